Background: an optimization exercise with open tools, aiming at small area. Do not read the settings as production practice. RTL that was checked went through simulation tests only; none was proved equivalent to the original. The runs stand in the order in which they began. Some may have run side by side, so a run need not build on the results above it, and the first need not be the original design. Not every run is shown, and edits may drop behaviour that the tests do not exercise. Function not checked in runs 1 to 10, 13 and 15: the RTL went through the layout flow alone. Power figures rest on the tool's default switching activity, not on a simulated workload.

==> design/flow/design.v <==
module	outCPLD	(
	input	pclk_50M,
	input	[1:8]	outP,
	input	[1:28]	out,
	output	logic	[1:8]	eoutP,
	output	logic	[1:28]	eout);
logic	[0:26]	cnt1;	
logic	[0:26]	cnt2;
logic	[0:26]	cnt3;
logic	[0:26]	cnt4;
logic	[0:26]	cnt5;
logic	[0:26]	cnt6;
logic	[0:26]	cnt7;
logic	[0:26]	cnt8;
localparam	logic	[0:26] delay		=	5000000;
logic	[6:0]	g1;
logic	[6:0]	g2;
logic	[6:0]	g3;
logic	[6:0]	g4;
logic	[6:0]	g5;
logic	[6:0]	g6;
logic	[6:0]	g7;
logic	[6:0]	g8;
always_comb	begin
	g1	=	{outP[8]	&	out[22],	outP[7]	&	out[16],	outP[6]	&	out[11],	outP[5]	&	out[7],		outP[4]	&	out[4],		outP[3]	&	out[2],		outP[2]	&	out[1]};
	g2	=	{outP[8]	&	out[23],	outP[7]	&	out[17],	outP[6]	&	out[12],	outP[5]	&	out[8],		outP[4]	&	out[5],		outP[3]	&	out[3],		outP[1]	&	out[1]};
	g3	=	{outP[8]	&	out[24],	outP[7]	&	out[18],	outP[6]	&	out[13],	outP[5]	&	out[9],		outP[4]	&	out[6],		outP[2]	&	out[3],		outP[1]	&	out[2]};
	g4	=	{outP[8]	&	out[25],	outP[7]	&	out[19],	outP[6]	&	out[14],	outP[5]	&	out[10],	outP[3]	&	out[6],		outP[2]	&	out[5],		outP[1]	&	out[4]};
	g5	=	{outP[8]	&	out[26],	outP[7]	&	out[20],	outP[6]	&	out[15],	outP[4]	&	out[10],	outP[3]	&	out[9],		outP[2]	&	out[8],		outP[1]	&	out[7]};
	g6	=	{outP[8]	&	out[27],	outP[7]	&	out[21],	outP[5]	&	out[15],	outP[4]	&	out[14],	outP[3]	&	out[13],	outP[2]	&	out[12],	outP[1]	&	out[11]};
	g7	=	{outP[8]	&	out[28],	outP[6]	&	out[21],	outP[5]	&	out[20],	outP[4]	&	out[19],	outP[3]	&	out[18],	outP[2]	&	out[17],	outP[1]	&	out[16]};
	g8	=	{outP[7]	&	out[28],	outP[6]	&	out[27],	outP[5]	&	out[26],	outP[4]	&	out[25],	outP[3]	&	out[24],	outP[2]	&	out[23],	outP[1]	&	out[22]};
end
always_ff	@(posedge	pclk_50M)	begin
	begin
	if	(outP[1]	==	1'b0) eoutP[1]	<=	(outP[1]	&	1'b1);
	if	(outP[2]	==	1'b0) eoutP[2]	<=	(outP[2]	&	1'b1);
	if	(outP[3]	==	1'b0)	eoutP[3]	<=	(outP[3]	&	1'b1);
	if	(outP[4]	==	1'b0)	eoutP[4]	<=	(outP[4]	&	1'b1);
	if	(outP[5]	==	1'b0)	eoutP[5]	<=	(outP[5]	&	1'b1);
	if	(outP[6]	==	1'b0)	eoutP[6]	<=	(outP[6]	&	1'b1);
	if	(outP[7]	==	1'b0)	eoutP[7]	<=	(outP[7]	&	1'b1);
	if	(outP[8]	==	1'b0)	eoutP[8]	<=	(outP[8]	&	1'b1);
	if	(out[1]	==	1'b0)	eout[1]	<=	(out[1]	&	1'b1);
	if	(out[2]	==	1'b0)	eout[2]	<=	(out[2]	&	1'b1);
	if	(out[3]	==	1'b0)	eout[3]	<=	(out[3]	&	1'b1);
	if	(out[4]	==	1'b0)	eout[4]	<=	(out[4]	&	1'b1);
	if	(out[5]	==	1'b0)	eout[5]	<=	(out[5]	&	1'b1);
	if	(out[6]	==	1'b0)	eout[6]	<=	(out[6]	&	1'b1);
	if	(out[7]	==	1'b0)	eout[7]	<=	(out[7]	&	1'b1);
	if	(out[8]	==	1'b0)	eout[8]	<=	(out[8]	&	1'b1);
	if	(out[9]	==	1'b0)	eout[9]	<=	(out[9]	&	1'b1);
	if	(out[10]	==	1'b0)	eout[10]	<=	(out[10]	&	1'b1);
	if	(out[11]	==	1'b0)	eout[11]	<=	(out[11]	&	1'b1);
	if	(out[12]	==	1'b0)	eout[12]	<=	(out[12]	&	1'b1);
	if	(out[13]	==	1'b0)	eout[13]	<=	(out[13]	&	1'b1);
	if	(out[14]	==	1'b0)	eout[14]	<=	(out[14]	&	1'b1);
	if	(out[15]	==	1'b0)	eout[15]	<=	(out[15]	&	1'b1);
	if	(out[16]	==	1'b0)	eout[16]	<=	(out[16]	&	1'b1);
	if	(out[17]	==	1'b0)	eout[17]	<=	(out[17]	&	1'b1);
	if	(out[18]	==	1'b0)	eout[18]	<=	(out[18]	&	1'b1);
	if	(out[19]	==	1'b0)	eout[19]	<=	(out[19]	&	1'b1);
	if	(out[20]	==	1'b0)	eout[20]	<=	(out[20]	&	1'b1);
	if	(out[21]	==	1'b0)	eout[21]	<=	(out[21]	&	1'b1);
	if	(out[22]	==	1'b0)	eout[22]	<=	(out[22]	&	1'b1);
	if	(out[23]	==	1'b0)	eout[23]	<=	(out[23]	&	1'b1);
	if	(out[24]	==	1'b0)	eout[24]	<=	(out[24]	&	1'b1);
	if	(out[25]	==	1'b0)	eout[25]	<=	(out[25]	&	1'b1);
	if	(out[26]	==	1'b0)	eout[26]	<=	(out[26]	&	1'b1);
	if	(out[27]	==	1'b0)	eout[27]	<=	(out[27]	&	1'b1);
	if	(out[28]	==	1'b0)	eout[28]	<=	(out[28]	&	1'b1);
	if	(~(outP[1]	^	outP[2]))	eout[1]	<=	out[1]	&	1'b0;	
	if	(~(outP[1]	^	outP[3]))	eout[2]	<=	out[2]	&	1'b0;	
	if	(~(outP[2]	^	outP[3]))	eout[3]	<=	out[3]	&	1'b0;	
	if	(~(outP[1]	^	outP[4]))	eout[4]	<=	out[4]	&	1'b0;	
	if	(~(outP[2]	^	outP[4]))	eout[5]	<=	out[5]	&	1'b0;
	if	(~(outP[3]	^	outP[4]))	eout[6]	<=	out[6]	&	1'b0;	
	if	(~(outP[1]	^	outP[5]))	eout[7]	<=	out[7]	&	1'b0;	
	if	(~(outP[2]	^	outP[5]))	eout[8]	<=	out[8]	&	1'b0;	
	if	(~(outP[3]	^	outP[5]))	eout[9]	<=	out[9]	&	1'b0;	
	if	(~(outP[4]	^	outP[5]))	eout[10]	<=	out[10]	&	1'b0;	
	if	(~(outP[1]	^	outP[6]))	eout[11]	<=	out[11]	&	1'b0;	
	if	(~(outP[2]	^	outP[6]))	eout[12]	<=	out[12]	&	1'b0;	
	if	(~(outP[3]	^	outP[6]))	eout[13]	<=	out[13]	&	1'b0;	
	if	(~(outP[4]	^	outP[6]))	eout[14]	<=	out[14]	&	1'b0;	
	if	(~(outP[5]	^	outP[6]))	eout[15]	<=	out[15]	&	1'b0;	
	if	(~(outP[1]	^	outP[7]))	eout[16]	<=	out[16]	&	1'b0;	
	if	(~(outP[2]	^	outP[7]))	eout[17]	<=	out[17]	&	1'b0;	
	if	(~(outP[3]	^	outP[7]))	eout[18]	<=	out[18]	&	1'b0;	
	if	(~(outP[4]	^	outP[7]))	eout[19]	<=	out[19]	&	1'b0;	
	if	(~(outP[5]	^	outP[7]))	eout[20]	<=	out[20]	&	1'b0;	
	if	(~(outP[6]	^	outP[7]))	eout[21]	<=	out[21]	&	1'b0;	
	if	(~(outP[1]	^	outP[8]))	eout[22]	<=	out[22]	&	1'b0;	
	if	(~(outP[2]	^	outP[8]))	eout[23]	<=	out[23]	&	1'b0;	
	if	(~(outP[3]	^	outP[8]))	eout[24]	<=	out[24]	&	1'b0;	
	if	(~(outP[4]	^	outP[8]))	eout[25]	<=	out[25]	&	1'b0;	
	if	(~(outP[5]	^	outP[8]))	eout[26]	<=	out[26]	&	1'b0;	
	if	(~(outP[6]	^	outP[8]))	eout[27]	<=	out[27]	&	1'b0;	
	if	(~(outP[7]	^	outP[8]))	eout[28]	<=	out[28]	&	1'b0;	
	if	(outP[1]	==	1'b0)	
	if	((g1	&	7'b0000001)	==	7'b0000001)	begin
	eout[1]	<=	out[1]	&	1'b1;
	if	(outP[3]	==	1'b1)	eout[2]		<=	out[2]	&	1'b0;
	if	(outP[4]	==	1'b1)	eout[4]		<=	out[4]	&	1'b0;
	if	(outP[5]	==	1'b1)	eout[7]		<=	out[7]	&	1'b0;
	if	(outP[6]	==	1'b1)	eout[11]	<=	out[11]	&	1'b0;
	if	(outP[7]	==	1'b1)	eout[16]	<=	out[16]	&	1'b0;
	if	(outP[8]	==	1'b1)	eout[22]	<=	out[22]	&	1'b0;
	end	else
	if	((g1	&	7'b0000011)	==	7'b0000010)	begin
	if	(outP[2]	==	1'b1)	eout[1]		<=	out[1]	&	1'b0;	
	eout[2]	<=	out[2]	&	1'b1;
	if	(outP[4]	==	1'b1)	eout[4]		<=	out[4]	&	1'b0;
	if	(outP[5]	==	1'b1)	eout[7]		<=	out[7]	&	1'b0;
	if	(outP[6]	==	1'b1)	eout[11]	<=	out[11]	&	1'b0;
	if	(outP[7]	==	1'b1)	eout[16]	<=	out[16]	&	1'b0;
	if	(outP[8]	==	1'b1)	eout[22]	<=	out[22]	&	1'b0;
	end	else
	if	((g1	&	7'b0000111)	==	7'b0000100)	begin
	if	(outP[2]	==	1'b1)	eout[1]		<=	out[1]	&	1'b0;	
	if	(outP[3]	==	1'b1)	eout[2]		<=	out[2]	&	1'b0;	
	eout[4]	<=	out[4]	&	1'b1;
	if	(outP[5]	==	1'b1)	eout[7]		<=	out[7]	&	1'b0;
	if	(outP[6]	==	1'b1)	eout[11]	<=	out[11]	&	1'b0;
	if	(outP[7]	==	1'b1)	eout[16]	<=	out[16]	&	1'b0;
	if	(outP[8]	==	1'b1)	eout[22]	<=	out[22]	&	1'b0;
	end	else
	if	((g1	&	7'b0001111)	==	7'b0001000)	begin
	if	(outP[2]	==	1'b1)	eout[1]		<=	out[1]	&	1'b0;	
	if	(outP[3]	==	1'b1)	eout[2]		<=	out[2]	&	1'b0;	
	if	(outP[4]	==	1'b1)	eout[4]		<=	out[4]	&	1'b0;
	eout[7]	<=	out[7]	&	1'b1;
	if	(outP[6]	==	1'b1)	eout[11]	<=	out[11]	&	1'b0;
	if	(outP[7]	==	1'b1)	eout[16]	<=	out[16]	&	1'b0;
	if	(outP[8]	==	1'b1)	eout[22]	<=	out[22]	&	1'b0;
	end	else
	if	((g1	&	7'b0011111)	==	7'b0010000)	begin
	if	(outP[2]	==	1'b1)	eout[1]		<=	out[1]	&	1'b0;	
	if	(outP[3]	==	1'b1)	eout[2]		<=	out[2]	&	1'b0;	
	if	(outP[4]	==	1'b1)	eout[4]		<=	out[4]	&	1'b0;
	if	(outP[5]	==	1'b1)	eout[7]		<=	out[7]	&	1'b0;
	eout[11]	<=	out[11]	&	1'b1;
	if	(outP[7]	==	1'b1)	eout[16]	<=	out[16]	&	1'b0;
	if	(outP[8]	==	1'b1)	eout[22]	<=	out[22]	&	1'b0;
	end	else
	if	((g1	&	7'b0111111)	==	7'b0100000)	begin
	if	(outP[2]	==	1'b1)	eout[1]		<=	out[1]	&	1'b0;	
	if	(outP[3]	==	1'b1)	eout[2]		<=	out[2]	&	1'b0;	
	if	(outP[4]	==	1'b1)	eout[4]		<=	out[4]	&	1'b0;
	if	(outP[5]	==	1'b1)	eout[7]		<=	out[7]	&	1'b0;
	if	(outP[6]	==	1'b1)	eout[11]	<=	out[11]	&	1'b0;
	eout[16]	<=	out[16]	&	1'b1;
	if	(outP[8]	==	1'b1)	eout[22]	<=	out[22]	&	1'b0;
	end	else
	if	((g1	&	7'b1111111)	==	7'b1000000)	begin
	if	(outP[2]	==	1'b1)	eout[1]		<=	out[1]	&	1'b0;	
	if	(outP[3]	==	1'b1)	eout[2]		<=	out[2]	&	1'b0;	
	if	(outP[4]	==	1'b1)	eout[4]		<=	out[4]	&	1'b0;
	if	(outP[5]	==	1'b1)	eout[7]		<=	out[7]	&	1'b0;
	if	(outP[6]	==	1'b1)	eout[11]	<=	out[11]	&	1'b0;
	if	(outP[7]	==	1'b1)	eout[16]	<=	out[16]	&	1'b0;
	eout[22]	<=	out[22]	&	1'b1;
	end
	if	(outP[2]	==	1'b0)	
	if	((g2	&	7'b0000001)	==	7'b0000001)	begin
	eout[1]	<=	out[1]	&	1'b1;
	if	(outP[3]	==	1'b1)	eout[3]		<=	out[3]	&	1'b0;
	if	(outP[4]	==	1'b1)	eout[5]		<=	out[5]	&	1'b0;
	if	(outP[5]	==	1'b1)	eout[8]		<=	out[8]	&	1'b0;
	if	(outP[6]	==	1'b1)	eout[12]	<=	out[12]	&	1'b0;
	if	(outP[7]	==	1'b1)	eout[17]	<=	out[17]	&	1'b0;
	if	(outP[8]	==	1'b1)	eout[23]	<=	out[23]	&	1'b0;
	end	else
	if	((g2	&	7'b0000011)	==	7'b0000010)	begin
	if	(outP[1]	==	1'b1)	eout[1]		<=	out[1]	&	1'b0;
	eout[3]	<=	out[3]	&	1'b1;
	if	(outP[4]	==	1'b1)	eout[5]		<=	out[5]	&	1'b0;
	if	(outP[5]	==	1'b1)	eout[8]		<=	out[8]	&	1'b0;
	if	(outP[6]	==	1'b1)	eout[12]	<=	out[12]	&	1'b0;
	if	(outP[7]	==	1'b1)	eout[17]	<=	out[17]	&	1'b0;
	if	(outP[8]	==	1'b1)	eout[23]	<=	out[23]	&	1'b0;
	end	else
	if	((g2	&	7'b0000111)	==	7'b0000100)	begin
	if	(outP[1]	==	1'b1)	eout[1]		<=	out[1]	&	1'b0;
	if	(outP[3]	==	1'b1)	eout[3]		<=	out[3]	&	1'b0;
	eout[5]	<=	out[5]	&	1'b1;
	if	(outP[5]	==	1'b1)	eout[8]		<=	out[8]	&	1'b0;
	if	(outP[6]	==	1'b1)	eout[12]	<=	out[12]	&	1'b0;
	if	(outP[7]	==	1'b1)	eout[17]	<=	out[17]	&	1'b0;
	if	(outP[8]	==	1'b1)	eout[23]	<=	out[23]	&	1'b0;
	end	else
	if	((g2	&	7'b0001111)	==	7'b0001000)	begin
	if	(outP[1]	==	1'b1)	eout[1]		<=	out[1]	&	1'b0;
	if	(outP[3]	==	1'b1)	eout[3]		<=	out[3]	&	1'b0;
	if	(outP[4]	==	1'b1)	eout[5]		<=	out[5]	&	1'b0;
	eout[8]	<=	out[8]	&	1'b1;
	if	(outP[6]	==	1'b1)	eout[12]	<=	out[12]	&	1'b0;
	if	(outP[7]	==	1'b1)	eout[17]	<=	out[17]	&	1'b0;
	if	(outP[8]	==	1'b1)	eout[23]	<=	out[23]	&	1'b0;
	end	else
	if	((g2	&	7'b0011111)	==	7'b0010000)	begin
	if	(outP[1]	==	1'b1)	eout[1]		<=	out[1]	&	1'b0;
	if	(outP[3]	==	1'b1)	eout[3]		<=	out[3]	&	1'b0;
	if	(outP[4]	==	1'b1)	eout[5]		<=	out[5]	&	1'b0;
	if	(outP[5]	==	1'b1)	eout[8]		<=	out[8]	&	1'b0;
	eout[12]	<=	out[12]	&	1'b1;
	if	(outP[7]	==	1'b1)	eout[17]	<=	out[17]	&	1'b0;
	if	(outP[8]	==	1'b1)	eout[23]	<=	out[23]	&	1'b0;
	end	else
	if	((g2	&	7'b0111111)	==	7'b0100000)	begin
	if	(outP[1]	==	1'b1)	eout[1]		<=	out[1]	&	1'b0;
	if	(outP[3]	==	1'b1)	eout[3]		<=	out[3]	&	1'b0;
	if	(outP[4]	==	1'b1)	eout[5]		<=	out[5]	&	1'b0;
	if	(outP[5]	==	1'b1)	eout[8]		<=	out[8]	&	1'b0;
	if	(outP[6]	==	1'b1)	eout[12]	<=	out[12]	&	1'b0;
	eout[17]	<=	out[17]	&	1'b1;
	if	(outP[8]	==	1'b1)	eout[23]	<=	out[23]	&	1'b0;
	end	else
	if	((g2	&	7'b1111111)	==	7'b1000000)	begin
	if	(outP[1]	==	1'b1)	eout[1]		<=	out[1]	&	1'b0;
	if	(outP[3]	==	1'b1)	eout[3]		<=	out[3]	&	1'b0;
	if	(outP[4]	==	1'b1)	eout[5]		<=	out[5]	&	1'b0;
	if	(outP[5]	==	1'b1)	eout[8]		<=	out[8]	&	1'b0;
	if	(outP[6]	==	1'b1)	eout[12]	<=	out[12]	&	1'b0;
	if	(outP[7]	==	1'b1)	eout[17]	<=	out[17]	&	1'b0;
	eout[23]	<=	out[23]	&	1'b1;
	end
	if	(outP[3]	==	1'b0)	
	if	((g3	&	7'b0000001)	==	7'b0000001)	begin
	eout[2]	<=	out[2]	&	1'b1;
	if	(outP[2]	==	1'b1)	eout[3]		<=	out[3]	&	1'b0;
	if	(outP[4]	==	1'b1)	eout[6]		<=	out[6]	&	1'b0;
	if	(outP[5]	==	1'b1)	eout[9]		<=	out[9]	&	1'b0;
	if	(outP[6]	==	1'b1)	eout[13]	<=	out[13]	&	1'b0;
	if	(outP[7]	==	1'b1)	eout[18]	<=	out[18]	&	1'b0;
	if	(outP[8]	==	1'b1)	eout[24]	<=	out[24]	&	1'b0;
	end	else
	if	((g3	&	7'b0000011)	==	7'b0000010)	begin
	if	(outP[1]	==	1'b1)	eout[2]		<=	out[2]	&	1'b0;
	eout[3]	<=	out[3]	&	1'b1;
	if	(outP[4]	==	1'b1)	eout[6]		<=	out[6]	&	1'b0;
	if	(outP[5]	==	1'b1)	eout[9]		<=	out[9]	&	1'b0;
	if	(outP[6]	==	1'b1)	eout[13]	<=	out[13]	&	1'b0;
	if	(outP[7]	==	1'b1)	eout[18]	<=	out[18]	&	1'b0;
	if	(outP[8]	==	1'b1)	eout[24]	<=	out[24]	&	1'b0;
	end	else
	if	((g3	&	7'b0000111)	==	7'b0000100)	begin
	if	(outP[1]	==	1'b1)	eout[2]		<=	out[2]	&	1'b0;
	if	(outP[2]	==	1'b1)	eout[3]		<=	out[3]	&	1'b0;
	eout[6]	<=	out[6]	&	1'b1;
	if	(outP[5]	==	1'b1)	eout[9]		<=	out[9]	&	1'b0;
	if	(outP[6]	==	1'b1)	eout[13]	<=	out[13]	&	1'b0;
	if	(outP[7]	==	1'b1)	eout[18]	<=	out[18]	&	1'b0;
	if	(outP[8]	==	1'b1)	eout[24]	<=	out[24]	&	1'b0;
	end	else
	if	((g3	&	7'b0001111)	==	7'b0001000)	begin
	if	(outP[1]	==	1'b1)	eout[2]		<=	out[2]	&	1'b0;
	if	(outP[2]	==	1'b1)	eout[3]		<=	out[3]	&	1'b0;
	if	(outP[4]	==	1'b1)	eout[6]		<=	out[6]	&	1'b0;
	eout[9]	<=	out[9]	&	1'b1;
	if	(outP[6]	==	1'b1)	eout[13]	<=	out[13]	&	1'b0;
	if	(outP[7]	==	1'b1)	eout[18]	<=	out[18]	&	1'b0;
	if	(outP[8]	==	1'b1)	eout[24]	<=	out[24]	&	1'b0;
	end	else
	if	((g3	&	7'b0011111)	==	7'b0010000)	begin
	if	(outP[1]	==	1'b1)	eout[2]		<=	out[2]	&	1'b0;
	if	(outP[2]	==	1'b1)	eout[3]		<=	out[3]	&	1'b0;
	if	(outP[4]	==	1'b1)	eout[6]		<=	out[6]	&	1'b0;
	if	(outP[5]	==	1'b1)	eout[9]		<=	out[9]	&	1'b0;
	eout[13]	<=	out[13]	&	1'b1;
	if	(outP[7]	==	1'b1)	eout[18]	<=	out[18]	&	1'b0;
	if	(outP[8]	==	1'b1)	eout[24]	<=	out[24]	&	1'b0;
	end	else
	if	((g3	&	7'b0111111)	==	7'b0100000)	begin
	if	(outP[1]	==	1'b1)	eout[2]		<=	out[2]	&	1'b0;
	if	(outP[2]	==	1'b1)	eout[3]		<=	out[3]	&	1'b0;
	if	(outP[4]	==	1'b1)	eout[6]		<=	out[6]	&	1'b0;
	if	(outP[5]	==	1'b1)	eout[9]		<=	out[9]	&	1'b0;
	if	(outP[6]	==	1'b1)	eout[13]	<=	out[13]	&	1'b0;
	eout[18]	<=	out[18]	&	1'b1;
	if	(outP[8]	==	1'b1)	eout[24]	<=	out[24]	&	1'b0;
	end	else
	if	((g3	&	7'b1111111)	==	7'b1000000)	begin
	if	(outP[1]	==	1'b1)	eout[2]		<=	out[2]	&	1'b0;
	if	(outP[2]	==	1'b1)	eout[3]		<=	out[3]	&	1'b0;
	if	(outP[4]	==	1'b1)	eout[6]		<=	out[6]	&	1'b0;
	if	(outP[5]	==	1'b1)	eout[9]		<=	out[9]	&	1'b0;
	if	(outP[6]	==	1'b1)	eout[13]	<=	out[13]	&	1'b0;
	if	(outP[7]	==	1'b1)	eout[18]	<=	out[18]	&	1'b0;
	eout[24]	<=	out[24]	&	1'b1;
	end
	if	(outP[4]	==	1'b0)	
	if	((g4	&	7'b0000001)	==	7'b0000001)	begin
	eout[4]	<=	out[4]	&	1'b1;
	if	(outP[2]	==	1'b1)	eout[5]		<=	out[5]	&	1'b0;
	if	(outP[3]	==	1'b1)	eout[6]		<=	out[6]	&	1'b0;
	if	(outP[5]	==	1'b1)	eout[10]	<=	out[10]	&	1'b0;
	if	(outP[6]	==	1'b1)	eout[14]	<=	out[14]	&	1'b0;
	if	(outP[7]	==	1'b1)	eout[19]	<=	out[19]	&	1'b0;
	if	(outP[8]	==	1'b1)	eout[25]	<=	out[25]	&	1'b0;
	end	else
	if	((g4	&	7'b0000011)	==	7'b0000010)	begin
	if	(outP[1]	==	1'b1)	eout[4]		<=	out[4]	&	1'b0;
	eout[5]	<=	out[5]	&	1'b1;
	if	(outP[3]	==	1'b1)	eout[6]		<=	out[6]	&	1'b0;
	if	(outP[5]	==	1'b1)	eout[10]	<=	out[10]	&	1'b0;
	if	(outP[6]	==	1'b1)	eout[14]	<=	out[14]	&	1'b0;
	if	(outP[7]	==	1'b1)	eout[19]	<=	out[19]	&	1'b0;
	if	(outP[8]	==	1'b1)	eout[25]	<=	out[25]	&	1'b0;
	end	else
	if	((g4	&	7'b0000111)	==	7'b0000100)	begin
	if	(outP[1]	==	1'b1)	eout[4]		<=	out[4]	&	1'b0;
	if	(outP[2]	==	1'b1)	eout[5]		<=	out[5]	&	1'b0;
	eout[6]	<=	out[6]	&	1'b1;
	if	(outP[5]	==	1'b1)	eout[10]	<=	out[10]	&	1'b0;
	if	(outP[6]	==	1'b1)	eout[14]	<=	out[14]	&	1'b0;
	if	(outP[7]	==	1'b1)	eout[19]	<=	out[19]	&	1'b0;
	if	(outP[8]	==	1'b1)	eout[25]	<=	out[25]	&	1'b0;
	end	else
	if	((g4	&	7'b0001111)	==	7'b0001000)	begin
	if	(outP[1]	==	1'b1)	eout[4]		<=	out[4]	&	1'b0;
	if	(outP[2]	==	1'b1)	eout[5]		<=	out[5]	&	1'b0;
	if	(outP[3]	==	1'b1)	eout[6]		<=	out[6]	&	1'b0;
	eout[10]	<=	out[10]	&	1'b1;
	if	(outP[6]	==	1'b1)	eout[14]	<=	out[14]	&	1'b0;
	if	(outP[7]	==	1'b1)	eout[19]	<=	out[19]	&	1'b0;
	if	(outP[8]	==	1'b1)	eout[25]	<=	out[25]	&	1'b0;
	end	else
	if	((g4	&	7'b0011111)	==	7'b0010000)	begin
	if	(outP[1]	==	1'b1)	eout[4]		<=	out[4]	&	1'b0;
	if	(outP[2]	==	1'b1)	eout[5]		<=	out[5]	&	1'b0;
	if	(outP[3]	==	1'b1)	eout[6]		<=	out[6]	&	1'b0;
	if	(outP[5]	==	1'b1)	eout[10]	<=	out[10]	&	1'b0;
	eout[14]	<=	out[14]	&	1'b1;
	if	(outP[7]	==	1'b1)	eout[19]	<=	out[19]	&	1'b0;
	if	(outP[8]	==	1'b1)	eout[25]	<=	out[25]	&	1'b0;
	end	else
	if	((g4	&	7'b0111111)	==	7'b0100000)	begin
	if	(outP[1]	==	1'b1)	eout[4]		<=	out[4]	&	1'b0;
	if	(outP[2]	==	1'b1)	eout[5]		<=	out[5]	&	1'b0;
	if	(outP[3]	==	1'b1)	eout[6]		<=	out[6]	&	1'b0;
	if	(outP[5]	==	1'b1)	eout[10]	<=	out[10]	&	1'b0;
	if	(outP[6]	==	1'b1)	eout[14]	<=	out[14]	&	1'b0;
	eout[19]	<=	out[19]	&	1'b1;
	if	(outP[8]	==	1'b1)	eout[25]	<=	out[25]	&	1'b0;
	end	else
	if	((g4	&	7'b1111111)	==	7'b1000000)	begin
	if	(outP[1]	==	1'b1)	eout[4]		<=	out[4]	&	1'b0;
	if	(outP[2]	==	1'b1)	eout[5]		<=	out[5]	&	1'b0;
	if	(outP[3]	==	1'b1)	eout[6]		<=	out[6]	&	1'b0;
	if	(outP[5]	==	1'b1)	eout[10]	<=	out[10]	&	1'b0;
	if	(outP[6]	==	1'b1)	eout[14]	<=	out[14]	&	1'b0;
	if	(outP[7]	==	1'b1)	eout[19]	<=	out[19]	&	1'b0;
	eout[25]	<=	out[25]	&	1'b1;
	end
	if	(outP[5]	==	1'b0)	
	if	((g5	&	7'b0000001)	==	7'b0000001)	begin
	eout[7]	<=	out[7]	&	1'b1;
	if	(outP[2]	==	1'b1)	eout[8]		<=	out[8]	&	1'b0;
	if	(outP[3]	==	1'b1)	eout[9]		<=	out[9]	&	1'b0;
	if	(outP[4]	==	1'b1)	eout[10]	<=	out[10]	&	1'b0;
	if	(outP[6]	==	1'b1)	eout[15]	<=	out[15]	&	1'b0;
	if	(outP[7]	==	1'b1)	eout[20]	<=	out[20]	&	1'b0;
	if	(outP[8]	==	1'b1)	eout[26]	<=	out[26]	&	1'b0;
	end	else
	if	((g5	&	7'b0000011)	==	7'b0000010)	begin
	if	(outP[1]	==	1'b1)	eout[7]		<=	out[7]	&	1'b0;
	eout[8]	<=	out[8]	&	1'b1;
	if	(outP[3]	==	1'b1)	eout[9]		<=	out[9]	&	1'b0;
	if	(outP[4]	==	1'b1)	eout[10]	<=	out[10]	&	1'b0;
	if	(outP[6]	==	1'b1)	eout[15]	<=	out[15]	&	1'b0;
	if	(outP[7]	==	1'b1)	eout[20]	<=	out[20]	&	1'b0;
	if	(outP[8]	==	1'b1)	eout[26]	<=	out[26]	&	1'b0;
	end	else
	if	((g5	&	7'b0000111)	==	7'b0000100)	begin
	if	(outP[1]	==	1'b1)	eout[7]		<=	out[7]	&	1'b0;
	if	(outP[2]	==	1'b1)	eout[8]		<=	out[8]	&	1'b0;
	eout[9]	<=	out[9]	&	1'b1;
	if	(outP[4]	==	1'b1)	eout[10]	<=	out[10]	&	1'b0;
	if	(outP[6]	==	1'b1)	eout[15]	<=	out[15]	&	1'b0;
	if	(outP[7]	==	1'b1)	eout[20]	<=	out[20]	&	1'b0;
	if	(outP[8]	==	1'b1)	eout[26]	<=	out[26]	&	1'b0;
	end	else
	if	((g5	&	7'b0001111)	==	7'b0001000)	begin
	if	(outP[1]	==	1'b1)	eout[7]		<=	out[7]	&	1'b0;
	if	(outP[2]	==	1'b1)	eout[8]		<=	out[8]	&	1'b0;
	if	(outP[3]	==	1'b1)	eout[9]		<=	out[9]	&	1'b0;
	eout[10]	<=	out[10]	&	1'b1;
	if	(outP[6]	==	1'b1)	eout[15]	<=	out[15]	&	1'b0;
	if	(outP[7]	==	1'b1)	eout[20]	<=	out[20]	&	1'b0;
	if	(outP[8]	==	1'b1)	eout[26]	<=	out[26]	&	1'b0;
	end	else
	if	((g5	&	7'b0011111)	==	7'b0010000)	begin
	if	(outP[1]	==	1'b1)	eout[7]		<=	out[7]	&	1'b0;
	if	(outP[2]	==	1'b1)	eout[8]		<=	out[8]	&	1'b0;
	if	(outP[3]	==	1'b1)	eout[9]		<=	out[9]	&	1'b0;
	if	(outP[4]	==	1'b1)	eout[10]	<=	out[10]	&	1'b0;
	eout[15]	<=	out[15]	&	1'b1;
	if	(outP[7]	==	1'b1)	eout[20]	<=	out[20]	&	1'b0;
	if	(outP[8]	==	1'b1)	eout[26]	<=	out[26]	&	1'b0;
	end	else
	if	((g5	&	7'b0111111)	==	7'b0100000)	begin
	if	(outP[1]	==	1'b1)	eout[7]		<=	out[7]	&	1'b0;
	if	(outP[2]	==	1'b1)	eout[8]		<=	out[8]	&	1'b0;
	if	(outP[3]	==	1'b1)	eout[9]		<=	out[9]	&	1'b0;
	if	(outP[4]	==	1'b1)	eout[10]	<=	out[10]	&	1'b0;
	if	(outP[6]	==	1'b1)	eout[15]	<=	out[15]	&	1'b0;
	eout[20]	<=	out[20]	&	1'b1;
	if	(outP[8]	==	1'b1)	eout[26]	<=	out[26]	&	1'b0;
	end	else
	if	((g5	&	7'b1111111)	==	7'b1000000)	begin
	if	(outP[1]	==	1'b1)	eout[7]		<=	out[7]	&	1'b0;
	if	(outP[2]	==	1'b1)	eout[8]		<=	out[8]	&	1'b0;
	if	(outP[3]	==	1'b1)	eout[9]		<=	out[9]	&	1'b0;
	if	(outP[4]	==	1'b1)	eout[10]	<=	out[10]	&	1'b0;
	if	(outP[6]	==	1'b1)	eout[15]	<=	out[15]	&	1'b0;
	if	(outP[7]	==	1'b1)	eout[20]	<=	out[20]	&	1'b0;
	eout[26]	<=	out[26]	&	1'b1;
	end
	if	(outP[6]	==	1'b0)	
	if	((g6	&	7'b0000001)	==	7'b0000001)	begin
	eout[11]	<=	out[11]	&	1'b1;
	if	(outP[2]	==	1'b1)	eout[12]	<=	out[12]	&	1'b0;
	if	(outP[3]	==	1'b1)	eout[13]	<=	out[13]	&	1'b0;
	if	(outP[4]	==	1'b1)	eout[14]	<=	out[14]	&	1'b0;
	if	(outP[5]	==	1'b1)	eout[15]	<=	out[15]	&	1'b0;
	if	(outP[7]	==	1'b1)	eout[21]	<=	out[21]	&	1'b0;
	if	(outP[8]	==	1'b1)	eout[27]	<=	out[27]	&	1'b0;
	end	else
	if	((g6	&	7'b0000011)	==	7'b0000010)	begin
	if	(outP[1]	==	1'b1)	eout[11]	<=	out[11]	&	1'b0;
	eout[12]	<=	out[12]	&	1'b1;
	if	(outP[3]	==	1'b1)	eout[13]	<=	out[13]	&	1'b0;
	if	(outP[4]	==	1'b1)	eout[14]	<=	out[14]	&	1'b0;
	if	(outP[5]	==	1'b1)	eout[15]	<=	out[15]	&	1'b0;
	if	(outP[7]	==	1'b1)	eout[21]	<=	out[21]	&	1'b0;
	if	(outP[8]	==	1'b1)	eout[27]	<=	out[27]	&	1'b0;
	end	else
	if	((g6	&	7'b0000111)	==	7'b0000100)	begin
	if	(outP[1]	==	1'b1)	eout[11]	<=	out[11]	&	1'b0;
	if	(outP[2]	==	1'b1)	eout[12]	<=	out[12]	&	1'b0;
	eout[13]	<=	out[13]	&	1'b1;
	if	(outP[4]	==	1'b1)	eout[14]	<=	out[14]	&	1'b0;
	if	(outP[5]	==	1'b1)	eout[15]	<=	out[15]	&	1'b0;
	if	(outP[7]	==	1'b1)	eout[21]	<=	out[21]	&	1'b0;
	if	(outP[8]	==	1'b1)	eout[27]	<=	out[27]	&	1'b0;
	end	else
	if	((g6	&	7'b0001111)	==	7'b0001000)	begin
	if	(outP[1]	==	1'b1)	eout[11]	<=	out[11]	&	1'b0;
	if	(outP[2]	==	1'b1)	eout[12]	<=	out[12]	&	1'b0;
	if	(outP[3]	==	1'b1)	eout[13]	<=	out[13]	&	1'b0;
	eout[14]	<=	out[14]	&	1'b1;
	if	(outP[5]	==	1'b1)	eout[15]	<=	out[15]	&	1'b0;
	if	(outP[7]	==	1'b1)	eout[21]	<=	out[21]	&	1'b0;
	if	(outP[8]	==	1'b1)	eout[27]	<=	out[27]	&	1'b0;
	end	else
	if	((g6	&	7'b0011111)	==	7'b0010000)	begin
	if	(outP[1]	==	1'b1)	eout[11]	<=	out[11]	&	1'b0;
	if	(outP[2]	==	1'b1)	eout[12]	<=	out[12]	&	1'b0;
	if	(outP[3]	==	1'b1)	eout[13]	<=	out[13]	&	1'b0;
	if	(outP[4]	==	1'b1)	eout[14]	<=	out[14]	&	1'b0;
	eout[15]	<=	out[15]	&	1'b1;
	if	(outP[7]	==	1'b1)	eout[21]	<=	out[21]	&	1'b0;
	if	(outP[8]	==	1'b1)	eout[27]	<=	out[27]	&	1'b0;
	end	else
	if	((g6	&	7'b0111111)	==	7'b0100000)	begin
	if	(outP[1]	==	1'b1)	eout[11]	<=	out[11]	&	1'b0;
	if	(outP[2]	==	1'b1)	eout[12]	<=	out[12]	&	1'b0;
	if	(outP[3]	==	1'b1)	eout[13]	<=	out[13]	&	1'b0;
	if	(outP[4]	==	1'b1)	eout[14]	<=	out[14]	&	1'b0;
	if	(outP[5]	==	1'b1)	eout[15]	<=	out[15]	&	1'b0;
	eout[21]	<=	out[21]	&	1'b1;
	if	(outP[8]	==	1'b1)	eout[27]	<=	out[27]	&	1'b0;
	end	else
	if	((g6	&	7'b1111111)	==	7'b1000000)	begin
	if	(outP[1]	==	1'b1)	eout[11]	<=	out[11]	&	1'b0;
	if	(outP[2]	==	1'b1)	eout[12]	<=	out[12]	&	1'b0;
	if	(outP[3]	==	1'b1)	eout[13]	<=	out[13]	&	1'b0;
	if	(outP[4]	==	1'b1)	eout[14]	<=	out[14]	&	1'b0;
	if	(outP[5]	==	1'b1)	eout[15]	<=	out[15]	&	1'b0;
	if	(outP[7]	==	1'b1)	eout[21]	<=	out[21]	&	1'b0;
	eout[27]	<=	out[27]	&	1'b1;
	end
	if	(outP[7]	==	1'b0)	
	if	((g7	&	7'b0000001)	==	7'b0000001)	begin
	eout[16]	<=	out[16]	&	1'b1;
	if	(outP[2]	==	1'b1)	eout[17]	<=	out[17]	&	1'b0;
	if	(outP[3]	==	1'b1)	eout[18]	<=	out[18]	&	1'b0;
	if	(outP[4]	==	1'b1)	eout[19]	<=	out[19]	&	1'b0;
	if	(outP[5]	==	1'b1)	eout[20]	<=	out[20]	&	1'b0;
	if	(outP[6]	==	1'b1)	eout[21]	<=	out[21]	&	1'b0;
	if	(outP[8]	==	1'b1)	eout[28]	<=	out[28]	&	1'b0;
	end	else
	if	((g7	&	7'b0000011)	==	7'b0000010)	begin
	if	(outP[1]	==	1'b1)	eout[16]	<=	out[16]	&	1'b0;
	eout[17]	<=	out[17]	&	1'b1;
	if	(outP[3]	==	1'b1)	eout[18]	<=	out[18]	&	1'b0;
	if	(outP[4]	==	1'b1)	eout[19]	<=	out[19]	&	1'b0;
	if	(outP[5]	==	1'b1)	eout[20]	<=	out[20]	&	1'b0;
	if	(outP[6]	==	1'b1)	eout[21]	<=	out[21]	&	1'b0;
	if	(outP[8]	==	1'b1)	eout[28]	<=	out[28]	&	1'b0;
	end	else
	if	((g7	&	7'b0000111)	==	7'b0000100)	begin
	if	(outP[1]	==	1'b1)	eout[16]	<=	out[16]	&	1'b0;
	if	(outP[2]	==	1'b1)	eout[17]	<=	out[17]	&	1'b0;
	eout[18]	<=	out[18]	&	1'b1;
	if	(outP[4]	==	1'b1)	eout[19]	<=	out[19]	&	1'b0;
	if	(outP[5]	==	1'b1)	eout[20]	<=	out[20]	&	1'b0;
	if	(outP[6]	==	1'b1)	eout[21]	<=	out[21]	&	1'b0;
	if	(outP[8]	==	1'b1)	eout[28]	<=	out[28]	&	1'b0;
	end	else
	if	((g7	&	7'b0001111)	==	7'b0001000)	begin
	if	(outP[1]	==	1'b1)	eout[16]	<=	out[16]	&	1'b0;
	if	(outP[2]	==	1'b1)	eout[17]	<=	out[17]	&	1'b0;
	if	(outP[3]	==	1'b1)	eout[18]	<=	out[18]	&	1'b0;
	eout[19]	<=	out[19]	&	1'b1;
	if	(outP[5]	==	1'b1)	eout[20]	<=	out[20]	&	1'b0;
	if	(outP[6]	==	1'b1)	eout[21]	<=	out[21]	&	1'b0;
	if	(outP[8]	==	1'b1)	eout[28]	<=	out[28]	&	1'b0;
	end	else
	if	((g7	&	7'b0011111)	==	7'b0010000)	begin
	if	(outP[1]	==	1'b1)	eout[16]	<=	out[16]	&	1'b0;
	if	(outP[2]	==	1'b1)	eout[17]	<=	out[17]	&	1'b0;
	if	(outP[3]	==	1'b1)	eout[18]	<=	out[18]	&	1'b0;
	if	(outP[4]	==	1'b1)	eout[19]	<=	out[19]	&	1'b0;
	eout[20]	<=	out[20]	&	1'b1;
	if	(outP[6]	==	1'b1)	eout[21]	<=	out[21]	&	1'b0;
	if	(outP[8]	==	1'b1)	eout[28]	<=	out[28]	&	1'b0;
	end	else
	if	((g7	&	7'b0111111)	==	7'b0100000)	begin
	if	(outP[1]	==	1'b1)	eout[16]	<=	out[16]	&	1'b0;
	if	(outP[2]	==	1'b1)	eout[17]	<=	out[17]	&	1'b0;
	if	(outP[3]	==	1'b1)	eout[18]	<=	out[18]	&	1'b0;
	if	(outP[4]	==	1'b1)	eout[19]	<=	out[19]	&	1'b0;
	if	(outP[5]	==	1'b1)	eout[20]	<=	out[20]	&	1'b0;
	eout[21]	<=	out[21]	&	1'b1;
	if	(outP[8]	==	1'b1)	eout[28]	<=	out[28]	&	1'b0;
	end	else
	if	((g7	&	7'b1111111)	==	7'b1000000)	begin
	if	(outP[1]	==	1'b1)	eout[16]	<=	out[16]	&	1'b0;
	if	(outP[2]	==	1'b1)	eout[17]	<=	out[17]	&	1'b0;
	if	(outP[3]	==	1'b1)	eout[18]	<=	out[18]	&	1'b0;
	if	(outP[4]	==	1'b1)	eout[19]	<=	out[19]	&	1'b0;
	if	(outP[5]	==	1'b1)	eout[20]	<=	out[20]	&	1'b0;
	if	(outP[6]	==	1'b1)	eout[21]	<=	out[21]	&	1'b0;
	eout[28]	<=	out[28]	&	1'b1;
	end
	if	(outP[8]	==	1'b0)	
	if	((g8	&	7'b0000001)	==	7'b0000001)	begin
	eout[22]	<=	out[22]	&	1'b1;
	if	(outP[2]	==	1'b1)	eout[23]	<=	out[23]	&	1'b0;
	if	(outP[3]	==	1'b1)	eout[24]	<=	out[24]	&	1'b0;
	if	(outP[4]	==	1'b1)	eout[25]	<=	out[25]	&	1'b0;
	if	(outP[5]	==	1'b1)	eout[26]	<=	out[26]	&	1'b0;
	if	(outP[6]	==	1'b1)	eout[27]	<=	out[27]	&	1'b0;
	if	(outP[7]	==	1'b1)	eout[28]	<=	out[28]	&	1'b0;
	end	else
	if	((g8	&	7'b0000011)	==	7'b0000010)	begin
	if	(outP[1]	==	1'b1)	eout[22]	<=	out[22]	&	1'b0;
	eout[23]	<=	out[23]	&	1'b1;
	if	(outP[3]	==	1'b1)	eout[24]	<=	out[24]	&	1'b0;
	if	(outP[4]	==	1'b1)	eout[25]	<=	out[25]	&	1'b0;
	if	(outP[5]	==	1'b1)	eout[26]	<=	out[26]	&	1'b0;
	if	(outP[6]	==	1'b1)	eout[27]	<=	out[27]	&	1'b0;
	if	(outP[7]	==	1'b1)	eout[28]	<=	out[28]	&	1'b0;
	end	else
	if	((g8	&	7'b0000111)	==	7'b0000100)	begin
	if	(outP[1]	==	1'b1)	eout[22]	<=	out[22]	&	1'b0;
	if	(outP[2]	==	1'b1)	eout[23]	<=	out[23]	&	1'b0;
	eout[24]	<=	out[24]	&	1'b1;
	if	(outP[4]	==	1'b1)	eout[25]	<=	out[25]	&	1'b0;
	if	(outP[5]	==	1'b1)	eout[26]	<=	out[26]	&	1'b0;
	if	(outP[6]	==	1'b1)	eout[27]	<=	out[27]	&	1'b0;
	if	(outP[7]	==	1'b1)	eout[28]	<=	out[28]	&	1'b0;
	end	else
	if	((g8	&	7'b0001111)	==	7'b0001000)	begin
	if	(outP[1]	==	1'b1)	eout[22]	<=	out[22]	&	1'b0;
	if	(outP[2]	==	1'b1)	eout[23]	<=	out[23]	&	1'b0;
	if	(outP[3]	==	1'b1)	eout[24]	<=	out[24]	&	1'b0;
	eout[25]	<=	out[25]	&	1'b1;
	if	(outP[5]	==	1'b1)	eout[26]	<=	out[26]	&	1'b0;
	if	(outP[6]	==	1'b1)	eout[27]	<=	out[27]	&	1'b0;
	if	(outP[7]	==	1'b1)	eout[28]	<=	out[28]	&	1'b0;
	end	else
	if	((g8	&	7'b0011111)	==	7'b0010000)	begin
	if	(outP[1]	==	1'b1)	eout[22]	<=	out[22]	&	1'b0;
	if	(outP[2]	==	1'b1)	eout[23]	<=	out[23]	&	1'b0;
	if	(outP[3]	==	1'b1)	eout[24]	<=	out[24]	&	1'b0;
	if	(outP[4]	==	1'b1)	eout[25]	<=	out[25]	&	1'b0;
	eout[26]	<=	out[26]	&	1'b1;
	if	(outP[6]	==	1'b1)	eout[27]	<=	out[27]	&	1'b0;
	if	(outP[7]	==	1'b1)	eout[28]	<=	out[28]	&	1'b0;
	end	else
	if	((g8	&	7'b0111111)	==	7'b0100000)	begin
	if	(outP[1]	==	1'b1)	eout[22]	<=	out[22]	&	1'b0;
	if	(outP[2]	==	1'b1)	eout[23]	<=	out[23]	&	1'b0;
	if	(outP[3]	==	1'b1)	eout[24]	<=	out[24]	&	1'b0;
	if	(outP[4]	==	1'b1)	eout[25]	<=	out[25]	&	1'b0;
	if	(outP[5]	==	1'b1)	eout[26]	<=	out[26]	&	1'b0;
	eout[27]	<=	out[27]	&	1'b1;
	if	(outP[7]	==	1'b1)	eout[28]	<=	out[28]	&	1'b0;
	end	else
	if	((g8	&	7'b1111111)	==	7'b1000000)	begin
	if	(outP[1]	==	1'b1)	eout[22]	<=	out[22]	&	1'b0;
	if	(outP[2]	==	1'b1)	eout[23]	<=	out[23]	&	1'b0;
	if	(outP[3]	==	1'b1)	eout[24]	<=	out[24]	&	1'b0;
	if	(outP[4]	==	1'b1)	eout[25]	<=	out[25]	&	1'b0;
	if	(outP[5]	==	1'b1)	eout[26]	<=	out[26]	&	1'b0;
	if	(outP[6]	==	1'b1)	eout[27]	<=	out[27]	&	1'b0;
	eout[28]	<=	out[28]	&	1'b1;
	end
	end
	begin
	if(cnt1<delay) cnt1	<=	cnt1	+	1'b1;
	else if(outP[1]	==	1'b1)	eoutP[1]	<=	(outP[1]	&	1'b1);
	if(cnt2<delay) cnt2	<=	cnt2	+	1'b1;
	else if(outP[2]	==	1'b1)	eoutP[2]	<=	(outP[2]	&	1'b1);
	if(cnt3<delay) cnt3	<=	cnt3	+	1'b1;
	else if(outP[3]	==	1'b1)	eoutP[3]	<=	(outP[3]	&	1'b1);
	if(cnt4<delay) cnt4	<=	cnt4	+	1'b1;
	else if(outP[4]	==	1'b1)	eoutP[4]	<=	(outP[4]	&	1'b1);
	if(cnt5<delay) cnt5	<=	cnt5	+	1'b1;
	else if(outP[5]	==	1'b1)	eoutP[5]	<=	(outP[5]	&	1'b1);
	if(cnt6<delay) cnt6	<=	cnt6	+	1'b1;
	else if(outP[6]	==	1'b1)	eoutP[6]	<=	(outP[6]	&	1'b1);
	if(cnt7<delay) cnt7	<=	cnt7	+	1'b1;
	else if(outP[7]	==	1'b1)	eoutP[7]	<=	(outP[7]	&	1'b1);
	if(cnt8<delay) cnt8	<=	cnt8	+	1'b1;
	else if(outP[8]	==	1'b1)	eoutP[8]	<=	(outP[8]	&	1'b1);
	end
	begin
	if(outP[1]	==	1'b0)  cnt1	<= 0;
	if(outP[2]	==	1'b0)  cnt2	<= 0;
	if(outP[3]	==	1'b0)  cnt3	<= 0;
	if(outP[4]	==	1'b0)  cnt4	<= 0;
	if(outP[5]	==	1'b0)  cnt5	<= 0;
	if(outP[6]	==	1'b0)  cnt6	<= 0;
	if(outP[7]	==	1'b0)  cnt7	<= 0;
	if(outP[8]	==	1'b0)  cnt8	<= 0;
	end
end
endmodule
==> design/flow/run.sh <==
#!/bin/bash
# synth_recipe.tcl (not shown) runs the flow's synth.tcl, then flattens the netlist and writes it again
# the make line also repeats each setting of config.mk as NAME=value (left out here)
make -C /OpenROAD-flow-scripts/flow DESIGN_CONFIG=/design/flow/config.mk WORK_HOME=/design/flow/orfs CLKGATE_MAP_FILE= SYNTH_SCRIPT=/design/flow/synth_recipe.tcl finish
==> design/flow/config.mk <==
export PLATFORM = sky130hd
export DESIGN_NAME = outCPLD
export DESIGN_NICKNAME = outCPLD
export VERILOG_FILES = /design/flow/design.v
export SDC_FILE = /design/flow/constraint.sdc
export NUM_CORES = 4
export LEC_CHECK = 0
export CAP_MARGIN = 20
export CORE_MARGIN = 2
export CORE_UTILIZATION = 40
export SLEW_MARGIN = 20
==> design/flow/constraint.sdc <==
create_clock -name core_clock -period 5.0 [get_ports {pclk_50M}]
set_input_delay 1.0000 -clock core_clock [delete_from_list [all_inputs] [get_ports {pclk_50M}]]
set_output_delay 1.0000 -clock core_clock [all_outputs]
set_load 0.01 [all_outputs]
==> results.txt, run 1 <==
- Setup repair after global routing left no endpoint under its margin.
- The synthesized design contains 0 enable-type register cells.
- Power spread over the standard cell area amounts to 325 nW/um2.
- Combinational logic burns 4.9% of the power.
- The number of hold buffers added after CTS was 0.
- The worst register-to-register path has a depth of 5.
- The total overflow left after global routing is 0.
- The total negative setup slack is 0 ns.
- The leakage power summed over all cells is 4.58 nW.
- The floorplan step defined a core boundary enclosing 29500 um2.
- The worst clock skew is 0.00746 ns.
- Data on the critical path is required at its endpoint by 5.47 ns.
- In this run the number of H-tree levels came out at 1.
- The number of setup buffers added after CTS is 0.
- The beginning of the worst hold path is cnt2[1]$_SDFFE_PN0P_.
- The pin count of the biggest net entering global routing is 44.
- The startpoint identified for the worst register-to-register timing path is cnt7[11]$_SDFFE_PN0P_.
- The final routed DRC violation total is 0.
- Along the worst hold path, the cell count comes to 1.
- The placed wire-length estimate after detailed placement is 20000 um.
- The critical path class is primary input to flip-flop.
- The flow ran to the end and the layout has no timing, DRC or antenna violations.
- The die is 177 um wide.
- For this configuration, the core starts out at a cell density of 40.5%.
- After synthesis, flip-flops and latches occupy 42.3% of the total area.
- For the pin with the worst max-slew slack, the measured transition is 0.978 ns.
- The final design utilization is 47.2%.
- The share of total power dissipated in the clock network is 49.5%.
- Max-cap violations in this run came to 0.
- The area enclosed by the die boundary is 31200 um2.
- The first global-routing pass estimated 48800 um of wire.
- Gates resized during post-CTS repair numbered 0.
- Data on the critical path arrives at its endpoint at 3.15 ns.
- The netlist area before placement is 11900 um2.
- The worst setup slack for register-to-register paths is 2.48 ns.
- The synthesized netlist contains 66 unique library cells.
- After detailed placement, the design holds a cell count of 1809.
- Synthesis produced a netlist whose cell count is 1416.
- Subtracting the final worst setup slack from the clock period gives 2.68 ns.
- Of the total power, registers draw 45.6%.
- The routability-driven placement congestion ratio is 0.857.
- The synthesis-to-finish area growth is 16.6%.
- In this run, synthesis produced a sequential element count of 252.
- The path with the worst hold slack has its endpoint at cnt2[1]$_SDFFE_PN0P_.
- Among all flip-flop cells after synthesis, the most frequent one is dfxtp_1.
- The I/O pin count is 73.
- The portion of the clock cycle consumed by the worst path in the final layout is 53.7%.
- Timing would allow up to 0.373 GHz.
- A synthesized cell averages 8.42 um2.
- The type of element capturing the critical path is a flip-flop.
- The number of violations reported at the end of detailed-routing iteration 0 is 658.
- After synthesis, the share of flip-flops with an asynchronous set or reset is 0%.
- Port buffering added 72 buffers.
- After layout, the design draws a total of 0.00452 W.
- Global routing consumed, over all layers together, 18.7% of the routing resources.
- Wires add up to 29600 um.
- The switching power total is 0.000988 W.
- For this run, the number of Yosys warnings is 1.
- The library cell used as clock root buffer is clkbuf_16.
- The type of the worst min-delay path is flip-flop to flip-flop.
- The largest driver fanout on the critical path is 22.
- In this run, CTS created clock tree buffers numbering 28.
- TritonCTS built the clock tree.
- Leaving out filler cells and counting taps, the final layout contains 1861.
- The launching element type of the critical path is a primary input.
- The final setup violation count is 0.
- The detailed-route wire length per cell is 15.9 um.
- The count of final max-slew check failures came to 0.
- The number of nets in the synthesized netlist is 1461.
- The via count of the first global-routing pass was 9708.
- IR analysis of the VDD net gives a maximum drop of 254 uV.
- The worst slew margin relative to its limit is 34.5%.
- The number of rows in the core area is 63.
- No sink is reached through more buffers than the 3 on the longest clock path.
- The source-to-sink clock delay at the later pin of the worst-skew pair is 0.53 ns.
- The hold violation count in the final report was 0.
- The endpoint identified for the worst register-to-register timing path is cnt7[11]$_SDFFE_PN0P_.
- The routed layout has 10700 vias.
- In the final layout, the share of cells above drive strength 1 is 4.97%.
- The remaining antenna violation count after routing is 0.
- Using the TritonRoute via totals, the vias-per-cell ratio works out to 5.75.
- The fraction of power spent switching nets is 21.9%.
- The chip height is 177 um.
- The initial antenna violation count is 1.
- The number of search-and-repair iterations in the first detailed-routing pass is 6.
- The final net count is 1495.
- The clock transition time at the flip-flop clock pins of the worst setup and hold paths is 0.06 ns.
- The design internal power is 0.00353 W.
- The clock net in this run drives a total of 252 sinks.
-- sequential cells by signal (all words and copies together), names as in the netlist, 27 cells and up --
signal  count
cnt2       27
cnt1       27
cnt7       27
eout       28
cnt5       27
cnt4       27
cnt8       27
cnt6       27
cnt3       27
-- final cells by class --
type / count / area [um2]
fill: 2887 / 15600
clock buffer: 36 / 782
multi-input combinational: 1057 / 6460
sequential: 252 / 5040
inverter: 28 / 105
tap: 390 / 488
antenna: 1 / 2.50
timing repair buffer: 83 / 798
clock inverter: 14 / 223
-- power groups by stage --
stage	sequential (W)	clock (W)	combinational, W
2_1_floorplan	0.00210	0	0.000119
3_3_place_gp	0.00211	0	0.000218
3_5_place_dp	0.00211	0	0.000221
4_1_cts	0.00206	0.00229	0.000222
5_1_grt	0.00206	0.00239	0.000246
6_report	0.00206	0.00224	0.000222
-- routing by layer --
metal / vias up / global-route usage, % / wire (um)
met2: 197 / 30.2 / 13500
met3: 44 / 2.88 / 1240
li1: 5402 / - / -
met4: 0 / 5.06 / 733
met5: - / 0 / 0
met1: 5060 / 26.0 / 14100
-- cells in the final DEF (no fill, tap or decap), types with 8 or more instances in the layout --
cell type,count
and3_1,13
nand2_1,150
dfxtp_1,252
nor4bb_1,10
or4_1,54
inv_1,27
ha_1,8
mux2i_1,33
nor2b_1,13
o21ai_0,75
a21oi_1,125
or3_1,64
buf_4,10
o41ai_1,9
xnor2_1,11
nand4_1,56
o211ai_1,15
clkdlybuf4s50_1,71
and2_1,44
nor4_1,42
nor2_1,55
clkbuf_16,29
nand3_1,75
nand2b_1,27
o21a_1,16
o31ai_1,51
o31a_1,8
nor3_1,16
-- how the worst max path moves through the flow --
stage | end | from | cells past startpoint
CTS | eout[20]$_DFF_P_ | outP[1] | 7
floorplan | cnt3[23]$_SDFFE_PN0P_ | outP[3] | 5
detailed placement | eout[20]$_DFF_P_ | outP[1] | 7
global route | eout[26]$_DFF_P_ | outP[1] | 7
finish | eout[20]$_DFF_P_ | outP[1] | 7
global placement | cnt4[23]$_SDFFE_PN0P_ | outP[4] | 4
-- logic make-up (layout without fill, tap and decap cells) --
logic type | Yosys count | count (layout) | synth area share, %
buffers and inverters | 107 | 161 | 3.62
muxes | 34 | 34 | 2.86
AOI/OAI and AO/OA | 343 | 343 | 18.3
xor gates and xnor gates | 18 | 18 | 1.32
and+or+nand+nor | 654 | 654 | 30.8
other | 0 | 1 | 0
DFF | 252 | 252 | 42.3
adders and majority gates | 8 | 8 | 0.839
-- per-stage QoR --
| step | hold WS [ns] | setup WS, ns | area, um2 |
|---|---|---|---|
| 3_5_place_dp | 0.446 | 1.75 | 12900 |
| 3_3_place_gp | 0.442 | 1.79 | 12900 |
| 2_1_floorplan | 0.430 | 2.62 | 11900 |
| 5_1_grt | 0.476 | 2.15 | 13900 |
| 4_1_cts | 0.463 | 2.32 | 13900 |
| 6_report | 0.460 | 2.32 | 13900 |
-- synthesized netlist by cell type, types with 33 or more instances --
| cell | instances | area share (%) |
|---|---|---|
| dfxtp_1 | 252 | 42 |
| nand2_1 | 150 | 4.7 |
| a21oi_1 | 125 | 5.2 |
| nand3_1 | 75 | 3.1 |
| o21ai_0 | 75 | 3.1 |
| or3_1 | 65 | 3.4 |
| clkbuf_1 | 62 | 2.0 |
| nand4_1 | 56 | 2.9 |
| nor2_1 | 55 | 1.7 |
| or4_1 | 54 | 3.4 |
| o31ai_1 | 51 | 3.2 |
| and2_1 | 44 | 2.3 |
| nor4_1 | 42 | 2.2 |
| mux2i_1 | 33 | 2.8 |
-- critical path, cell delays in order --
cell and delay, ns:
clkdlybuf4s50_1 0.66, buf_4 0.34, a221oi_1 0.38, nand2_1 0.16, a221oi_1 0.36, a21oi_1 0.12, nor2b_1 0.12
==> run 2, diff against run 1 <==
==> design/flow/design.v (replaced) <==
module outCPLD (
    input              pclk_50M,
    input        [1:8] outP,
    input       [1:28] out,
    output logic [1:8] eoutP,
    output logic [1:28] eout
);
  localparam logic [22:0] DONE  = 23'h14dd03;
  localparam logic [22:0] DMASK = 23'h3ffff9;
  logic [22:0] cnt1;
  logic [22:0] cnt2;
  logic [22:0] cnt3;
  logic [22:0] cnt4;
  logic [22:0] cnt5;
  logic [22:0] cnt6;
  logic [22:0] cnt7;
  logic [22:0] cnt8;
  always_ff @(posedge pclk_50M) begin
    cnt1 <= outP[1] ? {~cnt1[21:0], ~(cnt1[20] ^ cnt1[22])} : '1;
    cnt2 <= outP[2] ? {~cnt2[21:0], ~(cnt2[20] ^ cnt2[22])} : '1;
    cnt3 <= outP[3] ? {~cnt3[21:0], ~(cnt3[20] ^ cnt3[22])} : '1;
    cnt4 <= outP[4] ? {~cnt4[21:0], ~(cnt4[20] ^ cnt4[22])} : '1;
    cnt5 <= outP[5] ? {~cnt5[21:0], ~(cnt5[20] ^ cnt5[22])} : '1;
    cnt6 <= outP[6] ? {~cnt6[21:0], ~(cnt6[20] ^ cnt6[22])} : '1;
    cnt7 <= outP[7] ? {~cnt7[21:0], ~(cnt7[20] ^ cnt7[22])} : '1;
    cnt8 <= outP[8] ? {~cnt8[21:0], ~(cnt8[20] ^ cnt8[22])} : '1;
    eoutP[1] <= outP[1] & (eoutP[1] | ((cnt1 & DMASK) == (DONE & DMASK)));
    eoutP[2] <= outP[2] & (eoutP[2] | ((cnt2 & DMASK) == (DONE & DMASK)));
    eoutP[3] <= outP[3] & (eoutP[3] | ((cnt3 & DMASK) == (DONE & DMASK)));
    eoutP[4] <= outP[4] & (eoutP[4] | ((cnt4 & DMASK) == (DONE & DMASK)));
    eoutP[5] <= outP[5] & (eoutP[5] | ((cnt5 & DMASK) == (DONE & DMASK)));
    eoutP[6] <= outP[6] & (eoutP[6] | ((cnt6 & DMASK) == (DONE & DMASK)));
    eoutP[7] <= outP[7] & (eoutP[7] | ((cnt7 & DMASK) == (DONE & DMASK)));
    eoutP[8] <= outP[8] & (eoutP[8] | ((cnt8 & DMASK) == (DONE & DMASK)));
  end
  always_ff @(posedge pclk_50M) begin
    eout[1] <= out[1] & ((~outP[1] & outP[2]) | (outP[1] & ~outP[2]));
    eout[2] <= out[2] & ((~outP[1] & outP[3] & ~((outP[2] & out[1]))) | (outP[1] & ~outP[3]));
    eout[3] <= out[3] & ((~outP[2] & outP[3] & ~((outP[1] & out[1]))) | (outP[2] & ~outP[3] & ~((outP[1] & out[2]))));
    eout[4] <= out[4] & ((~outP[1] & outP[4] & ~((outP[2] & out[1]) | (outP[3] & out[2]))) | (outP[1] & ~outP[4]));
    eout[5] <= out[5] & ((~outP[2] & outP[4] & ~((outP[1] & out[1]) | (outP[3] & out[3]))) | (outP[2] & ~outP[4] & ~((outP[1] & out[4]))));
    eout[6] <= out[6] & ((~outP[3] & outP[4] & ~((outP[1] & out[2]) | (outP[2] & out[3]))) | (outP[3] & ~outP[4] & ~((outP[1] & out[4]) | (outP[2] & out[5]))));
    eout[7] <= out[7] & ((~outP[1] & outP[5] & ~((outP[2] & out[1]) | (outP[3] & out[2]) | (outP[4] & out[4]))) | (outP[1] & ~outP[5]));
    eout[8] <= out[8] & ((~outP[2] & outP[5] & ~((outP[1] & out[1]) | (outP[3] & out[3]) | (outP[4] & out[5]))) | (outP[2] & ~outP[5] & ~((outP[1] & out[7]))));
    eout[9] <= out[9] & ((~outP[3] & outP[5] & ~((outP[1] & out[2]) | (outP[2] & out[3]) | (outP[4] & out[6]))) | (outP[3] & ~outP[5] & ~((outP[1] & out[7]) | (outP[2] & out[8]))));
    eout[10] <= out[10] & ((~outP[4] & outP[5] & ~((outP[1] & out[4]) | (outP[2] & out[5]) | (outP[3] & out[6]))) | (outP[4] & ~outP[5] & ~((outP[1] & out[7]) | (outP[2] & out[8]) | (outP[3] & out[9]))));
    eout[11] <= out[11] & ((~outP[1] & outP[6] & ~((outP[2] & out[1]) | (outP[3] & out[2]) | (outP[4] & out[4]) | (outP[5] & out[7]))) | (outP[1] & ~outP[6]));
    eout[12] <= out[12] & ((~outP[2] & outP[6] & ~((outP[1] & out[1]) | (outP[3] & out[3]) | (outP[4] & out[5]) | (outP[5] & out[8]))) | (outP[2] & ~outP[6] & ~((outP[1] & out[11]))));
    eout[13] <= out[13] & ((~outP[3] & outP[6] & ~((outP[1] & out[2]) | (outP[2] & out[3]) | (outP[4] & out[6]) | (outP[5] & out[9]))) | (outP[3] & ~outP[6] & ~((outP[1] & out[11]) | (outP[2] & out[12]))));
    eout[14] <= out[14] & ((~outP[4] & outP[6] & ~((outP[1] & out[4]) | (outP[2] & out[5]) | (outP[3] & out[6]) | (outP[5] & out[10]))) | (outP[4] & ~outP[6] & ~((outP[1] & out[11]) | (outP[2] & out[12]) | (outP[3] & out[13]))));
    eout[15] <= out[15] & ((~outP[5] & outP[6] & ~((outP[1] & out[7]) | (outP[2] & out[8]) | (outP[3] & out[9]) | (outP[4] & out[10]))) | (outP[5] & ~outP[6] & ~((outP[1] & out[11]) | (outP[2] & out[12]) | (outP[3] & out[13]) | (outP[4] & out[14]))));
    eout[16] <= out[16] & ((~outP[1] & outP[7] & ~((outP[2] & out[1]) | (outP[3] & out[2]) | (outP[4] & out[4]) | (outP[5] & out[7]) | (outP[6] & out[11]))) | (outP[1] & ~outP[7]));
    eout[17] <= out[17] & ((~outP[2] & outP[7] & ~((outP[1] & out[1]) | (outP[3] & out[3]) | (outP[4] & out[5]) | (outP[5] & out[8]) | (outP[6] & out[12]))) | (outP[2] & ~outP[7] & ~((outP[1] & out[16]))));
    eout[18] <= out[18] & ((~outP[3] & outP[7] & ~((outP[1] & out[2]) | (outP[2] & out[3]) | (outP[4] & out[6]) | (outP[5] & out[9]) | (outP[6] & out[13]))) | (outP[3] & ~outP[7] & ~((outP[1] & out[16]) | (outP[2] & out[17]))));
    eout[19] <= out[19] & ((~outP[4] & outP[7] & ~((outP[1] & out[4]) | (outP[2] & out[5]) | (outP[3] & out[6]) | (outP[5] & out[10]) | (outP[6] & out[14]))) | (outP[4] & ~outP[7] & ~((outP[1] & out[16]) | (outP[2] & out[17]) | (outP[3] & out[18]))));
    eout[20] <= out[20] & ((~outP[5] & outP[7] & ~((outP[1] & out[7]) | (outP[2] & out[8]) | (outP[3] & out[9]) | (outP[4] & out[10]) | (outP[6] & out[15]))) | (outP[5] & ~outP[7] & ~((outP[1] & out[16]) | (outP[2] & out[17]) | (outP[3] & out[18]) | (outP[4] & out[19]))));
    eout[21] <= out[21] & ((~outP[6] & outP[7] & ~((outP[1] & out[11]) | (outP[2] & out[12]) | (outP[3] & out[13]) | (outP[4] & out[14]) | (outP[5] & out[15]))) | (outP[6] & ~outP[7] & ~((outP[1] & out[16]) | (outP[2] & out[17]) | (outP[3] & out[18]) | (outP[4] & out[19]) | (outP[5] & out[20]))));
    eout[22] <= out[22] & ((~outP[1] & outP[8] & ~((outP[2] & out[1]) | (outP[3] & out[2]) | (outP[4] & out[4]) | (outP[5] & out[7]) | (outP[6] & out[11]) | (outP[7] & out[16]))) | (outP[1] & ~outP[8]));
    eout[23] <= out[23] & ((~outP[2] & outP[8] & ~((outP[1] & out[1]) | (outP[3] & out[3]) | (outP[4] & out[5]) | (outP[5] & out[8]) | (outP[6] & out[12]) | (outP[7] & out[17]))) | (outP[2] & ~outP[8] & ~((outP[1] & out[22]))));
    eout[24] <= out[24] & ((~outP[3] & outP[8] & ~((outP[1] & out[2]) | (outP[2] & out[3]) | (outP[4] & out[6]) | (outP[5] & out[9]) | (outP[6] & out[13]) | (outP[7] & out[18]))) | (outP[3] & ~outP[8] & ~((outP[1] & out[22]) | (outP[2] & out[23]))));
    eout[25] <= out[25] & ((~outP[4] & outP[8] & ~((outP[1] & out[4]) | (outP[2] & out[5]) | (outP[3] & out[6]) | (outP[5] & out[10]) | (outP[6] & out[14]) | (outP[7] & out[19]))) | (outP[4] & ~outP[8] & ~((outP[1] & out[22]) | (outP[2] & out[23]) | (outP[3] & out[24]))));
    eout[26] <= out[26] & ((~outP[5] & outP[8] & ~((outP[1] & out[7]) | (outP[2] & out[8]) | (outP[3] & out[9]) | (outP[4] & out[10]) | (outP[6] & out[15]) | (outP[7] & out[20]))) | (outP[5] & ~outP[8] & ~((outP[1] & out[22]) | (outP[2] & out[23]) | (outP[3] & out[24]) | (outP[4] & out[25]))));
    eout[27] <= out[27] & ((~outP[6] & outP[8] & ~((outP[1] & out[11]) | (outP[2] & out[12]) | (outP[3] & out[13]) | (outP[4] & out[14]) | (outP[5] & out[15]) | (outP[7] & out[21]))) | (outP[6] & ~outP[8] & ~((outP[1] & out[22]) | (outP[2] & out[23]) | (outP[3] & out[24]) | (outP[4] & out[25]) | (outP[5] & out[26]))));
    eout[28] <= out[28] & ((~outP[7] & outP[8] & ~((outP[1] & out[16]) | (outP[2] & out[17]) | (outP[3] & out[18]) | (outP[4] & out[19]) | (outP[5] & out[20]) | (outP[6] & out[21]))) | (outP[7] & ~outP[8] & ~((outP[1] & out[22]) | (outP[2] & out[23]) | (outP[3] & out[24]) | (outP[4] & out[25]) | (outP[5] & out[26]) | (outP[6] & out[27]))));
  end
endmodule
--- a/design/flow/config.mk
+++ b/design/flow/config.mk
@@ -7,5 +7,6 @@
 export LEC_CHECK = 0
+export ABC_AREA = 1
 export CAP_MARGIN = 20
 export CORE_MARGIN = 2
-export CORE_UTILIZATION = 40
+export CORE_UTILIZATION = 70
 export SLEW_MARGIN = 20
==> results.txt, run 2 <==
- The placed wire-length estimate after detailed placement is 10300 um (-49%).
- The leakage power summed over all cells is 3.92 nW (-14%).
- Among all flip-flop cells after synthesis, the most frequent one is dfxtp_1.
- The post-cts sizing count was 0 (unchanged).
- The run finished with no timing, DRC or antenna violations.
- The area enclosed by the die boundary is 10900 um2 (-65%).
- The area growth from synthesis to layout is 20.6%.
- The final net count was 909 (-39%).
- The biggest area contributor in the post-synthesis netlist is dfxtp_1.
- The arrival time at the worst endpoint is 3.04 ns (-0.11 ns).
- The CTS H-tree depth is 1 (unchanged).
- The synthesized instance count is 800 (-44%).
- Leaving out fill and tap cells, the most frequent cell in the layout is nand2_1.
- The mean instance size in the synthesized netlist is 8.78 um2 (+4.3%).
- The critical path class is primary input to flip-flop.
- The time the worst path needs with I/O delays and setup is 2.61 ns (-0.0744 ns).
- The portion of the clock cycle consumed by the worst path in the final layout was 52.2% (-1.5 points).
- The netlist area before placement came to 7030 um2 (-41%).
- The share of flip-flops with an asynchronous set or reset is 0% (unchanged).
- The worst setup path is captured at a flip-flop.
- The portion of netlist area occupied by mux cells is 0% (-2.9 points).
- The tree is rooted in a clkbuf_8.
- The power per cell area came to 448 nW/um2 (+38%).
- The path class of the tightest hold or removal check is flip-flop to flip-flop.
- The post-CTS setup buffer count is 0 (unchanged).
- The number of nets in the synthesized netlist was 837 (-43%).
- The number of violations reported at the end of detailed-routing iteration 0 came to 304 (-54%).
- The number of rows in the core area was 36 (-43%).
- The remaining antenna violation count after routing is 0 (unchanged).
- The adder-cell share of the synthesized area is 0% (-0.84 points).
- The starting utilization of the core area came to 71.9% (+31 points).
- The post-route worst setup slack came to 2.39 ns (+0.0744 ns).
- The number of search-and-repair iterations in the first detailed-routing pass is 7 (+1).
- The via count of the first global-routing pass was 5521 (-43%).
- The average vias per placed instance is 5.35 (-6.9%).
- The CTS sink count is 220 (-13%).
- The aggregate global routing overflow was 0 (unchanged).
- The register bit count reported by yosys is 220 (-13%).
- The combined global-route utilization of all metal layers is 30.4% (+12 points).
- The pin count of the biggest net entering global routing is 41 (-6.8%).
- The area share of the largest cell type after synthesis is 62.7% (+20 points).
- The source-to-sink clock delay at the later pin of the worst-skew pair came to 0.55 ns (+0.02 ns).
- The register with the most flip-flops in the final layout is eout.
- The minimum hold slack is 0.365 ns (-0.0948 ns).
- The count of hold-fix buffers inserted at cts is 0 (unchanged).
- The most numerous cell in the Yosys netlist is nand2_1.
- By area, the combinational part of the netlist is dominated by simple AND/OR/NAND/NOR gates.
- The number of flops mapped to enable cells by yosys is 0 (unchanged).
- The share of layout cells above drive strength 1 is 8.47% (+3.5 points).
- The final routed DRC violation total was 0 (unchanged).
- STA classifies the critical path startpoint as a primary input.
- The number of buffers inserted by port buffering is 72 (unchanged).
- The compound-cell area share of the yosys netlist is 4.52% (-14 points).
- The final setup violation count is 0 (unchanged).
- The routability-driven placement congestion ratio came to 0.852 (-0.50%).
- The fraction of synthesized cell area in xor and xnor cells is 0% (-1.3 points).
- The detailed-route wire length per cell is 16.1 um (+1.4%).
- The die span in x is 104 um (-41%).
- The antenna diode instance count is 0 (-1).
- The CTS buffer count is 20 (-29%).
- The number of flip-flops under the largest register name came to 28 (unchanged).
- Counting instances in the post-synthesis netlist gives the leading cell types as nand2_1 (283), dfxtp_1 (220), nor2_1 (74), inv_1 (47), nand3_1 (33).
- The post-place setup slack is 1.90 ns (+0.151 ns).
- The yosys synthesis warning count is 1 (unchanged).
- The largest driver fanout on the critical path came to 22 (unchanged).
- The upper clock frequency limit came to 0.383 GHz (+2.9%).
- The worst slew margin relative to its limit is 32.4% (-2.1 points).
- The area share of and/or/nand/nor cells after synthesis is 26.9% (-3.8 points).
- The core area is 9770 um2 (-67%).
- The initial antenna violation count came to 0 (-1).
- The number of buffers on the longest clock path is 3 (unchanged).
- The worst clock skew was 0.0161 ns (+0.00861 ns).
- The number of vias after detailed routing is 5456 (-49%).
- The hold violation count in the final report was 0 (unchanged).
- The data required time of the critical path is 5.43 ns (-0.04 ns).
- The I/O pin count is 73 (unchanged).
- The sum of routed wire length over all layers is 16400 um (-44%).
- Setup repair after global routing left no endpoint under its margin.
- The clock transition time at the flip-flop clock pins of the worst setup and hold paths came to 0.07 ns (about the same).
- The first-pass GRT wire length is 26600 um (-46%).
- The worst-case vdd ir drop is 468 uV (+84%).
- The number of violations of the max-capacitance limit came to 0 (unchanged).
- The top cell types in the final layout, fill and taps aside, are nand2_1 (283), dfxtp_1 (220), nor2_1 (74), clkdlybuf4s50_1 (72), inv_1 (47).
- TritonCTS built the clock tree.
- The post-synthesis sequential area ratio is 62.7% (+20 points).
- The total negative setup slack was 0 ns (unchanged).
- The count of final max-slew check failures was 0 (unchanged).
- The number of distinct library cells after synthesis is 30 (-55%).
- The chip height was 104 um (-41%).
- Sorting the synthesized cells by area gives the leading types as dfxtp_1 (63%), nand2_1 (15%), nor2_1 (4.0%).
- The worst-margin pin slew was 1.01 ns (+0.0333 ns).
[run 2: path summary, 6_finish.rpt]
| path | cells past startpoint | startpoint | to | slack [ns] |
|---|---|---|---|---|
| worst max-delay path | 8 | outP[1] | eout[23]$_DFF_P_ | 2.39 |
| worst min-delay path | 1 | cnt3[2]$_SDFF_PN1_ | cnt3[3]$_SDFF_PN1_ | 0.36 |
| worst max register to register | 6 | cnt1[0]$_SDFF_PN1_ | eoutP[1]$_DFF_P_ | 3.93 |
| worst min register to register | 1 | cnt3[2]$_SDFF_PN1_ | cnt3[3]$_SDFF_PN1_ | 0.36 |
[run 2: cell type report]
cell class                 instances  area, um2
timing repair buffer              80        781
inverter                          57        216
sequential                       220       4400
clock buffer                      25        547
multi-input combinational        493       2210
clock inverter                    11        149
tap                              133        166
fill                             526       1300
[run 2: per-layer routing]
metal,vias up,part of all wire [%],global-route usage [%],wire length [um]
met1,2554,40,36.7,6560
li1,2647,-,-,-
met3,59,6.0,5.14,978
met2,196,50,54.3,8290
met5,-,0,0,0
met4,0,3.7,11.5,605
[run 2: metrics by stage]
step           utilization [%]  power, W  cells  area (um2)
3_5_place_dp              79.6   0.00223    983        7780
6_report                  86.7   0.00379   1019        8470
4_1_cts                   86.7   0.00380   1019        8470
2_1_floorplan                -   0.00212    800        7030
3_3_place_gp              79.6   0.00221    983        7780
5_1_grt                   86.7   0.00391   1019        8470
[run 2: logic make-up (layout without fill, tap and decap cells)]
logic type / after synthesis / count (layout)
flip-flops: 220 / 220
AND/OR/NAND/NOR: 438 / 438
buffers and inverters: 87 / 173
AO/OA/AOI/OAI: 55 / 55
[run 2: power breakdown]
| group | switching (W) | internal (W) |
|---|---|---|
| Clock | 0.000658 | 0.000929 |
| Sequential | 0.0000695 | 0.00187 |
| Combinational | 0.000153 | 0.000110 |
| Total | 0.000880 | 0.00291 |
[run 2: worst max-delay path, stage by stage]
cell and delay (ns):
clkdlybuf4s50_1 1.14, buf_4 0.33, nand2_1 0.10, nand2_1 0.13, inv_2 0.05, and3_1 0.16
nand3_1 0.07, nand2_1 0.06
==> run 3, diff against run 2 <==
--- a/design/flow/config.mk
+++ b/design/flow/config.mk
@@ -7,6 +7,5 @@
 export LEC_CHECK = 0
-export ABC_AREA = 1
 export CAP_MARGIN = 20
 export CORE_MARGIN = 2
-export CORE_UTILIZATION = 70
+export CORE_UTILIZATION = 40
 export SLEW_MARGIN = 20
==> results.txt, run 3 <==
- The initial antenna violation count is 0 (unchanged).
- The portion of the clock cycle consumed by the worst path in the final layout is 48.4% (-3.8 points).
- The CTS sink count is 220 (unchanged).
- The synthesized design spends more area on one cell type than any other, namely dfxtp_1.
- The CTS H-tree depth is 1 (unchanged).
- The number of distinct library cells after synthesis came to 37 (+23%).
- The worst slew margin relative to its limit came to 55.7% (+23 points).
- The yosys synthesis warning count came to 1 (unchanged).
- The chip height is 132 um (+26%).
- The number of flip-flops under the largest register name was 28 (unchanged).
- The number of flops mapped to enable cells by yosys is 0 (unchanged).
- The depth of the worst register-to-register path is 3 (-3).
- The synthesized instance count was 646 (-19%).
- The number of violations of the max-capacitance limit is 0 (unchanged).
- The share of layout cells above drive strength 1 was 5.75% (-2.7 points).
- The arrival time at the worst endpoint is 2.84 ns (-0.20 ns).
- The worst setup path is of the primary input to flip-flop kind.
- The worst clock skew is 0.0140 ns (-0.00205 ns).
- The clock transition time at the flip-flop clock pins of the worst setup and hold paths came to 0.06 ns (about the same).
- The post-cts sizing count is 0 (unchanged).
- The placed wire-length estimate after detailed placement is 9360 um (-9.0%).
- The delay contributed by the slowest stage of the critical path is 0.77 ns (-0.37 ns).
- The netlist area before placement was 6500 um2 (-7.4%).
- The detailed-route wire length per cell came to 14.1 um (-13%).
- The leakage power summed over all cells is 3.38 nW (-14%).
- The number of gates on the worst path with buffers counted is 4 (-4).
- The share of flip-flops with an asynchronous set or reset came to 0% (unchanged).
- The largest driver fanout on the critical path is 17 (-23%).
- The number of violations reported at the end of detailed-routing iteration 0 is 315 (+3.6%).
- The tree is rooted in a clkbuf_16.
- Following the worst setup path forward leads to its endpoint at eout[18]$_DFF_P_.
- The number of rows in the core area is 46 (+28%).
- The final routed DRC violation total came to 0 (unchanged).
- The core area was 15900 um2 (+63%).
- The power per cell area is 461 nW/um2 (+3.0%).
- In the layout the commonest cells are nand2_1 (239), dfxtp_1 (220), clkdlybuf4s50_1 (72).
- The endpoint of the worst-slack reg-to-reg timing path is eoutP[3]$_DFF_P_.
- The primary flip-flop cell chosen by synthesis mapping is dfxtp_1.
- The power after layout is 0.00374 W (-1.4%).
- The mean instance size in the synthesized netlist is 10.1 um2 (+15%).
- The number of vias after detailed routing is 4591 (-16%).
- The pin count of the biggest net entering global routing is 41 (unchanged).
- The number of nets in the synthesized netlist is 683 (-18%).
- The aggregate global routing overflow was 0 (unchanged).
- The data required time of the critical path came to 5.42 ns (about the same).
- The area enclosed by the die boundary came to 17300 um2 (+59%).
- The area occupied by multi-input gates is 1920 um2 (-13%).
- The average vias per placed instance is 4.85 (-9.5%).
- The antenna diode instance count is 0 (unchanged).
- The time the worst path needs with I/O delays and setup is 2.42 ns (-0.188 ns).
- The upper clock frequency limit was 0.413 GHz (+7.8%).
- The final setup violation count was 0 (unchanged).
- The final design utilization is 51.0% (-36 points).
- The sum of routed wire length over all layers is 13300 um (-19%).
- The count of final max-slew check failures is 0 (unchanged).
- The hold violation count in the final report is 0 (unchanged).
- The remaining antenna violation count after routing is 0 (unchanged).
- The area share of the largest cell type after synthesis is 67.7% (+5.0 points).
- The combined global-route utilization of all metal layers was 15.6% (-15 points).
- The I/O pin count is 73 (unchanged).
- The commonest non-fill, non-tap cell in the layout is nand2_1.
- The number of cells in the finished layout apart from fillers came to 947 (-7.1%).
- The cell count after placement is 909 (-7.5%).
- After synthesis, the cell types taking the most area are dfxtp_1 (68%), nand2_1 (14%), nand4_1 (2.2%).
- The number of buffers inserted by port buffering is 72 (unchanged).
- The count of hold-fix buffers inserted at cts is 0 (unchanged).
- The worst setup slack for register-to-register paths was 3.70 ns (-0.23 ns).
- Walking the worst path, the cells encountered are clkdlybuf4s50_1, a222oi_1, nand3_1, o21ai_0.
- TritonCTS built the clock tree.
- The first-pass GRT wire length is 22300 um (-16%).
- The critical path launch point is outP[1].
- The final net count came to 754 (-17%).
- The starting utilization of the core area is 40.9% (-31 points).
- The CTS buffer count is 22 (+10%).
- The cell family with the largest share of critical-path delay is compound AO/OA/AOI/OAI gates.
- The total negative setup slack is 0 ns (unchanged).
- The synthesis-to-finish area growth is 24.7%.
- The number of search-and-repair iterations in the first detailed-routing pass is 5 (-2).
- Among all cell types in the netlist, the one instantiated most often is nand2_1.
- In this run the critical register-to-register path is launched from cnt3[16]$_SDFF_PN1_.
- Setup repair after global routing left no endpoint under its margin.
- The number of fill cells was 1439 (+170%).
- The worst-case vdd ir drop is 238 uV (-49%).
- The sequential cell area is 4400 um2 (unchanged).
- The post-synthesis sequential area ratio is 67.7% (+5.0 points).
- The source-to-sink clock delay at the later pin of the worst-skew pair was 0.49 ns (-0.06 ns).
- The routability-driven placement congestion ratio is 0.800 (-6.1%).
- Counting flops per register, the top entry is eout.
- The type of the worst min-delay path is flip-flop to flip-flop.
- STA classifies the critical path startpoint as a primary input.
- The number of buffers and inverters on the critical path is 1 (-2).
- The worst-margin pin slew was 0.665 ns (-0.347 ns).
- By count the netlist is led by nand2_1 (239), dfxtp_1 (220), nand3_1 (23), nand4_1 (23).
- The largest individual stage delay along the critical path comes from the cell a222oi_1.
- The register bit count reported by yosys was 220 (unchanged).
- The die span in x is 132 um (+26%).
- The flow ran to the end and the layout has no timing, DRC or antenna violations.
- The number of buffers on the longest clock path is 3 (unchanged).
- The via count of the first global-routing pass is 4467 (-19%).
- The type of element capturing the critical path is a flip-flop.
- The post-CTS setup buffer count is 0 (unchanged).
## run 3: kinds of logic (layout without fill, tap and decap cells)
| family | count (synthesis) | in the layout | synth area share (%) |
|---|---|---|---|
| xor+xnor | 10 | 10 | 1.35 |
| simple gates | 327 | 327 | 22.2 |
| compound gates | 47 | 47 | 5.54 |
| mux | 2 | 2 | 0.327 |
| flops | 220 | 220 | 67.7 |
| buf+inv | 40 | 125 | 2.83 |
## run 3: per-layer routing
layer	GRT usage [%]	routed length [um]	vias up
li1	-	-	2318
met1	21.4	6390	2110
met2	24.8	5810	140
met3	3.47	854	23
met4	4.47	282	0
met5	0	0	-
## run 3: cell type report
type                            instances  share of cell area, %
Multi-Input combinational cell        386                   23.6
Tap cell                              216                   3.33
Inverter                                7                  0.324
Sequential cell                       220                   54.3
Timing Repair Buffer                   80                   9.63
Clock buffer                           35                   8.27
Clock inverter                          3                  0.494
## run 3: report_power, final
group | switching (W) | internal (W) | leakage, nW
Clock | 0.000624 | 0.000966 | 0.350
Sequential | 0.0000599 | 0.00188 | 1.84
Combinational | 0.000116 | 0.0000977 | 1.19
## run 3: how the worst min path moves through the flow
stage / startpoint / slack (ns) / end / depth (start not counted)
floorplan: cnt1[1]$_SDFF_PN1_ / 0.34 / cnt1[2]$_SDFF_PN1_ / 1
global placement: cnt7[1]$_SDFF_PN1_ / 0.35 / cnt7[2]$_SDFF_PN1_ / 1
detailed placement: cnt7[1]$_SDFF_PN1_ / 0.35 / cnt7[2]$_SDFF_PN1_ / 1
CTS: cnt6[2]$_SDFF_PN1_ / 0.36 / cnt6[3]$_SDFF_PN1_ / 1
global route: cnt5[2]$_SDFF_PN1_ / 0.37 / cnt5[3]$_SDFF_PN1_ / 1
finish: cnt6[2]$_SDFF_PN1_ / 0.36 / cnt6[3]$_SDFF_PN1_ / 1
## run 3: through the flow
step | setup WS, ns | instance area (um2) | hold slack, ns
6_report | 2.58 | 8110 | 0.357
5_1_grt | 2.42 | 8110 | 0.369
4_1_cts | 2.57 | 8110 | 0.359
3_5_place_dp | 2.11 | 7400 | 0.348
2_1_floorplan | 3.08 | 6500 | 0.343
3_3_place_gp | 2.20 | 7400 | 0.346
==> run 4, diff against run 3 <==
--- a/design/flow/config.mk
+++ b/design/flow/config.mk
@@ -9,3 +9,6 @@
 export CORE_MARGIN = 2
-export CORE_UTILIZATION = 40
+export CORE_UTILIZATION = 60
+export CTS_BUF_LIST = sky130_fd_sc_hd__clkbuf_2 sky130_fd_sc_hd__clkbuf_4 sky130_fd_sc_hd__clkbuf_8
+export CTS_CLUSTER_DIAMETER = 60
+export CTS_CLUSTER_SIZE = 20
 export SLEW_MARGIN = 20
==> results.txt, run 4 <==
- The mean instance size in the synthesized netlist is 10.1 um2 (unchanged).
- The number of nets in the synthesized netlist was 683 (unchanged).
- The synthesized instance count is 646 (unchanged).
- The upper clock frequency limit is 0.385 GHz (-6.9%).
- The netlist area before placement is 6500 um2 (unchanged).
- Compared with the post-synthesis result, the final layout area differs by 16.1%.
- The first-pass GRT wire length came to 20900 um (-6.4%).
- The data required time of the critical path is 5.41 ns (about the same).
- The total negative setup slack is 0 ns (unchanged).
- The clock transition time at the flip-flop clock pins of the worst setup and hold paths was 0.11 ns (+0.05 ns).
- The number of buffers on the longest clock path is 3 (unchanged).
- The most numerous cell in the Yosys netlist is nand2_1.
- The worst clock skew is 0.0256 ns (+0.0116 ns).
- The hold violation count in the final report is 0 (unchanged).
- The CTS H-tree depth is 1 (unchanged).
- In the post-synthesis netlist, the biggest area contributors are dfxtp_1 (68%), nand2_1 (14%), nand4_1 (2.2%).
- STA classifies the critical path startpoint as a primary input.
- The type of the worst min-delay path is flip-flop to flip-flop.
- The count of hold-fix buffers inserted at cts was 0 (unchanged).
- The final routed DRC violation total was 0 (unchanged).
- The number of violations of the max-capacitance limit came to 0 (unchanged).
- The number of violations reported at the end of detailed-routing iteration 0 is 288 (-8.6%).
- The initial antenna violation count is 0 (unchanged).
- The share of flip-flops with an asynchronous set or reset is 0% (unchanged).
- The number of rows in the core area is 38 (-17%).
- The number of flip-flops under the largest register name is 28 (unchanged).
- The via count of the first global-routing pass is 4384 (-1.9%).
- The remaining antenna violation count after routing is 0 (unchanged).
- The share of layout cells above drive strength 1 is 4.35% (-1.4 points).
- The sum of routed wire length over all layers is 12800 um (-4.0%).
- The post-route worst setup slack was 2.40 ns (-0.179 ns).
- The routability-driven placement congestion ratio was 0.880 (+10%).
- The core area is 10700 um2 (-33%).
- The placed wire-length estimate after detailed placement is 9200 um (-1.7%).
- The portion of the clock cycle consumed by the worst path in the final layout is 52.0% (+3.6 points).
- The detailed-route wire length per cell is 15.0 um (+6.7%).
- The number of buffers inserted by port buffering is 72 (unchanged).
- The number of flops mapped to enable cells by yosys is 0 (unchanged).
- The chip height is 108 um (-18%).
- The area enclosed by the die boundary is 11700 um2 (-32%).
- The leakage power summed over all cells is 3.15 nW (-6.6%).
- Leaving out fill and tap cells, the most frequent cells in the layout are nand2_1 (239), dfxtp_1 (220), clkdlybuf4s50_1 (71), nand4_1 (23), nand3_1 (23).
- The commonest non-fill, non-tap cell in the layout is nand2_1.
- The area share of the largest cell type after synthesis is 67.7% (unchanged).
- The post-CTS setup buffer count is 0 (unchanged).
- The aggregate global routing overflow is 0 (unchanged).
- The largest driver fanout on the critical path is 26 (+9).
- The clock tree from TritonCTS is built.
- The library cell used as clock root buffer is clkbuf_8.
- The post-place setup slack is 1.88 ns (-0.222 ns).
- The number of vias after detailed routing is 4572 (-0.41%).
- The arrival time at the worst endpoint was 3.01 ns (+0.17 ns).
- The worst-case vdd ir drop is 313 uV (+31%).
- The average vias per placed instance is 5.37 (+11%).
- The CTS sink count came to 220 (unchanged).
- The delay contributed by the slowest stage of the critical path is 0.90 ns (+0.13 ns).
- The register bit count reported by yosys is 220 (unchanged).
- The pin count of the biggest net entering global routing is 41 (unchanged).
- The final setup violation count is 0 (unchanged).
- The die span in x is 108 um (-18%).
- The combined global-route utilization of all metal layers came to 22.3% (+6.7 points).
- The register with the most flip-flops is eout.
- The CTS buffer count was 15 (-32%).
- The starting utilization of the core area is 60.8% (+20 points).
- The worst slew margin relative to its limit is 36.1% (-20 points).
- The time the worst path needs with I/O delays and setup is 2.60 ns (+0.179 ns).
- STA classifies the critical path endpoint as a flip-flop.
- The worst-margin pin slew is 0.955 ns (+0.291 ns).
- The post-synthesis sequential area ratio is 67.7% (unchanged).
- The source-to-sink clock delay at the later pin of the worst-skew pair came to 0.48 ns (about the same).
- The slowest stage of the critical path is the clkdlybuf4s50_1 cell.
- The yosys synthesis warning count is 1 (unchanged).
- The I/O pin count is 73 (unchanged).
- The number of distinct library cells after synthesis was 37 (unchanged).
- The critical path goes through clkdlybuf4s50_1, a221oi_1, nand4_1, o22ai_1.
- The power per cell area is 394 nW/um2 (-15%).
- The count of final max-slew check failures is 0 (unchanged).
- The worst setup path is of the primary input to flip-flop kind.
- The number of search-and-repair iterations in the first detailed-routing pass is 5 (unchanged).
- The commonest cells after synthesis are nand2_1 (239), dfxtp_1 (220), nand3_1 (23), nand4_1 (23).
- The final net count is 746 (-1.1%).
- The antenna diode instance count is 0 (unchanged).
- Among all flip-flop cells after synthesis, the most frequent one is dfxtp_1.
- The cell taking the most area after synthesis is dfxtp_1.
- Setup repair after global routing left no endpoint under its margin.
- The flow ran to the end and the layout has no timing, DRC or antenna violations.
- The post-cts sizing count is 0 (unchanged).
run 4: where the power goes:
| part | switching, W | internal (W) |
|---|---|---|
| logic | 0.000117 | 0.0000971 |
| registers | 0.0000596 | 0.00187 |
| clock network | 0.000512 | 0.000316 |
run 4: layout make-up:
| cell class | count | area (um2) |
|---|---|---|
| Sequential cell | 220 | 4400 |
| Fill cell | 884 | 3150 |
| Multi-Input combinational cell | 386 | 1920 |
| Timing Repair Buffer | 79 | 768 |
| Clock buffer | 18 | 235 |
| Tap cell | 140 | 175 |
| Inverter | 7 | 26.3 |
| Clock inverter | 2 | 23.8 |
run 4: metal layers:
metal	vias to the layer above	track usage (%)	wire length [um]
met3	23	3.86	773
met2	122	37.4	6140
met4	0	5.59	214
met1	2141	30.1	5680
li1	2286	-	-
met5	-	0	0
run 4: stage by stage:
stage | area, um2 | util, % | total power [W] | instances | hold WS [ns]
floorplan | 6500 | - | 0.00208 | 646 | 0.343
global placement | 7290 | 68.2 | 0.00218 | 832 | 0.344
detailed placement | 7290 | 68.2 | 0.00219 | 832 | 0.351
CTS | 7550 | 70.6 | 0.00300 | 852 | 0.358
global route | 7550 | 70.6 | 0.00311 | 852 | 0.374
finish | 7550 | 70.6 | 0.00297 | 852 | 0.356
run 4: kinds of logic (layout without fill, tap and decap cells):
group           after synthesis  after routing  synth area share [%]
compound gates               47             47                  5.54
xor+xnor                     10             10                  1.35
buf+inv                      40            106                  2.83
flops                       220            220                  67.7
mux                           2              2                 0.327
simple gates                327            327                  22.2
run 4: path summary, 6_finish.rpt:
| path | to | cells after the start | slack [ns] | startpoint |
|---|---|---|---|---|
| hold / removal | cnt6[3]$_SDFF_PN1_ | 1 | 0.36 | cnt6[2]$_SDFF_PN1_ |
| setup / recovery | eout[21]$_DFF_P_ | 4 | 2.40 | outP[2] |
| hold reg to reg | cnt6[3]$_SDFF_PN1_ | 1 | 0.36 | cnt6[2]$_SDFF_PN1_ |
| setup reg to reg | eoutP[6]$_DFF_P_ | 2 | 3.66 | cnt6[20]$_SDFF_PN1_ |
run 4: worst max-delay path: cells and delay by family:
family | cells | cell delay, ns
AOI/OAI and AO/OA | 2 | 0.89
buffers and inverters | 1 | 0.90
and+or+nand+nor | 1 | 0.22
==> run 5, diff against run 4 <==
--- a/design/flow/config.mk
+++ b/design/flow/config.mk
@@ -10,5 +10,5 @@
 export CORE_UTILIZATION = 60
-export CTS_BUF_LIST = sky130_fd_sc_hd__clkbuf_2 sky130_fd_sc_hd__clkbuf_4 sky130_fd_sc_hd__clkbuf_8
-export CTS_CLUSTER_DIAMETER = 60
-export CTS_CLUSTER_SIZE = 20
+export CTS_BUF_LIST = sky130_fd_sc_hd__clkbuf_4
+export CTS_CLUSTER_DIAMETER = 40
+export CTS_CLUSTER_SIZE = 12
 export SLEW_MARGIN = 20
==> results.txt, run 5 <==
- The compound-cell area share of the yosys netlist was 5.54% (unchanged).
- The commonest non-fill, non-tap cell in the layout is nand2_1.
- The delay contributed by the slowest stage of the critical path is 0.55 ns (-0.35 ns).
- The count of final max-slew check failures is 0 (unchanged).
- The post-cts sizing count is 0 (unchanged).
- The starting utilization of the core area is 60.8% (unchanged).
- The number of violations reported at the end of detailed-routing iteration 0 is 301 (+4.5%).
- The amount of wire on met3 after detailed routing is 778 um (+0.65%).
- The arrival time at the worst endpoint came to 1.52 ns (-1.49 ns).
- The register with the most flip-flops is eout.
- The leakage power summed over all cells was 3.20 nW (+1.4%).
- The detailed route wirelength on metal2 came to 6110 um (-0.52%).
- Ranked by instance count, the synthesized netlist is headed by nand2_1 (239), dfxtp_1 (220), nand3_1 (23), nand4_1 (23).
- The cell family contributing the most delay on the critical path is buffers and inverters.
- The cell count after placement is 832 (unchanged).
- The largest driver fanout on the critical path was 1 (-96%).
- The core area came to 10700 um2 (unchanged).
- The clock transition time at the flip-flop clock pins of the worst setup and hold paths is 0.12 ns (about the same).
- The time the worst path needs with I/O delays and setup is 2.52 ns (-0.0772 ns).
- In the layout the commonest cells are nand2_1 (239), dfxtp_1 (220), clkdlybuf4s50_1 (71), clkbuf_4 (29).
- The chip height is 108 um (unchanged).
- The hold violation count in the final report is 0 (unchanged).
- Setup repair after global routing left no endpoint under its margin.
- The number of flip-flops under the largest register name is 28 (unchanged).
- For this run, the leading register cell type out of synthesis is dfxtp_1.
- The netlist area before placement is 6500 um2 (unchanged).
- The first-pass GRT wire length is 21000 um (+0.59%).
- The register bit count reported by yosys was 220 (unchanged).
- The number of flops mapped to enable cells by yosys is 0 (unchanged).
- The adder-cell share of the synthesized area came to 0% (unchanged).
- The yosys synthesis warning count is 1 (unchanged).
- The portion of netlist area occupied by mux cells is 0.327% (unchanged).
- The sum of routed wire length over all layers is 12900 um (+0.91%).
- The number of rows in the core area is 38 (unchanged).
- The final net count came to 756 (+1.3%).
- The via count of the first global-routing pass is 4451 (+1.5%).
- The average vias per placed instance was 5.31 (-1.1%).
- The fraction of synthesized cell area in xor and xnor cells came to 1.35% (unchanged).
- The final routed DRC violation total is 0 (unchanged).
- The number of search-and-repair iterations in the first detailed-routing pass is 5 (unchanged).
- The number of distinct library cells after synthesis is 37 (unchanged).
- The upper clock frequency limit was 0.396 GHz (+3.1%).
- The synthesized instance count is 646 (unchanged).
- The data required time of the critical path is 4.00 ns (-1.41 ns).
- The cell taking the most area after synthesis is dfxtp_1.
- The area share of and/or/nand/nor cells after synthesis is 22.2% (unchanged).
- The mean instance size in the synthesized netlist is 10.1 um2 (unchanged).
- The worst clock skew is 0.0154 ns (-0.0103 ns).
- The most numerous cell in the Yosys netlist is nand2_1.
- The number of buffers on the longest clock path is 3 (unchanged).
- The antenna diode instance count is 0 (unchanged).
- The portion of the clock cycle consumed by the worst path in the final layout is 50.4% (-1.5 points).
- Sorting the synthesized cells by area gives the leading types as dfxtp_1 (68%), nand2_1 (14%), nand4_1 (2.2%).
- TritonCTS built the clock tree.
- The remaining antenna violation count after routing is 0 (unchanged).
- The detailed-route wire length per cell is 14.8 um (-1.5%).
- The area enclosed by the die boundary is 11700 um2 (unchanged).
- The source-to-sink clock delay at the later pin of the worst-skew pair is 0.59 ns (+0.11 ns).
- The post-CTS setup buffer count was 0 (unchanged).
- The area share of the largest cell type after synthesis is 67.7% (unchanged).
- The CTS buffer count came to 25 (+10).
- The post-synthesis sequential area ratio came to 67.7% (unchanged).
- The initial antenna violation count is 0 (unchanged).
- The cell type of the slowest stage on the worst timing path is clkdlybuf4s50_1.
- The number of vias after detailed routing is 4633 (+1.3%).
- The number of buffers and inverters on the critical path is 1 (unchanged).
- From synthesis to final layout, the design area changed by 16.8%.
- The critical path is of the flip-flop to output port type.
- The share of flip-flops with an asynchronous set or reset came to 0% (unchanged).
- The number of nets in the synthesized netlist is 683 (unchanged).
- The number of cells in the finished layout apart from fillers was 873 (+2.5%).
- The pin count of the biggest net entering global routing is 41 (unchanged).
- The aggregate global routing overflow is 0 (unchanged).
- The min-delay analysis places its worst path in the category flip-flop to flip-flop.
- The count of hold-fix buffers inserted at cts is 0 (unchanged).
- The worst-margin pin slew is 0.958 ns (+0.00332 ns).
- The worst-case vdd ir drop is 390 uV (+25%).
- The post-route met1 wirelength is 5770 um (+1.6%).
- The number of violations of the max-capacitance limit is 0 (unchanged).
- The flow ran to the end and the layout has no timing, DRC or antenna violations.
- The tree is rooted in a clkbuf_4.
- The power per cell area is 400 nW/um2 (+1.5%).
- The total negative setup slack is 0 ns (unchanged).
- The placed wire-length estimate after detailed placement is 9200 um (unchanged).
- The largest family of logic cells by synthesized area is simple AND/OR/NAND/NOR gates.
- The number of buffers inserted by port buffering is 72 (unchanged).
- The worst slew margin relative to its limit is 35.9% (-0.22 points).
- Traced cell by cell, the critical path runs through clkdlybuf4s50_1.
- The routability-driven placement congestion ratio is 0.880 (unchanged).
- STA classifies the critical path startpoint as a flip-flop.
- The CTS H-tree depth is 1 (unchanged).
- Signal routing reaches up to met4.
- The CTS sink count came to 220 (unchanged).
- The I/O pin count was 73 (unchanged).
- The die span in x came to 108 um (unchanged).
- The type of element capturing the critical path is an output port.
- The combined global-route utilization of all metal layers is 22.4% (+0.15 points).
- The final setup violation count is 0 (unchanged).
- The share of layout cells above drive strength 1 is 6.41% (+2.1 points).
run 5: metrics by stage:
step                      power, W  instance area, um2  worst slack, ns  util (%)  hold WS, ns
final                      0.00304                7600             2.48      71.0        0.374
after global routing       0.00318                7600             2.40      71.0        0.388
after CTS                  0.00306                7600             2.42      71.1        0.379
after detailed placement   0.00219                7290             1.88      68.2        0.351
after global placement     0.00218                7290             2.01      68.2        0.344
after floorplan            0.00208                6500             3.08         -        0.343
run 5: path summary, 6_finish.rpt:
check	startpoint	to	slack [ns]	cells past startpoint
hold / removal	cnt1[19]$_SDFF_PN1_	cnt1[20]$_SDFF_PN1_	0.37	1
setup / recovery	eout[17]$_DFF_P_	eout[17]	2.48	1
hold reg to reg	cnt1[19]$_SDFF_PN1_	cnt1[20]$_SDFF_PN1_	0.37	1
setup reg to reg	cnt6[20]$_SDFF_PN1_	eoutP[6]$_DFF_P_	3.63	2
run 5: logic make-up after synthesis:
family / after synthesis
and+or+nand+nor: 327
xor gates and xnor gates: 10
AOI/OAI and AO/OA: 47
buffers and inverters: 40
DFF: 220
muxes: 2
run 5: layout make-up:
cell class | instances | area (um2)
inverter | 7 | 26.3
sequential | 220 | 4400
multi-input combinational | 386 | 1920
timing repair buffer | 79 | 768
fill | 860 | 3100
clock buffer | 29 | 218
clock inverter | 12 | 88.8
tap | 140 | 175
run 5: power breakdown:
| group | internal (W) | switching [W] | total, W |
|---|---|---|---|
| clock | 0.000337 | 0.000555 | 0.000893 |
| combinational | 0.0000971 | 0.000117 | 0.000214 |
| sequential | 0.00187 | 0.0000595 | 0.00193 |
run 5: routing by layer:
| metal | vias up | track usage, % |
|---|---|---|
| met5 | - | 0 |
| met1 | 2164 | 29.7 |
| met4 | 0 | 7.14 |
| met3 | 19 | 4.28 |
| li1 | 2322 | - |
| met2 | 128 | 37.4 |
==> run 6, diff against run 5 <==
==> design/flow/flow/run.sh (new file) <==
#!/bin/bash
# Own layout flow: the standard ORFS flow, with the port buffers that
# global placement inserts made sky130_fd_sc_hd__buf_1 (the smallest buffer)
# instead of the cell buffer_ports picks by default.
set -euo pipefail
export BUFFER_PORTS_ARGS="-buffer_cell sky130_fd_sc_hd__buf_1"
bash standard.sh finish > standard_finish.log 2>&1
==> design/flow/standard.sh (new file) <==
#!/bin/bash
# synth_recipe.tcl (not shown) runs the flow's synth.tcl, then flattens the netlist and writes it again
# the make line also repeats each setting of config.mk as NAME=value (left out here)
make -C /OpenROAD-flow-scripts/flow DESIGN_CONFIG=/design/flow/config.mk WORK_HOME=/design/flow/orfs CLKGATE_MAP_FILE= SYNTH_SCRIPT=/design/flow/synth_recipe.tcl "${@:-finish}"
--- a/design/flow/config.mk
+++ b/design/flow/config.mk
@@ -10,5 +10,5 @@
 export CORE_UTILIZATION = 60
-export CTS_BUF_LIST = sky130_fd_sc_hd__clkbuf_4
-export CTS_CLUSTER_DIAMETER = 40
-export CTS_CLUSTER_SIZE = 12
+export CTS_BUF_LIST = sky130_fd_sc_hd__clkbuf_2 sky130_fd_sc_hd__clkbuf_4 sky130_fd_sc_hd__clkbuf_8
+export CTS_CLUSTER_DIAMETER = 60
+export CTS_CLUSTER_SIZE = 20
 export SLEW_MARGIN = 20
removed: design/flow/run.sh
==> results.txt, run 6 <==
- The primary flip-flop cell chosen by synthesis mapping is dfxtp_1.
- By instance count, the leading cell after synthesis is nand2_1.
- The routability-driven placement congestion ratio is 0.822 (-6.6%).
- The power per cell area is 416 nW/um2 (+3.9%).
- The number of flip-flops under the largest register name was 28 (unchanged).
- The area after detailed placement is 6840 um2 (-6.2%).
- The highest metal layer used by the detailed router is met4.
- The I/O pin count was 73 (unchanged).
- The number of violations of the max-capacitance limit was 0 (unchanged).
- The CTS buffer count is 15 (-40%).
- The area enclosed by the die boundary is 11700 um2 (unchanged).
- The top cell types in the final layout, fill and taps aside, are nand2_1 (239), dfxtp_1 (220), buf_1 (70), nand4_1 (23), nand3_1 (23).
- The antenna diode instance count came to 0 (unchanged).
- The portion of the clock cycle consumed by the worst path in the final layout came to 43.8% (-6.6 points).
- The count of hold-fix buffers inserted at cts was 0 (unchanged).
- The total negative setup slack came to 0 ns (unchanged).
- The first-pass GRT wire length is 20500 um (-2.4%).
- The compound-cell area share of the yosys netlist is 5.54% (unchanged).
- The final setup violation count is 0 (unchanged).
- The worst slew margin relative to its limit is 40.1% (+4.2 points).
- The largest family of logic cells by synthesized area is simple AND/OR/NAND/NOR gates.
- The register bit count reported by yosys is 220 (unchanged).
- The netlist area before placement came to 6500 um2 (unchanged).
- The adder-cell share of the synthesized area is 0% (unchanged).
- By count the netlist is led by nand2_1 (239), dfxtp_1 (220), nand3_1 (23), nand4_1 (23).
- The cell family with the largest share of critical-path delay is compound AO/OA/AOI/OAI gates.
- The number of violations reported at the end of detailed-routing iteration 0 is 303 (+0.66%).
- The source-to-sink clock delay at the later pin of the worst-skew pair is 0.48 ns (-0.11 ns).
- The number of buffers on the longest clock path is 3 (unchanged).
- The CTS sink count is 220 (unchanged).
- The number of vias after detailed routing is 4498 (-2.9%).
- The area share of the largest cell type after synthesis was 67.7% (unchanged).
- The post-route met1 wirelength was 5630 um (-2.4%).
- The switching power total is 0.000677 W (-7.5%).
- The number of flops mapped to enable cells by yosys is 0 (unchanged).
- The relative contribution of sequential cells to total power is 65.5% (+1.9 points).
- The combined global-route utilization of all metal layers is 21.8% (-0.62 points).
- The largest driver fanout on the critical path came to 46 (+45).
- STA classifies the critical path startpoint as a primary input.
- The final routed DRC violation total is 0 (unchanged).
- The clock transition time at the flip-flop clock pins of the worst setup and hold paths came to 0.11 ns (about the same).
- The initial antenna violation count is 0 (unchanged).
- The placed wire-length estimate after detailed placement came to 8790 um (-4.4%).
- The number of buffers and inverters on the critical path is 1 (unchanged).
- The leakage power summed over all cells came to 2.98 nW (-6.9%).
- The sum of routed wire length over all layers is 12500 um (-3.6%).
- The chip height is 108 um (unchanged).
- The post-cts sizing count came to 0 (unchanged).
- The cell count after placement was 831 (-0.12%).
- The arrival time at the worst endpoint came to 2.60 ns (+1.08 ns).
- The hold violation count in the final report is 0 (unchanged).
- Setup repair after global routing left no endpoint under its margin.
- The share of layout cells above drive strength 1 is 4.23% (-2.2 points).
- The fraction of synthesized cell area in xor and xnor cells is 1.35% (unchanged).
- The count of final max-slew check failures is 0 (unchanged).
- The final net count is 745 (-1.5%).
- The average vias per placed instance was 5.29 (-0.29%).
- The worst-case vdd ir drop was 304 uV (-22%).
- The detailed-route wire length per cell is 14.7 um (-1.0%).
- The remaining antenna violation count after routing is 0 (unchanged).
- The share of flip-flops with an asynchronous set or reset is 0% (unchanged).
- Ranked by flip-flop count, first place goes to eout.
- The share of power burned in combinational logic is 6.1% (-0.9 points).
- The area of all placed cells without fillers is 7100 um2 (-6.6%).
- The data required time of the critical path is 5.41 ns (+1.41 ns).
- The number of nets in the synthesized netlist is 683 (unchanged).
- The clock tree from TritonCTS is built.
- The critical path class is primary input to flip-flop.
- The largest individual stage delay along the critical path comes from the cell a222oi_1.
- By area the synthesized netlist is led by dfxtp_1 (68%), nand2_1 (14%), nand4_1 (2.2%).
- The post-synthesis sequential area ratio was 67.7% (unchanged).
- The fraction of power spent switching nets is 22.9% (-1.1 points).
- The number of search-and-repair iterations in the first detailed-routing pass is 4 (-1).
- The final design utilization is 66.4% (-4.7 points).
- The pin count of the biggest net entering global routing came to 47 (+15%).
- The upper clock frequency limit came to 0.456 GHz (+15%).
- The yosys synthesis warning count is 1 (unchanged).
- The number of cells in the finished layout apart from fillers is 850 (-2.6%).
- The commonest non-fill, non-tap cell in the layout is nand2_1.
- The time the worst path needs with I/O delays and setup was 2.19 ns (-0.330 ns).
- The synthesis-to-finish area growth is 9.14%.
- The design internal power is 0.00227 W (-1.5%).
- The sequential cell area is 4400 um2 (unchanged).
- The tree is rooted in a clkbuf_8.
- The synthesized design spends more area on one cell type than any other, namely dfxtp_1.
- The signal on the critical path passes through clkbuf_2, a222oi_1, nand4_1, a21boi_1.
- The die span in x is 108 um (unchanged).
- The min-delay analysis places its worst path in the category flip-flop to flip-flop.
- The post-CTS setup buffer count was 0 (unchanged).
- The flow ran to the end and the layout has no timing, DRC or antenna violations.
- STA classifies the critical path endpoint as a flip-flop.
- The mean instance size in the synthesized netlist is 10.1 um2 (unchanged).
- The portion of netlist area occupied by mux cells is 0.327% (unchanged).
- The number of rows in the core area is 38 (unchanged).
- The area share of and/or/nand/nor cells after synthesis is 22.2% (unchanged).
- The detailed route wirelength on metal2 is 5790 um (-5.2%).
- The area occupied by multi-input gates came to 1920 um2 (unchanged).
- The starting utilization of the core area is 60.8% (unchanged).
- The amount of wire on met3 after detailed routing came to 858 um (+10%).
- The number of fill cells was 911 (+5.9%).
- The aggregate global routing overflow is 0 (unchanged).
- The number of buffers inserted by port buffering came to 72 (unchanged).
- The fraction of power consumed by the clock network is 28.4% (-1.0 points).
- The CTS H-tree depth is 1 (unchanged).
- The power after layout is 0.00295 W (-2.9%).
- The via count of the first global-routing pass is 4379 (-1.6%).
- The synthesized instance count came to 646 (unchanged).
- The core area is 10700 um2 (unchanged).
- The number of distinct library cells after synthesis was 37 (unchanged).
- The worst clock skew came to 0.0161 ns (+0.000701 ns).
- The worst-margin pin slew is 0.898 ns (-0.0606 ns).
- The delay contributed by the slowest stage of the critical path was 0.78 ns (+0.23 ns).
[run 6: cell counts after synthesis]
Identical to the previous run, type by type.
[run 6: logic make-up (layout without fill, tap and decap cells)]
kind of cell | count (synthesis) | after routing
xor+xnor | 10 | 10
compound gates | 47 | 47
flops | 220 | 220
mux | 2 | 2
simple gates | 327 | 327
buf+inv | 40 | 104
[run 6: stage by stage]
stage | hold slack [ns] | setup WS, ns
CTS | 0.374 | 2.84
floorplan | 0.343 | 3.08
detailed placement | 0.349 | 2.34
global placement | 0.345 | 2.40
finish | 0.370 | 2.81
global route | 0.382 | 2.51
[run 6: final cells by class]
| class | instances | area share [%] |
|---|---|---|
| clock inverter | 4 | 0.740 |
| tap | 140 | 2.47 |
| timing repair buffer | 78 | 4.48 |
| inverter | 7 | 0.370 |
| sequential | 220 | 62.0 |
| clock buffer | 15 | 2.91 |
| multi-input combinational | 386 | 27.0 |
[run 6: metal layers]
metal,track usage [%],vias to the layer above
met5,0,-
met4,5.49,0
met3,5.00,12
met2,35.8,95
met1,29.4,2105
li1,-,2286
[run 6: power by group through the flow]
stage               registers, W  logic (W)  clock network [W]
floorplan                0.00196   0.000120                  0
global placement         0.00197   0.000174                  0
finish                   0.00193   0.000180           0.000838
CTS                      0.00193   0.000182           0.000871
detailed placement       0.00197   0.000181                  0
global route             0.00195   0.000207           0.000929
[run 6: worst paths after layout]
| path | from | end | slack, ns | depth (start not counted) |
|---|---|---|---|---|
| max | outP[1] | eout[13]$_DFF_P_ | 2.81 | 4 |
| min | cnt2[2]$_SDFF_PN1_ | cnt2[3]$_SDFF_PN1_ | 0.37 | 1 |
| max reg2reg | cnt4[16]$_SDFF_PN1_ | eoutP[4]$_DFF_P_ | 3.64 | 3 |
| min reg2reg | cnt2[2]$_SDFF_PN1_ | cnt2[3]$_SDFF_PN1_ | 0.37 | 1 |
==> run 7, diff against run 6 <==
==> design/flow/run.sh (new file) <==
#!/bin/bash
# synth_recipe.tcl (not shown) runs the flow's synth.tcl, then flattens the netlist and writes it again
# the make line also repeats each setting of config.mk as NAME=value (left out here)
make -C /OpenROAD-flow-scripts/flow DESIGN_CONFIG=/design/flow/config.mk WORK_HOME=/design/flow/orfs CLKGATE_MAP_FILE= SYNTH_SCRIPT=/design/flow/synth_recipe.tcl finish
==> design/flow/config.mk (replaced) <==
export PLATFORM = sky130hd
export DESIGN_NAME = outCPLD
export DESIGN_NICKNAME = outCPLD
export VERILOG_FILES = /design/flow/design.v
export SDC_FILE = /design/flow/constraint.sdc
export NUM_CORES = 4
export LEC_CHECK = 0
export CAP_MARGIN = 20
export CORE_MARGIN = 2
export CORE_UTILIZATION = 75
export CTS_BUF_LIST = sky130_fd_sc_hd__clkbuf_4 sky130_fd_sc_hd__clkbuf_8
export CTS_CLUSTER_DIAMETER = 40
export CTS_CLUSTER_SIZE = 16
export PLACE_DENSITY = 0.8
export SLEW_MARGIN = 20
removed: design/flow/flow/run.sh
removed: design/flow/standard.sh
==> results.txt, run 7 <==
- Leaving out fill and tap cells, the most frequent cell in the layout is nand2_1.
- The post-CTS setup buffer count came to 0 (unchanged).
- The register with the most flip-flops in the final layout is eout.
- The worst-case vdd ir drop is 343 uV (+13%).
- The initial antenna violation count came to 0 (unchanged).
- The clock tree from TritonCTS is built.
- The average vias per placed instance came to 6.02 (+14%).
- The combined global-route utilization of all metal layers came to 33.6% (+12 points).
- The hold violation count in the final report was 0 (unchanged).
- The mean instance size in the synthesized netlist is 10.1 um2 (unchanged).
- The fraction of power spent switching nets is 23.7% (+0.78 points).
- The final routed DRC violation total came to 0 (unchanged).
- The netlist area before placement is 6500 um2 (unchanged).
- The chip height is 97.1 um (-10%).
- The number of fill cells is 309 (-66%).
- The number of buffers inserted by port buffering is 72 (unchanged).
- The number of violations reported at the end of detailed-routing iteration 0 is 487 (+61%).
- The relative contribution of sequential cells to total power is 60.0% (-5.5 points).
- The pin count of the biggest net entering global routing is 47 (unchanged).
- The core area is 8300 um2 (-22%).
- By area the synthesized netlist is led by dfxtp_1 (68%), nand2_1 (14%), nand4_1 (2.2%).
- The number of flip-flops under the largest register name is 28 (unchanged).
- The cell taking the most area after synthesis is dfxtp_1.
- The flow ran to the end and the layout has no timing, DRC or antenna violations.
- The final net count is 748 (+0.40%).
- The detailed-route wire length per cell is 19.5 um (+33%).
- The startpoint identified for the worst hold timing path is cnt4[2]$_SDFF_PN1_.
- The clock transition time at the flip-flop clock pins of the worst setup and hold paths was 0.10 ns (about the same).
- The data required time of the critical path is 5.38 ns (-0.03 ns).
- The area enclosed by the die boundary is 9430 um2 (-19%).
- The worst setup path is captured at a flip-flop.
- The count of final max-slew check failures is 0 (unchanged).
- The number of nets in the synthesized netlist is 683 (unchanged).
- The routability-driven placement congestion ratio came to 0.935 (+14%).
- The share of power burned in combinational logic is 7.0% (+0.9 points).
- The antenna diode instance count is 0 (unchanged).
- The arrival time at the worst endpoint came to 3.15 ns (+0.55 ns).
- The type of the worst min-delay path is flip-flop to flip-flop.
- The starting utilization of the core area is 78.4% (+18 points).
- The remaining antenna violation count after routing is 0 (unchanged).
- The leakage power summed over all cells is 3.21 nW (+7.8%).
- The synthesized instance count was 646 (unchanged).
- The upper clock frequency limit is 0.361 GHz (-21%).
- The design internal power came to 0.00247 W (+8.8%).
- The synthesis-to-finish area growth is 17.1%.
- The portion of the clock cycle consumed by the worst path in the final layout came to 55.5% (+12 points).
- The worst-case hold path end point is cnt4[3]$_SDFF_PN1_.
- In the post-synthesis netlist, the cell with the most instances is nand2_1.
- The count of cells along the worst hold path is 1 (unchanged).
- The number of distinct library cells after synthesis came to 37 (unchanged).
- Setup repair after global routing left no endpoint under its margin.
- The depth of the worst register-to-register path is 3 (unchanged).
- The register bit count reported by yosys is 220 (unchanged).
- The number of vias after detailed routing is 4967 (+10%).
- The worst-margin pin slew came to 0.806 ns (-0.0913 ns).
- The critical path class is primary input to flip-flop.
- The area of all placed cells without fillers is 7620 um2 (+7.3%).
- The placed wire-length estimate after detailed placement came to 9700 um (+10%).
- The CTS H-tree depth is 1 (unchanged).
- The number of buffers on the longest clock path is 3 (unchanged).
- In this run the critical register-to-register path is captured at eoutP[4]$_DFF_P_.
- The number of violations of the max-capacitance limit was 0 (unchanged).
- The time the worst path needs with I/O delays and setup is 2.77 ns (+0.581 ns).
- The worst clock skew was 0.0191 ns (+0.00303 ns).
- The switching power total is 0.000769 W (+14%).
- The post-synthesis sequential area ratio is 67.7% (unchanged).
- The first-pass GRT wire length is 25500 um (+24%).
- The critical path starts at outP[2].
- The source-to-sink clock delay at the later pin of the worst-skew pair is 0.51 ns (+0.03 ns).
- The yosys synthesis warning count is 1 (unchanged).
- The critical register-to-register path startpoint is cnt4[16]$_SDFF_PN1_.
- The aggregate global routing overflow came to 0 (unchanged).
- The post-route worst setup slack is 2.23 ns (-0.581 ns).
- The area after detailed placement is 7240 um2 (+5.8%).
- The count of hold-fix buffers inserted at cts was 0 (unchanged).
- The library cell used as clock root buffer is clkbuf_8.
- The final setup violation count is 0 (unchanged).
- The primary flip-flop cell chosen by synthesis mapping is dfxtp_1.
- The share of layout cells above drive strength 1 is 5.69% (+1.5 points).
- The share of flip-flops with an asynchronous set or reset is 0% (unchanged).
- The worst slew margin relative to its limit is 46.1% (+5.9 points).
- The commonest cells after synthesis are nand2_1 (239), dfxtp_1 (220), nand3_1 (23), nand4_1 (23).
- The total negative setup slack is 0 ns (unchanged).
- The fraction of power consumed by the clock network is 33.0% (+4.6 points).
- The I/O pin count is 73 (unchanged).
- The library cells used most frequently in the layout, excluding fill and tap cells, are nand2_1 (239), dfxtp_1 (220), clkdlybuf4s50_1 (69), nand4_1 (23), nand3_1 (23).
- The number of search-and-repair iterations in the first detailed-routing pass was 6 (+2).
- The die span in x is 97.1 um (-10%).
- The largest driver fanout on the critical path was 19 (-59%).
- The number of rows in the core area was 33 (-13%).
- The post-place setup slack was 1.86 ns (-0.482 ns).
- The via count of the first global-routing pass is 4999 (+14%).
- The CTS buffer count was 19 (+4).
- The launching element type of the critical path is a primary input.
- The CTS sink count came to 220 (unchanged).
- The worst setup slack for register-to-register paths came to 3.54 ns (-0.10 ns).
- The power per cell area came to 426 nW/um2 (+2.4%).
- The area share of the largest cell type after synthesis is 67.7% (unchanged).
- The number of flops mapped to enable cells by yosys is 0 (unchanged).
- The post-cts sizing count was 0 (unchanged).
- The sum of routed wire length over all layers came to 16100 um (+29%).
[run 7: cell count changes in the layout (fill, tap and decap cells not counted), sizes merged]
cell and delta:
clkbuf +5, bufinv +1, buf -68, clkinvlp +3
clkdlybuf4s50 +69
[run 7: logic make-up after synthesis]
logic type	count (synthesis)	share of synthesized area, %
and+or+nand+nor	327	22.2
DFF	220	67.7
AOI/OAI and AO/OA	47	5.54
buffers and inverters	40	2.83
xor gates and xnor gates	10	1.35
muxes	2	0.327
[run 7: through the flow]
stage	util (%)	hold WS, ns	total power [W]	cells
after global routing	91.8	0.384	0.00334	825
after CTS	92.0	0.369	0.00324	825
after global placement	87.2	0.344	0.00217	795
final	91.8	0.368	0.00324	825
after floorplan	-	0.343	0.00208	646
after detailed placement	87.2	0.352	0.00219	795
[run 7: layout make-up]
cell class	count	area, um2	share of cell area [%]
Inverter	7	26.3	0.345
Sequential cell	220	4400	57.8
Multi-Input combinational cell	386	1920	25.1
Tap cell	105	131	1.72
Clock inverter	8	101	1.33
Timing Repair Buffer	77	743	9.76
Clock buffer	22	297	3.89
[run 7: power by group through the flow]
stage | Sequential (W) | Combinational, W | Clock, W
after floorplan | 0.00196 | 0.000120 | 0
after detailed placement | 0.00198 | 0.000216 | 0
after global routing | 0.00195 | 0.000247 | 0.00114
after global placement | 0.00197 | 0.000202 | 0
final | 0.00194 | 0.000228 | 0.00107
after CTS | 0.00194 | 0.000227 | 0.00107
[run 7: worst max-delay path by stage]
stage / endpoint / slack [ns] / cells after the start
floorplan: eout[19]$_DFF_P_ / 3.08 / 4
finish: eout[19]$_DFF_P_ / 2.23 / 4
CTS: eout[18]$_DFF_P_ / 2.15 / 4
global route: eout[19]$_DFF_P_ / 2.19 / 4
global placement: eout[9]$_DFF_P_ / 1.89 / 4
detailed placement: eout[9]$_DFF_P_ / 1.86 / 4
[run 7: routing by layer]
| metal | GRT usage, % | vias up | share of wire, % |
|---|---|---|---|
| met5 | 0 | - | 0 |
| met3 | 7.34 | 62 | 8.6 |
| met4 | 13.9 | 0 | 4.0 |
| met2 | 57.5 | 290 | 49 |
| li1 | - | 2290 | - |
| met1 | 41.4 | 2325 | 39 |
[run 7: critical path, stage by stage]
cell and delay [ns]:
clkdlybuf4s50_1 0.83, a222oi_1 0.62, nand2_1 0.24, o32ai_1 0.45
==> run 8, diff against run 7 <==
==> design/flow/flow/run.sh (new file) <==
#!/bin/bash
# Own layout flow: the standard ORFS flow, with the port buffers that
# global placement inserts made sky130_fd_sc_hd__buf_1 (the smallest buffer)
# instead of the cell buffer_ports picks by default.
set -euo pipefail
export BUFFER_PORTS_ARGS="-buffer_cell sky130_fd_sc_hd__buf_1"
bash standard.sh finish > standard_finish.log 2>&1
==> design/flow/standard.sh (new file) <==
#!/bin/bash
# synth_recipe.tcl (not shown) runs the flow's synth.tcl, then flattens the netlist and writes it again
# the make line also repeats each setting of config.mk as NAME=value (left out here)
make -C /OpenROAD-flow-scripts/flow DESIGN_CONFIG=/design/flow/config.mk WORK_HOME=/design/flow/orfs CLKGATE_MAP_FILE= SYNTH_SCRIPT=/design/flow/synth_recipe.tcl "${@:-finish}"
--- a/design/flow/config.mk
+++ b/design/flow/config.mk
@@ -9,7 +9,6 @@
 export CORE_MARGIN = 2
-export CORE_UTILIZATION = 75
-export CTS_BUF_LIST = sky130_fd_sc_hd__clkbuf_4 sky130_fd_sc_hd__clkbuf_8
+export CORE_UTILIZATION = 60
+export CTS_BUF_LIST = sky130_fd_sc_hd__clkbuf_8
 export CTS_CLUSTER_DIAMETER = 40
-export CTS_CLUSTER_SIZE = 16
-export PLACE_DENSITY = 0.8
+export CTS_CLUSTER_SIZE = 22
 export SLEW_MARGIN = 20
removed: design/flow/run.sh
==> results.txt, run 8 <==
- The run finished with no timing, DRC or antenna violations.
- Relative to the synthesized area, the layout overhead comes to 14.1%.
- The synthesized instance count was 646 (unchanged).
- The detailed-route wire length per cell is 14.6 um (-25%).
- The cell taking the most area after synthesis is dfxtp_1.
- The arrival time at the worst endpoint is 2.64 ns (-0.51 ns).
- The area share of the largest cell type after synthesis is 67.7% (unchanged).
- The data required time of the critical path is 5.46 ns (+0.08 ns).
- The number of distinct library cells after synthesis is 37 (unchanged).
- The worst setup path is launched from a primary input.
- The chip height is 108 um (+11%).
- The endpoint of the worst-slack reg-to-reg timing path is eoutP[4]$_DFF_P_.
- The remaining antenna violation count after routing is 0 (unchanged).
- The portion of the clock cycle consumed by the worst path in the final layout is 43.6% (-12 points).
- The average vias per placed instance is 5.31 (-12%).
- The upper clock frequency limit is 0.459 GHz (+27%).
- The clock transition time at the flip-flop clock pins of the worst setup and hold paths is 0.10 ns (about the same).
- The area share of and/or/nand/nor cells after synthesis is 22.2% (unchanged).
- The netlist area before placement is 6500 um2 (unchanged).
- The total negative setup slack is 0 ns (unchanged).
- The hold violation count in the final report is 0 (unchanged).
- The final net count is 754 (+0.80%).
- The number of violations of the max-capacitance limit is 0 (unchanged).
- The post-synthesis sequential area ratio is 67.7% (unchanged).
- The register bit count reported by yosys is 220 (unchanged).
- Setup repair after global routing left no endpoint under its margin.
- In the post-synthesis netlist, the biggest area contributors are dfxtp_1 (68%), nand2_1 (14%), nand4_1 (2.2%).
- The die span in x is 108 um (+11%).
- The most numerous cell in the Yosys netlist is nand2_1.
- The compound-cell area share of the yosys netlist was 5.54% (unchanged).
- The number of buffers inserted by port buffering came to 72 (unchanged).
- The final routed DRC violation total is 0 (unchanged).
- The CTS sink count is 220 (unchanged).
- The number of cells in the finished layout apart from fillers is 875 (+6.1%).
- By count the netlist is led by nand2_1 (239), dfxtp_1 (220), nand3_1 (23), nand4_1 (23).
- The routability-driven placement congestion ratio is 0.822 (-12%).
- The number of vias after detailed routing came to 4644 (-6.5%).
- The combined global-route utilization of all metal layers came to 22.5% (-11 points).
- The CTS buffer count is 24 (+5).
- The share of flip-flops with an asynchronous set or reset is 0% (unchanged).
- The clock tree from TritonCTS is built.
- The power per cell area was 462 nW/um2 (+8.7%).
- The core area is 10700 um2 (+29%).
- The initial antenna violation count is 0 (unchanged).
- The path with the worst hold slack has its endpoint at cnt2[3]$_SDFF_PN1_.
- The portion of netlist area occupied by mux cells is 0.327% (unchanged).
- The leakage power summed over all cells is 3.13 nW (-2.5%).
- More flip-flops sit in one register than any other, and that register is eout.
- The count of cells along the worst hold path was 1 (unchanged).
- The depth of the worst register-to-register path is 3 (unchanged).
- The area enclosed by the die boundary came to 11700 um2 (+24%).
- The number of flip-flops under the largest register name is 28 (unchanged).
- The worst setup path is captured at a flip-flop.
- The first-pass GRT wire length is 21100 um (-17%).
- The CTS H-tree depth is 1 (unchanged).
- The number of nets in the synthesized netlist was 683 (unchanged).
- The number of violations reported at the end of detailed-routing iteration 0 is 322 (-34%).
- The worst-case vdd ir drop was 340 uV (-0.94%).
- The number of flops mapped to enable cells by yosys was 0 (unchanged).
- The post-cts sizing count is 0 (unchanged).
- The fraction of synthesized cell area in xor and xnor cells is 1.35% (unchanged).
- The share of layout cells above drive strength 1 is 7.48% (+1.8 points).
- The pin count of the biggest net entering global routing came to 47 (unchanged).
- The count of final max-slew check failures is 0 (unchanged).
- The worst setup slack for register-to-register paths is 3.64 ns (+0.10 ns).
- The worst slew margin relative to its limit is 39.7% (-6.3 points).
- The I/O pin count is 73 (unchanged).
- In this run the worst setup path begins at outP[1].
- By area, the combinational part of the netlist is dominated by simple AND/OR/NAND/NOR gates.
- The yosys synthesis warning count is 1 (unchanged).
- The sum of routed wire length over all layers is 12800 um (-20%).
- The path class of the tightest hold or removal check is flip-flop to flip-flop.
- The number of search-and-repair iterations in the first detailed-routing pass is 7 (+1).
- The post-CTS setup buffer count was 0 (unchanged).
- The top cell types in the final layout, fill and taps aside, are nand2_1 (239), dfxtp_1 (220), buf_1 (70), clkbuf_8 (27).
- The aggregate global routing overflow is 0 (unchanged).
- The primary flip-flop cell chosen by synthesis mapping is dfxtp_1.
- The adder-cell share of the synthesized area is 0% (unchanged).
- The worst clock skew is 0.0192 ns (+0.000110 ns).
- The final setup violation count is 0 (unchanged).
- The number of fill cells was 865 (+180%).
- The count of hold-fix buffers inserted at cts is 0 (unchanged).
- Leaving out fill and tap cells, the most frequent cell in the layout is nand2_1.
- The worst-margin pin slew is 0.904 ns (+0.0976 ns).
- The critical register-to-register path startpoint is cnt4[16]$_SDFF_PN1_.
- In this run the clock root is driven by a clkbuf_8.
- The antenna diode instance count is 0 (unchanged).
- The number of buffers on the longest clock path was 3 (unchanged).
- The largest driver fanout on the critical path is 46 (+27).
- The source-to-sink clock delay at the later pin of the worst-skew pair is 0.54 ns (+0.03 ns).
- The number of rows in the core area came to 38 (+15%).
- The cell count after placement is 831 (+4.5%).
- The time the worst path needs with I/O delays and setup came to 2.18 ns (-0.593 ns).
- The critical path class is primary input to flip-flop.
- The startpoint identified for the worst hold timing path is cnt2[2]$_SDFF_PN1_.
- The starting utilization of the core area is 60.8% (-18 points).
- The mean instance size in the synthesized netlist came to 10.1 um2 (unchanged).
- The placed wire-length estimate after detailed placement is 8790 um (-9.4%).
- The via count of the first global-routing pass is 4506 (-9.9%).
==> run 8: cell counts after synthesis <==
No cell type changed its count.
==> run 8: stage by stage <==
stage / instance area (um2) / power, W / worst slack [ns] / utilization [%] / hold WS (ns)
after floorplan: 6500 / 0.00208 / 3.08 / - / 0.343
after global placement: 6840 / 0.00214 / 2.40 / 63.9 / 0.345
after detailed placement: 6840 / 0.00215 / 2.34 / 63.9 / 0.349
after CTS: 7420 / 0.00346 / 2.84 / 69.4 / 0.370
after global routing: 7420 / 0.00357 / 2.56 / 69.4 / 0.382
final: 7420 / 0.00343 / 2.82 / 69.4 / 0.362
==> run 8: worst max-delay path by stage <==
| stage | to | slack, ns |
|---|---|---|
| 3_5_place_dp | eout[13]$_DFF_P_ | 2.34 |
| 4_1_cts | eout[13]$_DFF_P_ | 2.84 |
| 3_3_place_gp | eout[18]$_DFF_P_ | 2.40 |
| 5_1_grt | eout[13]$_DFF_P_ | 2.56 |
| 6_report | eout[13]$_DFF_P_ | 2.82 |
| 2_1_floorplan | eout[19]$_DFF_P_ | 3.08 |
==> run 8: final cells by class <==
cell class / instances / area (um2) / area share (%)
inverter: 7 / 26.3 / 0.354
tap: 140 / 175 / 2.36
sequential: 220 / 4400 / 59.3
timing repair buffer: 78 / 318 / 4.28
multi-input combinational: 386 / 1920 / 25.8
clock buffer: 27 / 372 / 5.01
clock inverter: 17 / 211 / 2.85
==> run 8: routing by layer <==
metal | up-vias | share of wire (%) | global-route usage (%)
met2 | 139 | 46 | 36.3
met4 | 0 | 2.2 | 6.59
li1 | 2328 | - | -
met5 | - | 0 | 0
met1 | 2156 | 45 | 29.9
met3 | 21 | 7.8 | 5.91
==> run 8: kinds of logic after synthesis <==
logic type,after synthesis
AOI/OAI and AO/OA,47
DFF,220
and+or+nand+nor,327
muxes,2
buffers and inverters,40
xor gates and xnor gates,10
==> run 8: power by group <==
part | internal [W] | switching, W | leakage (nW)
Sequential | 0.00187 | 0.0000580 | 1.84
Combinational | 0.0000642 | 0.000117 | 1.00
Clock | 0.000577 | 0.000744 | 0.287
Total | 0.00251 | 0.000919 | 3.13
==> run 8: critical path, cell delays in order <==
cell	delay (ns)
clkbuf_2	0.49
a222oi_1	0.78
nand4_1	0.18
a21boi_1	0.16
==> run 9, diff against run 8 <==
--- a/design/flow/config.mk
+++ b/design/flow/config.mk
@@ -10,5 +10,5 @@
 export CORE_UTILIZATION = 60
-export CTS_BUF_LIST = sky130_fd_sc_hd__clkbuf_8
-export CTS_CLUSTER_DIAMETER = 40
-export CTS_CLUSTER_SIZE = 22
+export CTS_BUF_LIST = sky130_fd_sc_hd__clkbuf_16
+export CTS_CLUSTER_DIAMETER = 60
+export CTS_CLUSTER_SIZE = 40
 export SLEW_MARGIN = 20
==> results.txt, run 9 <==
- The upper clock frequency limit was 0.449 GHz (-2.1%).
- The number of distinct library cells after synthesis is 37 (unchanged).
- The sum of routed wire length over all layers came to 12600 um (-1.8%).
- The portion of the clock cycle consumed by the worst path in the final layout is 44.5% (+0.93 points).
- The I/O pin count is 73 (unchanged).
- The chip height is 108 um (unchanged).
- The number of vias after detailed routing is 4559 (-1.8%).
- The yosys synthesis warning count came to 1 (unchanged).
- The worst setup path is launched from a primary input.
- The mean instance size in the synthesized netlist is 10.1 um2 (unchanged).
- The number of rows in the core area was 38 (unchanged).
- The power per cell area is 451 nW/um2 (-2.5%).
- In the synthesized netlist the dominant register cell turns out to be dfxtp_1.
- Compared with the post-synthesis result, the final layout area differs by 12.5%.
- The leakage power summed over all cells came to 3.07 nW (-2.0%).
- The share of layout cells above drive strength 1 came to 4.76% (-2.7 points).
- The area share of and/or/nand/nor cells after synthesis is 22.2% (unchanged).
- The clock tree from TritonCTS is built.
- The via count of the first global-routing pass is 4370 (-3.0%).
- The number of flip-flops under the largest register name is 28 (unchanged).
- The first-pass GRT wire length was 20700 um (-1.9%).
- The type of element capturing the critical path is a flip-flop.
- The data required time of the critical path is 5.39 ns (-0.07 ns).
- The post-synthesis sequential area ratio is 67.7% (unchanged).
- The number of buffers inserted by port buffering is 72 (unchanged).
- The arrival time at the worst endpoint was 2.61 ns (-0.03 ns).
- The remaining antenna violation count after routing is 0 (unchanged).
- The CTS buffer count came to 14 (-42%).
- The most numerous cell in the Yosys netlist is nand2_1.
- The path class of the tightest hold or removal check is flip-flop to flip-flop.
- The core area is 10700 um2 (unchanged).
- The fraction of synthesized cell area in xor and xnor cells is 1.35% (unchanged).
- The worst slew margin relative to its limit was 40.0% (+0.27 points).
- The initial antenna violation count came to 0 (unchanged).
- The number of search-and-repair iterations in the first detailed-routing pass is 6 (-1).
- The final net count is 744 (-1.3%).
- The share of flip-flops with an asynchronous set or reset came to 0% (unchanged).
- The area enclosed by the die boundary is 11700 um2 (unchanged).
- The final setup violation count is 0 (unchanged).
- The worst-margin pin slew is 0.900 ns (-0.00409 ns).
- The compound-cell area share of the yosys netlist is 5.54% (unchanged).
- The critical path class is primary input to flip-flop.
- The aggregate global routing overflow is 0 (unchanged).
- The number of flops mapped to enable cells by yosys is 0 (unchanged).
- The number of nets in the synthesized netlist is 683 (unchanged).
- The average vias per placed instance is 5.33 (+0.47%).
- The post-place setup slack was 2.34 ns (unchanged).
- The number of violations reported at the end of detailed-routing iteration 0 is 331 (+2.8%).
- The placed wire-length estimate after detailed placement is 8790 um (unchanged).
- The detailed-route wire length per cell is 14.7 um (+0.52%).
- The synthesized instance count is 646 (unchanged).
- The die span in x is 108 um (unchanged).
- The starting utilization of the core area is 60.8% (unchanged).
- The number of fill cells is 887 (+2.5%).
- More flip-flops sit in one register than any other, and that register is eout.
- The post-cts sizing count is 0 (unchanged).
- The worst clock skew is 0.0156 ns (-0.00360 ns).
- The time the worst path needs with I/O delays and setup was 2.23 ns (+0.0464 ns).
- Clock tree synthesis selected as its root buffer the cell clkbuf_16.
- Of all cell types, the one taking the most synthesized area is dfxtp_1.
- The number of violations of the max-capacitance limit is 0 (unchanged).
- The pin count of the biggest net entering global routing is 47 (unchanged).
- By area, the combinational part of the netlist is dominated by simple AND/OR/NAND/NOR gates.
- Setup repair after global routing left no endpoint under its margin.
- The post-CTS setup buffer count was 0 (unchanged).
- The portion of netlist area occupied by mux cells is 0.327% (unchanged).
- The source-to-sink clock delay at the later pin of the worst-skew pair is 0.46 ns (-0.08 ns).
- Yosys attributes the largest share of cell area to dfxtp_1 (68%), nand2_1 (14%), nand4_1 (2.2%).
- The worst setup slack for register-to-register paths came to 3.63 ns (about the same).
- The CTS sink count was 220 (unchanged).
- The adder-cell share of the synthesized area is 0% (unchanged).
- The count of hold-fix buffers inserted at cts is 0 (unchanged).
- The total negative setup slack is 0 ns (unchanged).
- The commonest non-fill, non-tap cell in the layout is nand2_1.
- The worst-case vdd ir drop is 365 uV (+7.3%).
- The antenna diode instance count came to 0 (unchanged).
- The flow ran to the end and the layout has no timing, DRC or antenna violations.
- The final routed DRC violation total is 0 (unchanged).
- The clock transition time at the flip-flop clock pins of the worst setup and hold paths is 0.08 ns (-0.02 ns).
- The CTS H-tree depth is 1 (unchanged).
- The netlist area before placement was 6500 um2 (unchanged).
- The hold violation count in the final report is 0 (unchanged).
- The register bit count reported by yosys is 220 (unchanged).
- The combined global-route utilization of all metal layers was 22.1% (-0.40 points).
- The largest driver fanout on the critical path came to 46 (unchanged).
- The number of buffers on the longest clock path came to 3 (unchanged).
- The library cells used most frequently in the layout, excluding fill and tap cells, are nand2_1 (239), dfxtp_1 (220), buf_1 (70), nand4_1 (23), nand3_1 (23).
- The count of final max-slew check failures is 0 (unchanged).
- Ranked by instance count, the synthesized netlist is headed by nand2_1 (239), dfxtp_1 (220), nand3_1 (23), nand4_1 (23).
- The area share of the largest cell type after synthesis came to 67.7% (unchanged).
- The post-route worst setup slack is 2.77 ns (-0.0464 ns).
- The routability-driven placement congestion ratio is 0.822 (unchanged).
==> run 9: changes by cell type in the layout (fill, tap and decap cells not counted), sizes merged <==
cell    before  now
clkbuf      29   17
clkinv       8    4
inv         14   10
==> run 9: worst max-delay path, stage by stage <==
cell,delay (ns)
clkbuf_2,0.50
a222oi_1,0.79
nand4_1,0.16
a21boi_1,0.15
==> run 9: power by group <==
part | total, W | internal (W) | switching, W
Clock | 0.00119 | 0.000581 | 0.000608
Combinational | 0.000181 | 0.0000642 | 0.000117
Sequential | 0.00193 | 0.00187 | 0.0000587
==> run 9: routing by layer <==
metal	part of all wire [%]	GRT usage (%)	wire [um]
met5	0	0	0
met4	1.4	5.31	176
met3	6.6	4.88	831
met2	46	36.0	5820
met1	46	30.1	5750
==> run 9: path summary, 6_finish.rpt <==
kind,startpoint,endpoint,cells past startpoint
worst max-delay path,outP[1],eout[13]$_DFF_P_,4
worst min-delay path,cnt5[2]$_SDFF_PN1_,cnt5[3]$_SDFF_PN1_,1
worst max register to register,cnt4[16]$_SDFF_PN1_,eoutP[4]$_DFF_P_,3
worst min register to register,cnt5[2]$_SDFF_PN1_,cnt5[3]$_SDFF_PN1_,1
==> run 9: cells by family after synthesis <==
logic type / Yosys count
AOI/OAI and AO/OA: 47
xor gates and xnor gates: 10
buffers and inverters: 40
DFF: 220
muxes: 2
and+or+nand+nor: 327
==> run 9: area by class of cell <==
type                    count  area, um2  share of cell area [%]
inverters                   7       26.3                   0.359
well taps                 140        175                    2.39
repair buffers             78        318                    4.34
flip-flops and latches    220       4400                    60.2
multi-input cells         386       1920                    26.2
clock buffers              15        375                    5.13
clock inverters             9        104                    1.42
==> run 9: stage by stage <==
| step | std cells | instance area [um2] | total power [W] | util (%) | hold slack [ns] |
|---|---|---|---|---|---|
| after detailed placement | 831 | 6840 | 0.00215 | 63.9 | 0.349 |
| after CTS | 855 | 7320 | 0.00333 | 68.4 | 0.367 |
| after global placement | 831 | 6840 | 0.00214 | 63.9 | 0.345 |
| final | 855 | 7320 | 0.00330 | 68.4 | 0.369 |
| after global routing | 855 | 7320 | 0.00344 | 68.4 | 0.378 |
| after floorplan | 646 | 6500 | 0.00208 | - | 0.343 |
==> run 10, diff against run 9 <==
==> design/flow/flow/run.sh (replaced) <==
#!/bin/bash
# Own layout flow: the standard ORFS flow with
#  - port buffers inserted by global placement made sky130_fd_sc_hd__buf_1,
#  - clock tree synthesis without dummy loads.
set -euo pipefail
export BUFFER_PORTS_ARGS="-buffer_cell sky130_fd_sc_hd__buf_1"
export CTS_ARGS="-sink_clustering_enable -repair_clock_nets -sink_clustering_size 20 -sink_clustering_max_diameter 60 -buf_list {sky130_fd_sc_hd__clkbuf_2 sky130_fd_sc_hd__clkbuf_4 sky130_fd_sc_hd__clkbuf_8} -dont_use_dummy_load"
bash standard.sh finish > standard_finish.log 2>&1
--- a/design/flow/config.mk
+++ b/design/flow/config.mk
@@ -10,5 +10,5 @@
 export CORE_UTILIZATION = 60
-export CTS_BUF_LIST = sky130_fd_sc_hd__clkbuf_16
+export CTS_BUF_LIST = sky130_fd_sc_hd__clkbuf_2 sky130_fd_sc_hd__clkbuf_4 sky130_fd_sc_hd__clkbuf_8
 export CTS_CLUSTER_DIAMETER = 60
-export CTS_CLUSTER_SIZE = 40
+export CTS_CLUSTER_SIZE = 20
 export SLEW_MARGIN = 20
==> results.txt, run 10 <==
- In the post-synthesis netlist, the cell with the most instances is nand2_1.
- The synthesis-to-finish area growth is 8.33%.
- The type of the worst min-delay path is flip-flop to flip-flop.
- The share of power burned in combinational logic is 6.3% (+0.8 points).
- The mean instance size in the synthesized netlist was 10.1 um2 (unchanged).
- The CTS buffer count is 15 (+1).
- The design internal power is 0.00221 W (-12%).
- The core area is 10700 um2 (unchanged).
- The routability-driven placement congestion ratio is 0.822 (unchanged).
- The remaining antenna violation count after routing is 0 (unchanged).
- The primary flip-flop cell chosen by synthesis mapping is dfxtp_1.
- The post-synthesis sequential area ratio came to 67.7% (unchanged).
- The number of vias after detailed routing was 4533 (-0.57%).
- The fraction of power spent switching nets was 22.8% (-0.93 points).
- The share of layout cells above drive strength 1 is 3.68% (-1.1 points).
- The power per cell area came to 406 nW/um2 (-9.9%).
- The count of cells along the worst hold path was 1 (unchanged).
- The relative contribution of sequential cells to total power is 67.5% (+9.0 points).
- The netlist area before placement came to 6500 um2 (unchanged).
- The worst setup slack for register-to-register paths came to 3.64 ns (about the same).
- The first-pass GRT wire length is 20500 um (-1.1%).
- The final setup violation count came to 0 (unchanged).
- The largest driver fanout on the critical path is 46 (unchanged).
- CTS placed an instance of clkbuf_8 at the clock tree root.
- The final net count is 745 (+0.13%).
- The number of buffers inserted by port buffering came to 72 (unchanged).
- The source-to-sink clock delay at the later pin of the worst-skew pair came to 0.48 ns (+0.02 ns).
- The die span in x is 108 um (unchanged).
- The number of nets in the synthesized netlist was 683 (unchanged).
- The combined global-route utilization of all metal layers is 21.8% (-0.25 points).
- The depth of the worst register-to-register path was 3 (unchanged).
- The post-CTS setup buffer count was 0 (unchanged).
- The number of search-and-repair iterations in the first detailed-routing pass is 5 (-1).
- The share of flip-flops with an asynchronous set or reset is 0% (unchanged).
- Setup repair after global routing left no endpoint under its margin.
- The register with the most flip-flops is eout.
- The worst-case vdd ir drop is 304 uV (-17%).
- The placed wire-length estimate after detailed placement is 8790 um (unchanged).
- The final design utilization is 65.9% (-2.5 points).
- The post-cts sizing count is 0 (unchanged).
- The final routed DRC violation total is 0 (unchanged).
- The cell taking the most area after synthesis is dfxtp_1.
- The library cell used most frequently in the layout, excluding fill and tap cells, is nand2_1.
- The worst slew margin relative to its limit is 39.8% (-0.20 points).
- The worst-margin pin slew came to 0.903 ns (+0.00302 ns).
- The register bit count reported by yosys is 220 (unchanged).
- The leakage power summed over all cells is 2.95 nW (-3.8%).
- By count the netlist is led by nand2_1 (239), dfxtp_1 (220), nand3_1 (23), nand4_1 (23).
- The number of violations reported at the end of detailed-routing iteration 0 is 306 (-7.6%).
- The number of buffers on the longest clock path is 3 (unchanged).
- The sum of routed wire length over all layers is 12500 um (-0.74%).
- The portion of the clock cycle consumed by the worst path in the final layout is 44.9% (+0.35 points).
- The number of distinct library cells after synthesis is 37 (unchanged).
- The starting utilization of the core area is 60.8% (unchanged).
- The number of violations of the max-capacitance limit is 0 (unchanged).
- The type of element capturing the critical path is a flip-flop.
- The number of rows in the core area is 38 (unchanged).
- In the post-synthesis netlist, the biggest area contributors are dfxtp_1 (68%), nand2_1 (14%), nand4_1 (2.2%).
- The number of flip-flops under the largest register name is 28 (unchanged).
- The time the worst path needs with I/O delays and setup is 2.24 ns (+0.0175 ns).
- The synthesized instance count is 646 (unchanged).
- The CTS sink count is 220 (unchanged).
- The worst setup path is launched from a primary input.
- The average vias per placed instance came to 5.36 (+0.49%).
- The run finished with no timing, DRC or antenna violations.
- The initial antenna violation count was 0 (unchanged).
- The data required time of the critical path is 5.39 ns (about the same).
- The antenna diode instance count is 0 (unchanged).
- The area share of the largest cell type after synthesis is 67.7% (unchanged).
- The detailed-route wire length per cell was 14.8 um (+0.32%).
- The clock transition time at the flip-flop clock pins of the worst setup and hold paths is 0.10 ns (+0.02 ns).
- The fraction of power consumed by the clock network is 26.2% (-9.8 points).
- The clock tree from TritonCTS is built.
- The total negative setup slack was 0 ns (unchanged).
- The count of final max-slew check failures is 0 (unchanged).
- The aggregate global routing overflow is 0 (unchanged).
- The via count of the first global-routing pass is 4376 (+0.14%).
- The hold violation count in the final report came to 0 (unchanged).
- The count of hold-fix buffers inserted at cts is 0 (unchanged).
- The yosys synthesis warning count is 1 (unchanged).
- The top cell types in the final layout, fill and taps aside, are nand2_1 (239), dfxtp_1 (220), buf_1 (70), nand4_1 (23), nand3_1 (23).
- The switching power total was 0.000652 W (-17%).
- The chip height is 108 um (unchanged).
- The worst clock skew is 0.0245 ns (+0.00890 ns).
- The CTS H-tree depth is 1 (unchanged).
- The worst setup path is of the primary input to flip-flop kind.
- The arrival time at the worst endpoint is 2.63 ns (+0.02 ns).
- The I/O pin count is 73 (unchanged).
- The area enclosed by the die boundary is 11700 um2 (unchanged).
- The pin count of the biggest net entering global routing is 47 (unchanged).
- The upper clock frequency limit came to 0.446 GHz (-0.78%).
- The number of flops mapped to enable cells by yosys is 0 (unchanged).
run 10: changes by cell type in the layout (fill, tap and decap cells not counted), sizes merged:
cell	before	now
clkinvlp	2	0
clkinv	4	0
inv	10	7
run 10: metal layers:
metal  vias to the layer above  wire [um]  GRT usage, %
met5                         -          0             0
met4                         0        212          5.77
met3                        16        883          4.76
met2                       121       5790          35.7
met1                      2113       5600          29.5
li1                       2283          -             -
run 10: logic make-up (layout without fill, tap and decap cells):
logic type                Yosys count  after routing  synth area share, %
AOI/OAI and AO/OA                  47             47                 5.54
xor gates and xnor gates           10             10                 1.35
buffers and inverters              40            100                 2.83
DFF                               220            220                 67.7
muxes                               2              2                0.327
and+or+nand+nor                   327            327                 22.2
run 10: path summary, 6_finish.rpt:
| check | startpoint | endpoint |
|---|---|---|
| setup / recovery | outP[1] | eout[13]$_DFF_P_ |
| hold / removal | cnt2[2]$_SDFF_PN1_ | cnt2[3]$_SDFF_PN1_ |
| setup reg to reg | cnt4[16]$_SDFF_PN1_ | eoutP[4]$_DFF_P_ |
| hold reg to reg | cnt2[2]$_SDFF_PN1_ | cnt2[3]$_SDFF_PN1_ |
run 10: power by group through the flow:
stage | Sequential [W] | Clock, W | Combinational, W
after floorplan | 0.00196 | 0 | 0.000120
after global placement | 0.00197 | 0 | 0.000174
after detailed placement | 0.00197 | 0 | 0.000181
after CTS | 0.00193 | 0.000783 | 0.000182
after global routing | 0.00195 | 0.000841 | 0.000207
final | 0.00193 | 0.000750 | 0.000181
run 10: cell type report:
cell class,instances,area [um2]
inverters,7,26.3
fillers,917,3650
clock buffers,15,206
repair buffers,78,318
well taps,140,175
multi-input cells,386,1920
flip-flops and latches,220,4400
run 10: worst max-delay path, stage by stage:
cell	delay, ns
clkbuf_2	0.50
a222oi_1	0.81
nand4_1	0.16
a21boi_1	0.15
run 10: stage by stage:
stage / area [um2] / power [W] / hold WS (ns) / setup WS, ns / instances
finish: 7050 / 0.00286 / 0.356 / 2.76 / 846
global route: 7050 / 0.00299 / 0.380 / 2.49 / 846
CTS: 7050 / 0.00290 / 0.364 / 2.83 / 846
detailed placement: 6840 / 0.00215 / 0.349 / 2.34 / 831
floorplan: 6500 / 0.00208 / 0.343 / 3.08 / 646
global placement: 6840 / 0.00214 / 0.345 / 2.40 / 831
==> run 11, diff against run 10 <==
==> design/flow/design.v (replaced) <==
module outCPLD (
    input              pclk_50M,
    input        [1:8] outP,
    input       [1:28] out,
    output logic [1:8] eoutP,
    output logic [1:28] eout
);
  localparam logic [22:0] DONE  = 23'h14dd03;
  localparam logic [22:0] DMASK = 23'h3ffff9;
  logic [22:0] cnt1;
  logic [22:0] cnt2;
  logic [22:0] cnt3;
  logic [22:0] cnt4;
  logic [22:0] cnt5;
  logic [22:0] cnt6;
  logic [22:0] cnt7;
  logic [22:0] cnt8;
  always_ff @(posedge pclk_50M) begin
    cnt1 <= outP[1] ? {~cnt1[21:0], ~(cnt1[20] ^ cnt1[22])} : '1;
    cnt2 <= outP[2] ? {~cnt2[21:0], ~(cnt2[20] ^ cnt2[22])} : '1;
    cnt3 <= outP[3] ? {~cnt3[21:0], ~(cnt3[20] ^ cnt3[22])} : '1;
    cnt4 <= outP[4] ? {~cnt4[21:0], ~(cnt4[20] ^ cnt4[22])} : '1;
    cnt5 <= outP[5] ? {~cnt5[21:0], ~(cnt5[20] ^ cnt5[22])} : '1;
    cnt6 <= outP[6] ? {~cnt6[21:0], ~(cnt6[20] ^ cnt6[22])} : '1;
    cnt7 <= outP[7] ? {~cnt7[21:0], ~(cnt7[20] ^ cnt7[22])} : '1;
    cnt8 <= outP[8] ? {~cnt8[21:0], ~(cnt8[20] ^ cnt8[22])} : '1;
    eoutP[1] <= outP[1] & (eoutP[1] | ((cnt1 & DMASK) == (DONE & DMASK)));
    eoutP[2] <= outP[2] & (eoutP[2] | ((cnt2 & DMASK) == (DONE & DMASK)));
    eoutP[3] <= outP[3] & (eoutP[3] | ((cnt3 & DMASK) == (DONE & DMASK)));
    eoutP[4] <= outP[4] & (eoutP[4] | ((cnt4 & DMASK) == (DONE & DMASK)));
    eoutP[5] <= outP[5] & (eoutP[5] | ((cnt5 & DMASK) == (DONE & DMASK)));
    eoutP[6] <= outP[6] & (eoutP[6] | ((cnt6 & DMASK) == (DONE & DMASK)));
    eoutP[7] <= outP[7] & (eoutP[7] | ((cnt7 & DMASK) == (DONE & DMASK)));
    eoutP[8] <= outP[8] & (eoutP[8] | ((cnt8 & DMASK) == (DONE & DMASK)));
  end
  wire m_1_2 = ~outP[1];
  wire m_1_3 = m_1_2 & ~(outP[2] & out[1]);
  wire m_1_4 = m_1_3 & ~(outP[3] & out[2]);
  wire m_1_5 = m_1_4 & ~(outP[4] & out[4]);
  wire m_1_6 = m_1_5 & ~(outP[5] & out[7]);
  wire m_1_7 = m_1_6 & ~(outP[6] & out[11]);
  wire m_1_8 = m_1_7 & ~(outP[7] & out[16]);
  wire m_2_1 = ~outP[2];
  wire m_2_3 = m_2_1 & ~(outP[1] & out[1]);
  wire m_2_4 = m_2_3 & ~(outP[3] & out[3]);
  wire m_2_5 = m_2_4 & ~(outP[4] & out[5]);
  wire m_2_6 = m_2_5 & ~(outP[5] & out[8]);
  wire m_2_7 = m_2_6 & ~(outP[6] & out[12]);
  wire m_2_8 = m_2_7 & ~(outP[7] & out[17]);
  wire m_3_1 = ~outP[3];
  wire m_3_2 = m_3_1 & ~(outP[1] & out[2]);
  wire m_3_4 = m_3_2 & ~(outP[2] & out[3]);
  wire m_3_5 = m_3_4 & ~(outP[4] & out[6]);
  wire m_3_6 = m_3_5 & ~(outP[5] & out[9]);
  wire m_3_7 = m_3_6 & ~(outP[6] & out[13]);
  wire m_3_8 = m_3_7 & ~(outP[7] & out[18]);
  wire m_4_1 = ~outP[4];
  wire m_4_2 = m_4_1 & ~(outP[1] & out[4]);
  wire m_4_3 = m_4_2 & ~(outP[2] & out[5]);
  wire m_4_5 = m_4_3 & ~(outP[3] & out[6]);
  wire m_4_6 = m_4_5 & ~(outP[5] & out[10]);
  wire m_4_7 = m_4_6 & ~(outP[6] & out[14]);
  wire m_4_8 = m_4_7 & ~(outP[7] & out[19]);
  wire m_5_1 = ~outP[5];
  wire m_5_2 = m_5_1 & ~(outP[1] & out[7]);
  wire m_5_3 = m_5_2 & ~(outP[2] & out[8]);
  wire m_5_4 = m_5_3 & ~(outP[3] & out[9]);
  wire m_5_6 = m_5_4 & ~(outP[4] & out[10]);
  wire m_5_7 = m_5_6 & ~(outP[6] & out[15]);
  wire m_5_8 = m_5_7 & ~(outP[7] & out[20]);
  wire m_6_1 = ~outP[6];
  wire m_6_2 = m_6_1 & ~(outP[1] & out[11]);
  wire m_6_3 = m_6_2 & ~(outP[2] & out[12]);
  wire m_6_4 = m_6_3 & ~(outP[3] & out[13]);
  wire m_6_5 = m_6_4 & ~(outP[4] & out[14]);
  wire m_6_7 = m_6_5 & ~(outP[5] & out[15]);
  wire m_6_8 = m_6_7 & ~(outP[7] & out[21]);
  wire m_7_1 = ~outP[7];
  wire m_7_2 = m_7_1 & ~(outP[1] & out[16]);
  wire m_7_3 = m_7_2 & ~(outP[2] & out[17]);
  wire m_7_4 = m_7_3 & ~(outP[3] & out[18]);
  wire m_7_5 = m_7_4 & ~(outP[4] & out[19]);
  wire m_7_6 = m_7_5 & ~(outP[5] & out[20]);
  wire m_7_8 = m_7_6 & ~(outP[6] & out[21]);
  wire m_8_1 = ~outP[8];
  wire m_8_2 = m_8_1 & ~(outP[1] & out[22]);
  wire m_8_3 = m_8_2 & ~(outP[2] & out[23]);
  wire m_8_4 = m_8_3 & ~(outP[3] & out[24]);
  wire m_8_5 = m_8_4 & ~(outP[4] & out[25]);
  wire m_8_6 = m_8_5 & ~(outP[5] & out[26]);
  wire m_8_7 = m_8_6 & ~(outP[6] & out[27]);
  always_ff @(posedge pclk_50M) begin
    eout[1] <= (outP[2] & out[1] & m_1_2) | (outP[1] & out[1] & m_2_1);
    eout[2] <= (outP[3] & out[2] & m_1_3) | (outP[1] & out[2] & m_3_1);
    eout[3] <= (outP[3] & out[3] & m_2_3) | (outP[2] & out[3] & m_3_2);
    eout[4] <= (outP[4] & out[4] & m_1_4) | (outP[1] & out[4] & m_4_1);
    eout[5] <= (outP[4] & out[5] & m_2_4) | (outP[2] & out[5] & m_4_2);
    eout[6] <= (outP[4] & out[6] & m_3_4) | (outP[3] & out[6] & m_4_3);
    eout[7] <= (outP[5] & out[7] & m_1_5) | (outP[1] & out[7] & m_5_1);
    eout[8] <= (outP[5] & out[8] & m_2_5) | (outP[2] & out[8] & m_5_2);
    eout[9] <= (outP[5] & out[9] & m_3_5) | (outP[3] & out[9] & m_5_3);
    eout[10] <= (outP[5] & out[10] & m_4_5) | (outP[4] & out[10] & m_5_4);
    eout[11] <= (outP[6] & out[11] & m_1_6) | (outP[1] & out[11] & m_6_1);
    eout[12] <= (outP[6] & out[12] & m_2_6) | (outP[2] & out[12] & m_6_2);
    eout[13] <= (outP[6] & out[13] & m_3_6) | (outP[3] & out[13] & m_6_3);
    eout[14] <= (outP[6] & out[14] & m_4_6) | (outP[4] & out[14] & m_6_4);
    eout[15] <= (outP[6] & out[15] & m_5_6) | (outP[5] & out[15] & m_6_5);
    eout[16] <= (outP[7] & out[16] & m_1_7) | (outP[1] & out[16] & m_7_1);
    eout[17] <= (outP[7] & out[17] & m_2_7) | (outP[2] & out[17] & m_7_2);
    eout[18] <= (outP[7] & out[18] & m_3_7) | (outP[3] & out[18] & m_7_3);
    eout[19] <= (outP[7] & out[19] & m_4_7) | (outP[4] & out[19] & m_7_4);
    eout[20] <= (outP[7] & out[20] & m_5_7) | (outP[5] & out[20] & m_7_5);
    eout[21] <= (outP[7] & out[21] & m_6_7) | (outP[6] & out[21] & m_7_6);
    eout[22] <= (outP[8] & out[22] & m_1_8) | (outP[1] & out[22] & m_8_1);
    eout[23] <= (outP[8] & out[23] & m_2_8) | (outP[2] & out[23] & m_8_2);
    eout[24] <= (outP[8] & out[24] & m_3_8) | (outP[3] & out[24] & m_8_3);
    eout[25] <= (outP[8] & out[25] & m_4_8) | (outP[4] & out[25] & m_8_4);
    eout[26] <= (outP[8] & out[26] & m_5_8) | (outP[5] & out[26] & m_8_5);
    eout[27] <= (outP[8] & out[27] & m_6_8) | (outP[6] & out[27] & m_8_6);
    eout[28] <= (outP[8] & out[28] & m_7_8) | (outP[7] & out[28] & m_8_7);
  end
endmodule
==> results.txt, run 11 <==
- The routability-driven placement congestion ratio was 0.817 (-0.54%).
- The area share of the largest cell type after synthesis is 67.2% (-0.52 points).
- The aggregate global routing overflow is 0 (unchanged).
- The worst setup path is of the primary input to flip-flop kind.
- The portion of the clock cycle consumed by the worst path in the final layout is 41.9% (-3.0 points).
- The number of nets in the synthesized netlist is 678 (-0.73%).
- The synthesized instance count came to 641 (-0.77%).
- The die span in x came to 109 um (+0.37%).
- The upper clock frequency limit is 0.478 GHz (+7.2%).
- The depth of the worst register-to-register path was 3 (unchanged).
- The initial antenna violation count was 0 (unchanged).
- The data required time of the critical path is 5.41 ns (+0.02 ns).
- The clock tree from TritonCTS is built.
- The register bit count reported by yosys is 220 (unchanged).
- The number of rows in the core area was 38 (unchanged).
- The number of fill cells is 912 (-0.55%).
- The worst clock skew is 0.0480 ns (+0.0235 ns).
- The most numerous cell in the Yosys netlist is nand2_1.
- The synthesis-to-finish area growth is 8.17%.
- The number of violations of the max-capacitance limit came to 0 (unchanged).
- The clock transition time at the flip-flop clock pins of the worst setup and hold paths was 0.11 ns (about the same).
- The average vias per placed instance is 5.33 (-0.49%).
- The remaining antenna violation count after routing is 0 (unchanged).
- The power per cell area was 406 nW/um2 (about the same).
- The number of gates on the worst path with buffers counted is 4 (unchanged).
- In this run the critical register-to-register path is launched from cnt4[16]$_SDFF_PN1_.
- Walking the worst path, the cells encountered are clkbuf_2, a221oi_2, nand4_1, o22ai_1.
- The run finished with no timing, DRC or antenna violations.
- The tree is rooted in a clkbuf_8.
- The arrival time at the worst endpoint is 2.50 ns (-0.13 ns).
- The netlist area before placement is 6550 um2 (+0.77%).
- The share of layout cells above drive strength 1 is 4.71% (+1.0 points).
- The number of violations reported at the end of detailed-routing iteration 0 is 337 (+10%).
- The placed wire-length estimate after detailed placement is 8810 um (+0.19%).
- The number of distinct library cells after synthesis came to 42 (+14%).
- The worst setup slack for register-to-register paths is 3.64 ns (about the same).
- The primary flip-flop cell chosen by synthesis mapping is dfxtp_1.
- The commonest cells after synthesis are nand2_1 (237), dfxtp_1 (220), nand3_1 (20), nand4_1 (20), buf_2 (17).
- The chip height came to 109 um (+0.37%).
- The combined global-route utilization of all metal layers came to 21.1% (-0.69 points).
- Leaving out fill and tap cells, the most frequent cell in the layout is nand2_1.
- The hold violation count in the final report came to 0 (unchanged).
- In the layout the commonest cells are nand2_1 (237), dfxtp_1 (220), buf_1 (70), nand4_1 (20), nand3_1 (20).
- The power after layout was 0.00288 W (+0.53%).
- The time the worst path needs with I/O delays and setup is 2.09 ns (-0.150 ns).
- The type of the worst min-delay path is flip-flop to flip-flop.
- The source-to-sink clock delay at the later pin of the worst-skew pair is 0.48 ns (about the same).
- The cell type of the slowest stage on the worst timing path is a221oi_2.
- The post-CTS setup buffer count is 0 (unchanged).
- The antenna diode instance count was 0 (unchanged).
- The worst setup path is captured at a flip-flop.
- The final setup violation count is 0 (unchanged).
- The register with the most flip-flops is eout.
- The final net count is 740 (-0.67%).
- The sum of routed wire length over all layers is 12300 um (-1.4%).
- The largest driver fanout on the critical path is 45 (-2.2%).
- The first-pass GRT wire length is 19800 um (-3.2%).
- The minimum hold slack is 0.328 ns (-0.0283 ns).
- The area enclosed by the die boundary is 11800 um2 (+0.74%).
- The number of flops mapped to enable cells by yosys came to 0 (unchanged).
- The endpoint of the worst-slack reg-to-reg timing path is eoutP[4]$_DFF_P_.
- The cell family with the largest share of critical-path delay is compound AO/OA/AOI/OAI gates.
- The yosys synthesis warning count is 1 (unchanged).
- The last element of the critical path is eout[20]$_DFF_P_.
- The via count of the first global-routing pass is 4183 (-4.4%).
- The final routed DRC violation total came to 0 (unchanged).
- The worst slew margin relative to its limit is 35.7% (-4.2 points).
- The launching element type of the critical path is a primary input.
- Setup repair after global routing left no endpoint under its margin.
- The post-cts sizing count was 0 (unchanged).
- The share of flip-flops with an asynchronous set or reset is 0% (unchanged).
- The number of buffers inserted by port buffering is 72 (unchanged).
- The sequential cell area is 4400 um2 (unchanged).
- The count of hold-fix buffers inserted at cts is 0 (unchanged).
- The total negative setup slack is 0 ns (unchanged).
- The count of final max-slew check failures is 0 (unchanged).
- The core area came to 10700 um2 (+0.44%).
- The starting utilization of the core area is 61.0% (+0.20 points).
- The number of buffers and inverters on the critical path came to 1 (unchanged).
- The delay contributed by the slowest stage of the critical path came to 0.57 ns (-0.24 ns).
- The CTS H-tree depth is 1 (unchanged).
- The leakage power summed over all cells was 2.96 nW (+0.36%).
- The area occupied by multi-input gates is 1960 um2 (+2.3%).
- The pin count of the biggest net entering global routing is 46 (-2.1%).
- The critical path launch point is outP[1].
- The worst-margin pin slew is 0.965 ns (+0.0623 ns).
- The I/O pin count is 73 (unchanged).
- The number of search-and-repair iterations in the first detailed-routing pass is 4 (-1).
- The CTS sink count is 220 (unchanged).
- The synthesized design spends more area on one cell type than any other, namely dfxtp_1.
- The detailed-route wire length per cell is 14.6 um (-0.77%).
- The worst-case vdd ir drop came to 303 uV (-0.26%).
- The post-synthesis sequential area ratio is 67.2% (-0.52 points).
- The number of vias after detailed routing is 4484 (-1.1%).
- The mean instance size in the synthesized netlist was 10.2 um2 (+1.6%).
- Ranked by total cell area, the synthesized netlist is headed by dfxtp_1 (67%), nand2_1 (14%), nand4_1 (1.9%).
- The number of buffers on the longest clock path is 3 (unchanged).
- The number of flip-flops under the largest register name is 28 (unchanged).
- The CTS buffer count is 15 (unchanged).
[run 11: changes by cell type after synthesis, moves of 3 or more]
| cell | previous run | this run |
|---|---|---|
| nand4_1 | 23 | 20 |
| o21ai_0 | 9 | 5 |
| o22ai_1 | 5 | 9 |
| a21boi_0 | 4 | 1 |
| a221oi_1 | 4 | 1 |
| a221oi_2 | 2 | 5 |
| nand3_1 | 23 | 20 |
| o21ai_1 | 0 | 3 |
| buf_4 | 0 | 3 |
[run 11: through the flow]
step / setup slack [ns] / util, % / cell area, um2 / std cells
finish: 2.91 / 66.0 / 7090 / 841
global route: 2.72 / 66.0 / 7090 / 841
CTS: 2.94 / 66.0 / 7090 / 841
detailed placement: 2.41 / 64.1 / 6880 / 826
global placement: 2.47 / 64.1 / 6880 / 826
floorplan: 3.12 / - / 6550 / 641
[run 11: layer usage]
layer	wire length (um)	GRT usage (%)
met1	5690	29.6
met4	123	5.31
met5	0	0
met3	903	4.46
met2	5600	33.5
[run 11: cells by family after synthesis]
kind of cell / count (synthesis) / share of synthesized area (%)
AOI/OAI and AO/OA: 47 / 6.41
buffers and inverters: 40 / 2.90
DFF: 220 / 67.2
and+or+nand+nor: 322 / 21.8
muxes: 2 / 0.325
xor gates and xnor gates: 10 / 1.34
[run 11: power by group]
group          switching, W  internal [W]  total, W
sequential        0.0000592       0.00187   0.00193
clock              0.000488      0.000273  0.000761
combinational      0.000117     0.0000664  0.000183
total              0.000665       0.00221   0.00288
[run 11: worst register-to-register path, cell delays in order (launching register included)]
cell and delay [ns]:
dfxtp_1 0.34, or4_1 0.55, nor4_1 0.22, a32o_1 0.20
[run 11: worst min path at each step]
stage | from | to | slack (ns) | cells past startpoint
6_report | cnt6[17]$_SDFF_PN1_ | cnt6[18]$_SDFF_PN1_ | 0.33 | 1
5_1_grt | cnt6[17]$_SDFF_PN1_ | cnt6[18]$_SDFF_PN1_ | 0.34 | 1
4_1_cts | cnt6[17]$_SDFF_PN1_ | cnt6[18]$_SDFF_PN1_ | 0.33 | 1
3_5_place_dp | cnt2[2]$_SDFF_PN1_ | cnt2[3]$_SDFF_PN1_ | 0.35 | 1
3_3_place_gp | cnt1[1]$_SDFF_PN1_ | cnt1[2]$_SDFF_PN1_ | 0.35 | 1
2_1_floorplan | cnt1[1]$_SDFF_PN1_ | cnt1[2]$_SDFF_PN1_ | 0.34 | 1
[run 11: area by class of cell]
class	count	share of cell area, %
Timing Repair Buffer	78	4.48
Multi-Input combinational cell	381	27.6
Clock buffer	15	2.91
Tap cell	140	2.47
Inverter	7	0.371
Sequential cell	220	62.1
==> run 12, diff against run 11 <==
==> design/flow/flow/run.sh (replaced) <==
#!/bin/bash
# Own layout flow: the standard ORFS flow (standard.sh) with three changes.
#  1. After the standard synthesis, the combinational gates between the
#     flip-flops are re-mapped by ABC with an area-oriented script
#     (flow/resyn.ys.in); the flip-flops keep their cells, instance names and
#     nets. Logs: resyn.log, orfs/results/.../resyn_stat.txt.
#  2. Port buffers inserted at global placement are sky130_fd_sc_hd__buf_1.
#  3. Clock tree synthesis uses no dummy loads.
set -euo pipefail
here=$(pwd)
res=$here/orfs/results/$FLOW_PLATFORM/outCPLD/base
lib=$FLOW_HOME/platforms/$FLOW_PLATFORM/lib/sky130_fd_sc_hd__tt_025C_1v80.lib

export BUFFER_PORTS_ARGS="-buffer_cell sky130_fd_sc_hd__buf_1"
export CTS_ARGS="-sink_clustering_enable -repair_clock_nets -sink_clustering_size 20 -sink_clustering_max_diameter 60 -buf_list {sky130_fd_sc_hd__clkbuf_2 sky130_fd_sc_hd__clkbuf_4 sky130_fd_sc_hd__clkbuf_8} -dont_use_dummy_load"

bash standard.sh synth > standard_synth.log 2>&1

# the dont-use list the standard synthesis gave ABC
dontuse=$(grep -o -- '-dont_use [^ ]*' $here/orfs/logs/$FLOW_PLATFORM/outCPLD/base/1_2_yosys.log | sort -u | tr '\n' ' ')
cp $res/1_2_yosys.v $res/1_2_yosys_standard.v
sed -e "s|@LIB@|$lib|g" -e "s|@IN@|$res/1_2_yosys_standard.v|g" -e "s|@OUT@|$res/1_2_yosys.v|g" \
    -e "s|@OUTDIR@|$res|g" -e "s|@TOP@|$FLOW_TOP|g" -e "s|@DONTUSE@|$dontuse|g" \
    -e "s|@ABC@|+\&get,-n;\&st;\&dch;\&nf;\&put|g" \
    flow/resyn.ys.in > resyn.ys
yosys -s resyn.ys > resyn.log 2>&1
rm -f $res/1_synth.odb $res/1_synth.sdc

bash standard.sh finish > standard_finish.log 2>&1
==> design/flow/flow/resyn.tcl (new file) <==
# Re-map the combinational logic of the standard synthesis netlist for area.
# Flip-flops are kept as they are (same cells, instance names and nets); only
# the gates between them are re-mapped by ABC with an area-oriented script.
yosys -import
set lib $::env(LIB_FILE)
read_liberty -ignore_miss_func $lib
read_verilog $::env(IN_NETLIST)
hierarchy -top $::env(FLOW_TOP)
foreach ff {dfxtp_1 dfxtp_2 dfxtp_4} {
  catch { setattr -mod -set keep_hierarchy 1 sky130_fd_sc_hd__$ff }
}
flatten
delete {t:$scopeinfo}
opt_clean
set du {}
foreach c $::env(DONT_USE) { lappend du -dont_use $c }
abc -liberty $lib {*}$du -script $::env(ABC_SCRIPT)
splitnets
opt_clean -purge
hilomap -singleton -hicell sky130_fd_sc_hd__conb_1 HI -locell sky130_fd_sc_hd__conb_1 LO
insbuf -buf sky130_fd_sc_hd__buf_1 A X
tee -o $::env(OUT_DIR)/resyn_stat.txt stat -top $::env(FLOW_TOP) -liberty $lib
yosys select -module $::env(FLOW_TOP)
yosys write_verilog -noattr -noexpr -nohex -nodec -selected $::env(OUT_NETLIST)
design -reset
read_liberty -lib -ignore_miss_func $lib
read_verilog $::env(OUT_NETLIST)
hierarchy -top $::env(FLOW_TOP)
tee -o $::env(OUT_DIR)/resyn_check.txt check -assert -mapped
==> design/flow/flow/resyn.ys.in (new file) <==
# Re-map the combinational logic of the standard synthesis netlist for area.
# The flip-flops are kept as they are (same cells, instance names and nets);
# only the gates between them are re-mapped by ABC with another script.
read_liberty -ignore_miss_func @LIB@
read_verilog @IN@
hierarchy -top @TOP@
setattr -mod -set keep_hierarchy 1 sky130_fd_sc_hd__dfxtp_1
flatten
delete t:$scopeinfo
rename -hide w:*.*
opt_clean
abc -liberty @LIB@ @DONTUSE@ -script "@ABC@"
splitnets
opt_clean -purge
hilomap -singleton -hicell sky130_fd_sc_hd__conb_1 HI -locell sky130_fd_sc_hd__conb_1 LO
insbuf -buf sky130_fd_sc_hd__buf_1 A X
tee -o @OUTDIR@/resyn_stat.txt stat -liberty @LIB@
select @TOP@
write_verilog -noattr -noexpr -nohex -nodec -selected @OUT@
design -reset
read_liberty -lib -ignore_miss_func @LIB@
read_verilog @OUT@
hierarchy -top @TOP@
tee -o @OUTDIR@/resyn_check.txt check -assert -mapped
==> results.txt, run 12 <==
- The most critical setup path has its startpoint at outP[1].
- The chip height was 106 um (-2.1%).
- The arrival time at the worst endpoint came to 2.60 ns (+0.10 ns).
- The number of buffers inserted by port buffering is 72 (unchanged).
- The detailed-route wire length per cell is 14.0 um (-4.5%).
- The average vias per placed instance is 5.27 (-1.2%).
- The cell family with the largest share of critical-path delay is compound AO/OA/AOI/OAI gates.
- TritonCTS built the clock tree.
- The aggregate global routing overflow is 0 (unchanged).
- The initial antenna violation count was 0 (unchanged).
- The netlist area before placement is 6270 um2 (-4.3%).
- The worst-margin pin slew came to 0.801 ns (-0.164 ns).
- The area enclosed by the die boundary is 11300 um2 (-4.1%).
- The last element of the critical path is eout[27]$_DFF_P_.
- The signal on the critical path passes through clkbuf_2, a221oi_1, nand4_1, o22ai_1.
- The remaining antenna violation count after routing is 0 (unchanged).
- The count of cells along the worst hold path is 1 (unchanged).
- The mean instance size in the synthesized netlist is 10.3 um2 (+1.1%).
- The worst setup slack for register-to-register paths came to 3.81 ns (+0.17 ns).
- The post-cts sizing count was 0 (unchanged).
- The number of violations of the max-capacitance limit was 0 (unchanged).
- The depth of the worst register-to-register path is 3 (unchanged).
- The placed wire-length estimate after detailed placement came to 8110 um (-7.9%).
- The library cell used most frequently in the layout, excluding fill and tap cells, is nand2_1.
- The number of search-and-repair iterations in the first detailed-routing pass is 6 (+2).
- The post-CTS setup buffer count is 0 (unchanged).
- The type of element capturing the critical path is a flip-flop.
- The clock transition time at the flip-flop clock pins of the worst setup and hold paths is 0.11 ns (about the same).
- Relative to the synthesized area, the layout overhead comes to 10.9%.
- The number of gates on the worst path with buffers counted is 4 (unchanged).
- The CTS H-tree depth is 1 (unchanged).
- The largest driver fanout on the critical path is 45 (unchanged).
- The slowest stage of the critical path is the a221oi_1 cell.
- The post-place setup slack is 2.34 ns (-0.0752 ns).
- The core area is 10200 um2 (-4.8%).
- The total negative setup slack is 0 ns (unchanged).
- The worst register-to-register path begins at cnt5[16]$_SDFF_PN1_.
- The pin count of the biggest net entering global routing was 46 (unchanged).
- Setup repair after global routing left no endpoint under its margin.
- eout holds more flip-flops than any other register.
- The power per cell area is 408 nW/um2 (+0.41%).
- The sequential cell area is 4400 um2 (unchanged).
- The number of nets in the synthesized netlist came to 644 (-5.0%).
- The number of buffers and inverters on the critical path is 1 (unchanged).
- The leakage power summed over all cells is 2.90 nW (-2.2%).
- The time the worst path needs with I/O delays and setup is 2.19 ns (+0.0984 ns).
- The launching element type of the critical path is a primary input.
- The delay contributed by the slowest stage of the critical path came to 0.70 ns (+0.13 ns).
- The endpoint of the worst-slack reg-to-reg timing path is eoutP[5]$_DFF_P_.
- The first-pass GRT wire length is 19500 um (-1.5%).
- The synthesized instance count is 607 (-5.3%).
- The final routed DRC violation total is 0 (unchanged).
- The count of final max-slew check failures is 0 (unchanged).
- The post-route worst setup slack is 2.81 ns (-0.0984 ns).
- The source-to-sink clock delay at the later pin of the worst-skew pair is 0.47 ns (about the same).
- The I/O pin count is 73 (unchanged).
- The sum of routed wire length over all layers was 11700 um (-5.0%).
- The routability-driven placement congestion ratio is 0.811 (-0.73%).
- The yosys synthesis warning count is 1 (unchanged).
- The number of rows in the core area is 37 (-2.6%).
- The count of hold-fix buffers inserted at cts was 0 (unchanged).
- The worst-case vdd ir drop came to 270 uV (-11%).
- The upper clock frequency limit came to 0.456 GHz (-4.5%).
- The via count of the first global-routing pass was 4183 (unchanged).
- The number of vias after detailed routing was 4404 (-1.8%).
- The combined global-route utilization of all metal layers is 21.2% (+0.064 points).
- The area occupied by multi-input gates is 1870 um2 (-4.7%).
- The antenna diode instance count is 0 (unchanged).
- The worst slew margin relative to its limit is 46.6% (+11 points).
- The critical path in this run is classified as primary input to flip-flop.
- The portion of the clock cycle consumed by the worst path in the final layout is 43.8% (+2.0 points).
- The hold violation count in the final report came to 0 (unchanged).
- The type of the worst min-delay path is flip-flop to flip-flop.
- The share of layout cells above drive strength 1 was 3.14% (-1.6 points).
- The data required time of the critical path is 5.40 ns (about the same).
- The number of buffers on the longest clock path is 3 (unchanged).
- The CTS sink count came to 220 (unchanged).
- The CTS buffer count is 14 (-1).
- The number of fill cells is 835 (-8.4%).
- The top cell types in the final layout, fill and taps aside, are nand2_1 (235), dfxtp_1 (220), buf_1 (71), nand3_1 (29), nand4_1 (23).
- The worst clock skew was 0.00494 ns (-0.0431 ns).
- The final setup violation count was 0 (unchanged).
- The number of violations reported at the end of detailed-routing iteration 0 was 265 (-21%).
- The flow ran to the end and the layout has no timing, DRC or antenna violations.
- The number of flip-flops under the largest register name is 28 (unchanged).
- The starting utilization of the core area is 61.3% (+0.34 points).
- The library cell used as clock root buffer is clkbuf_8.
- The die span in x was 106 um (-2.1%).
- The final net count came to 739 (-0.14%).
[run 12: layout make-up]
type / instances / area share [%]
sequential: 220 / 63.3
multi-input combinational: 386 / 26.8
timing repair buffer: 79 / 4.65
clock buffer: 14 / 2.77
tap: 136 / 2.44
inverter: 1 / 0.0539
[run 12: per-layer routing]
metal | routed length (um) | GRT usage, % | share of wire [%]
met5 | 0 | 0 | 0
met4 | 265 | 6.39 | 2.3
met3 | 779 | 4.84 | 6.7
met2 | 5180 | 32.6 | 44
met1 | 5480 | 30.0 | 47
[run 12: how the worst min path moves through the flow]
stage	startpoint	endpoint
finish	cnt8[1]$_SDFF_PN1_	cnt8[2]$_SDFF_PN1_
global route	cnt8[1]$_SDFF_PN1_	cnt8[2]$_SDFF_PN1_
floorplan	cnt1[1]$_SDFF_PN1_	cnt1[2]$_SDFF_PN1_
detailed placement	cnt2[2]$_SDFF_PN1_	cnt2[3]$_SDFF_PN1_
CTS	cnt6[2]$_SDFF_PN1_	cnt6[3]$_SDFF_PN1_
global placement	cnt6[1]$_SDFF_PN1_	cnt6[2]$_SDFF_PN1_
[run 12: through the flow]
stage / std cells / instance area [um2] / util [%] / hold slack (ns) / power, W
4_1_cts: 836 / 6960 / 68.0 / 0.384 / 0.00286
6_report: 836 / 6960 / 68.0 / 0.381 / 0.00284
3_5_place_dp: 822 / 6770 / 66.2 / 0.359 / 0.00214
3_3_place_gp: 822 / 6770 / 66.2 / 0.353 / 0.00214
2_1_floorplan: 607 / 6270 / - / 0.350 / 0.00205
5_1_grt: 836 / 6960 / 68.0 / 0.399 / 0.00296
[run 12: where the power goes]
part           total [W]  switching (W)  internal, W
sequential       0.00193      0.0000592      0.00187
combinational   0.000172       0.000108    0.0000646
clock           0.000732       0.000476     0.000256
total            0.00284       0.000643      0.00219
==> run 13, diff against run 12 <==
==> design/flow/design.v: back to that of run 2 <==
==> design/flow/flow/run.sh (replaced) <==
#!/bin/bash
# Own layout flow: the standard ORFS flow with
#  - port buffers inserted by global placement made sky130_fd_sc_hd__buf_1,
#  - clock tree synthesis without dummy loads.
set -euo pipefail
export BUFFER_PORTS_ARGS="-buffer_cell sky130_fd_sc_hd__buf_1"
export CTS_ARGS="-sink_clustering_enable -repair_clock_nets -sink_clustering_size 36 -sink_clustering_max_diameter 80 -buf_list {sky130_fd_sc_hd__clkbuf_16} -root_buf sky130_fd_sc_hd__clkbuf_8 -tree_buf sky130_fd_sc_hd__clkbuf_8 -dont_use_dummy_load"
bash standard.sh finish > standard_finish.log 2>&1
removed: design/flow/flow/resyn.tcl
removed: design/flow/flow/resyn.ys.in
==> results.txt, run 13 <==
- The chip height came to 108 um (+1.7%).
- The first-pass GRT wire length came to 20400 um (+4.8%).
- The share of layout cells above drive strength 1 is 3.00% (-0.15 points).
- The depth of the worst register-to-register path is 3 (unchanged).
- The power after layout was 0.00289 W (+2.0%).
- By count the netlist is led by nand2_1 (239), dfxtp_1 (220), nand3_1 (23), nand4_1 (23).
- The count of final max-slew check failures came to 0 (unchanged).
- The I/O pin count was 73 (unchanged).
- The mean instance size in the synthesized netlist is 10.1 um2 (-2.6%).
- The library cell used as clock root buffer is clkbuf_8.
- By area the synthesized netlist is led by dfxtp_1 (68%), nand2_1 (14%), nand4_1 (2.2%).
- The register with the most flip-flops is eout.
- The area enclosed by the die boundary is 11700 um2 (+3.5%).
- The placed wire-length estimate after detailed placement is 8790 um (+8.4%).
- The number of flip-flops under the largest register name came to 28 (unchanged).
- Setup repair after global routing left no endpoint under its margin.
- The CTS buffer count was 10 (-4).
- The netlist area before placement is 6500 um2 (+3.6%).
- The flow ran to the end and the layout has no timing, DRC or antenna violations.
- The worst slew margin relative to its limit is 39.7% (-6.9 points).
- The power per cell area is 410 nW/um2 (+0.67%).
- The initial antenna violation count is 0 (unchanged).
- The worst-margin pin slew was 0.904 ns (+0.103 ns).
- The remaining antenna violation count after routing is 0 (unchanged).
- The largest driver fanout on the critical path is 46 (+2.2%).
- The final routed DRC violation total was 0 (unchanged).
- The area share of the largest cell type after synthesis is 67.7%.
- The CTS sink count was 220 (unchanged).
- The die span in x is 108 um (+1.7%).
- The count of hold-fix buffers inserted at cts is 0 (unchanged).
- From synthesis to final layout, the design area changed by 8.48%.
- The time the worst path needs with I/O delays and setup is 2.19 ns (+0.00187 ns).
- Of all cell types, the one taking the most synthesized area is dfxtp_1.
- The number of rows in the core area came to 38 (+2.7%).
- The CTS H-tree depth is 1 (unchanged).
- The number of buffers inserted by port buffering is 72 (unchanged).
- The combined global-route utilization of all metal layers is 21.7% (+0.56 points).
- The area of all placed cells without fillers is 7060 um2 (+1.3%).
- The post-cts sizing count is 0 (unchanged).
- STA classifies the critical path endpoint as a flip-flop.
- The worst-case vdd ir drop is 386 uV (+43%).
- The routability-driven placement congestion ratio came to 0.822 (+1.3%).
- The arrival time at the worst endpoint is 2.61 ns (about the same).
- Leaving out fill and tap cells, the most frequent cell in the layout is nand2_1.
- The number of fill cells is 917 (+9.8%).
- The pin count of the biggest net entering global routing is 47 (+2.2%).
- The share of flip-flops with an asynchronous set or reset is 0%.
- The synthesized instance count came to 646 (+6.4%).
- The total negative setup slack is 0 ns (unchanged).
- The detailed-route wire length per cell is 14.7 um (+4.9%).
- The portion of the clock cycle consumed by the worst path in the final layout is 43.9% (about the same).
- The number of distinct library cells after synthesis is 37.
- In this run, synthesis inferred 0 flip-flops with an integrated enable.
- The count of cells along the worst hold path is 1 (unchanged).
- The aggregate global routing overflow is 0 (unchanged).
- The register bit count reported by yosys is 220.
- The leakage power summed over all cells is 2.95 nW (+1.9%).
- The number of nets in the synthesized netlist is 683 (+6.1%).
- The source-to-sink clock delay at the later pin of the worst-skew pair is 0.49 ns (+0.02 ns).
- The via count of the first global-routing pass is 4350 (+4.0%).
- The final setup violation count is 0 (unchanged).
- The clock transition time at the flip-flop clock pins of the worst setup and hold paths is 0.12 ns (about the same).
- In this run the worst hold path is classified as flip-flop to flip-flop.
- The top cell types in the final layout, fill and taps aside, are nand2_1 (239), dfxtp_1 (220), buf_1 (70), nand4_1 (23), nand3_1 (23).
- The share of the Yosys chip area taken by registers is 67.7%.
- nand2_1 is the most common cell in the netlist.
- The sum of routed wire length over all layers was 12300 um (+5.6%).
- The final net count is 740 (+0.14%).
- The critical path class is primary input to flip-flop.
- The number of search-and-repair iterations in the first detailed-routing pass came to 5 (-1).
- The final design utilization is 66.0% (-2.1 points).
- The average vias per placed instance was 5.36 (+1.7%).
- The upper clock frequency limit is 0.456 GHz (about the same).
- The data required time of the critical path came to 5.41 ns (about the same).
- The area after detailed placement is 6840 um2 (+1.0%).
- The number of buffers on the longest clock path is 3 (unchanged).
- The hold violation count in the final report came to 0 (unchanged).
- The core area is 10700 um2 (+4.6%).
- The worst clock skew is 0.0487 ns (+0.0438 ns).
- The number of violations of the max-capacitance limit is 0 (unchanged).
- TritonCTS built the clock tree.
- The primary flip-flop cell chosen by synthesis mapping is dfxtp_1.
- The antenna diode instance count was 0 (unchanged).
- The number of vias after detailed routing is 4504 (+2.3%).
- The yosys synthesis warning count was 1 (unchanged).
- STA classifies the critical path startpoint as a primary input.
- The starting utilization of the core area came to 60.8% (-0.54 points).
- The post-CTS setup buffer count was 0 (unchanged).
- The number of violations reported at the end of detailed-routing iteration 0 is 322 (+22%).
run 13: cell count changes in the layout (fill, tap and decap cells not counted), moves of 6 or more:
cell	before	now
o22ai_1	12	5
clkbuf_8	14	3
nor4bb_1	7	0
inv_1	0	7
clkbuf_16	0	7
or4_1	0	6
a32o_1	0	6
nand3_1	29	23
run 13: area by class of cell:
type | count | area, um2 | area share [%]
timing repair buffer | 78 | 318 | 4.50
multi-input combinational | 386 | 1920 | 27.2
inverter | 7 | 26.3 | 0.372
tap | 140 | 175 | 2.48
sequential | 220 | 4400 | 62.4
clock buffer | 10 | 216 | 3.07
run 13: critical path, cell delays in order:
cell	delay (ns)
clkbuf_2	0.50
a222oi_1	0.79
nand4_1	0.16
a21boi_1	0.15
run 13: final timing paths:
| kind | startpoint | end | slack (ns) |
|---|---|---|---|
| worst max-delay path | outP[1] | eout[13]$_DFF_P_ | 2.81 |
| worst min-delay path | cnt6[5]$_SDFF_PN1_ | cnt6[6]$_SDFF_PN1_ | 0.32 |
| worst max register to register | cnt4[16]$_SDFF_PN1_ | eoutP[4]$_DFF_P_ | 3.65 |
| worst min register to register | cnt6[5]$_SDFF_PN1_ | cnt6[6]$_SDFF_PN1_ | 0.32 |
run 13: cells by family after synthesis:
family          after synthesis  synth area share [%]
mux                           2                 0.327
flops                       220                  67.7
compound gates               47                  5.54
xor+xnor                     10                  1.35
simple gates                327                  22.2
buf+inv                      40                  2.83
run 13: stage by stage:
stage | setup WS (ns) | hold WS [ns] | instances
after floorplan | 3.08 | 0.343 | 646
after global placement | 2.40 | 0.345 | 831
after detailed placement | 2.34 | 0.349 | 831
after CTS | 2.84 | 0.329 | 841
after global routing | 2.55 | 0.346 | 841
final | 2.81 | 0.323 | 841
run 13: routing by layer:
metal  vias up  GRT usage (%)  share of wire (%)
met5         -              0                  0
met4         0           5.04                2.0
met3        18           4.46                6.7
met2       108           35.7                 46
met1      2102           29.8                 45
li1       2276              -                  -
run 13: where the power goes:
group / internal, W / switching (W)
clock network: 0.000310 / 0.000472
registers: 0.00187 / 0.0000585
logic: 0.0000642 / 0.000116
==> run 14, diff against run 13 <==
==> design/flow/design.v: back to that of run 11 <==
==> design/flow/flow/run.sh (replaced) <==
#!/bin/bash
# Own layout flow: the standard ORFS flow (standard.sh) with three changes.
#  1. After the standard synthesis, the combinational gates between the
#     flip-flops are re-mapped by ABC with an area-oriented script
#     (flow/resyn.ys.in); the flip-flops keep their cells, instance names and
#     nets. Logs: resyn.log, orfs/results/.../resyn_stat.txt.
#  2. Port buffers inserted at global placement are sky130_fd_sc_hd__buf_1.
#  3. Clock tree synthesis uses no dummy loads.
set -euo pipefail
here=$(pwd)
res=$here/orfs/results/$FLOW_PLATFORM/outCPLD/base
lib=$FLOW_HOME/platforms/$FLOW_PLATFORM/lib/sky130_fd_sc_hd__tt_025C_1v80.lib

export BUFFER_PORTS_ARGS="-buffer_cell sky130_fd_sc_hd__buf_1"
export CTS_ARGS="-sink_clustering_enable -repair_clock_nets -sink_clustering_size 20 -sink_clustering_max_diameter 60 -buf_list {sky130_fd_sc_hd__clkbuf_2 sky130_fd_sc_hd__clkbuf_4 sky130_fd_sc_hd__clkbuf_8} -dont_use_dummy_load"

bash standard.sh synth > standard_synth.log 2>&1

# the dont-use list the standard synthesis gave ABC
dontuse=$(grep -o -- '-dont_use [^ ]*' $here/orfs/logs/$FLOW_PLATFORM/outCPLD/base/1_2_yosys.log | sort -u | tr '\n' ' ')
cp $res/1_2_yosys.v $res/1_2_yosys_standard.v
sed -e "s|@LIB@|$lib|g" -e "s|@IN@|$res/1_2_yosys_standard.v|g" -e "s|@OUT@|$res/1_2_yosys.v|g" \
    -e "s|@OUTDIR@|$res|g" -e "s|@TOP@|$FLOW_TOP|g" -e "s|@DONTUSE@|$dontuse|g" \
    -e "s|@ABC@|+\&get,-n;\&st;\&dch,-f;\&nf,-R,1000;\&put|g" \
    flow/resyn.ys.in > resyn.ys
yosys -s resyn.ys > resyn.log 2>&1
rm -f $res/1_synth.odb $res/1_synth.sdc

bash standard.sh finish > standard_finish.log 2>&1
==> design/flow/flow/resyn.ys.in (new file) <==
# Re-map the combinational logic of the standard synthesis netlist for area.
# The flip-flops are kept as they are (same cells, instance names and nets);
# only the gates between them are re-mapped by ABC with another script.
read_liberty -ignore_miss_func @LIB@
read_verilog @IN@
hierarchy -top @TOP@
setattr -mod -set keep_hierarchy 1 sky130_fd_sc_hd__dfxtp_1
flatten
delete t:$scopeinfo
rename -hide w:*.*
opt_clean
abc -liberty @LIB@ @DONTUSE@ -script "@ABC@"
splitnets
opt_clean -purge
hilomap -singleton -hicell sky130_fd_sc_hd__conb_1 HI -locell sky130_fd_sc_hd__conb_1 LO
insbuf -buf sky130_fd_sc_hd__buf_1 A X
tee -o @OUTDIR@/resyn_stat.txt stat -liberty @LIB@
select @TOP@
write_verilog -noattr -noexpr -nohex -nodec -selected @OUT@
design -reset
read_liberty -lib -ignore_miss_func @LIB@
read_verilog @OUT@
hierarchy -top @TOP@
tee -o @OUTDIR@/resyn_check.txt check -assert -mapped
==> results.txt, run 14 <==
- The run finished with no timing, DRC or antenna violations.
- The share of layout cells above drive strength 1 came to 3.23% (+0.24 points).
- The final setup violation count is 0 (unchanged).
- The final routed DRC violation total is 0 (unchanged).
- The CTS H-tree depth came to 1 (unchanged).
- The average vias per placed instance was 5.20 (-2.9%).
- The number of nets in the synthesized netlist is 653 (-4.4%).
- The number of flip-flops under the largest register name came to 28 (unchanged).
- The worst slew margin relative to its limit was 70.0% (+30 points).
- The post-CTS setup buffer count is 0 (unchanged).
- The largest driver fanout on the critical path was 1 (-98%).
- The sequential cell area is 4400 um2 (unchanged).
- The number of violations reported at the end of detailed-routing iteration 0 is 339 (+5.3%).
- The core area is 10200 um2 (-4.4%).
- The starting utilization of the core area is 61.1% (+0.30 points).
- The critical path goes through buf_1.
- In the layout the commonest cells are nand2_1 (245), dfxtp_1 (220), buf_1 (72), nand3_1 (28), nand4_1 (21).
- The worst setup path is of the flip-flop to output port kind.
- The total negative setup slack is 0 ns (unchanged).
- The number of search-and-repair iterations in the first detailed-routing pass is 5 (unchanged).
- Setup repair after global routing left no endpoint under its margin.
- The source-to-sink clock delay at the later pin of the worst-skew pair is 0.47 ns (-0.02 ns).
- Leaving out fill and tap cells, the most frequent cell in the layout is nand2_1.
- Ranked by flip-flop count, first place goes to eout.
- The post-cts sizing count is 0 (unchanged).
- The pin count of the biggest net entering global routing is 44 (-6.4%).
- The CTS buffer count is 15 (+5).
- The mean instance size in the synthesized netlist is 10.1 um2 (+0.79%).
- The netlist area before placement is 6250 um2 (-3.9%).
- The delay contributed by the slowest stage of the critical path is 0.36 ns (-0.43 ns).
- On the critical path, the stage with the largest delay is an instance of dfxtp_1.
- The number of violations of the max-capacitance limit is 0 (unchanged).
- The worst-margin pin slew is 0.449 ns (-0.455 ns).
- The worst setup path is captured at an output port.
- The combined global-route utilization of all metal layers came to 21.3% (-0.39 points).
- The number of vias after detailed routing is 4404 (-2.2%).
- The number of buffers inserted by port buffering is 72 (unchanged).
- The routability-driven placement congestion ratio was 0.809 (-1.5%).
- The area of all placed cells without fillers came to 6960 um2 (-1.4%).
- The aggregate global routing overflow is 0 (unchanged).
- The count of hold-fix buffers inserted at cts is 0 (unchanged).
- The clock transition time at the flip-flop clock pins of the worst setup and hold paths is 0.11 ns (about the same).
- The data required time of the critical path was 4.00 ns (-1.41 ns).
- The detailed-route wire length per cell is 13.6 um (-7.1%).
- The worst clock skew is 0.0657 ns (+0.0170 ns).
- The power after layout is 0.00285 W (-1.4%).
- The leakage power summed over all cells is 2.93 nW (-0.67%).
- The arrival time at the worst endpoint is 1.01 ns (-1.60 ns).
- The first-pass GRT wire length was 19500 um (-4.6%).
- The remaining antenna violation count after routing is 0 (unchanged).
- The upper clock frequency limit is 0.496 GHz (+8.9%).
- The worst setup path is launched from a flip-flop.
- The power per cell area is 410 nW/um2 (about the same).
- The sum of routed wire length over all layers is 11600 um (-6.4%).
- The number of fill cells is 819 (-11%).
- The area enclosed by the die boundary was 11300 um2 (-3.7%).
- The final design utilization came to 68.0% (+2.1 points).
- The CTS sink count is 220 (unchanged).
- The I/O pin count was 73 (unchanged).
- The yosys synthesis warning count is 1 (unchanged).
- The hold violation count in the final report is 0 (unchanged).
- The number of buffers and inverters on the critical path is 1 (unchanged).
- The final net count came to 750 (+1.4%).
- The chip height came to 106 um (-1.9%).
- The portion of the clock cycle consumed by the worst path in the final layout was 40.3% (-3.6 points).
- TritonCTS built the clock tree.
- The library cell used as clock root buffer is clkbuf_8.
- The placed wire-length estimate after detailed placement came to 8130 um (-7.6%).
- The minimum hold slack was 0.307 ns (-0.0160 ns).
- The antenna diode instance count is 0 (unchanged).
- The number of buffers on the longest clock path is 3 (unchanged).
- The initial antenna violation count is 0 (unchanged).
- In this run the worst hold path is classified as flip-flop to flip-flop.
- The count of final max-slew check failures came to 0 (unchanged).
- The synthesized instance count is 616 (-4.6%).
- The area occupied by multi-input gates is 1850 um2 (-3.6%).
- The area after detailed placement was 6750 um2 (-1.3%).
- The number of rows in the core area came to 37 (-2.6%).
- The time the worst path needs with I/O delays and setup is 2.01 ns (-0.180 ns).
- The synthesis-to-finish area growth is 11.3%.
- The worst-case vdd ir drop was 342 uV (-11%).
- The cell family with the largest share of critical-path delay is flip-flops.
- The die span in x is 106 um (-1.9%).
- The via count of the first global-routing pass is 4154 (-4.5%).
-- run 14: changes by cell type in the layout (fill, tap and decap cells not counted), moves of 5 or more --
cell,previous run,this run
inv_1,7,0
clkbuf_8,3,15
clkbuf_16,7,0
a32o_1,6,0
nand3_1,23,28
o22ai_1,5,12
nand2_1,239,245
a21oi_1,4,13
nand4b_1,8,3
nor2b_1,1,6
-- run 14: final cells by class --
cell class / instances / area share [%]
clock buffers: 15 / 2.97
multi-input cells: 396 / 26.5
flip-flops and latches: 220 / 63.3
well taps: 136 / 2.45
repair buffers: 80 / 4.75
-- run 14: path summary, 6_finish.rpt --
check,from,end,slack [ns],depth (start not counted)
max reg2reg,cnt1[5]$_SDFF_PN1_,eoutP[1]$_DFF_P_,3.67,3
max,eout[12]$_DFF_P_,eout[12],2.99,1
min,cnt3[9]$_SDFF_PN1_,cnt3[10]$_SDFF_PN1_,0.31,1
min reg2reg,cnt3[9]$_SDFF_PN1_,cnt3[10]$_SDFF_PN1_,0.31,1
-- run 14: stage by stage --
step / setup WS [ns] / std cells
3_3_place_gp: 2.67 / 832
6_report: 2.99 / 847
5_1_grt: 2.91 / 847
3_5_place_dp: 2.63 / 832
4_1_cts: 2.96 / 847
2_1_floorplan: 3.08 / 616
-- run 14: layer usage --
| layer | vias up | wire, um | global-route usage [%] |
|---|---|---|---|
| li1 | 2254 | - | - |
| met5 | - | 0 | 0 |
| met4 | 0 | 191 | 5.36 |
| met3 | 17 | 667 | 4.90 |
| met2 | 97 | 5270 | 34.0 |
| met1 | 2036 | 5430 | 29.7 |
-- run 14: power breakdown --
part | switching, W | internal [W] | leakage [nW]
logic | 0.000107 | 0.0000625 | 0.981
clock network | 0.000477 | 0.000272 | 0.108
registers | 0.0000604 | 0.00187 | 1.84
total | 0.000645 | 0.00221 | 2.93
==> run 15, diff against run 14 <==
==> design/flow/design.v: back to that of run 2 <==
==> design/flow/flow/run.sh (replaced) <==
#!/bin/bash
# Own layout flow: the standard ORFS flow with
#  - port buffers inserted by global placement made sky130_fd_sc_hd__buf_1,
#  - clock tree synthesis without dummy loads.
set -euo pipefail
export BUFFER_PORTS_ARGS="-buffer_cell sky130_fd_sc_hd__buf_1"
export CTS_ARGS="-sink_clustering_enable -repair_clock_nets -sink_clustering_size 20 -sink_clustering_max_diameter 60 -buf_list {sky130_fd_sc_hd__clkbuf_2 sky130_fd_sc_hd__clkbuf_4 sky130_fd_sc_hd__clkbuf_8} -dont_use_dummy_load"
bash standard.sh finish > standard_finish.log 2>&1
==> design/flow/config.mk (replaced) <==
export PLATFORM = sky130hd
export DESIGN_NAME = outCPLD
export DESIGN_NICKNAME = outCPLD
export VERILOG_FILES = /design/flow/design.v
export SDC_FILE = /design/flow/constraint.sdc
export NUM_CORES = 4
export LEC_CHECK = 0
export CAP_MARGIN = 0
export CORE_MARGIN = 2
export CORE_UTILIZATION = 60
export SLEW_MARGIN = 0
removed: design/flow/flow/resyn.ys.in
==> results.txt, run 15 <==
- The synthesized netlist contains 37 unique library cells.
- The area enclosed by the die boundary is 11700 um2 (+3.9%).
- Sorting the synthesized cells by how often they occur yields nand2_1 (239), dfxtp_1 (220), nand3_1 (23), nand4_1 (23).
- The run finished with no timing, DRC or antenna violations.
- The number of buffers inserted by port buffering was 72 (unchanged).
- The switching power total is 0.000652 W (+1.2%).
- The number of violations reported at the end of detailed-routing iteration 0 was 306 (-9.7%).
- The via count of the first global-routing pass was 4376 (+5.3%).
- The largest driver fanout on the critical path is 46 (+45).
- The design internal power came to 0.00221 W (about the same).
- The number of violations of the max-capacitance limit was 0 (unchanged).
- The cell count after placement is 831 (-0.12%).
- The post-CTS setup buffer count is 0 (unchanged).
- STA classifies the critical path startpoint as a primary input.
- On the critical path, the stage with the largest delay is an instance of a222oi_1.
- The worst clock skew is 0.0245 ns (-0.0412 ns).
- The fraction of power consumed by the clock network was 26.2% (about the same).
- The time the worst path needs with I/O delays and setup is 2.24 ns (+0.229 ns).
- The relative contribution of sequential cells to total power is 67.5% (-0.3 points).
- The worst slew margin relative to its limit came to 39.8% (-30 points).
- The synthesized instance count is 646 (+4.9%).
- The final setup violation count is 0 (unchanged).
- The upper clock frequency limit is 0.446 GHz (-10%).
- The arrival time at the worst endpoint came to 2.63 ns (+1.62 ns).
- The final net count is 745 (-0.67%).
- The synthesis-to-finish area growth is 8.33%.
- The aggregate global routing overflow came to 0 (unchanged).
- The worst setup path is of the primary input to flip-flop kind.
- The total negative setup slack is 0 ns (unchanged).
- The data required time of the critical path is 5.39 ns (+1.39 ns).
- The share of layout cells above drive strength 1 came to 3.68% (+0.45 points).
- The count of final max-slew check failures was 0 (unchanged).
- The number of cells in the finished layout apart from fillers is 846 (-0.12%).
- The netlist area before placement came to 6500 um2 (+4.0%).
- The I/O pin count is 73 (unchanged).
- Grouping stages by cell kind, the critical path spends the most delay in compound AO/OA/AOI/OAI gates.
- The minimum hold slack is 0.356 ns (+0.0487 ns).
- The top cell types in the final layout, fill and taps aside, are nand2_1 (239), dfxtp_1 (220), buf_1 (70), nand4_1 (23), nand3_1 (23).
- The final design utilization was 65.9% (-2.1 points).
- The number of flip-flops under the largest register name is 28 (unchanged).
- The critical path goes through clkbuf_2, a222oi_1, nand4_1, a21boi_1.
- The mean instance size in the synthesized netlist is 10.1 um2 (-0.79%).
- The fraction of power spent switching nets is 22.8% (+0.20 points).
- For this run, the leading register cell type out of synthesis is dfxtp_1.
- The count of hold-fix buffers inserted at cts is 0 (unchanged).
- The core area is 10700 um2 (+4.6%).
- The combined global-route utilization of all metal layers is 21.8% (+0.46 points).
- The cell taking the most area after synthesis is dfxtp_1.
- Setup repair after global routing left no endpoint under its margin.
- Of the post-synthesis cell area, the dominant cell type holds 67.7%.
- The share of power burned in combinational logic is 6.3% (+0.4 points).
- Clock tree synthesis selected as its root buffer the cell clkbuf_8.
- The remaining antenna violation count after routing came to 0 (unchanged).
- The number of buffers on the longest clock path is 3 (unchanged).
- The chip height is 108 um (+1.9%).
- The final routed DRC violation total was 0 (unchanged).
- The CTS buffer count was 15 (unchanged).
- The routability-driven placement congestion ratio is 0.822 (+1.5%).
- The number of search-and-repair iterations in the first detailed-routing pass is 5 (unchanged).
- The CTS sink count was 220 (unchanged).
- The post-cts sizing count came to 0 (unchanged).
- The most common cell in the synthesized netlist is nand2_1.
- The type of the worst min-delay path is flip-flop to flip-flop.
- The post-place setup slack is 2.34 ns (-0.291 ns).
- The first-pass GRT wire length was 20500 um (+4.9%).
- The share of flip-flops with an asynchronous set or reset is 0%.
- The die span in x was 108 um (+1.9%).
- The number of nets in the synthesized netlist is 683 (+4.6%).
- The initial antenna violation count was 0 (unchanged).
- The post-synthesis sequential area ratio is 67.7%.
- The clock transition time at the flip-flop clock pins of the worst setup and hold paths was 0.10 ns (about the same).
- The number of rows in the core area is 38 (+2.7%).
- The number of flops mapped to enable cells by yosys is 0.
- After synthesis the netlist holds a flip-flop and latch count of 220.
- The delay contributed by the slowest stage of the critical path is 0.81 ns (+0.45 ns).
- The portion of the clock cycle consumed by the worst path in the final layout came to 44.9% (+4.6 points).
- eout holds more flip-flops than any other register.
- The commonest non-fill, non-tap cell in the layout is nand2_1.
- The number of buffers and inverters on the critical path is 1 (unchanged).
- The post-route worst setup slack is 2.76 ns (-0.229 ns).
- The placed wire-length estimate after detailed placement was 8790 um (+8.2%).
- The pin count of the biggest net entering global routing is 47 (+6.8%).
- STA classifies the critical path endpoint as a flip-flop.
- The worst-margin pin slew is 0.903 ns (+0.453 ns).
- The number of vias after detailed routing is 4533 (+2.9%).
- The hold violation count in the final report is 0 (unchanged).
- The yosys synthesis warning count is 1 (unchanged).
- TritonCTS built the clock tree.
- The average vias per placed instance came to 5.36 (+3.1%).
- The starting utilization of the core area is 60.8% (-0.30 points).
- The sum of routed wire length over all layers is 12500 um (+8.1%).
- After synthesis, the cell types taking the most area are dfxtp_1 (68%), nand2_1 (14%), nand4_1 (2.2%).
- The leakage power summed over all cells was 2.95 nW (+0.68%).
- The antenna diode instance count is 0 (unchanged).
- The CTS H-tree depth is 1 (unchanged).
- The power per cell area is 406 nW/um2 (-0.94%).
- The source-to-sink clock delay at the later pin of the worst-skew pair came to 0.48 ns (about the same).
- The detailed-route wire length per cell came to 14.8 um (+8.2%).
- The worst-case vdd ir drop is 304 uV (-11%).
## run 15: final timing paths
check                      start                  to  slack [ns]  cells after the start
max                      outP[1]    eout[13]$_DFF_P_        2.76                      4
min reg2reg   cnt2[2]$_SDFF_PN1_  cnt2[3]$_SDFF_PN1_        0.36                      1
max reg2reg  cnt4[16]$_SDFF_PN1_    eoutP[4]$_DFF_P_        3.64                      3
min           cnt2[2]$_SDFF_PN1_  cnt2[3]$_SDFF_PN1_        0.36                      1
## run 15: metal layers
metal / wire, um / part of all wire [%] / track usage (%) / vias up
met2: 5790 / 46 / 35.7 / 121
met5: 0 / 0 / 0 / -
li1: - / - / - / 2283
met1: 5600 / 45 / 29.5 / 2113
met3: 883 / 7.1 / 4.76 / 16
met4: 212 / 1.7 / 5.77 / 0
## run 15: area by class of cell
cell class	instances	area, um2
timing repair buffer	78	318
multi-input combinational	386	1920
fill	917	3650
clock buffer	15	206
sequential	220	4400
tap	140	175
inverter	7	26.3
## run 15: through the flow
step | instance area [um2] | total power (W)
final | 7050 | 0.00286
after global routing | 7050 | 0.00299
after CTS | 7050 | 0.00290
after detailed placement | 6840 | 0.00215
after global placement | 6840 | 0.00214
after floorplan | 6500 | 0.00208
## run 15: cell families after synthesis
| kind of cell | synth area share, % |
|---|---|
| buffers and inverters | 2.83 |
| AOI/OAI and AO/OA | 5.54 |
| xor gates and xnor gates | 1.35 |
| DFF | 67.7 |
| muxes | 0.327 |
| and+or+nand+nor | 22.2 |
## run 15: power groups by stage
stage | clock network, W | logic [W] | registers [W]
after global routing | 0.000841 | 0.000207 | 0.00195
after detailed placement | 0 | 0.000181 | 0.00197
after floorplan | 0 | 0.000120 | 0.00196
after CTS | 0.000783 | 0.000182 | 0.00193
final | 0.000750 | 0.000181 | 0.00193
after global placement | 0 | 0.000174 | 0.00197
==> run 16, diff against run 15 <==
==> design/flow/design.v: back to that of run 11 <==
==> design/flow/flow/run.sh (replaced) <==
#!/bin/bash
# Own layout flow: the standard ORFS flow (standard.sh) with three changes.
#  1. After the standard synthesis, the combinational gates between the
#     flip-flops are re-mapped by ABC with an area-oriented script
#     (flow/resyn.ys.in); the flip-flops keep their cells, instance names and
#     nets. Logs: resyn.log, orfs/results/.../resyn_stat.txt.
#  2. Port buffers inserted at global placement are sky130_fd_sc_hd__buf_1.
#  3. Clock tree synthesis uses no dummy loads.
set -euo pipefail
here=$(pwd)
res=$here/orfs/results/$FLOW_PLATFORM/outCPLD/base
lib=$FLOW_HOME/platforms/$FLOW_PLATFORM/lib/sky130_fd_sc_hd__tt_025C_1v80.lib

export BUFFER_PORTS_ARGS="-buffer_cell sky130_fd_sc_hd__buf_1"
export CTS_ARGS="-sink_clustering_enable -repair_clock_nets -sink_clustering_size 20 -sink_clustering_max_diameter 60 -buf_list {sky130_fd_sc_hd__clkbuf_2 sky130_fd_sc_hd__clkbuf_4 sky130_fd_sc_hd__clkbuf_8} -dont_use_dummy_load"

bash standard.sh synth > standard_synth.log 2>&1

# the dont-use list the standard synthesis gave ABC
dontuse=$(grep -o -- '-dont_use [^ ]*' $here/orfs/logs/$FLOW_PLATFORM/outCPLD/base/1_2_yosys.log | sort -u | tr '\n' ' ')
cp $res/1_2_yosys.v $res/1_2_yosys_standard.v
sed -e "s|@LIB@|$lib|g" -e "s|@IN@|$res/1_2_yosys_standard.v|g" -e "s|@OUT@|$res/1_2_yosys.v|g" \
    -e "s|@OUTDIR@|$res|g" -e "s|@TOP@|$FLOW_TOP|g" -e "s|@DONTUSE@|$dontuse|g" \
    -e "s|@ABC@|+\&get,-n;\&st;\&dch,-f;\&nf,-R,1000;\&put|g" \
    flow/resyn.ys.in > resyn.ys
yosys -s resyn.ys > resyn.log 2>&1
rm -f $res/1_synth.odb $res/1_synth.sdc

bash standard.sh finish > standard_finish.log 2>&1
==> design/flow/flow/resyn.ys.in (new file) <==
# Re-map the combinational logic of the standard synthesis netlist for area.
# The flip-flops are kept as they are (same cells, instance names and nets);
# only the gates between them are re-mapped by ABC with another script.
read_liberty -ignore_miss_func @LIB@
read_verilog @IN@
hierarchy -top @TOP@
setattr -mod -set keep_hierarchy 1 sky130_fd_sc_hd__dfxtp_1
flatten
delete t:$scopeinfo
rename -hide w:*.*
opt_clean
abc -liberty @LIB@ @DONTUSE@ -script "@ABC@"
splitnets
opt_clean -purge
hilomap -singleton -hicell sky130_fd_sc_hd__conb_1 HI -locell sky130_fd_sc_hd__conb_1 LO
insbuf -buf sky130_fd_sc_hd__buf_1 A X
tee -o @OUTDIR@/resyn_stat.txt stat -liberty @LIB@
select @TOP@
write_verilog -noattr -noexpr -nohex -nodec -selected @OUT@
design -reset
read_liberty -lib -ignore_miss_func @LIB@
read_verilog @OUT@
hierarchy -top @TOP@
tee -o @OUTDIR@/resyn_check.txt check -assert -mapped
--- a/design/flow/config.mk
+++ b/design/flow/config.mk
@@ -7,5 +7,6 @@
 export LEC_CHECK = 0
-export CAP_MARGIN = 0
+export CAP_MARGIN = 20
 export CORE_MARGIN = 2
 export CORE_UTILIZATION = 60
-export SLEW_MARGIN = 0
+export GPL_TIMING_DRIVEN = 0
+export SLEW_MARGIN = 20
==> results.txt, run 16 <==
- The flow ran to the end and the layout has no timing, DRC or antenna violations.
- The share of layout cells above drive strength 1 is 3.13% (-0.55 points).
- The initial antenna violation count is 0 (unchanged).
- The number of vias after detailed routing came to 4379 (-3.4%).
- The remaining antenna violation count after routing came to 0 (unchanged).
- The CTS H-tree depth is 1 (unchanged).
- The power per cell area is 411 nW/um2 (+1.0%).
- The post-CTS setup buffer count is 0 (unchanged).
- The critical path class is primary input to flip-flop.
- The mean instance size in the synthesized netlist is 10.1 um2 (+0.79%).
- Leaving out fill and tap cells, the most frequent cells in the layout are nand2_1 (245), dfxtp_1 (220), buf_1 (64), nand3_1 (28), nand4_1 (21).
- The chip height came to 106 um (-1.9%).
- In this run the critical register-to-register path is captured at eoutP[1]$_DFF_P_.
- The source-to-sink clock delay at the later pin of the worst-skew pair was 0.47 ns (about the same).
- The via count of the first global-routing pass is 4060 (-7.2%).
- The number of violations reported at the end of detailed-routing iteration 0 is 205 (-33%).
- The post-cts sizing count was 0 (unchanged).
- The die span in x is 106 um (-1.9%).
- The number of search-and-repair iterations in the first detailed-routing pass is 4 (-1).
- The worst-case hold path end point is cnt2[2]$_SDFF_PN1_.
- The number of rows in the core area was 37 (-2.6%).
- The worst setup slack for register-to-register paths is 3.54 ns (-0.10 ns).
- The number of fill cells is 893 (-2.6%).
- The number of buffers on the longest clock path came to 3 (unchanged).
- Setup repair after global routing left no endpoint under its margin.
- The I/O pin count is 73 (unchanged).
- The count of cells along the worst hold path is 1 (unchanged).
- The number of flip-flops under the largest register name is 28 (unchanged).
- The upper clock frequency limit is 0.466 GHz (+4.7%).
- The library cell used most frequently in the layout, excluding fill and tap cells, is nand2_1.
- The worst-case vdd ir drop came to 284 uV (-6.4%).
- The aggregate global routing overflow came to 0 (unchanged).
- The placed wire-length estimate after detailed placement is 7940 um (-9.7%).
- STA classifies the critical path endpoint as a flip-flop.
- The startpoint identified for the worst hold timing path is cnt2[1]$_SDFF_PN1_.
- The synthesis-to-finish area growth is 10.3%.
- The count of hold-fix buffers inserted at cts came to 0 (unchanged).
- The sum of routed wire length over all layers is 11500 um (-8.1%).
- The starting utilization of the core area is 61.1% (+0.30 points).
- The leakage power summed over all cells came to 2.91 nW (-1.5%).
- TritonCTS built the clock tree.
- The detailed-route wire length per cell is 13.7 um (-7.2%).
- The area enclosed by the die boundary is 11300 um2 (-3.7%).
- The hold violation count in the final report is 0 (unchanged).
- The worst clock skew is 0.0189 ns (-0.00556 ns).
- The synthesized instance count is 616 (-4.6%).
- The time the worst path needs with I/O delays and setup is 2.14 ns (-0.100 ns).
- The clock transition time at the flip-flop clock pins of the worst setup and hold paths is 0.11 ns (about the same).
- The routability-driven placement congestion ratio is 0.756 (-8.0%).
- The largest driver fanout on the critical path is 43 (-6.5%).
- The type of the worst min-delay path is flip-flop to flip-flop.
- The number of buffers inserted by port buffering came to 72 (unchanged).
- The average vias per placed instance is 5.23 (-2.5%).
- The pin count of the biggest net entering global routing is 44 (-6.4%).
- The yosys synthesis warning count is 1 (unchanged).
- The arrival time at the worst endpoint is 2.55 ns (-0.08 ns).
- The total negative setup slack came to 0 ns (unchanged).
- In this run the clock root is driven by a clkbuf_8.
- The worst-margin pin slew is 0.704 ns (-0.199 ns).
- The core area is 10200 um2 (-4.4%).
- The power after layout is 0.00283 W (-1.1%).
- The worst setup path is launched from a primary input.
- The final net count is 741 (-0.54%).
- The netlist area before placement is 6250 um2 (-3.9%).
- The CTS sink count is 220 (unchanged).
- The register with the most flip-flops is eout.
- The portion of the clock cycle consumed by the worst path in the final layout came to 42.9% (-2.0 points).
- The first-pass GRT wire length is 18800 um (-8.0%).
- In this run the critical register-to-register path is launched from cnt1[5]$_SDFF_PN1_.
- The combined global-route utilization of all metal layers was 20.5% (-1.3 points).
- The CTS buffer count is 14 (-1).
- The depth of the worst register-to-register path is 3 (unchanged).
- The antenna diode instance count is 0 (unchanged).
- The final routed DRC violation total came to 0 (unchanged).
- The data required time of the critical path was 5.41 ns (+0.02 ns).
- The worst slew margin relative to its limit is 53.1% (+13 points).
- The count of final max-slew check failures is 0 (unchanged).
- The final setup violation count came to 0 (unchanged).
- The number of nets in the synthesized netlist came to 653 (-4.4%).
- The number of violations of the max-capacitance limit is 0 (unchanged).
==> run 16: critical path, cell delays in order <==
cell and delay [ns]:
buf_2 0.33, a221o_1 0.45, a21oi_1 0.33, nand3_1 0.23, o22ai_1 0.21
==> run 16: how the worst max path moves through the flow <==
stage               startpoint  cells after the start  slack [ns]               end
CTS                    outP[2]                      5        2.86  eout[27]$_DFF_P_
global route           outP[1]                      6        2.78  eout[21]$_DFF_P_
detailed placement     outP[2]                      5        2.33  eout[27]$_DFF_P_
global placement       outP[2]                      6        1.75  eout[21]$_DFF_P_
floorplan              out[17]                      5        3.08  eout[21]$_DFF_P_
finish                 outP[2]                      5        2.86  eout[27]$_DFF_P_
==> run 16: report_power, final <==
group / switching, W / internal [W] / total [W]
Combinational: 0.000108 / 0.0000602 / 0.000168
Clock: 0.000474 / 0.000256 / 0.000729
Sequential: 0.0000593 / 0.00187 / 0.00193
==> run 16: metrics by stage <==
stage	cells	instance area (um2)	utilization, %	hold slack [ns]	worst slack (ns)
6_report	838	6890	67.4	0.370	2.86
4_1_cts	838	6890	67.4	0.367	2.86
3_3_place_gp	824	6690	65.4	0.354	1.75
5_1_grt	838	6890	67.4	0.381	2.78
3_5_place_dp	824	6700	65.5	0.356	2.33
2_1_floorplan	616	6250	-	0.350	3.08
==> run 16: cell type report <==
cell class	instances	area (um2)	share of cell area, %
Clock buffer	14	193	2.79
Multi-Input combinational cell	396	1850	26.8
Sequential cell	220	4400	63.9
Tap cell	136	170	2.47
Timing Repair Buffer	72	280	4.07
==> run 16: layer usage <==
metal	vias up	global-route usage, %	part of all wire, %
met3	16	3.86	5.1
met5	-	0	0
met1	2041	28.7	48
li1	2241	-	-
met4	0	4.32	1.2
met2	81	33.6	46
==> run 17, diff against run 16 <==
--- a/design/flow/config.mk
+++ b/design/flow/config.mk
@@ -9,3 +9,4 @@
 export CORE_MARGIN = 2
-export CORE_UTILIZATION = 60
+export CORE_UTILIZATION = 70
+export GPL_ROUTABILITY_DRIVEN = 0
 export GPL_TIMING_DRIVEN = 0
==> results.txt, run 17 <==
- The number of nets in the synthesized netlist is 653 (unchanged).
- The die span in x is 98.5 um (-7.1%).
- Leaving out fill and tap cells, the most frequent cells in the layout are nand2_1 (245), dfxtp_1 (220), buf_1 (64), nand3_1 (28), nand4_1 (21).
- The worst-case hold path end point is cnt3[3]$_SDFF_PN1_.
- The area enclosed by the die boundary is 9700 um2 (-14%).
- The worst setup path is captured at a flip-flop.
- The endpoint identified for the worst register-to-register timing path is eoutP[1]$_DFF_P_.
- The starting utilization of the core area was 72.0% (+11 points).
- The chip height is 98.5 um (-7.1%).
- The combined global-route utilization of all metal layers came to 24.2% (+3.6 points).
- The area growth from synthesis to layout is 9.73%.
- The tightest min-delay check is of the flip-flop to flip-flop type.
- The antenna diode instance count was 0 (unchanged).
- The mean instance size in the synthesized netlist is 10.1 um2 (unchanged).
- The number of buffers on the longest clock path came to 3 (unchanged).
- The clock transition time at the flip-flop clock pins of the worst setup and hold paths is 0.11 ns (about the same).
- The root buffer cell chosen for the clock tree is clkbuf_8.
- The remaining antenna violation count after routing was 0 (unchanged).
- The aggregate global routing overflow is 0 (unchanged).
- The worst-case vdd ir drop is 294 uV (+3.5%).
- The depth of the worst register-to-register path is 3 (unchanged).
- The number of vias after detailed routing is 4453 (+1.7%).
- The I/O pin count is 73 (unchanged).
- The detailed-route wire length per cell is 14.4 um (+5.3%).
- The total negative setup slack is 0 ns (unchanged).
- The worst clock skew is 0.0258 ns (+0.00682 ns).
- The final net count was 741 (unchanged).
- The final routed DRC violation total is 0 (unchanged).
- The number of flip-flops under the largest register name is 28 (unchanged).
- The arrival time at the worst endpoint is 2.52 ns (-0.03 ns).
- The via count of the first global-routing pass is 4206 (+3.6%).
- The final design utilization is 79.0% (+12 points).
- The upper clock frequency limit was 0.468 GHz (+0.42%).
- The number of violations of the max-capacitance limit is 0 (unchanged).
- The portion of the clock cycle consumed by the worst path in the final layout is 42.7% (-0.18 points).
- The post-cts sizing count came to 0 (unchanged).
- The post-route worst setup slack is 2.87 ns (+0.00893 ns).
- The signal on the critical path passes through buf_2, a221o_1, a21oi_1, nand3_1, o22ai_1.
- The register with the most flip-flops is eout.
- The number of violations reported at the end of detailed-routing iteration 0 is 266 (+30%).
- The pin count of the biggest net entering global routing came to 44 (unchanged).
- The worst register-to-register path begins at cnt1[5]$_SDFF_PN1_.
- The share of layout cells above drive strength 1 was 3.13% (unchanged).
- The CTS sink count is 220 (unchanged).
- The count of cells along the worst hold path was 1 (unchanged).
- The largest driver fanout on the critical path is 43 (unchanged).
- The core area was 8680 um2 (-15%).
- The worst setup slack for register-to-register paths came to 3.65 ns (+0.11 ns).
- The run finished with no timing, DRC or antenna violations.
- The minimum hold slack is 0.377 ns (+0.00712 ns).
- Setup repair after global routing left no endpoint under its margin.
- The number of fill cells is 585 (-34%).
- The synthesized instance count was 616 (unchanged).
- The first-pass GRT wire length was 19300 um (+2.7%).
- The leakage power summed over all cells is 2.91 nW (unchanged).
- The count of final max-slew check failures is 0 (unchanged).
- The source-to-sink clock delay at the later pin of the worst-skew pair came to 0.48 ns (about the same).
- The power after layout is 0.00283 W (about the same).
- The count of hold-fix buffers inserted at cts is 0 (unchanged).
- The number of search-and-repair iterations in the first detailed-routing pass came to 5 (+1).
- The beginning of the worst hold path is cnt3[2]$_SDFF_PN1_.
- The worst-margin pin slew was 0.680 ns (-0.0238 ns).
- The number of rows in the core area is 34 (-8.1%).
- The average vias per placed instance is 5.50 (+5.2%).
- The data required time of the critical path is 5.39 ns (-0.02 ns).
- The hold violation count in the final report is 0 (unchanged).
- The clock tree from TritonCTS is built.
- The CTS buffer count is 14 (unchanged).
- The netlist area before placement is 6250 um2 (unchanged).
- The final setup violation count is 0 (unchanged).
- The sum of routed wire length over all layers is 11700 um (+1.8%).
- The cell type of the slowest stage on the worst timing path is a221o_1.
- The launching element type of the critical path is a primary input.
- Leaving out fill and tap cells, the most frequent cell in the layout is nand2_1.
- The initial antenna violation count is 0 (unchanged).
- The number of buffers inserted by port buffering is 72 (unchanged).
- The yosys synthesis warning count is 1 (unchanged).
- The most critical setup path has its startpoint at outP[2].
- The CTS H-tree depth was 1 (unchanged).
- The worst slew margin relative to its limit is 54.7% (+1.6 points).
- The power per cell area is 413 nW/um2 (+0.60%).
- The delay contributed by the slowest stage of the critical path is 0.44 ns (about the same).
- The post-CTS setup buffer count is 0 (unchanged).
- The critical path class is primary input to flip-flop.
- The placed wire-length estimate after detailed placement is 8080 um (+1.8%).
- The time the worst path needs with I/O delays and setup is 2.13 ns (-0.00893 ns).
- The post-place setup slack is 2.43 ns (+0.0978 ns).
run 17: cell counts in the layout (fill, tap and decap cells not counted):
Identical to the previous run, type by type.
run 17: critical path, delay by kind of cell:
kind                   cells  cell delay (ns)
buffers and inverters      1             0.32
AO/OA/AOI/OAI              3             0.98
AND/OR/NAND/NOR            1             0.21
run 17: cell type report:
class | count | area (um2) | share of cell area (%)
multi-input combinational | 396 | 1850 | 26.9
clock buffer | 14 | 193 | 2.81
sequential | 220 | 4400 | 64.2
timing repair buffer | 72 | 280 | 4.09
tap | 108 | 135 | 1.97
run 17: metal layers:
layer  track usage [%]  vias up  wire length [um]
met5                 0        -                 0
met2              41.1      113              5530
met1              32.7     2079              5260
met3              4.33       19               676
li1                  -     2242                 -
met4              5.37        0               211
run 17: power breakdown:
part	internal, W	leakage [nW]	switching [W]
Clock	0.000256	0.101	0.000473
Combinational	0.0000601	0.965	0.000108
Sequential	0.00187	1.84	0.0000626
Total	0.00219	2.91	0.000643
run 17: worst max path at each step:
stage | endpoint
floorplan | eout[21]$_DFF_P_
detailed placement | eout[27]$_DFF_P_
CTS | eout[27]$_DFF_P_
finish | eout[27]$_DFF_P_
global placement | eout[21]$_DFF_P_
global route | eout[27]$_DFF_P_
run 17: stage by stage:
stage,std cells,instance area [um2]
global route,810,6860
detailed placement,796,6670
global placement,796,6660
finish,810,6860
CTS,810,6860
floorplan,616,6250
==> run 18, diff against run 17 <==
==> design/flow/flow/run.sh (replaced) <==
#!/bin/bash
# Own layout flow: the standard ORFS flow (standard.sh) with these changes.
#  1. Synthesis: the standard synthesis runs first (standard_synth.log). Then
#     the RTL is synthesized again for area (flow/ownsynth.ys.in, ownsynth.log),
#     and flow/rename_ff.py gives its flip-flops the standard synthesis's
#     instance names (matched by register, i.e. Q net), checking that the
#     flip-flop sets match. If any of that fails, the standard netlist's
#     combinational gates are re-mapped instead (flow/resyn.ys.in, resyn.log).
#     The result replaces 1_2_yosys.v; the standard one is kept beside it.
#  2. Port buffers inserted at global placement are sky130_fd_sc_hd__buf_1.
#  3. Clock tree synthesis uses no dummy loads.
set -euo pipefail
here=$(pwd)
res=$here/orfs/results/$FLOW_PLATFORM/outCPLD/base
lib=$FLOW_HOME/platforms/$FLOW_PLATFORM/lib/sky130_fd_sc_hd__tt_025C_1v80.lib
abc='+\&get,-n;\&st;\&dch,-f;\&nf,-R,1000;\&put'

export BUFFER_PORTS_ARGS="-buffer_cell sky130_fd_sc_hd__buf_1"
export CTS_ARGS="-sink_clustering_enable -repair_clock_nets -sink_clustering_size 20 -sink_clustering_max_diameter 60 -buf_list {sky130_fd_sc_hd__clkbuf_2 sky130_fd_sc_hd__clkbuf_4 sky130_fd_sc_hd__clkbuf_8} -dont_use_dummy_load"

bash standard.sh synth > standard_synth.log 2>&1

# the dont-use list the standard synthesis gave ABC
dontuse=$(grep -o -- '-dont_use [^ ]*' $here/orfs/logs/$FLOW_PLATFORM/outCPLD/base/1_2_yosys.log | sort -u | tr '\n' ' ')
cp $res/1_2_yosys.v $res/1_2_yosys_standard.v

subst() {
  sed -e "s|@LIB@|$lib|g" -e "s|@DESIGN@|$FLOW_DESIGN|g" -e "s|@TOP@|$FLOW_TOP|g" \
      -e "s|@DONTUSE@|$dontuse|g" -e "s|@ABC@|$abc|g" -e "s|@OUTDIR@|$res|g" \
      -e "s|@IN@|$res/1_2_yosys_standard.v|g" -e "s|@OUT@|$2|g" "$1"
}

ok=0
subst flow/ownsynth.ys.in $res/1_2_yosys_own.v > ownsynth.ys
if yosys -s ownsynth.ys > ownsynth.log 2>&1 &&
   python3 flow/rename_ff.py $res/1_2_yosys_standard.v $res/1_2_yosys_own.v $res/1_2_yosys_own_renamed.v > rename_ff.log 2>&1; then
  cp $res/1_2_yosys_own_renamed.v $res/1_2_yosys.v
  ok=1
fi
if [[ $ok != 1 ]]; then
  subst flow/resyn.ys.in $res/1_2_yosys.v > resyn.ys
  yosys -s resyn.ys > resyn.log 2>&1
fi
rm -f $res/1_synth.odb $res/1_synth.sdc

bash standard.sh finish > standard_finish.log 2>&1
==> design/flow/flow/ownsynth.ys.in (new file) <==
read_verilog -sv @DESIGN@
hierarchy -check -top @TOP@
synth -flatten -top @TOP@ -nofsm -noshare
rename -hide w:*$func$*
dfflibmap -liberty @LIB@ @DONTUSE@
opt
setundef -zero
abc -liberty @LIB@ @DONTUSE@ -script "@ABC@"
splitnets
opt_clean -purge
hilomap -singleton -hicell sky130_fd_sc_hd__conb_1 HI -locell sky130_fd_sc_hd__conb_1 LO
insbuf -buf sky130_fd_sc_hd__buf_1 A X
tee -o @OUTDIR@/ownsynth_stat.txt stat -liberty @LIB@
write_verilog -noattr -noexpr -nohex -nodec @OUT@
design -reset
read_liberty -lib -ignore_miss_func @LIB@
read_verilog @OUT@
hierarchy -top @TOP@
tee -o @OUTDIR@/ownsynth_check.txt check -assert -mapped
==> design/flow/flow/rename_ff.py (new file) <==
#!/usr/bin/env python3
"""rename_ff.py STANDARD.v OWN.v OUT.v

Gives each flip-flop in OWN.v the instance name that the flip-flop driving the
same Q net has in STANDARD.v. Fails (exit 1) unless both netlists have the
same number of flip-flops, on the same Q nets, with the same cell types."""
import re
import sys

FF = re.compile(r"(sky130_fd_sc_hd__(?:dfxtp|dfxbp|dfrtp|dfstp|edfxtp|sdfxtp)_\d+)\s+(\\\S+\s|[A-Za-z_]\w*)\s*\((.*?)\);", re.S)
Q = re.compile(r"\.Q\(\s*(\\\S+\s|[^\s()]+)\s*\)")


def flops(text):
    out = {}
    for m in FF.finditer(text):
        q = Q.search(m.group(3))
        if not q:
            sys.exit(f"no Q pin on {m.group(2)}")
        net = q.group(1).strip().lstrip("\\")
        if net in out:
            sys.exit(f"two flip-flops drive {net}")
        out[net] = (m.group(1), m.group(2).strip(), m)
    return out


std_text = open(sys.argv[1]).read()
own_text = open(sys.argv[2]).read()
std = flops(std_text)
own = flops(own_text)
if set(std) != set(own):
    sys.exit(f"flip-flop Q nets differ: {sorted(set(std) ^ set(own))[:10]}")
for net, (cell, _, _) in own.items():
    if std[net][0] != cell:
        sys.exit(f"cell type differs on {net}: {cell} vs {std[net][0]}")
names = [v[1] for v in std.values()]
if len(set(names)) != len(names):
    sys.exit("duplicate flip-flop names in the standard netlist")

pieces = []
pos = 0
for m in sorted((v[2] for v in own.values()), key=lambda m: m.start()):
    net = Q.search(m.group(3)).group(1).strip().lstrip("\\")
    name = std[net][1]
    if name.startswith("\\"):
        name += " "
    pieces.append(own_text[pos:m.start(2)])
    pieces.append(name)
    pos = m.end(2)
pieces.append(own_text[pos:])
new = "".join(pieces)
# every instance name must be unique
inst = re.findall(r"^\s*sky130_fd_sc_hd__\w+\s+(\\\S+|[A-Za-z_]\w*)\s*\(", new, re.M)
if len(set(inst)) != len(inst):
    sys.exit("instance names are not unique after renaming")
open(sys.argv[3], "w").write(new)
print(f"renamed {len(own)} flip-flops")
--- a/design/flow/config.mk
+++ b/design/flow/config.mk
@@ -9,4 +9,3 @@
 export CORE_MARGIN = 2
-export CORE_UTILIZATION = 70
-export GPL_ROUTABILITY_DRIVEN = 0
+export CORE_UTILIZATION = 60
 export GPL_TIMING_DRIVEN = 0
==> results.txt, run 18 <==
- The post-route worst setup slack is 2.65 ns (-0.211 ns).
- The pin count of the biggest net entering global routing is 40 (-9.1%).
- The upper clock frequency limit is 0.426 GHz (-9.0%).
- The final net count is 735 (-0.81%).
- The via count of the first global-routing pass is 4142 (-1.5%).
- The core area was 10200 um2 (+17%).
- The first-pass GRT wire length was 18700 um (-3.1%).
- Counting flops per register, the top entry is eout.
- The worst-margin pin slew is 0.642 ns (-0.0375 ns).
- The CTS sink count is 220 (unchanged).
- The worst slew margin relative to its limit is 57.2% (+2.5 points).
- The data required time of the critical path is 5.39 ns (about the same).
- The arrival time at the worst endpoint is 2.73 ns (+0.21 ns).
- The final setup violation count came to 0 (unchanged).
- The number of fill cells is 862 (+47%).
- The sequential cell area is 4400 um2 (unchanged).
- The number of search-and-repair iterations in the first detailed-routing pass came to 4 (-1).
- The routability-driven placement congestion ratio is 0.766.
- The switching power total came to 0.000642 W (-0.12%).
- The I/O pin count is 73 (unchanged).
- The flow ran to the end and the layout has no timing, DRC or antenna violations.
- The commonest non-fill, non-tap cell in the layout is nand2_1.
- Setup repair after global routing left no endpoint under its margin.
- The count of final max-slew check failures came to 0 (unchanged).
- The number of violations reported at the end of detailed-routing iteration 0 is 209 (-21%).
- The power per cell area was 415 nW/um2 (+0.60%).
- The number of nets in the synthesized netlist is 646 (-1.1%).
- The number of flip-flops under the largest register name is 28 (unchanged).
- The area of all placed cells without fillers is 6850 um2 (about the same).
- The library cell used as clock root buffer is clkbuf_8.
- The area after detailed placement came to 6650 um2 (-0.28%).
- The mean instance size in the synthesized netlist is 10.2 um2 (+0.28%).
- The netlist area before placement is 6200 um2 (-0.86%).
- The synthesized instance count is 609 (-1.1%).
- The last element of the critical path is eout[22]$_DFF_P_.
- The leakage power summed over all cells is 2.89 nW (-0.67%).
- The worst clock skew was 0.0562 ns (+0.0304 ns).
- The critical register-to-register path startpoint is cnt6[19]$_SDFF_PN1_.
- The CTS H-tree depth is 1 (unchanged).
- The post-CTS setup buffer count is 0 (unchanged).
- The critical path class is primary input to flip-flop.
- Relative to the synthesized area, the layout overhead comes to 10.6%.
- The post-place setup slack is 2.21 ns (-0.212 ns).
- The share of layout cells above drive strength 1 is 3.30% (+0.17 points).
- The number of violations of the max-capacitance limit is 0 (unchanged).
- The worst-case vdd ir drop is 310 uV (+5.3%).
- The clock transition time at the flip-flop clock pins of the worst setup and hold paths is 0.10 ns (about the same).
- The clock tree from TritonCTS is built.
- The remaining antenna violation count after routing is 0 (unchanged).
- The yosys synthesis warning count is 1 (unchanged).
- The initial antenna violation count is 0 (unchanged).
- The fraction of power spent switching nets is 22.6% (-0.15 points).
- The number of buffers on the longest clock path is 3 (unchanged).
- Leaving out fill and tap cells, the most frequent cells in the layout are nand2_1 (242), dfxtp_1 (220), buf_1 (64), nand3_1 (34), a21oi_1 (21).
- The fraction of power consumed by the clock network was 26.4% (+0.7 points).
- The CTS buffer count is 15 (+1).
- The launching element type of the critical path is a primary input.
- The relative contribution of sequential cells to total power was 67.9% (-0.5 points).
- The placed wire-length estimate after detailed placement is 7740 um (-4.2%).
- The design internal power was 0.00221 W (+0.72%).
- The share of power burned in combinational logic is 5.7% (-0.2 points).
- The number of buffers inserted by port buffering is 72 (unchanged).
- The number of vias after detailed routing is 4362 (-2.0%).
- The area enclosed by the die boundary is 11200 um2 (+15%).
- The portion of the clock cycle consumed by the worst path in the final layout was 46.9% (+4.2 points).
- The aggregate global routing overflow came to 0 (unchanged).
- The type of the worst min-delay path is flip-flop to flip-flop.
- The critical path launch point is outP[2].
- The source-to-sink clock delay at the later pin of the worst-skew pair came to 0.48 ns (about the same).
- The worst setup slack for register-to-register paths was 3.69 ns (+0.04 ns).
- The number of rows in the core area is 37 (+8.8%).
- The endpoint identified for the worst register-to-register timing path is eoutP[6]$_DFF_P_.
- The chip height is 106 um (+7.2%).
- The total negative setup slack was 0 ns (unchanged).
- The largest driver fanout on the critical path is 38 (-12%).
- The starting utilization of the core area is 60.8% (-11 points).
- The combined global-route utilization of all metal layers is 20.5% (-3.7 points).
- The die span in x came to 106 um (+7.2%).
- The post-cts sizing count is 0 (unchanged).
- The time the worst path needs with I/O delays and setup is 2.35 ns (+0.211 ns).
- The detailed-route wire length per cell is 13.3 um (-7.5%).
- The type of element capturing the critical path is a flip-flop.
- The final routed DRC violation total is 0 (unchanged).
- The average vias per placed instance came to 5.24 (-4.6%).
- The count of hold-fix buffers inserted at cts came to 0 (unchanged).
- The antenna diode instance count came to 0 (unchanged).
- The depth of the worst register-to-register path was 4 (+1).
- The area occupied by multi-input gates came to 1790 um2 (-2.9%).
- The sum of routed wire length over all layers is 11100 um (-5.0%).
- The hold violation count in the final report is 0 (unchanged).
run 18: worst min path at each step:
stage,depth (start not counted),slack [ns],end,start
floorplan,1,0.34,cnt1[2]$_SDFF_PN1_,cnt1[1]$_SDFF_PN1_
global placement,1,0.34,cnt3[3]$_SDFF_PN1_,cnt3[2]$_SDFF_PN1_
detailed placement,1,0.35,cnt2[3]$_SDFF_PN1_,cnt2[2]$_SDFF_PN1_
CTS,1,0.32,cnt3[18]$_SDFF_PN1_,cnt3[17]$_SDFF_PN1_
global route,1,0.34,cnt3[18]$_SDFF_PN1_,cnt3[17]$_SDFF_PN1_
finish,1,0.32,cnt3[18]$_SDFF_PN1_,cnt3[17]$_SDFF_PN1_
run 18: power groups by stage:
stage          sequential [W]  combinational, W  clock, W
2_1_floorplan         0.00196         0.0000821         0
3_3_place_gp          0.00197          0.000160         0
3_5_place_dp          0.00197          0.000165         0
4_1_cts               0.00193          0.000166  0.000777
5_1_grt               0.00195          0.000190  0.000840
6_report              0.00193          0.000163  0.000751
run 18: final cells by class:
type | instances | area share (%)
clock buffers | 15 | 3.01
multi-input cells | 389 | 26.2
flip-flops and latches | 220 | 64.3
well taps | 136 | 2.48
repair buffers | 72 | 4.09
run 18: through the flow:
stage / power [W] / std cells / hold slack, ns / util (%)
after global placement: 0.00213 / 817 / 0.344 / 65.2
after CTS: 0.00288 / 832 / 0.318 / 67.3
final: 0.00285 / 832 / 0.322 / 67.3
after floorplan: 0.00205 / 609 / 0.343 / -
after global routing: 0.00298 / 832 / 0.338 / 67.3
after detailed placement: 0.00214 / 817 / 0.348 / 65.3
run 18: routing by layer:
layer / global-route usage, % / part of all wire, % / up-vias
li1: - / - / 2216
met5: 0 / 0 / -
met3: 4.21 / 5.9 / 18
met4: 5.73 / 1.5 / 0
met1: 27.8 / 46 / 2040
met2: 33.7 / 46 / 88
run 18: critical path, stage by stage:
cell and delay [ns]:
buf_2 0.31, a21oi_1 0.32, a21boi_0 0.36, nand2_1 0.09, a21oi_1 0.35, nand4_1 0.14
a21oi_1 0.17
==> run 19, diff against run 18 <==
==> design/flow/design.v (replaced) <==
module outCPLD (
    input              pclk_50M,
    input        [1:8] outP,
    input       [1:28] out,
    output logic [1:8] eoutP,
    output logic [1:28] eout
);
  localparam logic [22:0] DONE  = 23'h14dd03;
  localparam logic [22:0] DMASK = 23'h3ffff9;
  logic [22:0] cnt1;
  logic [22:0] cnt2;
  logic [22:0] cnt3;
  logic [22:0] cnt4;
  logic [22:0] cnt5;
  logic [22:0] cnt6;
  logic [22:0] cnt7;
  logic [22:0] cnt8;
  always_ff @(posedge pclk_50M) begin
    cnt1 <= outP[1] ? {~cnt1[21:0], ~(cnt1[20] ^ cnt1[22])} : '1;
    cnt2 <= outP[2] ? {~cnt2[21:0], ~(cnt2[20] ^ cnt2[22])} : '1;
    cnt3 <= outP[3] ? {~cnt3[21:0], ~(cnt3[20] ^ cnt3[22])} : '1;
    cnt4 <= outP[4] ? {~cnt4[21:0], ~(cnt4[20] ^ cnt4[22])} : '1;
    cnt5 <= outP[5] ? {~cnt5[21:0], ~(cnt5[20] ^ cnt5[22])} : '1;
    cnt6 <= outP[6] ? {~cnt6[21:0], ~(cnt6[20] ^ cnt6[22])} : '1;
    cnt7 <= outP[7] ? {~cnt7[21:0], ~(cnt7[20] ^ cnt7[22])} : '1;
    cnt8 <= outP[8] ? {~cnt8[21:0], ~(cnt8[20] ^ cnt8[22])} : '1;
    eoutP[1] <= outP[1] & (eoutP[1] | ((cnt1 & DMASK) == (DONE & DMASK)));
    eoutP[2] <= outP[2] & (eoutP[2] | ((cnt2 & DMASK) == (DONE & DMASK)));
    eoutP[3] <= outP[3] & (eoutP[3] | ((cnt3 & DMASK) == (DONE & DMASK)));
    eoutP[4] <= outP[4] & (eoutP[4] | ((cnt4 & DMASK) == (DONE & DMASK)));
    eoutP[5] <= outP[5] & (eoutP[5] | ((cnt5 & DMASK) == (DONE & DMASK)));
    eoutP[6] <= outP[6] & (eoutP[6] | ((cnt6 & DMASK) == (DONE & DMASK)));
    eoutP[7] <= outP[7] & (eoutP[7] | ((cnt7 & DMASK) == (DONE & DMASK)));
    eoutP[8] <= outP[8] & (eoutP[8] | ((cnt8 & DMASK) == (DONE & DMASK)));
  end
  wire m_1_2 = ~outP[1];
  wire w_1_2 = m_1_2 & outP[2] & out[1];
  wire m_1_3 = m_1_2 & ~w_1_2;
  wire w_1_3 = m_1_3 & outP[3] & out[2];
  wire m_1_4 = m_1_3 & ~w_1_3;
  wire w_1_4 = m_1_4 & outP[4] & out[4];
  wire m_1_5 = m_1_4 & ~w_1_4;
  wire w_1_5 = m_1_5 & outP[5] & out[7];
  wire m_1_6 = m_1_5 & ~w_1_5;
  wire w_1_6 = m_1_6 & outP[6] & out[11];
  wire m_1_7 = m_1_6 & ~w_1_6;
  wire w_1_7 = m_1_7 & outP[7] & out[16];
  wire m_1_8 = m_1_7 & ~w_1_7;
  wire w_1_8 = m_1_8 & outP[8] & out[22];
  wire m_2_1 = ~outP[2];
  wire w_2_1 = m_2_1 & outP[1] & out[1];
  wire m_2_3 = m_2_1 & ~w_2_1;
  wire w_2_3 = m_2_3 & outP[3] & out[3];
  wire m_2_4 = m_2_3 & ~w_2_3;
  wire w_2_4 = m_2_4 & outP[4] & out[5];
  wire m_2_5 = m_2_4 & ~w_2_4;
  wire w_2_5 = m_2_5 & outP[5] & out[8];
  wire m_2_6 = m_2_5 & ~w_2_5;
  wire w_2_6 = m_2_6 & outP[6] & out[12];
  wire m_2_7 = m_2_6 & ~w_2_6;
  wire w_2_7 = m_2_7 & outP[7] & out[17];
  wire m_2_8 = m_2_7 & ~w_2_7;
  wire w_2_8 = m_2_8 & outP[8] & out[23];
  wire m_3_1 = ~outP[3];
  wire w_3_1 = m_3_1 & outP[1] & out[2];
  wire m_3_2 = m_3_1 & ~w_3_1;
  wire w_3_2 = m_3_2 & outP[2] & out[3];
  wire m_3_4 = m_3_2 & ~w_3_2;
  wire w_3_4 = m_3_4 & outP[4] & out[6];
  wire m_3_5 = m_3_4 & ~w_3_4;
  wire w_3_5 = m_3_5 & outP[5] & out[9];
  wire m_3_6 = m_3_5 & ~w_3_5;
  wire w_3_6 = m_3_6 & outP[6] & out[13];
  wire m_3_7 = m_3_6 & ~w_3_6;
  wire w_3_7 = m_3_7 & outP[7] & out[18];
  wire m_3_8 = m_3_7 & ~w_3_7;
  wire w_3_8 = m_3_8 & outP[8] & out[24];
  wire m_4_1 = ~outP[4];
  wire w_4_1 = m_4_1 & outP[1] & out[4];
  wire m_4_2 = m_4_1 & ~w_4_1;
  wire w_4_2 = m_4_2 & outP[2] & out[5];
  wire m_4_3 = m_4_2 & ~w_4_2;
  wire w_4_3 = m_4_3 & outP[3] & out[6];
  wire m_4_5 = m_4_3 & ~w_4_3;
  wire w_4_5 = m_4_5 & outP[5] & out[10];
  wire m_4_6 = m_4_5 & ~w_4_5;
  wire w_4_6 = m_4_6 & outP[6] & out[14];
  wire m_4_7 = m_4_6 & ~w_4_6;
  wire w_4_7 = m_4_7 & outP[7] & out[19];
  wire m_4_8 = m_4_7 & ~w_4_7;
  wire w_4_8 = m_4_8 & outP[8] & out[25];
  wire m_5_1 = ~outP[5];
  wire w_5_1 = m_5_1 & outP[1] & out[7];
  wire m_5_2 = m_5_1 & ~w_5_1;
  wire w_5_2 = m_5_2 & outP[2] & out[8];
  wire m_5_3 = m_5_2 & ~w_5_2;
  wire w_5_3 = m_5_3 & outP[3] & out[9];
  wire m_5_4 = m_5_3 & ~w_5_3;
  wire w_5_4 = m_5_4 & outP[4] & out[10];
  wire m_5_6 = m_5_4 & ~w_5_4;
  wire w_5_6 = m_5_6 & outP[6] & out[15];
  wire m_5_7 = m_5_6 & ~w_5_6;
  wire w_5_7 = m_5_7 & outP[7] & out[20];
  wire m_5_8 = m_5_7 & ~w_5_7;
  wire w_5_8 = m_5_8 & outP[8] & out[26];
  wire m_6_1 = ~outP[6];
  wire w_6_1 = m_6_1 & outP[1] & out[11];
  wire m_6_2 = m_6_1 & ~w_6_1;
  wire w_6_2 = m_6_2 & outP[2] & out[12];
  wire m_6_3 = m_6_2 & ~w_6_2;
  wire w_6_3 = m_6_3 & outP[3] & out[13];
  wire m_6_4 = m_6_3 & ~w_6_3;
  wire w_6_4 = m_6_4 & outP[4] & out[14];
  wire m_6_5 = m_6_4 & ~w_6_4;
  wire w_6_5 = m_6_5 & outP[5] & out[15];
  wire m_6_7 = m_6_5 & ~w_6_5;
  wire w_6_7 = m_6_7 & outP[7] & out[21];
  wire m_6_8 = m_6_7 & ~w_6_7;
  wire w_6_8 = m_6_8 & outP[8] & out[27];
  wire m_7_1 = ~outP[7];
  wire w_7_1 = m_7_1 & outP[1] & out[16];
  wire m_7_2 = m_7_1 & ~w_7_1;
  wire w_7_2 = m_7_2 & outP[2] & out[17];
  wire m_7_3 = m_7_2 & ~w_7_2;
  wire w_7_3 = m_7_3 & outP[3] & out[18];
  wire m_7_4 = m_7_3 & ~w_7_3;
  wire w_7_4 = m_7_4 & outP[4] & out[19];
  wire m_7_5 = m_7_4 & ~w_7_4;
  wire w_7_5 = m_7_5 & outP[5] & out[20];
  wire m_7_6 = m_7_5 & ~w_7_5;
  wire w_7_6 = m_7_6 & outP[6] & out[21];
  wire m_7_8 = m_7_6 & ~w_7_6;
  wire w_7_8 = m_7_8 & outP[8] & out[28];
  wire m_8_1 = ~outP[8];
  wire w_8_1 = m_8_1 & outP[1] & out[22];
  wire m_8_2 = m_8_1 & ~w_8_1;
  wire w_8_2 = m_8_2 & outP[2] & out[23];
  wire m_8_3 = m_8_2 & ~w_8_2;
  wire w_8_3 = m_8_3 & outP[3] & out[24];
  wire m_8_4 = m_8_3 & ~w_8_3;
  wire w_8_4 = m_8_4 & outP[4] & out[25];
  wire m_8_5 = m_8_4 & ~w_8_4;
  wire w_8_5 = m_8_5 & outP[5] & out[26];
  wire m_8_6 = m_8_5 & ~w_8_5;
  wire w_8_6 = m_8_6 & outP[6] & out[27];
  wire m_8_7 = m_8_6 & ~w_8_6;
  wire w_8_7 = m_8_7 & outP[7] & out[28];
  always_ff @(posedge pclk_50M) begin
    eout[1] <= w_1_2 | w_2_1;
    eout[2] <= w_1_3 | w_3_1;
    eout[3] <= w_2_3 | w_3_2;
    eout[4] <= w_1_4 | w_4_1;
    eout[5] <= w_2_4 | w_4_2;
    eout[6] <= w_3_4 | w_4_3;
    eout[7] <= w_1_5 | w_5_1;
    eout[8] <= w_2_5 | w_5_2;
    eout[9] <= w_3_5 | w_5_3;
    eout[10] <= w_4_5 | w_5_4;
    eout[11] <= w_1_6 | w_6_1;
    eout[12] <= w_2_6 | w_6_2;
    eout[13] <= w_3_6 | w_6_3;
    eout[14] <= w_4_6 | w_6_4;
    eout[15] <= w_5_6 | w_6_5;
    eout[16] <= w_1_7 | w_7_1;
    eout[17] <= w_2_7 | w_7_2;
    eout[18] <= w_3_7 | w_7_3;
    eout[19] <= w_4_7 | w_7_4;
    eout[20] <= w_5_7 | w_7_5;
    eout[21] <= w_6_7 | w_7_6;
    eout[22] <= w_1_8 | w_8_1;
    eout[23] <= w_2_8 | w_8_2;
    eout[24] <= w_3_8 | w_8_3;
    eout[25] <= w_4_8 | w_8_4;
    eout[26] <= w_5_8 | w_8_5;
    eout[27] <= w_6_8 | w_8_6;
    eout[28] <= w_7_8 | w_8_7;
  end
endmodule
--- a/design/flow/flow/run.sh
+++ b/design/flow/flow/run.sh
@@ -15,3 +15,3 @@
 lib=$FLOW_HOME/platforms/$FLOW_PLATFORM/lib/sky130_fd_sc_hd__tt_025C_1v80.lib
-abc='+\&get,-n;\&st;\&dch,-f;\&nf,-R,1000;\&put'
+abc='+\&get,-n;\&st;\&dch,-f;\&nf,-R,1000;\&put;\&get,-n;\&st;\&dch,-f;\&nf,-R,1000;\&put'
 
==> results.txt, run 19 <==
- The count of hold-fix buffers inserted at cts is 0 (unchanged).
- The synthesized instance count came to 596 (-2.1%).
- The worst-margin pin slew is 0.673 ns (+0.0303 ns).
- The average vias per placed instance came to 5.18 (-1.3%).
- The total negative setup slack was 0 ns (unchanged).
- STA classifies the critical path startpoint as a primary input.
- The run finished with no timing, DRC or antenna violations.
- The area growth from synthesis to layout is 10.4%.
- The number of fill cells came to 805 (-6.6%).
- The number of buffers on the longest clock path was 3 (unchanged).
- Ranked by flip-flop count, first place goes to eout.
- In this run the worst hold path is classified as flip-flop to flip-flop.
- The CTS H-tree depth was 1 (unchanged).
- The final routed DRC violation total is 0 (unchanged).
- The largest driver fanout on the critical path is 33 (-13%).
- Clock tree synthesis selected as its root buffer the cell clkbuf_8.
- The final net count came to 721 (-1.9%).
- The antenna diode instance count is 0 (unchanged).
- The routability-driven placement congestion ratio was 0.739 (-3.5%).
- The worst slew margin relative to its limit was 54.8% (-2.4 points).
- The time the worst path needs with I/O delays and setup is 2.70 ns (+0.353 ns).
- The initial antenna violation count came to 0 (unchanged).
- The type of element capturing the critical path is a flip-flop.
- The number of flip-flops under the largest register name is 28 (unchanged).
- The data required time of the critical path is 5.40 ns (about the same).
- The area occupied by multi-input gates came to 1730 um2 (-3.8%).
- The placed wire-length estimate after detailed placement is 7810 um (+0.87%).
- The detailed-route wire length per cell is 13.5 um (+1.6%).
- The CTS sink count is 220 (unchanged).
- The beginning of the worst hold path is cnt8[2]$_SDFF_PN1_.
- The remaining antenna violation count after routing was 0 (unchanged).
- The worst-case vdd ir drop was 303 uV (-2.1%).
- The critical path class is primary input to flip-flop.
- The number of cells in the finished layout apart from fillers is 815 (-2.0%).
- The post-cts sizing count is 0 (unchanged).
- The pin count of the biggest net entering global routing is 39 (-2.5%).
- The post-CTS setup buffer count is 0 (unchanged).
- The critical path launch point is outP[7].
- The number of rows in the core area is 36 (-2.7%).
- The area enclosed by the die boundary is 11000 um2 (-1.0%).
- The via count of the first global-routing pass is 4047 (-2.3%).
- The CTS buffer count is 14 (-1).
- The number of search-and-repair iterations in the first detailed-routing pass is 5 (+1).
- In this run the critical register-to-register path is launched from cnt6[9]$_SDFF_PN1_.
- The upper clock frequency limit came to 0.371 GHz (-13%).
- The core area is 9860 um2 (-3.1%).
- The number of violations reported at the end of detailed-routing iteration 0 is 185 (-11%).
- The first-pass GRT wire length came to 18800 um (+0.56%).
- The number of buffers inserted by port buffering is 72 (unchanged).
- The arrival time at the worst endpoint is 3.10 ns (+0.37 ns).
- The clock tree from TritonCTS is built.
- The count of final max-slew check failures is 0 (unchanged).
- The cell count after placement was 801 (-2.0%).
- The library cell used most frequently in the layout, excluding fill and tap cells, is nand2_1.
- The combined global-route utilization of all metal layers was 20.8% (+0.23 points).
- The top cell types in the final layout, fill and taps aside, are nand2_1 (225), dfxtp_1 (220), buf_1 (64), nand4_1 (30), nand3_1 (28).
- The number of vias after detailed routing is 4219 (-3.3%).
- The starting utilization of the core area is 62.1% (+1.3 points).
- The clock transition time at the flip-flop clock pins of the worst setup and hold paths came to 0.11 ns (about the same).
- The portion of the clock cycle consumed by the worst path in the final layout was 54.0% (+7.1 points).
- The source-to-sink clock delay at the later pin of the worst-skew pair was 0.48 ns (about the same).
- The chip height was 105 um (-0.53%).
- The mean instance size in the synthesized netlist is 10.3 um2 (+1.1%).
- The number of nets in the synthesized netlist is 633 (-2.0%).
- The yosys synthesis warning count is 1 (unchanged).
- The I/O pin count was 73 (unchanged).
- The final setup violation count is 0 (unchanged).
- The netlist area before placement is 6130 um2 (-1.1%).
- The share of layout cells above drive strength 1 came to 3.23% (-0.079 points).
- The sum of routed wire length over all layers came to 11000 um (-0.49%).
- Setup repair after global routing left no endpoint under its margin.
- The leakage power summed over all cells was 2.88 nW (-0.23%).
- The power per cell area is 418 nW/um2 (+0.63%).
- The aggregate global routing overflow is 0 (unchanged).
- The hold violation count in the final report is 0 (unchanged).
- The sequential cell area is 4400 um2 (unchanged).
- The die span in x is 105 um (-0.53%).
- The number of violations of the max-capacitance limit is 0 (unchanged).
- The worst clock skew came to 0.0308 ns (-0.0254 ns).
run 19: cell count changes in the layout (fill, tap and decap cells not counted), sizes merged, moves of 2 or more:
cell    change
nand2      -17
o22ai       -8
a21oi       +6
nand4      +10
nor4b       -7
nand2b      -2
and2        +6
nor3        +7
nand3       -6
run 19: worst paths after layout:
path                                      endpoint  slack (ns)  cells after the start
worst min-delay path            cnt8[3]$_SDFF_PN1_        0.37                      1
worst max register to register    eoutP[6]$_DFF_P_        3.75                      4
worst min register to register  cnt8[3]$_SDFF_PN1_        0.37                      1
worst max-delay path              eout[28]$_DFF_P_        2.30                     12
run 19: cell type report:
type / count / area share [%]
Tap cell: 133 / 2.46
Multi-Input combinational cell: 376 / 25.5
Clock buffer: 14 / 2.85
Timing Repair Buffer: 72 / 4.14
Sequential cell: 220 / 65.1
run 19: per-layer routing:
layer  routed length (um)  GRT usage [%]  part of all wire (%)  up-vias
li1                     -              -                     -     2162
met1                 5210           28.9                    47     1972
met2                 5170           33.9                    47       71
met3                  491           3.81                   4.4       14
met4                  175           4.76                   1.6        0
met5                    0              0                     0        -
run 19: worst max-delay path: stages:
cell,delay (ns)
buf_2,0.28
a21oi_1,0.32
nand3_1,0.14
and2_0,0.23
nand3_1,0.11
nand2_1,0.09
a21oi_1,0.20
nand3_1,0.13
and2_0,0.25
nand3_1,0.12
nand4_1,0.12
nand2_1,0.11
run 19: where the power goes:
part / total (W) / switching [W] / internal, W
combinational: 0.000161 / 0.000105 / 0.0000561
clock: 0.000732 / 0.000477 / 0.000255
sequential: 0.00194 / 0.0000602 / 0.00188
run 19: stage by stage:
| stage | util (%) | area [um2] | worst slack [ns] | hold slack [ns] | power (W) |
|---|---|---|---|---|---|
| detailed placement | 66.7 | 6580 | 1.84 | 0.349 | 0.00214 |
| finish | 68.6 | 6770 | 2.30 | 0.373 | 0.00283 |
| global route | 68.6 | 6770 | 2.06 | 0.379 | 0.00295 |
| CTS | 68.6 | 6770 | 2.32 | 0.378 | 0.00286 |
| floorplan | - | 6130 | 2.70 | 0.343 | 0.00205 |
| global placement | 66.6 | 6570 | 1.14 | 0.344 | 0.00213 |
==> run 20, diff against run 19 <==
--- a/design/flow/flow/run.sh
+++ b/design/flow/flow/run.sh
@@ -18,3 +18,3 @@
 export BUFFER_PORTS_ARGS="-buffer_cell sky130_fd_sc_hd__buf_1"
-export CTS_ARGS="-sink_clustering_enable -repair_clock_nets -sink_clustering_size 20 -sink_clustering_max_diameter 60 -buf_list {sky130_fd_sc_hd__clkbuf_2 sky130_fd_sc_hd__clkbuf_4 sky130_fd_sc_hd__clkbuf_8} -dont_use_dummy_load"
+export CTS_ARGS="-sink_clustering_enable -repair_clock_nets -sink_clustering_size 22 -sink_clustering_max_diameter 50 -buf_list {sky130_fd_sc_hd__clkbuf_2 sky130_fd_sc_hd__clkbuf_4 sky130_fd_sc_hd__clkbuf_8} -dont_use_dummy_load"
 
==> results.txt, run 20 <==
- The run finished with no timing, DRC or antenna violations.
- The combined global-route utilization of all metal layers is 20.8% (+0.048 points).
- The area enclosed by the die boundary was 11000 um2 (unchanged).
- The count of cells along the worst hold path is 1 (unchanged).
- The final setup violation count is 0 (unchanged).
- The number of cells in the finished layout apart from fillers was 816 (+0.12%).
- The upper clock frequency limit is 0.368 GHz (-0.60%).
- The launching element type of the critical path is a primary input.
- Leaving out fill and tap cells, the most frequent cells in the layout are nand2_1 (225), dfxtp_1 (220), buf_1 (64), nand4_1 (30), nand3_1 (28).
- The placed wire-length estimate after detailed placement is 7810 um (unchanged).
- The number of buffers inserted by port buffering came to 72 (unchanged).
- The cell count after placement was 801 (unchanged).
- The CTS buffer count came to 15 (+1).
- STA classifies the critical path endpoint as a flip-flop.
- The number of fill cells came to 797 (-0.99%).
- The clock tree from TritonCTS is built.
- The core area is 9860 um2 (unchanged).
- The data required time of the critical path is 5.41 ns (about the same).
- The I/O pin count is 73 (unchanged).
- The post-CTS setup buffer count was 0 (unchanged).
- The detailed-route wire length per cell is 13.6 um (+0.68%).
- Tracing the worst setup path back leads to its startpoint at outP[7].
- The minimum hold slack is 0.357 ns (-0.0161 ns).
- The die span in x is 105 um (unchanged).
- The fraction of power spent switching nets is 22.6% (-0.11 points).
- The source-to-sink clock delay at the later pin of the worst-skew pair is 0.48 ns (about the same).
- The number of search-and-repair iterations in the first detailed-routing pass was 5 (unchanged).
- The design internal power is 0.00220 W (+0.78%).
- The share of power burned in combinational logic is 5.7% (about the same).
- The switching power total is 0.000643 W (+0.17%).
- The portion of the clock cycle consumed by the worst path in the final layout is 54.3% (+0.32 points).
- The depth of the worst register-to-register path was 4 (unchanged).
- The chip height is 105 um (unchanged).
- The routability-driven placement congestion ratio was 0.739 (unchanged).
- The number of violations of the max-capacitance limit is 0 (unchanged).
- The total negative setup slack is 0 ns (unchanged).
- The worst-margin pin slew is 0.692 ns (+0.0199 ns).
- The arrival time at the worst endpoint is 3.13 ns (+0.03 ns).
- The count of final max-slew check failures is 0 (unchanged).
- Counting flops per register, the top entry is eout.
- The number of violations reported at the end of detailed-routing iteration 0 came to 151 (-18%).
- The critical register-to-register path startpoint is cnt6[9]$_SDFF_PN1_.
- The post-cts sizing count is 0 (unchanged).
- Setup repair after global routing left no endpoint under its margin.
- The worst setup slack for register-to-register paths is 3.75 ns (about the same).
- The commonest non-fill, non-tap cell in the layout is nand2_1.
- The area occupied by multi-input gates came to 1730 um2 (unchanged).
- The beginning of the worst hold path is cnt7[1]$_SDFF_PN1_.
- The pin count of the biggest net entering global routing is 39 (unchanged).
- The relative contribution of sequential cells to total power is 68.0% (-0.4 points).
- The initial antenna violation count is 0 (unchanged).
- The number of vias after detailed routing is 4235 (+0.38%).
- The path with the worst hold slack has its endpoint at cnt7[2]$_SDFF_PN1_.
- The clock transition time at the flip-flop clock pins of the worst setup and hold paths is 0.12 ns (about the same).
- The final design utilization is 68.8% (+0.14 points).
- The power per cell area is 420 nW/um2 (+0.44%).
- The mean instance size in the synthesized netlist is 10.3 um2 (unchanged).
- The type of the worst min-delay path is flip-flop to flip-flop.
- The yosys synthesis warning count came to 1 (unchanged).
- The worst clock skew is 0.0296 ns (-0.00113 ns).
- The final net count is 722 (+0.14%).
- The library cell used as clock root buffer is clkbuf_8.
- The count of hold-fix buffers inserted at cts is 0 (unchanged).
- The CTS sink count came to 220 (unchanged).
- The average vias per placed instance came to 5.19 (+0.26%).
- The synthesis-to-finish area growth is 10.7%.
- The first-pass GRT wire length was 18900 um (+0.11%).
- The starting utilization of the core area is 62.1% (unchanged).
- The leakage power summed over all cells came to 2.89 nW (+0.25%).
- The antenna diode instance count was 0 (unchanged).
- The share of layout cells above drive strength 1 is 3.37% (+0.14 points).
- The aggregate global routing overflow is 0 (unchanged).
- The synthesized instance count is 596 (unchanged).
- The worst-case vdd ir drop is 255 uV (-16%).
- By startpoint and endpoint, the worst setup path is classified as primary input to flip-flop.
- The netlist area before placement came to 6130 um2 (unchanged).
- The time the worst path needs with I/O delays and setup is 2.72 ns (+0.0162 ns).
- The number of rows in the core area is 36 (unchanged).
- The largest driver fanout on the critical path was 33 (unchanged).
- The remaining antenna violation count after routing was 0 (unchanged).
- The number of buffers on the longest clock path is 3 (unchanged).
- The sequential cell area came to 4400 um2 (unchanged).
- The fraction of power consumed by the clock network is 26.3% (+0.4 points).
- The via count of the first global-routing pass is 4062 (+0.37%).
- The number of nets in the synthesized netlist is 633 (unchanged).
- In this run the critical register-to-register path is captured at eoutP[6]$_DFF_P_.
- The final routed DRC violation total is 0 (unchanged).
- The worst slew margin relative to its limit is 53.8% (-0.93 points).
- The number of flip-flops under the largest register name is 28 (unchanged).
- The hold violation count in the final report is 0 (unchanged).
- The sum of routed wire length over all layers is 11100 um (+0.81%).
- The CTS H-tree depth is 1 (unchanged).
run 20: area by class of cell:
| cell class | count | area share (%) |
|---|---|---|
| flip-flops and latches | 220 | 64.9 |
| well taps | 133 | 2.45 |
| clock buffers | 15 | 3.04 |
| multi-input cells | 376 | 25.4 |
| repair buffers | 72 | 4.13 |
run 20: metrics by stage:
| stage | instance area (um2) | total power [W] | worst slack, ns |
|---|---|---|---|
| 6_report | 6780 | 0.00285 | 2.28 |
| 5_1_grt | 6780 | 0.00298 | 2.08 |
| 4_1_cts | 6780 | 0.00287 | 2.33 |
| 3_5_place_dp | 6580 | 0.00214 | 1.84 |
| 3_3_place_gp | 6570 | 0.00213 | 1.14 |
| 2_1_floorplan | 6130 | 0.00205 | 2.70 |
run 20: how the worst max path moves through the flow:
| stage | end | slack (ns) |
|---|---|---|
| after floorplan | eout[28]$_DFF_P_ | 2.70 |
| final | eout[28]$_DFF_P_ | 2.28 |
| after CTS | eout[28]$_DFF_P_ | 2.33 |
| after global routing | eout[28]$_DFF_P_ | 2.08 |
| after global placement | eout[25]$_DFF_P_ | 1.14 |
| after detailed placement | eout[28]$_DFF_P_ | 1.84 |
run 20: per-layer routing:
| metal | global-route usage (%) | up-vias | wire, um |
|---|---|---|---|
| met1 | 28.6 | 1982 | 5270 |
| met2 | 34.3 | 77 | 5170 |
| met3 | 3.81 | 14 | 502 |
| met5 | 0 | - | 0 |
| met4 | 4.86 | 0 | 187 |
| li1 | - | 2162 | - |
run 20: worst max-delay path, stage by stage:
cell and delay (ns):
buf_2 0.28, a21oi_1 0.32, nand3_1 0.14, and2_0 0.23, nand3_1 0.11, nand2_1 0.09, a21oi_1 0.21, nand3_1 0.13
and2_0 0.25, nand3_1 0.12, nand4_1 0.12, nand2_1 0.11
run 20: power groups by stage:
stage	clock, W	combinational [W]	sequential [W]
2_1_floorplan	0	0.0000780	0.00197
3_3_place_gp	0	0.000157	0.00197
3_5_place_dp	0	0.000163	0.00198
4_1_cts	0.000773	0.000165	0.00194
5_1_grt	0.000837	0.000188	0.00195
6_report	0.000750	0.000162	0.00194
==> run 21, diff against run 20 <==
--- a/design/flow/flow/run.sh
+++ b/design/flow/flow/run.sh
@@ -18,3 +18,3 @@
 export BUFFER_PORTS_ARGS="-buffer_cell sky130_fd_sc_hd__buf_1"
-export CTS_ARGS="-sink_clustering_enable -repair_clock_nets -sink_clustering_size 22 -sink_clustering_max_diameter 50 -buf_list {sky130_fd_sc_hd__clkbuf_2 sky130_fd_sc_hd__clkbuf_4 sky130_fd_sc_hd__clkbuf_8} -dont_use_dummy_load"
+export CTS_ARGS="-sink_clustering_enable -repair_clock_nets -sink_clustering_size 20 -sink_clustering_max_diameter 60 -buf_list {sky130_fd_sc_hd__clkbuf_8} -root_buf sky130_fd_sc_hd__clkbuf_4 -tree_buf sky130_fd_sc_hd__clkbuf_4 -dont_use_dummy_load"
 
==> results.txt, run 21 <==
- The run finished with no timing, DRC or antenna violations.
- The source-to-sink clock delay at the later pin of the worst-skew pair is 0.56 ns (+0.08 ns).
- The type of element capturing the critical path is a flip-flop.
- The area enclosed by the die boundary is 11000 um2 (unchanged).
- The die span in x is 105 um (unchanged).
- The number of search-and-repair iterations in the first detailed-routing pass was 4 (-1).
- The launching element type of the critical path is a primary input.
- The total negative setup slack came to 0 ns (unchanged).
- The clock tree from TritonCTS is built.
- The area after detailed placement is 6580 um2 (unchanged).
- The type of the worst min-delay path is flip-flop to flip-flop.
- The upper clock frequency limit was 0.381 GHz (+3.4%).
- The number of vias after detailed routing is 4224 (-0.26%).
- The aggregate global routing overflow is 0 (unchanged).
- The post-cts sizing count is 0 (unchanged).
- The synthesis-to-finish area growth is 10.1%.
- The post-CTS setup buffer count is 0 (unchanged).
- The worst-case vdd ir drop is 302 uV (+18%).
- The antenna diode instance count is 0 (unchanged).
- The number of violations reported at the end of detailed-routing iteration 0 was 166 (+9.9%).
- In the layout the commonest cells are nand2_1 (225), dfxtp_1 (220), buf_1 (64), nand4_1 (30), nand3_1 (28).
- The mean instance size in the synthesized netlist is 10.3 um2 (unchanged).
- The remaining antenna violation count after routing is 0 (unchanged).
- The worst slew margin relative to its limit is 53.3% (-0.50 points).
- Traced cell by cell, the critical path runs through buf_2, a21oi_1, nand3_1, and2_0, nand3_1, nand2_1, a21oi_1, nand3_1, and2_0, nand3_1, nand4_1, nand2_1.
- The synthesized instance count is 596 (unchanged).
- The CTS sink count was 220 (unchanged).
- The placed wire-length estimate after detailed placement came to 7810 um (unchanged).
- The power after layout is 0.00280 W (-1.8%).
- The clock transition time at the flip-flop clock pins of the worst setup and hold paths is 0.11 ns (about the same).
- The area occupied by multi-input gates is 1730 um2 (unchanged).
- The register with the most flip-flops is eout.
- The first-pass GRT wire length is 18800 um (-0.11%).
- The number of fill cells is 809 (+1.5%).
- The final routed DRC violation total is 0 (unchanged).
- The portion of the clock cycle consumed by the worst path in the final layout is 52.5% (-1.8 points).
- The combined global-route utilization of all metal layers was 20.7% (-0.075 points).
- The hold violation count in the final report is 0 (unchanged).
- The count of hold-fix buffers inserted at cts was 0 (unchanged).
- The largest driver fanout on the critical path was 33 (unchanged).
- The average vias per placed instance came to 5.18 (-0.14%).
- The number of flip-flops under the largest register name is 28 (unchanged).
- The number of buffers inserted by port buffering is 72 (unchanged).
- The count of cells along the worst hold path is 1 (unchanged).
- The worst setup slack for register-to-register paths came to 3.76 ns (about the same).
- The routability-driven placement congestion ratio came to 0.739 (unchanged).
- The starting utilization of the core area is 62.1% (unchanged).
- The delay contributed by the slowest stage of the critical path is 0.32 ns (about the same).
- The cell type of the slowest stage on the worst timing path is a21oi_1.
- The worst-margin pin slew is 0.694 ns (+0.00133 ns).
- The worst-case hold path end point is cnt7[20]$_SDFF_PN1_.
- Setup repair after global routing left no endpoint under its margin.
- The initial antenna violation count is 0 (unchanged).
- The depth of the worst register-to-register path came to 4 (unchanged).
- The most critical setup path has its startpoint at outP[1].
- The startpoint identified for the worst register-to-register timing path is cnt6[9]$_SDFF_PN1_.
- The critical path class is primary input to flip-flop.
- The CTS H-tree depth is 1 (unchanged).
- The time the worst path needs with I/O delays and setup came to 2.63 ns (-0.0880 ns).
- The power per cell area is 414 nW/um2 (-1.3%).
- The worst clock skew is 0.0391 ns (+0.00946 ns).
- The via count of the first global-routing pass is 4051 (-0.27%).
- The final setup violation count came to 0 (unchanged).
- The leakage power summed over all cells was 2.87 nW (-0.52%).
- The netlist area before placement is 6130 um2 (unchanged).
- The sequential cell area is 4400 um2 (unchanged).
- The chip height is 105 um (unchanged).
- The share of layout cells above drive strength 1 came to 3.23% (-0.14 points).
- The number of buffers on the longest clock path is 3 (unchanged).
- The number of violations of the max-capacitance limit is 0 (unchanged).
- The yosys synthesis warning count is 1 (unchanged).
- The I/O pin count came to 73 (unchanged).
- The count of final max-slew check failures is 0 (unchanged).
- The CTS buffer count is 14 (-1).
- The detailed-route wire length per cell is 13.5 um (-0.68%).
- The number of nets in the synthesized netlist is 633 (unchanged).
- The pin count of the biggest net entering global routing is 39 (unchanged).
- In this run the critical register-to-register path is captured at eoutP[6]$_DFF_P_.
- The sum of routed wire length over all layers is 11000 um (-0.80%).
- The core area was 9860 um2 (unchanged).
- Clock tree synthesis selected as its root buffer the cell clkbuf_4.
- The arrival time at the worst endpoint came to 3.10 ns (-0.03 ns).
- The most frequent cell on the critical path is nand3_1.
- The commonest non-fill, non-tap cell in the layout is nand2_1.
- The data required time of the critical path is 5.47 ns (+0.06 ns).
- The number of rows in the core area came to 36 (unchanged).
- The area of all placed cells without fillers is 6750 um2 (-0.48%).
- The beginning of the worst hold path is cnt7[19]$_SDFF_PN1_.
- The final net count came to 721 (-0.14%).
[run 21: how the worst max path moves through the flow]
| stage | to | slack (ns) | cells past startpoint |
|---|---|---|---|
| floorplan | eout[28]$_DFF_P_ | 2.70 | 11 |
| global route | eout[28]$_DFF_P_ | 2.14 | 12 |
| CTS | eout[28]$_DFF_P_ | 2.40 | 12 |
| global placement | eout[25]$_DFF_P_ | 1.14 | 11 |
| detailed placement | eout[28]$_DFF_P_ | 1.84 | 12 |
| finish | eout[28]$_DFF_P_ | 2.37 | 12 |
[run 21: power breakdown]
group	switching (W)	internal (W)	total (W)
clock	0.000472	0.000228	0.000700
combinational	0.000105	0.0000561	0.000161
sequential	0.0000602	0.00188	0.00194
total	0.000637	0.00216	0.00280
[run 21: cell type report]
type / instances / share of cell area [%]
clock buffers: 14 / 2.58
flip-flops and latches: 220 / 65.2
well taps: 133 / 2.47
multi-input cells: 376 / 25.6
repair buffers: 72 / 4.15
[run 21: critical path: cells and delay by family]
| family | cells | cell delay, ns |
|---|---|---|
| AND/OR/NAND/NOR | 9 | 1.30 |
| AO/OA/AOI/OAI | 2 | 0.52 |
| buffers and inverters | 1 | 0.28 |
[run 21: metrics by stage]
step / std cells / utilization [%] / setup slack [ns] / hold WS (ns)
floorplan: 596 / - / 2.70 / 0.343
global placement: 801 / 66.6 / 1.14 / 0.344
detailed placement: 801 / 66.7 / 1.84 / 0.349
CTS: 815 / 68.4 / 2.40 / 0.368
global route: 815 / 68.4 / 2.14 / 0.379
finish: 815 / 68.4 / 2.37 / 0.368
[run 21: routing by layer]
metal / part of all wire [%] / vias to the layer above / routed length, um / GRT usage (%)
met5: 0 / - / 0 / 0
met4: 1.8 / 0 / 203 / 4.48
met3: 4.1 / 18 / 452 / 3.87
met2: 47 / 69 / 5140 / 33.9
met1: 48 / 1977 / 5250 / 28.9
li1: - / 2160 / - / -
==> run 22, diff against run 21 <==
--- a/design/flow/flow/run.sh
+++ b/design/flow/flow/run.sh
@@ -18,3 +18,3 @@
 export BUFFER_PORTS_ARGS="-buffer_cell sky130_fd_sc_hd__buf_1"
-export CTS_ARGS="-sink_clustering_enable -repair_clock_nets -sink_clustering_size 20 -sink_clustering_max_diameter 60 -buf_list {sky130_fd_sc_hd__clkbuf_8} -root_buf sky130_fd_sc_hd__clkbuf_4 -tree_buf sky130_fd_sc_hd__clkbuf_4 -dont_use_dummy_load"
+export CTS_ARGS="-sink_clustering_enable -repair_clock_nets -sink_clustering_size 20 -sink_clustering_max_diameter 60 -buf_list {sky130_fd_sc_hd__clkbuf_8} -root_buf sky130_fd_sc_hd__clkbuf_2 -tree_buf sky130_fd_sc_hd__clkbuf_2 -dont_use_dummy_load"
 
==> results.txt, run 22 <==
- The number of violations reported at the end of detailed-routing iteration 0 is 172 (+3.6%).
- Relative to the synthesized area, the layout overhead comes to 10.0%.
- The antenna diode instance count came to 0 (unchanged).
- The minimum hold slack was 0.343 ns (-0.0259 ns).
- The upper clock frequency limit is 0.389 GHz (+2.2%).
- The initial antenna violation count is 0 (unchanged).
- The data required time of the critical path is 5.53 ns (+0.06 ns).
- The type of the worst min-delay path is flip-flop to flip-flop.
- The number of nets in the synthesized netlist is 633 (unchanged).
- The commonest non-fill, non-tap cell in the layout is nand2_1.
- The aggregate global routing overflow is 0 (unchanged).
- The clock tree from TritonCTS is built.
- Among the stages of the critical path, the cell type that occurs most often is nand3_1.
- The netlist area before placement is 6130 um2 (unchanged).
- The final setup violation count is 0 (unchanged).
- The die span in x is 105 um (unchanged).
- The synthesized instance count was 596 (unchanged).
- The share of layout cells above drive strength 1 is 3.23% (unchanged).
- The number of flip-flops under the largest register name came to 28 (unchanged).
- The chip height is 105 um (unchanged).
- The total negative setup slack is 0 ns (unchanged).
- The clock transition time at the flip-flop clock pins of the worst setup and hold paths is 0.11 ns (about the same).
- The power after layout is 0.00279 W (-0.44%).
- The delay contributed by the slowest stage of the critical path was 0.32 ns (about the same).
- Clock tree synthesis selected as its root buffer the cell clkbuf_2.
- The count of final max-slew check failures came to 0 (unchanged).
- The number of search-and-repair iterations in the first detailed-routing pass came to 4 (unchanged).
- The number of buffers on the longest clock path is 3 (unchanged).
- The portion of the clock cycle consumed by the worst path in the final layout was 51.4% (-1.1 points).
- The type of element capturing the critical path is a flip-flop.
- The detailed-route wire length per cell is 13.6 um (+0.25%).
- The average vias per placed instance is 5.17 (-0.28%).
- The yosys synthesis warning count came to 1 (unchanged).
- The worst-case vdd ir drop is 301 uV (-0.35%).
- The register with the most flip-flops is eout.
- The final net count is 721 (unchanged).
- The worst setup path is launched from a primary input.
- The number of vias after detailed routing is 4212 (-0.28%).
- The time the worst path needs with I/O delays and setup was 2.57 ns (-0.0562 ns).
- The hold violation count in the final report is 0 (unchanged).
- The final design utilization came to 68.4% (-0.076 points).
- The area after detailed placement is 6580 um2 (unchanged).
- The run finished with no timing, DRC or antenna violations.
- The worst slew margin relative to its limit came to 53.3% (unchanged).
- The core area was 9860 um2 (unchanged).
- The number of rows in the core area is 36 (unchanged).
- The number of violations of the max-capacitance limit is 0 (unchanged).
- The post-CTS setup buffer count is 0 (unchanged).
- The worst setup path is of the primary input to flip-flop kind.
- The worst-margin pin slew is 0.694 ns (unchanged).
- The largest driver fanout on the critical path came to 33 (unchanged).
- The placed wire-length estimate after detailed placement was 7810 um (unchanged).
- The CTS H-tree depth was 1 (unchanged).
- The critical path goes through buf_2, a21oi_1, nand3_1, and2_0, nand3_1, nand2_1, a21oi_1, nand3_1, and2_0, nand3_1, nand4_1, nand2_1.
- The leakage power summed over all cells is 2.87 nW (about the same).
- The cell type of the slowest stage on the worst timing path is a21oi_1.
- The number of fill cells is 810 (+0.12%).
- The arrival time at the worst endpoint came to 3.10 ns (about the same).
- The starting utilization of the core area came to 62.1% (unchanged).
- The CTS buffer count was 14 (unchanged).
- The pin count of the biggest net entering global routing was 39 (unchanged).
- The number of buffers inserted by port buffering is 72 (unchanged).
- The first-pass GRT wire length is 18800 um (unchanged).
- The count of hold-fix buffers inserted at cts is 0 (unchanged).
- The area enclosed by the die boundary is 11000 um2 (unchanged).
- The remaining antenna violation count after routing is 0 (unchanged).
- The I/O pin count came to 73 (unchanged).
- The source-to-sink clock delay at the later pin of the worst-skew pair is 0.64 ns (+0.08 ns).
- The final routed DRC violation total is 0 (unchanged).
- The power per cell area is 413 nW/um2 (-0.33%).
- The routability-driven placement congestion ratio is 0.739 (unchanged).
- The combined global-route utilization of all metal layers is 20.7% (unchanged).
- The area of all placed cells without fillers is 6740 um2 (-0.11%).
- The CTS sink count is 220 (unchanged).
- The post-cts sizing count was 0 (unchanged).
- The via count of the first global-routing pass is 4048 (-0.074%).
- Setup repair after global routing left no endpoint under its margin.
- Leaving out fill and tap cells, the most frequent cells in the layout are nand2_1 (225), dfxtp_1 (220), buf_1 (64), nand4_1 (30), nand3_1 (28).
- The mean instance size in the synthesized netlist is 10.3 um2 (unchanged).
- The sum of routed wire length over all layers is 11100 um (+0.25%).
- The worst clock skew is 0.0652 ns (+0.0261 ns).
## run 22: metal layers
layer	global-route usage (%)	vias to the layer above	routed length, um
met5	0	-	0
met3	3.87	16	442
met4	4.48	0	191
met1	28.9	1968	5260
li1	-	2160	-
met2	33.9	68	5170
## run 22: power by group
group / internal [W] / leakage [nW] / switching [W]
Sequential: 0.00188 / 1.84 / 0.0000601
Clock: 0.000212 / 0.0915 / 0.000475
Combinational: 0.0000561 / 0.937 / 0.000105
## run 22: worst paths after layout
path                            start                  end  slack (ns)  depth (start not counted)
hold reg to reg   cnt7[19]$_SDFF_PN1_  cnt7[20]$_SDFF_PN1_        0.34                          1
hold / removal    cnt7[19]$_SDFF_PN1_  cnt7[20]$_SDFF_PN1_        0.34                          1
setup reg to reg   cnt6[9]$_SDFF_PN1_     eoutP[6]$_DFF_P_        3.75                          4
setup / recovery              outP[1]     eout[28]$_DFF_P_        2.43                         12
## run 22: critical path: cells and delay by family
kind / cells / cell delay, ns
and+or+nand+nor: 9 / 1.30
buffers and inverters: 1 / 0.28
AOI/OAI and AO/OA: 2 / 0.52
## run 22: final cells by class
| cell class | instances | area, um2 | share of cell area (%) |
|---|---|---|---|
| timing repair buffer | 72 | 280 | 4.16 |
| multi-input combinational | 376 | 1730 | 25.6 |
| tap | 133 | 166 | 2.47 |
| sequential | 220 | 4400 | 65.3 |
| clock buffer | 14 | 166 | 2.47 |
## run 22: stage by stage
step,cells,setup WS [ns]
finish,815,2.43
global route,815,2.21
CTS,815,2.47
detailed placement,801,1.84
global placement,801,1.14
floorplan,596,2.70
==> run 23, diff against run 22 <==
--- a/design/flow/flow/run.sh
+++ b/design/flow/flow/run.sh
@@ -18,3 +18,3 @@
 export BUFFER_PORTS_ARGS="-buffer_cell sky130_fd_sc_hd__buf_1"
-export CTS_ARGS="-sink_clustering_enable -repair_clock_nets -sink_clustering_size 20 -sink_clustering_max_diameter 60 -buf_list {sky130_fd_sc_hd__clkbuf_8} -root_buf sky130_fd_sc_hd__clkbuf_2 -tree_buf sky130_fd_sc_hd__clkbuf_2 -dont_use_dummy_load"
+export CTS_ARGS="-sink_clustering_enable -repair_clock_nets -sink_clustering_size 37 -sink_clustering_max_diameter 70 -buf_list {sky130_fd_sc_hd__clkbuf_16} -root_buf sky130_fd_sc_hd__clkbuf_2 -tree_buf sky130_fd_sc_hd__clkbuf_2 -dont_use_dummy_load"
 
==> results.txt, run 23 <==
- The mean instance size in the synthesized netlist was 10.3 um2 (unchanged).
- The worst clock skew was 0.0614 ns (-0.00377 ns).
- The I/O pin count was 73 (unchanged).
- The total negative setup slack is 0 ns (unchanged).
- The CTS buffer count is 11 (-3).
- The library cell used as clock root buffer is clkbuf_2.
- The critical path class is primary input to flip-flop.
- The relative contribution of sequential cells to total power is 67.5% (-2.0 points).
- The share of power burned in combinational logic was 5.6% (-0.2 points).
- The initial antenna violation count is 0 (unchanged).
- The area enclosed by the die boundary was 11000 um2 (unchanged).
- The average vias per placed instance is 5.18 (+0.15%).
- The number of fill cells is 796 (-1.7%).
- The critical path launch point is outP[1].
- The number of vias after detailed routing is 4203 (-0.21%).
- The number of rows in the core area is 36 (unchanged).
- The placed wire-length estimate after detailed placement was 7810 um (unchanged).
- The combined global-route utilization of all metal layers is 20.6% (-0.096 points).
- The aggregate global routing overflow is 0 (unchanged).
- The fraction of power spent switching nets is 22.2% (-0.78 points).
- The number of violations reported at the end of detailed-routing iteration 0 is 164 (-4.7%).
- The count of hold-fix buffers inserted at cts came to 0 (unchanged).
- The delay contributed by the slowest stage of the critical path is 0.33 ns (about the same).
- In the layout the commonest cells are nand2_1 (225), dfxtp_1 (220), buf_1 (64), nand4_1 (30), nand3_1 (28).
- The post-cts sizing count came to 0 (unchanged).
- The most frequent cell on the critical path is nand3_1.
- The clock transition time at the flip-flop clock pins of the worst setup and hold paths is 0.12 ns (about the same).
- The post-route worst setup slack came to 2.44 ns (+0.0121 ns).
- The chip height was 105 um (unchanged).
- The number of buffers inserted by port buffering is 72 (unchanged).
- The number of buffers and inverters on the critical path was 1 (unchanged).
- The antenna diode instance count is 0 (unchanged).
- The worst register-to-register path begins at cnt6[9]$_SDFF_PN1_.
- The number of flip-flops under the largest register name is 28 (unchanged).
- The largest individual stage delay along the critical path comes from the cell a21oi_1.
- The upper clock frequency limit was 0.391 GHz (+0.47%).
- The flow ran to the end and the layout has no timing, DRC or antenna violations.
- The final routed DRC violation total is 0 (unchanged).
- The count of final max-slew check failures is 0 (unchanged).
- The remaining antenna violation count after routing was 0 (unchanged).
- The design internal power is 0.00223 W (+4.0%).
- The core area is 9860 um2 (unchanged).
- The CTS H-tree depth is 1 (unchanged).
- The detailed-route wire length per cell is 13.5 um (-0.46%).
- The number of buffers on the longest clock path is 3 (unchanged).
- The worst-margin pin slew is 0.698 ns (+0.00443 ns).
- The data required time of the critical path is 5.57 ns (+0.04 ns).
- The worst slew margin relative to its limit was 53.5% (+0.12 points).
- The signal on the critical path passes through buf_2, a21oi_1, nand3_1, and2_0, nand3_1, nand2_1, a21oi_1, nand3_1, and2_0, nand3_1, nand4_1, nand2_1.
- The fraction of power consumed by the clock network came to 26.8% (+2.1 points).
- The number of violations of the max-capacitance limit came to 0 (unchanged).
- The portion of the clock cycle consumed by the worst path in the final layout is 51.2% (-0.24 points).
- The final setup violation count is 0 (unchanged).
- Setup repair after global routing left no endpoint under its margin.
- The post-CTS setup buffer count is 0 (unchanged).
- Grouping stages by cell kind, the critical path spends the most delay in simple AND/OR/NAND/NOR gates.
- The hold violation count in the final report was 0 (unchanged).
- The power per cell area is 422 nW/um2 (+2.2%).
- The startpoint identified for the worst hold timing path is cnt1[0]$_SDFF_PN1_.
- The final net count is 718 (-0.42%).
- The pin count of the biggest net entering global routing is 39 (unchanged).
- The register with the most flip-flops is eout.
- The post-place setup slack is 1.84 ns (unchanged).
- The switching power total is 0.000637 W (-0.54%).
- The starting utilization of the core area came to 62.1% (unchanged).
- The die span in x came to 105 um (unchanged).
- The CTS sink count came to 220 (unchanged).
- The final design utilization is 68.8% (+0.49 points).
- Compared with the post-synthesis result, the final layout area differs by 10.8%.
- The share of layout cells above drive strength 1 is 2.80% (-0.43 points).
- The yosys synthesis warning count was 1 (unchanged).
- The type of the worst min-delay path is flip-flop to flip-flop.
- The netlist area before placement is 6130 um2 (unchanged).
- The worst setup path is captured at a flip-flop.
- The arrival time at the worst endpoint is 3.12 ns (+0.02 ns).
- TritonCTS built the clock tree.
- The minimum hold slack is 0.314 ns (-0.0282 ns).
- The synthesized instance count is 596 (unchanged).
- The routability-driven placement congestion ratio is 0.739 (unchanged).
- The sum of routed wire length over all layers is 11000 um (-0.83%).
- The worst-case vdd ir drop is 301 uV (about the same).
- The time the worst path needs with I/O delays and setup was 2.56 ns (-0.0121 ns).
- The number of search-and-repair iterations in the first detailed-routing pass was 4 (unchanged).
- The via count of the first global-routing pass was 4012 (-0.89%).
- The source-to-sink clock delay at the later pin of the worst-skew pair was 0.64 ns (about the same).
- The largest driver fanout on the critical path is 33 (unchanged).
- The leakage power summed over all cells came to 2.89 nW (+0.68%).
- The library cell used most frequently in the layout, excluding fill and tap cells, is nand2_1.
- The first-pass GRT wire length is 18700 um (-0.48%).
- The number of nets in the synthesized netlist came to 633 (unchanged).
- STA classifies the critical path startpoint as a primary input.
-- run 23: worst paths after layout --
check / slack [ns] / end / depth (start not counted)
max: 2.44 / eout[28]$_DFF_P_ / 12
min: 0.31 / cnt1[1]$_SDFF_PN1_ / 1
max reg2reg: 3.76 / eoutP[6]$_DFF_P_ / 4
min reg2reg: 0.31 / cnt1[1]$_SDFF_PN1_ / 1
-- run 23: stage by stage --
stage	instance area [um2]	instances	power [W]
floorplan	6130	596	0.00205
global placement	6570	801	0.00213
detailed placement	6580	801	0.00214
CTS	6790	812	0.00290
global route	6790	812	0.00300
finish	6790	812	0.00287
-- run 23: power groups by stage --
stage	logic, W	registers [W]	clock network [W]
3_5_place_dp	0.000163	0.00198	0
2_1_floorplan	0.0000780	0.00197	0
4_1_cts	0.000164	0.00194	0.000795
3_3_place_gp	0.000157	0.00197	0
6_report	0.000162	0.00194	0.000770
5_1_grt	0.000188	0.00195	0.000855
-- run 23: per-layer routing --
metal | GRT usage, % | part of all wire, % | wire length (um)
met4 | 4.48 | 1.7 | 184
met1 | 28.9 | 48 | 5260
met5 | 0 | 0 | 0
met3 | 3.31 | 4.0 | 436
met2 | 34.0 | 46 | 5100
-- run 23: layout make-up --
| cell class | count | area [um2] | share of cell area (%) |
|---|---|---|---|
| Sequential cell | 220 | 4400 | 64.8 |
| Multi-Input combinational cell | 376 | 1730 | 25.4 |
| Timing Repair Buffer | 72 | 280 | 4.13 |
| Clock buffer | 11 | 215 | 3.17 |
| Tap cell | 133 | 166 | 2.45 |
-- run 23: worst register-to-register path: stages, from the launching register on --
cell and delay (ns):
dfxtp_1 0.33, nor4_1 0.37, nand2_1 0.09, nor4_1 0.27, o21a_1 0.14
==> run 24, diff against run 23 <==
--- a/design/flow/flow/run.sh
+++ b/design/flow/flow/run.sh
@@ -18,3 +18,3 @@
 export BUFFER_PORTS_ARGS="-buffer_cell sky130_fd_sc_hd__buf_1"
-export CTS_ARGS="-sink_clustering_enable -repair_clock_nets -sink_clustering_size 37 -sink_clustering_max_diameter 70 -buf_list {sky130_fd_sc_hd__clkbuf_16} -root_buf sky130_fd_sc_hd__clkbuf_2 -tree_buf sky130_fd_sc_hd__clkbuf_2 -dont_use_dummy_load"
+export CTS_ARGS="-sink_clustering_enable -repair_clock_nets -sink_clustering_size 20 -sink_clustering_max_diameter 60 -buf_list {sky130_fd_sc_hd__clkbuf_8} -root_buf sky130_fd_sc_hd__clkbuf_2 -tree_buf sky130_fd_sc_hd__clkbuf_2 -dont_use_dummy_load"
 
--- a/design/flow/config.mk
+++ b/design/flow/config.mk
@@ -7,3 +7,3 @@
 export LEC_CHECK = 0
-export CAP_MARGIN = 20
+export CAP_MARGIN = 0
 export CORE_MARGIN = 2
@@ -11,2 +11,2 @@
 export GPL_TIMING_DRIVEN = 0
-export SLEW_MARGIN = 20
+export SLEW_MARGIN = 0
==> results.txt, run 24 <==
- The fraction of power spent switching nets is 22.9% (+0.72 points).
- The yosys synthesis warning count is 1 (unchanged).
- The run finished with no timing, DRC or antenna violations.
- The relative contribution of sequential cells to total power is 69.5% (+2.0 points).
- The count of final max-slew check failures is 0 (unchanged).
- Setup repair after global routing left no endpoint under its margin.
- The number of search-and-repair iterations in the first detailed-routing pass is 4 (unchanged).
- The worst slew margin relative to its limit was 11.9% (-42 points).
- The post-cts sizing count came to 0 (unchanged).
- The final routed DRC violation total is 0 (unchanged).
- The beginning of the worst hold path is cnt7[5]$_SDFF_PN1_.
- The arrival time at the worst endpoint is 3.67 ns (+0.55 ns).
- The post-CTS setup buffer count was 0 (unchanged).
- The library cell used as clock root buffer is clkbuf_2.
- The register with the most flip-flops is eout.
- The power per cell area is 413 nW/um2 (-2.2%).
- The sum of routed wire length over all layers is 11000 um (+0.45%).
- The first-pass GRT wire length is 18300 um (-2.1%).
- The total negative setup slack is 0 ns (unchanged).
- The CTS H-tree depth is 1 (unchanged).
- The number of nets in the synthesized netlist is 633 (unchanged).
- The critical path class is primary input to flip-flop.
- The CTS buffer count is 14 (+3).
- The worst setup path is captured at a flip-flop.
- The leakage power summed over all cells is 2.86 nW (-0.93%).
- Grouping stages by cell kind, the critical path spends the most delay in simple AND/OR/NAND/NOR gates.
- The worst hold path belongs to the class flip-flop to flip-flop.
- The number of flip-flops under the largest register name is 28 (unchanged).
- The number of vias after detailed routing is 4218 (+0.36%).
- The data required time of the critical path was 5.49 ns (-0.08 ns).
- The combined global-route utilization of all metal layers is 20.3% (-0.33 points).
- The worst-margin pin slew was 1.32 ns (+0.623 ns).
- The count of hold-fix buffers inserted at cts is 0 (unchanged).
- The pin count of the biggest net entering global routing was 39 (unchanged).
- The upper clock frequency limit is 0.314 GHz (-20%).
- Walking the worst path, the cells encountered are buf_1, a21oi_1, nand3_1, and2_0, nand3_1, nand2_1, a21oi_1, nand3_1, and2_0, nand3_1, nand4_1, nand2_1.
- The remaining antenna violation count after routing is 0 (unchanged).
- The detailed-route wire length per cell is 13.5 um (about the same).
- The via count of the first global-routing pass is 3936 (-1.9%).
- The number of violations of the max-capacitance limit is 0 (unchanged).
- The final net count came to 721 (+0.42%).
- The power after layout was 0.00278 W (-2.9%).
- The placed wire-length estimate after detailed placement is 7850 um (+0.48%).
- The I/O pin count came to 73 (unchanged).
- The starting utilization of the core area is 62.1% (unchanged).
- The hold violation count in the final report is 0 (unchanged).
- The number of rows in the core area is 36 (unchanged).
- The number of buffers on the longest clock path is 3 (unchanged).
- The global-route track usage on met3 was 3.43% (+0.12 points).
- The mean instance size in the synthesized netlist is 10.3 um2 (unchanged).
- The final setup violation count came to 0 (unchanged).
- The largest driver fanout on the critical path is 33 (unchanged).
- The source-to-sink clock delay at the later pin of the worst-skew pair is 0.63 ns (about the same).
- The die span in x is 105 um (unchanged).
- The design internal power came to 0.00215 W (-3.8%).
- The netlist area before placement was 6130 um2 (unchanged).
- The most used routing layer in global routing is met2.
- The critical path launch point is outP[1].
- Counting stages on the worst path, the most repeated cell is nand3_1.
- The share of layout cells above drive strength 1 is 2.79% (-0.012 points).
- The area enclosed by the die boundary was 11000 um2 (unchanged).
- The worst-case vdd ir drop is 283 uV (-5.9%).
- The average vias per placed instance is 5.18 (about the same).
- Leaving out fill and tap cells, the most frequent cells in the layout are nand2_1 (225), dfxtp_1 (220), buf_1 (67), nand4_1 (30), nand3_1 (28).
- The worst register-to-register path begins at cnt6[9]$_SDFF_PN1_.
- The portion of the clock cycle consumed by the worst path in the final layout is 63.6% (+12 points).
- The number of buffers and inverters on the critical path is 1 (unchanged).
- The share of power burned in combinational logic was 5.8% (+0.2 points).
- The delay contributed by the slowest stage of the critical path is 0.94 ns (+0.61 ns).
- The number of buffers inserted by port buffering was 72 (unchanged).
- The synthesized instance count was 596 (unchanged).
- The cell type of the slowest stage on the worst timing path is buf_1.
- The aggregate global routing overflow is 0 (unchanged).
- The number of violations reported at the end of detailed-routing iteration 0 is 145 (-12%).
- The worst clock skew is 0.0515 ns (-0.00994 ns).
- The commonest non-fill, non-tap cell in the layout is nand2_1.
- The switching power total is 0.000638 W (+0.22%).
- The core area is 9860 um2 (unchanged).
- The antenna diode instance count is 0 (unchanged).
- The initial antenna violation count is 0 (unchanged).
- The routability-driven placement congestion ratio is 0.739 (unchanged).
- The met2 usage in global routing is 33.1% (-0.83 points).
- The met1 global-route usage is 28.4% (-0.47 points).
- The time the worst path needs with I/O delays and setup is 3.18 ns (+0.622 ns).
- The CTS sink count is 220 (unchanged).
- TritonCTS built the clock tree.
- The area growth from synthesis to layout is 9.94%.
- The chip height is 105 um (unchanged).
- The clock transition time at the flip-flop clock pins of the worst setup and hold paths is 0.12 ns (about the same).
- The fraction of power consumed by the clock network came to 24.6% (-2.2 points).
- The launching element type of the critical path is a primary input.
==> run 24: changes by cell type in the layout (fill, tap and decap cells not counted) <==
cell,previous run,this run
clkbuf_8,0,11
buf_2,8,1
clkbuf_2,3,7
clkbuf_16,8,0
buf_1,64,67
==> run 24: power by group through the flow <==
stage / Sequential [W] / Combinational (W) / Clock (W)
floorplan: 0.00197 / 0.0000780 / 0
global placement: 0.00197 / 0.000157 / 0
detailed placement: 0.00198 / 0.000165 / 0
CTS: 0.00194 / 0.000166 / 0.000707
global route: 0.00195 / 0.000187 / 0.000767
finish: 0.00194 / 0.000162 / 0.000686
==> run 24: metrics by stage <==
stage,area [um2],utilization [%],setup WS (ns),std cells,hold slack (ns)
floorplan,6130,-,2.70,596,0.343
global placement,6570,66.6,1.14,801,0.344
detailed placement,6570,66.6,1.08,801,0.350
CTS,6730,68.3,1.72,815,0.362
global route,6740,68.3,1.49,815,0.347
finish,6740,68.3,1.82,815,0.362
==> run 24: worst reg2reg max path: cells and delay by family, from the launching register on <==
| kind | cells | cell delay (ns) |
|---|---|---|
| flip-flops | 1 | 0.33 |
| AO/OA/AOI/OAI | 1 | 0.14 |
| AND/OR/NAND/NOR | 3 | 0.72 |
==> run 24: final cells by class <==
class,instances,area [um2]
Clock buffer,14,166
Sequential cell,220,4400
Fill cell,809,3130
Tap cell,133,166
Timing Repair Buffer,72,277
Multi-Input combinational cell,376,1730
==> run 24: worst paths after layout <==
check | to | slack, ns | cells after the start
setup / recovery | eout[28]$_DFF_P_ | 1.82 | 12
setup reg to reg | eoutP[6]$_DFF_P_ | 3.77 | 4
hold reg to reg | cnt7[6]$_SDFF_PN1_ | 0.36 | 1
hold / removal | cnt7[6]$_SDFF_PN1_ | 0.36 | 1
==> run 24: routing by layer <==
| layer | up-vias | part of all wire, % |
|---|---|---|
| met2 | 77 | 46 |
| met5 | - | 0 |
| met1 | 1961 | 48 |
| met3 | 17 | 3.8 |
| li1 | 2163 | - |
| met4 | 0 | 1.7 |
==> run 25, diff against run 24 <==
--- a/design/flow/flow/run.sh
+++ b/design/flow/flow/run.sh
@@ -18,3 +18,3 @@
 export BUFFER_PORTS_ARGS="-buffer_cell sky130_fd_sc_hd__buf_1"
-export CTS_ARGS="-sink_clustering_enable -repair_clock_nets -sink_clustering_size 20 -sink_clustering_max_diameter 60 -buf_list {sky130_fd_sc_hd__clkbuf_8} -root_buf sky130_fd_sc_hd__clkbuf_2 -tree_buf sky130_fd_sc_hd__clkbuf_2 -dont_use_dummy_load"
+export CTS_ARGS="-sink_clustering_enable -repair_clock_nets -sink_clustering_size 21 -sink_clustering_max_diameter 80 -buf_list {sky130_fd_sc_hd__clkbuf_8} -root_buf sky130_fd_sc_hd__clkbuf_2 -tree_buf sky130_fd_sc_hd__clkbuf_2 -dont_use_dummy_load"
 
--- a/design/flow/config.mk
+++ b/design/flow/config.mk
@@ -7,3 +7,3 @@
 export LEC_CHECK = 0
-export CAP_MARGIN = 0
+export CAP_MARGIN = 20
 export CORE_MARGIN = 2
@@ -11,2 +11,2 @@
 export GPL_TIMING_DRIVEN = 0
-export SLEW_MARGIN = 0
+export SLEW_MARGIN = 20
==> results.txt, run 25 <==
- The count of hold-fix buffers inserted at cts is 0 (unchanged).
- The leakage power summed over all cells is 2.87 nW (+0.26%).
- The critical path class is primary input to flip-flop.
- The number of search-and-repair iterations in the first detailed-routing pass is 4 (unchanged).
- The aggregate global routing overflow is 0 (unchanged).
- The worst-margin pin slew is 0.678 ns (-0.643 ns).
- The I/O pin count came to 73 (unchanged).
- The post-CTS setup buffer count is 0 (unchanged).
- The worst setup path is captured at a flip-flop.
- The mean instance size in the synthesized netlist is 10.3 um2 (unchanged).
- STA classifies the critical path startpoint as a primary input.
- The routability-driven placement congestion ratio is 0.739 (unchanged).
- The average vias per placed instance is 5.19 (+0.33%).
- The chip height is 105 um (unchanged).
- The share of power burned in combinational logic came to 5.8% (about the same).
- The clock transition time at the flip-flop clock pins of the worst setup and hold paths is 0.11 ns (about the same).
- TritonCTS built the clock tree.
- The placed wire-length estimate after detailed placement is 7810 um (-0.48%).
- The number of cells in the finished layout apart from fillers is 815 (unchanged).
- The hold violation count in the final report came to 0 (unchanged).
- The netlist area before placement came to 6130 um2 (unchanged).
- The final net count is 721 (unchanged).
- The area enclosed by the die boundary is 11000 um2 (unchanged).
- In the layout the commonest cells are nand2_1 (225), dfxtp_1 (220), buf_1 (64), nand4_1 (30), nand3_1 (28).
- The most frequent cell on the critical path is nand3_1.
- The worst slew margin relative to its limit is 54.4% (+42 points).
- The sum of routed wire length over all layers is 11000 um (-0.52%).
- The worst clock skew is 0.0518 ns (+0.000309 ns).
- The starting utilization of the core area is 62.1% (unchanged).
- Clock tree synthesis selected as its root buffer the cell clkbuf_2.
- The combined global-route utilization of all metal layers came to 20.6% (+0.33 points).
- The number of violations of the max-capacitance limit is 0 (unchanged).
- The upper clock frequency limit was 0.389 GHz (+24%).
- The number of buffers on the longest clock path is 3 (unchanged).
- The run finished with no timing, DRC or antenna violations.
- The number of vias after detailed routing was 4232 (+0.33%).
- The slowest stage of the critical path belongs to the cell a21oi_1.
- The number of buffers inserted by port buffering was 72 (unchanged).
- The final routed DRC violation total was 0 (unchanged).
- The number of buffers and inverters on the critical path was 1 (unchanged).
- The largest driver fanout on the critical path is 33 (unchanged).
- The pin count of the biggest net entering global routing is 39 (unchanged).
- The arrival time at the worst endpoint is 3.08 ns (-0.59 ns).
- The synthesized instance count is 596 (unchanged).
- The relative contribution of sequential cells to total power is 69.8% (+0.3 points).
- The synthesis-to-finish area growth was 10.0% (about the same).
- The type of the worst min-delay path is flip-flop to flip-flop.
- The share of layout cells above drive strength 1 is 3.23% (+0.44 points).
- The portion of the clock cycle consumed by the worst path in the final layout came to 51.4% (-12 points).
- The antenna diode instance count came to 0 (unchanged).
- Traced cell by cell, the critical path runs through buf_2, a21oi_1, nand3_1, and2_0, nand3_1, nand2_1, a21oi_1, nand3_1, and2_0, nand3_1, nand4_1, nand2_1.
- The power per cell area is 411 nW/um2 (-0.39%).
- The switching power total is 0.000629 W (-1.4%).
- The count of final max-slew check failures was 0 (unchanged).
- The source-to-sink clock delay at the later pin of the worst-skew pair is 0.62 ns (about the same).
- The commonest non-fill, non-tap cell in the layout is nand2_1.
- The via count of the first global-routing pass was 4051 (+2.9%).
- Grouping stages by cell kind, the critical path spends the most delay in simple AND/OR/NAND/NOR gates.
- The core area was 9860 um2 (unchanged).
- The CTS sink count is 220 (unchanged).
- The post-cts sizing count is 0 (unchanged).
- The CTS H-tree depth came to 1 (unchanged).
- The cell count after placement is 801 (unchanged).
- The CTS buffer count is 14 (unchanged).
- Setup repair after global routing left no endpoint under its margin.
- The detailed-route wire length per cell is 13.5 um (-0.52%).
- The number of flip-flops under the largest register name is 28 (unchanged).
- The design internal power is 0.00215 W (about the same).
- The delay contributed by the slowest stage of the critical path is 0.31 ns (-0.63 ns).
- The number of violations reported at the end of detailed-routing iteration 0 came to 156 (+7.6%).
- The die span in x was 105 um (unchanged).
- The fraction of power consumed by the clock network was 24.4% (-0.2 points).
- The first-pass GRT wire length is 18700 um (+1.9%).
- The remaining antenna violation count after routing is 0 (unchanged).
- The number of nets in the synthesized netlist is 633 (unchanged).
- The total negative setup slack is 0 ns (unchanged).
- The time the worst path needs with I/O delays and setup is 2.57 ns (-0.613 ns).
- The number of rows in the core area is 36 (unchanged).
- The final design utilization came to 68.4% (about the same).
- The yosys synthesis warning count is 1 (unchanged).
- The fraction of power spent switching nets is 22.7% (-0.24 points).
- The initial antenna violation count is 0 (unchanged).
- The final setup violation count is 0 (unchanged).
- The data required time of the critical path came to 5.51 ns (+0.02 ns).
- The worst-case vdd ir drop came to 284 uV (+0.29%).
- Ranked by flip-flop count, first place goes to eout.
run 25: path summary, 6_finish.rpt:
| kind | cells past startpoint | from | slack (ns) | end |
|---|---|---|---|---|
| setup reg to reg | 4 | cnt6[9]$_SDFF_PN1_ | 3.77 | eoutP[6]$_DFF_P_ |
| hold / removal | 1 | cnt1[19]$_SDFF_PN1_ | 0.34 | cnt1[20]$_SDFF_PN1_ |
| hold reg to reg | 1 | cnt1[19]$_SDFF_PN1_ | 0.34 | cnt1[20]$_SDFF_PN1_ |
| setup / recovery | 12 | outP[7] | 2.43 | eout[28]$_DFF_P_ |
run 25: area by class of cell:
class | count | area (um2)
tap | 133 | 166
sequential | 220 | 4400
multi-input combinational | 376 | 1730
timing repair buffer | 72 | 280
clock buffer | 14 | 166
fill | 809 | 3120
run 25: worst reg2reg max path, stage by stage (launching register included):
cell and delay (ns):
dfxtp_1 0.33, nor4_1 0.36, nand2_1 0.09, nor4_1 0.27
o21a_1 0.14
run 25: power by group through the flow:
stage / registers, W / logic, W / clock network (W)
after CTS: 0.00194 / 0.000164 / 0.000704
after global placement: 0.00197 / 0.000157 / 0
after floorplan: 0.00197 / 0.0000780 / 0
after detailed placement: 0.00198 / 0.000163 / 0
after global routing: 0.00195 / 0.000187 / 0.000760
final: 0.00194 / 0.000161 / 0.000677
run 25: layer usage:
layer  vias up  GRT usage [%]  part of all wire (%)
li1       2162              -                     -
met1      1980           28.0                    47
met2        74           34.2                    47
met3        16           3.99                   4.3
met4         0           4.86                   1.8
met5         -              0                     0
run 25: metrics by stage:
step / instance area (um2) / worst slack, ns / hold slack, ns / total power (W)
2_1_floorplan: 6130 / 2.70 / 0.343 / 0.00205
3_3_place_gp: 6570 / 1.14 / 0.344 / 0.00213
3_5_place_dp: 6580 / 1.84 / 0.349 / 0.00214
4_1_cts: 6740 / 2.47 / 0.338 / 0.00281
5_1_grt: 6740 / 2.22 / 0.356 / 0.00290
6_report: 6740 / 2.43 / 0.336 / 0.00277
==> run 26, diff against run 25 <==
--- a/design/flow/flow/run.sh
+++ b/design/flow/flow/run.sh
@@ -18,3 +18,3 @@
 export BUFFER_PORTS_ARGS="-buffer_cell sky130_fd_sc_hd__buf_1"
-export CTS_ARGS="-sink_clustering_enable -repair_clock_nets -sink_clustering_size 21 -sink_clustering_max_diameter 80 -buf_list {sky130_fd_sc_hd__clkbuf_8} -root_buf sky130_fd_sc_hd__clkbuf_2 -tree_buf sky130_fd_sc_hd__clkbuf_2 -dont_use_dummy_load"
+export CTS_ARGS="-sink_clustering_enable -repair_clock_nets -sink_clustering_size 22 -sink_clustering_max_diameter 70 -buf_list {sky130_fd_sc_hd__clkbuf_8} -root_buf sky130_fd_sc_hd__clkbuf_2 -tree_buf sky130_fd_sc_hd__clkbuf_2 -dont_use_dummy_load"
 
==> results.txt, run 26 <==
- The run finished with no timing, DRC or antenna violations.
- The number of violations reported at the end of detailed-routing iteration 0 is 177 (+13%).
- The netlist area before placement is 6130 um2 (unchanged).
- The worst-case vdd ir drop is 279 uV (-1.9%).
- The starting utilization of the core area is 62.1% (unchanged).
- The minimum hold slack was 0.376 ns (+0.0395 ns).
- eout holds more flip-flops than any other register.
- The number of rows in the core area came to 36 (unchanged).
- The critical path launch point is outP[7].
- The final net count is 720 (-0.14%).
- The number of cells in the finished layout apart from fillers is 814 (-0.12%).
- TritonCTS built the clock tree.
- The worst-margin pin slew is 0.685 ns (+0.00706 ns).
- The detailed-route wire length per cell is 13.6 um (+0.80%).
- The cell count after placement is 801 (unchanged).
- The tree is rooted in a clkbuf_2.
- The CTS H-tree depth is 1 (unchanged).
- The placed wire-length estimate after detailed placement came to 7810 um (unchanged).
- The critical register-to-register path startpoint is cnt6[9]$_SDFF_PN1_.
- In the layout the commonest cells are nand2_1 (225), dfxtp_1 (220), buf_1 (64), nand4_1 (30), nand3_1 (28).
- The count of hold-fix buffers inserted at cts is 0 (unchanged).
- The first-pass GRT wire length is 18700 um (+0.22%).
- The aggregate global routing overflow was 0 (unchanged).
- The fraction of power spent switching nets came to 23.0% (+0.31 points).
- The initial antenna violation count is 0 (unchanged).
- The source-to-sink clock delay at the later pin of the worst-skew pair came to 0.60 ns (-0.02 ns).
- The number of buffers inserted by port buffering came to 72 (unchanged).
- The library cell used most frequently in the layout, excluding fill and tap cells, is nand2_1.
- The routability-driven placement congestion ratio is 0.739 (unchanged).
- The CTS sink count is 220 (unchanged).
- The endpoint of the worst-slack reg-to-reg timing path is eoutP[6]$_DFF_P_.
- The via count of the first global-routing pass came to 4023 (-0.69%).
- The relative contribution of sequential cells to total power is 70.1% (+0.3 points).
- The number of nets in the synthesized netlist is 633 (unchanged).
- The core area is 9860 um2 (unchanged).
- The min-delay analysis places its worst path in the category flip-flop to flip-flop.
- The combined global-route utilization of all metal layers is 20.6% (about the same).
- The time the worst path needs with I/O delays and setup is 2.57 ns (+0.00562 ns).
- The total negative setup slack was 0 ns (unchanged).
- The pin count of the biggest net entering global routing was 39 (unchanged).
- The yosys synthesis warning count is 1 (unchanged).
- The portion of the clock cycle consumed by the worst path in the final layout is 51.5% (+0.11 points).
- The I/O pin count came to 73 (unchanged).
- The antenna diode instance count is 0 (unchanged).
- The most critical setup path has its endpoint at eout[28]$_DFF_P_.
- The fraction of power consumed by the clock network was 24.1% (-0.3 points).
- The count of final max-slew check failures came to 0 (unchanged).
- The mean instance size in the synthesized netlist is 10.3 um2 (unchanged).
- The number of violations of the max-capacitance limit came to 0 (unchanged).
- The share of power burned in combinational logic is 5.9% (about the same).
- The number of buffers on the longest clock path is 3 (unchanged).
- The CTS buffer count is 13 (-1).
- The remaining antenna violation count after routing is 0 (unchanged).
- The synthesis-to-finish area growth is 9.78%.
- The sum of routed wire length over all layers is 11000 um (+0.67%).
- Setup repair after global routing left no endpoint under its margin.
- The number of vias after detailed routing came to 4206 (-0.61%).
- The average vias per placed instance is 5.17 (-0.49%).
- The chip height is 105 um (unchanged).
- The die span in x is 105 um (unchanged).
- The arrival time at the worst endpoint came to 3.11 ns (+0.03 ns).
- The synthesized instance count is 596 (unchanged).
- The switching power total is 0.000635 W (+0.99%).
- STA classifies the critical path endpoint as a flip-flop.
- The number of flip-flops under the largest register name is 28 (unchanged).
- The share of layout cells above drive strength 1 came to 3.08% (-0.14 points).
- The number of search-and-repair iterations in the first detailed-routing pass is 4 (unchanged).
- The data required time of the critical path is 5.54 ns (+0.03 ns).
- The post-cts sizing count is 0 (unchanged).
- The leakage power summed over all cells is 2.86 nW (-0.25%).
- The design internal power is 0.00213 W (-0.79%).
- The critical path class is primary input to flip-flop.
- The hold violation count in the final report is 0 (unchanged).
- The worst setup path is launched from a primary input.
- The worst slew margin relative to its limit is 54.3% (-0.065 points).
- The area enclosed by the die boundary is 11000 um2 (unchanged).
- The final routed DRC violation total came to 0 (unchanged).
- The upper clock frequency limit is 0.389 GHz (-0.22%).
- The largest driver fanout on the critical path is 33 (unchanged).
- The worst clock skew is 0.0174 ns (-0.0345 ns).
- The worst setup slack for register-to-register paths came to 3.75 ns (-0.02 ns).
- The clock transition time at the flip-flop clock pins of the worst setup and hold paths was 0.12 ns (about the same).
- The depth of the worst register-to-register path is 4 (unchanged).
- The final setup violation count is 0 (unchanged).
- The post-CTS setup buffer count came to 0 (unchanged).
- The power per cell area is 411 nW/um2 (-0.19%).
-- run 26: per-layer routing --
metal | up-vias | track usage [%] | share of wire (%)
li1 | 2162 | - | -
met1 | 1965 | 28.8 | 48
met2 | 65 | 33.7 | 47
met3 | 14 | 3.43 | 4.1
met4 | 0 | 4.95 | 1.4
met5 | - | 0 | 0
-- run 26: layout make-up --
| cell class | instances | area, um2 |
|---|---|---|
| clock buffers | 13 | 153 |
| multi-input cells | 376 | 1730 |
| well taps | 133 | 166 |
| flip-flops and latches | 220 | 4400 |
| fillers | 804 | 3140 |
| repair buffers | 72 | 280 |
-- run 26: power by group through the flow --
stage | logic [W] | registers [W] | clock network, W
2_1_floorplan | 0.0000780 | 0.00197 | 0
3_3_place_gp | 0.000157 | 0.00197 | 0
3_5_place_dp | 0.000163 | 0.00198 | 0
4_1_cts | 0.000164 | 0.00194 | 0.000690
5_1_grt | 0.000187 | 0.00195 | 0.000749
6_report | 0.000162 | 0.00194 | 0.000665
-- run 26: how the worst min path moves through the flow --
stage                             from  cells past startpoint  slack, ns                  to
detailed placement  cnt8[1]$_SDFF_PN1_                      1       0.35  cnt8[2]$_SDFF_PN1_
global placement    cnt4[1]$_SDFF_PN1_                      1       0.34  cnt4[2]$_SDFF_PN1_
finish              cnt8[2]$_SDFF_PN1_                      1       0.38  cnt8[3]$_SDFF_PN1_
global route        cnt1[2]$_SDFF_PN1_                      1       0.39  cnt1[3]$_SDFF_PN1_
floorplan           cnt1[1]$_SDFF_PN1_                      1       0.34  cnt1[2]$_SDFF_PN1_
CTS                 cnt6[3]$_SDFF_PN1_                      1       0.38  cnt6[4]$_SDFF_PN1_
-- run 26: worst max-delay path: stages --
cell and delay (ns):
buf_2 0.28, a21oi_1 0.32, nand3_1 0.14, and2_0 0.23
nand3_1 0.11, nand2_1 0.09, a21oi_1 0.20, nand3_1 0.13
and2_0 0.25, nand3_1 0.12, nand4_1 0.11, nand2_1 0.11
-- run 26: through the flow --
step | setup WS (ns) | utilization (%) | power [W] | instance area (um2)
global placement | 1.14 | 66.6 | 0.00213 | 6570
CTS | 2.49 | 68.2 | 0.00279 | 6730
floorplan | 2.70 | - | 0.00205 | 6130
finish | 2.43 | 68.2 | 0.00276 | 6730
detailed placement | 1.84 | 66.7 | 0.00214 | 6580
global route | 2.21 | 68.2 | 0.00289 | 6730

## port drivers added, routing unchanged
The flow's constraints put no driver on any port. The routed layouts listed below were extracted and timed again, unchanged, in two steps.
Step 1 sets driving cells, clkbuf_16 on the clock port and buf_2 on the other inputs (assumed; they add their load-dependent delay and slew).
Step 2 adds t to the input delays and takes it off the output delays; t is the mean of the earliest and latest rising clock arrival at the registers after step 1. Input paths then give back, and output paths get back, about the clock's delay inside the block.
Slacks: ideal ports / drivers / drivers and shift; pairs: ideal ports / drivers.
run | t (ns) | setup WS [ns] | latest minus earliest clock arrival (ns)
run 1 | 0.583 | 2.317 / 2.324 / 1.742 | 0.009 / 0.009
run 2 | 0.575 | 2.392 / 2.406 / 1.831 | 0.018 / 0.018
run 3 | 0.528 | 2.580 / 2.559 / 2.067 | 0.017 / 0.017
run 4 | 0.503 | 2.401 / 2.414 / 1.911 | 0.038 / 0.038
run 5 | 0.622 | 2.478 / 2.445 / 1.894 | 0.028 / 0.028
run 6 | 0.505 | 2.808 / 2.822 / 2.317 | 0.016 / 0.016
run 7 | 0.532 | 2.227 / 2.224 / 1.692 | 0.025 / 0.024
run 8 | 0.556 | 2.820 / 2.832 / 2.276 | 0.031 / 0.031
run 9 | 0.499 | 2.774 / 2.794 / 2.295 | 0.017 / 0.017
run 10 | 0.496 | 2.756 / 2.770 / 2.274 | 0.030 / 0.031
run 11 | 0.491 | 2.906 / 2.915 / 2.431 | 0.056 / 0.056
run 12 | 0.500 | 2.808 / 2.822 / 2.322 | 0.007 / 0.006
run 13 | 0.502 | 2.806 / 2.817 / 2.316 | 0.049 / 0.049
run 14 | 0.479 | 2.986 / 2.951 / 2.622 | 0.081 / 0.081
run 15 | 0.496 | 2.756 / 2.770 / 2.274 | 0.030 / 0.031
run 16 | 0.498 | 2.856 / 2.871 / 2.372 | 0.023 / 0.023
run 17 | 0.498 | 2.865 / 2.878 / 2.380 | 0.030 / 0.030
run 18 | 0.488 | 2.655 / 2.676 / 2.188 | 0.056 / 0.056
run 19 | 0.502 | 2.301 / 2.316 / 1.815 | 0.035 / 0.035
run 20 | 0.499 | 2.285 / 2.300 / 1.801 | 0.034 / 0.034
run 21 | 0.570 | 2.373 / 2.386 / 1.816 | 0.042 / 0.041
run 22 | 0.644 | 2.429 / 2.442 / 1.798 | 0.068 / 0.068
run 23 | 0.641 | 2.441 / 2.454 / 1.813 | 0.065 / 0.065
run 24 | 0.633 | 1.819 / 1.820 / 1.187 | 0.053 / 0.053
run 25 | 0.627 | 2.432 / 2.446 / 1.819 | 0.059 / 0.059
run 26 | 0.626 | 2.426 / 2.439 / 1.813 | 0.024 / 0.024
After both steps every run listed still meets setup and hold. The setup slack of run 24, which loses most, moves by +0.001 ns with the drivers and by -0.632 ns with both steps.
